This is an optimization exercise on Yosys and OpenROAD, whose aim is small area, a short achievable clock period and few clock cycles, not a production implementation.
At most, simulation tests tie the RTL to the original design; equivalence was not proved.
Runs are listed by start time; runs that overlapped did not see each other's results, and the first one shown may already differ from the original design.
Some runs may be left out. An edit can pass the tests and still lose a function that they never use.
Function not checked in runs 2, 5, 6, 8, 12 and 15: the RTL went through the layout flow alone.
Power figures rest on the tool's default switching activity, not on a simulated workload.

$ cat run.sh
#!/bin/bash
# synth_recipe.tcl (not shown) runs the flow's synth.tcl, then flattens the netlist and writes it again
# the make line also repeats each setting of config.mk as NAME=value (left out here)
make -C /OpenROAD-flow-scripts/flow DESIGN_CONFIG=/design/flow/config.mk WORK_HOME=/design/flow/orfs CLKGATE_MAP_FILE= SYNTH_SCRIPT=/design/flow/synth_recipe.tcl finish
$ cat config.mk
export PLATFORM = sky130hd
export DESIGN_NAME = systolic_4x4
export DESIGN_NICKNAME = systolic_4x4
export VERILOG_FILES = /design/flow/design.v
export SDC_FILE = /design/flow/constraint.sdc
export NUM_CORES = 4
export LEC_CHECK = 0
export CAP_MARGIN = 20
export CORE_MARGIN = 2
export CORE_UTILIZATION = 22
export PLACE_DENSITY = 0.35
export SLEW_MARGIN = 20
$ cat constraint.sdc
create_clock -name core_clock -period 10.0 [get_ports {clk}]
set_input_delay 2.0000 -clock core_clock [delete_from_list [all_inputs] [get_ports {clk}]]
set_output_delay 2.0000 -clock core_clock [all_outputs]
set_load 0.01 [all_outputs]
$ cat design.v
/*verilator lint_off WIDTH*/
module std_reg #(
    parameter width = 32
) (
   input wire [ width-1:0]    in,
   input wire                 write_en,
   input wire                 clk,
   input wire                 reset,
   output logic [width - 1:0] out,
   output logic               done
);
  always_ff @(posedge clk) begin
    if (reset) begin
      out <= 0;
      done <= 1'd0;
    end else if (write_en) begin
      out <= in;
      done <= 1'd1;
    end else done <= 1'd0;
  end
endmodule
module std_add #(
    parameter width = 32
) (
   input wire               logic [width-1:0] left,
   input wire               logic [width-1:0] right,
   output logic [width-1:0] out
);
  assign out = left + right;
endmodule
module std_mult_pipe #(
    parameter width = 32
) (
    input  logic [width-1:0] left,
    input  logic [width-1:0] right,
    input  logic             go,
    input  logic             clk,
    input  logic             reset,
    output logic [width-1:0] out,
    output logic             done
);
  logic [width-1:0] rtmp;
  logic [width-1:0] ltmp;
  logic [width-1:0] out_tmp;
  reg done_buf[1:0];
  always_ff @(posedge clk) begin
    if (reset) begin
      rtmp <= 0;
      ltmp <= 0;
      out_tmp <= 0;
      out <= 0;
      done <= 0;
      done_buf[0] <= 0;
      done_buf[1] <= 0;
    end else if (go) begin
      rtmp <= right;
      ltmp <= left;
      out_tmp <= rtmp * ltmp;
      out <= out_tmp;
      done <= done_buf[1];
      done_buf[0] <= 1'b1;
      done_buf[1] <= done_buf[0];
    end else begin
      rtmp <= 0;
      ltmp <= 0;
      out_tmp <= 0;
      out <= 0;
      done <= 0;
      done_buf[0] <= 0;
      done_buf[1] <= 0;
    end
  end
endmodule
/*verilator lint_off WIDTH*/
module systolic_4x4 (
    input logic go,
    input logic clk,
    input logic reset,
    output logic done,
    output logic [4:0] t0_addr0,
    input logic [31:0] t0_read_data,
    output logic [4:0] t1_addr0,
    input logic [31:0] t1_read_data,
    output logic [4:0] t2_addr0,
    input logic [31:0] t2_read_data,
    output logic [4:0] t3_addr0,
    input logic [31:0] t3_read_data,
    output logic [4:0] l0_addr0,
    input logic [31:0] l0_read_data,
    output logic [4:0] l1_addr0,
    input logic [31:0] l1_read_data,
    output logic [4:0] l2_addr0,
    input logic [31:0] l2_read_data,
    output logic [4:0] l3_addr0,
    input logic [31:0] l3_read_data,
    output logic [4:0] out_mem_addr0,
    output logic [4:0] out_mem_addr1,
    output logic [31:0] out_mem_write_data,
    output logic out_mem_write_en
);
    logic [4:0] t0_idx_in;
    logic t0_idx_write_en;
    logic t0_idx_clk;
    logic [4:0] t0_idx_out;
    logic t0_idx_done;
    logic [4:0] t0_add_left;
    logic [4:0] t0_add_right;
    logic [4:0] t0_add_out;
    logic [4:0] t1_idx_in;
    logic t1_idx_write_en;
    logic t1_idx_clk;
    logic [4:0] t1_idx_out;
    logic t1_idx_done;
    logic [4:0] t1_add_left;
    logic [4:0] t1_add_right;
    logic [4:0] t1_add_out;
    logic [4:0] t2_idx_in;
    logic t2_idx_write_en;
    logic t2_idx_clk;
    logic [4:0] t2_idx_out;
    logic t2_idx_done;
    logic [4:0] t2_add_left;
    logic [4:0] t2_add_right;
    logic [4:0] t2_add_out;
    logic [4:0] t3_idx_in;
    logic t3_idx_write_en;
    logic t3_idx_clk;
    logic [4:0] t3_idx_out;
    logic t3_idx_done;
    logic [4:0] t3_add_left;
    logic [4:0] t3_add_right;
    logic [4:0] t3_add_out;
    logic [4:0] l0_idx_in;
    logic l0_idx_write_en;
    logic l0_idx_clk;
    logic [4:0] l0_idx_out;
    logic l0_idx_done;
    logic [4:0] l0_add_left;
    logic [4:0] l0_add_right;
    logic [4:0] l0_add_out;
    logic [4:0] l1_idx_in;
    logic l1_idx_write_en;
    logic l1_idx_clk;
    logic [4:0] l1_idx_out;
    logic l1_idx_done;
    logic [4:0] l1_add_left;
    logic [4:0] l1_add_right;
    logic [4:0] l1_add_out;
    logic [4:0] l2_idx_in;
    logic l2_idx_write_en;
    logic l2_idx_clk;
    logic [4:0] l2_idx_out;
    logic l2_idx_done;
    logic [4:0] l2_add_left;
    logic [4:0] l2_add_right;
    logic [4:0] l2_add_out;
    logic [4:0] l3_idx_in;
    logic l3_idx_write_en;
    logic l3_idx_clk;
    logic [4:0] l3_idx_out;
    logic l3_idx_done;
    logic [4:0] l3_add_left;
    logic [4:0] l3_add_right;
    logic [4:0] l3_add_out;
    logic [31:0] pe_0_0_top;
    logic [31:0] pe_0_0_left;
    logic [31:0] pe_0_0_out;
    logic pe_0_0_go;
    logic pe_0_0_clk;
    logic pe_0_0_done;
    logic [31:0] top_0_0_in;
    logic top_0_0_write_en;
    logic top_0_0_clk;
    logic [31:0] top_0_0_out;
    logic top_0_0_done;
    logic [31:0] left_0_0_in;
    logic left_0_0_write_en;
    logic left_0_0_clk;
    logic [31:0] left_0_0_out;
    logic left_0_0_done;
    logic [31:0] pe_0_1_top;
    logic [31:0] pe_0_1_left;
    logic [31:0] pe_0_1_out;
    logic pe_0_1_go;
    logic pe_0_1_clk;
    logic pe_0_1_done;
    logic [31:0] top_0_1_in;
    logic top_0_1_write_en;
    logic top_0_1_clk;
    logic [31:0] top_0_1_out;
    logic top_0_1_done;
    logic [31:0] left_0_1_in;
    logic left_0_1_write_en;
    logic left_0_1_clk;
    logic [31:0] left_0_1_out;
    logic left_0_1_done;
    logic [31:0] pe_0_2_top;
    logic [31:0] pe_0_2_left;
    logic [31:0] pe_0_2_out;
    logic pe_0_2_go;
    logic pe_0_2_clk;
    logic pe_0_2_done;
    logic [31:0] top_0_2_in;
    logic top_0_2_write_en;
    logic top_0_2_clk;
    logic [31:0] top_0_2_out;
    logic top_0_2_done;
    logic [31:0] left_0_2_in;
    logic left_0_2_write_en;
    logic left_0_2_clk;
    logic [31:0] left_0_2_out;
    logic left_0_2_done;
    logic [31:0] pe_0_3_top;
    logic [31:0] pe_0_3_left;
    logic [31:0] pe_0_3_out;
    logic pe_0_3_go;
    logic pe_0_3_clk;
    logic pe_0_3_done;
    logic [31:0] top_0_3_in;
    logic top_0_3_write_en;
    logic top_0_3_clk;
    logic [31:0] top_0_3_out;
    logic top_0_3_done;
    logic [31:0] left_0_3_in;
    logic left_0_3_write_en;
    logic left_0_3_clk;
    logic [31:0] left_0_3_out;
    logic left_0_3_done;
    logic [31:0] pe_1_0_top;
    logic [31:0] pe_1_0_left;
    logic [31:0] pe_1_0_out;
    logic pe_1_0_go;
    logic pe_1_0_clk;
    logic pe_1_0_done;
    logic [31:0] top_1_0_in;
    logic top_1_0_write_en;
    logic top_1_0_clk;
    logic [31:0] top_1_0_out;
    logic top_1_0_done;
    logic [31:0] left_1_0_in;
    logic left_1_0_write_en;
    logic left_1_0_clk;
    logic [31:0] left_1_0_out;
    logic left_1_0_done;
    logic [31:0] pe_1_1_top;
    logic [31:0] pe_1_1_left;
    logic [31:0] pe_1_1_out;
    logic pe_1_1_go;
    logic pe_1_1_clk;
    logic pe_1_1_done;
    logic [31:0] top_1_1_in;
    logic top_1_1_write_en;
    logic top_1_1_clk;
    logic [31:0] top_1_1_out;
    logic top_1_1_done;
    logic [31:0] left_1_1_in;
    logic left_1_1_write_en;
    logic left_1_1_clk;
    logic [31:0] left_1_1_out;
    logic left_1_1_done;
    logic [31:0] pe_1_2_top;
    logic [31:0] pe_1_2_left;
    logic [31:0] pe_1_2_out;
    logic pe_1_2_go;
    logic pe_1_2_clk;
    logic pe_1_2_done;
    logic [31:0] top_1_2_in;
    logic top_1_2_write_en;
    logic top_1_2_clk;
    logic [31:0] top_1_2_out;
    logic top_1_2_done;
    logic [31:0] left_1_2_in;
    logic left_1_2_write_en;
    logic left_1_2_clk;
    logic [31:0] left_1_2_out;
    logic left_1_2_done;
    logic [31:0] pe_1_3_top;
    logic [31:0] pe_1_3_left;
    logic [31:0] pe_1_3_out;
    logic pe_1_3_go;
    logic pe_1_3_clk;
    logic pe_1_3_done;
    logic [31:0] top_1_3_in;
    logic top_1_3_write_en;
    logic top_1_3_clk;
    logic [31:0] top_1_3_out;
    logic top_1_3_done;
    logic [31:0] left_1_3_in;
    logic left_1_3_write_en;
    logic left_1_3_clk;
    logic [31:0] left_1_3_out;
    logic left_1_3_done;
    logic [31:0] pe_2_0_top;
    logic [31:0] pe_2_0_left;
    logic [31:0] pe_2_0_out;
    logic pe_2_0_go;
    logic pe_2_0_clk;
    logic pe_2_0_done;
    logic [31:0] top_2_0_in;
    logic top_2_0_write_en;
    logic top_2_0_clk;
    logic [31:0] top_2_0_out;
    logic top_2_0_done;
    logic [31:0] left_2_0_in;
    logic left_2_0_write_en;
    logic left_2_0_clk;
    logic [31:0] left_2_0_out;
    logic left_2_0_done;
    logic [31:0] pe_2_1_top;
    logic [31:0] pe_2_1_left;
    logic [31:0] pe_2_1_out;
    logic pe_2_1_go;
    logic pe_2_1_clk;
    logic pe_2_1_done;
    logic [31:0] top_2_1_in;
    logic top_2_1_write_en;
    logic top_2_1_clk;
    logic [31:0] top_2_1_out;
    logic top_2_1_done;
    logic [31:0] left_2_1_in;
    logic left_2_1_write_en;
    logic left_2_1_clk;
    logic [31:0] left_2_1_out;
    logic left_2_1_done;
    logic [31:0] pe_2_2_top;
    logic [31:0] pe_2_2_left;
    logic [31:0] pe_2_2_out;
    logic pe_2_2_go;
    logic pe_2_2_clk;
    logic pe_2_2_done;
    logic [31:0] top_2_2_in;
    logic top_2_2_write_en;
    logic top_2_2_clk;
    logic [31:0] top_2_2_out;
    logic top_2_2_done;
    logic [31:0] left_2_2_in;
    logic left_2_2_write_en;
    logic left_2_2_clk;
    logic [31:0] left_2_2_out;
    logic left_2_2_done;
    logic [31:0] pe_2_3_top;
    logic [31:0] pe_2_3_left;
    logic [31:0] pe_2_3_out;
    logic pe_2_3_go;
    logic pe_2_3_clk;
    logic pe_2_3_done;
    logic [31:0] top_2_3_in;
    logic top_2_3_write_en;
    logic top_2_3_clk;
    logic [31:0] top_2_3_out;
    logic top_2_3_done;
    logic [31:0] left_2_3_in;
    logic left_2_3_write_en;
    logic left_2_3_clk;
    logic [31:0] left_2_3_out;
    logic left_2_3_done;
    logic [31:0] pe_3_0_top;
    logic [31:0] pe_3_0_left;
    logic [31:0] pe_3_0_out;
    logic pe_3_0_go;
    logic pe_3_0_clk;
    logic pe_3_0_done;
    logic [31:0] top_3_0_in;
    logic top_3_0_write_en;
    logic top_3_0_clk;
    logic [31:0] top_3_0_out;
    logic top_3_0_done;
    logic [31:0] left_3_0_in;
    logic left_3_0_write_en;
    logic left_3_0_clk;
    logic [31:0] left_3_0_out;
    logic left_3_0_done;
    logic [31:0] pe_3_1_top;
    logic [31:0] pe_3_1_left;
    logic [31:0] pe_3_1_out;
    logic pe_3_1_go;
    logic pe_3_1_clk;
    logic pe_3_1_done;
    logic [31:0] top_3_1_in;
    logic top_3_1_write_en;
    logic top_3_1_clk;
    logic [31:0] top_3_1_out;
    logic top_3_1_done;
    logic [31:0] left_3_1_in;
    logic left_3_1_write_en;
    logic left_3_1_clk;
    logic [31:0] left_3_1_out;
    logic left_3_1_done;
    logic [31:0] pe_3_2_top;
    logic [31:0] pe_3_2_left;
    logic [31:0] pe_3_2_out;
    logic pe_3_2_go;
    logic pe_3_2_clk;
    logic pe_3_2_done;
    logic [31:0] top_3_2_in;
    logic top_3_2_write_en;
    logic top_3_2_clk;
    logic [31:0] top_3_2_out;
    logic top_3_2_done;
    logic [31:0] left_3_2_in;
    logic left_3_2_write_en;
    logic left_3_2_clk;
    logic [31:0] left_3_2_out;
    logic left_3_2_done;
    logic [31:0] pe_3_3_top;
    logic [31:0] pe_3_3_left;
    logic [31:0] pe_3_3_out;
    logic pe_3_3_go;
    logic pe_3_3_clk;
    logic pe_3_3_done;
    logic [31:0] top_3_3_in;
    logic top_3_3_write_en;
    logic top_3_3_clk;
    logic [31:0] top_3_3_out;
    logic top_3_3_done;
    logic [31:0] left_3_3_in;
    logic left_3_3_write_en;
    logic left_3_3_clk;
    logic [31:0] left_3_3_out;
    logic left_3_3_done;
    logic fsm_in;
    logic fsm_write_en;
    logic fsm_clk;
    logic fsm_out;
    logic fsm_done;
    logic incr_left;
    logic incr_right;
    logic incr_out;
    logic fsm0_in;
    logic fsm0_write_en;
    logic fsm0_clk;
    logic fsm0_out;
    logic fsm0_done;
    logic incr0_left;
    logic incr0_right;
    logic incr0_out;
    logic fsm1_in;
    logic fsm1_write_en;
    logic fsm1_clk;
    logic fsm1_out;
    logic fsm1_done;
    logic incr1_left;
    logic incr1_right;
    logic incr1_out;
    logic [2:0] fsm2_in;
    logic fsm2_write_en;
    logic fsm2_clk;
    logic [2:0] fsm2_out;
    logic fsm2_done;
    logic [2:0] incr2_left;
    logic [2:0] incr2_right;
    logic [2:0] incr2_out;
    logic fsm3_in;
    logic fsm3_write_en;
    logic fsm3_clk;
    logic fsm3_out;
    logic fsm3_done;
    logic incr3_left;
    logic incr3_right;
    logic incr3_out;
    logic [2:0] fsm4_in;
    logic fsm4_write_en;
    logic fsm4_clk;
    logic [2:0] fsm4_out;
    logic fsm4_done;
    logic [2:0] incr4_left;
    logic [2:0] incr4_right;
    logic [2:0] incr4_out;
    logic fsm5_in;
    logic fsm5_write_en;
    logic fsm5_clk;
    logic fsm5_out;
    logic fsm5_done;
    logic incr5_left;
    logic incr5_right;
    logic incr5_out;
    logic [2:0] fsm6_in;
    logic fsm6_write_en;
    logic fsm6_clk;
    logic [2:0] fsm6_out;
    logic fsm6_done;
    logic [2:0] incr6_left;
    logic [2:0] incr6_right;
    logic [2:0] incr6_out;
    logic fsm7_in;
    logic fsm7_write_en;
    logic fsm7_clk;
    logic fsm7_out;
    logic fsm7_done;
    logic incr7_left;
    logic incr7_right;
    logic incr7_out;
    logic [2:0] fsm8_in;
    logic fsm8_write_en;
    logic fsm8_clk;
    logic [2:0] fsm8_out;
    logic fsm8_done;
    logic [2:0] incr8_left;
    logic [2:0] incr8_right;
    logic [2:0] incr8_out;
    logic fsm9_in;
    logic fsm9_write_en;
    logic fsm9_clk;
    logic fsm9_out;
    logic fsm9_done;
    logic incr9_left;
    logic incr9_right;
    logic incr9_out;
    logic [2:0] fsm10_in;
    logic fsm10_write_en;
    logic fsm10_clk;
    logic [2:0] fsm10_out;
    logic fsm10_done;
    logic [2:0] incr10_left;
    logic [2:0] incr10_right;
    logic [2:0] incr10_out;
    logic fsm11_in;
    logic fsm11_write_en;
    logic fsm11_clk;
    logic fsm11_out;
    logic fsm11_done;
    logic incr11_left;
    logic incr11_right;
    logic incr11_out;
    logic [2:0] fsm12_in;
    logic fsm12_write_en;
    logic fsm12_clk;
    logic [2:0] fsm12_out;
    logic fsm12_done;
    logic [2:0] incr12_left;
    logic [2:0] incr12_right;
    logic [2:0] incr12_out;
    logic fsm13_in;
    logic fsm13_write_en;
    logic fsm13_clk;
    logic fsm13_out;
    logic fsm13_done;
    logic incr13_left;
    logic incr13_right;
    logic incr13_out;
    logic [2:0] fsm14_in;
    logic fsm14_write_en;
    logic fsm14_clk;
    logic [2:0] fsm14_out;
    logic fsm14_done;
    logic [2:0] incr14_left;
    logic [2:0] incr14_right;
    logic [2:0] incr14_out;
    logic fsm15_in;
    logic fsm15_write_en;
    logic fsm15_clk;
    logic fsm15_out;
    logic fsm15_done;
    logic incr15_left;
    logic incr15_right;
    logic incr15_out;
    logic [2:0] fsm16_in;
    logic fsm16_write_en;
    logic fsm16_clk;
    logic [2:0] fsm16_out;
    logic fsm16_done;
    logic [2:0] incr16_left;
    logic [2:0] incr16_right;
    logic [2:0] incr16_out;
    logic fsm17_in;
    logic fsm17_write_en;
    logic fsm17_clk;
    logic fsm17_out;
    logic fsm17_done;
    logic incr17_left;
    logic incr17_right;
    logic incr17_out;
    logic [2:0] fsm18_in;
    logic fsm18_write_en;
    logic fsm18_clk;
    logic [2:0] fsm18_out;
    logic fsm18_done;
    logic [2:0] incr18_left;
    logic [2:0] incr18_right;
    logic [2:0] incr18_out;
    logic fsm19_in;
    logic fsm19_write_en;
    logic fsm19_clk;
    logic fsm19_out;
    logic fsm19_done;
    logic incr19_left;
    logic incr19_right;
    logic incr19_out;
    logic [2:0] fsm20_in;
    logic fsm20_write_en;
    logic fsm20_clk;
    logic [2:0] fsm20_out;
    logic fsm20_done;
    logic [2:0] incr20_left;
    logic [2:0] incr20_right;
    logic [2:0] incr20_out;
    logic fsm21_in;
    logic fsm21_write_en;
    logic fsm21_clk;
    logic fsm21_out;
    logic fsm21_done;
    logic incr21_left;
    logic incr21_right;
    logic incr21_out;
    logic [2:0] fsm22_in;
    logic fsm22_write_en;
    logic fsm22_clk;
    logic [2:0] fsm22_out;
    logic fsm22_done;
    logic [2:0] incr22_left;
    logic [2:0] incr22_right;
    logic [2:0] incr22_out;
    logic fsm23_in;
    logic fsm23_write_en;
    logic fsm23_clk;
    logic fsm23_out;
    logic fsm23_done;
    logic incr23_left;
    logic incr23_right;
    logic incr23_out;
    logic [2:0] fsm24_in;
    logic fsm24_write_en;
    logic fsm24_clk;
    logic [2:0] fsm24_out;
    logic fsm24_done;
    logic [2:0] incr24_left;
    logic [2:0] incr24_right;
    logic [2:0] incr24_out;
    logic fsm25_in;
    logic fsm25_write_en;
    logic fsm25_clk;
    logic fsm25_out;
    logic fsm25_done;
    logic incr25_left;
    logic incr25_right;
    logic incr25_out;
    logic [2:0] fsm26_in;
    logic fsm26_write_en;
    logic fsm26_clk;
    logic [2:0] fsm26_out;
    logic fsm26_done;
    logic [2:0] incr26_left;
    logic [2:0] incr26_right;
    logic [2:0] incr26_out;
    logic fsm27_in;
    logic fsm27_write_en;
    logic fsm27_clk;
    logic fsm27_out;
    logic fsm27_done;
    logic incr27_left;
    logic incr27_right;
    logic incr27_out;
    logic [2:0] fsm28_in;
    logic fsm28_write_en;
    logic fsm28_clk;
    logic [2:0] fsm28_out;
    logic fsm28_done;
    logic [2:0] incr28_left;
    logic [2:0] incr28_right;
    logic [2:0] incr28_out;
    logic fsm29_in;
    logic fsm29_write_en;
    logic fsm29_clk;
    logic fsm29_out;
    logic fsm29_done;
    logic incr29_left;
    logic incr29_right;
    logic incr29_out;
    logic [2:0] fsm30_in;
    logic fsm30_write_en;
    logic fsm30_clk;
    logic [2:0] fsm30_out;
    logic fsm30_done;
    logic [2:0] incr30_left;
    logic [2:0] incr30_right;
    logic [2:0] incr30_out;
    logic fsm31_in;
    logic fsm31_write_en;
    logic fsm31_clk;
    logic fsm31_out;
    logic fsm31_done;
    logic incr31_left;
    logic incr31_right;
    logic incr31_out;
    logic [2:0] fsm32_in;
    logic fsm32_write_en;
    logic fsm32_clk;
    logic [2:0] fsm32_out;
    logic fsm32_done;
    logic [2:0] incr32_left;
    logic [2:0] incr32_right;
    logic [2:0] incr32_out;
    logic fsm33_in;
    logic fsm33_write_en;
    logic fsm33_clk;
    logic fsm33_out;
    logic fsm33_done;
    logic incr33_left;
    logic incr33_right;
    logic incr33_out;
    logic [2:0] fsm34_in;
    logic fsm34_write_en;
    logic fsm34_clk;
    logic [2:0] fsm34_out;
    logic fsm34_done;
    logic [2:0] incr34_left;
    logic [2:0] incr34_right;
    logic [2:0] incr34_out;
    logic fsm35_in;
    logic fsm35_write_en;
    logic fsm35_clk;
    logic fsm35_out;
    logic fsm35_done;
    logic incr35_left;
    logic incr35_right;
    logic incr35_out;
    logic [2:0] fsm36_in;
    logic fsm36_write_en;
    logic fsm36_clk;
    logic [2:0] fsm36_out;
    logic fsm36_done;
    logic [2:0] incr36_left;
    logic [2:0] incr36_right;
    logic [2:0] incr36_out;
    logic fsm37_in;
    logic fsm37_write_en;
    logic fsm37_clk;
    logic fsm37_out;
    logic fsm37_done;
    logic incr37_left;
    logic incr37_right;
    logic incr37_out;
    logic [2:0] fsm38_in;
    logic fsm38_write_en;
    logic fsm38_clk;
    logic [2:0] fsm38_out;
    logic fsm38_done;
    logic [2:0] incr38_left;
    logic [2:0] incr38_right;
    logic [2:0] incr38_out;
    logic fsm39_in;
    logic fsm39_write_en;
    logic fsm39_clk;
    logic fsm39_out;
    logic fsm39_done;
    logic incr39_left;
    logic incr39_right;
    logic incr39_out;
    logic [2:0] fsm40_in;
    logic fsm40_write_en;
    logic fsm40_clk;
    logic [2:0] fsm40_out;
    logic fsm40_done;
    logic [2:0] incr40_left;
    logic [2:0] incr40_right;
    logic [2:0] incr40_out;
    logic fsm41_in;
    logic fsm41_write_en;
    logic fsm41_clk;
    logic fsm41_out;
    logic fsm41_done;
    logic incr41_left;
    logic incr41_right;
    logic incr41_out;
    logic [2:0] fsm42_in;
    logic fsm42_write_en;
    logic fsm42_clk;
    logic [2:0] fsm42_out;
    logic fsm42_done;
    logic [2:0] incr42_left;
    logic [2:0] incr42_right;
    logic [2:0] incr42_out;
    logic fsm43_in;
    logic fsm43_write_en;
    logic fsm43_clk;
    logic fsm43_out;
    logic fsm43_done;
    logic incr43_left;
    logic incr43_right;
    logic incr43_out;
    logic [2:0] fsm44_in;
    logic fsm44_write_en;
    logic fsm44_clk;
    logic [2:0] fsm44_out;
    logic fsm44_done;
    logic [2:0] incr44_left;
    logic [2:0] incr44_right;
    logic [2:0] incr44_out;
    logic fsm45_in;
    logic fsm45_write_en;
    logic fsm45_clk;
    logic fsm45_out;
    logic fsm45_done;
    logic incr45_left;
    logic incr45_right;
    logic incr45_out;
    logic [2:0] fsm46_in;
    logic fsm46_write_en;
    logic fsm46_clk;
    logic [2:0] fsm46_out;
    logic fsm46_done;
    logic [2:0] incr46_left;
    logic [2:0] incr46_right;
    logic [2:0] incr46_out;
    logic fsm47_in;
    logic fsm47_write_en;
    logic fsm47_clk;
    logic fsm47_out;
    logic fsm47_done;
    logic incr47_left;
    logic incr47_right;
    logic incr47_out;
    logic [2:0] fsm48_in;
    logic fsm48_write_en;
    logic fsm48_clk;
    logic [2:0] fsm48_out;
    logic fsm48_done;
    logic [2:0] incr48_left;
    logic [2:0] incr48_right;
    logic [2:0] incr48_out;
    logic fsm49_in;
    logic fsm49_write_en;
    logic fsm49_clk;
    logic fsm49_out;
    logic fsm49_done;
    logic incr49_left;
    logic incr49_right;
    logic incr49_out;
    logic [2:0] fsm50_in;
    logic fsm50_write_en;
    logic fsm50_clk;
    logic [2:0] fsm50_out;
    logic fsm50_done;
    logic [2:0] incr50_left;
    logic [2:0] incr50_right;
    logic [2:0] incr50_out;
    logic fsm51_in;
    logic fsm51_write_en;
    logic fsm51_clk;
    logic fsm51_out;
    logic fsm51_done;
    logic incr51_left;
    logic incr51_right;
    logic incr51_out;
    logic [2:0] fsm52_in;
    logic fsm52_write_en;
    logic fsm52_clk;
    logic [2:0] fsm52_out;
    logic fsm52_done;
    logic [2:0] incr52_left;
    logic [2:0] incr52_right;
    logic [2:0] incr52_out;
    logic fsm53_in;
    logic fsm53_write_en;
    logic fsm53_clk;
    logic fsm53_out;
    logic fsm53_done;
    logic incr53_left;
    logic incr53_right;
    logic incr53_out;
    logic [2:0] fsm54_in;
    logic fsm54_write_en;
    logic fsm54_clk;
    logic [2:0] fsm54_out;
    logic fsm54_done;
    logic [2:0] incr54_left;
    logic [2:0] incr54_right;
    logic [2:0] incr54_out;
    logic fsm55_in;
    logic fsm55_write_en;
    logic fsm55_clk;
    logic fsm55_out;
    logic fsm55_done;
    logic incr55_left;
    logic incr55_right;
    logic incr55_out;
    logic [2:0] fsm56_in;
    logic fsm56_write_en;
    logic fsm56_clk;
    logic [2:0] fsm56_out;
    logic fsm56_done;
    logic [2:0] incr56_left;
    logic [2:0] incr56_right;
    logic [2:0] incr56_out;
    logic fsm57_in;
    logic fsm57_write_en;
    logic fsm57_clk;
    logic fsm57_out;
    logic fsm57_done;
    logic incr57_left;
    logic incr57_right;
    logic incr57_out;
    logic [2:0] fsm58_in;
    logic fsm58_write_en;
    logic fsm58_clk;
    logic [2:0] fsm58_out;
    logic fsm58_done;
    logic [2:0] incr58_left;
    logic [2:0] incr58_right;
    logic [2:0] incr58_out;
    logic fsm59_in;
    logic fsm59_write_en;
    logic fsm59_clk;
    logic fsm59_out;
    logic fsm59_done;
    logic incr59_left;
    logic incr59_right;
    logic incr59_out;
    logic [2:0] fsm60_in;
    logic fsm60_write_en;
    logic fsm60_clk;
    logic [2:0] fsm60_out;
    logic fsm60_done;
    logic [2:0] incr60_left;
    logic [2:0] incr60_right;
    logic [2:0] incr60_out;
    logic fsm61_in;
    logic fsm61_write_en;
    logic fsm61_clk;
    logic fsm61_out;
    logic fsm61_done;
    logic incr61_left;
    logic incr61_right;
    logic incr61_out;
    logic [2:0] fsm62_in;
    logic fsm62_write_en;
    logic fsm62_clk;
    logic [2:0] fsm62_out;
    logic fsm62_done;
    logic [2:0] incr62_left;
    logic [2:0] incr62_right;
    logic [2:0] incr62_out;
    logic fsm63_in;
    logic fsm63_write_en;
    logic fsm63_clk;
    logic fsm63_out;
    logic fsm63_done;
    logic incr63_left;
    logic incr63_right;
    logic incr63_out;
    logic [2:0] fsm64_in;
    logic fsm64_write_en;
    logic fsm64_clk;
    logic [2:0] fsm64_out;
    logic fsm64_done;
    logic [2:0] incr64_left;
    logic [2:0] incr64_right;
    logic [2:0] incr64_out;
    logic fsm65_in;
    logic fsm65_write_en;
    logic fsm65_clk;
    logic fsm65_out;
    logic fsm65_done;
    logic incr65_left;
    logic incr65_right;
    logic incr65_out;
    logic [2:0] fsm66_in;
    logic fsm66_write_en;
    logic fsm66_clk;
    logic [2:0] fsm66_out;
    logic fsm66_done;
    logic [2:0] incr66_left;
    logic [2:0] incr66_right;
    logic [2:0] incr66_out;
    logic fsm67_in;
    logic fsm67_write_en;
    logic fsm67_clk;
    logic fsm67_out;
    logic fsm67_done;
    logic incr67_left;
    logic incr67_right;
    logic incr67_out;
    logic [2:0] fsm68_in;
    logic fsm68_write_en;
    logic fsm68_clk;
    logic [2:0] fsm68_out;
    logic fsm68_done;
    logic [2:0] incr68_left;
    logic [2:0] incr68_right;
    logic [2:0] incr68_out;
    logic fsm69_in;
    logic fsm69_write_en;
    logic fsm69_clk;
    logic fsm69_out;
    logic fsm69_done;
    logic incr69_left;
    logic incr69_right;
    logic incr69_out;
    logic [2:0] fsm70_in;
    logic fsm70_write_en;
    logic fsm70_clk;
    logic [2:0] fsm70_out;
    logic fsm70_done;
    logic [2:0] incr70_left;
    logic [2:0] incr70_right;
    logic [2:0] incr70_out;
    logic fsm71_in;
    logic fsm71_write_en;
    logic fsm71_clk;
    logic fsm71_out;
    logic fsm71_done;
    logic incr71_left;
    logic incr71_right;
    logic incr71_out;
    logic [2:0] fsm72_in;
    logic fsm72_write_en;
    logic fsm72_clk;
    logic [2:0] fsm72_out;
    logic fsm72_done;
    logic [2:0] incr72_left;
    logic [2:0] incr72_right;
    logic [2:0] incr72_out;
    logic fsm73_in;
    logic fsm73_write_en;
    logic fsm73_clk;
    logic fsm73_out;
    logic fsm73_done;
    logic incr73_left;
    logic incr73_right;
    logic incr73_out;
    logic [2:0] fsm74_in;
    logic fsm74_write_en;
    logic fsm74_clk;
    logic [2:0] fsm74_out;
    logic fsm74_done;
    logic [2:0] incr74_left;
    logic [2:0] incr74_right;
    logic [2:0] incr74_out;
    logic fsm75_in;
    logic fsm75_write_en;
    logic fsm75_clk;
    logic fsm75_out;
    logic fsm75_done;
    logic incr75_left;
    logic incr75_right;
    logic incr75_out;
    logic [2:0] fsm76_in;
    logic fsm76_write_en;
    logic fsm76_clk;
    logic [2:0] fsm76_out;
    logic fsm76_done;
    logic [2:0] incr76_left;
    logic [2:0] incr76_right;
    logic [2:0] incr76_out;
    logic fsm77_in;
    logic fsm77_write_en;
    logic fsm77_clk;
    logic fsm77_out;
    logic fsm77_done;
    logic incr77_left;
    logic incr77_right;
    logic incr77_out;
    logic [2:0] fsm78_in;
    logic fsm78_write_en;
    logic fsm78_clk;
    logic [2:0] fsm78_out;
    logic fsm78_done;
    logic [2:0] incr78_left;
    logic [2:0] incr78_right;
    logic [2:0] incr78_out;
    logic fsm79_in;
    logic fsm79_write_en;
    logic fsm79_clk;
    logic fsm79_out;
    logic fsm79_done;
    logic incr79_left;
    logic incr79_right;
    logic incr79_out;
    logic [2:0] fsm80_in;
    logic fsm80_write_en;
    logic fsm80_clk;
    logic [2:0] fsm80_out;
    logic fsm80_done;
    logic [2:0] incr80_left;
    logic [2:0] incr80_right;
    logic [2:0] incr80_out;
    logic fsm81_in;
    logic fsm81_write_en;
    logic fsm81_clk;
    logic fsm81_out;
    logic fsm81_done;
    logic incr81_left;
    logic incr81_right;
    logic incr81_out;
    logic [2:0] fsm82_in;
    logic fsm82_write_en;
    logic fsm82_clk;
    logic [2:0] fsm82_out;
    logic fsm82_done;
    logic [2:0] incr82_left;
    logic [2:0] incr82_right;
    logic [2:0] incr82_out;
    logic fsm83_in;
    logic fsm83_write_en;
    logic fsm83_clk;
    logic fsm83_out;
    logic fsm83_done;
    logic incr83_left;
    logic incr83_right;
    logic incr83_out;
    logic [2:0] fsm84_in;
    logic fsm84_write_en;
    logic fsm84_clk;
    logic [2:0] fsm84_out;
    logic fsm84_done;
    logic [2:0] incr84_left;
    logic [2:0] incr84_right;
    logic [2:0] incr84_out;
    logic fsm85_in;
    logic fsm85_write_en;
    logic fsm85_clk;
    logic fsm85_out;
    logic fsm85_done;
    logic incr85_left;
    logic incr85_right;
    logic incr85_out;
    logic [2:0] fsm86_in;
    logic fsm86_write_en;
    logic fsm86_clk;
    logic [2:0] fsm86_out;
    logic fsm86_done;
    logic [2:0] incr86_left;
    logic [2:0] incr86_right;
    logic [2:0] incr86_out;
    logic fsm87_in;
    logic fsm87_write_en;
    logic fsm87_clk;
    logic fsm87_out;
    logic fsm87_done;
    logic incr87_left;
    logic incr87_right;
    logic incr87_out;
    logic [2:0] fsm88_in;
    logic fsm88_write_en;
    logic fsm88_clk;
    logic [2:0] fsm88_out;
    logic fsm88_done;
    logic [2:0] incr88_left;
    logic [2:0] incr88_right;
    logic [2:0] incr88_out;
    logic fsm89_in;
    logic fsm89_write_en;
    logic fsm89_clk;
    logic fsm89_out;
    logic fsm89_done;
    logic incr89_left;
    logic incr89_right;
    logic incr89_out;
    logic [2:0] fsm90_in;
    logic fsm90_write_en;
    logic fsm90_clk;
    logic [2:0] fsm90_out;
    logic fsm90_done;
    logic [2:0] incr90_left;
    logic [2:0] incr90_right;
    logic [2:0] incr90_out;
    logic fsm91_in;
    logic fsm91_write_en;
    logic fsm91_clk;
    logic fsm91_out;
    logic fsm91_done;
    logic incr91_left;
    logic incr91_right;
    logic incr91_out;
    logic [9:0] fsm92_in;
    logic fsm92_write_en;
    logic fsm92_clk;
    logic [9:0] fsm92_out;
    logic fsm92_done;
    logic [9:0] incr92_left;
    logic [9:0] incr92_right;
    logic [9:0] incr92_out;
    std_reg # (
        .width(5)
    ) t0_idx (
        .clk(t0_idx_clk),
        .reset(reset),
        .done(t0_idx_done),
        .in(t0_idx_in),
        .out(t0_idx_out),
        .write_en(t0_idx_write_en)
    );
    std_add # (
        .width(5)
    ) t0_add (
        .left(t0_add_left),
        .out(t0_add_out),
        .right(t0_add_right)
    );
    std_reg # (
        .width(5)
    ) t1_idx (
        .clk(t1_idx_clk),
        .reset(reset),
        .done(t1_idx_done),
        .in(t1_idx_in),
        .out(t1_idx_out),
        .write_en(t1_idx_write_en)
    );
    std_add # (
        .width(5)
    ) t1_add (
        .left(t1_add_left),
        .out(t1_add_out),
        .right(t1_add_right)
    );
    std_reg # (
        .width(5)
    ) t2_idx (
        .clk(t2_idx_clk),
        .reset(reset),
        .done(t2_idx_done),
        .in(t2_idx_in),
        .out(t2_idx_out),
        .write_en(t2_idx_write_en)
    );
    std_add # (
        .width(5)
    ) t2_add (
        .left(t2_add_left),
        .out(t2_add_out),
        .right(t2_add_right)
    );
    std_reg # (
        .width(5)
    ) t3_idx (
        .clk(t3_idx_clk),
        .reset(reset),
        .done(t3_idx_done),
        .in(t3_idx_in),
        .out(t3_idx_out),
        .write_en(t3_idx_write_en)
    );
    std_add # (
        .width(5)
    ) t3_add (
        .left(t3_add_left),
        .out(t3_add_out),
        .right(t3_add_right)
    );
    std_reg # (
        .width(5)
    ) l0_idx (
        .clk(l0_idx_clk),
        .reset(reset),
        .done(l0_idx_done),
        .in(l0_idx_in),
        .out(l0_idx_out),
        .write_en(l0_idx_write_en)
    );
    std_add # (
        .width(5)
    ) l0_add (
        .left(l0_add_left),
        .out(l0_add_out),
        .right(l0_add_right)
    );
    std_reg # (
        .width(5)
    ) l1_idx (
        .clk(l1_idx_clk),
        .reset(reset),
        .done(l1_idx_done),
        .in(l1_idx_in),
        .out(l1_idx_out),
        .write_en(l1_idx_write_en)
    );
    std_add # (
        .width(5)
    ) l1_add (
        .left(l1_add_left),
        .out(l1_add_out),
        .right(l1_add_right)
    );
    std_reg # (
        .width(5)
    ) l2_idx (
        .clk(l2_idx_clk),
        .reset(reset),
        .done(l2_idx_done),
        .in(l2_idx_in),
        .out(l2_idx_out),
        .write_en(l2_idx_write_en)
    );
    std_add # (
        .width(5)
    ) l2_add (
        .left(l2_add_left),
        .out(l2_add_out),
        .right(l2_add_right)
    );
    std_reg # (
        .width(5)
    ) l3_idx (
        .clk(l3_idx_clk),
        .reset(reset),
        .done(l3_idx_done),
        .in(l3_idx_in),
        .out(l3_idx_out),
        .write_en(l3_idx_write_en)
    );
    std_add # (
        .width(5)
    ) l3_add (
        .left(l3_add_left),
        .out(l3_add_out),
        .right(l3_add_right)
    );
    mac_pe pe_0_0 (
        .clk(pe_0_0_clk),
        .reset(reset),
        .done(pe_0_0_done),
        .go(pe_0_0_go),
        .left(pe_0_0_left),
        .out(pe_0_0_out),
        .top(pe_0_0_top)
    );
    std_reg # (
        .width(32)
    ) top_0_0 (
        .clk(top_0_0_clk),
        .reset(reset),
        .done(top_0_0_done),
        .in(top_0_0_in),
        .out(top_0_0_out),
        .write_en(top_0_0_write_en)
    );
    std_reg # (
        .width(32)
    ) left_0_0 (
        .clk(left_0_0_clk),
        .reset(reset),
        .done(left_0_0_done),
        .in(left_0_0_in),
        .out(left_0_0_out),
        .write_en(left_0_0_write_en)
    );
    mac_pe pe_0_1 (
        .clk(pe_0_1_clk),
        .reset(reset),
        .done(pe_0_1_done),
        .go(pe_0_1_go),
        .left(pe_0_1_left),
        .out(pe_0_1_out),
        .top(pe_0_1_top)
    );
    std_reg # (
        .width(32)
    ) top_0_1 (
        .clk(top_0_1_clk),
        .reset(reset),
        .done(top_0_1_done),
        .in(top_0_1_in),
        .out(top_0_1_out),
        .write_en(top_0_1_write_en)
    );
    std_reg # (
        .width(32)
    ) left_0_1 (
        .clk(left_0_1_clk),
        .reset(reset),
        .done(left_0_1_done),
        .in(left_0_1_in),
        .out(left_0_1_out),
        .write_en(left_0_1_write_en)
    );
    mac_pe pe_0_2 (
        .clk(pe_0_2_clk),
        .reset(reset),
        .done(pe_0_2_done),
        .go(pe_0_2_go),
        .left(pe_0_2_left),
        .out(pe_0_2_out),
        .top(pe_0_2_top)
    );
    std_reg # (
        .width(32)
    ) top_0_2 (
        .clk(top_0_2_clk),
        .reset(reset),
        .done(top_0_2_done),
        .in(top_0_2_in),
        .out(top_0_2_out),
        .write_en(top_0_2_write_en)
    );
    std_reg # (
        .width(32)
    ) left_0_2 (
        .clk(left_0_2_clk),
        .reset(reset),
        .done(left_0_2_done),
        .in(left_0_2_in),
        .out(left_0_2_out),
        .write_en(left_0_2_write_en)
    );
    mac_pe pe_0_3 (
        .clk(pe_0_3_clk),
        .reset(reset),
        .done(pe_0_3_done),
        .go(pe_0_3_go),
        .left(pe_0_3_left),
        .out(pe_0_3_out),
        .top(pe_0_3_top)
    );
    std_reg # (
        .width(32)
    ) top_0_3 (
        .clk(top_0_3_clk),
        .reset(reset),
        .done(top_0_3_done),
        .in(top_0_3_in),
        .out(top_0_3_out),
        .write_en(top_0_3_write_en)
    );
    std_reg # (
        .width(32)
    ) left_0_3 (
        .clk(left_0_3_clk),
        .reset(reset),
        .done(left_0_3_done),
        .in(left_0_3_in),
        .out(left_0_3_out),
        .write_en(left_0_3_write_en)
    );
    mac_pe pe_1_0 (
        .clk(pe_1_0_clk),
        .reset(reset),
        .done(pe_1_0_done),
        .go(pe_1_0_go),
        .left(pe_1_0_left),
        .out(pe_1_0_out),
        .top(pe_1_0_top)
    );
    std_reg # (
        .width(32)
    ) top_1_0 (
        .clk(top_1_0_clk),
        .reset(reset),
        .done(top_1_0_done),
        .in(top_1_0_in),
        .out(top_1_0_out),
        .write_en(top_1_0_write_en)
    );
    std_reg # (
        .width(32)
    ) left_1_0 (
        .clk(left_1_0_clk),
        .reset(reset),
        .done(left_1_0_done),
        .in(left_1_0_in),
        .out(left_1_0_out),
        .write_en(left_1_0_write_en)
    );
    mac_pe pe_1_1 (
        .clk(pe_1_1_clk),
        .reset(reset),
        .done(pe_1_1_done),
        .go(pe_1_1_go),
        .left(pe_1_1_left),
        .out(pe_1_1_out),
        .top(pe_1_1_top)
    );
    std_reg # (
        .width(32)
    ) top_1_1 (
        .clk(top_1_1_clk),
        .reset(reset),
        .done(top_1_1_done),
        .in(top_1_1_in),
        .out(top_1_1_out),
        .write_en(top_1_1_write_en)
    );
    std_reg # (
        .width(32)
    ) left_1_1 (
        .clk(left_1_1_clk),
        .reset(reset),
        .done(left_1_1_done),
        .in(left_1_1_in),
        .out(left_1_1_out),
        .write_en(left_1_1_write_en)
    );
    mac_pe pe_1_2 (
        .clk(pe_1_2_clk),
        .reset(reset),
        .done(pe_1_2_done),
        .go(pe_1_2_go),
        .left(pe_1_2_left),
        .out(pe_1_2_out),
        .top(pe_1_2_top)
    );
    std_reg # (
        .width(32)
    ) top_1_2 (
        .clk(top_1_2_clk),
        .reset(reset),
        .done(top_1_2_done),
        .in(top_1_2_in),
        .out(top_1_2_out),
        .write_en(top_1_2_write_en)
    );
    std_reg # (
        .width(32)
    ) left_1_2 (
        .clk(left_1_2_clk),
        .reset(reset),
        .done(left_1_2_done),
        .in(left_1_2_in),
        .out(left_1_2_out),
        .write_en(left_1_2_write_en)
    );
    mac_pe pe_1_3 (
        .clk(pe_1_3_clk),
        .reset(reset),
        .done(pe_1_3_done),
        .go(pe_1_3_go),
        .left(pe_1_3_left),
        .out(pe_1_3_out),
        .top(pe_1_3_top)
    );
    std_reg # (
        .width(32)
    ) top_1_3 (
        .clk(top_1_3_clk),
        .reset(reset),
        .done(top_1_3_done),
        .in(top_1_3_in),
        .out(top_1_3_out),
        .write_en(top_1_3_write_en)
    );
    std_reg # (
        .width(32)
    ) left_1_3 (
        .clk(left_1_3_clk),
        .reset(reset),
        .done(left_1_3_done),
        .in(left_1_3_in),
        .out(left_1_3_out),
        .write_en(left_1_3_write_en)
    );
    mac_pe pe_2_0 (
        .clk(pe_2_0_clk),
        .reset(reset),
        .done(pe_2_0_done),
        .go(pe_2_0_go),
        .left(pe_2_0_left),
        .out(pe_2_0_out),
        .top(pe_2_0_top)
    );
    std_reg # (
        .width(32)
    ) top_2_0 (
        .clk(top_2_0_clk),
        .reset(reset),
        .done(top_2_0_done),
        .in(top_2_0_in),
        .out(top_2_0_out),
        .write_en(top_2_0_write_en)
    );
    std_reg # (
        .width(32)
    ) left_2_0 (
        .clk(left_2_0_clk),
        .reset(reset),
        .done(left_2_0_done),
        .in(left_2_0_in),
        .out(left_2_0_out),
        .write_en(left_2_0_write_en)
    );
    mac_pe pe_2_1 (
        .clk(pe_2_1_clk),
        .reset(reset),
        .done(pe_2_1_done),
        .go(pe_2_1_go),
        .left(pe_2_1_left),
        .out(pe_2_1_out),
        .top(pe_2_1_top)
    );
    std_reg # (
        .width(32)
    ) top_2_1 (
        .clk(top_2_1_clk),
        .reset(reset),
        .done(top_2_1_done),
        .in(top_2_1_in),
        .out(top_2_1_out),
        .write_en(top_2_1_write_en)
    );
    std_reg # (
        .width(32)
    ) left_2_1 (
        .clk(left_2_1_clk),
        .reset(reset),
        .done(left_2_1_done),
        .in(left_2_1_in),
        .out(left_2_1_out),
        .write_en(left_2_1_write_en)
    );
    mac_pe pe_2_2 (
        .clk(pe_2_2_clk),
        .reset(reset),
        .done(pe_2_2_done),
        .go(pe_2_2_go),
        .left(pe_2_2_left),
        .out(pe_2_2_out),
        .top(pe_2_2_top)
    );
    std_reg # (
        .width(32)
    ) top_2_2 (
        .clk(top_2_2_clk),
        .reset(reset),
        .done(top_2_2_done),
        .in(top_2_2_in),
        .out(top_2_2_out),
        .write_en(top_2_2_write_en)
    );
    std_reg # (
        .width(32)
    ) left_2_2 (
        .clk(left_2_2_clk),
        .reset(reset),
        .done(left_2_2_done),
        .in(left_2_2_in),
        .out(left_2_2_out),
        .write_en(left_2_2_write_en)
    );
    mac_pe pe_2_3 (
        .clk(pe_2_3_clk),
        .reset(reset),
        .done(pe_2_3_done),
        .go(pe_2_3_go),
        .left(pe_2_3_left),
        .out(pe_2_3_out),
        .top(pe_2_3_top)
    );
    std_reg # (
        .width(32)
    ) top_2_3 (
        .clk(top_2_3_clk),
        .reset(reset),
        .done(top_2_3_done),
        .in(top_2_3_in),
        .out(top_2_3_out),
        .write_en(top_2_3_write_en)
    );
    std_reg # (
        .width(32)
    ) left_2_3 (
        .clk(left_2_3_clk),
        .reset(reset),
        .done(left_2_3_done),
        .in(left_2_3_in),
        .out(left_2_3_out),
        .write_en(left_2_3_write_en)
    );
    mac_pe pe_3_0 (
        .clk(pe_3_0_clk),
        .reset(reset),
        .done(pe_3_0_done),
        .go(pe_3_0_go),
        .left(pe_3_0_left),
        .out(pe_3_0_out),
        .top(pe_3_0_top)
    );
    std_reg # (
        .width(32)
    ) top_3_0 (
        .clk(top_3_0_clk),
        .reset(reset),
        .done(top_3_0_done),
        .in(top_3_0_in),
        .out(top_3_0_out),
        .write_en(top_3_0_write_en)
    );
    std_reg # (
        .width(32)
    ) left_3_0 (
        .clk(left_3_0_clk),
        .reset(reset),
        .done(left_3_0_done),
        .in(left_3_0_in),
        .out(left_3_0_out),
        .write_en(left_3_0_write_en)
    );
    mac_pe pe_3_1 (
        .clk(pe_3_1_clk),
        .reset(reset),
        .done(pe_3_1_done),
        .go(pe_3_1_go),
        .left(pe_3_1_left),
        .out(pe_3_1_out),
        .top(pe_3_1_top)
    );
    std_reg # (
        .width(32)
    ) top_3_1 (
        .clk(top_3_1_clk),
        .reset(reset),
        .done(top_3_1_done),
        .in(top_3_1_in),
        .out(top_3_1_out),
        .write_en(top_3_1_write_en)
    );
    std_reg # (
        .width(32)
    ) left_3_1 (
        .clk(left_3_1_clk),
        .reset(reset),
        .done(left_3_1_done),
        .in(left_3_1_in),
        .out(left_3_1_out),
        .write_en(left_3_1_write_en)
    );
    mac_pe pe_3_2 (
        .clk(pe_3_2_clk),
        .reset(reset),
        .done(pe_3_2_done),
        .go(pe_3_2_go),
        .left(pe_3_2_left),
        .out(pe_3_2_out),
        .top(pe_3_2_top)
    );
    std_reg # (
        .width(32)
    ) top_3_2 (
        .clk(top_3_2_clk),
        .reset(reset),
        .done(top_3_2_done),
        .in(top_3_2_in),
        .out(top_3_2_out),
        .write_en(top_3_2_write_en)
    );
    std_reg # (
        .width(32)
    ) left_3_2 (
        .clk(left_3_2_clk),
        .reset(reset),
        .done(left_3_2_done),
        .in(left_3_2_in),
        .out(left_3_2_out),
        .write_en(left_3_2_write_en)
    );
    mac_pe pe_3_3 (
        .clk(pe_3_3_clk),
        .reset(reset),
        .done(pe_3_3_done),
        .go(pe_3_3_go),
        .left(pe_3_3_left),
        .out(pe_3_3_out),
        .top(pe_3_3_top)
    );
    std_reg # (
        .width(32)
    ) top_3_3 (
        .clk(top_3_3_clk),
        .reset(reset),
        .done(top_3_3_done),
        .in(top_3_3_in),
        .out(top_3_3_out),
        .write_en(top_3_3_write_en)
    );
    std_reg # (
        .width(32)
    ) left_3_3 (
        .clk(left_3_3_clk),
        .reset(reset),
        .done(left_3_3_done),
        .in(left_3_3_in),
        .out(left_3_3_out),
        .write_en(left_3_3_write_en)
    );
    std_reg # (
        .width(1)
    ) fsm (
        .clk(fsm_clk),
        .reset(reset),
        .done(fsm_done),
        .in(fsm_in),
        .out(fsm_out),
        .write_en(fsm_write_en)
    );
    std_add # (
        .width(1)
    ) incr (
        .left(incr_left),
        .out(incr_out),
        .right(incr_right)
    );
    std_reg # (
        .width(1)
    ) fsm0 (
        .clk(fsm0_clk),
        .reset(reset),
        .done(fsm0_done),
        .in(fsm0_in),
        .out(fsm0_out),
        .write_en(fsm0_write_en)
    );
    std_add # (
        .width(1)
    ) incr0 (
        .left(incr0_left),
        .out(incr0_out),
        .right(incr0_right)
    );
    std_reg # (
        .width(1)
    ) fsm1 (
        .clk(fsm1_clk),
        .reset(reset),
        .done(fsm1_done),
        .in(fsm1_in),
        .out(fsm1_out),
        .write_en(fsm1_write_en)
    );
    std_add # (
        .width(1)
    ) incr1 (
        .left(incr1_left),
        .out(incr1_out),
        .right(incr1_right)
    );
    std_reg # (
        .width(3)
    ) fsm2 (
        .clk(fsm2_clk),
        .reset(reset),
        .done(fsm2_done),
        .in(fsm2_in),
        .out(fsm2_out),
        .write_en(fsm2_write_en)
    );
    std_add # (
        .width(3)
    ) incr2 (
        .left(incr2_left),
        .out(incr2_out),
        .right(incr2_right)
    );
    std_reg # (
        .width(1)
    ) fsm3 (
        .clk(fsm3_clk),
        .reset(reset),
        .done(fsm3_done),
        .in(fsm3_in),
        .out(fsm3_out),
        .write_en(fsm3_write_en)
    );
    std_add # (
        .width(1)
    ) incr3 (
        .left(incr3_left),
        .out(incr3_out),
        .right(incr3_right)
    );
    std_reg # (
        .width(3)
    ) fsm4 (
        .clk(fsm4_clk),
        .reset(reset),
        .done(fsm4_done),
        .in(fsm4_in),
        .out(fsm4_out),
        .write_en(fsm4_write_en)
    );
    std_add # (
        .width(3)
    ) incr4 (
        .left(incr4_left),
        .out(incr4_out),
        .right(incr4_right)
    );
    std_reg # (
        .width(1)
    ) fsm5 (
        .clk(fsm5_clk),
        .reset(reset),
        .done(fsm5_done),
        .in(fsm5_in),
        .out(fsm5_out),
        .write_en(fsm5_write_en)
    );
    std_add # (
        .width(1)
    ) incr5 (
        .left(incr5_left),
        .out(incr5_out),
        .right(incr5_right)
    );
    std_reg # (
        .width(3)
    ) fsm6 (
        .clk(fsm6_clk),
        .reset(reset),
        .done(fsm6_done),
        .in(fsm6_in),
        .out(fsm6_out),
        .write_en(fsm6_write_en)
    );
    std_add # (
        .width(3)
    ) incr6 (
        .left(incr6_left),
        .out(incr6_out),
        .right(incr6_right)
    );
    std_reg # (
        .width(1)
    ) fsm7 (
        .clk(fsm7_clk),
        .reset(reset),
        .done(fsm7_done),
        .in(fsm7_in),
        .out(fsm7_out),
        .write_en(fsm7_write_en)
    );
    std_add # (
        .width(1)
    ) incr7 (
        .left(incr7_left),
        .out(incr7_out),
        .right(incr7_right)
    );
    std_reg # (
        .width(3)
    ) fsm8 (
        .clk(fsm8_clk),
        .reset(reset),
        .done(fsm8_done),
        .in(fsm8_in),
        .out(fsm8_out),
        .write_en(fsm8_write_en)
    );
    std_add # (
        .width(3)
    ) incr8 (
        .left(incr8_left),
        .out(incr8_out),
        .right(incr8_right)
    );
    std_reg # (
        .width(1)
    ) fsm9 (
        .clk(fsm9_clk),
        .reset(reset),
        .done(fsm9_done),
        .in(fsm9_in),
        .out(fsm9_out),
        .write_en(fsm9_write_en)
    );
    std_add # (
        .width(1)
    ) incr9 (
        .left(incr9_left),
        .out(incr9_out),
        .right(incr9_right)
    );
    std_reg # (
        .width(3)
    ) fsm10 (
        .clk(fsm10_clk),
        .reset(reset),
        .done(fsm10_done),
        .in(fsm10_in),
        .out(fsm10_out),
        .write_en(fsm10_write_en)
    );
    std_add # (
        .width(3)
    ) incr10 (
        .left(incr10_left),
        .out(incr10_out),
        .right(incr10_right)
    );
    std_reg # (
        .width(1)
    ) fsm11 (
        .clk(fsm11_clk),
        .reset(reset),
        .done(fsm11_done),
        .in(fsm11_in),
        .out(fsm11_out),
        .write_en(fsm11_write_en)
    );
    std_add # (
        .width(1)
    ) incr11 (
        .left(incr11_left),
        .out(incr11_out),
        .right(incr11_right)
    );
    std_reg # (
        .width(3)
    ) fsm12 (
        .clk(fsm12_clk),
        .reset(reset),
        .done(fsm12_done),
        .in(fsm12_in),
        .out(fsm12_out),
        .write_en(fsm12_write_en)
    );
    std_add # (
        .width(3)
    ) incr12 (
        .left(incr12_left),
        .out(incr12_out),
        .right(incr12_right)
    );
    std_reg # (
        .width(1)
    ) fsm13 (
        .clk(fsm13_clk),
        .reset(reset),
        .done(fsm13_done),
        .in(fsm13_in),
        .out(fsm13_out),
        .write_en(fsm13_write_en)
    );
    std_add # (
        .width(1)
    ) incr13 (
        .left(incr13_left),
        .out(incr13_out),
        .right(incr13_right)
    );
    std_reg # (
        .width(3)
    ) fsm14 (
        .clk(fsm14_clk),
        .reset(reset),
        .done(fsm14_done),
        .in(fsm14_in),
        .out(fsm14_out),
        .write_en(fsm14_write_en)
    );
    std_add # (
        .width(3)
    ) incr14 (
        .left(incr14_left),
        .out(incr14_out),
        .right(incr14_right)
    );
    std_reg # (
        .width(1)
    ) fsm15 (
        .clk(fsm15_clk),
        .reset(reset),
        .done(fsm15_done),
        .in(fsm15_in),
        .out(fsm15_out),
        .write_en(fsm15_write_en)
    );
    std_add # (
        .width(1)
    ) incr15 (
        .left(incr15_left),
        .out(incr15_out),
        .right(incr15_right)
    );
    std_reg # (
        .width(3)
    ) fsm16 (
        .clk(fsm16_clk),
        .reset(reset),
        .done(fsm16_done),
        .in(fsm16_in),
        .out(fsm16_out),
        .write_en(fsm16_write_en)
    );
    std_add # (
        .width(3)
    ) incr16 (
        .left(incr16_left),
        .out(incr16_out),
        .right(incr16_right)
    );
    std_reg # (
        .width(1)
    ) fsm17 (
        .clk(fsm17_clk),
        .reset(reset),
        .done(fsm17_done),
        .in(fsm17_in),
        .out(fsm17_out),
        .write_en(fsm17_write_en)
    );
    std_add # (
        .width(1)
    ) incr17 (
        .left(incr17_left),
        .out(incr17_out),
        .right(incr17_right)
    );
    std_reg # (
        .width(3)
    ) fsm18 (
        .clk(fsm18_clk),
        .reset(reset),
        .done(fsm18_done),
        .in(fsm18_in),
        .out(fsm18_out),
        .write_en(fsm18_write_en)
    );
    std_add # (
        .width(3)
    ) incr18 (
        .left(incr18_left),
        .out(incr18_out),
        .right(incr18_right)
    );
    std_reg # (
        .width(1)
    ) fsm19 (
        .clk(fsm19_clk),
        .reset(reset),
        .done(fsm19_done),
        .in(fsm19_in),
        .out(fsm19_out),
        .write_en(fsm19_write_en)
    );
    std_add # (
        .width(1)
    ) incr19 (
        .left(incr19_left),
        .out(incr19_out),
        .right(incr19_right)
    );
    std_reg # (
        .width(3)
    ) fsm20 (
        .clk(fsm20_clk),
        .reset(reset),
        .done(fsm20_done),
        .in(fsm20_in),
        .out(fsm20_out),
        .write_en(fsm20_write_en)
    );
    std_add # (
        .width(3)
    ) incr20 (
        .left(incr20_left),
        .out(incr20_out),
        .right(incr20_right)
    );
    std_reg # (
        .width(1)
    ) fsm21 (
        .clk(fsm21_clk),
        .reset(reset),
        .done(fsm21_done),
        .in(fsm21_in),
        .out(fsm21_out),
        .write_en(fsm21_write_en)
    );
    std_add # (
        .width(1)
    ) incr21 (
        .left(incr21_left),
        .out(incr21_out),
        .right(incr21_right)
    );
    std_reg # (
        .width(3)
    ) fsm22 (
        .clk(fsm22_clk),
        .reset(reset),
        .done(fsm22_done),
        .in(fsm22_in),
        .out(fsm22_out),
        .write_en(fsm22_write_en)
    );
    std_add # (
        .width(3)
    ) incr22 (
        .left(incr22_left),
        .out(incr22_out),
        .right(incr22_right)
    );
    std_reg # (
        .width(1)
    ) fsm23 (
        .clk(fsm23_clk),
        .reset(reset),
        .done(fsm23_done),
        .in(fsm23_in),
        .out(fsm23_out),
        .write_en(fsm23_write_en)
    );
    std_add # (
        .width(1)
    ) incr23 (
        .left(incr23_left),
        .out(incr23_out),
        .right(incr23_right)
    );
    std_reg # (
        .width(3)
    ) fsm24 (
        .clk(fsm24_clk),
        .reset(reset),
        .done(fsm24_done),
        .in(fsm24_in),
        .out(fsm24_out),
        .write_en(fsm24_write_en)
    );
    std_add # (
        .width(3)
    ) incr24 (
        .left(incr24_left),
        .out(incr24_out),
        .right(incr24_right)
    );
    std_reg # (
        .width(1)
    ) fsm25 (
        .clk(fsm25_clk),
        .reset(reset),
        .done(fsm25_done),
        .in(fsm25_in),
        .out(fsm25_out),
        .write_en(fsm25_write_en)
    );
    std_add # (
        .width(1)
    ) incr25 (
        .left(incr25_left),
        .out(incr25_out),
        .right(incr25_right)
    );
    std_reg # (
        .width(3)
    ) fsm26 (
        .clk(fsm26_clk),
        .reset(reset),
        .done(fsm26_done),
        .in(fsm26_in),
        .out(fsm26_out),
        .write_en(fsm26_write_en)
    );
    std_add # (
        .width(3)
    ) incr26 (
        .left(incr26_left),
        .out(incr26_out),
        .right(incr26_right)
    );
    std_reg # (
        .width(1)
    ) fsm27 (
        .clk(fsm27_clk),
        .reset(reset),
        .done(fsm27_done),
        .in(fsm27_in),
        .out(fsm27_out),
        .write_en(fsm27_write_en)
    );
    std_add # (
        .width(1)
    ) incr27 (
        .left(incr27_left),
        .out(incr27_out),
        .right(incr27_right)
    );
    std_reg # (
        .width(3)
    ) fsm28 (
        .clk(fsm28_clk),
        .reset(reset),
        .done(fsm28_done),
        .in(fsm28_in),
        .out(fsm28_out),
        .write_en(fsm28_write_en)
    );
    std_add # (
        .width(3)
    ) incr28 (
        .left(incr28_left),
        .out(incr28_out),
        .right(incr28_right)
    );
    std_reg # (
        .width(1)
    ) fsm29 (
        .clk(fsm29_clk),
        .reset(reset),
        .done(fsm29_done),
        .in(fsm29_in),
        .out(fsm29_out),
        .write_en(fsm29_write_en)
    );
    std_add # (
        .width(1)
    ) incr29 (
        .left(incr29_left),
        .out(incr29_out),
        .right(incr29_right)
    );
    std_reg # (
        .width(3)
    ) fsm30 (
        .clk(fsm30_clk),
        .reset(reset),
        .done(fsm30_done),
        .in(fsm30_in),
        .out(fsm30_out),
        .write_en(fsm30_write_en)
    );
    std_add # (
        .width(3)
    ) incr30 (
        .left(incr30_left),
        .out(incr30_out),
        .right(incr30_right)
    );
    std_reg # (
        .width(1)
    ) fsm31 (
        .clk(fsm31_clk),
        .reset(reset),
        .done(fsm31_done),
        .in(fsm31_in),
        .out(fsm31_out),
        .write_en(fsm31_write_en)
    );
    std_add # (
        .width(1)
    ) incr31 (
        .left(incr31_left),
        .out(incr31_out),
        .right(incr31_right)
    );
    std_reg # (
        .width(3)
    ) fsm32 (
        .clk(fsm32_clk),
        .reset(reset),
        .done(fsm32_done),
        .in(fsm32_in),
        .out(fsm32_out),
        .write_en(fsm32_write_en)
    );
    std_add # (
        .width(3)
    ) incr32 (
        .left(incr32_left),
        .out(incr32_out),
        .right(incr32_right)
    );
    std_reg # (
        .width(1)
    ) fsm33 (
        .clk(fsm33_clk),
        .reset(reset),
        .done(fsm33_done),
        .in(fsm33_in),
        .out(fsm33_out),
        .write_en(fsm33_write_en)
    );
    std_add # (
        .width(1)
    ) incr33 (
        .left(incr33_left),
        .out(incr33_out),
        .right(incr33_right)
    );
    std_reg # (
        .width(3)
    ) fsm34 (
        .clk(fsm34_clk),
        .reset(reset),
        .done(fsm34_done),
        .in(fsm34_in),
        .out(fsm34_out),
        .write_en(fsm34_write_en)
    );
    std_add # (
        .width(3)
    ) incr34 (
        .left(incr34_left),
        .out(incr34_out),
        .right(incr34_right)
    );
    std_reg # (
        .width(1)
    ) fsm35 (
        .clk(fsm35_clk),
        .reset(reset),
        .done(fsm35_done),
        .in(fsm35_in),
        .out(fsm35_out),
        .write_en(fsm35_write_en)
    );
    std_add # (
        .width(1)
    ) incr35 (
        .left(incr35_left),
        .out(incr35_out),
        .right(incr35_right)
    );
    std_reg # (
        .width(3)
    ) fsm36 (
        .clk(fsm36_clk),
        .reset(reset),
        .done(fsm36_done),
        .in(fsm36_in),
        .out(fsm36_out),
        .write_en(fsm36_write_en)
    );
    std_add # (
        .width(3)
    ) incr36 (
        .left(incr36_left),
        .out(incr36_out),
        .right(incr36_right)
    );
    std_reg # (
        .width(1)
    ) fsm37 (
        .clk(fsm37_clk),
        .reset(reset),
        .done(fsm37_done),
        .in(fsm37_in),
        .out(fsm37_out),
        .write_en(fsm37_write_en)
    );
    std_add # (
        .width(1)
    ) incr37 (
        .left(incr37_left),
        .out(incr37_out),
        .right(incr37_right)
    );
    std_reg # (
        .width(3)
    ) fsm38 (
        .clk(fsm38_clk),
        .reset(reset),
        .done(fsm38_done),
        .in(fsm38_in),
        .out(fsm38_out),
        .write_en(fsm38_write_en)
    );
    std_add # (
        .width(3)
    ) incr38 (
        .left(incr38_left),
        .out(incr38_out),
        .right(incr38_right)
    );
    std_reg # (
        .width(1)
    ) fsm39 (
        .clk(fsm39_clk),
        .reset(reset),
        .done(fsm39_done),
        .in(fsm39_in),
        .out(fsm39_out),
        .write_en(fsm39_write_en)
    );
    std_add # (
        .width(1)
    ) incr39 (
        .left(incr39_left),
        .out(incr39_out),
        .right(incr39_right)
    );
    std_reg # (
        .width(3)
    ) fsm40 (
        .clk(fsm40_clk),
        .reset(reset),
        .done(fsm40_done),
        .in(fsm40_in),
        .out(fsm40_out),
        .write_en(fsm40_write_en)
    );
    std_add # (
        .width(3)
    ) incr40 (
        .left(incr40_left),
        .out(incr40_out),
        .right(incr40_right)
    );
    std_reg # (
        .width(1)
    ) fsm41 (
        .clk(fsm41_clk),
        .reset(reset),
        .done(fsm41_done),
        .in(fsm41_in),
        .out(fsm41_out),
        .write_en(fsm41_write_en)
    );
    std_add # (
        .width(1)
    ) incr41 (
        .left(incr41_left),
        .out(incr41_out),
        .right(incr41_right)
    );
    std_reg # (
        .width(3)
    ) fsm42 (
        .clk(fsm42_clk),
        .reset(reset),
        .done(fsm42_done),
        .in(fsm42_in),
        .out(fsm42_out),
        .write_en(fsm42_write_en)
    );
    std_add # (
        .width(3)
    ) incr42 (
        .left(incr42_left),
        .out(incr42_out),
        .right(incr42_right)
    );
    std_reg # (
        .width(1)
    ) fsm43 (
        .clk(fsm43_clk),
        .reset(reset),
        .done(fsm43_done),
        .in(fsm43_in),
        .out(fsm43_out),
        .write_en(fsm43_write_en)
    );
    std_add # (
        .width(1)
    ) incr43 (
        .left(incr43_left),
        .out(incr43_out),
        .right(incr43_right)
    );
    std_reg # (
        .width(3)
    ) fsm44 (
        .clk(fsm44_clk),
        .reset(reset),
        .done(fsm44_done),
        .in(fsm44_in),
        .out(fsm44_out),
        .write_en(fsm44_write_en)
    );
    std_add # (
        .width(3)
    ) incr44 (
        .left(incr44_left),
        .out(incr44_out),
        .right(incr44_right)
    );
    std_reg # (
        .width(1)
    ) fsm45 (
        .clk(fsm45_clk),
        .reset(reset),
        .done(fsm45_done),
        .in(fsm45_in),
        .out(fsm45_out),
        .write_en(fsm45_write_en)
    );
    std_add # (
        .width(1)
    ) incr45 (
        .left(incr45_left),
        .out(incr45_out),
        .right(incr45_right)
    );
    std_reg # (
        .width(3)
    ) fsm46 (
        .clk(fsm46_clk),
        .reset(reset),
        .done(fsm46_done),
        .in(fsm46_in),
        .out(fsm46_out),
        .write_en(fsm46_write_en)
    );
    std_add # (
        .width(3)
    ) incr46 (
        .left(incr46_left),
        .out(incr46_out),
        .right(incr46_right)
    );
    std_reg # (
        .width(1)
    ) fsm47 (
        .clk(fsm47_clk),
        .reset(reset),
        .done(fsm47_done),
        .in(fsm47_in),
        .out(fsm47_out),
        .write_en(fsm47_write_en)
    );
    std_add # (
        .width(1)
    ) incr47 (
        .left(incr47_left),
        .out(incr47_out),
        .right(incr47_right)
    );
    std_reg # (
        .width(3)
    ) fsm48 (
        .clk(fsm48_clk),
        .reset(reset),
        .done(fsm48_done),
        .in(fsm48_in),
        .out(fsm48_out),
        .write_en(fsm48_write_en)
    );
    std_add # (
        .width(3)
    ) incr48 (
        .left(incr48_left),
        .out(incr48_out),
        .right(incr48_right)
    );
    std_reg # (
        .width(1)
    ) fsm49 (
        .clk(fsm49_clk),
        .reset(reset),
        .done(fsm49_done),
        .in(fsm49_in),
        .out(fsm49_out),
        .write_en(fsm49_write_en)
    );
    std_add # (
        .width(1)
    ) incr49 (
        .left(incr49_left),
        .out(incr49_out),
        .right(incr49_right)
    );
    std_reg # (
        .width(3)
    ) fsm50 (
        .clk(fsm50_clk),
        .reset(reset),
        .done(fsm50_done),
        .in(fsm50_in),
        .out(fsm50_out),
        .write_en(fsm50_write_en)
    );
    std_add # (
        .width(3)
    ) incr50 (
        .left(incr50_left),
        .out(incr50_out),
        .right(incr50_right)
    );
    std_reg # (
        .width(1)
    ) fsm51 (
        .clk(fsm51_clk),
        .reset(reset),
        .done(fsm51_done),
        .in(fsm51_in),
        .out(fsm51_out),
        .write_en(fsm51_write_en)
    );
    std_add # (
        .width(1)
    ) incr51 (
        .left(incr51_left),
        .out(incr51_out),
        .right(incr51_right)
    );
    std_reg # (
        .width(3)
    ) fsm52 (
        .clk(fsm52_clk),
        .reset(reset),
        .done(fsm52_done),
        .in(fsm52_in),
        .out(fsm52_out),
        .write_en(fsm52_write_en)
    );
    std_add # (
        .width(3)
    ) incr52 (
        .left(incr52_left),
        .out(incr52_out),
        .right(incr52_right)
    );
    std_reg # (
        .width(1)
    ) fsm53 (
        .clk(fsm53_clk),
        .reset(reset),
        .done(fsm53_done),
        .in(fsm53_in),
        .out(fsm53_out),
        .write_en(fsm53_write_en)
    );
    std_add # (
        .width(1)
    ) incr53 (
        .left(incr53_left),
        .out(incr53_out),
        .right(incr53_right)
    );
    std_reg # (
        .width(3)
    ) fsm54 (
        .clk(fsm54_clk),
        .reset(reset),
        .done(fsm54_done),
        .in(fsm54_in),
        .out(fsm54_out),
        .write_en(fsm54_write_en)
    );
    std_add # (
        .width(3)
    ) incr54 (
        .left(incr54_left),
        .out(incr54_out),
        .right(incr54_right)
    );
    std_reg # (
        .width(1)
    ) fsm55 (
        .clk(fsm55_clk),
        .reset(reset),
        .done(fsm55_done),
        .in(fsm55_in),
        .out(fsm55_out),
        .write_en(fsm55_write_en)
    );
    std_add # (
        .width(1)
    ) incr55 (
        .left(incr55_left),
        .out(incr55_out),
        .right(incr55_right)
    );
    std_reg # (
        .width(3)
    ) fsm56 (
        .clk(fsm56_clk),
        .reset(reset),
        .done(fsm56_done),
        .in(fsm56_in),
        .out(fsm56_out),
        .write_en(fsm56_write_en)
    );
    std_add # (
        .width(3)
    ) incr56 (
        .left(incr56_left),
        .out(incr56_out),
        .right(incr56_right)
    );
    std_reg # (
        .width(1)
    ) fsm57 (
        .clk(fsm57_clk),
        .reset(reset),
        .done(fsm57_done),
        .in(fsm57_in),
        .out(fsm57_out),
        .write_en(fsm57_write_en)
    );
    std_add # (
        .width(1)
    ) incr57 (
        .left(incr57_left),
        .out(incr57_out),
        .right(incr57_right)
    );
    std_reg # (
        .width(3)
    ) fsm58 (
        .clk(fsm58_clk),
        .reset(reset),
        .done(fsm58_done),
        .in(fsm58_in),
        .out(fsm58_out),
        .write_en(fsm58_write_en)
    );
    std_add # (
        .width(3)
    ) incr58 (
        .left(incr58_left),
        .out(incr58_out),
        .right(incr58_right)
    );
    std_reg # (
        .width(1)
    ) fsm59 (
        .clk(fsm59_clk),
        .reset(reset),
        .done(fsm59_done),
        .in(fsm59_in),
        .out(fsm59_out),
        .write_en(fsm59_write_en)
    );
    std_add # (
        .width(1)
    ) incr59 (
        .left(incr59_left),
        .out(incr59_out),
        .right(incr59_right)
    );
    std_reg # (
        .width(3)
    ) fsm60 (
        .clk(fsm60_clk),
        .reset(reset),
        .done(fsm60_done),
        .in(fsm60_in),
        .out(fsm60_out),
        .write_en(fsm60_write_en)
    );
    std_add # (
        .width(3)
    ) incr60 (
        .left(incr60_left),
        .out(incr60_out),
        .right(incr60_right)
    );
    std_reg # (
        .width(1)
    ) fsm61 (
        .clk(fsm61_clk),
        .reset(reset),
        .done(fsm61_done),
        .in(fsm61_in),
        .out(fsm61_out),
        .write_en(fsm61_write_en)
    );
    std_add # (
        .width(1)
    ) incr61 (
        .left(incr61_left),
        .out(incr61_out),
        .right(incr61_right)
    );
    std_reg # (
        .width(3)
    ) fsm62 (
        .clk(fsm62_clk),
        .reset(reset),
        .done(fsm62_done),
        .in(fsm62_in),
        .out(fsm62_out),
        .write_en(fsm62_write_en)
    );
    std_add # (
        .width(3)
    ) incr62 (
        .left(incr62_left),
        .out(incr62_out),
        .right(incr62_right)
    );
    std_reg # (
        .width(1)
    ) fsm63 (
        .clk(fsm63_clk),
        .reset(reset),
        .done(fsm63_done),
        .in(fsm63_in),
        .out(fsm63_out),
        .write_en(fsm63_write_en)
    );
    std_add # (
        .width(1)
    ) incr63 (
        .left(incr63_left),
        .out(incr63_out),
        .right(incr63_right)
    );
    std_reg # (
        .width(3)
    ) fsm64 (
        .clk(fsm64_clk),
        .reset(reset),
        .done(fsm64_done),
        .in(fsm64_in),
        .out(fsm64_out),
        .write_en(fsm64_write_en)
    );
    std_add # (
        .width(3)
    ) incr64 (
        .left(incr64_left),
        .out(incr64_out),
        .right(incr64_right)
    );
    std_reg # (
        .width(1)
    ) fsm65 (
        .clk(fsm65_clk),
        .reset(reset),
        .done(fsm65_done),
        .in(fsm65_in),
        .out(fsm65_out),
        .write_en(fsm65_write_en)
    );
    std_add # (
        .width(1)
    ) incr65 (
        .left(incr65_left),
        .out(incr65_out),
        .right(incr65_right)
    );
    std_reg # (
        .width(3)
    ) fsm66 (
        .clk(fsm66_clk),
        .reset(reset),
        .done(fsm66_done),
        .in(fsm66_in),
        .out(fsm66_out),
        .write_en(fsm66_write_en)
    );
    std_add # (
        .width(3)
    ) incr66 (
        .left(incr66_left),
        .out(incr66_out),
        .right(incr66_right)
    );
    std_reg # (
        .width(1)
    ) fsm67 (
        .clk(fsm67_clk),
        .reset(reset),
        .done(fsm67_done),
        .in(fsm67_in),
        .out(fsm67_out),
        .write_en(fsm67_write_en)
    );
    std_add # (
        .width(1)
    ) incr67 (
        .left(incr67_left),
        .out(incr67_out),
        .right(incr67_right)
    );
    std_reg # (
        .width(3)
    ) fsm68 (
        .clk(fsm68_clk),
        .reset(reset),
        .done(fsm68_done),
        .in(fsm68_in),
        .out(fsm68_out),
        .write_en(fsm68_write_en)
    );
    std_add # (
        .width(3)
    ) incr68 (
        .left(incr68_left),
        .out(incr68_out),
        .right(incr68_right)
    );
    std_reg # (
        .width(1)
    ) fsm69 (
        .clk(fsm69_clk),
        .reset(reset),
        .done(fsm69_done),
        .in(fsm69_in),
        .out(fsm69_out),
        .write_en(fsm69_write_en)
    );
    std_add # (
        .width(1)
    ) incr69 (
        .left(incr69_left),
        .out(incr69_out),
        .right(incr69_right)
    );
    std_reg # (
        .width(3)
    ) fsm70 (
        .clk(fsm70_clk),
        .reset(reset),
        .done(fsm70_done),
        .in(fsm70_in),
        .out(fsm70_out),
        .write_en(fsm70_write_en)
    );
    std_add # (
        .width(3)
    ) incr70 (
        .left(incr70_left),
        .out(incr70_out),
        .right(incr70_right)
    );
    std_reg # (
        .width(1)
    ) fsm71 (
        .clk(fsm71_clk),
        .reset(reset),
        .done(fsm71_done),
        .in(fsm71_in),
        .out(fsm71_out),
        .write_en(fsm71_write_en)
    );
    std_add # (
        .width(1)
    ) incr71 (
        .left(incr71_left),
        .out(incr71_out),
        .right(incr71_right)
    );
    std_reg # (
        .width(3)
    ) fsm72 (
        .clk(fsm72_clk),
        .reset(reset),
        .done(fsm72_done),
        .in(fsm72_in),
        .out(fsm72_out),
        .write_en(fsm72_write_en)
    );
    std_add # (
        .width(3)
    ) incr72 (
        .left(incr72_left),
        .out(incr72_out),
        .right(incr72_right)
    );
    std_reg # (
        .width(1)
    ) fsm73 (
        .clk(fsm73_clk),
        .reset(reset),
        .done(fsm73_done),
        .in(fsm73_in),
        .out(fsm73_out),
        .write_en(fsm73_write_en)
    );
    std_add # (
        .width(1)
    ) incr73 (
        .left(incr73_left),
        .out(incr73_out),
        .right(incr73_right)
    );
    std_reg # (
        .width(3)
    ) fsm74 (
        .clk(fsm74_clk),
        .reset(reset),
        .done(fsm74_done),
        .in(fsm74_in),
        .out(fsm74_out),
        .write_en(fsm74_write_en)
    );
    std_add # (
        .width(3)
    ) incr74 (
        .left(incr74_left),
        .out(incr74_out),
        .right(incr74_right)
    );
    std_reg # (
        .width(1)
    ) fsm75 (
        .clk(fsm75_clk),
        .reset(reset),
        .done(fsm75_done),
        .in(fsm75_in),
        .out(fsm75_out),
        .write_en(fsm75_write_en)
    );
    std_add # (
        .width(1)
    ) incr75 (
        .left(incr75_left),
        .out(incr75_out),
        .right(incr75_right)
    );
    std_reg # (
        .width(3)
    ) fsm76 (
        .clk(fsm76_clk),
        .reset(reset),
        .done(fsm76_done),
        .in(fsm76_in),
        .out(fsm76_out),
        .write_en(fsm76_write_en)
    );
    std_add # (
        .width(3)
    ) incr76 (
        .left(incr76_left),
        .out(incr76_out),
        .right(incr76_right)
    );
    std_reg # (
        .width(1)
    ) fsm77 (
        .clk(fsm77_clk),
        .reset(reset),
        .done(fsm77_done),
        .in(fsm77_in),
        .out(fsm77_out),
        .write_en(fsm77_write_en)
    );
    std_add # (
        .width(1)
    ) incr77 (
        .left(incr77_left),
        .out(incr77_out),
        .right(incr77_right)
    );
    std_reg # (
        .width(3)
    ) fsm78 (
        .clk(fsm78_clk),
        .reset(reset),
        .done(fsm78_done),
        .in(fsm78_in),
        .out(fsm78_out),
        .write_en(fsm78_write_en)
    );
    std_add # (
        .width(3)
    ) incr78 (
        .left(incr78_left),
        .out(incr78_out),
        .right(incr78_right)
    );
    std_reg # (
        .width(1)
    ) fsm79 (
        .clk(fsm79_clk),
        .reset(reset),
        .done(fsm79_done),
        .in(fsm79_in),
        .out(fsm79_out),
        .write_en(fsm79_write_en)
    );
    std_add # (
        .width(1)
    ) incr79 (
        .left(incr79_left),
        .out(incr79_out),
        .right(incr79_right)
    );
    std_reg # (
        .width(3)
    ) fsm80 (
        .clk(fsm80_clk),
        .reset(reset),
        .done(fsm80_done),
        .in(fsm80_in),
        .out(fsm80_out),
        .write_en(fsm80_write_en)
    );
    std_add # (
        .width(3)
    ) incr80 (
        .left(incr80_left),
        .out(incr80_out),
        .right(incr80_right)
    );
    std_reg # (
        .width(1)
    ) fsm81 (
        .clk(fsm81_clk),
        .reset(reset),
        .done(fsm81_done),
        .in(fsm81_in),
        .out(fsm81_out),
        .write_en(fsm81_write_en)
    );
    std_add # (
        .width(1)
    ) incr81 (
        .left(incr81_left),
        .out(incr81_out),
        .right(incr81_right)
    );
    std_reg # (
        .width(3)
    ) fsm82 (
        .clk(fsm82_clk),
        .reset(reset),
        .done(fsm82_done),
        .in(fsm82_in),
        .out(fsm82_out),
        .write_en(fsm82_write_en)
    );
    std_add # (
        .width(3)
    ) incr82 (
        .left(incr82_left),
        .out(incr82_out),
        .right(incr82_right)
    );
    std_reg # (
        .width(1)
    ) fsm83 (
        .clk(fsm83_clk),
        .reset(reset),
        .done(fsm83_done),
        .in(fsm83_in),
        .out(fsm83_out),
        .write_en(fsm83_write_en)
    );
    std_add # (
        .width(1)
    ) incr83 (
        .left(incr83_left),
        .out(incr83_out),
        .right(incr83_right)
    );
    std_reg # (
        .width(3)
    ) fsm84 (
        .clk(fsm84_clk),
        .reset(reset),
        .done(fsm84_done),
        .in(fsm84_in),
        .out(fsm84_out),
        .write_en(fsm84_write_en)
    );
    std_add # (
        .width(3)
    ) incr84 (
        .left(incr84_left),
        .out(incr84_out),
        .right(incr84_right)
    );
    std_reg # (
        .width(1)
    ) fsm85 (
        .clk(fsm85_clk),
        .reset(reset),
        .done(fsm85_done),
        .in(fsm85_in),
        .out(fsm85_out),
        .write_en(fsm85_write_en)
    );
    std_add # (
        .width(1)
    ) incr85 (
        .left(incr85_left),
        .out(incr85_out),
        .right(incr85_right)
    );
    std_reg # (
        .width(3)
    ) fsm86 (
        .clk(fsm86_clk),
        .reset(reset),
        .done(fsm86_done),
        .in(fsm86_in),
        .out(fsm86_out),
        .write_en(fsm86_write_en)
    );
    std_add # (
        .width(3)
    ) incr86 (
        .left(incr86_left),
        .out(incr86_out),
        .right(incr86_right)
    );
    std_reg # (
        .width(1)
    ) fsm87 (
        .clk(fsm87_clk),
        .reset(reset),
        .done(fsm87_done),
        .in(fsm87_in),
        .out(fsm87_out),
        .write_en(fsm87_write_en)
    );
    std_add # (
        .width(1)
    ) incr87 (
        .left(incr87_left),
        .out(incr87_out),
        .right(incr87_right)
    );
    std_reg # (
        .width(3)
    ) fsm88 (
        .clk(fsm88_clk),
        .reset(reset),
        .done(fsm88_done),
        .in(fsm88_in),
        .out(fsm88_out),
        .write_en(fsm88_write_en)
    );
    std_add # (
        .width(3)
    ) incr88 (
        .left(incr88_left),
        .out(incr88_out),
        .right(incr88_right)
    );
    std_reg # (
        .width(1)
    ) fsm89 (
        .clk(fsm89_clk),
        .reset(reset),
        .done(fsm89_done),
        .in(fsm89_in),
        .out(fsm89_out),
        .write_en(fsm89_write_en)
    );
    std_add # (
        .width(1)
    ) incr89 (
        .left(incr89_left),
        .out(incr89_out),
        .right(incr89_right)
    );
    std_reg # (
        .width(3)
    ) fsm90 (
        .clk(fsm90_clk),
        .reset(reset),
        .done(fsm90_done),
        .in(fsm90_in),
        .out(fsm90_out),
        .write_en(fsm90_write_en)
    );
    std_add # (
        .width(3)
    ) incr90 (
        .left(incr90_left),
        .out(incr90_out),
        .right(incr90_right)
    );
    std_reg # (
        .width(1)
    ) fsm91 (
        .clk(fsm91_clk),
        .reset(reset),
        .done(fsm91_done),
        .in(fsm91_in),
        .out(fsm91_out),
        .write_en(fsm91_write_en)
    );
    std_add # (
        .width(1)
    ) incr91 (
        .left(incr91_left),
        .out(incr91_out),
        .right(incr91_right)
    );
    std_reg # (
        .width(10)
    ) fsm92 (
        .clk(fsm92_clk),
        .reset(reset),
        .done(fsm92_done),
        .in(fsm92_in),
        .out(fsm92_out),
        .write_en(fsm92_write_en)
    );
    std_add # (
        .width(10)
    ) incr92 (
        .left(incr92_left),
        .out(incr92_out),
        .right(incr92_right)
    );
    assign done =
     fsm92_out == 10'd534 ? 1'd1 : 1'd0;
    assign l0_addr0 =
     fsm1_out < 1'd1 & fsm92_out == 10'd2 & go | fsm3_out < 1'd1 & fsm92_out == 10'd8 & go | fsm5_out < 1'd1 & fsm92_out == 10'd14 & go | fsm7_out < 1'd1 & fsm92_out == 10'd20 & go | fsm9_out < 1'd1 & fsm92_out == 10'd26 & go | fsm11_out < 1'd1 & fsm92_out == 10'd32 & go | fsm13_out < 1'd1 & fsm92_out == 10'd38 & go | fsm15_out < 1'd1 & fsm92_out == 10'd44 & go | fsm17_out < 1'd1 & fsm92_out == 10'd50 & go | fsm19_out < 1'd1 & fsm92_out == 10'd56 & go | fsm21_out < 1'd1 & fsm92_out == 10'd62 & go | fsm23_out < 1'd1 & fsm92_out == 10'd68 & go | fsm25_out < 1'd1 & fsm92_out == 10'd74 & go | fsm27_out < 1'd1 & fsm92_out == 10'd80 & go | fsm29_out < 1'd1 & fsm92_out == 10'd86 & go | fsm31_out < 1'd1 & fsm92_out == 10'd92 & go ? l0_idx_out : 5'd0;
    assign l1_addr0 =
     fsm3_out < 1'd1 & fsm92_out == 10'd8 & go | fsm5_out < 1'd1 & fsm92_out == 10'd14 & go | fsm7_out < 1'd1 & fsm92_out == 10'd20 & go | fsm9_out < 1'd1 & fsm92_out == 10'd26 & go | fsm11_out < 1'd1 & fsm92_out == 10'd32 & go | fsm13_out < 1'd1 & fsm92_out == 10'd38 & go | fsm15_out < 1'd1 & fsm92_out == 10'd44 & go | fsm17_out < 1'd1 & fsm92_out == 10'd50 & go | fsm19_out < 1'd1 & fsm92_out == 10'd56 & go | fsm21_out < 1'd1 & fsm92_out == 10'd62 & go | fsm23_out < 1'd1 & fsm92_out == 10'd68 & go | fsm25_out < 1'd1 & fsm92_out == 10'd74 & go | fsm27_out < 1'd1 & fsm92_out == 10'd80 & go | fsm29_out < 1'd1 & fsm92_out == 10'd86 & go | fsm31_out < 1'd1 & fsm92_out == 10'd92 & go | fsm33_out < 1'd1 & fsm92_out == 10'd98 & go ? l1_idx_out : 5'd0;
    assign l2_addr0 =
     fsm5_out < 1'd1 & fsm92_out == 10'd14 & go | fsm7_out < 1'd1 & fsm92_out == 10'd20 & go | fsm9_out < 1'd1 & fsm92_out == 10'd26 & go | fsm11_out < 1'd1 & fsm92_out == 10'd32 & go | fsm13_out < 1'd1 & fsm92_out == 10'd38 & go | fsm15_out < 1'd1 & fsm92_out == 10'd44 & go | fsm17_out < 1'd1 & fsm92_out == 10'd50 & go | fsm19_out < 1'd1 & fsm92_out == 10'd56 & go | fsm21_out < 1'd1 & fsm92_out == 10'd62 & go | fsm23_out < 1'd1 & fsm92_out == 10'd68 & go | fsm25_out < 1'd1 & fsm92_out == 10'd74 & go | fsm27_out < 1'd1 & fsm92_out == 10'd80 & go | fsm29_out < 1'd1 & fsm92_out == 10'd86 & go | fsm31_out < 1'd1 & fsm92_out == 10'd92 & go | fsm33_out < 1'd1 & fsm92_out == 10'd98 & go | fsm35_out < 1'd1 & fsm92_out == 10'd104 & go ? l2_idx_out : 5'd0;
    assign l3_addr0 =
     fsm7_out < 1'd1 & fsm92_out == 10'd20 & go | fsm9_out < 1'd1 & fsm92_out == 10'd26 & go | fsm11_out < 1'd1 & fsm92_out == 10'd32 & go | fsm13_out < 1'd1 & fsm92_out == 10'd38 & go | fsm15_out < 1'd1 & fsm92_out == 10'd44 & go | fsm17_out < 1'd1 & fsm92_out == 10'd50 & go | fsm19_out < 1'd1 & fsm92_out == 10'd56 & go | fsm21_out < 1'd1 & fsm92_out == 10'd62 & go | fsm23_out < 1'd1 & fsm92_out == 10'd68 & go | fsm25_out < 1'd1 & fsm92_out == 10'd74 & go | fsm27_out < 1'd1 & fsm92_out == 10'd80 & go | fsm29_out < 1'd1 & fsm92_out == 10'd86 & go | fsm31_out < 1'd1 & fsm92_out == 10'd92 & go | fsm33_out < 1'd1 & fsm92_out == 10'd98 & go | fsm35_out < 1'd1 & fsm92_out == 10'd104 & go | fsm37_out < 1'd1 & fsm92_out == 10'd110 & go ? l3_idx_out : 5'd0;
    assign out_mem_addr0 =
     fsm92_out == 10'd278 & go | fsm92_out == 10'd279 & go | fsm92_out == 10'd280 & go | fsm92_out == 10'd281 & go | fsm92_out == 10'd282 & go | fsm92_out == 10'd283 & go | fsm92_out == 10'd284 & go | fsm92_out == 10'd285 & go | fsm92_out == 10'd286 & go | fsm92_out == 10'd287 & go | fsm92_out == 10'd288 & go | fsm92_out == 10'd289 & go | fsm92_out == 10'd290 & go | fsm92_out == 10'd291 & go | fsm92_out == 10'd292 & go | fsm92_out == 10'd293 & go ? 5'd0 :
     fsm92_out == 10'd438 & go | fsm92_out == 10'd439 & go | fsm92_out == 10'd440 & go | fsm92_out == 10'd441 & go | fsm92_out == 10'd442 & go | fsm92_out == 10'd443 & go | fsm92_out == 10'd444 & go | fsm92_out == 10'd445 & go | fsm92_out == 10'd446 & go | fsm92_out == 10'd447 & go | fsm92_out == 10'd448 & go | fsm92_out == 10'd449 & go | fsm92_out == 10'd450 & go | fsm92_out == 10'd451 & go | fsm92_out == 10'd452 & go | fsm92_out == 10'd453 & go ? 5'd10 :
     fsm92_out == 10'd454 & go | fsm92_out == 10'd455 & go | fsm92_out == 10'd456 & go | fsm92_out == 10'd457 & go | fsm92_out == 10'd458 & go | fsm92_out == 10'd459 & go | fsm92_out == 10'd460 & go | fsm92_out == 10'd461 & go | fsm92_out == 10'd462 & go | fsm92_out == 10'd463 & go | fsm92_out == 10'd464 & go | fsm92_out == 10'd465 & go | fsm92_out == 10'd466 & go | fsm92_out == 10'd467 & go | fsm92_out == 10'd468 & go | fsm92_out == 10'd469 & go ? 5'd11 :
     fsm92_out == 10'd470 & go | fsm92_out == 10'd471 & go | fsm92_out == 10'd472 & go | fsm92_out == 10'd473 & go | fsm92_out == 10'd474 & go | fsm92_out == 10'd475 & go | fsm92_out == 10'd476 & go | fsm92_out == 10'd477 & go | fsm92_out == 10'd478 & go | fsm92_out == 10'd479 & go | fsm92_out == 10'd480 & go | fsm92_out == 10'd481 & go | fsm92_out == 10'd482 & go | fsm92_out == 10'd483 & go | fsm92_out == 10'd484 & go | fsm92_out == 10'd485 & go ? 5'd12 :
     fsm92_out == 10'd486 & go | fsm92_out == 10'd487 & go | fsm92_out == 10'd488 & go | fsm92_out == 10'd489 & go | fsm92_out == 10'd490 & go | fsm92_out == 10'd491 & go | fsm92_out == 10'd492 & go | fsm92_out == 10'd493 & go | fsm92_out == 10'd494 & go | fsm92_out == 10'd495 & go | fsm92_out == 10'd496 & go | fsm92_out == 10'd497 & go | fsm92_out == 10'd498 & go | fsm92_out == 10'd499 & go | fsm92_out == 10'd500 & go | fsm92_out == 10'd501 & go ? 5'd13 :
     fsm92_out == 10'd502 & go | fsm92_out == 10'd503 & go | fsm92_out == 10'd504 & go | fsm92_out == 10'd505 & go | fsm92_out == 10'd506 & go | fsm92_out == 10'd507 & go | fsm92_out == 10'd508 & go | fsm92_out == 10'd509 & go | fsm92_out == 10'd510 & go | fsm92_out == 10'd511 & go | fsm92_out == 10'd512 & go | fsm92_out == 10'd513 & go | fsm92_out == 10'd514 & go | fsm92_out == 10'd515 & go | fsm92_out == 10'd516 & go | fsm92_out == 10'd517 & go ? 5'd14 :
     fsm92_out == 10'd518 & go | fsm92_out == 10'd519 & go | fsm92_out == 10'd520 & go | fsm92_out == 10'd521 & go | fsm92_out == 10'd522 & go | fsm92_out == 10'd523 & go | fsm92_out == 10'd524 & go | fsm92_out == 10'd525 & go | fsm92_out == 10'd526 & go | fsm92_out == 10'd527 & go | fsm92_out == 10'd528 & go | fsm92_out == 10'd529 & go | fsm92_out == 10'd530 & go | fsm92_out == 10'd531 & go | fsm92_out == 10'd532 & go | fsm92_out == 10'd533 & go ? 5'd15 :
     fsm92_out == 10'd294 & go | fsm92_out == 10'd295 & go | fsm92_out == 10'd296 & go | fsm92_out == 10'd297 & go | fsm92_out == 10'd298 & go | fsm92_out == 10'd299 & go | fsm92_out == 10'd300 & go | fsm92_out == 10'd301 & go | fsm92_out == 10'd302 & go | fsm92_out == 10'd303 & go | fsm92_out == 10'd304 & go | fsm92_out == 10'd305 & go | fsm92_out == 10'd306 & go | fsm92_out == 10'd307 & go | fsm92_out == 10'd308 & go | fsm92_out == 10'd309 & go ? 5'd1 :
     fsm92_out == 10'd310 & go | fsm92_out == 10'd311 & go | fsm92_out == 10'd312 & go | fsm92_out == 10'd313 & go | fsm92_out == 10'd314 & go | fsm92_out == 10'd315 & go | fsm92_out == 10'd316 & go | fsm92_out == 10'd317 & go | fsm92_out == 10'd318 & go | fsm92_out == 10'd319 & go | fsm92_out == 10'd320 & go | fsm92_out == 10'd321 & go | fsm92_out == 10'd322 & go | fsm92_out == 10'd323 & go | fsm92_out == 10'd324 & go | fsm92_out == 10'd325 & go ? 5'd2 :
     fsm92_out == 10'd326 & go | fsm92_out == 10'd327 & go | fsm92_out == 10'd328 & go | fsm92_out == 10'd329 & go | fsm92_out == 10'd330 & go | fsm92_out == 10'd331 & go | fsm92_out == 10'd332 & go | fsm92_out == 10'd333 & go | fsm92_out == 10'd334 & go | fsm92_out == 10'd335 & go | fsm92_out == 10'd336 & go | fsm92_out == 10'd337 & go | fsm92_out == 10'd338 & go | fsm92_out == 10'd339 & go | fsm92_out == 10'd340 & go | fsm92_out == 10'd341 & go ? 5'd3 :
     fsm92_out == 10'd342 & go | fsm92_out == 10'd343 & go | fsm92_out == 10'd344 & go | fsm92_out == 10'd345 & go | fsm92_out == 10'd346 & go | fsm92_out == 10'd347 & go | fsm92_out == 10'd348 & go | fsm92_out == 10'd349 & go | fsm92_out == 10'd350 & go | fsm92_out == 10'd351 & go | fsm92_out == 10'd352 & go | fsm92_out == 10'd353 & go | fsm92_out == 10'd354 & go | fsm92_out == 10'd355 & go | fsm92_out == 10'd356 & go | fsm92_out == 10'd357 & go ? 5'd4 :
     fsm92_out == 10'd358 & go | fsm92_out == 10'd359 & go | fsm92_out == 10'd360 & go | fsm92_out == 10'd361 & go | fsm92_out == 10'd362 & go | fsm92_out == 10'd363 & go | fsm92_out == 10'd364 & go | fsm92_out == 10'd365 & go | fsm92_out == 10'd366 & go | fsm92_out == 10'd367 & go | fsm92_out == 10'd368 & go | fsm92_out == 10'd369 & go | fsm92_out == 10'd370 & go | fsm92_out == 10'd371 & go | fsm92_out == 10'd372 & go | fsm92_out == 10'd373 & go ? 5'd5 :
     fsm92_out == 10'd374 & go | fsm92_out == 10'd375 & go | fsm92_out == 10'd376 & go | fsm92_out == 10'd377 & go | fsm92_out == 10'd378 & go | fsm92_out == 10'd379 & go | fsm92_out == 10'd380 & go | fsm92_out == 10'd381 & go | fsm92_out == 10'd382 & go | fsm92_out == 10'd383 & go | fsm92_out == 10'd384 & go | fsm92_out == 10'd385 & go | fsm92_out == 10'd386 & go | fsm92_out == 10'd387 & go | fsm92_out == 10'd388 & go | fsm92_out == 10'd389 & go ? 5'd6 :
     fsm92_out == 10'd390 & go | fsm92_out == 10'd391 & go | fsm92_out == 10'd392 & go | fsm92_out == 10'd393 & go | fsm92_out == 10'd394 & go | fsm92_out == 10'd395 & go | fsm92_out == 10'd396 & go | fsm92_out == 10'd397 & go | fsm92_out == 10'd398 & go | fsm92_out == 10'd399 & go | fsm92_out == 10'd400 & go | fsm92_out == 10'd401 & go | fsm92_out == 10'd402 & go | fsm92_out == 10'd403 & go | fsm92_out == 10'd404 & go | fsm92_out == 10'd405 & go ? 5'd7 :
     fsm92_out == 10'd406 & go | fsm92_out == 10'd407 & go | fsm92_out == 10'd408 & go | fsm92_out == 10'd409 & go | fsm92_out == 10'd410 & go | fsm92_out == 10'd411 & go | fsm92_out == 10'd412 & go | fsm92_out == 10'd413 & go | fsm92_out == 10'd414 & go | fsm92_out == 10'd415 & go | fsm92_out == 10'd416 & go | fsm92_out == 10'd417 & go | fsm92_out == 10'd418 & go | fsm92_out == 10'd419 & go | fsm92_out == 10'd420 & go | fsm92_out == 10'd421 & go ? 5'd8 :
     fsm92_out == 10'd422 & go | fsm92_out == 10'd423 & go | fsm92_out == 10'd424 & go | fsm92_out == 10'd425 & go | fsm92_out == 10'd426 & go | fsm92_out == 10'd427 & go | fsm92_out == 10'd428 & go | fsm92_out == 10'd429 & go | fsm92_out == 10'd430 & go | fsm92_out == 10'd431 & go | fsm92_out == 10'd432 & go | fsm92_out == 10'd433 & go | fsm92_out == 10'd434 & go | fsm92_out == 10'd435 & go | fsm92_out == 10'd436 & go | fsm92_out == 10'd437 & go ? 5'd9 : 5'd0;
    assign out_mem_addr1 =
     fsm92_out == 10'd278 & go | fsm92_out == 10'd294 & go | fsm92_out == 10'd310 & go | fsm92_out == 10'd326 & go | fsm92_out == 10'd342 & go | fsm92_out == 10'd358 & go | fsm92_out == 10'd374 & go | fsm92_out == 10'd390 & go | fsm92_out == 10'd406 & go | fsm92_out == 10'd422 & go | fsm92_out == 10'd438 & go | fsm92_out == 10'd454 & go | fsm92_out == 10'd470 & go | fsm92_out == 10'd486 & go | fsm92_out == 10'd502 & go | fsm92_out == 10'd518 & go ? 5'd0 :
     fsm92_out == 10'd288 & go | fsm92_out == 10'd304 & go | fsm92_out == 10'd320 & go | fsm92_out == 10'd336 & go | fsm92_out == 10'd352 & go | fsm92_out == 10'd368 & go | fsm92_out == 10'd384 & go | fsm92_out == 10'd400 & go | fsm92_out == 10'd416 & go | fsm92_out == 10'd432 & go | fsm92_out == 10'd448 & go | fsm92_out == 10'd464 & go | fsm92_out == 10'd480 & go | fsm92_out == 10'd496 & go | fsm92_out == 10'd512 & go | fsm92_out == 10'd528 & go ? 5'd10 :
     fsm92_out == 10'd289 & go | fsm92_out == 10'd305 & go | fsm92_out == 10'd321 & go | fsm92_out == 10'd337 & go | fsm92_out == 10'd353 & go | fsm92_out == 10'd369 & go | fsm92_out == 10'd385 & go | fsm92_out == 10'd401 & go | fsm92_out == 10'd417 & go | fsm92_out == 10'd433 & go | fsm92_out == 10'd449 & go | fsm92_out == 10'd465 & go | fsm92_out == 10'd481 & go | fsm92_out == 10'd497 & go | fsm92_out == 10'd513 & go | fsm92_out == 10'd529 & go ? 5'd11 :
     fsm92_out == 10'd290 & go | fsm92_out == 10'd306 & go | fsm92_out == 10'd322 & go | fsm92_out == 10'd338 & go | fsm92_out == 10'd354 & go | fsm92_out == 10'd370 & go | fsm92_out == 10'd386 & go | fsm92_out == 10'd402 & go | fsm92_out == 10'd418 & go | fsm92_out == 10'd434 & go | fsm92_out == 10'd450 & go | fsm92_out == 10'd466 & go | fsm92_out == 10'd482 & go | fsm92_out == 10'd498 & go | fsm92_out == 10'd514 & go | fsm92_out == 10'd530 & go ? 5'd12 :
     fsm92_out == 10'd291 & go | fsm92_out == 10'd307 & go | fsm92_out == 10'd323 & go | fsm92_out == 10'd339 & go | fsm92_out == 10'd355 & go | fsm92_out == 10'd371 & go | fsm92_out == 10'd387 & go | fsm92_out == 10'd403 & go | fsm92_out == 10'd419 & go | fsm92_out == 10'd435 & go | fsm92_out == 10'd451 & go | fsm92_out == 10'd467 & go | fsm92_out == 10'd483 & go | fsm92_out == 10'd499 & go | fsm92_out == 10'd515 & go | fsm92_out == 10'd531 & go ? 5'd13 :
     fsm92_out == 10'd292 & go | fsm92_out == 10'd308 & go | fsm92_out == 10'd324 & go | fsm92_out == 10'd340 & go | fsm92_out == 10'd356 & go | fsm92_out == 10'd372 & go | fsm92_out == 10'd388 & go | fsm92_out == 10'd404 & go | fsm92_out == 10'd420 & go | fsm92_out == 10'd436 & go | fsm92_out == 10'd452 & go | fsm92_out == 10'd468 & go | fsm92_out == 10'd484 & go | fsm92_out == 10'd500 & go | fsm92_out == 10'd516 & go | fsm92_out == 10'd532 & go ? 5'd14 :
     fsm92_out == 10'd293 & go | fsm92_out == 10'd309 & go | fsm92_out == 10'd325 & go | fsm92_out == 10'd341 & go | fsm92_out == 10'd357 & go | fsm92_out == 10'd373 & go | fsm92_out == 10'd389 & go | fsm92_out == 10'd405 & go | fsm92_out == 10'd421 & go | fsm92_out == 10'd437 & go | fsm92_out == 10'd453 & go | fsm92_out == 10'd469 & go | fsm92_out == 10'd485 & go | fsm92_out == 10'd501 & go | fsm92_out == 10'd517 & go | fsm92_out == 10'd533 & go ? 5'd15 :
     fsm92_out == 10'd279 & go | fsm92_out == 10'd295 & go | fsm92_out == 10'd311 & go | fsm92_out == 10'd327 & go | fsm92_out == 10'd343 & go | fsm92_out == 10'd359 & go | fsm92_out == 10'd375 & go | fsm92_out == 10'd391 & go | fsm92_out == 10'd407 & go | fsm92_out == 10'd423 & go | fsm92_out == 10'd439 & go | fsm92_out == 10'd455 & go | fsm92_out == 10'd471 & go | fsm92_out == 10'd487 & go | fsm92_out == 10'd503 & go | fsm92_out == 10'd519 & go ? 5'd1 :
     fsm92_out == 10'd280 & go | fsm92_out == 10'd296 & go | fsm92_out == 10'd312 & go | fsm92_out == 10'd328 & go | fsm92_out == 10'd344 & go | fsm92_out == 10'd360 & go | fsm92_out == 10'd376 & go | fsm92_out == 10'd392 & go | fsm92_out == 10'd408 & go | fsm92_out == 10'd424 & go | fsm92_out == 10'd440 & go | fsm92_out == 10'd456 & go | fsm92_out == 10'd472 & go | fsm92_out == 10'd488 & go | fsm92_out == 10'd504 & go | fsm92_out == 10'd520 & go ? 5'd2 :
     fsm92_out == 10'd281 & go | fsm92_out == 10'd297 & go | fsm92_out == 10'd313 & go | fsm92_out == 10'd329 & go | fsm92_out == 10'd345 & go | fsm92_out == 10'd361 & go | fsm92_out == 10'd377 & go | fsm92_out == 10'd393 & go | fsm92_out == 10'd409 & go | fsm92_out == 10'd425 & go | fsm92_out == 10'd441 & go | fsm92_out == 10'd457 & go | fsm92_out == 10'd473 & go | fsm92_out == 10'd489 & go | fsm92_out == 10'd505 & go | fsm92_out == 10'd521 & go ? 5'd3 :
     fsm92_out == 10'd282 & go | fsm92_out == 10'd298 & go | fsm92_out == 10'd314 & go | fsm92_out == 10'd330 & go | fsm92_out == 10'd346 & go | fsm92_out == 10'd362 & go | fsm92_out == 10'd378 & go | fsm92_out == 10'd394 & go | fsm92_out == 10'd410 & go | fsm92_out == 10'd426 & go | fsm92_out == 10'd442 & go | fsm92_out == 10'd458 & go | fsm92_out == 10'd474 & go | fsm92_out == 10'd490 & go | fsm92_out == 10'd506 & go | fsm92_out == 10'd522 & go ? 5'd4 :
     fsm92_out == 10'd283 & go | fsm92_out == 10'd299 & go | fsm92_out == 10'd315 & go | fsm92_out == 10'd331 & go | fsm92_out == 10'd347 & go | fsm92_out == 10'd363 & go | fsm92_out == 10'd379 & go | fsm92_out == 10'd395 & go | fsm92_out == 10'd411 & go | fsm92_out == 10'd427 & go | fsm92_out == 10'd443 & go | fsm92_out == 10'd459 & go | fsm92_out == 10'd475 & go | fsm92_out == 10'd491 & go | fsm92_out == 10'd507 & go | fsm92_out == 10'd523 & go ? 5'd5 :
     fsm92_out == 10'd284 & go | fsm92_out == 10'd300 & go | fsm92_out == 10'd316 & go | fsm92_out == 10'd332 & go | fsm92_out == 10'd348 & go | fsm92_out == 10'd364 & go | fsm92_out == 10'd380 & go | fsm92_out == 10'd396 & go | fsm92_out == 10'd412 & go | fsm92_out == 10'd428 & go | fsm92_out == 10'd444 & go | fsm92_out == 10'd460 & go | fsm92_out == 10'd476 & go | fsm92_out == 10'd492 & go | fsm92_out == 10'd508 & go | fsm92_out == 10'd524 & go ? 5'd6 :
     fsm92_out == 10'd285 & go | fsm92_out == 10'd301 & go | fsm92_out == 10'd317 & go | fsm92_out == 10'd333 & go | fsm92_out == 10'd349 & go | fsm92_out == 10'd365 & go | fsm92_out == 10'd381 & go | fsm92_out == 10'd397 & go | fsm92_out == 10'd413 & go | fsm92_out == 10'd429 & go | fsm92_out == 10'd445 & go | fsm92_out == 10'd461 & go | fsm92_out == 10'd477 & go | fsm92_out == 10'd493 & go | fsm92_out == 10'd509 & go | fsm92_out == 10'd525 & go ? 5'd7 :
     fsm92_out == 10'd286 & go | fsm92_out == 10'd302 & go | fsm92_out == 10'd318 & go | fsm92_out == 10'd334 & go | fsm92_out == 10'd350 & go | fsm92_out == 10'd366 & go | fsm92_out == 10'd382 & go | fsm92_out == 10'd398 & go | fsm92_out == 10'd414 & go | fsm92_out == 10'd430 & go | fsm92_out == 10'd446 & go | fsm92_out == 10'd462 & go | fsm92_out == 10'd478 & go | fsm92_out == 10'd494 & go | fsm92_out == 10'd510 & go | fsm92_out == 10'd526 & go ? 5'd8 :
     fsm92_out == 10'd287 & go | fsm92_out == 10'd303 & go | fsm92_out == 10'd319 & go | fsm92_out == 10'd335 & go | fsm92_out == 10'd351 & go | fsm92_out == 10'd367 & go | fsm92_out == 10'd383 & go | fsm92_out == 10'd399 & go | fsm92_out == 10'd415 & go | fsm92_out == 10'd431 & go | fsm92_out == 10'd447 & go | fsm92_out == 10'd463 & go | fsm92_out == 10'd479 & go | fsm92_out == 10'd495 & go | fsm92_out == 10'd511 & go | fsm92_out == 10'd527 & go ? 5'd9 : 5'd0;
    assign out_mem_write_data =
     fsm92_out == 10'd278 & go ? pe_0_0_out :
     fsm92_out == 10'd279 & go ? pe_0_1_out :
     fsm92_out == 10'd280 & go ? pe_0_2_out :
     fsm92_out == 10'd281 & go ? pe_0_3_out :
     fsm92_out == 10'd294 & go ? pe_1_0_out :
     fsm92_out == 10'd295 & go ? pe_1_1_out :
     fsm92_out == 10'd296 & go ? pe_1_2_out :
     fsm92_out == 10'd297 & go ? pe_1_3_out :
     fsm92_out == 10'd310 & go ? pe_2_0_out :
     fsm92_out == 10'd311 & go ? pe_2_1_out :
     fsm92_out == 10'd312 & go ? pe_2_2_out :
     fsm92_out == 10'd313 & go ? pe_2_3_out :
     fsm92_out == 10'd326 & go ? pe_3_0_out :
     fsm92_out == 10'd327 & go ? pe_3_1_out :
     fsm92_out == 10'd328 & go ? pe_3_2_out :
     fsm92_out == 10'd329 & go ? pe_3_3_out :
     32'd0;
    assign out_mem_write_en =
     fsm92_out == 10'd278 & go | fsm92_out == 10'd279 & go | fsm92_out == 10'd280 & go | fsm92_out == 10'd281 & go | fsm92_out == 10'd294 & go | fsm92_out == 10'd295 & go | fsm92_out == 10'd296 & go | fsm92_out == 10'd297 & go | fsm92_out == 10'd310 & go | fsm92_out == 10'd311 & go | fsm92_out == 10'd312 & go | fsm92_out == 10'd313 & go | fsm92_out == 10'd326 & go | fsm92_out == 10'd327 & go | fsm92_out == 10'd328 & go | fsm92_out == 10'd329 & go ? 1'd1 : 1'd0;
    assign t0_addr0 =
     fsm1_out < 1'd1 & fsm92_out == 10'd2 & go | fsm3_out < 1'd1 & fsm92_out == 10'd8 & go | fsm5_out < 1'd1 & fsm92_out == 10'd14 & go | fsm7_out < 1'd1 & fsm92_out == 10'd20 & go | fsm9_out < 1'd1 & fsm92_out == 10'd26 & go | fsm11_out < 1'd1 & fsm92_out == 10'd32 & go | fsm13_out < 1'd1 & fsm92_out == 10'd38 & go | fsm15_out < 1'd1 & fsm92_out == 10'd44 & go | fsm17_out < 1'd1 & fsm92_out == 10'd50 & go | fsm19_out < 1'd1 & fsm92_out == 10'd56 & go | fsm21_out < 1'd1 & fsm92_out == 10'd62 & go | fsm23_out < 1'd1 & fsm92_out == 10'd68 & go | fsm25_out < 1'd1 & fsm92_out == 10'd74 & go | fsm27_out < 1'd1 & fsm92_out == 10'd80 & go | fsm29_out < 1'd1 & fsm92_out == 10'd86 & go | fsm31_out < 1'd1 & fsm92_out == 10'd92 & go ? t0_idx_out : 5'd0;
    assign t1_addr0 =
     fsm3_out < 1'd1 & fsm92_out == 10'd8 & go | fsm5_out < 1'd1 & fsm92_out == 10'd14 & go | fsm7_out < 1'd1 & fsm92_out == 10'd20 & go | fsm9_out < 1'd1 & fsm92_out == 10'd26 & go | fsm11_out < 1'd1 & fsm92_out == 10'd32 & go | fsm13_out < 1'd1 & fsm92_out == 10'd38 & go | fsm15_out < 1'd1 & fsm92_out == 10'd44 & go | fsm17_out < 1'd1 & fsm92_out == 10'd50 & go | fsm19_out < 1'd1 & fsm92_out == 10'd56 & go | fsm21_out < 1'd1 & fsm92_out == 10'd62 & go | fsm23_out < 1'd1 & fsm92_out == 10'd68 & go | fsm25_out < 1'd1 & fsm92_out == 10'd74 & go | fsm27_out < 1'd1 & fsm92_out == 10'd80 & go | fsm29_out < 1'd1 & fsm92_out == 10'd86 & go | fsm31_out < 1'd1 & fsm92_out == 10'd92 & go | fsm33_out < 1'd1 & fsm92_out == 10'd98 & go ? t1_idx_out : 5'd0;
    assign t2_addr0 =
     fsm5_out < 1'd1 & fsm92_out == 10'd14 & go | fsm7_out < 1'd1 & fsm92_out == 10'd20 & go | fsm9_out < 1'd1 & fsm92_out == 10'd26 & go | fsm11_out < 1'd1 & fsm92_out == 10'd32 & go | fsm13_out < 1'd1 & fsm92_out == 10'd38 & go | fsm15_out < 1'd1 & fsm92_out == 10'd44 & go | fsm17_out < 1'd1 & fsm92_out == 10'd50 & go | fsm19_out < 1'd1 & fsm92_out == 10'd56 & go | fsm21_out < 1'd1 & fsm92_out == 10'd62 & go | fsm23_out < 1'd1 & fsm92_out == 10'd68 & go | fsm25_out < 1'd1 & fsm92_out == 10'd74 & go | fsm27_out < 1'd1 & fsm92_out == 10'd80 & go | fsm29_out < 1'd1 & fsm92_out == 10'd86 & go | fsm31_out < 1'd1 & fsm92_out == 10'd92 & go | fsm33_out < 1'd1 & fsm92_out == 10'd98 & go | fsm35_out < 1'd1 & fsm92_out == 10'd104 & go ? t2_idx_out : 5'd0;
    assign t3_addr0 =
     fsm7_out < 1'd1 & fsm92_out == 10'd20 & go | fsm9_out < 1'd1 & fsm92_out == 10'd26 & go | fsm11_out < 1'd1 & fsm92_out == 10'd32 & go | fsm13_out < 1'd1 & fsm92_out == 10'd38 & go | fsm15_out < 1'd1 & fsm92_out == 10'd44 & go | fsm17_out < 1'd1 & fsm92_out == 10'd50 & go | fsm19_out < 1'd1 & fsm92_out == 10'd56 & go | fsm21_out < 1'd1 & fsm92_out == 10'd62 & go | fsm23_out < 1'd1 & fsm92_out == 10'd68 & go | fsm25_out < 1'd1 & fsm92_out == 10'd74 & go | fsm27_out < 1'd1 & fsm92_out == 10'd80 & go | fsm29_out < 1'd1 & fsm92_out == 10'd86 & go | fsm31_out < 1'd1 & fsm92_out == 10'd92 & go | fsm33_out < 1'd1 & fsm92_out == 10'd98 & go | fsm35_out < 1'd1 & fsm92_out == 10'd104 & go | fsm37_out < 1'd1 & fsm92_out == 10'd110 & go ? t3_idx_out : 5'd0;
    assign fsm_clk =
     1'b1 ? clk : 1'd0;
    assign fsm_in =
     fsm_out == 1'd1 ? 1'd0 :
     fsm_out != 1'd1 & fsm92_out == 10'd0 & go ? incr_out : 1'd0;
    assign fsm_write_en =
     fsm_out != 1'd1 & fsm92_out == 10'd0 & go | fsm_out == 1'd1 ? 1'd1 : 1'd0;
    assign fsm0_clk =
     1'b1 ? clk : 1'd0;
    assign fsm0_in =
     fsm0_out == 1'd1 ? 1'd0 :
     fsm0_out != 1'd1 & fsm92_out == 10'd1 & go ? incr0_out : 1'd0;
    assign fsm0_write_en =
     fsm0_out != 1'd1 & fsm92_out == 10'd1 & go | fsm0_out == 1'd1 ? 1'd1 : 1'd0;
    assign fsm1_clk =
     1'b1 ? clk : 1'd0;
    assign fsm1_in =
     fsm1_out == 1'd1 ? 1'd0 :
     fsm1_out != 1'd1 & fsm92_out == 10'd2 & go ? incr1_out : 1'd0;
    assign fsm1_write_en =
     fsm1_out != 1'd1 & fsm92_out == 10'd2 & go | fsm1_out == 1'd1 ? 1'd1 : 1'd0;
    assign fsm10_clk =
     1'b1 ? clk : 1'd0;
    assign fsm10_in =
     fsm10_out == 3'd5 ? 3'd0 :
     fsm10_out != 3'd5 & fsm92_out >= 10'd27 & fsm92_out < 10'd32 & go ? incr10_out : 3'd0;
    assign fsm10_write_en =
     fsm10_out != 3'd5 & fsm92_out >= 10'd27 & fsm92_out < 10'd32 & go | fsm10_out == 3'd5 ? 1'd1 : 1'd0;
    assign fsm11_clk =
     1'b1 ? clk : 1'd0;
    assign fsm11_in =
     fsm11_out == 1'd1 ? 1'd0 :
     fsm11_out != 1'd1 & fsm92_out == 10'd32 & go ? incr11_out : 1'd0;
    assign fsm11_write_en =
     fsm11_out != 1'd1 & fsm92_out == 10'd32 & go | fsm11_out == 1'd1 ? 1'd1 : 1'd0;
    assign fsm12_clk =
     1'b1 ? clk : 1'd0;
    assign fsm12_in =
     fsm12_out == 3'd5 ? 3'd0 :
     fsm12_out != 3'd5 & fsm92_out >= 10'd33 & fsm92_out < 10'd38 & go ? incr12_out : 3'd0;
    assign fsm12_write_en =
     fsm12_out != 3'd5 & fsm92_out >= 10'd33 & fsm92_out < 10'd38 & go | fsm12_out == 3'd5 ? 1'd1 : 1'd0;
    assign fsm13_clk =
     1'b1 ? clk : 1'd0;
    assign fsm13_in =
     fsm13_out == 1'd1 ? 1'd0 :
     fsm13_out != 1'd1 & fsm92_out == 10'd38 & go ? incr13_out : 1'd0;
    assign fsm13_write_en =
     fsm13_out != 1'd1 & fsm92_out == 10'd38 & go | fsm13_out == 1'd1 ? 1'd1 : 1'd0;
    assign fsm14_clk =
     1'b1 ? clk : 1'd0;
    assign fsm14_in =
     fsm14_out == 3'd5 ? 3'd0 :
     fsm14_out != 3'd5 & fsm92_out >= 10'd39 & fsm92_out < 10'd44 & go ? incr14_out : 3'd0;
    assign fsm14_write_en =
     fsm14_out != 3'd5 & fsm92_out >= 10'd39 & fsm92_out < 10'd44 & go | fsm14_out == 3'd5 ? 1'd1 : 1'd0;
    assign fsm15_clk =
     1'b1 ? clk : 1'd0;
    assign fsm15_in =
     fsm15_out == 1'd1 ? 1'd0 :
     fsm15_out != 1'd1 & fsm92_out == 10'd44 & go ? incr15_out : 1'd0;
    assign fsm15_write_en =
     fsm15_out != 1'd1 & fsm92_out == 10'd44 & go | fsm15_out == 1'd1 ? 1'd1 : 1'd0;
    assign fsm16_clk =
     1'b1 ? clk : 1'd0;
    assign fsm16_in =
     fsm16_out == 3'd5 ? 3'd0 :
     fsm16_out != 3'd5 & fsm92_out >= 10'd45 & fsm92_out < 10'd50 & go ? incr16_out : 3'd0;
    assign fsm16_write_en =
     fsm16_out != 3'd5 & fsm92_out >= 10'd45 & fsm92_out < 10'd50 & go | fsm16_out == 3'd5 ? 1'd1 : 1'd0;
    assign fsm17_clk =
     1'b1 ? clk : 1'd0;
    assign fsm17_in =
     fsm17_out == 1'd1 ? 1'd0 :
     fsm17_out != 1'd1 & fsm92_out == 10'd50 & go ? incr17_out : 1'd0;
    assign fsm17_write_en =
     fsm17_out != 1'd1 & fsm92_out == 10'd50 & go | fsm17_out == 1'd1 ? 1'd1 : 1'd0;
    assign fsm18_clk =
     1'b1 ? clk : 1'd0;
    assign fsm18_in =
     fsm18_out == 3'd5 ? 3'd0 :
     fsm18_out != 3'd5 & fsm92_out >= 10'd51 & fsm92_out < 10'd56 & go ? incr18_out : 3'd0;
    assign fsm18_write_en =
     fsm18_out != 3'd5 & fsm92_out >= 10'd51 & fsm92_out < 10'd56 & go | fsm18_out == 3'd5 ? 1'd1 : 1'd0;
    assign fsm19_clk =
     1'b1 ? clk : 1'd0;
    assign fsm19_in =
     fsm19_out == 1'd1 ? 1'd0 :
     fsm19_out != 1'd1 & fsm92_out == 10'd56 & go ? incr19_out : 1'd0;
    assign fsm19_write_en =
     fsm19_out != 1'd1 & fsm92_out == 10'd56 & go | fsm19_out == 1'd1 ? 1'd1 : 1'd0;
    assign fsm2_clk =
     1'b1 ? clk : 1'd0;
    assign fsm2_in =
     fsm2_out == 3'd5 ? 3'd0 :
     fsm2_out != 3'd5 & fsm92_out >= 10'd3 & fsm92_out < 10'd8 & go ? incr2_out : 3'd0;
    assign fsm2_write_en =
     fsm2_out != 3'd5 & fsm92_out >= 10'd3 & fsm92_out < 10'd8 & go | fsm2_out == 3'd5 ? 1'd1 : 1'd0;
    assign fsm20_clk =
     1'b1 ? clk : 1'd0;
    assign fsm20_in =
     fsm20_out == 3'd5 ? 3'd0 :
     fsm20_out != 3'd5 & fsm92_out >= 10'd57 & fsm92_out < 10'd62 & go ? incr20_out : 3'd0;
    assign fsm20_write_en =
     fsm20_out != 3'd5 & fsm92_out >= 10'd57 & fsm92_out < 10'd62 & go | fsm20_out == 3'd5 ? 1'd1 : 1'd0;
    assign fsm21_clk =
     1'b1 ? clk : 1'd0;
    assign fsm21_in =
     fsm21_out == 1'd1 ? 1'd0 :
     fsm21_out != 1'd1 & fsm92_out == 10'd62 & go ? incr21_out : 1'd0;
    assign fsm21_write_en =
     fsm21_out != 1'd1 & fsm92_out == 10'd62 & go | fsm21_out == 1'd1 ? 1'd1 : 1'd0;
    assign fsm22_clk =
     1'b1 ? clk : 1'd0;
    assign fsm22_in =
     fsm22_out == 3'd5 ? 3'd0 :
     fsm22_out != 3'd5 & fsm92_out >= 10'd63 & fsm92_out < 10'd68 & go ? incr22_out : 3'd0;
    assign fsm22_write_en =
     fsm22_out != 3'd5 & fsm92_out >= 10'd63 & fsm92_out < 10'd68 & go | fsm22_out == 3'd5 ? 1'd1 : 1'd0;
    assign fsm23_clk =
     1'b1 ? clk : 1'd0;
    assign fsm23_in =
     fsm23_out == 1'd1 ? 1'd0 :
     fsm23_out != 1'd1 & fsm92_out == 10'd68 & go ? incr23_out : 1'd0;
    assign fsm23_write_en =
     fsm23_out != 1'd1 & fsm92_out == 10'd68 & go | fsm23_out == 1'd1 ? 1'd1 : 1'd0;
    assign fsm24_clk =
     1'b1 ? clk : 1'd0;
    assign fsm24_in =
     fsm24_out == 3'd5 ? 3'd0 :
     fsm24_out != 3'd5 & fsm92_out >= 10'd69 & fsm92_out < 10'd74 & go ? incr24_out : 3'd0;
    assign fsm24_write_en =
     fsm24_out != 3'd5 & fsm92_out >= 10'd69 & fsm92_out < 10'd74 & go | fsm24_out == 3'd5 ? 1'd1 : 1'd0;
    assign fsm25_clk =
     1'b1 ? clk : 1'd0;
    assign fsm25_in =
     fsm25_out == 1'd1 ? 1'd0 :
     fsm25_out != 1'd1 & fsm92_out == 10'd74 & go ? incr25_out : 1'd0;
    assign fsm25_write_en =
     fsm25_out != 1'd1 & fsm92_out == 10'd74 & go | fsm25_out == 1'd1 ? 1'd1 : 1'd0;
    assign fsm26_clk =
     1'b1 ? clk : 1'd0;
    assign fsm26_in =
     fsm26_out == 3'd5 ? 3'd0 :
     fsm26_out != 3'd5 & fsm92_out >= 10'd75 & fsm92_out < 10'd80 & go ? incr26_out : 3'd0;
    assign fsm26_write_en =
     fsm26_out != 3'd5 & fsm92_out >= 10'd75 & fsm92_out < 10'd80 & go | fsm26_out == 3'd5 ? 1'd1 : 1'd0;
    assign fsm27_clk =
     1'b1 ? clk : 1'd0;
    assign fsm27_in =
     fsm27_out == 1'd1 ? 1'd0 :
     fsm27_out != 1'd1 & fsm92_out == 10'd80 & go ? incr27_out : 1'd0;
    assign fsm27_write_en =
     fsm27_out != 1'd1 & fsm92_out == 10'd80 & go | fsm27_out == 1'd1 ? 1'd1 : 1'd0;
    assign fsm28_clk =
     1'b1 ? clk : 1'd0;
    assign fsm28_in =
     fsm28_out == 3'd5 ? 3'd0 :
     fsm28_out != 3'd5 & fsm92_out >= 10'd81 & fsm92_out < 10'd86 & go ? incr28_out : 3'd0;
    assign fsm28_write_en =
     fsm28_out != 3'd5 & fsm92_out >= 10'd81 & fsm92_out < 10'd86 & go | fsm28_out == 3'd5 ? 1'd1 : 1'd0;
    assign fsm29_clk =
     1'b1 ? clk : 1'd0;
    assign fsm29_in =
     fsm29_out == 1'd1 ? 1'd0 :
     fsm29_out != 1'd1 & fsm92_out == 10'd86 & go ? incr29_out : 1'd0;
    assign fsm29_write_en =
     fsm29_out != 1'd1 & fsm92_out == 10'd86 & go | fsm29_out == 1'd1 ? 1'd1 : 1'd0;
    assign fsm3_clk =
     1'b1 ? clk : 1'd0;
    assign fsm3_in =
     fsm3_out == 1'd1 ? 1'd0 :
     fsm3_out != 1'd1 & fsm92_out == 10'd8 & go ? incr3_out : 1'd0;
    assign fsm3_write_en =
     fsm3_out != 1'd1 & fsm92_out == 10'd8 & go | fsm3_out == 1'd1 ? 1'd1 : 1'd0;
    assign fsm30_clk =
     1'b1 ? clk : 1'd0;
    assign fsm30_in =
     fsm30_out == 3'd5 ? 3'd0 :
     fsm30_out != 3'd5 & fsm92_out >= 10'd87 & fsm92_out < 10'd92 & go ? incr30_out : 3'd0;
    assign fsm30_write_en =
     fsm30_out != 3'd5 & fsm92_out >= 10'd87 & fsm92_out < 10'd92 & go | fsm30_out == 3'd5 ? 1'd1 : 1'd0;
    assign fsm31_clk =
     1'b1 ? clk : 1'd0;
    assign fsm31_in =
     fsm31_out == 1'd1 ? 1'd0 :
     fsm31_out != 1'd1 & fsm92_out == 10'd92 & go ? incr31_out : 1'd0;
    assign fsm31_write_en =
     fsm31_out != 1'd1 & fsm92_out == 10'd92 & go | fsm31_out == 1'd1 ? 1'd1 : 1'd0;
    assign fsm32_clk =
     1'b1 ? clk : 1'd0;
    assign fsm32_in =
     fsm32_out == 3'd5 ? 3'd0 :
     fsm32_out != 3'd5 & fsm92_out >= 10'd93 & fsm92_out < 10'd98 & go ? incr32_out : 3'd0;
    assign fsm32_write_en =
     fsm32_out != 3'd5 & fsm92_out >= 10'd93 & fsm92_out < 10'd98 & go | fsm32_out == 3'd5 ? 1'd1 : 1'd0;
    assign fsm33_clk =
     1'b1 ? clk : 1'd0;
    assign fsm33_in =
     fsm33_out == 1'd1 ? 1'd0 :
     fsm33_out != 1'd1 & fsm92_out == 10'd98 & go ? incr33_out : 1'd0;
    assign fsm33_write_en =
     fsm33_out != 1'd1 & fsm92_out == 10'd98 & go | fsm33_out == 1'd1 ? 1'd1 : 1'd0;
    assign fsm34_clk =
     1'b1 ? clk : 1'd0;
    assign fsm34_in =
     fsm34_out == 3'd5 ? 3'd0 :
     fsm34_out != 3'd5 & fsm92_out >= 10'd99 & fsm92_out < 10'd104 & go ? incr34_out : 3'd0;
    assign fsm34_write_en =
     fsm34_out != 3'd5 & fsm92_out >= 10'd99 & fsm92_out < 10'd104 & go | fsm34_out == 3'd5 ? 1'd1 : 1'd0;
    assign fsm35_clk =
     1'b1 ? clk : 1'd0;
    assign fsm35_in =
     fsm35_out == 1'd1 ? 1'd0 :
     fsm35_out != 1'd1 & fsm92_out == 10'd104 & go ? incr35_out : 1'd0;
    assign fsm35_write_en =
     fsm35_out != 1'd1 & fsm92_out == 10'd104 & go | fsm35_out == 1'd1 ? 1'd1 : 1'd0;
    assign fsm36_clk =
     1'b1 ? clk : 1'd0;
    assign fsm36_in =
     fsm36_out == 3'd5 ? 3'd0 :
     fsm36_out != 3'd5 & fsm92_out >= 10'd105 & fsm92_out < 10'd110 & go ? incr36_out : 3'd0;
    assign fsm36_write_en =
     fsm36_out != 3'd5 & fsm92_out >= 10'd105 & fsm92_out < 10'd110 & go | fsm36_out == 3'd5 ? 1'd1 : 1'd0;
    assign fsm37_clk =
     1'b1 ? clk : 1'd0;
    assign fsm37_in =
     fsm37_out == 1'd1 ? 1'd0 :
     fsm37_out != 1'd1 & fsm92_out == 10'd110 & go ? incr37_out : 1'd0;
    assign fsm37_write_en =
     fsm37_out != 1'd1 & fsm92_out == 10'd110 & go | fsm37_out == 1'd1 ? 1'd1 : 1'd0;
    assign fsm38_clk =
     1'b1 ? clk : 1'd0;
    assign fsm38_in =
     fsm38_out == 3'd5 ? 3'd0 :
     fsm38_out != 3'd5 & fsm92_out >= 10'd111 & fsm92_out < 10'd116 & go ? incr38_out : 3'd0;
    assign fsm38_write_en =
     fsm38_out != 3'd5 & fsm92_out >= 10'd111 & fsm92_out < 10'd116 & go | fsm38_out == 3'd5 ? 1'd1 : 1'd0;
    assign fsm39_clk =
     1'b1 ? clk : 1'd0;
    assign fsm39_in =
     fsm39_out == 1'd1 ? 1'd0 :
     fsm39_out != 1'd1 & fsm92_out == 10'd116 & go ? incr39_out : 1'd0;
    assign fsm39_write_en =
     fsm39_out != 1'd1 & fsm92_out == 10'd116 & go | fsm39_out == 1'd1 ? 1'd1 : 1'd0;
    assign fsm4_clk =
     1'b1 ? clk : 1'd0;
    assign fsm4_in =
     fsm4_out == 3'd5 ? 3'd0 :
     fsm4_out != 3'd5 & fsm92_out >= 10'd9 & fsm92_out < 10'd14 & go ? incr4_out : 3'd0;
    assign fsm4_write_en =
     fsm4_out != 3'd5 & fsm92_out >= 10'd9 & fsm92_out < 10'd14 & go | fsm4_out == 3'd5 ? 1'd1 : 1'd0;
    assign fsm40_clk =
     1'b1 ? clk : 1'd0;
    assign fsm40_in =
     fsm40_out == 3'd5 ? 3'd0 :
     fsm40_out != 3'd5 & fsm92_out >= 10'd117 & fsm92_out < 10'd122 & go ? incr40_out : 3'd0;
    assign fsm40_write_en =
     fsm40_out != 3'd5 & fsm92_out >= 10'd117 & fsm92_out < 10'd122 & go | fsm40_out == 3'd5 ? 1'd1 : 1'd0;
    assign fsm41_clk =
     1'b1 ? clk : 1'd0;
    assign fsm41_in =
     fsm41_out == 1'd1 ? 1'd0 :
     fsm41_out != 1'd1 & fsm92_out == 10'd122 & go ? incr41_out : 1'd0;
    assign fsm41_write_en =
     fsm41_out != 1'd1 & fsm92_out == 10'd122 & go | fsm41_out == 1'd1 ? 1'd1 : 1'd0;
    assign fsm42_clk =
     1'b1 ? clk : 1'd0;
    assign fsm42_in =
     fsm42_out == 3'd5 ? 3'd0 :
     fsm42_out != 3'd5 & fsm92_out >= 10'd123 & fsm92_out < 10'd128 & go ? incr42_out : 3'd0;
    assign fsm42_write_en =
     fsm42_out != 3'd5 & fsm92_out >= 10'd123 & fsm92_out < 10'd128 & go | fsm42_out == 3'd5 ? 1'd1 : 1'd0;
    assign fsm43_clk =
     1'b1 ? clk : 1'd0;
    assign fsm43_in =
     fsm43_out == 1'd1 ? 1'd0 :
     fsm43_out != 1'd1 & fsm92_out == 10'd128 & go ? incr43_out : 1'd0;
    assign fsm43_write_en =
     fsm43_out != 1'd1 & fsm92_out == 10'd128 & go | fsm43_out == 1'd1 ? 1'd1 : 1'd0;
    assign fsm44_clk =
     1'b1 ? clk : 1'd0;
    assign fsm44_in =
     fsm44_out == 3'd5 ? 3'd0 :
     fsm44_out != 3'd5 & fsm92_out >= 10'd129 & fsm92_out < 10'd134 & go ? incr44_out : 3'd0;
    assign fsm44_write_en =
     fsm44_out != 3'd5 & fsm92_out >= 10'd129 & fsm92_out < 10'd134 & go | fsm44_out == 3'd5 ? 1'd1 : 1'd0;
    assign fsm45_clk =
     1'b1 ? clk : 1'd0;
    assign fsm45_in =
     fsm45_out == 1'd1 ? 1'd0 :
     fsm45_out != 1'd1 & fsm92_out == 10'd134 & go ? incr45_out : 1'd0;
    assign fsm45_write_en =
     fsm45_out != 1'd1 & fsm92_out == 10'd134 & go | fsm45_out == 1'd1 ? 1'd1 : 1'd0;
    assign fsm46_clk =
     1'b1 ? clk : 1'd0;
    assign fsm46_in =
     fsm46_out == 3'd5 ? 3'd0 :
     fsm46_out != 3'd5 & fsm92_out >= 10'd135 & fsm92_out < 10'd140 & go ? incr46_out : 3'd0;
    assign fsm46_write_en =
     fsm46_out != 3'd5 & fsm92_out >= 10'd135 & fsm92_out < 10'd140 & go | fsm46_out == 3'd5 ? 1'd1 : 1'd0;
    assign fsm47_clk =
     1'b1 ? clk : 1'd0;
    assign fsm47_in =
     fsm47_out == 1'd1 ? 1'd0 :
     fsm47_out != 1'd1 & fsm92_out == 10'd140 & go ? incr47_out : 1'd0;
    assign fsm47_write_en =
     fsm47_out != 1'd1 & fsm92_out == 10'd140 & go | fsm47_out == 1'd1 ? 1'd1 : 1'd0;
    assign fsm48_clk =
     1'b1 ? clk : 1'd0;
    assign fsm48_in =
     fsm48_out == 3'd5 ? 3'd0 :
     fsm48_out != 3'd5 & fsm92_out >= 10'd141 & fsm92_out < 10'd146 & go ? incr48_out : 3'd0;
    assign fsm48_write_en =
     fsm48_out != 3'd5 & fsm92_out >= 10'd141 & fsm92_out < 10'd146 & go | fsm48_out == 3'd5 ? 1'd1 : 1'd0;
    assign fsm49_clk =
     1'b1 ? clk : 1'd0;
    assign fsm49_in =
     fsm49_out == 1'd1 ? 1'd0 :
     fsm49_out != 1'd1 & fsm92_out == 10'd146 & go ? incr49_out : 1'd0;
    assign fsm49_write_en =
     fsm49_out != 1'd1 & fsm92_out == 10'd146 & go | fsm49_out == 1'd1 ? 1'd1 : 1'd0;
    assign fsm5_clk =
     1'b1 ? clk : 1'd0;
    assign fsm5_in =
     fsm5_out == 1'd1 ? 1'd0 :
     fsm5_out != 1'd1 & fsm92_out == 10'd14 & go ? incr5_out : 1'd0;
    assign fsm5_write_en =
     fsm5_out != 1'd1 & fsm92_out == 10'd14 & go | fsm5_out == 1'd1 ? 1'd1 : 1'd0;
    assign fsm50_clk =
     1'b1 ? clk : 1'd0;
    assign fsm50_in =
     fsm50_out == 3'd5 ? 3'd0 :
     fsm50_out != 3'd5 & fsm92_out >= 10'd147 & fsm92_out < 10'd152 & go ? incr50_out : 3'd0;
    assign fsm50_write_en =
     fsm50_out != 3'd5 & fsm92_out >= 10'd147 & fsm92_out < 10'd152 & go | fsm50_out == 3'd5 ? 1'd1 : 1'd0;
    assign fsm51_clk =
     1'b1 ? clk : 1'd0;
    assign fsm51_in =
     fsm51_out == 1'd1 ? 1'd0 :
     fsm51_out != 1'd1 & fsm92_out == 10'd152 & go ? incr51_out : 1'd0;
    assign fsm51_write_en =
     fsm51_out != 1'd1 & fsm92_out == 10'd152 & go | fsm51_out == 1'd1 ? 1'd1 : 1'd0;
    assign fsm52_clk =
     1'b1 ? clk : 1'd0;
    assign fsm52_in =
     fsm52_out == 3'd5 ? 3'd0 :
     fsm52_out != 3'd5 & fsm92_out >= 10'd153 & fsm92_out < 10'd158 & go ? incr52_out : 3'd0;
    assign fsm52_write_en =
     fsm52_out != 3'd5 & fsm92_out >= 10'd153 & fsm92_out < 10'd158 & go | fsm52_out == 3'd5 ? 1'd1 : 1'd0;
    assign fsm53_clk =
     1'b1 ? clk : 1'd0;
    assign fsm53_in =
     fsm53_out == 1'd1 ? 1'd0 :
     fsm53_out != 1'd1 & fsm92_out == 10'd158 & go ? incr53_out : 1'd0;
    assign fsm53_write_en =
     fsm53_out != 1'd1 & fsm92_out == 10'd158 & go | fsm53_out == 1'd1 ? 1'd1 : 1'd0;
    assign fsm54_clk =
     1'b1 ? clk : 1'd0;
    assign fsm54_in =
     fsm54_out == 3'd5 ? 3'd0 :
     fsm54_out != 3'd5 & fsm92_out >= 10'd159 & fsm92_out < 10'd164 & go ? incr54_out : 3'd0;
    assign fsm54_write_en =
     fsm54_out != 3'd5 & fsm92_out >= 10'd159 & fsm92_out < 10'd164 & go | fsm54_out == 3'd5 ? 1'd1 : 1'd0;
    assign fsm55_clk =
     1'b1 ? clk : 1'd0;
    assign fsm55_in =
     fsm55_out == 1'd1 ? 1'd0 :
     fsm55_out != 1'd1 & fsm92_out == 10'd164 & go ? incr55_out : 1'd0;
    assign fsm55_write_en =
     fsm55_out != 1'd1 & fsm92_out == 10'd164 & go | fsm55_out == 1'd1 ? 1'd1 : 1'd0;
    assign fsm56_clk =
     1'b1 ? clk : 1'd0;
    assign fsm56_in =
     fsm56_out == 3'd5 ? 3'd0 :
     fsm56_out != 3'd5 & fsm92_out >= 10'd165 & fsm92_out < 10'd170 & go ? incr56_out : 3'd0;
    assign fsm56_write_en =
     fsm56_out != 3'd5 & fsm92_out >= 10'd165 & fsm92_out < 10'd170 & go | fsm56_out == 3'd5 ? 1'd1 : 1'd0;
    assign fsm57_clk =
     1'b1 ? clk : 1'd0;
    assign fsm57_in =
     fsm57_out == 1'd1 ? 1'd0 :
     fsm57_out != 1'd1 & fsm92_out == 10'd170 & go ? incr57_out : 1'd0;
    assign fsm57_write_en =
     fsm57_out != 1'd1 & fsm92_out == 10'd170 & go | fsm57_out == 1'd1 ? 1'd1 : 1'd0;
    assign fsm58_clk =
     1'b1 ? clk : 1'd0;
    assign fsm58_in =
     fsm58_out == 3'd5 ? 3'd0 :
     fsm58_out != 3'd5 & fsm92_out >= 10'd171 & fsm92_out < 10'd176 & go ? incr58_out : 3'd0;
    assign fsm58_write_en =
     fsm58_out != 3'd5 & fsm92_out >= 10'd171 & fsm92_out < 10'd176 & go | fsm58_out == 3'd5 ? 1'd1 : 1'd0;
    assign fsm59_clk =
     1'b1 ? clk : 1'd0;
    assign fsm59_in =
     fsm59_out == 1'd1 ? 1'd0 :
     fsm59_out != 1'd1 & fsm92_out == 10'd176 & go ? incr59_out : 1'd0;
    assign fsm59_write_en =
     fsm59_out != 1'd1 & fsm92_out == 10'd176 & go | fsm59_out == 1'd1 ? 1'd1 : 1'd0;
    assign fsm6_clk =
     1'b1 ? clk : 1'd0;
    assign fsm6_in =
     fsm6_out == 3'd5 ? 3'd0 :
     fsm6_out != 3'd5 & fsm92_out >= 10'd15 & fsm92_out < 10'd20 & go ? incr6_out : 3'd0;
    assign fsm6_write_en =
     fsm6_out != 3'd5 & fsm92_out >= 10'd15 & fsm92_out < 10'd20 & go | fsm6_out == 3'd5 ? 1'd1 : 1'd0;
    assign fsm60_clk =
     1'b1 ? clk : 1'd0;
    assign fsm60_in =
     fsm60_out == 3'd5 ? 3'd0 :
     fsm60_out != 3'd5 & fsm92_out >= 10'd177 & fsm92_out < 10'd182 & go ? incr60_out : 3'd0;
    assign fsm60_write_en =
     fsm60_out != 3'd5 & fsm92_out >= 10'd177 & fsm92_out < 10'd182 & go | fsm60_out == 3'd5 ? 1'd1 : 1'd0;
    assign fsm61_clk =
     1'b1 ? clk : 1'd0;
    assign fsm61_in =
     fsm61_out == 1'd1 ? 1'd0 :
     fsm61_out != 1'd1 & fsm92_out == 10'd182 & go ? incr61_out : 1'd0;
    assign fsm61_write_en =
     fsm61_out != 1'd1 & fsm92_out == 10'd182 & go | fsm61_out == 1'd1 ? 1'd1 : 1'd0;
    assign fsm62_clk =
     1'b1 ? clk : 1'd0;
    assign fsm62_in =
     fsm62_out == 3'd5 ? 3'd0 :
     fsm62_out != 3'd5 & fsm92_out >= 10'd183 & fsm92_out < 10'd188 & go ? incr62_out : 3'd0;
    assign fsm62_write_en =
     fsm62_out != 3'd5 & fsm92_out >= 10'd183 & fsm92_out < 10'd188 & go | fsm62_out == 3'd5 ? 1'd1 : 1'd0;
    assign fsm63_clk =
     1'b1 ? clk : 1'd0;
    assign fsm63_in =
     fsm63_out == 1'd1 ? 1'd0 :
     fsm63_out != 1'd1 & fsm92_out == 10'd188 & go ? incr63_out : 1'd0;
    assign fsm63_write_en =
     fsm63_out != 1'd1 & fsm92_out == 10'd188 & go | fsm63_out == 1'd1 ? 1'd1 : 1'd0;
    assign fsm64_clk =
     1'b1 ? clk : 1'd0;
    assign fsm64_in =
     fsm64_out == 3'd5 ? 3'd0 :
     fsm64_out != 3'd5 & fsm92_out >= 10'd189 & fsm92_out < 10'd194 & go ? incr64_out : 3'd0;
    assign fsm64_write_en =
     fsm64_out != 3'd5 & fsm92_out >= 10'd189 & fsm92_out < 10'd194 & go | fsm64_out == 3'd5 ? 1'd1 : 1'd0;
    assign fsm65_clk =
     1'b1 ? clk : 1'd0;
    assign fsm65_in =
     fsm65_out == 1'd1 ? 1'd0 :
     fsm65_out != 1'd1 & fsm92_out == 10'd194 & go ? incr65_out : 1'd0;
    assign fsm65_write_en =
     fsm65_out != 1'd1 & fsm92_out == 10'd194 & go | fsm65_out == 1'd1 ? 1'd1 : 1'd0;
    assign fsm66_clk =
     1'b1 ? clk : 1'd0;
    assign fsm66_in =
     fsm66_out == 3'd5 ? 3'd0 :
     fsm66_out != 3'd5 & fsm92_out >= 10'd195 & fsm92_out < 10'd200 & go ? incr66_out : 3'd0;
    assign fsm66_write_en =
     fsm66_out != 3'd5 & fsm92_out >= 10'd195 & fsm92_out < 10'd200 & go | fsm66_out == 3'd5 ? 1'd1 : 1'd0;
    assign fsm67_clk =
     1'b1 ? clk : 1'd0;
    assign fsm67_in =
     fsm67_out == 1'd1 ? 1'd0 :
     fsm67_out != 1'd1 & fsm92_out == 10'd200 & go ? incr67_out : 1'd0;
    assign fsm67_write_en =
     fsm67_out != 1'd1 & fsm92_out == 10'd200 & go | fsm67_out == 1'd1 ? 1'd1 : 1'd0;
    assign fsm68_clk =
     1'b1 ? clk : 1'd0;
    assign fsm68_in =
     fsm68_out == 3'd5 ? 3'd0 :
     fsm68_out != 3'd5 & fsm92_out >= 10'd201 & fsm92_out < 10'd206 & go ? incr68_out : 3'd0;
    assign fsm68_write_en =
     fsm68_out != 3'd5 & fsm92_out >= 10'd201 & fsm92_out < 10'd206 & go | fsm68_out == 3'd5 ? 1'd1 : 1'd0;
    assign fsm69_clk =
     1'b1 ? clk : 1'd0;
    assign fsm69_in =
     fsm69_out == 1'd1 ? 1'd0 :
     fsm69_out != 1'd1 & fsm92_out == 10'd206 & go ? incr69_out : 1'd0;
    assign fsm69_write_en =
     fsm69_out != 1'd1 & fsm92_out == 10'd206 & go | fsm69_out == 1'd1 ? 1'd1 : 1'd0;
    assign fsm7_clk =
     1'b1 ? clk : 1'd0;
    assign fsm7_in =
     fsm7_out == 1'd1 ? 1'd0 :
     fsm7_out != 1'd1 & fsm92_out == 10'd20 & go ? incr7_out : 1'd0;
    assign fsm7_write_en =
     fsm7_out != 1'd1 & fsm92_out == 10'd20 & go | fsm7_out == 1'd1 ? 1'd1 : 1'd0;
    assign fsm70_clk =
     1'b1 ? clk : 1'd0;
    assign fsm70_in =
     fsm70_out == 3'd5 ? 3'd0 :
     fsm70_out != 3'd5 & fsm92_out >= 10'd207 & fsm92_out < 10'd212 & go ? incr70_out : 3'd0;
    assign fsm70_write_en =
     fsm70_out != 3'd5 & fsm92_out >= 10'd207 & fsm92_out < 10'd212 & go | fsm70_out == 3'd5 ? 1'd1 : 1'd0;
    assign fsm71_clk =
     1'b1 ? clk : 1'd0;
    assign fsm71_in =
     fsm71_out == 1'd1 ? 1'd0 :
     fsm71_out != 1'd1 & fsm92_out == 10'd212 & go ? incr71_out : 1'd0;
    assign fsm71_write_en =
     fsm71_out != 1'd1 & fsm92_out == 10'd212 & go | fsm71_out == 1'd1 ? 1'd1 : 1'd0;
    assign fsm72_clk =
     1'b1 ? clk : 1'd0;
    assign fsm72_in =
     fsm72_out == 3'd5 ? 3'd0 :
     fsm72_out != 3'd5 & fsm92_out >= 10'd213 & fsm92_out < 10'd218 & go ? incr72_out : 3'd0;
    assign fsm72_write_en =
     fsm72_out != 3'd5 & fsm92_out >= 10'd213 & fsm92_out < 10'd218 & go | fsm72_out == 3'd5 ? 1'd1 : 1'd0;
    assign fsm73_clk =
     1'b1 ? clk : 1'd0;
    assign fsm73_in =
     fsm73_out == 1'd1 ? 1'd0 :
     fsm73_out != 1'd1 & fsm92_out == 10'd218 & go ? incr73_out : 1'd0;
    assign fsm73_write_en =
     fsm73_out != 1'd1 & fsm92_out == 10'd218 & go | fsm73_out == 1'd1 ? 1'd1 : 1'd0;
    assign fsm74_clk =
     1'b1 ? clk : 1'd0;
    assign fsm74_in =
     fsm74_out == 3'd5 ? 3'd0 :
     fsm74_out != 3'd5 & fsm92_out >= 10'd219 & fsm92_out < 10'd224 & go ? incr74_out : 3'd0;
    assign fsm74_write_en =
     fsm74_out != 3'd5 & fsm92_out >= 10'd219 & fsm92_out < 10'd224 & go | fsm74_out == 3'd5 ? 1'd1 : 1'd0;
    assign fsm75_clk =
     1'b1 ? clk : 1'd0;
    assign fsm75_in =
     fsm75_out == 1'd1 ? 1'd0 :
     fsm75_out != 1'd1 & fsm92_out == 10'd224 & go ? incr75_out : 1'd0;
    assign fsm75_write_en =
     fsm75_out != 1'd1 & fsm92_out == 10'd224 & go | fsm75_out == 1'd1 ? 1'd1 : 1'd0;
    assign fsm76_clk =
     1'b1 ? clk : 1'd0;
    assign fsm76_in =
     fsm76_out == 3'd5 ? 3'd0 :
     fsm76_out != 3'd5 & fsm92_out >= 10'd225 & fsm92_out < 10'd230 & go ? incr76_out : 3'd0;
    assign fsm76_write_en =
     fsm76_out != 3'd5 & fsm92_out >= 10'd225 & fsm92_out < 10'd230 & go | fsm76_out == 3'd5 ? 1'd1 : 1'd0;
    assign fsm77_clk =
     1'b1 ? clk : 1'd0;
    assign fsm77_in =
     fsm77_out == 1'd1 ? 1'd0 :
     fsm77_out != 1'd1 & fsm92_out == 10'd230 & go ? incr77_out : 1'd0;
    assign fsm77_write_en =
     fsm77_out != 1'd1 & fsm92_out == 10'd230 & go | fsm77_out == 1'd1 ? 1'd1 : 1'd0;
    assign fsm78_clk =
     1'b1 ? clk : 1'd0;
    assign fsm78_in =
     fsm78_out == 3'd5 ? 3'd0 :
     fsm78_out != 3'd5 & fsm92_out >= 10'd231 & fsm92_out < 10'd236 & go ? incr78_out : 3'd0;
    assign fsm78_write_en =
     fsm78_out != 3'd5 & fsm92_out >= 10'd231 & fsm92_out < 10'd236 & go | fsm78_out == 3'd5 ? 1'd1 : 1'd0;
    assign fsm79_clk =
     1'b1 ? clk : 1'd0;
    assign fsm79_in =
     fsm79_out == 1'd1 ? 1'd0 :
     fsm79_out != 1'd1 & fsm92_out == 10'd236 & go ? incr79_out : 1'd0;
    assign fsm79_write_en =
     fsm79_out != 1'd1 & fsm92_out == 10'd236 & go | fsm79_out == 1'd1 ? 1'd1 : 1'd0;
    assign fsm8_clk =
     1'b1 ? clk : 1'd0;
    assign fsm8_in =
     fsm8_out == 3'd5 ? 3'd0 :
     fsm8_out != 3'd5 & fsm92_out >= 10'd21 & fsm92_out < 10'd26 & go ? incr8_out : 3'd0;
    assign fsm8_write_en =
     fsm8_out != 3'd5 & fsm92_out >= 10'd21 & fsm92_out < 10'd26 & go | fsm8_out == 3'd5 ? 1'd1 : 1'd0;
    assign fsm80_clk =
     1'b1 ? clk : 1'd0;
    assign fsm80_in =
     fsm80_out == 3'd5 ? 3'd0 :
     fsm80_out != 3'd5 & fsm92_out >= 10'd237 & fsm92_out < 10'd242 & go ? incr80_out : 3'd0;
    assign fsm80_write_en =
     fsm80_out != 3'd5 & fsm92_out >= 10'd237 & fsm92_out < 10'd242 & go | fsm80_out == 3'd5 ? 1'd1 : 1'd0;
    assign fsm81_clk =
     1'b1 ? clk : 1'd0;
    assign fsm81_in =
     fsm81_out == 1'd1 ? 1'd0 :
     fsm81_out != 1'd1 & fsm92_out == 10'd242 & go ? incr81_out : 1'd0;
    assign fsm81_write_en =
     fsm81_out != 1'd1 & fsm92_out == 10'd242 & go | fsm81_out == 1'd1 ? 1'd1 : 1'd0;
    assign fsm82_clk =
     1'b1 ? clk : 1'd0;
    assign fsm82_in =
     fsm82_out == 3'd5 ? 3'd0 :
     fsm82_out != 3'd5 & fsm92_out >= 10'd243 & fsm92_out < 10'd248 & go ? incr82_out : 3'd0;
    assign fsm82_write_en =
     fsm82_out != 3'd5 & fsm92_out >= 10'd243 & fsm92_out < 10'd248 & go | fsm82_out == 3'd5 ? 1'd1 : 1'd0;
    assign fsm83_clk =
     1'b1 ? clk : 1'd0;
    assign fsm83_in =
     fsm83_out == 1'd1 ? 1'd0 :
     fsm83_out != 1'd1 & fsm92_out == 10'd248 & go ? incr83_out : 1'd0;
    assign fsm83_write_en =
     fsm83_out != 1'd1 & fsm92_out == 10'd248 & go | fsm83_out == 1'd1 ? 1'd1 : 1'd0;
    assign fsm84_clk =
     1'b1 ? clk : 1'd0;
    assign fsm84_in =
     fsm84_out == 3'd5 ? 3'd0 :
     fsm84_out != 3'd5 & fsm92_out >= 10'd249 & fsm92_out < 10'd254 & go ? incr84_out : 3'd0;
    assign fsm84_write_en =
     fsm84_out != 3'd5 & fsm92_out >= 10'd249 & fsm92_out < 10'd254 & go | fsm84_out == 3'd5 ? 1'd1 : 1'd0;
    assign fsm85_clk =
     1'b1 ? clk : 1'd0;
    assign fsm85_in =
     fsm85_out == 1'd1 ? 1'd0 :
     fsm85_out != 1'd1 & fsm92_out == 10'd254 & go ? incr85_out : 1'd0;
    assign fsm85_write_en =
     fsm85_out != 1'd1 & fsm92_out == 10'd254 & go | fsm85_out == 1'd1 ? 1'd1 : 1'd0;
    assign fsm86_clk =
     1'b1 ? clk : 1'd0;
    assign fsm86_in =
     fsm86_out == 3'd5 ? 3'd0 :
     fsm86_out != 3'd5 & fsm92_out >= 10'd255 & fsm92_out < 10'd260 & go ? incr86_out : 3'd0;
    assign fsm86_write_en =
     fsm86_out != 3'd5 & fsm92_out >= 10'd255 & fsm92_out < 10'd260 & go | fsm86_out == 3'd5 ? 1'd1 : 1'd0;
    assign fsm87_clk =
     1'b1 ? clk : 1'd0;
    assign fsm87_in =
     fsm87_out == 1'd1 ? 1'd0 :
     fsm87_out != 1'd1 & fsm92_out == 10'd260 & go ? incr87_out : 1'd0;
    assign fsm87_write_en =
     fsm87_out != 1'd1 & fsm92_out == 10'd260 & go | fsm87_out == 1'd1 ? 1'd1 : 1'd0;
    assign fsm88_clk =
     1'b1 ? clk : 1'd0;
    assign fsm88_in =
     fsm88_out == 3'd5 ? 3'd0 :
     fsm88_out != 3'd5 & fsm92_out >= 10'd261 & fsm92_out < 10'd266 & go ? incr88_out : 3'd0;
    assign fsm88_write_en =
     fsm88_out != 3'd5 & fsm92_out >= 10'd261 & fsm92_out < 10'd266 & go | fsm88_out == 3'd5 ? 1'd1 : 1'd0;
    assign fsm89_clk =
     1'b1 ? clk : 1'd0;
    assign fsm89_in =
     fsm89_out == 1'd1 ? 1'd0 :
     fsm89_out != 1'd1 & fsm92_out == 10'd266 & go ? incr89_out : 1'd0;
    assign fsm89_write_en =
     fsm89_out != 1'd1 & fsm92_out == 10'd266 & go | fsm89_out == 1'd1 ? 1'd1 : 1'd0;
    assign fsm9_clk =
     1'b1 ? clk : 1'd0;
    assign fsm9_in =
     fsm9_out == 1'd1 ? 1'd0 :
     fsm9_out != 1'd1 & fsm92_out == 10'd26 & go ? incr9_out : 1'd0;
    assign fsm9_write_en =
     fsm9_out != 1'd1 & fsm92_out == 10'd26 & go | fsm9_out == 1'd1 ? 1'd1 : 1'd0;
    assign fsm90_clk =
     1'b1 ? clk : 1'd0;
    assign fsm90_in =
     fsm90_out == 3'd5 ? 3'd0 :
     fsm90_out != 3'd5 & fsm92_out >= 10'd267 & fsm92_out < 10'd272 & go ? incr90_out : 3'd0;
    assign fsm90_write_en =
     fsm90_out != 3'd5 & fsm92_out >= 10'd267 & fsm92_out < 10'd272 & go | fsm90_out == 3'd5 ? 1'd1 : 1'd0;
    assign fsm91_clk =
     1'b1 ? clk : 1'd0;
    assign fsm91_in =
     fsm91_out == 1'd1 ? 1'd0 :
     fsm91_out != 1'd1 & fsm92_out == 10'd272 & go ? incr91_out : 1'd0;
    assign fsm91_write_en =
     fsm91_out != 1'd1 & fsm92_out == 10'd272 & go | fsm91_out == 1'd1 ? 1'd1 : 1'd0;
    assign fsm92_clk =
     1'b1 ? clk : 1'd0;
    assign fsm92_in =
     fsm92_out == 10'd534 ? 10'd0 :
     fsm92_out != 10'd534 & go ? incr92_out : 10'd0;
    assign fsm92_write_en =
     fsm92_out != 10'd534 & go | fsm92_out == 10'd534 ? 1'd1 : 1'd0;
    assign incr_left =
     fsm92_out == 10'd0 & go ? 1'd1 : 1'd0;
    assign incr_right =
     fsm92_out == 10'd0 & go ? fsm_out : 1'd0;
    assign incr0_left =
     fsm92_out == 10'd1 & go ? 1'd1 : 1'd0;
    assign incr0_right =
     fsm92_out == 10'd1 & go ? fsm0_out : 1'd0;
    assign incr1_left =
     fsm92_out == 10'd2 & go ? 1'd1 : 1'd0;
    assign incr1_right =
     fsm92_out == 10'd2 & go ? fsm1_out : 1'd0;
    assign incr10_left =
     fsm92_out >= 10'd27 & fsm92_out < 10'd32 & go ? 3'd1 : 3'd0;
    assign incr10_right =
     fsm92_out >= 10'd27 & fsm92_out < 10'd32 & go ? fsm10_out : 3'd0;
    assign incr11_left =
     fsm92_out == 10'd32 & go ? 1'd1 : 1'd0;
    assign incr11_right =
     fsm92_out == 10'd32 & go ? fsm11_out : 1'd0;
    assign incr12_left =
     fsm92_out >= 10'd33 & fsm92_out < 10'd38 & go ? 3'd1 : 3'd0;
    assign incr12_right =
     fsm92_out >= 10'd33 & fsm92_out < 10'd38 & go ? fsm12_out : 3'd0;
    assign incr13_left =
     fsm92_out == 10'd38 & go ? 1'd1 : 1'd0;
    assign incr13_right =
     fsm92_out == 10'd38 & go ? fsm13_out : 1'd0;
    assign incr14_left =
     fsm92_out >= 10'd39 & fsm92_out < 10'd44 & go ? 3'd1 : 3'd0;
    assign incr14_right =
     fsm92_out >= 10'd39 & fsm92_out < 10'd44 & go ? fsm14_out : 3'd0;
    assign incr15_left =
     fsm92_out == 10'd44 & go ? 1'd1 : 1'd0;
    assign incr15_right =
     fsm92_out == 10'd44 & go ? fsm15_out : 1'd0;
    assign incr16_left =
     fsm92_out >= 10'd45 & fsm92_out < 10'd50 & go ? 3'd1 : 3'd0;
    assign incr16_right =
     fsm92_out >= 10'd45 & fsm92_out < 10'd50 & go ? fsm16_out : 3'd0;
    assign incr17_left =
     fsm92_out == 10'd50 & go ? 1'd1 : 1'd0;
    assign incr17_right =
     fsm92_out == 10'd50 & go ? fsm17_out : 1'd0;
    assign incr18_left =
     fsm92_out >= 10'd51 & fsm92_out < 10'd56 & go ? 3'd1 : 3'd0;
    assign incr18_right =
     fsm92_out >= 10'd51 & fsm92_out < 10'd56 & go ? fsm18_out : 3'd0;
    assign incr19_left =
     fsm92_out == 10'd56 & go ? 1'd1 : 1'd0;
    assign incr19_right =
     fsm92_out == 10'd56 & go ? fsm19_out : 1'd0;
    assign incr2_left =
     fsm92_out >= 10'd3 & fsm92_out < 10'd8 & go ? 3'd1 : 3'd0;
    assign incr2_right =
     fsm92_out >= 10'd3 & fsm92_out < 10'd8 & go ? fsm2_out : 3'd0;
    assign incr20_left =
     fsm92_out >= 10'd57 & fsm92_out < 10'd62 & go ? 3'd1 : 3'd0;
    assign incr20_right =
     fsm92_out >= 10'd57 & fsm92_out < 10'd62 & go ? fsm20_out : 3'd0;
    assign incr21_left =
     fsm92_out == 10'd62 & go ? 1'd1 : 1'd0;
    assign incr21_right =
     fsm92_out == 10'd62 & go ? fsm21_out : 1'd0;
    assign incr22_left =
     fsm92_out >= 10'd63 & fsm92_out < 10'd68 & go ? 3'd1 : 3'd0;
    assign incr22_right =
     fsm92_out >= 10'd63 & fsm92_out < 10'd68 & go ? fsm22_out : 3'd0;
    assign incr23_left =
     fsm92_out == 10'd68 & go ? 1'd1 : 1'd0;
    assign incr23_right =
     fsm92_out == 10'd68 & go ? fsm23_out : 1'd0;
    assign incr24_left =
     fsm92_out >= 10'd69 & fsm92_out < 10'd74 & go ? 3'd1 : 3'd0;
    assign incr24_right =
     fsm92_out >= 10'd69 & fsm92_out < 10'd74 & go ? fsm24_out : 3'd0;
    assign incr25_left =
     fsm92_out == 10'd74 & go ? 1'd1 : 1'd0;
    assign incr25_right =
     fsm92_out == 10'd74 & go ? fsm25_out : 1'd0;
    assign incr26_left =
     fsm92_out >= 10'd75 & fsm92_out < 10'd80 & go ? 3'd1 : 3'd0;
    assign incr26_right =
     fsm92_out >= 10'd75 & fsm92_out < 10'd80 & go ? fsm26_out : 3'd0;
    assign incr27_left =
     fsm92_out == 10'd80 & go ? 1'd1 : 1'd0;
    assign incr27_right =
     fsm92_out == 10'd80 & go ? fsm27_out : 1'd0;
    assign incr28_left =
     fsm92_out >= 10'd81 & fsm92_out < 10'd86 & go ? 3'd1 : 3'd0;
    assign incr28_right =
     fsm92_out >= 10'd81 & fsm92_out < 10'd86 & go ? fsm28_out : 3'd0;
    assign incr29_left =
     fsm92_out == 10'd86 & go ? 1'd1 : 1'd0;
    assign incr29_right =
     fsm92_out == 10'd86 & go ? fsm29_out : 1'd0;
    assign incr3_left =
     fsm92_out == 10'd8 & go ? 1'd1 : 1'd0;
    assign incr3_right =
     fsm92_out == 10'd8 & go ? fsm3_out : 1'd0;
    assign incr30_left =
     fsm92_out >= 10'd87 & fsm92_out < 10'd92 & go ? 3'd1 : 3'd0;
    assign incr30_right =
     fsm92_out >= 10'd87 & fsm92_out < 10'd92 & go ? fsm30_out : 3'd0;
    assign incr31_left =
     fsm92_out == 10'd92 & go ? 1'd1 : 1'd0;
    assign incr31_right =
     fsm92_out == 10'd92 & go ? fsm31_out : 1'd0;
    assign incr32_left =
     fsm92_out >= 10'd93 & fsm92_out < 10'd98 & go ? 3'd1 : 3'd0;
    assign incr32_right =
     fsm92_out >= 10'd93 & fsm92_out < 10'd98 & go ? fsm32_out : 3'd0;
    assign incr33_left =
     fsm92_out == 10'd98 & go ? 1'd1 : 1'd0;
    assign incr33_right =
     fsm92_out == 10'd98 & go ? fsm33_out : 1'd0;
    assign incr34_left =
     fsm92_out >= 10'd99 & fsm92_out < 10'd104 & go ? 3'd1 : 3'd0;
    assign incr34_right =
     fsm92_out >= 10'd99 & fsm92_out < 10'd104 & go ? fsm34_out : 3'd0;
    assign incr35_left =
     fsm92_out == 10'd104 & go ? 1'd1 : 1'd0;
    assign incr35_right =
     fsm92_out == 10'd104 & go ? fsm35_out : 1'd0;
    assign incr36_left =
     fsm92_out >= 10'd105 & fsm92_out < 10'd110 & go ? 3'd1 : 3'd0;
    assign incr36_right =
     fsm92_out >= 10'd105 & fsm92_out < 10'd110 & go ? fsm36_out : 3'd0;
    assign incr37_left =
     fsm92_out == 10'd110 & go ? 1'd1 : 1'd0;
    assign incr37_right =
     fsm92_out == 10'd110 & go ? fsm37_out : 1'd0;
    assign incr38_left =
     fsm92_out >= 10'd111 & fsm92_out < 10'd116 & go ? 3'd1 : 3'd0;
    assign incr38_right =
     fsm92_out >= 10'd111 & fsm92_out < 10'd116 & go ? fsm38_out : 3'd0;
    assign incr39_left =
     fsm92_out == 10'd116 & go ? 1'd1 : 1'd0;
    assign incr39_right =
     fsm92_out == 10'd116 & go ? fsm39_out : 1'd0;
    assign incr4_left =
     fsm92_out >= 10'd9 & fsm92_out < 10'd14 & go ? 3'd1 : 3'd0;
    assign incr4_right =
     fsm92_out >= 10'd9 & fsm92_out < 10'd14 & go ? fsm4_out : 3'd0;
    assign incr40_left =
     fsm92_out >= 10'd117 & fsm92_out < 10'd122 & go ? 3'd1 : 3'd0;
    assign incr40_right =
     fsm92_out >= 10'd117 & fsm92_out < 10'd122 & go ? fsm40_out : 3'd0;
    assign incr41_left =
     fsm92_out == 10'd122 & go ? 1'd1 : 1'd0;
    assign incr41_right =
     fsm92_out == 10'd122 & go ? fsm41_out : 1'd0;
    assign incr42_left =
     fsm92_out >= 10'd123 & fsm92_out < 10'd128 & go ? 3'd1 : 3'd0;
    assign incr42_right =
     fsm92_out >= 10'd123 & fsm92_out < 10'd128 & go ? fsm42_out : 3'd0;
    assign incr43_left =
     fsm92_out == 10'd128 & go ? 1'd1 : 1'd0;
    assign incr43_right =
     fsm92_out == 10'd128 & go ? fsm43_out : 1'd0;
    assign incr44_left =
     fsm92_out >= 10'd129 & fsm92_out < 10'd134 & go ? 3'd1 : 3'd0;
    assign incr44_right =
     fsm92_out >= 10'd129 & fsm92_out < 10'd134 & go ? fsm44_out : 3'd0;
    assign incr45_left =
     fsm92_out == 10'd134 & go ? 1'd1 : 1'd0;
    assign incr45_right =
     fsm92_out == 10'd134 & go ? fsm45_out : 1'd0;
    assign incr46_left =
     fsm92_out >= 10'd135 & fsm92_out < 10'd140 & go ? 3'd1 : 3'd0;
    assign incr46_right =
     fsm92_out >= 10'd135 & fsm92_out < 10'd140 & go ? fsm46_out : 3'd0;
    assign incr47_left =
     fsm92_out == 10'd140 & go ? 1'd1 : 1'd0;
    assign incr47_right =
     fsm92_out == 10'd140 & go ? fsm47_out : 1'd0;
    assign incr48_left =
     fsm92_out >= 10'd141 & fsm92_out < 10'd146 & go ? 3'd1 : 3'd0;
    assign incr48_right =
     fsm92_out >= 10'd141 & fsm92_out < 10'd146 & go ? fsm48_out : 3'd0;
    assign incr49_left =
     fsm92_out == 10'd146 & go ? 1'd1 : 1'd0;
    assign incr49_right =
     fsm92_out == 10'd146 & go ? fsm49_out : 1'd0;
    assign incr5_left =
     fsm92_out == 10'd14 & go ? 1'd1 : 1'd0;
    assign incr5_right =
     fsm92_out == 10'd14 & go ? fsm5_out : 1'd0;
    assign incr50_left =
     fsm92_out >= 10'd147 & fsm92_out < 10'd152 & go ? 3'd1 : 3'd0;
    assign incr50_right =
     fsm92_out >= 10'd147 & fsm92_out < 10'd152 & go ? fsm50_out : 3'd0;
    assign incr51_left =
     fsm92_out == 10'd152 & go ? 1'd1 : 1'd0;
    assign incr51_right =
     fsm92_out == 10'd152 & go ? fsm51_out : 1'd0;
    assign incr52_left =
     fsm92_out >= 10'd153 & fsm92_out < 10'd158 & go ? 3'd1 : 3'd0;
    assign incr52_right =
     fsm92_out >= 10'd153 & fsm92_out < 10'd158 & go ? fsm52_out : 3'd0;
    assign incr53_left =
     fsm92_out == 10'd158 & go ? 1'd1 : 1'd0;
    assign incr53_right =
     fsm92_out == 10'd158 & go ? fsm53_out : 1'd0;
    assign incr54_left =
     fsm92_out >= 10'd159 & fsm92_out < 10'd164 & go ? 3'd1 : 3'd0;
    assign incr54_right =
     fsm92_out >= 10'd159 & fsm92_out < 10'd164 & go ? fsm54_out : 3'd0;
    assign incr55_left =
     fsm92_out == 10'd164 & go ? 1'd1 : 1'd0;
    assign incr55_right =
     fsm92_out == 10'd164 & go ? fsm55_out : 1'd0;
    assign incr56_left =
     fsm92_out >= 10'd165 & fsm92_out < 10'd170 & go ? 3'd1 : 3'd0;
    assign incr56_right =
     fsm92_out >= 10'd165 & fsm92_out < 10'd170 & go ? fsm56_out : 3'd0;
    assign incr57_left =
     fsm92_out == 10'd170 & go ? 1'd1 : 1'd0;
    assign incr57_right =
     fsm92_out == 10'd170 & go ? fsm57_out : 1'd0;
    assign incr58_left =
     fsm92_out >= 10'd171 & fsm92_out < 10'd176 & go ? 3'd1 : 3'd0;
    assign incr58_right =
     fsm92_out >= 10'd171 & fsm92_out < 10'd176 & go ? fsm58_out : 3'd0;
    assign incr59_left =
     fsm92_out == 10'd176 & go ? 1'd1 : 1'd0;
    assign incr59_right =
     fsm92_out == 10'd176 & go ? fsm59_out : 1'd0;
    assign incr6_left =
     fsm92_out >= 10'd15 & fsm92_out < 10'd20 & go ? 3'd1 : 3'd0;
    assign incr6_right =
     fsm92_out >= 10'd15 & fsm92_out < 10'd20 & go ? fsm6_out : 3'd0;
    assign incr60_left =
     fsm92_out >= 10'd177 & fsm92_out < 10'd182 & go ? 3'd1 : 3'd0;
    assign incr60_right =
     fsm92_out >= 10'd177 & fsm92_out < 10'd182 & go ? fsm60_out : 3'd0;
    assign incr61_left =
     fsm92_out == 10'd182 & go ? 1'd1 : 1'd0;
    assign incr61_right =
     fsm92_out == 10'd182 & go ? fsm61_out : 1'd0;
    assign incr62_left =
     fsm92_out >= 10'd183 & fsm92_out < 10'd188 & go ? 3'd1 : 3'd0;
    assign incr62_right =
     fsm92_out >= 10'd183 & fsm92_out < 10'd188 & go ? fsm62_out : 3'd0;
    assign incr63_left =
     fsm92_out == 10'd188 & go ? 1'd1 : 1'd0;
    assign incr63_right =
     fsm92_out == 10'd188 & go ? fsm63_out : 1'd0;
    assign incr64_left =
     fsm92_out >= 10'd189 & fsm92_out < 10'd194 & go ? 3'd1 : 3'd0;
    assign incr64_right =
     fsm92_out >= 10'd189 & fsm92_out < 10'd194 & go ? fsm64_out : 3'd0;
    assign incr65_left =
     fsm92_out == 10'd194 & go ? 1'd1 : 1'd0;
    assign incr65_right =
     fsm92_out == 10'd194 & go ? fsm65_out : 1'd0;
    assign incr66_left =
     fsm92_out >= 10'd195 & fsm92_out < 10'd200 & go ? 3'd1 : 3'd0;
    assign incr66_right =
     fsm92_out >= 10'd195 & fsm92_out < 10'd200 & go ? fsm66_out : 3'd0;
    assign incr67_left =
     fsm92_out == 10'd200 & go ? 1'd1 : 1'd0;
    assign incr67_right =
     fsm92_out == 10'd200 & go ? fsm67_out : 1'd0;
    assign incr68_left =
     fsm92_out >= 10'd201 & fsm92_out < 10'd206 & go ? 3'd1 : 3'd0;
    assign incr68_right =
     fsm92_out >= 10'd201 & fsm92_out < 10'd206 & go ? fsm68_out : 3'd0;
    assign incr69_left =
     fsm92_out == 10'd206 & go ? 1'd1 : 1'd0;
    assign incr69_right =
     fsm92_out == 10'd206 & go ? fsm69_out : 1'd0;
    assign incr7_left =
     fsm92_out == 10'd20 & go ? 1'd1 : 1'd0;
    assign incr7_right =
     fsm92_out == 10'd20 & go ? fsm7_out : 1'd0;
    assign incr70_left =
     fsm92_out >= 10'd207 & fsm92_out < 10'd212 & go ? 3'd1 : 3'd0;
    assign incr70_right =
     fsm92_out >= 10'd207 & fsm92_out < 10'd212 & go ? fsm70_out : 3'd0;
    assign incr71_left =
     fsm92_out == 10'd212 & go ? 1'd1 : 1'd0;
    assign incr71_right =
     fsm92_out == 10'd212 & go ? fsm71_out : 1'd0;
    assign incr72_left =
     fsm92_out >= 10'd213 & fsm92_out < 10'd218 & go ? 3'd1 : 3'd0;
    assign incr72_right =
     fsm92_out >= 10'd213 & fsm92_out < 10'd218 & go ? fsm72_out : 3'd0;
    assign incr73_left =
     fsm92_out == 10'd218 & go ? 1'd1 : 1'd0;
    assign incr73_right =
     fsm92_out == 10'd218 & go ? fsm73_out : 1'd0;
    assign incr74_left =
     fsm92_out >= 10'd219 & fsm92_out < 10'd224 & go ? 3'd1 : 3'd0;
    assign incr74_right =
     fsm92_out >= 10'd219 & fsm92_out < 10'd224 & go ? fsm74_out : 3'd0;
    assign incr75_left =
     fsm92_out == 10'd224 & go ? 1'd1 : 1'd0;
    assign incr75_right =
     fsm92_out == 10'd224 & go ? fsm75_out : 1'd0;
    assign incr76_left =
     fsm92_out >= 10'd225 & fsm92_out < 10'd230 & go ? 3'd1 : 3'd0;
    assign incr76_right =
     fsm92_out >= 10'd225 & fsm92_out < 10'd230 & go ? fsm76_out : 3'd0;
    assign incr77_left =
     fsm92_out == 10'd230 & go ? 1'd1 : 1'd0;
    assign incr77_right =
     fsm92_out == 10'd230 & go ? fsm77_out : 1'd0;
    assign incr78_left =
     fsm92_out >= 10'd231 & fsm92_out < 10'd236 & go ? 3'd1 : 3'd0;
    assign incr78_right =
     fsm92_out >= 10'd231 & fsm92_out < 10'd236 & go ? fsm78_out : 3'd0;
    assign incr79_left =
     fsm92_out == 10'd236 & go ? 1'd1 : 1'd0;
    assign incr79_right =
     fsm92_out == 10'd236 & go ? fsm79_out : 1'd0;
    assign incr8_left =
     fsm92_out >= 10'd21 & fsm92_out < 10'd26 & go ? 3'd1 : 3'd0;
    assign incr8_right =
     fsm92_out >= 10'd21 & fsm92_out < 10'd26 & go ? fsm8_out : 3'd0;
    assign incr80_left =
     fsm92_out >= 10'd237 & fsm92_out < 10'd242 & go ? 3'd1 : 3'd0;
    assign incr80_right =
     fsm92_out >= 10'd237 & fsm92_out < 10'd242 & go ? fsm80_out : 3'd0;
    assign incr81_left =
     fsm92_out == 10'd242 & go ? 1'd1 : 1'd0;
    assign incr81_right =
     fsm92_out == 10'd242 & go ? fsm81_out : 1'd0;
    assign incr82_left =
     fsm92_out >= 10'd243 & fsm92_out < 10'd248 & go ? 3'd1 : 3'd0;
    assign incr82_right =
     fsm92_out >= 10'd243 & fsm92_out < 10'd248 & go ? fsm82_out : 3'd0;
    assign incr83_left =
     fsm92_out == 10'd248 & go ? 1'd1 : 1'd0;
    assign incr83_right =
     fsm92_out == 10'd248 & go ? fsm83_out : 1'd0;
    assign incr84_left =
     fsm92_out >= 10'd249 & fsm92_out < 10'd254 & go ? 3'd1 : 3'd0;
    assign incr84_right =
     fsm92_out >= 10'd249 & fsm92_out < 10'd254 & go ? fsm84_out : 3'd0;
    assign incr85_left =
     fsm92_out == 10'd254 & go ? 1'd1 : 1'd0;
    assign incr85_right =
     fsm92_out == 10'd254 & go ? fsm85_out : 1'd0;
    assign incr86_left =
     fsm92_out >= 10'd255 & fsm92_out < 10'd260 & go ? 3'd1 : 3'd0;
    assign incr86_right =
     fsm92_out >= 10'd255 & fsm92_out < 10'd260 & go ? fsm86_out : 3'd0;
    assign incr87_left =
     fsm92_out == 10'd260 & go ? 1'd1 : 1'd0;
    assign incr87_right =
     fsm92_out == 10'd260 & go ? fsm87_out : 1'd0;
    assign incr88_left =
     fsm92_out >= 10'd261 & fsm92_out < 10'd266 & go ? 3'd1 : 3'd0;
    assign incr88_right =
     fsm92_out >= 10'd261 & fsm92_out < 10'd266 & go ? fsm88_out : 3'd0;
    assign incr89_left =
     fsm92_out == 10'd266 & go ? 1'd1 : 1'd0;
    assign incr89_right =
     fsm92_out == 10'd266 & go ? fsm89_out : 1'd0;
    assign incr9_left =
     fsm92_out == 10'd26 & go ? 1'd1 : 1'd0;
    assign incr9_right =
     fsm92_out == 10'd26 & go ? fsm9_out : 1'd0;
    assign incr90_left =
     fsm92_out >= 10'd267 & fsm92_out < 10'd272 & go ? 3'd1 : 3'd0;
    assign incr90_right =
     fsm92_out >= 10'd267 & fsm92_out < 10'd272 & go ? fsm90_out : 3'd0;
    assign incr91_left =
     fsm92_out == 10'd272 & go ? 1'd1 : 1'd0;
    assign incr91_right =
     fsm92_out == 10'd272 & go ? fsm91_out : 1'd0;
    assign incr92_left =
     go ? 10'd1 : 10'd0;
    assign incr92_right =
     go ? fsm92_out : 10'd0;
    assign l0_add_left =
     fsm0_out < 1'd1 & fsm92_out == 10'd1 & go | fsm2_out < 3'd1 & fsm92_out >= 10'd3 & fsm92_out < 10'd8 & go | fsm4_out < 3'd1 & fsm92_out >= 10'd9 & fsm92_out < 10'd14 & go | fsm6_out < 3'd1 & fsm92_out >= 10'd15 & fsm92_out < 10'd20 & go | fsm8_out < 3'd1 & fsm92_out >= 10'd21 & fsm92_out < 10'd26 & go | fsm10_out < 3'd1 & fsm92_out >= 10'd27 & fsm92_out < 10'd32 & go | fsm12_out < 3'd1 & fsm92_out >= 10'd33 & fsm92_out < 10'd38 & go | fsm14_out < 3'd1 & fsm92_out >= 10'd39 & fsm92_out < 10'd44 & go | fsm16_out < 3'd1 & fsm92_out >= 10'd45 & fsm92_out < 10'd50 & go | fsm18_out < 3'd1 & fsm92_out >= 10'd51 & fsm92_out < 10'd56 & go | fsm20_out < 3'd1 & fsm92_out >= 10'd57 & fsm92_out < 10'd62 & go | fsm22_out < 3'd1 & fsm92_out >= 10'd63 & fsm92_out < 10'd68 & go | fsm24_out < 3'd1 & fsm92_out >= 10'd69 & fsm92_out < 10'd74 & go | fsm26_out < 3'd1 & fsm92_out >= 10'd75 & fsm92_out < 10'd80 & go | fsm28_out < 3'd1 & fsm92_out >= 10'd81 & fsm92_out < 10'd86 & go | fsm30_out < 3'd1 & fsm92_out >= 10'd87 & fsm92_out < 10'd92 & go ? 5'd1 : 5'd0;
    assign l0_add_right =
     fsm0_out < 1'd1 & fsm92_out == 10'd1 & go | fsm2_out < 3'd1 & fsm92_out >= 10'd3 & fsm92_out < 10'd8 & go | fsm4_out < 3'd1 & fsm92_out >= 10'd9 & fsm92_out < 10'd14 & go | fsm6_out < 3'd1 & fsm92_out >= 10'd15 & fsm92_out < 10'd20 & go | fsm8_out < 3'd1 & fsm92_out >= 10'd21 & fsm92_out < 10'd26 & go | fsm10_out < 3'd1 & fsm92_out >= 10'd27 & fsm92_out < 10'd32 & go | fsm12_out < 3'd1 & fsm92_out >= 10'd33 & fsm92_out < 10'd38 & go | fsm14_out < 3'd1 & fsm92_out >= 10'd39 & fsm92_out < 10'd44 & go | fsm16_out < 3'd1 & fsm92_out >= 10'd45 & fsm92_out < 10'd50 & go | fsm18_out < 3'd1 & fsm92_out >= 10'd51 & fsm92_out < 10'd56 & go | fsm20_out < 3'd1 & fsm92_out >= 10'd57 & fsm92_out < 10'd62 & go | fsm22_out < 3'd1 & fsm92_out >= 10'd63 & fsm92_out < 10'd68 & go | fsm24_out < 3'd1 & fsm92_out >= 10'd69 & fsm92_out < 10'd74 & go | fsm26_out < 3'd1 & fsm92_out >= 10'd75 & fsm92_out < 10'd80 & go | fsm28_out < 3'd1 & fsm92_out >= 10'd81 & fsm92_out < 10'd86 & go | fsm30_out < 3'd1 & fsm92_out >= 10'd87 & fsm92_out < 10'd92 & go ? l0_idx_out : 5'd0;
    assign l0_idx_clk =
     1'b1 ? clk : 1'd0;
    assign l0_idx_in =
     fsm_out < 1'd1 & fsm92_out == 10'd0 & go ? 5'd31 :
     fsm0_out < 1'd1 & fsm92_out == 10'd1 & go | fsm2_out < 3'd1 & fsm92_out >= 10'd3 & fsm92_out < 10'd8 & go | fsm4_out < 3'd1 & fsm92_out >= 10'd9 & fsm92_out < 10'd14 & go | fsm6_out < 3'd1 & fsm92_out >= 10'd15 & fsm92_out < 10'd20 & go | fsm8_out < 3'd1 & fsm92_out >= 10'd21 & fsm92_out < 10'd26 & go | fsm10_out < 3'd1 & fsm92_out >= 10'd27 & fsm92_out < 10'd32 & go | fsm12_out < 3'd1 & fsm92_out >= 10'd33 & fsm92_out < 10'd38 & go | fsm14_out < 3'd1 & fsm92_out >= 10'd39 & fsm92_out < 10'd44 & go | fsm16_out < 3'd1 & fsm92_out >= 10'd45 & fsm92_out < 10'd50 & go | fsm18_out < 3'd1 & fsm92_out >= 10'd51 & fsm92_out < 10'd56 & go | fsm20_out < 3'd1 & fsm92_out >= 10'd57 & fsm92_out < 10'd62 & go | fsm22_out < 3'd1 & fsm92_out >= 10'd63 & fsm92_out < 10'd68 & go | fsm24_out < 3'd1 & fsm92_out >= 10'd69 & fsm92_out < 10'd74 & go | fsm26_out < 3'd1 & fsm92_out >= 10'd75 & fsm92_out < 10'd80 & go | fsm28_out < 3'd1 & fsm92_out >= 10'd81 & fsm92_out < 10'd86 & go | fsm30_out < 3'd1 & fsm92_out >= 10'd87 & fsm92_out < 10'd92 & go ? l0_add_out : 5'd0;
    assign l0_idx_write_en =
     fsm_out < 1'd1 & fsm92_out == 10'd0 & go | fsm0_out < 1'd1 & fsm92_out == 10'd1 & go | fsm2_out < 3'd1 & fsm92_out >= 10'd3 & fsm92_out < 10'd8 & go | fsm4_out < 3'd1 & fsm92_out >= 10'd9 & fsm92_out < 10'd14 & go | fsm6_out < 3'd1 & fsm92_out >= 10'd15 & fsm92_out < 10'd20 & go | fsm8_out < 3'd1 & fsm92_out >= 10'd21 & fsm92_out < 10'd26 & go | fsm10_out < 3'd1 & fsm92_out >= 10'd27 & fsm92_out < 10'd32 & go | fsm12_out < 3'd1 & fsm92_out >= 10'd33 & fsm92_out < 10'd38 & go | fsm14_out < 3'd1 & fsm92_out >= 10'd39 & fsm92_out < 10'd44 & go | fsm16_out < 3'd1 & fsm92_out >= 10'd45 & fsm92_out < 10'd50 & go | fsm18_out < 3'd1 & fsm92_out >= 10'd51 & fsm92_out < 10'd56 & go | fsm20_out < 3'd1 & fsm92_out >= 10'd57 & fsm92_out < 10'd62 & go | fsm22_out < 3'd1 & fsm92_out >= 10'd63 & fsm92_out < 10'd68 & go | fsm24_out < 3'd1 & fsm92_out >= 10'd69 & fsm92_out < 10'd74 & go | fsm26_out < 3'd1 & fsm92_out >= 10'd75 & fsm92_out < 10'd80 & go | fsm28_out < 3'd1 & fsm92_out >= 10'd81 & fsm92_out < 10'd86 & go | fsm30_out < 3'd1 & fsm92_out >= 10'd87 & fsm92_out < 10'd92 & go ? 1'd1 : 1'd0;
    assign l1_add_left =
     fsm2_out < 3'd1 & fsm92_out >= 10'd3 & fsm92_out < 10'd8 & go | fsm4_out < 3'd1 & fsm92_out >= 10'd9 & fsm92_out < 10'd14 & go | fsm6_out < 3'd1 & fsm92_out >= 10'd15 & fsm92_out < 10'd20 & go | fsm8_out < 3'd1 & fsm92_out >= 10'd21 & fsm92_out < 10'd26 & go | fsm10_out < 3'd1 & fsm92_out >= 10'd27 & fsm92_out < 10'd32 & go | fsm12_out < 3'd1 & fsm92_out >= 10'd33 & fsm92_out < 10'd38 & go | fsm14_out < 3'd1 & fsm92_out >= 10'd39 & fsm92_out < 10'd44 & go | fsm16_out < 3'd1 & fsm92_out >= 10'd45 & fsm92_out < 10'd50 & go | fsm18_out < 3'd1 & fsm92_out >= 10'd51 & fsm92_out < 10'd56 & go | fsm20_out < 3'd1 & fsm92_out >= 10'd57 & fsm92_out < 10'd62 & go | fsm22_out < 3'd1 & fsm92_out >= 10'd63 & fsm92_out < 10'd68 & go | fsm24_out < 3'd1 & fsm92_out >= 10'd69 & fsm92_out < 10'd74 & go | fsm26_out < 3'd1 & fsm92_out >= 10'd75 & fsm92_out < 10'd80 & go | fsm28_out < 3'd1 & fsm92_out >= 10'd81 & fsm92_out < 10'd86 & go | fsm30_out < 3'd1 & fsm92_out >= 10'd87 & fsm92_out < 10'd92 & go | fsm32_out < 3'd1 & fsm92_out >= 10'd93 & fsm92_out < 10'd98 & go ? 5'd1 : 5'd0;
    assign l1_add_right =
     fsm2_out < 3'd1 & fsm92_out >= 10'd3 & fsm92_out < 10'd8 & go | fsm4_out < 3'd1 & fsm92_out >= 10'd9 & fsm92_out < 10'd14 & go | fsm6_out < 3'd1 & fsm92_out >= 10'd15 & fsm92_out < 10'd20 & go | fsm8_out < 3'd1 & fsm92_out >= 10'd21 & fsm92_out < 10'd26 & go | fsm10_out < 3'd1 & fsm92_out >= 10'd27 & fsm92_out < 10'd32 & go | fsm12_out < 3'd1 & fsm92_out >= 10'd33 & fsm92_out < 10'd38 & go | fsm14_out < 3'd1 & fsm92_out >= 10'd39 & fsm92_out < 10'd44 & go | fsm16_out < 3'd1 & fsm92_out >= 10'd45 & fsm92_out < 10'd50 & go | fsm18_out < 3'd1 & fsm92_out >= 10'd51 & fsm92_out < 10'd56 & go | fsm20_out < 3'd1 & fsm92_out >= 10'd57 & fsm92_out < 10'd62 & go | fsm22_out < 3'd1 & fsm92_out >= 10'd63 & fsm92_out < 10'd68 & go | fsm24_out < 3'd1 & fsm92_out >= 10'd69 & fsm92_out < 10'd74 & go | fsm26_out < 3'd1 & fsm92_out >= 10'd75 & fsm92_out < 10'd80 & go | fsm28_out < 3'd1 & fsm92_out >= 10'd81 & fsm92_out < 10'd86 & go | fsm30_out < 3'd1 & fsm92_out >= 10'd87 & fsm92_out < 10'd92 & go | fsm32_out < 3'd1 & fsm92_out >= 10'd93 & fsm92_out < 10'd98 & go ? l1_idx_out : 5'd0;
    assign l1_idx_clk =
     1'b1 ? clk : 1'd0;
    assign l1_idx_in =
     fsm_out < 1'd1 & fsm92_out == 10'd0 & go ? 5'd31 :
     fsm2_out < 3'd1 & fsm92_out >= 10'd3 & fsm92_out < 10'd8 & go | fsm4_out < 3'd1 & fsm92_out >= 10'd9 & fsm92_out < 10'd14 & go | fsm6_out < 3'd1 & fsm92_out >= 10'd15 & fsm92_out < 10'd20 & go | fsm8_out < 3'd1 & fsm92_out >= 10'd21 & fsm92_out < 10'd26 & go | fsm10_out < 3'd1 & fsm92_out >= 10'd27 & fsm92_out < 10'd32 & go | fsm12_out < 3'd1 & fsm92_out >= 10'd33 & fsm92_out < 10'd38 & go | fsm14_out < 3'd1 & fsm92_out >= 10'd39 & fsm92_out < 10'd44 & go | fsm16_out < 3'd1 & fsm92_out >= 10'd45 & fsm92_out < 10'd50 & go | fsm18_out < 3'd1 & fsm92_out >= 10'd51 & fsm92_out < 10'd56 & go | fsm20_out < 3'd1 & fsm92_out >= 10'd57 & fsm92_out < 10'd62 & go | fsm22_out < 3'd1 & fsm92_out >= 10'd63 & fsm92_out < 10'd68 & go | fsm24_out < 3'd1 & fsm92_out >= 10'd69 & fsm92_out < 10'd74 & go | fsm26_out < 3'd1 & fsm92_out >= 10'd75 & fsm92_out < 10'd80 & go | fsm28_out < 3'd1 & fsm92_out >= 10'd81 & fsm92_out < 10'd86 & go | fsm30_out < 3'd1 & fsm92_out >= 10'd87 & fsm92_out < 10'd92 & go | fsm32_out < 3'd1 & fsm92_out >= 10'd93 & fsm92_out < 10'd98 & go ? l1_add_out : 5'd0;
    assign l1_idx_write_en =
     fsm_out < 1'd1 & fsm92_out == 10'd0 & go | fsm2_out < 3'd1 & fsm92_out >= 10'd3 & fsm92_out < 10'd8 & go | fsm4_out < 3'd1 & fsm92_out >= 10'd9 & fsm92_out < 10'd14 & go | fsm6_out < 3'd1 & fsm92_out >= 10'd15 & fsm92_out < 10'd20 & go | fsm8_out < 3'd1 & fsm92_out >= 10'd21 & fsm92_out < 10'd26 & go | fsm10_out < 3'd1 & fsm92_out >= 10'd27 & fsm92_out < 10'd32 & go | fsm12_out < 3'd1 & fsm92_out >= 10'd33 & fsm92_out < 10'd38 & go | fsm14_out < 3'd1 & fsm92_out >= 10'd39 & fsm92_out < 10'd44 & go | fsm16_out < 3'd1 & fsm92_out >= 10'd45 & fsm92_out < 10'd50 & go | fsm18_out < 3'd1 & fsm92_out >= 10'd51 & fsm92_out < 10'd56 & go | fsm20_out < 3'd1 & fsm92_out >= 10'd57 & fsm92_out < 10'd62 & go | fsm22_out < 3'd1 & fsm92_out >= 10'd63 & fsm92_out < 10'd68 & go | fsm24_out < 3'd1 & fsm92_out >= 10'd69 & fsm92_out < 10'd74 & go | fsm26_out < 3'd1 & fsm92_out >= 10'd75 & fsm92_out < 10'd80 & go | fsm28_out < 3'd1 & fsm92_out >= 10'd81 & fsm92_out < 10'd86 & go | fsm30_out < 3'd1 & fsm92_out >= 10'd87 & fsm92_out < 10'd92 & go | fsm32_out < 3'd1 & fsm92_out >= 10'd93 & fsm92_out < 10'd98 & go ? 1'd1 : 1'd0;
    assign l2_add_left =
     fsm4_out < 3'd1 & fsm92_out >= 10'd9 & fsm92_out < 10'd14 & go | fsm6_out < 3'd1 & fsm92_out >= 10'd15 & fsm92_out < 10'd20 & go | fsm8_out < 3'd1 & fsm92_out >= 10'd21 & fsm92_out < 10'd26 & go | fsm10_out < 3'd1 & fsm92_out >= 10'd27 & fsm92_out < 10'd32 & go | fsm12_out < 3'd1 & fsm92_out >= 10'd33 & fsm92_out < 10'd38 & go | fsm14_out < 3'd1 & fsm92_out >= 10'd39 & fsm92_out < 10'd44 & go | fsm16_out < 3'd1 & fsm92_out >= 10'd45 & fsm92_out < 10'd50 & go | fsm18_out < 3'd1 & fsm92_out >= 10'd51 & fsm92_out < 10'd56 & go | fsm20_out < 3'd1 & fsm92_out >= 10'd57 & fsm92_out < 10'd62 & go | fsm22_out < 3'd1 & fsm92_out >= 10'd63 & fsm92_out < 10'd68 & go | fsm24_out < 3'd1 & fsm92_out >= 10'd69 & fsm92_out < 10'd74 & go | fsm26_out < 3'd1 & fsm92_out >= 10'd75 & fsm92_out < 10'd80 & go | fsm28_out < 3'd1 & fsm92_out >= 10'd81 & fsm92_out < 10'd86 & go | fsm30_out < 3'd1 & fsm92_out >= 10'd87 & fsm92_out < 10'd92 & go | fsm32_out < 3'd1 & fsm92_out >= 10'd93 & fsm92_out < 10'd98 & go | fsm34_out < 3'd1 & fsm92_out >= 10'd99 & fsm92_out < 10'd104 & go ? 5'd1 : 5'd0;
    assign l2_add_right =
     fsm4_out < 3'd1 & fsm92_out >= 10'd9 & fsm92_out < 10'd14 & go | fsm6_out < 3'd1 & fsm92_out >= 10'd15 & fsm92_out < 10'd20 & go | fsm8_out < 3'd1 & fsm92_out >= 10'd21 & fsm92_out < 10'd26 & go | fsm10_out < 3'd1 & fsm92_out >= 10'd27 & fsm92_out < 10'd32 & go | fsm12_out < 3'd1 & fsm92_out >= 10'd33 & fsm92_out < 10'd38 & go | fsm14_out < 3'd1 & fsm92_out >= 10'd39 & fsm92_out < 10'd44 & go | fsm16_out < 3'd1 & fsm92_out >= 10'd45 & fsm92_out < 10'd50 & go | fsm18_out < 3'd1 & fsm92_out >= 10'd51 & fsm92_out < 10'd56 & go | fsm20_out < 3'd1 & fsm92_out >= 10'd57 & fsm92_out < 10'd62 & go | fsm22_out < 3'd1 & fsm92_out >= 10'd63 & fsm92_out < 10'd68 & go | fsm24_out < 3'd1 & fsm92_out >= 10'd69 & fsm92_out < 10'd74 & go | fsm26_out < 3'd1 & fsm92_out >= 10'd75 & fsm92_out < 10'd80 & go | fsm28_out < 3'd1 & fsm92_out >= 10'd81 & fsm92_out < 10'd86 & go | fsm30_out < 3'd1 & fsm92_out >= 10'd87 & fsm92_out < 10'd92 & go | fsm32_out < 3'd1 & fsm92_out >= 10'd93 & fsm92_out < 10'd98 & go | fsm34_out < 3'd1 & fsm92_out >= 10'd99 & fsm92_out < 10'd104 & go ? l2_idx_out : 5'd0;
    assign l2_idx_clk =
     1'b1 ? clk : 1'd0;
    assign l2_idx_in =
     fsm_out < 1'd1 & fsm92_out == 10'd0 & go ? 5'd31 :
     fsm4_out < 3'd1 & fsm92_out >= 10'd9 & fsm92_out < 10'd14 & go | fsm6_out < 3'd1 & fsm92_out >= 10'd15 & fsm92_out < 10'd20 & go | fsm8_out < 3'd1 & fsm92_out >= 10'd21 & fsm92_out < 10'd26 & go | fsm10_out < 3'd1 & fsm92_out >= 10'd27 & fsm92_out < 10'd32 & go | fsm12_out < 3'd1 & fsm92_out >= 10'd33 & fsm92_out < 10'd38 & go | fsm14_out < 3'd1 & fsm92_out >= 10'd39 & fsm92_out < 10'd44 & go | fsm16_out < 3'd1 & fsm92_out >= 10'd45 & fsm92_out < 10'd50 & go | fsm18_out < 3'd1 & fsm92_out >= 10'd51 & fsm92_out < 10'd56 & go | fsm20_out < 3'd1 & fsm92_out >= 10'd57 & fsm92_out < 10'd62 & go | fsm22_out < 3'd1 & fsm92_out >= 10'd63 & fsm92_out < 10'd68 & go | fsm24_out < 3'd1 & fsm92_out >= 10'd69 & fsm92_out < 10'd74 & go | fsm26_out < 3'd1 & fsm92_out >= 10'd75 & fsm92_out < 10'd80 & go | fsm28_out < 3'd1 & fsm92_out >= 10'd81 & fsm92_out < 10'd86 & go | fsm30_out < 3'd1 & fsm92_out >= 10'd87 & fsm92_out < 10'd92 & go | fsm32_out < 3'd1 & fsm92_out >= 10'd93 & fsm92_out < 10'd98 & go | fsm34_out < 3'd1 & fsm92_out >= 10'd99 & fsm92_out < 10'd104 & go ? l2_add_out : 5'd0;
    assign l2_idx_write_en =
     fsm_out < 1'd1 & fsm92_out == 10'd0 & go | fsm4_out < 3'd1 & fsm92_out >= 10'd9 & fsm92_out < 10'd14 & go | fsm6_out < 3'd1 & fsm92_out >= 10'd15 & fsm92_out < 10'd20 & go | fsm8_out < 3'd1 & fsm92_out >= 10'd21 & fsm92_out < 10'd26 & go | fsm10_out < 3'd1 & fsm92_out >= 10'd27 & fsm92_out < 10'd32 & go | fsm12_out < 3'd1 & fsm92_out >= 10'd33 & fsm92_out < 10'd38 & go | fsm14_out < 3'd1 & fsm92_out >= 10'd39 & fsm92_out < 10'd44 & go | fsm16_out < 3'd1 & fsm92_out >= 10'd45 & fsm92_out < 10'd50 & go | fsm18_out < 3'd1 & fsm92_out >= 10'd51 & fsm92_out < 10'd56 & go | fsm20_out < 3'd1 & fsm92_out >= 10'd57 & fsm92_out < 10'd62 & go | fsm22_out < 3'd1 & fsm92_out >= 10'd63 & fsm92_out < 10'd68 & go | fsm24_out < 3'd1 & fsm92_out >= 10'd69 & fsm92_out < 10'd74 & go | fsm26_out < 3'd1 & fsm92_out >= 10'd75 & fsm92_out < 10'd80 & go | fsm28_out < 3'd1 & fsm92_out >= 10'd81 & fsm92_out < 10'd86 & go | fsm30_out < 3'd1 & fsm92_out >= 10'd87 & fsm92_out < 10'd92 & go | fsm32_out < 3'd1 & fsm92_out >= 10'd93 & fsm92_out < 10'd98 & go | fsm34_out < 3'd1 & fsm92_out >= 10'd99 & fsm92_out < 10'd104 & go ? 1'd1 : 1'd0;
    assign l3_add_left =
     fsm6_out < 3'd1 & fsm92_out >= 10'd15 & fsm92_out < 10'd20 & go | fsm8_out < 3'd1 & fsm92_out >= 10'd21 & fsm92_out < 10'd26 & go | fsm10_out < 3'd1 & fsm92_out >= 10'd27 & fsm92_out < 10'd32 & go | fsm12_out < 3'd1 & fsm92_out >= 10'd33 & fsm92_out < 10'd38 & go | fsm14_out < 3'd1 & fsm92_out >= 10'd39 & fsm92_out < 10'd44 & go | fsm16_out < 3'd1 & fsm92_out >= 10'd45 & fsm92_out < 10'd50 & go | fsm18_out < 3'd1 & fsm92_out >= 10'd51 & fsm92_out < 10'd56 & go | fsm20_out < 3'd1 & fsm92_out >= 10'd57 & fsm92_out < 10'd62 & go | fsm22_out < 3'd1 & fsm92_out >= 10'd63 & fsm92_out < 10'd68 & go | fsm24_out < 3'd1 & fsm92_out >= 10'd69 & fsm92_out < 10'd74 & go | fsm26_out < 3'd1 & fsm92_out >= 10'd75 & fsm92_out < 10'd80 & go | fsm28_out < 3'd1 & fsm92_out >= 10'd81 & fsm92_out < 10'd86 & go | fsm30_out < 3'd1 & fsm92_out >= 10'd87 & fsm92_out < 10'd92 & go | fsm32_out < 3'd1 & fsm92_out >= 10'd93 & fsm92_out < 10'd98 & go | fsm34_out < 3'd1 & fsm92_out >= 10'd99 & fsm92_out < 10'd104 & go | fsm36_out < 3'd1 & fsm92_out >= 10'd105 & fsm92_out < 10'd110 & go ? 5'd1 : 5'd0;
    assign l3_add_right =
     fsm6_out < 3'd1 & fsm92_out >= 10'd15 & fsm92_out < 10'd20 & go | fsm8_out < 3'd1 & fsm92_out >= 10'd21 & fsm92_out < 10'd26 & go | fsm10_out < 3'd1 & fsm92_out >= 10'd27 & fsm92_out < 10'd32 & go | fsm12_out < 3'd1 & fsm92_out >= 10'd33 & fsm92_out < 10'd38 & go | fsm14_out < 3'd1 & fsm92_out >= 10'd39 & fsm92_out < 10'd44 & go | fsm16_out < 3'd1 & fsm92_out >= 10'd45 & fsm92_out < 10'd50 & go | fsm18_out < 3'd1 & fsm92_out >= 10'd51 & fsm92_out < 10'd56 & go | fsm20_out < 3'd1 & fsm92_out >= 10'd57 & fsm92_out < 10'd62 & go | fsm22_out < 3'd1 & fsm92_out >= 10'd63 & fsm92_out < 10'd68 & go | fsm24_out < 3'd1 & fsm92_out >= 10'd69 & fsm92_out < 10'd74 & go | fsm26_out < 3'd1 & fsm92_out >= 10'd75 & fsm92_out < 10'd80 & go | fsm28_out < 3'd1 & fsm92_out >= 10'd81 & fsm92_out < 10'd86 & go | fsm30_out < 3'd1 & fsm92_out >= 10'd87 & fsm92_out < 10'd92 & go | fsm32_out < 3'd1 & fsm92_out >= 10'd93 & fsm92_out < 10'd98 & go | fsm34_out < 3'd1 & fsm92_out >= 10'd99 & fsm92_out < 10'd104 & go | fsm36_out < 3'd1 & fsm92_out >= 10'd105 & fsm92_out < 10'd110 & go ? l3_idx_out : 5'd0;
    assign l3_idx_clk =
     1'b1 ? clk : 1'd0;
    assign l3_idx_in =
     fsm_out < 1'd1 & fsm92_out == 10'd0 & go ? 5'd31 :
     fsm6_out < 3'd1 & fsm92_out >= 10'd15 & fsm92_out < 10'd20 & go | fsm8_out < 3'd1 & fsm92_out >= 10'd21 & fsm92_out < 10'd26 & go | fsm10_out < 3'd1 & fsm92_out >= 10'd27 & fsm92_out < 10'd32 & go | fsm12_out < 3'd1 & fsm92_out >= 10'd33 & fsm92_out < 10'd38 & go | fsm14_out < 3'd1 & fsm92_out >= 10'd39 & fsm92_out < 10'd44 & go | fsm16_out < 3'd1 & fsm92_out >= 10'd45 & fsm92_out < 10'd50 & go | fsm18_out < 3'd1 & fsm92_out >= 10'd51 & fsm92_out < 10'd56 & go | fsm20_out < 3'd1 & fsm92_out >= 10'd57 & fsm92_out < 10'd62 & go | fsm22_out < 3'd1 & fsm92_out >= 10'd63 & fsm92_out < 10'd68 & go | fsm24_out < 3'd1 & fsm92_out >= 10'd69 & fsm92_out < 10'd74 & go | fsm26_out < 3'd1 & fsm92_out >= 10'd75 & fsm92_out < 10'd80 & go | fsm28_out < 3'd1 & fsm92_out >= 10'd81 & fsm92_out < 10'd86 & go | fsm30_out < 3'd1 & fsm92_out >= 10'd87 & fsm92_out < 10'd92 & go | fsm32_out < 3'd1 & fsm92_out >= 10'd93 & fsm92_out < 10'd98 & go | fsm34_out < 3'd1 & fsm92_out >= 10'd99 & fsm92_out < 10'd104 & go | fsm36_out < 3'd1 & fsm92_out >= 10'd105 & fsm92_out < 10'd110 & go ? l3_add_out : 5'd0;
    assign l3_idx_write_en =
     fsm_out < 1'd1 & fsm92_out == 10'd0 & go | fsm6_out < 3'd1 & fsm92_out >= 10'd15 & fsm92_out < 10'd20 & go | fsm8_out < 3'd1 & fsm92_out >= 10'd21 & fsm92_out < 10'd26 & go | fsm10_out < 3'd1 & fsm92_out >= 10'd27 & fsm92_out < 10'd32 & go | fsm12_out < 3'd1 & fsm92_out >= 10'd33 & fsm92_out < 10'd38 & go | fsm14_out < 3'd1 & fsm92_out >= 10'd39 & fsm92_out < 10'd44 & go | fsm16_out < 3'd1 & fsm92_out >= 10'd45 & fsm92_out < 10'd50 & go | fsm18_out < 3'd1 & fsm92_out >= 10'd51 & fsm92_out < 10'd56 & go | fsm20_out < 3'd1 & fsm92_out >= 10'd57 & fsm92_out < 10'd62 & go | fsm22_out < 3'd1 & fsm92_out >= 10'd63 & fsm92_out < 10'd68 & go | fsm24_out < 3'd1 & fsm92_out >= 10'd69 & fsm92_out < 10'd74 & go | fsm26_out < 3'd1 & fsm92_out >= 10'd75 & fsm92_out < 10'd80 & go | fsm28_out < 3'd1 & fsm92_out >= 10'd81 & fsm92_out < 10'd86 & go | fsm30_out < 3'd1 & fsm92_out >= 10'd87 & fsm92_out < 10'd92 & go | fsm32_out < 3'd1 & fsm92_out >= 10'd93 & fsm92_out < 10'd98 & go | fsm34_out < 3'd1 & fsm92_out >= 10'd99 & fsm92_out < 10'd104 & go | fsm36_out < 3'd1 & fsm92_out >= 10'd105 & fsm92_out < 10'd110 & go ? 1'd1 : 1'd0;
    assign left_0_0_clk =
     1'b1 ? clk : 1'd0;
    assign left_0_0_in =
     fsm1_out < 1'd1 & fsm92_out == 10'd2 & go | fsm3_out < 1'd1 & fsm92_out == 10'd8 & go | fsm5_out < 1'd1 & fsm92_out == 10'd14 & go | fsm7_out < 1'd1 & fsm92_out == 10'd20 & go | fsm9_out < 1'd1 & fsm92_out == 10'd26 & go | fsm11_out < 1'd1 & fsm92_out == 10'd32 & go | fsm13_out < 1'd1 & fsm92_out == 10'd38 & go | fsm15_out < 1'd1 & fsm92_out == 10'd44 & go | fsm17_out < 1'd1 & fsm92_out == 10'd50 & go | fsm19_out < 1'd1 & fsm92_out == 10'd56 & go | fsm21_out < 1'd1 & fsm92_out == 10'd62 & go | fsm23_out < 1'd1 & fsm92_out == 10'd68 & go | fsm25_out < 1'd1 & fsm92_out == 10'd74 & go | fsm27_out < 1'd1 & fsm92_out == 10'd80 & go | fsm29_out < 1'd1 & fsm92_out == 10'd86 & go | fsm31_out < 1'd1 & fsm92_out == 10'd92 & go ? l0_read_data : 32'd0;
    assign left_0_0_write_en =
     fsm1_out < 1'd1 & fsm92_out == 10'd2 & go | fsm3_out < 1'd1 & fsm92_out == 10'd8 & go | fsm5_out < 1'd1 & fsm92_out == 10'd14 & go | fsm7_out < 1'd1 & fsm92_out == 10'd20 & go | fsm9_out < 1'd1 & fsm92_out == 10'd26 & go | fsm11_out < 1'd1 & fsm92_out == 10'd32 & go | fsm13_out < 1'd1 & fsm92_out == 10'd38 & go | fsm15_out < 1'd1 & fsm92_out == 10'd44 & go | fsm17_out < 1'd1 & fsm92_out == 10'd50 & go | fsm19_out < 1'd1 & fsm92_out == 10'd56 & go | fsm21_out < 1'd1 & fsm92_out == 10'd62 & go | fsm23_out < 1'd1 & fsm92_out == 10'd68 & go | fsm25_out < 1'd1 & fsm92_out == 10'd74 & go | fsm27_out < 1'd1 & fsm92_out == 10'd80 & go | fsm29_out < 1'd1 & fsm92_out == 10'd86 & go | fsm31_out < 1'd1 & fsm92_out == 10'd92 & go ? 1'd1 : 1'd0;
    assign left_0_1_clk =
     1'b1 ? clk : 1'd0;
    assign left_0_1_in =
     fsm3_out < 1'd1 & fsm92_out == 10'd8 & go | fsm5_out < 1'd1 & fsm92_out == 10'd14 & go | fsm7_out < 1'd1 & fsm92_out == 10'd20 & go | fsm9_out < 1'd1 & fsm92_out == 10'd26 & go | fsm11_out < 1'd1 & fsm92_out == 10'd32 & go | fsm13_out < 1'd1 & fsm92_out == 10'd38 & go | fsm15_out < 1'd1 & fsm92_out == 10'd44 & go | fsm17_out < 1'd1 & fsm92_out == 10'd50 & go | fsm19_out < 1'd1 & fsm92_out == 10'd56 & go | fsm21_out < 1'd1 & fsm92_out == 10'd62 & go | fsm23_out < 1'd1 & fsm92_out == 10'd68 & go | fsm25_out < 1'd1 & fsm92_out == 10'd74 & go | fsm27_out < 1'd1 & fsm92_out == 10'd80 & go | fsm29_out < 1'd1 & fsm92_out == 10'd86 & go | fsm31_out < 1'd1 & fsm92_out == 10'd92 & go | fsm33_out < 1'd1 & fsm92_out == 10'd98 & go ? left_0_0_out : 32'd0;
    assign left_0_1_write_en =
     fsm3_out < 1'd1 & fsm92_out == 10'd8 & go | fsm5_out < 1'd1 & fsm92_out == 10'd14 & go | fsm7_out < 1'd1 & fsm92_out == 10'd20 & go | fsm9_out < 1'd1 & fsm92_out == 10'd26 & go | fsm11_out < 1'd1 & fsm92_out == 10'd32 & go | fsm13_out < 1'd1 & fsm92_out == 10'd38 & go | fsm15_out < 1'd1 & fsm92_out == 10'd44 & go | fsm17_out < 1'd1 & fsm92_out == 10'd50 & go | fsm19_out < 1'd1 & fsm92_out == 10'd56 & go | fsm21_out < 1'd1 & fsm92_out == 10'd62 & go | fsm23_out < 1'd1 & fsm92_out == 10'd68 & go | fsm25_out < 1'd1 & fsm92_out == 10'd74 & go | fsm27_out < 1'd1 & fsm92_out == 10'd80 & go | fsm29_out < 1'd1 & fsm92_out == 10'd86 & go | fsm31_out < 1'd1 & fsm92_out == 10'd92 & go | fsm33_out < 1'd1 & fsm92_out == 10'd98 & go ? 1'd1 : 1'd0;
    assign left_0_2_clk =
     1'b1 ? clk : 1'd0;
    assign left_0_2_in =
     fsm5_out < 1'd1 & fsm92_out == 10'd14 & go | fsm7_out < 1'd1 & fsm92_out == 10'd20 & go | fsm9_out < 1'd1 & fsm92_out == 10'd26 & go | fsm11_out < 1'd1 & fsm92_out == 10'd32 & go | fsm13_out < 1'd1 & fsm92_out == 10'd38 & go | fsm15_out < 1'd1 & fsm92_out == 10'd44 & go | fsm17_out < 1'd1 & fsm92_out == 10'd50 & go | fsm19_out < 1'd1 & fsm92_out == 10'd56 & go | fsm21_out < 1'd1 & fsm92_out == 10'd62 & go | fsm23_out < 1'd1 & fsm92_out == 10'd68 & go | fsm25_out < 1'd1 & fsm92_out == 10'd74 & go | fsm27_out < 1'd1 & fsm92_out == 10'd80 & go | fsm29_out < 1'd1 & fsm92_out == 10'd86 & go | fsm31_out < 1'd1 & fsm92_out == 10'd92 & go | fsm33_out < 1'd1 & fsm92_out == 10'd98 & go | fsm35_out < 1'd1 & fsm92_out == 10'd104 & go ? left_0_1_out : 32'd0;
    assign left_0_2_write_en =
     fsm5_out < 1'd1 & fsm92_out == 10'd14 & go | fsm7_out < 1'd1 & fsm92_out == 10'd20 & go | fsm9_out < 1'd1 & fsm92_out == 10'd26 & go | fsm11_out < 1'd1 & fsm92_out == 10'd32 & go | fsm13_out < 1'd1 & fsm92_out == 10'd38 & go | fsm15_out < 1'd1 & fsm92_out == 10'd44 & go | fsm17_out < 1'd1 & fsm92_out == 10'd50 & go | fsm19_out < 1'd1 & fsm92_out == 10'd56 & go | fsm21_out < 1'd1 & fsm92_out == 10'd62 & go | fsm23_out < 1'd1 & fsm92_out == 10'd68 & go | fsm25_out < 1'd1 & fsm92_out == 10'd74 & go | fsm27_out < 1'd1 & fsm92_out == 10'd80 & go | fsm29_out < 1'd1 & fsm92_out == 10'd86 & go | fsm31_out < 1'd1 & fsm92_out == 10'd92 & go | fsm33_out < 1'd1 & fsm92_out == 10'd98 & go | fsm35_out < 1'd1 & fsm92_out == 10'd104 & go ? 1'd1 : 1'd0;
    assign left_0_3_clk =
     1'b1 ? clk : 1'd0;
    assign left_0_3_in =
     fsm7_out < 1'd1 & fsm92_out == 10'd20 & go | fsm9_out < 1'd1 & fsm92_out == 10'd26 & go | fsm11_out < 1'd1 & fsm92_out == 10'd32 & go | fsm13_out < 1'd1 & fsm92_out == 10'd38 & go | fsm15_out < 1'd1 & fsm92_out == 10'd44 & go | fsm17_out < 1'd1 & fsm92_out == 10'd50 & go | fsm19_out < 1'd1 & fsm92_out == 10'd56 & go | fsm21_out < 1'd1 & fsm92_out == 10'd62 & go | fsm23_out < 1'd1 & fsm92_out == 10'd68 & go | fsm25_out < 1'd1 & fsm92_out == 10'd74 & go | fsm27_out < 1'd1 & fsm92_out == 10'd80 & go | fsm29_out < 1'd1 & fsm92_out == 10'd86 & go | fsm31_out < 1'd1 & fsm92_out == 10'd92 & go | fsm33_out < 1'd1 & fsm92_out == 10'd98 & go | fsm35_out < 1'd1 & fsm92_out == 10'd104 & go | fsm37_out < 1'd1 & fsm92_out == 10'd110 & go ? left_0_2_out : 32'd0;
    assign left_0_3_write_en =
     fsm7_out < 1'd1 & fsm92_out == 10'd20 & go | fsm9_out < 1'd1 & fsm92_out == 10'd26 & go | fsm11_out < 1'd1 & fsm92_out == 10'd32 & go | fsm13_out < 1'd1 & fsm92_out == 10'd38 & go | fsm15_out < 1'd1 & fsm92_out == 10'd44 & go | fsm17_out < 1'd1 & fsm92_out == 10'd50 & go | fsm19_out < 1'd1 & fsm92_out == 10'd56 & go | fsm21_out < 1'd1 & fsm92_out == 10'd62 & go | fsm23_out < 1'd1 & fsm92_out == 10'd68 & go | fsm25_out < 1'd1 & fsm92_out == 10'd74 & go | fsm27_out < 1'd1 & fsm92_out == 10'd80 & go | fsm29_out < 1'd1 & fsm92_out == 10'd86 & go | fsm31_out < 1'd1 & fsm92_out == 10'd92 & go | fsm33_out < 1'd1 & fsm92_out == 10'd98 & go | fsm35_out < 1'd1 & fsm92_out == 10'd104 & go | fsm37_out < 1'd1 & fsm92_out == 10'd110 & go ? 1'd1 : 1'd0;
    assign left_1_0_clk =
     1'b1 ? clk : 1'd0;
    assign left_1_0_in =
     fsm3_out < 1'd1 & fsm92_out == 10'd8 & go | fsm5_out < 1'd1 & fsm92_out == 10'd14 & go | fsm7_out < 1'd1 & fsm92_out == 10'd20 & go | fsm9_out < 1'd1 & fsm92_out == 10'd26 & go | fsm11_out < 1'd1 & fsm92_out == 10'd32 & go | fsm13_out < 1'd1 & fsm92_out == 10'd38 & go | fsm15_out < 1'd1 & fsm92_out == 10'd44 & go | fsm17_out < 1'd1 & fsm92_out == 10'd50 & go | fsm19_out < 1'd1 & fsm92_out == 10'd56 & go | fsm21_out < 1'd1 & fsm92_out == 10'd62 & go | fsm23_out < 1'd1 & fsm92_out == 10'd68 & go | fsm25_out < 1'd1 & fsm92_out == 10'd74 & go | fsm27_out < 1'd1 & fsm92_out == 10'd80 & go | fsm29_out < 1'd1 & fsm92_out == 10'd86 & go | fsm31_out < 1'd1 & fsm92_out == 10'd92 & go | fsm33_out < 1'd1 & fsm92_out == 10'd98 & go ? l1_read_data : 32'd0;
    assign left_1_0_write_en =
     fsm3_out < 1'd1 & fsm92_out == 10'd8 & go | fsm5_out < 1'd1 & fsm92_out == 10'd14 & go | fsm7_out < 1'd1 & fsm92_out == 10'd20 & go | fsm9_out < 1'd1 & fsm92_out == 10'd26 & go | fsm11_out < 1'd1 & fsm92_out == 10'd32 & go | fsm13_out < 1'd1 & fsm92_out == 10'd38 & go | fsm15_out < 1'd1 & fsm92_out == 10'd44 & go | fsm17_out < 1'd1 & fsm92_out == 10'd50 & go | fsm19_out < 1'd1 & fsm92_out == 10'd56 & go | fsm21_out < 1'd1 & fsm92_out == 10'd62 & go | fsm23_out < 1'd1 & fsm92_out == 10'd68 & go | fsm25_out < 1'd1 & fsm92_out == 10'd74 & go | fsm27_out < 1'd1 & fsm92_out == 10'd80 & go | fsm29_out < 1'd1 & fsm92_out == 10'd86 & go | fsm31_out < 1'd1 & fsm92_out == 10'd92 & go | fsm33_out < 1'd1 & fsm92_out == 10'd98 & go ? 1'd1 : 1'd0;
    assign left_1_1_clk =
     1'b1 ? clk : 1'd0;
    assign left_1_1_in =
     fsm5_out < 1'd1 & fsm92_out == 10'd14 & go | fsm7_out < 1'd1 & fsm92_out == 10'd20 & go | fsm9_out < 1'd1 & fsm92_out == 10'd26 & go | fsm11_out < 1'd1 & fsm92_out == 10'd32 & go | fsm13_out < 1'd1 & fsm92_out == 10'd38 & go | fsm15_out < 1'd1 & fsm92_out == 10'd44 & go | fsm17_out < 1'd1 & fsm92_out == 10'd50 & go | fsm19_out < 1'd1 & fsm92_out == 10'd56 & go | fsm21_out < 1'd1 & fsm92_out == 10'd62 & go | fsm23_out < 1'd1 & fsm92_out == 10'd68 & go | fsm25_out < 1'd1 & fsm92_out == 10'd74 & go | fsm27_out < 1'd1 & fsm92_out == 10'd80 & go | fsm29_out < 1'd1 & fsm92_out == 10'd86 & go | fsm31_out < 1'd1 & fsm92_out == 10'd92 & go | fsm33_out < 1'd1 & fsm92_out == 10'd98 & go | fsm35_out < 1'd1 & fsm92_out == 10'd104 & go ? left_1_0_out : 32'd0;
    assign left_1_1_write_en =
     fsm5_out < 1'd1 & fsm92_out == 10'd14 & go | fsm7_out < 1'd1 & fsm92_out == 10'd20 & go | fsm9_out < 1'd1 & fsm92_out == 10'd26 & go | fsm11_out < 1'd1 & fsm92_out == 10'd32 & go | fsm13_out < 1'd1 & fsm92_out == 10'd38 & go | fsm15_out < 1'd1 & fsm92_out == 10'd44 & go | fsm17_out < 1'd1 & fsm92_out == 10'd50 & go | fsm19_out < 1'd1 & fsm92_out == 10'd56 & go | fsm21_out < 1'd1 & fsm92_out == 10'd62 & go | fsm23_out < 1'd1 & fsm92_out == 10'd68 & go | fsm25_out < 1'd1 & fsm92_out == 10'd74 & go | fsm27_out < 1'd1 & fsm92_out == 10'd80 & go | fsm29_out < 1'd1 & fsm92_out == 10'd86 & go | fsm31_out < 1'd1 & fsm92_out == 10'd92 & go | fsm33_out < 1'd1 & fsm92_out == 10'd98 & go | fsm35_out < 1'd1 & fsm92_out == 10'd104 & go ? 1'd1 : 1'd0;
    assign left_1_2_clk =
     1'b1 ? clk : 1'd0;
    assign left_1_2_in =
     fsm7_out < 1'd1 & fsm92_out == 10'd20 & go | fsm9_out < 1'd1 & fsm92_out == 10'd26 & go | fsm11_out < 1'd1 & fsm92_out == 10'd32 & go | fsm13_out < 1'd1 & fsm92_out == 10'd38 & go | fsm15_out < 1'd1 & fsm92_out == 10'd44 & go | fsm17_out < 1'd1 & fsm92_out == 10'd50 & go | fsm19_out < 1'd1 & fsm92_out == 10'd56 & go | fsm21_out < 1'd1 & fsm92_out == 10'd62 & go | fsm23_out < 1'd1 & fsm92_out == 10'd68 & go | fsm25_out < 1'd1 & fsm92_out == 10'd74 & go | fsm27_out < 1'd1 & fsm92_out == 10'd80 & go | fsm29_out < 1'd1 & fsm92_out == 10'd86 & go | fsm31_out < 1'd1 & fsm92_out == 10'd92 & go | fsm33_out < 1'd1 & fsm92_out == 10'd98 & go | fsm35_out < 1'd1 & fsm92_out == 10'd104 & go | fsm37_out < 1'd1 & fsm92_out == 10'd110 & go ? left_1_1_out : 32'd0;
    assign left_1_2_write_en =
     fsm7_out < 1'd1 & fsm92_out == 10'd20 & go | fsm9_out < 1'd1 & fsm92_out == 10'd26 & go | fsm11_out < 1'd1 & fsm92_out == 10'd32 & go | fsm13_out < 1'd1 & fsm92_out == 10'd38 & go | fsm15_out < 1'd1 & fsm92_out == 10'd44 & go | fsm17_out < 1'd1 & fsm92_out == 10'd50 & go | fsm19_out < 1'd1 & fsm92_out == 10'd56 & go | fsm21_out < 1'd1 & fsm92_out == 10'd62 & go | fsm23_out < 1'd1 & fsm92_out == 10'd68 & go | fsm25_out < 1'd1 & fsm92_out == 10'd74 & go | fsm27_out < 1'd1 & fsm92_out == 10'd80 & go | fsm29_out < 1'd1 & fsm92_out == 10'd86 & go | fsm31_out < 1'd1 & fsm92_out == 10'd92 & go | fsm33_out < 1'd1 & fsm92_out == 10'd98 & go | fsm35_out < 1'd1 & fsm92_out == 10'd104 & go | fsm37_out < 1'd1 & fsm92_out == 10'd110 & go ? 1'd1 : 1'd0;
    assign left_1_3_clk =
     1'b1 ? clk : 1'd0;
    assign left_1_3_in =
     fsm9_out < 1'd1 & fsm92_out == 10'd26 & go | fsm11_out < 1'd1 & fsm92_out == 10'd32 & go | fsm13_out < 1'd1 & fsm92_out == 10'd38 & go | fsm15_out < 1'd1 & fsm92_out == 10'd44 & go | fsm17_out < 1'd1 & fsm92_out == 10'd50 & go | fsm19_out < 1'd1 & fsm92_out == 10'd56 & go | fsm21_out < 1'd1 & fsm92_out == 10'd62 & go | fsm23_out < 1'd1 & fsm92_out == 10'd68 & go | fsm25_out < 1'd1 & fsm92_out == 10'd74 & go | fsm27_out < 1'd1 & fsm92_out == 10'd80 & go | fsm29_out < 1'd1 & fsm92_out == 10'd86 & go | fsm31_out < 1'd1 & fsm92_out == 10'd92 & go | fsm33_out < 1'd1 & fsm92_out == 10'd98 & go | fsm35_out < 1'd1 & fsm92_out == 10'd104 & go | fsm37_out < 1'd1 & fsm92_out == 10'd110 & go | fsm39_out < 1'd1 & fsm92_out == 10'd116 & go ? left_1_2_out : 32'd0;
    assign left_1_3_write_en =
     fsm9_out < 1'd1 & fsm92_out == 10'd26 & go | fsm11_out < 1'd1 & fsm92_out == 10'd32 & go | fsm13_out < 1'd1 & fsm92_out == 10'd38 & go | fsm15_out < 1'd1 & fsm92_out == 10'd44 & go | fsm17_out < 1'd1 & fsm92_out == 10'd50 & go | fsm19_out < 1'd1 & fsm92_out == 10'd56 & go | fsm21_out < 1'd1 & fsm92_out == 10'd62 & go | fsm23_out < 1'd1 & fsm92_out == 10'd68 & go | fsm25_out < 1'd1 & fsm92_out == 10'd74 & go | fsm27_out < 1'd1 & fsm92_out == 10'd80 & go | fsm29_out < 1'd1 & fsm92_out == 10'd86 & go | fsm31_out < 1'd1 & fsm92_out == 10'd92 & go | fsm33_out < 1'd1 & fsm92_out == 10'd98 & go | fsm35_out < 1'd1 & fsm92_out == 10'd104 & go | fsm37_out < 1'd1 & fsm92_out == 10'd110 & go | fsm39_out < 1'd1 & fsm92_out == 10'd116 & go ? 1'd1 : 1'd0;
    assign left_2_0_clk =
     1'b1 ? clk : 1'd0;
    assign left_2_0_in =
     fsm5_out < 1'd1 & fsm92_out == 10'd14 & go | fsm7_out < 1'd1 & fsm92_out == 10'd20 & go | fsm9_out < 1'd1 & fsm92_out == 10'd26 & go | fsm11_out < 1'd1 & fsm92_out == 10'd32 & go | fsm13_out < 1'd1 & fsm92_out == 10'd38 & go | fsm15_out < 1'd1 & fsm92_out == 10'd44 & go | fsm17_out < 1'd1 & fsm92_out == 10'd50 & go | fsm19_out < 1'd1 & fsm92_out == 10'd56 & go | fsm21_out < 1'd1 & fsm92_out == 10'd62 & go | fsm23_out < 1'd1 & fsm92_out == 10'd68 & go | fsm25_out < 1'd1 & fsm92_out == 10'd74 & go | fsm27_out < 1'd1 & fsm92_out == 10'd80 & go | fsm29_out < 1'd1 & fsm92_out == 10'd86 & go | fsm31_out < 1'd1 & fsm92_out == 10'd92 & go | fsm33_out < 1'd1 & fsm92_out == 10'd98 & go | fsm35_out < 1'd1 & fsm92_out == 10'd104 & go ? l2_read_data : 32'd0;
    assign left_2_0_write_en =
     fsm5_out < 1'd1 & fsm92_out == 10'd14 & go | fsm7_out < 1'd1 & fsm92_out == 10'd20 & go | fsm9_out < 1'd1 & fsm92_out == 10'd26 & go | fsm11_out < 1'd1 & fsm92_out == 10'd32 & go | fsm13_out < 1'd1 & fsm92_out == 10'd38 & go | fsm15_out < 1'd1 & fsm92_out == 10'd44 & go | fsm17_out < 1'd1 & fsm92_out == 10'd50 & go | fsm19_out < 1'd1 & fsm92_out == 10'd56 & go | fsm21_out < 1'd1 & fsm92_out == 10'd62 & go | fsm23_out < 1'd1 & fsm92_out == 10'd68 & go | fsm25_out < 1'd1 & fsm92_out == 10'd74 & go | fsm27_out < 1'd1 & fsm92_out == 10'd80 & go | fsm29_out < 1'd1 & fsm92_out == 10'd86 & go | fsm31_out < 1'd1 & fsm92_out == 10'd92 & go | fsm33_out < 1'd1 & fsm92_out == 10'd98 & go | fsm35_out < 1'd1 & fsm92_out == 10'd104 & go ? 1'd1 : 1'd0;
    assign left_2_1_clk =
     1'b1 ? clk : 1'd0;
    assign left_2_1_in =
     fsm7_out < 1'd1 & fsm92_out == 10'd20 & go | fsm9_out < 1'd1 & fsm92_out == 10'd26 & go | fsm11_out < 1'd1 & fsm92_out == 10'd32 & go | fsm13_out < 1'd1 & fsm92_out == 10'd38 & go | fsm15_out < 1'd1 & fsm92_out == 10'd44 & go | fsm17_out < 1'd1 & fsm92_out == 10'd50 & go | fsm19_out < 1'd1 & fsm92_out == 10'd56 & go | fsm21_out < 1'd1 & fsm92_out == 10'd62 & go | fsm23_out < 1'd1 & fsm92_out == 10'd68 & go | fsm25_out < 1'd1 & fsm92_out == 10'd74 & go | fsm27_out < 1'd1 & fsm92_out == 10'd80 & go | fsm29_out < 1'd1 & fsm92_out == 10'd86 & go | fsm31_out < 1'd1 & fsm92_out == 10'd92 & go | fsm33_out < 1'd1 & fsm92_out == 10'd98 & go | fsm35_out < 1'd1 & fsm92_out == 10'd104 & go | fsm37_out < 1'd1 & fsm92_out == 10'd110 & go ? left_2_0_out : 32'd0;
    assign left_2_1_write_en =
     fsm7_out < 1'd1 & fsm92_out == 10'd20 & go | fsm9_out < 1'd1 & fsm92_out == 10'd26 & go | fsm11_out < 1'd1 & fsm92_out == 10'd32 & go | fsm13_out < 1'd1 & fsm92_out == 10'd38 & go | fsm15_out < 1'd1 & fsm92_out == 10'd44 & go | fsm17_out < 1'd1 & fsm92_out == 10'd50 & go | fsm19_out < 1'd1 & fsm92_out == 10'd56 & go | fsm21_out < 1'd1 & fsm92_out == 10'd62 & go | fsm23_out < 1'd1 & fsm92_out == 10'd68 & go | fsm25_out < 1'd1 & fsm92_out == 10'd74 & go | fsm27_out < 1'd1 & fsm92_out == 10'd80 & go | fsm29_out < 1'd1 & fsm92_out == 10'd86 & go | fsm31_out < 1'd1 & fsm92_out == 10'd92 & go | fsm33_out < 1'd1 & fsm92_out == 10'd98 & go | fsm35_out < 1'd1 & fsm92_out == 10'd104 & go | fsm37_out < 1'd1 & fsm92_out == 10'd110 & go ? 1'd1 : 1'd0;
    assign left_2_2_clk =
     1'b1 ? clk : 1'd0;
    assign left_2_2_in =
     fsm9_out < 1'd1 & fsm92_out == 10'd26 & go | fsm11_out < 1'd1 & fsm92_out == 10'd32 & go | fsm13_out < 1'd1 & fsm92_out == 10'd38 & go | fsm15_out < 1'd1 & fsm92_out == 10'd44 & go | fsm17_out < 1'd1 & fsm92_out == 10'd50 & go | fsm19_out < 1'd1 & fsm92_out == 10'd56 & go | fsm21_out < 1'd1 & fsm92_out == 10'd62 & go | fsm23_out < 1'd1 & fsm92_out == 10'd68 & go | fsm25_out < 1'd1 & fsm92_out == 10'd74 & go | fsm27_out < 1'd1 & fsm92_out == 10'd80 & go | fsm29_out < 1'd1 & fsm92_out == 10'd86 & go | fsm31_out < 1'd1 & fsm92_out == 10'd92 & go | fsm33_out < 1'd1 & fsm92_out == 10'd98 & go | fsm35_out < 1'd1 & fsm92_out == 10'd104 & go | fsm37_out < 1'd1 & fsm92_out == 10'd110 & go | fsm39_out < 1'd1 & fsm92_out == 10'd116 & go ? left_2_1_out : 32'd0;
    assign left_2_2_write_en =
     fsm9_out < 1'd1 & fsm92_out == 10'd26 & go | fsm11_out < 1'd1 & fsm92_out == 10'd32 & go | fsm13_out < 1'd1 & fsm92_out == 10'd38 & go | fsm15_out < 1'd1 & fsm92_out == 10'd44 & go | fsm17_out < 1'd1 & fsm92_out == 10'd50 & go | fsm19_out < 1'd1 & fsm92_out == 10'd56 & go | fsm21_out < 1'd1 & fsm92_out == 10'd62 & go | fsm23_out < 1'd1 & fsm92_out == 10'd68 & go | fsm25_out < 1'd1 & fsm92_out == 10'd74 & go | fsm27_out < 1'd1 & fsm92_out == 10'd80 & go | fsm29_out < 1'd1 & fsm92_out == 10'd86 & go | fsm31_out < 1'd1 & fsm92_out == 10'd92 & go | fsm33_out < 1'd1 & fsm92_out == 10'd98 & go | fsm35_out < 1'd1 & fsm92_out == 10'd104 & go | fsm37_out < 1'd1 & fsm92_out == 10'd110 & go | fsm39_out < 1'd1 & fsm92_out == 10'd116 & go ? 1'd1 : 1'd0;
    assign left_2_3_clk =
     1'b1 ? clk : 1'd0;
    assign left_2_3_in =
     fsm11_out < 1'd1 & fsm92_out == 10'd32 & go | fsm13_out < 1'd1 & fsm92_out == 10'd38 & go | fsm15_out < 1'd1 & fsm92_out == 10'd44 & go | fsm17_out < 1'd1 & fsm92_out == 10'd50 & go | fsm19_out < 1'd1 & fsm92_out == 10'd56 & go | fsm21_out < 1'd1 & fsm92_out == 10'd62 & go | fsm23_out < 1'd1 & fsm92_out == 10'd68 & go | fsm25_out < 1'd1 & fsm92_out == 10'd74 & go | fsm27_out < 1'd1 & fsm92_out == 10'd80 & go | fsm29_out < 1'd1 & fsm92_out == 10'd86 & go | fsm31_out < 1'd1 & fsm92_out == 10'd92 & go | fsm33_out < 1'd1 & fsm92_out == 10'd98 & go | fsm35_out < 1'd1 & fsm92_out == 10'd104 & go | fsm37_out < 1'd1 & fsm92_out == 10'd110 & go | fsm39_out < 1'd1 & fsm92_out == 10'd116 & go | fsm41_out < 1'd1 & fsm92_out == 10'd122 & go ? left_2_2_out : 32'd0;
    assign left_2_3_write_en =
     fsm11_out < 1'd1 & fsm92_out == 10'd32 & go | fsm13_out < 1'd1 & fsm92_out == 10'd38 & go | fsm15_out < 1'd1 & fsm92_out == 10'd44 & go | fsm17_out < 1'd1 & fsm92_out == 10'd50 & go | fsm19_out < 1'd1 & fsm92_out == 10'd56 & go | fsm21_out < 1'd1 & fsm92_out == 10'd62 & go | fsm23_out < 1'd1 & fsm92_out == 10'd68 & go | fsm25_out < 1'd1 & fsm92_out == 10'd74 & go | fsm27_out < 1'd1 & fsm92_out == 10'd80 & go | fsm29_out < 1'd1 & fsm92_out == 10'd86 & go | fsm31_out < 1'd1 & fsm92_out == 10'd92 & go | fsm33_out < 1'd1 & fsm92_out == 10'd98 & go | fsm35_out < 1'd1 & fsm92_out == 10'd104 & go | fsm37_out < 1'd1 & fsm92_out == 10'd110 & go | fsm39_out < 1'd1 & fsm92_out == 10'd116 & go | fsm41_out < 1'd1 & fsm92_out == 10'd122 & go ? 1'd1 : 1'd0;
    assign left_3_0_clk =
     1'b1 ? clk : 1'd0;
    assign left_3_0_in =
     fsm7_out < 1'd1 & fsm92_out == 10'd20 & go | fsm9_out < 1'd1 & fsm92_out == 10'd26 & go | fsm11_out < 1'd1 & fsm92_out == 10'd32 & go | fsm13_out < 1'd1 & fsm92_out == 10'd38 & go | fsm15_out < 1'd1 & fsm92_out == 10'd44 & go | fsm17_out < 1'd1 & fsm92_out == 10'd50 & go | fsm19_out < 1'd1 & fsm92_out == 10'd56 & go | fsm21_out < 1'd1 & fsm92_out == 10'd62 & go | fsm23_out < 1'd1 & fsm92_out == 10'd68 & go | fsm25_out < 1'd1 & fsm92_out == 10'd74 & go | fsm27_out < 1'd1 & fsm92_out == 10'd80 & go | fsm29_out < 1'd1 & fsm92_out == 10'd86 & go | fsm31_out < 1'd1 & fsm92_out == 10'd92 & go | fsm33_out < 1'd1 & fsm92_out == 10'd98 & go | fsm35_out < 1'd1 & fsm92_out == 10'd104 & go | fsm37_out < 1'd1 & fsm92_out == 10'd110 & go ? l3_read_data : 32'd0;
    assign left_3_0_write_en =
     fsm7_out < 1'd1 & fsm92_out == 10'd20 & go | fsm9_out < 1'd1 & fsm92_out == 10'd26 & go | fsm11_out < 1'd1 & fsm92_out == 10'd32 & go | fsm13_out < 1'd1 & fsm92_out == 10'd38 & go | fsm15_out < 1'd1 & fsm92_out == 10'd44 & go | fsm17_out < 1'd1 & fsm92_out == 10'd50 & go | fsm19_out < 1'd1 & fsm92_out == 10'd56 & go | fsm21_out < 1'd1 & fsm92_out == 10'd62 & go | fsm23_out < 1'd1 & fsm92_out == 10'd68 & go | fsm25_out < 1'd1 & fsm92_out == 10'd74 & go | fsm27_out < 1'd1 & fsm92_out == 10'd80 & go | fsm29_out < 1'd1 & fsm92_out == 10'd86 & go | fsm31_out < 1'd1 & fsm92_out == 10'd92 & go | fsm33_out < 1'd1 & fsm92_out == 10'd98 & go | fsm35_out < 1'd1 & fsm92_out == 10'd104 & go | fsm37_out < 1'd1 & fsm92_out == 10'd110 & go ? 1'd1 : 1'd0;
    assign left_3_1_clk =
     1'b1 ? clk : 1'd0;
    assign left_3_1_in =
     fsm9_out < 1'd1 & fsm92_out == 10'd26 & go | fsm11_out < 1'd1 & fsm92_out == 10'd32 & go | fsm13_out < 1'd1 & fsm92_out == 10'd38 & go | fsm15_out < 1'd1 & fsm92_out == 10'd44 & go | fsm17_out < 1'd1 & fsm92_out == 10'd50 & go | fsm19_out < 1'd1 & fsm92_out == 10'd56 & go | fsm21_out < 1'd1 & fsm92_out == 10'd62 & go | fsm23_out < 1'd1 & fsm92_out == 10'd68 & go | fsm25_out < 1'd1 & fsm92_out == 10'd74 & go | fsm27_out < 1'd1 & fsm92_out == 10'd80 & go | fsm29_out < 1'd1 & fsm92_out == 10'd86 & go | fsm31_out < 1'd1 & fsm92_out == 10'd92 & go | fsm33_out < 1'd1 & fsm92_out == 10'd98 & go | fsm35_out < 1'd1 & fsm92_out == 10'd104 & go | fsm37_out < 1'd1 & fsm92_out == 10'd110 & go | fsm39_out < 1'd1 & fsm92_out == 10'd116 & go ? left_3_0_out : 32'd0;
    assign left_3_1_write_en =
     fsm9_out < 1'd1 & fsm92_out == 10'd26 & go | fsm11_out < 1'd1 & fsm92_out == 10'd32 & go | fsm13_out < 1'd1 & fsm92_out == 10'd38 & go | fsm15_out < 1'd1 & fsm92_out == 10'd44 & go | fsm17_out < 1'd1 & fsm92_out == 10'd50 & go | fsm19_out < 1'd1 & fsm92_out == 10'd56 & go | fsm21_out < 1'd1 & fsm92_out == 10'd62 & go | fsm23_out < 1'd1 & fsm92_out == 10'd68 & go | fsm25_out < 1'd1 & fsm92_out == 10'd74 & go | fsm27_out < 1'd1 & fsm92_out == 10'd80 & go | fsm29_out < 1'd1 & fsm92_out == 10'd86 & go | fsm31_out < 1'd1 & fsm92_out == 10'd92 & go | fsm33_out < 1'd1 & fsm92_out == 10'd98 & go | fsm35_out < 1'd1 & fsm92_out == 10'd104 & go | fsm37_out < 1'd1 & fsm92_out == 10'd110 & go | fsm39_out < 1'd1 & fsm92_out == 10'd116 & go ? 1'd1 : 1'd0;
    assign left_3_2_clk =
     1'b1 ? clk : 1'd0;
    assign left_3_2_in =
     fsm11_out < 1'd1 & fsm92_out == 10'd32 & go | fsm13_out < 1'd1 & fsm92_out == 10'd38 & go | fsm15_out < 1'd1 & fsm92_out == 10'd44 & go | fsm17_out < 1'd1 & fsm92_out == 10'd50 & go | fsm19_out < 1'd1 & fsm92_out == 10'd56 & go | fsm21_out < 1'd1 & fsm92_out == 10'd62 & go | fsm23_out < 1'd1 & fsm92_out == 10'd68 & go | fsm25_out < 1'd1 & fsm92_out == 10'd74 & go | fsm27_out < 1'd1 & fsm92_out == 10'd80 & go | fsm29_out < 1'd1 & fsm92_out == 10'd86 & go | fsm31_out < 1'd1 & fsm92_out == 10'd92 & go | fsm33_out < 1'd1 & fsm92_out == 10'd98 & go | fsm35_out < 1'd1 & fsm92_out == 10'd104 & go | fsm37_out < 1'd1 & fsm92_out == 10'd110 & go | fsm39_out < 1'd1 & fsm92_out == 10'd116 & go | fsm41_out < 1'd1 & fsm92_out == 10'd122 & go ? left_3_1_out : 32'd0;
    assign left_3_2_write_en =
     fsm11_out < 1'd1 & fsm92_out == 10'd32 & go | fsm13_out < 1'd1 & fsm92_out == 10'd38 & go | fsm15_out < 1'd1 & fsm92_out == 10'd44 & go | fsm17_out < 1'd1 & fsm92_out == 10'd50 & go | fsm19_out < 1'd1 & fsm92_out == 10'd56 & go | fsm21_out < 1'd1 & fsm92_out == 10'd62 & go | fsm23_out < 1'd1 & fsm92_out == 10'd68 & go | fsm25_out < 1'd1 & fsm92_out == 10'd74 & go | fsm27_out < 1'd1 & fsm92_out == 10'd80 & go | fsm29_out < 1'd1 & fsm92_out == 10'd86 & go | fsm31_out < 1'd1 & fsm92_out == 10'd92 & go | fsm33_out < 1'd1 & fsm92_out == 10'd98 & go | fsm35_out < 1'd1 & fsm92_out == 10'd104 & go | fsm37_out < 1'd1 & fsm92_out == 10'd110 & go | fsm39_out < 1'd1 & fsm92_out == 10'd116 & go | fsm41_out < 1'd1 & fsm92_out == 10'd122 & go ? 1'd1 : 1'd0;
    assign left_3_3_clk =
     1'b1 ? clk : 1'd0;
    assign left_3_3_in =
     fsm13_out < 1'd1 & fsm92_out == 10'd38 & go | fsm15_out < 1'd1 & fsm92_out == 10'd44 & go | fsm17_out < 1'd1 & fsm92_out == 10'd50 & go | fsm19_out < 1'd1 & fsm92_out == 10'd56 & go | fsm21_out < 1'd1 & fsm92_out == 10'd62 & go | fsm23_out < 1'd1 & fsm92_out == 10'd68 & go | fsm25_out < 1'd1 & fsm92_out == 10'd74 & go | fsm27_out < 1'd1 & fsm92_out == 10'd80 & go | fsm29_out < 1'd1 & fsm92_out == 10'd86 & go | fsm31_out < 1'd1 & fsm92_out == 10'd92 & go | fsm33_out < 1'd1 & fsm92_out == 10'd98 & go | fsm35_out < 1'd1 & fsm92_out == 10'd104 & go | fsm37_out < 1'd1 & fsm92_out == 10'd110 & go | fsm39_out < 1'd1 & fsm92_out == 10'd116 & go | fsm41_out < 1'd1 & fsm92_out == 10'd122 & go | fsm43_out < 1'd1 & fsm92_out == 10'd128 & go ? left_3_2_out : 32'd0;
    assign left_3_3_write_en =
     fsm13_out < 1'd1 & fsm92_out == 10'd38 & go | fsm15_out < 1'd1 & fsm92_out == 10'd44 & go | fsm17_out < 1'd1 & fsm92_out == 10'd50 & go | fsm19_out < 1'd1 & fsm92_out == 10'd56 & go | fsm21_out < 1'd1 & fsm92_out == 10'd62 & go | fsm23_out < 1'd1 & fsm92_out == 10'd68 & go | fsm25_out < 1'd1 & fsm92_out == 10'd74 & go | fsm27_out < 1'd1 & fsm92_out == 10'd80 & go | fsm29_out < 1'd1 & fsm92_out == 10'd86 & go | fsm31_out < 1'd1 & fsm92_out == 10'd92 & go | fsm33_out < 1'd1 & fsm92_out == 10'd98 & go | fsm35_out < 1'd1 & fsm92_out == 10'd104 & go | fsm37_out < 1'd1 & fsm92_out == 10'd110 & go | fsm39_out < 1'd1 & fsm92_out == 10'd116 & go | fsm41_out < 1'd1 & fsm92_out == 10'd122 & go | fsm43_out < 1'd1 & fsm92_out == 10'd128 & go ? 1'd1 : 1'd0;
    assign pe_0_0_clk =
     1'b1 ? clk : 1'd0;
    assign pe_0_0_go =
     fsm2_out < 3'd5 & fsm92_out >= 10'd3 & fsm92_out < 10'd8 & go | fsm4_out < 3'd5 & fsm92_out >= 10'd9 & fsm92_out < 10'd14 & go | fsm6_out < 3'd5 & fsm92_out >= 10'd15 & fsm92_out < 10'd20 & go | fsm8_out < 3'd5 & fsm92_out >= 10'd21 & fsm92_out < 10'd26 & go | fsm10_out < 3'd5 & fsm92_out >= 10'd27 & fsm92_out < 10'd32 & go | fsm12_out < 3'd5 & fsm92_out >= 10'd33 & fsm92_out < 10'd38 & go | fsm14_out < 3'd5 & fsm92_out >= 10'd39 & fsm92_out < 10'd44 & go | fsm16_out < 3'd5 & fsm92_out >= 10'd45 & fsm92_out < 10'd50 & go | fsm18_out < 3'd5 & fsm92_out >= 10'd51 & fsm92_out < 10'd56 & go | fsm20_out < 3'd5 & fsm92_out >= 10'd57 & fsm92_out < 10'd62 & go | fsm22_out < 3'd5 & fsm92_out >= 10'd63 & fsm92_out < 10'd68 & go | fsm24_out < 3'd5 & fsm92_out >= 10'd69 & fsm92_out < 10'd74 & go | fsm26_out < 3'd5 & fsm92_out >= 10'd75 & fsm92_out < 10'd80 & go | fsm28_out < 3'd5 & fsm92_out >= 10'd81 & fsm92_out < 10'd86 & go | fsm30_out < 3'd5 & fsm92_out >= 10'd87 & fsm92_out < 10'd92 & go | fsm32_out < 3'd5 & fsm92_out >= 10'd93 & fsm92_out < 10'd98 & go ? 1'd1 : 1'd0;
    assign pe_0_0_left =
     fsm2_out < 3'd5 & fsm92_out >= 10'd3 & fsm92_out < 10'd8 & go | fsm4_out < 3'd5 & fsm92_out >= 10'd9 & fsm92_out < 10'd14 & go | fsm6_out < 3'd5 & fsm92_out >= 10'd15 & fsm92_out < 10'd20 & go | fsm8_out < 3'd5 & fsm92_out >= 10'd21 & fsm92_out < 10'd26 & go | fsm10_out < 3'd5 & fsm92_out >= 10'd27 & fsm92_out < 10'd32 & go | fsm12_out < 3'd5 & fsm92_out >= 10'd33 & fsm92_out < 10'd38 & go | fsm14_out < 3'd5 & fsm92_out >= 10'd39 & fsm92_out < 10'd44 & go | fsm16_out < 3'd5 & fsm92_out >= 10'd45 & fsm92_out < 10'd50 & go | fsm18_out < 3'd5 & fsm92_out >= 10'd51 & fsm92_out < 10'd56 & go | fsm20_out < 3'd5 & fsm92_out >= 10'd57 & fsm92_out < 10'd62 & go | fsm22_out < 3'd5 & fsm92_out >= 10'd63 & fsm92_out < 10'd68 & go | fsm24_out < 3'd5 & fsm92_out >= 10'd69 & fsm92_out < 10'd74 & go | fsm26_out < 3'd5 & fsm92_out >= 10'd75 & fsm92_out < 10'd80 & go | fsm28_out < 3'd5 & fsm92_out >= 10'd81 & fsm92_out < 10'd86 & go | fsm30_out < 3'd5 & fsm92_out >= 10'd87 & fsm92_out < 10'd92 & go | fsm32_out < 3'd5 & fsm92_out >= 10'd93 & fsm92_out < 10'd98 & go ? left_0_0_out : 32'd0;
    assign pe_0_0_top =
     fsm2_out < 3'd5 & fsm92_out >= 10'd3 & fsm92_out < 10'd8 & go | fsm4_out < 3'd5 & fsm92_out >= 10'd9 & fsm92_out < 10'd14 & go | fsm6_out < 3'd5 & fsm92_out >= 10'd15 & fsm92_out < 10'd20 & go | fsm8_out < 3'd5 & fsm92_out >= 10'd21 & fsm92_out < 10'd26 & go | fsm10_out < 3'd5 & fsm92_out >= 10'd27 & fsm92_out < 10'd32 & go | fsm12_out < 3'd5 & fsm92_out >= 10'd33 & fsm92_out < 10'd38 & go | fsm14_out < 3'd5 & fsm92_out >= 10'd39 & fsm92_out < 10'd44 & go | fsm16_out < 3'd5 & fsm92_out >= 10'd45 & fsm92_out < 10'd50 & go | fsm18_out < 3'd5 & fsm92_out >= 10'd51 & fsm92_out < 10'd56 & go | fsm20_out < 3'd5 & fsm92_out >= 10'd57 & fsm92_out < 10'd62 & go | fsm22_out < 3'd5 & fsm92_out >= 10'd63 & fsm92_out < 10'd68 & go | fsm24_out < 3'd5 & fsm92_out >= 10'd69 & fsm92_out < 10'd74 & go | fsm26_out < 3'd5 & fsm92_out >= 10'd75 & fsm92_out < 10'd80 & go | fsm28_out < 3'd5 & fsm92_out >= 10'd81 & fsm92_out < 10'd86 & go | fsm30_out < 3'd5 & fsm92_out >= 10'd87 & fsm92_out < 10'd92 & go | fsm32_out < 3'd5 & fsm92_out >= 10'd93 & fsm92_out < 10'd98 & go ? top_0_0_out : 32'd0;
    assign pe_0_1_clk =
     1'b1 ? clk : 1'd0;
    assign pe_0_1_go =
     fsm4_out < 3'd5 & fsm92_out >= 10'd9 & fsm92_out < 10'd14 & go | fsm6_out < 3'd5 & fsm92_out >= 10'd15 & fsm92_out < 10'd20 & go | fsm8_out < 3'd5 & fsm92_out >= 10'd21 & fsm92_out < 10'd26 & go | fsm10_out < 3'd5 & fsm92_out >= 10'd27 & fsm92_out < 10'd32 & go | fsm12_out < 3'd5 & fsm92_out >= 10'd33 & fsm92_out < 10'd38 & go | fsm14_out < 3'd5 & fsm92_out >= 10'd39 & fsm92_out < 10'd44 & go | fsm16_out < 3'd5 & fsm92_out >= 10'd45 & fsm92_out < 10'd50 & go | fsm18_out < 3'd5 & fsm92_out >= 10'd51 & fsm92_out < 10'd56 & go | fsm20_out < 3'd5 & fsm92_out >= 10'd57 & fsm92_out < 10'd62 & go | fsm22_out < 3'd5 & fsm92_out >= 10'd63 & fsm92_out < 10'd68 & go | fsm24_out < 3'd5 & fsm92_out >= 10'd69 & fsm92_out < 10'd74 & go | fsm26_out < 3'd5 & fsm92_out >= 10'd75 & fsm92_out < 10'd80 & go | fsm28_out < 3'd5 & fsm92_out >= 10'd81 & fsm92_out < 10'd86 & go | fsm30_out < 3'd5 & fsm92_out >= 10'd87 & fsm92_out < 10'd92 & go | fsm32_out < 3'd5 & fsm92_out >= 10'd93 & fsm92_out < 10'd98 & go | fsm34_out < 3'd5 & fsm92_out >= 10'd99 & fsm92_out < 10'd104 & go ? 1'd1 : 1'd0;
    assign pe_0_1_left =
     fsm4_out < 3'd5 & fsm92_out >= 10'd9 & fsm92_out < 10'd14 & go | fsm6_out < 3'd5 & fsm92_out >= 10'd15 & fsm92_out < 10'd20 & go | fsm8_out < 3'd5 & fsm92_out >= 10'd21 & fsm92_out < 10'd26 & go | fsm10_out < 3'd5 & fsm92_out >= 10'd27 & fsm92_out < 10'd32 & go | fsm12_out < 3'd5 & fsm92_out >= 10'd33 & fsm92_out < 10'd38 & go | fsm14_out < 3'd5 & fsm92_out >= 10'd39 & fsm92_out < 10'd44 & go | fsm16_out < 3'd5 & fsm92_out >= 10'd45 & fsm92_out < 10'd50 & go | fsm18_out < 3'd5 & fsm92_out >= 10'd51 & fsm92_out < 10'd56 & go | fsm20_out < 3'd5 & fsm92_out >= 10'd57 & fsm92_out < 10'd62 & go | fsm22_out < 3'd5 & fsm92_out >= 10'd63 & fsm92_out < 10'd68 & go | fsm24_out < 3'd5 & fsm92_out >= 10'd69 & fsm92_out < 10'd74 & go | fsm26_out < 3'd5 & fsm92_out >= 10'd75 & fsm92_out < 10'd80 & go | fsm28_out < 3'd5 & fsm92_out >= 10'd81 & fsm92_out < 10'd86 & go | fsm30_out < 3'd5 & fsm92_out >= 10'd87 & fsm92_out < 10'd92 & go | fsm32_out < 3'd5 & fsm92_out >= 10'd93 & fsm92_out < 10'd98 & go | fsm34_out < 3'd5 & fsm92_out >= 10'd99 & fsm92_out < 10'd104 & go ? left_0_1_out : 32'd0;
    assign pe_0_1_top =
     fsm4_out < 3'd5 & fsm92_out >= 10'd9 & fsm92_out < 10'd14 & go | fsm6_out < 3'd5 & fsm92_out >= 10'd15 & fsm92_out < 10'd20 & go | fsm8_out < 3'd5 & fsm92_out >= 10'd21 & fsm92_out < 10'd26 & go | fsm10_out < 3'd5 & fsm92_out >= 10'd27 & fsm92_out < 10'd32 & go | fsm12_out < 3'd5 & fsm92_out >= 10'd33 & fsm92_out < 10'd38 & go | fsm14_out < 3'd5 & fsm92_out >= 10'd39 & fsm92_out < 10'd44 & go | fsm16_out < 3'd5 & fsm92_out >= 10'd45 & fsm92_out < 10'd50 & go | fsm18_out < 3'd5 & fsm92_out >= 10'd51 & fsm92_out < 10'd56 & go | fsm20_out < 3'd5 & fsm92_out >= 10'd57 & fsm92_out < 10'd62 & go | fsm22_out < 3'd5 & fsm92_out >= 10'd63 & fsm92_out < 10'd68 & go | fsm24_out < 3'd5 & fsm92_out >= 10'd69 & fsm92_out < 10'd74 & go | fsm26_out < 3'd5 & fsm92_out >= 10'd75 & fsm92_out < 10'd80 & go | fsm28_out < 3'd5 & fsm92_out >= 10'd81 & fsm92_out < 10'd86 & go | fsm30_out < 3'd5 & fsm92_out >= 10'd87 & fsm92_out < 10'd92 & go | fsm32_out < 3'd5 & fsm92_out >= 10'd93 & fsm92_out < 10'd98 & go | fsm34_out < 3'd5 & fsm92_out >= 10'd99 & fsm92_out < 10'd104 & go ? top_0_1_out : 32'd0;
    assign pe_0_2_clk =
     1'b1 ? clk : 1'd0;
    assign pe_0_2_go =
     fsm6_out < 3'd5 & fsm92_out >= 10'd15 & fsm92_out < 10'd20 & go | fsm8_out < 3'd5 & fsm92_out >= 10'd21 & fsm92_out < 10'd26 & go | fsm10_out < 3'd5 & fsm92_out >= 10'd27 & fsm92_out < 10'd32 & go | fsm12_out < 3'd5 & fsm92_out >= 10'd33 & fsm92_out < 10'd38 & go | fsm14_out < 3'd5 & fsm92_out >= 10'd39 & fsm92_out < 10'd44 & go | fsm16_out < 3'd5 & fsm92_out >= 10'd45 & fsm92_out < 10'd50 & go | fsm18_out < 3'd5 & fsm92_out >= 10'd51 & fsm92_out < 10'd56 & go | fsm20_out < 3'd5 & fsm92_out >= 10'd57 & fsm92_out < 10'd62 & go | fsm22_out < 3'd5 & fsm92_out >= 10'd63 & fsm92_out < 10'd68 & go | fsm24_out < 3'd5 & fsm92_out >= 10'd69 & fsm92_out < 10'd74 & go | fsm26_out < 3'd5 & fsm92_out >= 10'd75 & fsm92_out < 10'd80 & go | fsm28_out < 3'd5 & fsm92_out >= 10'd81 & fsm92_out < 10'd86 & go | fsm30_out < 3'd5 & fsm92_out >= 10'd87 & fsm92_out < 10'd92 & go | fsm32_out < 3'd5 & fsm92_out >= 10'd93 & fsm92_out < 10'd98 & go | fsm34_out < 3'd5 & fsm92_out >= 10'd99 & fsm92_out < 10'd104 & go | fsm36_out < 3'd5 & fsm92_out >= 10'd105 & fsm92_out < 10'd110 & go ? 1'd1 : 1'd0;
    assign pe_0_2_left =
     fsm6_out < 3'd5 & fsm92_out >= 10'd15 & fsm92_out < 10'd20 & go | fsm8_out < 3'd5 & fsm92_out >= 10'd21 & fsm92_out < 10'd26 & go | fsm10_out < 3'd5 & fsm92_out >= 10'd27 & fsm92_out < 10'd32 & go | fsm12_out < 3'd5 & fsm92_out >= 10'd33 & fsm92_out < 10'd38 & go | fsm14_out < 3'd5 & fsm92_out >= 10'd39 & fsm92_out < 10'd44 & go | fsm16_out < 3'd5 & fsm92_out >= 10'd45 & fsm92_out < 10'd50 & go | fsm18_out < 3'd5 & fsm92_out >= 10'd51 & fsm92_out < 10'd56 & go | fsm20_out < 3'd5 & fsm92_out >= 10'd57 & fsm92_out < 10'd62 & go | fsm22_out < 3'd5 & fsm92_out >= 10'd63 & fsm92_out < 10'd68 & go | fsm24_out < 3'd5 & fsm92_out >= 10'd69 & fsm92_out < 10'd74 & go | fsm26_out < 3'd5 & fsm92_out >= 10'd75 & fsm92_out < 10'd80 & go | fsm28_out < 3'd5 & fsm92_out >= 10'd81 & fsm92_out < 10'd86 & go | fsm30_out < 3'd5 & fsm92_out >= 10'd87 & fsm92_out < 10'd92 & go | fsm32_out < 3'd5 & fsm92_out >= 10'd93 & fsm92_out < 10'd98 & go | fsm34_out < 3'd5 & fsm92_out >= 10'd99 & fsm92_out < 10'd104 & go | fsm36_out < 3'd5 & fsm92_out >= 10'd105 & fsm92_out < 10'd110 & go ? left_0_2_out : 32'd0;
    assign pe_0_2_top =
     fsm6_out < 3'd5 & fsm92_out >= 10'd15 & fsm92_out < 10'd20 & go | fsm8_out < 3'd5 & fsm92_out >= 10'd21 & fsm92_out < 10'd26 & go | fsm10_out < 3'd5 & fsm92_out >= 10'd27 & fsm92_out < 10'd32 & go | fsm12_out < 3'd5 & fsm92_out >= 10'd33 & fsm92_out < 10'd38 & go | fsm14_out < 3'd5 & fsm92_out >= 10'd39 & fsm92_out < 10'd44 & go | fsm16_out < 3'd5 & fsm92_out >= 10'd45 & fsm92_out < 10'd50 & go | fsm18_out < 3'd5 & fsm92_out >= 10'd51 & fsm92_out < 10'd56 & go | fsm20_out < 3'd5 & fsm92_out >= 10'd57 & fsm92_out < 10'd62 & go | fsm22_out < 3'd5 & fsm92_out >= 10'd63 & fsm92_out < 10'd68 & go | fsm24_out < 3'd5 & fsm92_out >= 10'd69 & fsm92_out < 10'd74 & go | fsm26_out < 3'd5 & fsm92_out >= 10'd75 & fsm92_out < 10'd80 & go | fsm28_out < 3'd5 & fsm92_out >= 10'd81 & fsm92_out < 10'd86 & go | fsm30_out < 3'd5 & fsm92_out >= 10'd87 & fsm92_out < 10'd92 & go | fsm32_out < 3'd5 & fsm92_out >= 10'd93 & fsm92_out < 10'd98 & go | fsm34_out < 3'd5 & fsm92_out >= 10'd99 & fsm92_out < 10'd104 & go | fsm36_out < 3'd5 & fsm92_out >= 10'd105 & fsm92_out < 10'd110 & go ? top_0_2_out : 32'd0;
    assign pe_0_3_clk =
     1'b1 ? clk : 1'd0;
    assign pe_0_3_go =
     fsm8_out < 3'd5 & fsm92_out >= 10'd21 & fsm92_out < 10'd26 & go | fsm10_out < 3'd5 & fsm92_out >= 10'd27 & fsm92_out < 10'd32 & go | fsm12_out < 3'd5 & fsm92_out >= 10'd33 & fsm92_out < 10'd38 & go | fsm14_out < 3'd5 & fsm92_out >= 10'd39 & fsm92_out < 10'd44 & go | fsm16_out < 3'd5 & fsm92_out >= 10'd45 & fsm92_out < 10'd50 & go | fsm18_out < 3'd5 & fsm92_out >= 10'd51 & fsm92_out < 10'd56 & go | fsm20_out < 3'd5 & fsm92_out >= 10'd57 & fsm92_out < 10'd62 & go | fsm22_out < 3'd5 & fsm92_out >= 10'd63 & fsm92_out < 10'd68 & go | fsm24_out < 3'd5 & fsm92_out >= 10'd69 & fsm92_out < 10'd74 & go | fsm26_out < 3'd5 & fsm92_out >= 10'd75 & fsm92_out < 10'd80 & go | fsm28_out < 3'd5 & fsm92_out >= 10'd81 & fsm92_out < 10'd86 & go | fsm30_out < 3'd5 & fsm92_out >= 10'd87 & fsm92_out < 10'd92 & go | fsm32_out < 3'd5 & fsm92_out >= 10'd93 & fsm92_out < 10'd98 & go | fsm34_out < 3'd5 & fsm92_out >= 10'd99 & fsm92_out < 10'd104 & go | fsm36_out < 3'd5 & fsm92_out >= 10'd105 & fsm92_out < 10'd110 & go | fsm38_out < 3'd5 & fsm92_out >= 10'd111 & fsm92_out < 10'd116 & go ? 1'd1 : 1'd0;
    assign pe_0_3_left =
     fsm8_out < 3'd5 & fsm92_out >= 10'd21 & fsm92_out < 10'd26 & go | fsm10_out < 3'd5 & fsm92_out >= 10'd27 & fsm92_out < 10'd32 & go | fsm12_out < 3'd5 & fsm92_out >= 10'd33 & fsm92_out < 10'd38 & go | fsm14_out < 3'd5 & fsm92_out >= 10'd39 & fsm92_out < 10'd44 & go | fsm16_out < 3'd5 & fsm92_out >= 10'd45 & fsm92_out < 10'd50 & go | fsm18_out < 3'd5 & fsm92_out >= 10'd51 & fsm92_out < 10'd56 & go | fsm20_out < 3'd5 & fsm92_out >= 10'd57 & fsm92_out < 10'd62 & go | fsm22_out < 3'd5 & fsm92_out >= 10'd63 & fsm92_out < 10'd68 & go | fsm24_out < 3'd5 & fsm92_out >= 10'd69 & fsm92_out < 10'd74 & go | fsm26_out < 3'd5 & fsm92_out >= 10'd75 & fsm92_out < 10'd80 & go | fsm28_out < 3'd5 & fsm92_out >= 10'd81 & fsm92_out < 10'd86 & go | fsm30_out < 3'd5 & fsm92_out >= 10'd87 & fsm92_out < 10'd92 & go | fsm32_out < 3'd5 & fsm92_out >= 10'd93 & fsm92_out < 10'd98 & go | fsm34_out < 3'd5 & fsm92_out >= 10'd99 & fsm92_out < 10'd104 & go | fsm36_out < 3'd5 & fsm92_out >= 10'd105 & fsm92_out < 10'd110 & go | fsm38_out < 3'd5 & fsm92_out >= 10'd111 & fsm92_out < 10'd116 & go ? left_0_3_out : 32'd0;
    assign pe_0_3_top =
     fsm8_out < 3'd5 & fsm92_out >= 10'd21 & fsm92_out < 10'd26 & go | fsm10_out < 3'd5 & fsm92_out >= 10'd27 & fsm92_out < 10'd32 & go | fsm12_out < 3'd5 & fsm92_out >= 10'd33 & fsm92_out < 10'd38 & go | fsm14_out < 3'd5 & fsm92_out >= 10'd39 & fsm92_out < 10'd44 & go | fsm16_out < 3'd5 & fsm92_out >= 10'd45 & fsm92_out < 10'd50 & go | fsm18_out < 3'd5 & fsm92_out >= 10'd51 & fsm92_out < 10'd56 & go | fsm20_out < 3'd5 & fsm92_out >= 10'd57 & fsm92_out < 10'd62 & go | fsm22_out < 3'd5 & fsm92_out >= 10'd63 & fsm92_out < 10'd68 & go | fsm24_out < 3'd5 & fsm92_out >= 10'd69 & fsm92_out < 10'd74 & go | fsm26_out < 3'd5 & fsm92_out >= 10'd75 & fsm92_out < 10'd80 & go | fsm28_out < 3'd5 & fsm92_out >= 10'd81 & fsm92_out < 10'd86 & go | fsm30_out < 3'd5 & fsm92_out >= 10'd87 & fsm92_out < 10'd92 & go | fsm32_out < 3'd5 & fsm92_out >= 10'd93 & fsm92_out < 10'd98 & go | fsm34_out < 3'd5 & fsm92_out >= 10'd99 & fsm92_out < 10'd104 & go | fsm36_out < 3'd5 & fsm92_out >= 10'd105 & fsm92_out < 10'd110 & go | fsm38_out < 3'd5 & fsm92_out >= 10'd111 & fsm92_out < 10'd116 & go ? top_0_3_out : 32'd0;
    assign pe_1_0_clk =
     1'b1 ? clk : 1'd0;
    assign pe_1_0_go =
     fsm4_out < 3'd5 & fsm92_out >= 10'd9 & fsm92_out < 10'd14 & go | fsm6_out < 3'd5 & fsm92_out >= 10'd15 & fsm92_out < 10'd20 & go | fsm8_out < 3'd5 & fsm92_out >= 10'd21 & fsm92_out < 10'd26 & go | fsm10_out < 3'd5 & fsm92_out >= 10'd27 & fsm92_out < 10'd32 & go | fsm12_out < 3'd5 & fsm92_out >= 10'd33 & fsm92_out < 10'd38 & go | fsm14_out < 3'd5 & fsm92_out >= 10'd39 & fsm92_out < 10'd44 & go | fsm16_out < 3'd5 & fsm92_out >= 10'd45 & fsm92_out < 10'd50 & go | fsm18_out < 3'd5 & fsm92_out >= 10'd51 & fsm92_out < 10'd56 & go | fsm20_out < 3'd5 & fsm92_out >= 10'd57 & fsm92_out < 10'd62 & go | fsm22_out < 3'd5 & fsm92_out >= 10'd63 & fsm92_out < 10'd68 & go | fsm24_out < 3'd5 & fsm92_out >= 10'd69 & fsm92_out < 10'd74 & go | fsm26_out < 3'd5 & fsm92_out >= 10'd75 & fsm92_out < 10'd80 & go | fsm28_out < 3'd5 & fsm92_out >= 10'd81 & fsm92_out < 10'd86 & go | fsm30_out < 3'd5 & fsm92_out >= 10'd87 & fsm92_out < 10'd92 & go | fsm32_out < 3'd5 & fsm92_out >= 10'd93 & fsm92_out < 10'd98 & go | fsm34_out < 3'd5 & fsm92_out >= 10'd99 & fsm92_out < 10'd104 & go ? 1'd1 : 1'd0;
    assign pe_1_0_left =
     fsm4_out < 3'd5 & fsm92_out >= 10'd9 & fsm92_out < 10'd14 & go | fsm6_out < 3'd5 & fsm92_out >= 10'd15 & fsm92_out < 10'd20 & go | fsm8_out < 3'd5 & fsm92_out >= 10'd21 & fsm92_out < 10'd26 & go | fsm10_out < 3'd5 & fsm92_out >= 10'd27 & fsm92_out < 10'd32 & go | fsm12_out < 3'd5 & fsm92_out >= 10'd33 & fsm92_out < 10'd38 & go | fsm14_out < 3'd5 & fsm92_out >= 10'd39 & fsm92_out < 10'd44 & go | fsm16_out < 3'd5 & fsm92_out >= 10'd45 & fsm92_out < 10'd50 & go | fsm18_out < 3'd5 & fsm92_out >= 10'd51 & fsm92_out < 10'd56 & go | fsm20_out < 3'd5 & fsm92_out >= 10'd57 & fsm92_out < 10'd62 & go | fsm22_out < 3'd5 & fsm92_out >= 10'd63 & fsm92_out < 10'd68 & go | fsm24_out < 3'd5 & fsm92_out >= 10'd69 & fsm92_out < 10'd74 & go | fsm26_out < 3'd5 & fsm92_out >= 10'd75 & fsm92_out < 10'd80 & go | fsm28_out < 3'd5 & fsm92_out >= 10'd81 & fsm92_out < 10'd86 & go | fsm30_out < 3'd5 & fsm92_out >= 10'd87 & fsm92_out < 10'd92 & go | fsm32_out < 3'd5 & fsm92_out >= 10'd93 & fsm92_out < 10'd98 & go | fsm34_out < 3'd5 & fsm92_out >= 10'd99 & fsm92_out < 10'd104 & go ? left_1_0_out : 32'd0;
    assign pe_1_0_top =
     fsm4_out < 3'd5 & fsm92_out >= 10'd9 & fsm92_out < 10'd14 & go | fsm6_out < 3'd5 & fsm92_out >= 10'd15 & fsm92_out < 10'd20 & go | fsm8_out < 3'd5 & fsm92_out >= 10'd21 & fsm92_out < 10'd26 & go | fsm10_out < 3'd5 & fsm92_out >= 10'd27 & fsm92_out < 10'd32 & go | fsm12_out < 3'd5 & fsm92_out >= 10'd33 & fsm92_out < 10'd38 & go | fsm14_out < 3'd5 & fsm92_out >= 10'd39 & fsm92_out < 10'd44 & go | fsm16_out < 3'd5 & fsm92_out >= 10'd45 & fsm92_out < 10'd50 & go | fsm18_out < 3'd5 & fsm92_out >= 10'd51 & fsm92_out < 10'd56 & go | fsm20_out < 3'd5 & fsm92_out >= 10'd57 & fsm92_out < 10'd62 & go | fsm22_out < 3'd5 & fsm92_out >= 10'd63 & fsm92_out < 10'd68 & go | fsm24_out < 3'd5 & fsm92_out >= 10'd69 & fsm92_out < 10'd74 & go | fsm26_out < 3'd5 & fsm92_out >= 10'd75 & fsm92_out < 10'd80 & go | fsm28_out < 3'd5 & fsm92_out >= 10'd81 & fsm92_out < 10'd86 & go | fsm30_out < 3'd5 & fsm92_out >= 10'd87 & fsm92_out < 10'd92 & go | fsm32_out < 3'd5 & fsm92_out >= 10'd93 & fsm92_out < 10'd98 & go | fsm34_out < 3'd5 & fsm92_out >= 10'd99 & fsm92_out < 10'd104 & go ? top_1_0_out : 32'd0;
    assign pe_1_1_clk =
     1'b1 ? clk : 1'd0;
    assign pe_1_1_go =
     fsm6_out < 3'd5 & fsm92_out >= 10'd15 & fsm92_out < 10'd20 & go | fsm8_out < 3'd5 & fsm92_out >= 10'd21 & fsm92_out < 10'd26 & go | fsm10_out < 3'd5 & fsm92_out >= 10'd27 & fsm92_out < 10'd32 & go | fsm12_out < 3'd5 & fsm92_out >= 10'd33 & fsm92_out < 10'd38 & go | fsm14_out < 3'd5 & fsm92_out >= 10'd39 & fsm92_out < 10'd44 & go | fsm16_out < 3'd5 & fsm92_out >= 10'd45 & fsm92_out < 10'd50 & go | fsm18_out < 3'd5 & fsm92_out >= 10'd51 & fsm92_out < 10'd56 & go | fsm20_out < 3'd5 & fsm92_out >= 10'd57 & fsm92_out < 10'd62 & go | fsm22_out < 3'd5 & fsm92_out >= 10'd63 & fsm92_out < 10'd68 & go | fsm24_out < 3'd5 & fsm92_out >= 10'd69 & fsm92_out < 10'd74 & go | fsm26_out < 3'd5 & fsm92_out >= 10'd75 & fsm92_out < 10'd80 & go | fsm28_out < 3'd5 & fsm92_out >= 10'd81 & fsm92_out < 10'd86 & go | fsm30_out < 3'd5 & fsm92_out >= 10'd87 & fsm92_out < 10'd92 & go | fsm32_out < 3'd5 & fsm92_out >= 10'd93 & fsm92_out < 10'd98 & go | fsm34_out < 3'd5 & fsm92_out >= 10'd99 & fsm92_out < 10'd104 & go | fsm36_out < 3'd5 & fsm92_out >= 10'd105 & fsm92_out < 10'd110 & go ? 1'd1 : 1'd0;
    assign pe_1_1_left =
     fsm6_out < 3'd5 & fsm92_out >= 10'd15 & fsm92_out < 10'd20 & go | fsm8_out < 3'd5 & fsm92_out >= 10'd21 & fsm92_out < 10'd26 & go | fsm10_out < 3'd5 & fsm92_out >= 10'd27 & fsm92_out < 10'd32 & go | fsm12_out < 3'd5 & fsm92_out >= 10'd33 & fsm92_out < 10'd38 & go | fsm14_out < 3'd5 & fsm92_out >= 10'd39 & fsm92_out < 10'd44 & go | fsm16_out < 3'd5 & fsm92_out >= 10'd45 & fsm92_out < 10'd50 & go | fsm18_out < 3'd5 & fsm92_out >= 10'd51 & fsm92_out < 10'd56 & go | fsm20_out < 3'd5 & fsm92_out >= 10'd57 & fsm92_out < 10'd62 & go | fsm22_out < 3'd5 & fsm92_out >= 10'd63 & fsm92_out < 10'd68 & go | fsm24_out < 3'd5 & fsm92_out >= 10'd69 & fsm92_out < 10'd74 & go | fsm26_out < 3'd5 & fsm92_out >= 10'd75 & fsm92_out < 10'd80 & go | fsm28_out < 3'd5 & fsm92_out >= 10'd81 & fsm92_out < 10'd86 & go | fsm30_out < 3'd5 & fsm92_out >= 10'd87 & fsm92_out < 10'd92 & go | fsm32_out < 3'd5 & fsm92_out >= 10'd93 & fsm92_out < 10'd98 & go | fsm34_out < 3'd5 & fsm92_out >= 10'd99 & fsm92_out < 10'd104 & go | fsm36_out < 3'd5 & fsm92_out >= 10'd105 & fsm92_out < 10'd110 & go ? left_1_1_out : 32'd0;
    assign pe_1_1_top =
     fsm6_out < 3'd5 & fsm92_out >= 10'd15 & fsm92_out < 10'd20 & go | fsm8_out < 3'd5 & fsm92_out >= 10'd21 & fsm92_out < 10'd26 & go | fsm10_out < 3'd5 & fsm92_out >= 10'd27 & fsm92_out < 10'd32 & go | fsm12_out < 3'd5 & fsm92_out >= 10'd33 & fsm92_out < 10'd38 & go | fsm14_out < 3'd5 & fsm92_out >= 10'd39 & fsm92_out < 10'd44 & go | fsm16_out < 3'd5 & fsm92_out >= 10'd45 & fsm92_out < 10'd50 & go | fsm18_out < 3'd5 & fsm92_out >= 10'd51 & fsm92_out < 10'd56 & go | fsm20_out < 3'd5 & fsm92_out >= 10'd57 & fsm92_out < 10'd62 & go | fsm22_out < 3'd5 & fsm92_out >= 10'd63 & fsm92_out < 10'd68 & go | fsm24_out < 3'd5 & fsm92_out >= 10'd69 & fsm92_out < 10'd74 & go | fsm26_out < 3'd5 & fsm92_out >= 10'd75 & fsm92_out < 10'd80 & go | fsm28_out < 3'd5 & fsm92_out >= 10'd81 & fsm92_out < 10'd86 & go | fsm30_out < 3'd5 & fsm92_out >= 10'd87 & fsm92_out < 10'd92 & go | fsm32_out < 3'd5 & fsm92_out >= 10'd93 & fsm92_out < 10'd98 & go | fsm34_out < 3'd5 & fsm92_out >= 10'd99 & fsm92_out < 10'd104 & go | fsm36_out < 3'd5 & fsm92_out >= 10'd105 & fsm92_out < 10'd110 & go ? top_1_1_out : 32'd0;
    assign pe_1_2_clk =
     1'b1 ? clk : 1'd0;
    assign pe_1_2_go =
     fsm8_out < 3'd5 & fsm92_out >= 10'd21 & fsm92_out < 10'd26 & go | fsm10_out < 3'd5 & fsm92_out >= 10'd27 & fsm92_out < 10'd32 & go | fsm12_out < 3'd5 & fsm92_out >= 10'd33 & fsm92_out < 10'd38 & go | fsm14_out < 3'd5 & fsm92_out >= 10'd39 & fsm92_out < 10'd44 & go | fsm16_out < 3'd5 & fsm92_out >= 10'd45 & fsm92_out < 10'd50 & go | fsm18_out < 3'd5 & fsm92_out >= 10'd51 & fsm92_out < 10'd56 & go | fsm20_out < 3'd5 & fsm92_out >= 10'd57 & fsm92_out < 10'd62 & go | fsm22_out < 3'd5 & fsm92_out >= 10'd63 & fsm92_out < 10'd68 & go | fsm24_out < 3'd5 & fsm92_out >= 10'd69 & fsm92_out < 10'd74 & go | fsm26_out < 3'd5 & fsm92_out >= 10'd75 & fsm92_out < 10'd80 & go | fsm28_out < 3'd5 & fsm92_out >= 10'd81 & fsm92_out < 10'd86 & go | fsm30_out < 3'd5 & fsm92_out >= 10'd87 & fsm92_out < 10'd92 & go | fsm32_out < 3'd5 & fsm92_out >= 10'd93 & fsm92_out < 10'd98 & go | fsm34_out < 3'd5 & fsm92_out >= 10'd99 & fsm92_out < 10'd104 & go | fsm36_out < 3'd5 & fsm92_out >= 10'd105 & fsm92_out < 10'd110 & go | fsm38_out < 3'd5 & fsm92_out >= 10'd111 & fsm92_out < 10'd116 & go ? 1'd1 : 1'd0;
    assign pe_1_2_left =
     fsm8_out < 3'd5 & fsm92_out >= 10'd21 & fsm92_out < 10'd26 & go | fsm10_out < 3'd5 & fsm92_out >= 10'd27 & fsm92_out < 10'd32 & go | fsm12_out < 3'd5 & fsm92_out >= 10'd33 & fsm92_out < 10'd38 & go | fsm14_out < 3'd5 & fsm92_out >= 10'd39 & fsm92_out < 10'd44 & go | fsm16_out < 3'd5 & fsm92_out >= 10'd45 & fsm92_out < 10'd50 & go | fsm18_out < 3'd5 & fsm92_out >= 10'd51 & fsm92_out < 10'd56 & go | fsm20_out < 3'd5 & fsm92_out >= 10'd57 & fsm92_out < 10'd62 & go | fsm22_out < 3'd5 & fsm92_out >= 10'd63 & fsm92_out < 10'd68 & go | fsm24_out < 3'd5 & fsm92_out >= 10'd69 & fsm92_out < 10'd74 & go | fsm26_out < 3'd5 & fsm92_out >= 10'd75 & fsm92_out < 10'd80 & go | fsm28_out < 3'd5 & fsm92_out >= 10'd81 & fsm92_out < 10'd86 & go | fsm30_out < 3'd5 & fsm92_out >= 10'd87 & fsm92_out < 10'd92 & go | fsm32_out < 3'd5 & fsm92_out >= 10'd93 & fsm92_out < 10'd98 & go | fsm34_out < 3'd5 & fsm92_out >= 10'd99 & fsm92_out < 10'd104 & go | fsm36_out < 3'd5 & fsm92_out >= 10'd105 & fsm92_out < 10'd110 & go | fsm38_out < 3'd5 & fsm92_out >= 10'd111 & fsm92_out < 10'd116 & go ? left_1_2_out : 32'd0;
    assign pe_1_2_top =
     fsm8_out < 3'd5 & fsm92_out >= 10'd21 & fsm92_out < 10'd26 & go | fsm10_out < 3'd5 & fsm92_out >= 10'd27 & fsm92_out < 10'd32 & go | fsm12_out < 3'd5 & fsm92_out >= 10'd33 & fsm92_out < 10'd38 & go | fsm14_out < 3'd5 & fsm92_out >= 10'd39 & fsm92_out < 10'd44 & go | fsm16_out < 3'd5 & fsm92_out >= 10'd45 & fsm92_out < 10'd50 & go | fsm18_out < 3'd5 & fsm92_out >= 10'd51 & fsm92_out < 10'd56 & go | fsm20_out < 3'd5 & fsm92_out >= 10'd57 & fsm92_out < 10'd62 & go | fsm22_out < 3'd5 & fsm92_out >= 10'd63 & fsm92_out < 10'd68 & go | fsm24_out < 3'd5 & fsm92_out >= 10'd69 & fsm92_out < 10'd74 & go | fsm26_out < 3'd5 & fsm92_out >= 10'd75 & fsm92_out < 10'd80 & go | fsm28_out < 3'd5 & fsm92_out >= 10'd81 & fsm92_out < 10'd86 & go | fsm30_out < 3'd5 & fsm92_out >= 10'd87 & fsm92_out < 10'd92 & go | fsm32_out < 3'd5 & fsm92_out >= 10'd93 & fsm92_out < 10'd98 & go | fsm34_out < 3'd5 & fsm92_out >= 10'd99 & fsm92_out < 10'd104 & go | fsm36_out < 3'd5 & fsm92_out >= 10'd105 & fsm92_out < 10'd110 & go | fsm38_out < 3'd5 & fsm92_out >= 10'd111 & fsm92_out < 10'd116 & go ? top_1_2_out : 32'd0;
    assign pe_1_3_clk =
     1'b1 ? clk : 1'd0;
    assign pe_1_3_go =
     fsm10_out < 3'd5 & fsm92_out >= 10'd27 & fsm92_out < 10'd32 & go | fsm12_out < 3'd5 & fsm92_out >= 10'd33 & fsm92_out < 10'd38 & go | fsm14_out < 3'd5 & fsm92_out >= 10'd39 & fsm92_out < 10'd44 & go | fsm16_out < 3'd5 & fsm92_out >= 10'd45 & fsm92_out < 10'd50 & go | fsm18_out < 3'd5 & fsm92_out >= 10'd51 & fsm92_out < 10'd56 & go | fsm20_out < 3'd5 & fsm92_out >= 10'd57 & fsm92_out < 10'd62 & go | fsm22_out < 3'd5 & fsm92_out >= 10'd63 & fsm92_out < 10'd68 & go | fsm24_out < 3'd5 & fsm92_out >= 10'd69 & fsm92_out < 10'd74 & go | fsm26_out < 3'd5 & fsm92_out >= 10'd75 & fsm92_out < 10'd80 & go | fsm28_out < 3'd5 & fsm92_out >= 10'd81 & fsm92_out < 10'd86 & go | fsm30_out < 3'd5 & fsm92_out >= 10'd87 & fsm92_out < 10'd92 & go | fsm32_out < 3'd5 & fsm92_out >= 10'd93 & fsm92_out < 10'd98 & go | fsm34_out < 3'd5 & fsm92_out >= 10'd99 & fsm92_out < 10'd104 & go | fsm36_out < 3'd5 & fsm92_out >= 10'd105 & fsm92_out < 10'd110 & go | fsm38_out < 3'd5 & fsm92_out >= 10'd111 & fsm92_out < 10'd116 & go | fsm40_out < 3'd5 & fsm92_out >= 10'd117 & fsm92_out < 10'd122 & go ? 1'd1 : 1'd0;
    assign pe_1_3_left =
     fsm10_out < 3'd5 & fsm92_out >= 10'd27 & fsm92_out < 10'd32 & go | fsm12_out < 3'd5 & fsm92_out >= 10'd33 & fsm92_out < 10'd38 & go | fsm14_out < 3'd5 & fsm92_out >= 10'd39 & fsm92_out < 10'd44 & go | fsm16_out < 3'd5 & fsm92_out >= 10'd45 & fsm92_out < 10'd50 & go | fsm18_out < 3'd5 & fsm92_out >= 10'd51 & fsm92_out < 10'd56 & go | fsm20_out < 3'd5 & fsm92_out >= 10'd57 & fsm92_out < 10'd62 & go | fsm22_out < 3'd5 & fsm92_out >= 10'd63 & fsm92_out < 10'd68 & go | fsm24_out < 3'd5 & fsm92_out >= 10'd69 & fsm92_out < 10'd74 & go | fsm26_out < 3'd5 & fsm92_out >= 10'd75 & fsm92_out < 10'd80 & go | fsm28_out < 3'd5 & fsm92_out >= 10'd81 & fsm92_out < 10'd86 & go | fsm30_out < 3'd5 & fsm92_out >= 10'd87 & fsm92_out < 10'd92 & go | fsm32_out < 3'd5 & fsm92_out >= 10'd93 & fsm92_out < 10'd98 & go | fsm34_out < 3'd5 & fsm92_out >= 10'd99 & fsm92_out < 10'd104 & go | fsm36_out < 3'd5 & fsm92_out >= 10'd105 & fsm92_out < 10'd110 & go | fsm38_out < 3'd5 & fsm92_out >= 10'd111 & fsm92_out < 10'd116 & go | fsm40_out < 3'd5 & fsm92_out >= 10'd117 & fsm92_out < 10'd122 & go ? left_1_3_out : 32'd0;
    assign pe_1_3_top =
     fsm10_out < 3'd5 & fsm92_out >= 10'd27 & fsm92_out < 10'd32 & go | fsm12_out < 3'd5 & fsm92_out >= 10'd33 & fsm92_out < 10'd38 & go | fsm14_out < 3'd5 & fsm92_out >= 10'd39 & fsm92_out < 10'd44 & go | fsm16_out < 3'd5 & fsm92_out >= 10'd45 & fsm92_out < 10'd50 & go | fsm18_out < 3'd5 & fsm92_out >= 10'd51 & fsm92_out < 10'd56 & go | fsm20_out < 3'd5 & fsm92_out >= 10'd57 & fsm92_out < 10'd62 & go | fsm22_out < 3'd5 & fsm92_out >= 10'd63 & fsm92_out < 10'd68 & go | fsm24_out < 3'd5 & fsm92_out >= 10'd69 & fsm92_out < 10'd74 & go | fsm26_out < 3'd5 & fsm92_out >= 10'd75 & fsm92_out < 10'd80 & go | fsm28_out < 3'd5 & fsm92_out >= 10'd81 & fsm92_out < 10'd86 & go | fsm30_out < 3'd5 & fsm92_out >= 10'd87 & fsm92_out < 10'd92 & go | fsm32_out < 3'd5 & fsm92_out >= 10'd93 & fsm92_out < 10'd98 & go | fsm34_out < 3'd5 & fsm92_out >= 10'd99 & fsm92_out < 10'd104 & go | fsm36_out < 3'd5 & fsm92_out >= 10'd105 & fsm92_out < 10'd110 & go | fsm38_out < 3'd5 & fsm92_out >= 10'd111 & fsm92_out < 10'd116 & go | fsm40_out < 3'd5 & fsm92_out >= 10'd117 & fsm92_out < 10'd122 & go ? top_1_3_out : 32'd0;
    assign pe_2_0_clk =
     1'b1 ? clk : 1'd0;
    assign pe_2_0_go =
     fsm6_out < 3'd5 & fsm92_out >= 10'd15 & fsm92_out < 10'd20 & go | fsm8_out < 3'd5 & fsm92_out >= 10'd21 & fsm92_out < 10'd26 & go | fsm10_out < 3'd5 & fsm92_out >= 10'd27 & fsm92_out < 10'd32 & go | fsm12_out < 3'd5 & fsm92_out >= 10'd33 & fsm92_out < 10'd38 & go | fsm14_out < 3'd5 & fsm92_out >= 10'd39 & fsm92_out < 10'd44 & go | fsm16_out < 3'd5 & fsm92_out >= 10'd45 & fsm92_out < 10'd50 & go | fsm18_out < 3'd5 & fsm92_out >= 10'd51 & fsm92_out < 10'd56 & go | fsm20_out < 3'd5 & fsm92_out >= 10'd57 & fsm92_out < 10'd62 & go | fsm22_out < 3'd5 & fsm92_out >= 10'd63 & fsm92_out < 10'd68 & go | fsm24_out < 3'd5 & fsm92_out >= 10'd69 & fsm92_out < 10'd74 & go | fsm26_out < 3'd5 & fsm92_out >= 10'd75 & fsm92_out < 10'd80 & go | fsm28_out < 3'd5 & fsm92_out >= 10'd81 & fsm92_out < 10'd86 & go | fsm30_out < 3'd5 & fsm92_out >= 10'd87 & fsm92_out < 10'd92 & go | fsm32_out < 3'd5 & fsm92_out >= 10'd93 & fsm92_out < 10'd98 & go | fsm34_out < 3'd5 & fsm92_out >= 10'd99 & fsm92_out < 10'd104 & go | fsm36_out < 3'd5 & fsm92_out >= 10'd105 & fsm92_out < 10'd110 & go ? 1'd1 : 1'd0;
    assign pe_2_0_left =
     fsm6_out < 3'd5 & fsm92_out >= 10'd15 & fsm92_out < 10'd20 & go | fsm8_out < 3'd5 & fsm92_out >= 10'd21 & fsm92_out < 10'd26 & go | fsm10_out < 3'd5 & fsm92_out >= 10'd27 & fsm92_out < 10'd32 & go | fsm12_out < 3'd5 & fsm92_out >= 10'd33 & fsm92_out < 10'd38 & go | fsm14_out < 3'd5 & fsm92_out >= 10'd39 & fsm92_out < 10'd44 & go | fsm16_out < 3'd5 & fsm92_out >= 10'd45 & fsm92_out < 10'd50 & go | fsm18_out < 3'd5 & fsm92_out >= 10'd51 & fsm92_out < 10'd56 & go | fsm20_out < 3'd5 & fsm92_out >= 10'd57 & fsm92_out < 10'd62 & go | fsm22_out < 3'd5 & fsm92_out >= 10'd63 & fsm92_out < 10'd68 & go | fsm24_out < 3'd5 & fsm92_out >= 10'd69 & fsm92_out < 10'd74 & go | fsm26_out < 3'd5 & fsm92_out >= 10'd75 & fsm92_out < 10'd80 & go | fsm28_out < 3'd5 & fsm92_out >= 10'd81 & fsm92_out < 10'd86 & go | fsm30_out < 3'd5 & fsm92_out >= 10'd87 & fsm92_out < 10'd92 & go | fsm32_out < 3'd5 & fsm92_out >= 10'd93 & fsm92_out < 10'd98 & go | fsm34_out < 3'd5 & fsm92_out >= 10'd99 & fsm92_out < 10'd104 & go | fsm36_out < 3'd5 & fsm92_out >= 10'd105 & fsm92_out < 10'd110 & go ? left_2_0_out : 32'd0;
    assign pe_2_0_top =
     fsm6_out < 3'd5 & fsm92_out >= 10'd15 & fsm92_out < 10'd20 & go | fsm8_out < 3'd5 & fsm92_out >= 10'd21 & fsm92_out < 10'd26 & go | fsm10_out < 3'd5 & fsm92_out >= 10'd27 & fsm92_out < 10'd32 & go | fsm12_out < 3'd5 & fsm92_out >= 10'd33 & fsm92_out < 10'd38 & go | fsm14_out < 3'd5 & fsm92_out >= 10'd39 & fsm92_out < 10'd44 & go | fsm16_out < 3'd5 & fsm92_out >= 10'd45 & fsm92_out < 10'd50 & go | fsm18_out < 3'd5 & fsm92_out >= 10'd51 & fsm92_out < 10'd56 & go | fsm20_out < 3'd5 & fsm92_out >= 10'd57 & fsm92_out < 10'd62 & go | fsm22_out < 3'd5 & fsm92_out >= 10'd63 & fsm92_out < 10'd68 & go | fsm24_out < 3'd5 & fsm92_out >= 10'd69 & fsm92_out < 10'd74 & go | fsm26_out < 3'd5 & fsm92_out >= 10'd75 & fsm92_out < 10'd80 & go | fsm28_out < 3'd5 & fsm92_out >= 10'd81 & fsm92_out < 10'd86 & go | fsm30_out < 3'd5 & fsm92_out >= 10'd87 & fsm92_out < 10'd92 & go | fsm32_out < 3'd5 & fsm92_out >= 10'd93 & fsm92_out < 10'd98 & go | fsm34_out < 3'd5 & fsm92_out >= 10'd99 & fsm92_out < 10'd104 & go | fsm36_out < 3'd5 & fsm92_out >= 10'd105 & fsm92_out < 10'd110 & go ? top_2_0_out : 32'd0;
    assign pe_2_1_clk =
     1'b1 ? clk : 1'd0;
    assign pe_2_1_go =
     fsm8_out < 3'd5 & fsm92_out >= 10'd21 & fsm92_out < 10'd26 & go | fsm10_out < 3'd5 & fsm92_out >= 10'd27 & fsm92_out < 10'd32 & go | fsm12_out < 3'd5 & fsm92_out >= 10'd33 & fsm92_out < 10'd38 & go | fsm14_out < 3'd5 & fsm92_out >= 10'd39 & fsm92_out < 10'd44 & go | fsm16_out < 3'd5 & fsm92_out >= 10'd45 & fsm92_out < 10'd50 & go | fsm18_out < 3'd5 & fsm92_out >= 10'd51 & fsm92_out < 10'd56 & go | fsm20_out < 3'd5 & fsm92_out >= 10'd57 & fsm92_out < 10'd62 & go | fsm22_out < 3'd5 & fsm92_out >= 10'd63 & fsm92_out < 10'd68 & go | fsm24_out < 3'd5 & fsm92_out >= 10'd69 & fsm92_out < 10'd74 & go | fsm26_out < 3'd5 & fsm92_out >= 10'd75 & fsm92_out < 10'd80 & go | fsm28_out < 3'd5 & fsm92_out >= 10'd81 & fsm92_out < 10'd86 & go | fsm30_out < 3'd5 & fsm92_out >= 10'd87 & fsm92_out < 10'd92 & go | fsm32_out < 3'd5 & fsm92_out >= 10'd93 & fsm92_out < 10'd98 & go | fsm34_out < 3'd5 & fsm92_out >= 10'd99 & fsm92_out < 10'd104 & go | fsm36_out < 3'd5 & fsm92_out >= 10'd105 & fsm92_out < 10'd110 & go | fsm38_out < 3'd5 & fsm92_out >= 10'd111 & fsm92_out < 10'd116 & go ? 1'd1 : 1'd0;
    assign pe_2_1_left =
     fsm8_out < 3'd5 & fsm92_out >= 10'd21 & fsm92_out < 10'd26 & go | fsm10_out < 3'd5 & fsm92_out >= 10'd27 & fsm92_out < 10'd32 & go | fsm12_out < 3'd5 & fsm92_out >= 10'd33 & fsm92_out < 10'd38 & go | fsm14_out < 3'd5 & fsm92_out >= 10'd39 & fsm92_out < 10'd44 & go | fsm16_out < 3'd5 & fsm92_out >= 10'd45 & fsm92_out < 10'd50 & go | fsm18_out < 3'd5 & fsm92_out >= 10'd51 & fsm92_out < 10'd56 & go | fsm20_out < 3'd5 & fsm92_out >= 10'd57 & fsm92_out < 10'd62 & go | fsm22_out < 3'd5 & fsm92_out >= 10'd63 & fsm92_out < 10'd68 & go | fsm24_out < 3'd5 & fsm92_out >= 10'd69 & fsm92_out < 10'd74 & go | fsm26_out < 3'd5 & fsm92_out >= 10'd75 & fsm92_out < 10'd80 & go | fsm28_out < 3'd5 & fsm92_out >= 10'd81 & fsm92_out < 10'd86 & go | fsm30_out < 3'd5 & fsm92_out >= 10'd87 & fsm92_out < 10'd92 & go | fsm32_out < 3'd5 & fsm92_out >= 10'd93 & fsm92_out < 10'd98 & go | fsm34_out < 3'd5 & fsm92_out >= 10'd99 & fsm92_out < 10'd104 & go | fsm36_out < 3'd5 & fsm92_out >= 10'd105 & fsm92_out < 10'd110 & go | fsm38_out < 3'd5 & fsm92_out >= 10'd111 & fsm92_out < 10'd116 & go ? left_2_1_out : 32'd0;
    assign pe_2_1_top =
     fsm8_out < 3'd5 & fsm92_out >= 10'd21 & fsm92_out < 10'd26 & go | fsm10_out < 3'd5 & fsm92_out >= 10'd27 & fsm92_out < 10'd32 & go | fsm12_out < 3'd5 & fsm92_out >= 10'd33 & fsm92_out < 10'd38 & go | fsm14_out < 3'd5 & fsm92_out >= 10'd39 & fsm92_out < 10'd44 & go | fsm16_out < 3'd5 & fsm92_out >= 10'd45 & fsm92_out < 10'd50 & go | fsm18_out < 3'd5 & fsm92_out >= 10'd51 & fsm92_out < 10'd56 & go | fsm20_out < 3'd5 & fsm92_out >= 10'd57 & fsm92_out < 10'd62 & go | fsm22_out < 3'd5 & fsm92_out >= 10'd63 & fsm92_out < 10'd68 & go | fsm24_out < 3'd5 & fsm92_out >= 10'd69 & fsm92_out < 10'd74 & go | fsm26_out < 3'd5 & fsm92_out >= 10'd75 & fsm92_out < 10'd80 & go | fsm28_out < 3'd5 & fsm92_out >= 10'd81 & fsm92_out < 10'd86 & go | fsm30_out < 3'd5 & fsm92_out >= 10'd87 & fsm92_out < 10'd92 & go | fsm32_out < 3'd5 & fsm92_out >= 10'd93 & fsm92_out < 10'd98 & go | fsm34_out < 3'd5 & fsm92_out >= 10'd99 & fsm92_out < 10'd104 & go | fsm36_out < 3'd5 & fsm92_out >= 10'd105 & fsm92_out < 10'd110 & go | fsm38_out < 3'd5 & fsm92_out >= 10'd111 & fsm92_out < 10'd116 & go ? top_2_1_out : 32'd0;
    assign pe_2_2_clk =
     1'b1 ? clk : 1'd0;
    assign pe_2_2_go =
     fsm10_out < 3'd5 & fsm92_out >= 10'd27 & fsm92_out < 10'd32 & go | fsm12_out < 3'd5 & fsm92_out >= 10'd33 & fsm92_out < 10'd38 & go | fsm14_out < 3'd5 & fsm92_out >= 10'd39 & fsm92_out < 10'd44 & go | fsm16_out < 3'd5 & fsm92_out >= 10'd45 & fsm92_out < 10'd50 & go | fsm18_out < 3'd5 & fsm92_out >= 10'd51 & fsm92_out < 10'd56 & go | fsm20_out < 3'd5 & fsm92_out >= 10'd57 & fsm92_out < 10'd62 & go | fsm22_out < 3'd5 & fsm92_out >= 10'd63 & fsm92_out < 10'd68 & go | fsm24_out < 3'd5 & fsm92_out >= 10'd69 & fsm92_out < 10'd74 & go | fsm26_out < 3'd5 & fsm92_out >= 10'd75 & fsm92_out < 10'd80 & go | fsm28_out < 3'd5 & fsm92_out >= 10'd81 & fsm92_out < 10'd86 & go | fsm30_out < 3'd5 & fsm92_out >= 10'd87 & fsm92_out < 10'd92 & go | fsm32_out < 3'd5 & fsm92_out >= 10'd93 & fsm92_out < 10'd98 & go | fsm34_out < 3'd5 & fsm92_out >= 10'd99 & fsm92_out < 10'd104 & go | fsm36_out < 3'd5 & fsm92_out >= 10'd105 & fsm92_out < 10'd110 & go | fsm38_out < 3'd5 & fsm92_out >= 10'd111 & fsm92_out < 10'd116 & go | fsm40_out < 3'd5 & fsm92_out >= 10'd117 & fsm92_out < 10'd122 & go ? 1'd1 : 1'd0;
    assign pe_2_2_left =
     fsm10_out < 3'd5 & fsm92_out >= 10'd27 & fsm92_out < 10'd32 & go | fsm12_out < 3'd5 & fsm92_out >= 10'd33 & fsm92_out < 10'd38 & go | fsm14_out < 3'd5 & fsm92_out >= 10'd39 & fsm92_out < 10'd44 & go | fsm16_out < 3'd5 & fsm92_out >= 10'd45 & fsm92_out < 10'd50 & go | fsm18_out < 3'd5 & fsm92_out >= 10'd51 & fsm92_out < 10'd56 & go | fsm20_out < 3'd5 & fsm92_out >= 10'd57 & fsm92_out < 10'd62 & go | fsm22_out < 3'd5 & fsm92_out >= 10'd63 & fsm92_out < 10'd68 & go | fsm24_out < 3'd5 & fsm92_out >= 10'd69 & fsm92_out < 10'd74 & go | fsm26_out < 3'd5 & fsm92_out >= 10'd75 & fsm92_out < 10'd80 & go | fsm28_out < 3'd5 & fsm92_out >= 10'd81 & fsm92_out < 10'd86 & go | fsm30_out < 3'd5 & fsm92_out >= 10'd87 & fsm92_out < 10'd92 & go | fsm32_out < 3'd5 & fsm92_out >= 10'd93 & fsm92_out < 10'd98 & go | fsm34_out < 3'd5 & fsm92_out >= 10'd99 & fsm92_out < 10'd104 & go | fsm36_out < 3'd5 & fsm92_out >= 10'd105 & fsm92_out < 10'd110 & go | fsm38_out < 3'd5 & fsm92_out >= 10'd111 & fsm92_out < 10'd116 & go | fsm40_out < 3'd5 & fsm92_out >= 10'd117 & fsm92_out < 10'd122 & go ? left_2_2_out : 32'd0;
    assign pe_2_2_top =
     fsm10_out < 3'd5 & fsm92_out >= 10'd27 & fsm92_out < 10'd32 & go | fsm12_out < 3'd5 & fsm92_out >= 10'd33 & fsm92_out < 10'd38 & go | fsm14_out < 3'd5 & fsm92_out >= 10'd39 & fsm92_out < 10'd44 & go | fsm16_out < 3'd5 & fsm92_out >= 10'd45 & fsm92_out < 10'd50 & go | fsm18_out < 3'd5 & fsm92_out >= 10'd51 & fsm92_out < 10'd56 & go | fsm20_out < 3'd5 & fsm92_out >= 10'd57 & fsm92_out < 10'd62 & go | fsm22_out < 3'd5 & fsm92_out >= 10'd63 & fsm92_out < 10'd68 & go | fsm24_out < 3'd5 & fsm92_out >= 10'd69 & fsm92_out < 10'd74 & go | fsm26_out < 3'd5 & fsm92_out >= 10'd75 & fsm92_out < 10'd80 & go | fsm28_out < 3'd5 & fsm92_out >= 10'd81 & fsm92_out < 10'd86 & go | fsm30_out < 3'd5 & fsm92_out >= 10'd87 & fsm92_out < 10'd92 & go | fsm32_out < 3'd5 & fsm92_out >= 10'd93 & fsm92_out < 10'd98 & go | fsm34_out < 3'd5 & fsm92_out >= 10'd99 & fsm92_out < 10'd104 & go | fsm36_out < 3'd5 & fsm92_out >= 10'd105 & fsm92_out < 10'd110 & go | fsm38_out < 3'd5 & fsm92_out >= 10'd111 & fsm92_out < 10'd116 & go | fsm40_out < 3'd5 & fsm92_out >= 10'd117 & fsm92_out < 10'd122 & go ? top_2_2_out : 32'd0;
    assign pe_2_3_clk =
     1'b1 ? clk : 1'd0;
    assign pe_2_3_go =
     fsm12_out < 3'd5 & fsm92_out >= 10'd33 & fsm92_out < 10'd38 & go | fsm14_out < 3'd5 & fsm92_out >= 10'd39 & fsm92_out < 10'd44 & go | fsm16_out < 3'd5 & fsm92_out >= 10'd45 & fsm92_out < 10'd50 & go | fsm18_out < 3'd5 & fsm92_out >= 10'd51 & fsm92_out < 10'd56 & go | fsm20_out < 3'd5 & fsm92_out >= 10'd57 & fsm92_out < 10'd62 & go | fsm22_out < 3'd5 & fsm92_out >= 10'd63 & fsm92_out < 10'd68 & go | fsm24_out < 3'd5 & fsm92_out >= 10'd69 & fsm92_out < 10'd74 & go | fsm26_out < 3'd5 & fsm92_out >= 10'd75 & fsm92_out < 10'd80 & go | fsm28_out < 3'd5 & fsm92_out >= 10'd81 & fsm92_out < 10'd86 & go | fsm30_out < 3'd5 & fsm92_out >= 10'd87 & fsm92_out < 10'd92 & go | fsm32_out < 3'd5 & fsm92_out >= 10'd93 & fsm92_out < 10'd98 & go | fsm34_out < 3'd5 & fsm92_out >= 10'd99 & fsm92_out < 10'd104 & go | fsm36_out < 3'd5 & fsm92_out >= 10'd105 & fsm92_out < 10'd110 & go | fsm38_out < 3'd5 & fsm92_out >= 10'd111 & fsm92_out < 10'd116 & go | fsm40_out < 3'd5 & fsm92_out >= 10'd117 & fsm92_out < 10'd122 & go | fsm42_out < 3'd5 & fsm92_out >= 10'd123 & fsm92_out < 10'd128 & go ? 1'd1 : 1'd0;
    assign pe_2_3_left =
     fsm12_out < 3'd5 & fsm92_out >= 10'd33 & fsm92_out < 10'd38 & go | fsm14_out < 3'd5 & fsm92_out >= 10'd39 & fsm92_out < 10'd44 & go | fsm16_out < 3'd5 & fsm92_out >= 10'd45 & fsm92_out < 10'd50 & go | fsm18_out < 3'd5 & fsm92_out >= 10'd51 & fsm92_out < 10'd56 & go | fsm20_out < 3'd5 & fsm92_out >= 10'd57 & fsm92_out < 10'd62 & go | fsm22_out < 3'd5 & fsm92_out >= 10'd63 & fsm92_out < 10'd68 & go | fsm24_out < 3'd5 & fsm92_out >= 10'd69 & fsm92_out < 10'd74 & go | fsm26_out < 3'd5 & fsm92_out >= 10'd75 & fsm92_out < 10'd80 & go | fsm28_out < 3'd5 & fsm92_out >= 10'd81 & fsm92_out < 10'd86 & go | fsm30_out < 3'd5 & fsm92_out >= 10'd87 & fsm92_out < 10'd92 & go | fsm32_out < 3'd5 & fsm92_out >= 10'd93 & fsm92_out < 10'd98 & go | fsm34_out < 3'd5 & fsm92_out >= 10'd99 & fsm92_out < 10'd104 & go | fsm36_out < 3'd5 & fsm92_out >= 10'd105 & fsm92_out < 10'd110 & go | fsm38_out < 3'd5 & fsm92_out >= 10'd111 & fsm92_out < 10'd116 & go | fsm40_out < 3'd5 & fsm92_out >= 10'd117 & fsm92_out < 10'd122 & go | fsm42_out < 3'd5 & fsm92_out >= 10'd123 & fsm92_out < 10'd128 & go ? left_2_3_out : 32'd0;
    assign pe_2_3_top =
     fsm12_out < 3'd5 & fsm92_out >= 10'd33 & fsm92_out < 10'd38 & go | fsm14_out < 3'd5 & fsm92_out >= 10'd39 & fsm92_out < 10'd44 & go | fsm16_out < 3'd5 & fsm92_out >= 10'd45 & fsm92_out < 10'd50 & go | fsm18_out < 3'd5 & fsm92_out >= 10'd51 & fsm92_out < 10'd56 & go | fsm20_out < 3'd5 & fsm92_out >= 10'd57 & fsm92_out < 10'd62 & go | fsm22_out < 3'd5 & fsm92_out >= 10'd63 & fsm92_out < 10'd68 & go | fsm24_out < 3'd5 & fsm92_out >= 10'd69 & fsm92_out < 10'd74 & go | fsm26_out < 3'd5 & fsm92_out >= 10'd75 & fsm92_out < 10'd80 & go | fsm28_out < 3'd5 & fsm92_out >= 10'd81 & fsm92_out < 10'd86 & go | fsm30_out < 3'd5 & fsm92_out >= 10'd87 & fsm92_out < 10'd92 & go | fsm32_out < 3'd5 & fsm92_out >= 10'd93 & fsm92_out < 10'd98 & go | fsm34_out < 3'd5 & fsm92_out >= 10'd99 & fsm92_out < 10'd104 & go | fsm36_out < 3'd5 & fsm92_out >= 10'd105 & fsm92_out < 10'd110 & go | fsm38_out < 3'd5 & fsm92_out >= 10'd111 & fsm92_out < 10'd116 & go | fsm40_out < 3'd5 & fsm92_out >= 10'd117 & fsm92_out < 10'd122 & go | fsm42_out < 3'd5 & fsm92_out >= 10'd123 & fsm92_out < 10'd128 & go ? top_2_3_out : 32'd0;
    assign pe_3_0_clk =
     1'b1 ? clk : 1'd0;
    assign pe_3_0_go =
     fsm8_out < 3'd5 & fsm92_out >= 10'd21 & fsm92_out < 10'd26 & go | fsm10_out < 3'd5 & fsm92_out >= 10'd27 & fsm92_out < 10'd32 & go | fsm12_out < 3'd5 & fsm92_out >= 10'd33 & fsm92_out < 10'd38 & go | fsm14_out < 3'd5 & fsm92_out >= 10'd39 & fsm92_out < 10'd44 & go | fsm16_out < 3'd5 & fsm92_out >= 10'd45 & fsm92_out < 10'd50 & go | fsm18_out < 3'd5 & fsm92_out >= 10'd51 & fsm92_out < 10'd56 & go | fsm20_out < 3'd5 & fsm92_out >= 10'd57 & fsm92_out < 10'd62 & go | fsm22_out < 3'd5 & fsm92_out >= 10'd63 & fsm92_out < 10'd68 & go | fsm24_out < 3'd5 & fsm92_out >= 10'd69 & fsm92_out < 10'd74 & go | fsm26_out < 3'd5 & fsm92_out >= 10'd75 & fsm92_out < 10'd80 & go | fsm28_out < 3'd5 & fsm92_out >= 10'd81 & fsm92_out < 10'd86 & go | fsm30_out < 3'd5 & fsm92_out >= 10'd87 & fsm92_out < 10'd92 & go | fsm32_out < 3'd5 & fsm92_out >= 10'd93 & fsm92_out < 10'd98 & go | fsm34_out < 3'd5 & fsm92_out >= 10'd99 & fsm92_out < 10'd104 & go | fsm36_out < 3'd5 & fsm92_out >= 10'd105 & fsm92_out < 10'd110 & go | fsm38_out < 3'd5 & fsm92_out >= 10'd111 & fsm92_out < 10'd116 & go ? 1'd1 : 1'd0;
    assign pe_3_0_left =
     fsm8_out < 3'd5 & fsm92_out >= 10'd21 & fsm92_out < 10'd26 & go | fsm10_out < 3'd5 & fsm92_out >= 10'd27 & fsm92_out < 10'd32 & go | fsm12_out < 3'd5 & fsm92_out >= 10'd33 & fsm92_out < 10'd38 & go | fsm14_out < 3'd5 & fsm92_out >= 10'd39 & fsm92_out < 10'd44 & go | fsm16_out < 3'd5 & fsm92_out >= 10'd45 & fsm92_out < 10'd50 & go | fsm18_out < 3'd5 & fsm92_out >= 10'd51 & fsm92_out < 10'd56 & go | fsm20_out < 3'd5 & fsm92_out >= 10'd57 & fsm92_out < 10'd62 & go | fsm22_out < 3'd5 & fsm92_out >= 10'd63 & fsm92_out < 10'd68 & go | fsm24_out < 3'd5 & fsm92_out >= 10'd69 & fsm92_out < 10'd74 & go | fsm26_out < 3'd5 & fsm92_out >= 10'd75 & fsm92_out < 10'd80 & go | fsm28_out < 3'd5 & fsm92_out >= 10'd81 & fsm92_out < 10'd86 & go | fsm30_out < 3'd5 & fsm92_out >= 10'd87 & fsm92_out < 10'd92 & go | fsm32_out < 3'd5 & fsm92_out >= 10'd93 & fsm92_out < 10'd98 & go | fsm34_out < 3'd5 & fsm92_out >= 10'd99 & fsm92_out < 10'd104 & go | fsm36_out < 3'd5 & fsm92_out >= 10'd105 & fsm92_out < 10'd110 & go | fsm38_out < 3'd5 & fsm92_out >= 10'd111 & fsm92_out < 10'd116 & go ? left_3_0_out : 32'd0;
    assign pe_3_0_top =
     fsm8_out < 3'd5 & fsm92_out >= 10'd21 & fsm92_out < 10'd26 & go | fsm10_out < 3'd5 & fsm92_out >= 10'd27 & fsm92_out < 10'd32 & go | fsm12_out < 3'd5 & fsm92_out >= 10'd33 & fsm92_out < 10'd38 & go | fsm14_out < 3'd5 & fsm92_out >= 10'd39 & fsm92_out < 10'd44 & go | fsm16_out < 3'd5 & fsm92_out >= 10'd45 & fsm92_out < 10'd50 & go | fsm18_out < 3'd5 & fsm92_out >= 10'd51 & fsm92_out < 10'd56 & go | fsm20_out < 3'd5 & fsm92_out >= 10'd57 & fsm92_out < 10'd62 & go | fsm22_out < 3'd5 & fsm92_out >= 10'd63 & fsm92_out < 10'd68 & go | fsm24_out < 3'd5 & fsm92_out >= 10'd69 & fsm92_out < 10'd74 & go | fsm26_out < 3'd5 & fsm92_out >= 10'd75 & fsm92_out < 10'd80 & go | fsm28_out < 3'd5 & fsm92_out >= 10'd81 & fsm92_out < 10'd86 & go | fsm30_out < 3'd5 & fsm92_out >= 10'd87 & fsm92_out < 10'd92 & go | fsm32_out < 3'd5 & fsm92_out >= 10'd93 & fsm92_out < 10'd98 & go | fsm34_out < 3'd5 & fsm92_out >= 10'd99 & fsm92_out < 10'd104 & go | fsm36_out < 3'd5 & fsm92_out >= 10'd105 & fsm92_out < 10'd110 & go | fsm38_out < 3'd5 & fsm92_out >= 10'd111 & fsm92_out < 10'd116 & go ? top_3_0_out : 32'd0;
    assign pe_3_1_clk =
     1'b1 ? clk : 1'd0;
    assign pe_3_1_go =
     fsm10_out < 3'd5 & fsm92_out >= 10'd27 & fsm92_out < 10'd32 & go | fsm12_out < 3'd5 & fsm92_out >= 10'd33 & fsm92_out < 10'd38 & go | fsm14_out < 3'd5 & fsm92_out >= 10'd39 & fsm92_out < 10'd44 & go | fsm16_out < 3'd5 & fsm92_out >= 10'd45 & fsm92_out < 10'd50 & go | fsm18_out < 3'd5 & fsm92_out >= 10'd51 & fsm92_out < 10'd56 & go | fsm20_out < 3'd5 & fsm92_out >= 10'd57 & fsm92_out < 10'd62 & go | fsm22_out < 3'd5 & fsm92_out >= 10'd63 & fsm92_out < 10'd68 & go | fsm24_out < 3'd5 & fsm92_out >= 10'd69 & fsm92_out < 10'd74 & go | fsm26_out < 3'd5 & fsm92_out >= 10'd75 & fsm92_out < 10'd80 & go | fsm28_out < 3'd5 & fsm92_out >= 10'd81 & fsm92_out < 10'd86 & go | fsm30_out < 3'd5 & fsm92_out >= 10'd87 & fsm92_out < 10'd92 & go | fsm32_out < 3'd5 & fsm92_out >= 10'd93 & fsm92_out < 10'd98 & go | fsm34_out < 3'd5 & fsm92_out >= 10'd99 & fsm92_out < 10'd104 & go | fsm36_out < 3'd5 & fsm92_out >= 10'd105 & fsm92_out < 10'd110 & go | fsm38_out < 3'd5 & fsm92_out >= 10'd111 & fsm92_out < 10'd116 & go | fsm40_out < 3'd5 & fsm92_out >= 10'd117 & fsm92_out < 10'd122 & go ? 1'd1 : 1'd0;
    assign pe_3_1_left =
     fsm10_out < 3'd5 & fsm92_out >= 10'd27 & fsm92_out < 10'd32 & go | fsm12_out < 3'd5 & fsm92_out >= 10'd33 & fsm92_out < 10'd38 & go | fsm14_out < 3'd5 & fsm92_out >= 10'd39 & fsm92_out < 10'd44 & go | fsm16_out < 3'd5 & fsm92_out >= 10'd45 & fsm92_out < 10'd50 & go | fsm18_out < 3'd5 & fsm92_out >= 10'd51 & fsm92_out < 10'd56 & go | fsm20_out < 3'd5 & fsm92_out >= 10'd57 & fsm92_out < 10'd62 & go | fsm22_out < 3'd5 & fsm92_out >= 10'd63 & fsm92_out < 10'd68 & go | fsm24_out < 3'd5 & fsm92_out >= 10'd69 & fsm92_out < 10'd74 & go | fsm26_out < 3'd5 & fsm92_out >= 10'd75 & fsm92_out < 10'd80 & go | fsm28_out < 3'd5 & fsm92_out >= 10'd81 & fsm92_out < 10'd86 & go | fsm30_out < 3'd5 & fsm92_out >= 10'd87 & fsm92_out < 10'd92 & go | fsm32_out < 3'd5 & fsm92_out >= 10'd93 & fsm92_out < 10'd98 & go | fsm34_out < 3'd5 & fsm92_out >= 10'd99 & fsm92_out < 10'd104 & go | fsm36_out < 3'd5 & fsm92_out >= 10'd105 & fsm92_out < 10'd110 & go | fsm38_out < 3'd5 & fsm92_out >= 10'd111 & fsm92_out < 10'd116 & go | fsm40_out < 3'd5 & fsm92_out >= 10'd117 & fsm92_out < 10'd122 & go ? left_3_1_out : 32'd0;
    assign pe_3_1_top =
     fsm10_out < 3'd5 & fsm92_out >= 10'd27 & fsm92_out < 10'd32 & go | fsm12_out < 3'd5 & fsm92_out >= 10'd33 & fsm92_out < 10'd38 & go | fsm14_out < 3'd5 & fsm92_out >= 10'd39 & fsm92_out < 10'd44 & go | fsm16_out < 3'd5 & fsm92_out >= 10'd45 & fsm92_out < 10'd50 & go | fsm18_out < 3'd5 & fsm92_out >= 10'd51 & fsm92_out < 10'd56 & go | fsm20_out < 3'd5 & fsm92_out >= 10'd57 & fsm92_out < 10'd62 & go | fsm22_out < 3'd5 & fsm92_out >= 10'd63 & fsm92_out < 10'd68 & go | fsm24_out < 3'd5 & fsm92_out >= 10'd69 & fsm92_out < 10'd74 & go | fsm26_out < 3'd5 & fsm92_out >= 10'd75 & fsm92_out < 10'd80 & go | fsm28_out < 3'd5 & fsm92_out >= 10'd81 & fsm92_out < 10'd86 & go | fsm30_out < 3'd5 & fsm92_out >= 10'd87 & fsm92_out < 10'd92 & go | fsm32_out < 3'd5 & fsm92_out >= 10'd93 & fsm92_out < 10'd98 & go | fsm34_out < 3'd5 & fsm92_out >= 10'd99 & fsm92_out < 10'd104 & go | fsm36_out < 3'd5 & fsm92_out >= 10'd105 & fsm92_out < 10'd110 & go | fsm38_out < 3'd5 & fsm92_out >= 10'd111 & fsm92_out < 10'd116 & go | fsm40_out < 3'd5 & fsm92_out >= 10'd117 & fsm92_out < 10'd122 & go ? top_3_1_out : 32'd0;
    assign pe_3_2_clk =
     1'b1 ? clk : 1'd0;
    assign pe_3_2_go =
     fsm12_out < 3'd5 & fsm92_out >= 10'd33 & fsm92_out < 10'd38 & go | fsm14_out < 3'd5 & fsm92_out >= 10'd39 & fsm92_out < 10'd44 & go | fsm16_out < 3'd5 & fsm92_out >= 10'd45 & fsm92_out < 10'd50 & go | fsm18_out < 3'd5 & fsm92_out >= 10'd51 & fsm92_out < 10'd56 & go | fsm20_out < 3'd5 & fsm92_out >= 10'd57 & fsm92_out < 10'd62 & go | fsm22_out < 3'd5 & fsm92_out >= 10'd63 & fsm92_out < 10'd68 & go | fsm24_out < 3'd5 & fsm92_out >= 10'd69 & fsm92_out < 10'd74 & go | fsm26_out < 3'd5 & fsm92_out >= 10'd75 & fsm92_out < 10'd80 & go | fsm28_out < 3'd5 & fsm92_out >= 10'd81 & fsm92_out < 10'd86 & go | fsm30_out < 3'd5 & fsm92_out >= 10'd87 & fsm92_out < 10'd92 & go | fsm32_out < 3'd5 & fsm92_out >= 10'd93 & fsm92_out < 10'd98 & go | fsm34_out < 3'd5 & fsm92_out >= 10'd99 & fsm92_out < 10'd104 & go | fsm36_out < 3'd5 & fsm92_out >= 10'd105 & fsm92_out < 10'd110 & go | fsm38_out < 3'd5 & fsm92_out >= 10'd111 & fsm92_out < 10'd116 & go | fsm40_out < 3'd5 & fsm92_out >= 10'd117 & fsm92_out < 10'd122 & go | fsm42_out < 3'd5 & fsm92_out >= 10'd123 & fsm92_out < 10'd128 & go ? 1'd1 : 1'd0;
    assign pe_3_2_left =
     fsm12_out < 3'd5 & fsm92_out >= 10'd33 & fsm92_out < 10'd38 & go | fsm14_out < 3'd5 & fsm92_out >= 10'd39 & fsm92_out < 10'd44 & go | fsm16_out < 3'd5 & fsm92_out >= 10'd45 & fsm92_out < 10'd50 & go | fsm18_out < 3'd5 & fsm92_out >= 10'd51 & fsm92_out < 10'd56 & go | fsm20_out < 3'd5 & fsm92_out >= 10'd57 & fsm92_out < 10'd62 & go | fsm22_out < 3'd5 & fsm92_out >= 10'd63 & fsm92_out < 10'd68 & go | fsm24_out < 3'd5 & fsm92_out >= 10'd69 & fsm92_out < 10'd74 & go | fsm26_out < 3'd5 & fsm92_out >= 10'd75 & fsm92_out < 10'd80 & go | fsm28_out < 3'd5 & fsm92_out >= 10'd81 & fsm92_out < 10'd86 & go | fsm30_out < 3'd5 & fsm92_out >= 10'd87 & fsm92_out < 10'd92 & go | fsm32_out < 3'd5 & fsm92_out >= 10'd93 & fsm92_out < 10'd98 & go | fsm34_out < 3'd5 & fsm92_out >= 10'd99 & fsm92_out < 10'd104 & go | fsm36_out < 3'd5 & fsm92_out >= 10'd105 & fsm92_out < 10'd110 & go | fsm38_out < 3'd5 & fsm92_out >= 10'd111 & fsm92_out < 10'd116 & go | fsm40_out < 3'd5 & fsm92_out >= 10'd117 & fsm92_out < 10'd122 & go | fsm42_out < 3'd5 & fsm92_out >= 10'd123 & fsm92_out < 10'd128 & go ? left_3_2_out : 32'd0;
    assign pe_3_2_top =
     fsm12_out < 3'd5 & fsm92_out >= 10'd33 & fsm92_out < 10'd38 & go | fsm14_out < 3'd5 & fsm92_out >= 10'd39 & fsm92_out < 10'd44 & go | fsm16_out < 3'd5 & fsm92_out >= 10'd45 & fsm92_out < 10'd50 & go | fsm18_out < 3'd5 & fsm92_out >= 10'd51 & fsm92_out < 10'd56 & go | fsm20_out < 3'd5 & fsm92_out >= 10'd57 & fsm92_out < 10'd62 & go | fsm22_out < 3'd5 & fsm92_out >= 10'd63 & fsm92_out < 10'd68 & go | fsm24_out < 3'd5 & fsm92_out >= 10'd69 & fsm92_out < 10'd74 & go | fsm26_out < 3'd5 & fsm92_out >= 10'd75 & fsm92_out < 10'd80 & go | fsm28_out < 3'd5 & fsm92_out >= 10'd81 & fsm92_out < 10'd86 & go | fsm30_out < 3'd5 & fsm92_out >= 10'd87 & fsm92_out < 10'd92 & go | fsm32_out < 3'd5 & fsm92_out >= 10'd93 & fsm92_out < 10'd98 & go | fsm34_out < 3'd5 & fsm92_out >= 10'd99 & fsm92_out < 10'd104 & go | fsm36_out < 3'd5 & fsm92_out >= 10'd105 & fsm92_out < 10'd110 & go | fsm38_out < 3'd5 & fsm92_out >= 10'd111 & fsm92_out < 10'd116 & go | fsm40_out < 3'd5 & fsm92_out >= 10'd117 & fsm92_out < 10'd122 & go | fsm42_out < 3'd5 & fsm92_out >= 10'd123 & fsm92_out < 10'd128 & go ? top_3_2_out : 32'd0;
    assign pe_3_3_clk =
     1'b1 ? clk : 1'd0;
    assign pe_3_3_go =
     fsm14_out < 3'd5 & fsm92_out >= 10'd39 & fsm92_out < 10'd44 & go | fsm16_out < 3'd5 & fsm92_out >= 10'd45 & fsm92_out < 10'd50 & go | fsm18_out < 3'd5 & fsm92_out >= 10'd51 & fsm92_out < 10'd56 & go | fsm20_out < 3'd5 & fsm92_out >= 10'd57 & fsm92_out < 10'd62 & go | fsm22_out < 3'd5 & fsm92_out >= 10'd63 & fsm92_out < 10'd68 & go | fsm24_out < 3'd5 & fsm92_out >= 10'd69 & fsm92_out < 10'd74 & go | fsm26_out < 3'd5 & fsm92_out >= 10'd75 & fsm92_out < 10'd80 & go | fsm28_out < 3'd5 & fsm92_out >= 10'd81 & fsm92_out < 10'd86 & go | fsm30_out < 3'd5 & fsm92_out >= 10'd87 & fsm92_out < 10'd92 & go | fsm32_out < 3'd5 & fsm92_out >= 10'd93 & fsm92_out < 10'd98 & go | fsm34_out < 3'd5 & fsm92_out >= 10'd99 & fsm92_out < 10'd104 & go | fsm36_out < 3'd5 & fsm92_out >= 10'd105 & fsm92_out < 10'd110 & go | fsm38_out < 3'd5 & fsm92_out >= 10'd111 & fsm92_out < 10'd116 & go | fsm40_out < 3'd5 & fsm92_out >= 10'd117 & fsm92_out < 10'd122 & go | fsm42_out < 3'd5 & fsm92_out >= 10'd123 & fsm92_out < 10'd128 & go | fsm44_out < 3'd5 & fsm92_out >= 10'd129 & fsm92_out < 10'd134 & go ? 1'd1 : 1'd0;
    assign pe_3_3_left =
     fsm14_out < 3'd5 & fsm92_out >= 10'd39 & fsm92_out < 10'd44 & go | fsm16_out < 3'd5 & fsm92_out >= 10'd45 & fsm92_out < 10'd50 & go | fsm18_out < 3'd5 & fsm92_out >= 10'd51 & fsm92_out < 10'd56 & go | fsm20_out < 3'd5 & fsm92_out >= 10'd57 & fsm92_out < 10'd62 & go | fsm22_out < 3'd5 & fsm92_out >= 10'd63 & fsm92_out < 10'd68 & go | fsm24_out < 3'd5 & fsm92_out >= 10'd69 & fsm92_out < 10'd74 & go | fsm26_out < 3'd5 & fsm92_out >= 10'd75 & fsm92_out < 10'd80 & go | fsm28_out < 3'd5 & fsm92_out >= 10'd81 & fsm92_out < 10'd86 & go | fsm30_out < 3'd5 & fsm92_out >= 10'd87 & fsm92_out < 10'd92 & go | fsm32_out < 3'd5 & fsm92_out >= 10'd93 & fsm92_out < 10'd98 & go | fsm34_out < 3'd5 & fsm92_out >= 10'd99 & fsm92_out < 10'd104 & go | fsm36_out < 3'd5 & fsm92_out >= 10'd105 & fsm92_out < 10'd110 & go | fsm38_out < 3'd5 & fsm92_out >= 10'd111 & fsm92_out < 10'd116 & go | fsm40_out < 3'd5 & fsm92_out >= 10'd117 & fsm92_out < 10'd122 & go | fsm42_out < 3'd5 & fsm92_out >= 10'd123 & fsm92_out < 10'd128 & go | fsm44_out < 3'd5 & fsm92_out >= 10'd129 & fsm92_out < 10'd134 & go ? left_3_3_out : 32'd0;
    assign pe_3_3_top =
     fsm14_out < 3'd5 & fsm92_out >= 10'd39 & fsm92_out < 10'd44 & go | fsm16_out < 3'd5 & fsm92_out >= 10'd45 & fsm92_out < 10'd50 & go | fsm18_out < 3'd5 & fsm92_out >= 10'd51 & fsm92_out < 10'd56 & go | fsm20_out < 3'd5 & fsm92_out >= 10'd57 & fsm92_out < 10'd62 & go | fsm22_out < 3'd5 & fsm92_out >= 10'd63 & fsm92_out < 10'd68 & go | fsm24_out < 3'd5 & fsm92_out >= 10'd69 & fsm92_out < 10'd74 & go | fsm26_out < 3'd5 & fsm92_out >= 10'd75 & fsm92_out < 10'd80 & go | fsm28_out < 3'd5 & fsm92_out >= 10'd81 & fsm92_out < 10'd86 & go | fsm30_out < 3'd5 & fsm92_out >= 10'd87 & fsm92_out < 10'd92 & go | fsm32_out < 3'd5 & fsm92_out >= 10'd93 & fsm92_out < 10'd98 & go | fsm34_out < 3'd5 & fsm92_out >= 10'd99 & fsm92_out < 10'd104 & go | fsm36_out < 3'd5 & fsm92_out >= 10'd105 & fsm92_out < 10'd110 & go | fsm38_out < 3'd5 & fsm92_out >= 10'd111 & fsm92_out < 10'd116 & go | fsm40_out < 3'd5 & fsm92_out >= 10'd117 & fsm92_out < 10'd122 & go | fsm42_out < 3'd5 & fsm92_out >= 10'd123 & fsm92_out < 10'd128 & go | fsm44_out < 3'd5 & fsm92_out >= 10'd129 & fsm92_out < 10'd134 & go ? top_3_3_out : 32'd0;
    assign t0_add_left =
     fsm0_out < 1'd1 & fsm92_out == 10'd1 & go | fsm2_out < 3'd1 & fsm92_out >= 10'd3 & fsm92_out < 10'd8 & go | fsm4_out < 3'd1 & fsm92_out >= 10'd9 & fsm92_out < 10'd14 & go | fsm6_out < 3'd1 & fsm92_out >= 10'd15 & fsm92_out < 10'd20 & go | fsm8_out < 3'd1 & fsm92_out >= 10'd21 & fsm92_out < 10'd26 & go | fsm10_out < 3'd1 & fsm92_out >= 10'd27 & fsm92_out < 10'd32 & go | fsm12_out < 3'd1 & fsm92_out >= 10'd33 & fsm92_out < 10'd38 & go | fsm14_out < 3'd1 & fsm92_out >= 10'd39 & fsm92_out < 10'd44 & go | fsm16_out < 3'd1 & fsm92_out >= 10'd45 & fsm92_out < 10'd50 & go | fsm18_out < 3'd1 & fsm92_out >= 10'd51 & fsm92_out < 10'd56 & go | fsm20_out < 3'd1 & fsm92_out >= 10'd57 & fsm92_out < 10'd62 & go | fsm22_out < 3'd1 & fsm92_out >= 10'd63 & fsm92_out < 10'd68 & go | fsm24_out < 3'd1 & fsm92_out >= 10'd69 & fsm92_out < 10'd74 & go | fsm26_out < 3'd1 & fsm92_out >= 10'd75 & fsm92_out < 10'd80 & go | fsm28_out < 3'd1 & fsm92_out >= 10'd81 & fsm92_out < 10'd86 & go | fsm30_out < 3'd1 & fsm92_out >= 10'd87 & fsm92_out < 10'd92 & go ? 5'd1 : 5'd0;
    assign t0_add_right =
     fsm0_out < 1'd1 & fsm92_out == 10'd1 & go | fsm2_out < 3'd1 & fsm92_out >= 10'd3 & fsm92_out < 10'd8 & go | fsm4_out < 3'd1 & fsm92_out >= 10'd9 & fsm92_out < 10'd14 & go | fsm6_out < 3'd1 & fsm92_out >= 10'd15 & fsm92_out < 10'd20 & go | fsm8_out < 3'd1 & fsm92_out >= 10'd21 & fsm92_out < 10'd26 & go | fsm10_out < 3'd1 & fsm92_out >= 10'd27 & fsm92_out < 10'd32 & go | fsm12_out < 3'd1 & fsm92_out >= 10'd33 & fsm92_out < 10'd38 & go | fsm14_out < 3'd1 & fsm92_out >= 10'd39 & fsm92_out < 10'd44 & go | fsm16_out < 3'd1 & fsm92_out >= 10'd45 & fsm92_out < 10'd50 & go | fsm18_out < 3'd1 & fsm92_out >= 10'd51 & fsm92_out < 10'd56 & go | fsm20_out < 3'd1 & fsm92_out >= 10'd57 & fsm92_out < 10'd62 & go | fsm22_out < 3'd1 & fsm92_out >= 10'd63 & fsm92_out < 10'd68 & go | fsm24_out < 3'd1 & fsm92_out >= 10'd69 & fsm92_out < 10'd74 & go | fsm26_out < 3'd1 & fsm92_out >= 10'd75 & fsm92_out < 10'd80 & go | fsm28_out < 3'd1 & fsm92_out >= 10'd81 & fsm92_out < 10'd86 & go | fsm30_out < 3'd1 & fsm92_out >= 10'd87 & fsm92_out < 10'd92 & go ? t0_idx_out : 5'd0;
    assign t0_idx_clk =
     1'b1 ? clk : 1'd0;
    assign t0_idx_in =
     fsm_out < 1'd1 & fsm92_out == 10'd0 & go ? 5'd31 :
     fsm0_out < 1'd1 & fsm92_out == 10'd1 & go | fsm2_out < 3'd1 & fsm92_out >= 10'd3 & fsm92_out < 10'd8 & go | fsm4_out < 3'd1 & fsm92_out >= 10'd9 & fsm92_out < 10'd14 & go | fsm6_out < 3'd1 & fsm92_out >= 10'd15 & fsm92_out < 10'd20 & go | fsm8_out < 3'd1 & fsm92_out >= 10'd21 & fsm92_out < 10'd26 & go | fsm10_out < 3'd1 & fsm92_out >= 10'd27 & fsm92_out < 10'd32 & go | fsm12_out < 3'd1 & fsm92_out >= 10'd33 & fsm92_out < 10'd38 & go | fsm14_out < 3'd1 & fsm92_out >= 10'd39 & fsm92_out < 10'd44 & go | fsm16_out < 3'd1 & fsm92_out >= 10'd45 & fsm92_out < 10'd50 & go | fsm18_out < 3'd1 & fsm92_out >= 10'd51 & fsm92_out < 10'd56 & go | fsm20_out < 3'd1 & fsm92_out >= 10'd57 & fsm92_out < 10'd62 & go | fsm22_out < 3'd1 & fsm92_out >= 10'd63 & fsm92_out < 10'd68 & go | fsm24_out < 3'd1 & fsm92_out >= 10'd69 & fsm92_out < 10'd74 & go | fsm26_out < 3'd1 & fsm92_out >= 10'd75 & fsm92_out < 10'd80 & go | fsm28_out < 3'd1 & fsm92_out >= 10'd81 & fsm92_out < 10'd86 & go | fsm30_out < 3'd1 & fsm92_out >= 10'd87 & fsm92_out < 10'd92 & go ? t0_add_out : 5'd0;
    assign t0_idx_write_en =
     fsm_out < 1'd1 & fsm92_out == 10'd0 & go | fsm0_out < 1'd1 & fsm92_out == 10'd1 & go | fsm2_out < 3'd1 & fsm92_out >= 10'd3 & fsm92_out < 10'd8 & go | fsm4_out < 3'd1 & fsm92_out >= 10'd9 & fsm92_out < 10'd14 & go | fsm6_out < 3'd1 & fsm92_out >= 10'd15 & fsm92_out < 10'd20 & go | fsm8_out < 3'd1 & fsm92_out >= 10'd21 & fsm92_out < 10'd26 & go | fsm10_out < 3'd1 & fsm92_out >= 10'd27 & fsm92_out < 10'd32 & go | fsm12_out < 3'd1 & fsm92_out >= 10'd33 & fsm92_out < 10'd38 & go | fsm14_out < 3'd1 & fsm92_out >= 10'd39 & fsm92_out < 10'd44 & go | fsm16_out < 3'd1 & fsm92_out >= 10'd45 & fsm92_out < 10'd50 & go | fsm18_out < 3'd1 & fsm92_out >= 10'd51 & fsm92_out < 10'd56 & go | fsm20_out < 3'd1 & fsm92_out >= 10'd57 & fsm92_out < 10'd62 & go | fsm22_out < 3'd1 & fsm92_out >= 10'd63 & fsm92_out < 10'd68 & go | fsm24_out < 3'd1 & fsm92_out >= 10'd69 & fsm92_out < 10'd74 & go | fsm26_out < 3'd1 & fsm92_out >= 10'd75 & fsm92_out < 10'd80 & go | fsm28_out < 3'd1 & fsm92_out >= 10'd81 & fsm92_out < 10'd86 & go | fsm30_out < 3'd1 & fsm92_out >= 10'd87 & fsm92_out < 10'd92 & go ? 1'd1 : 1'd0;
    assign t1_add_left =
     fsm2_out < 3'd1 & fsm92_out >= 10'd3 & fsm92_out < 10'd8 & go | fsm4_out < 3'd1 & fsm92_out >= 10'd9 & fsm92_out < 10'd14 & go | fsm6_out < 3'd1 & fsm92_out >= 10'd15 & fsm92_out < 10'd20 & go | fsm8_out < 3'd1 & fsm92_out >= 10'd21 & fsm92_out < 10'd26 & go | fsm10_out < 3'd1 & fsm92_out >= 10'd27 & fsm92_out < 10'd32 & go | fsm12_out < 3'd1 & fsm92_out >= 10'd33 & fsm92_out < 10'd38 & go | fsm14_out < 3'd1 & fsm92_out >= 10'd39 & fsm92_out < 10'd44 & go | fsm16_out < 3'd1 & fsm92_out >= 10'd45 & fsm92_out < 10'd50 & go | fsm18_out < 3'd1 & fsm92_out >= 10'd51 & fsm92_out < 10'd56 & go | fsm20_out < 3'd1 & fsm92_out >= 10'd57 & fsm92_out < 10'd62 & go | fsm22_out < 3'd1 & fsm92_out >= 10'd63 & fsm92_out < 10'd68 & go | fsm24_out < 3'd1 & fsm92_out >= 10'd69 & fsm92_out < 10'd74 & go | fsm26_out < 3'd1 & fsm92_out >= 10'd75 & fsm92_out < 10'd80 & go | fsm28_out < 3'd1 & fsm92_out >= 10'd81 & fsm92_out < 10'd86 & go | fsm30_out < 3'd1 & fsm92_out >= 10'd87 & fsm92_out < 10'd92 & go | fsm32_out < 3'd1 & fsm92_out >= 10'd93 & fsm92_out < 10'd98 & go ? 5'd1 : 5'd0;
    assign t1_add_right =
     fsm2_out < 3'd1 & fsm92_out >= 10'd3 & fsm92_out < 10'd8 & go | fsm4_out < 3'd1 & fsm92_out >= 10'd9 & fsm92_out < 10'd14 & go | fsm6_out < 3'd1 & fsm92_out >= 10'd15 & fsm92_out < 10'd20 & go | fsm8_out < 3'd1 & fsm92_out >= 10'd21 & fsm92_out < 10'd26 & go | fsm10_out < 3'd1 & fsm92_out >= 10'd27 & fsm92_out < 10'd32 & go | fsm12_out < 3'd1 & fsm92_out >= 10'd33 & fsm92_out < 10'd38 & go | fsm14_out < 3'd1 & fsm92_out >= 10'd39 & fsm92_out < 10'd44 & go | fsm16_out < 3'd1 & fsm92_out >= 10'd45 & fsm92_out < 10'd50 & go | fsm18_out < 3'd1 & fsm92_out >= 10'd51 & fsm92_out < 10'd56 & go | fsm20_out < 3'd1 & fsm92_out >= 10'd57 & fsm92_out < 10'd62 & go | fsm22_out < 3'd1 & fsm92_out >= 10'd63 & fsm92_out < 10'd68 & go | fsm24_out < 3'd1 & fsm92_out >= 10'd69 & fsm92_out < 10'd74 & go | fsm26_out < 3'd1 & fsm92_out >= 10'd75 & fsm92_out < 10'd80 & go | fsm28_out < 3'd1 & fsm92_out >= 10'd81 & fsm92_out < 10'd86 & go | fsm30_out < 3'd1 & fsm92_out >= 10'd87 & fsm92_out < 10'd92 & go | fsm32_out < 3'd1 & fsm92_out >= 10'd93 & fsm92_out < 10'd98 & go ? t1_idx_out : 5'd0;
    assign t1_idx_clk =
     1'b1 ? clk : 1'd0;
    assign t1_idx_in =
     fsm_out < 1'd1 & fsm92_out == 10'd0 & go ? 5'd31 :
     fsm2_out < 3'd1 & fsm92_out >= 10'd3 & fsm92_out < 10'd8 & go | fsm4_out < 3'd1 & fsm92_out >= 10'd9 & fsm92_out < 10'd14 & go | fsm6_out < 3'd1 & fsm92_out >= 10'd15 & fsm92_out < 10'd20 & go | fsm8_out < 3'd1 & fsm92_out >= 10'd21 & fsm92_out < 10'd26 & go | fsm10_out < 3'd1 & fsm92_out >= 10'd27 & fsm92_out < 10'd32 & go | fsm12_out < 3'd1 & fsm92_out >= 10'd33 & fsm92_out < 10'd38 & go | fsm14_out < 3'd1 & fsm92_out >= 10'd39 & fsm92_out < 10'd44 & go | fsm16_out < 3'd1 & fsm92_out >= 10'd45 & fsm92_out < 10'd50 & go | fsm18_out < 3'd1 & fsm92_out >= 10'd51 & fsm92_out < 10'd56 & go | fsm20_out < 3'd1 & fsm92_out >= 10'd57 & fsm92_out < 10'd62 & go | fsm22_out < 3'd1 & fsm92_out >= 10'd63 & fsm92_out < 10'd68 & go | fsm24_out < 3'd1 & fsm92_out >= 10'd69 & fsm92_out < 10'd74 & go | fsm26_out < 3'd1 & fsm92_out >= 10'd75 & fsm92_out < 10'd80 & go | fsm28_out < 3'd1 & fsm92_out >= 10'd81 & fsm92_out < 10'd86 & go | fsm30_out < 3'd1 & fsm92_out >= 10'd87 & fsm92_out < 10'd92 & go | fsm32_out < 3'd1 & fsm92_out >= 10'd93 & fsm92_out < 10'd98 & go ? t1_add_out : 5'd0;
    assign t1_idx_write_en =
     fsm_out < 1'd1 & fsm92_out == 10'd0 & go | fsm2_out < 3'd1 & fsm92_out >= 10'd3 & fsm92_out < 10'd8 & go | fsm4_out < 3'd1 & fsm92_out >= 10'd9 & fsm92_out < 10'd14 & go | fsm6_out < 3'd1 & fsm92_out >= 10'd15 & fsm92_out < 10'd20 & go | fsm8_out < 3'd1 & fsm92_out >= 10'd21 & fsm92_out < 10'd26 & go | fsm10_out < 3'd1 & fsm92_out >= 10'd27 & fsm92_out < 10'd32 & go | fsm12_out < 3'd1 & fsm92_out >= 10'd33 & fsm92_out < 10'd38 & go | fsm14_out < 3'd1 & fsm92_out >= 10'd39 & fsm92_out < 10'd44 & go | fsm16_out < 3'd1 & fsm92_out >= 10'd45 & fsm92_out < 10'd50 & go | fsm18_out < 3'd1 & fsm92_out >= 10'd51 & fsm92_out < 10'd56 & go | fsm20_out < 3'd1 & fsm92_out >= 10'd57 & fsm92_out < 10'd62 & go | fsm22_out < 3'd1 & fsm92_out >= 10'd63 & fsm92_out < 10'd68 & go | fsm24_out < 3'd1 & fsm92_out >= 10'd69 & fsm92_out < 10'd74 & go | fsm26_out < 3'd1 & fsm92_out >= 10'd75 & fsm92_out < 10'd80 & go | fsm28_out < 3'd1 & fsm92_out >= 10'd81 & fsm92_out < 10'd86 & go | fsm30_out < 3'd1 & fsm92_out >= 10'd87 & fsm92_out < 10'd92 & go | fsm32_out < 3'd1 & fsm92_out >= 10'd93 & fsm92_out < 10'd98 & go ? 1'd1 : 1'd0;
    assign t2_add_left =
     fsm4_out < 3'd1 & fsm92_out >= 10'd9 & fsm92_out < 10'd14 & go | fsm6_out < 3'd1 & fsm92_out >= 10'd15 & fsm92_out < 10'd20 & go | fsm8_out < 3'd1 & fsm92_out >= 10'd21 & fsm92_out < 10'd26 & go | fsm10_out < 3'd1 & fsm92_out >= 10'd27 & fsm92_out < 10'd32 & go | fsm12_out < 3'd1 & fsm92_out >= 10'd33 & fsm92_out < 10'd38 & go | fsm14_out < 3'd1 & fsm92_out >= 10'd39 & fsm92_out < 10'd44 & go | fsm16_out < 3'd1 & fsm92_out >= 10'd45 & fsm92_out < 10'd50 & go | fsm18_out < 3'd1 & fsm92_out >= 10'd51 & fsm92_out < 10'd56 & go | fsm20_out < 3'd1 & fsm92_out >= 10'd57 & fsm92_out < 10'd62 & go | fsm22_out < 3'd1 & fsm92_out >= 10'd63 & fsm92_out < 10'd68 & go | fsm24_out < 3'd1 & fsm92_out >= 10'd69 & fsm92_out < 10'd74 & go | fsm26_out < 3'd1 & fsm92_out >= 10'd75 & fsm92_out < 10'd80 & go | fsm28_out < 3'd1 & fsm92_out >= 10'd81 & fsm92_out < 10'd86 & go | fsm30_out < 3'd1 & fsm92_out >= 10'd87 & fsm92_out < 10'd92 & go | fsm32_out < 3'd1 & fsm92_out >= 10'd93 & fsm92_out < 10'd98 & go | fsm34_out < 3'd1 & fsm92_out >= 10'd99 & fsm92_out < 10'd104 & go ? 5'd1 : 5'd0;
    assign t2_add_right =
     fsm4_out < 3'd1 & fsm92_out >= 10'd9 & fsm92_out < 10'd14 & go | fsm6_out < 3'd1 & fsm92_out >= 10'd15 & fsm92_out < 10'd20 & go | fsm8_out < 3'd1 & fsm92_out >= 10'd21 & fsm92_out < 10'd26 & go | fsm10_out < 3'd1 & fsm92_out >= 10'd27 & fsm92_out < 10'd32 & go | fsm12_out < 3'd1 & fsm92_out >= 10'd33 & fsm92_out < 10'd38 & go | fsm14_out < 3'd1 & fsm92_out >= 10'd39 & fsm92_out < 10'd44 & go | fsm16_out < 3'd1 & fsm92_out >= 10'd45 & fsm92_out < 10'd50 & go | fsm18_out < 3'd1 & fsm92_out >= 10'd51 & fsm92_out < 10'd56 & go | fsm20_out < 3'd1 & fsm92_out >= 10'd57 & fsm92_out < 10'd62 & go | fsm22_out < 3'd1 & fsm92_out >= 10'd63 & fsm92_out < 10'd68 & go | fsm24_out < 3'd1 & fsm92_out >= 10'd69 & fsm92_out < 10'd74 & go | fsm26_out < 3'd1 & fsm92_out >= 10'd75 & fsm92_out < 10'd80 & go | fsm28_out < 3'd1 & fsm92_out >= 10'd81 & fsm92_out < 10'd86 & go | fsm30_out < 3'd1 & fsm92_out >= 10'd87 & fsm92_out < 10'd92 & go | fsm32_out < 3'd1 & fsm92_out >= 10'd93 & fsm92_out < 10'd98 & go | fsm34_out < 3'd1 & fsm92_out >= 10'd99 & fsm92_out < 10'd104 & go ? t2_idx_out : 5'd0;
    assign t2_idx_clk =
     1'b1 ? clk : 1'd0;
    assign t2_idx_in =
     fsm_out < 1'd1 & fsm92_out == 10'd0 & go ? 5'd31 :
     fsm4_out < 3'd1 & fsm92_out >= 10'd9 & fsm92_out < 10'd14 & go | fsm6_out < 3'd1 & fsm92_out >= 10'd15 & fsm92_out < 10'd20 & go | fsm8_out < 3'd1 & fsm92_out >= 10'd21 & fsm92_out < 10'd26 & go | fsm10_out < 3'd1 & fsm92_out >= 10'd27 & fsm92_out < 10'd32 & go | fsm12_out < 3'd1 & fsm92_out >= 10'd33 & fsm92_out < 10'd38 & go | fsm14_out < 3'd1 & fsm92_out >= 10'd39 & fsm92_out < 10'd44 & go | fsm16_out < 3'd1 & fsm92_out >= 10'd45 & fsm92_out < 10'd50 & go | fsm18_out < 3'd1 & fsm92_out >= 10'd51 & fsm92_out < 10'd56 & go | fsm20_out < 3'd1 & fsm92_out >= 10'd57 & fsm92_out < 10'd62 & go | fsm22_out < 3'd1 & fsm92_out >= 10'd63 & fsm92_out < 10'd68 & go | fsm24_out < 3'd1 & fsm92_out >= 10'd69 & fsm92_out < 10'd74 & go | fsm26_out < 3'd1 & fsm92_out >= 10'd75 & fsm92_out < 10'd80 & go | fsm28_out < 3'd1 & fsm92_out >= 10'd81 & fsm92_out < 10'd86 & go | fsm30_out < 3'd1 & fsm92_out >= 10'd87 & fsm92_out < 10'd92 & go | fsm32_out < 3'd1 & fsm92_out >= 10'd93 & fsm92_out < 10'd98 & go | fsm34_out < 3'd1 & fsm92_out >= 10'd99 & fsm92_out < 10'd104 & go ? t2_add_out : 5'd0;
    assign t2_idx_write_en =
     fsm_out < 1'd1 & fsm92_out == 10'd0 & go | fsm4_out < 3'd1 & fsm92_out >= 10'd9 & fsm92_out < 10'd14 & go | fsm6_out < 3'd1 & fsm92_out >= 10'd15 & fsm92_out < 10'd20 & go | fsm8_out < 3'd1 & fsm92_out >= 10'd21 & fsm92_out < 10'd26 & go | fsm10_out < 3'd1 & fsm92_out >= 10'd27 & fsm92_out < 10'd32 & go | fsm12_out < 3'd1 & fsm92_out >= 10'd33 & fsm92_out < 10'd38 & go | fsm14_out < 3'd1 & fsm92_out >= 10'd39 & fsm92_out < 10'd44 & go | fsm16_out < 3'd1 & fsm92_out >= 10'd45 & fsm92_out < 10'd50 & go | fsm18_out < 3'd1 & fsm92_out >= 10'd51 & fsm92_out < 10'd56 & go | fsm20_out < 3'd1 & fsm92_out >= 10'd57 & fsm92_out < 10'd62 & go | fsm22_out < 3'd1 & fsm92_out >= 10'd63 & fsm92_out < 10'd68 & go | fsm24_out < 3'd1 & fsm92_out >= 10'd69 & fsm92_out < 10'd74 & go | fsm26_out < 3'd1 & fsm92_out >= 10'd75 & fsm92_out < 10'd80 & go | fsm28_out < 3'd1 & fsm92_out >= 10'd81 & fsm92_out < 10'd86 & go | fsm30_out < 3'd1 & fsm92_out >= 10'd87 & fsm92_out < 10'd92 & go | fsm32_out < 3'd1 & fsm92_out >= 10'd93 & fsm92_out < 10'd98 & go | fsm34_out < 3'd1 & fsm92_out >= 10'd99 & fsm92_out < 10'd104 & go ? 1'd1 : 1'd0;
    assign t3_add_left =
     fsm6_out < 3'd1 & fsm92_out >= 10'd15 & fsm92_out < 10'd20 & go | fsm8_out < 3'd1 & fsm92_out >= 10'd21 & fsm92_out < 10'd26 & go | fsm10_out < 3'd1 & fsm92_out >= 10'd27 & fsm92_out < 10'd32 & go | fsm12_out < 3'd1 & fsm92_out >= 10'd33 & fsm92_out < 10'd38 & go | fsm14_out < 3'd1 & fsm92_out >= 10'd39 & fsm92_out < 10'd44 & go | fsm16_out < 3'd1 & fsm92_out >= 10'd45 & fsm92_out < 10'd50 & go | fsm18_out < 3'd1 & fsm92_out >= 10'd51 & fsm92_out < 10'd56 & go | fsm20_out < 3'd1 & fsm92_out >= 10'd57 & fsm92_out < 10'd62 & go | fsm22_out < 3'd1 & fsm92_out >= 10'd63 & fsm92_out < 10'd68 & go | fsm24_out < 3'd1 & fsm92_out >= 10'd69 & fsm92_out < 10'd74 & go | fsm26_out < 3'd1 & fsm92_out >= 10'd75 & fsm92_out < 10'd80 & go | fsm28_out < 3'd1 & fsm92_out >= 10'd81 & fsm92_out < 10'd86 & go | fsm30_out < 3'd1 & fsm92_out >= 10'd87 & fsm92_out < 10'd92 & go | fsm32_out < 3'd1 & fsm92_out >= 10'd93 & fsm92_out < 10'd98 & go | fsm34_out < 3'd1 & fsm92_out >= 10'd99 & fsm92_out < 10'd104 & go | fsm36_out < 3'd1 & fsm92_out >= 10'd105 & fsm92_out < 10'd110 & go ? 5'd1 : 5'd0;
    assign t3_add_right =
     fsm6_out < 3'd1 & fsm92_out >= 10'd15 & fsm92_out < 10'd20 & go | fsm8_out < 3'd1 & fsm92_out >= 10'd21 & fsm92_out < 10'd26 & go | fsm10_out < 3'd1 & fsm92_out >= 10'd27 & fsm92_out < 10'd32 & go | fsm12_out < 3'd1 & fsm92_out >= 10'd33 & fsm92_out < 10'd38 & go | fsm14_out < 3'd1 & fsm92_out >= 10'd39 & fsm92_out < 10'd44 & go | fsm16_out < 3'd1 & fsm92_out >= 10'd45 & fsm92_out < 10'd50 & go | fsm18_out < 3'd1 & fsm92_out >= 10'd51 & fsm92_out < 10'd56 & go | fsm20_out < 3'd1 & fsm92_out >= 10'd57 & fsm92_out < 10'd62 & go | fsm22_out < 3'd1 & fsm92_out >= 10'd63 & fsm92_out < 10'd68 & go | fsm24_out < 3'd1 & fsm92_out >= 10'd69 & fsm92_out < 10'd74 & go | fsm26_out < 3'd1 & fsm92_out >= 10'd75 & fsm92_out < 10'd80 & go | fsm28_out < 3'd1 & fsm92_out >= 10'd81 & fsm92_out < 10'd86 & go | fsm30_out < 3'd1 & fsm92_out >= 10'd87 & fsm92_out < 10'd92 & go | fsm32_out < 3'd1 & fsm92_out >= 10'd93 & fsm92_out < 10'd98 & go | fsm34_out < 3'd1 & fsm92_out >= 10'd99 & fsm92_out < 10'd104 & go | fsm36_out < 3'd1 & fsm92_out >= 10'd105 & fsm92_out < 10'd110 & go ? t3_idx_out : 5'd0;
    assign t3_idx_clk =
     1'b1 ? clk : 1'd0;
    assign t3_idx_in =
     fsm_out < 1'd1 & fsm92_out == 10'd0 & go ? 5'd31 :
     fsm6_out < 3'd1 & fsm92_out >= 10'd15 & fsm92_out < 10'd20 & go | fsm8_out < 3'd1 & fsm92_out >= 10'd21 & fsm92_out < 10'd26 & go | fsm10_out < 3'd1 & fsm92_out >= 10'd27 & fsm92_out < 10'd32 & go | fsm12_out < 3'd1 & fsm92_out >= 10'd33 & fsm92_out < 10'd38 & go | fsm14_out < 3'd1 & fsm92_out >= 10'd39 & fsm92_out < 10'd44 & go | fsm16_out < 3'd1 & fsm92_out >= 10'd45 & fsm92_out < 10'd50 & go | fsm18_out < 3'd1 & fsm92_out >= 10'd51 & fsm92_out < 10'd56 & go | fsm20_out < 3'd1 & fsm92_out >= 10'd57 & fsm92_out < 10'd62 & go | fsm22_out < 3'd1 & fsm92_out >= 10'd63 & fsm92_out < 10'd68 & go | fsm24_out < 3'd1 & fsm92_out >= 10'd69 & fsm92_out < 10'd74 & go | fsm26_out < 3'd1 & fsm92_out >= 10'd75 & fsm92_out < 10'd80 & go | fsm28_out < 3'd1 & fsm92_out >= 10'd81 & fsm92_out < 10'd86 & go | fsm30_out < 3'd1 & fsm92_out >= 10'd87 & fsm92_out < 10'd92 & go | fsm32_out < 3'd1 & fsm92_out >= 10'd93 & fsm92_out < 10'd98 & go | fsm34_out < 3'd1 & fsm92_out >= 10'd99 & fsm92_out < 10'd104 & go | fsm36_out < 3'd1 & fsm92_out >= 10'd105 & fsm92_out < 10'd110 & go ? t3_add_out : 5'd0;
    assign t3_idx_write_en =
     fsm_out < 1'd1 & fsm92_out == 10'd0 & go | fsm6_out < 3'd1 & fsm92_out >= 10'd15 & fsm92_out < 10'd20 & go | fsm8_out < 3'd1 & fsm92_out >= 10'd21 & fsm92_out < 10'd26 & go | fsm10_out < 3'd1 & fsm92_out >= 10'd27 & fsm92_out < 10'd32 & go | fsm12_out < 3'd1 & fsm92_out >= 10'd33 & fsm92_out < 10'd38 & go | fsm14_out < 3'd1 & fsm92_out >= 10'd39 & fsm92_out < 10'd44 & go | fsm16_out < 3'd1 & fsm92_out >= 10'd45 & fsm92_out < 10'd50 & go | fsm18_out < 3'd1 & fsm92_out >= 10'd51 & fsm92_out < 10'd56 & go | fsm20_out < 3'd1 & fsm92_out >= 10'd57 & fsm92_out < 10'd62 & go | fsm22_out < 3'd1 & fsm92_out >= 10'd63 & fsm92_out < 10'd68 & go | fsm24_out < 3'd1 & fsm92_out >= 10'd69 & fsm92_out < 10'd74 & go | fsm26_out < 3'd1 & fsm92_out >= 10'd75 & fsm92_out < 10'd80 & go | fsm28_out < 3'd1 & fsm92_out >= 10'd81 & fsm92_out < 10'd86 & go | fsm30_out < 3'd1 & fsm92_out >= 10'd87 & fsm92_out < 10'd92 & go | fsm32_out < 3'd1 & fsm92_out >= 10'd93 & fsm92_out < 10'd98 & go | fsm34_out < 3'd1 & fsm92_out >= 10'd99 & fsm92_out < 10'd104 & go | fsm36_out < 3'd1 & fsm92_out >= 10'd105 & fsm92_out < 10'd110 & go ? 1'd1 : 1'd0;
    assign top_0_0_clk =
     1'b1 ? clk : 1'd0;
    assign top_0_0_in =
     fsm1_out < 1'd1 & fsm92_out == 10'd2 & go | fsm3_out < 1'd1 & fsm92_out == 10'd8 & go | fsm5_out < 1'd1 & fsm92_out == 10'd14 & go | fsm7_out < 1'd1 & fsm92_out == 10'd20 & go | fsm9_out < 1'd1 & fsm92_out == 10'd26 & go | fsm11_out < 1'd1 & fsm92_out == 10'd32 & go | fsm13_out < 1'd1 & fsm92_out == 10'd38 & go | fsm15_out < 1'd1 & fsm92_out == 10'd44 & go | fsm17_out < 1'd1 & fsm92_out == 10'd50 & go | fsm19_out < 1'd1 & fsm92_out == 10'd56 & go | fsm21_out < 1'd1 & fsm92_out == 10'd62 & go | fsm23_out < 1'd1 & fsm92_out == 10'd68 & go | fsm25_out < 1'd1 & fsm92_out == 10'd74 & go | fsm27_out < 1'd1 & fsm92_out == 10'd80 & go | fsm29_out < 1'd1 & fsm92_out == 10'd86 & go | fsm31_out < 1'd1 & fsm92_out == 10'd92 & go ? t0_read_data : 32'd0;
    assign top_0_0_write_en =
     fsm1_out < 1'd1 & fsm92_out == 10'd2 & go | fsm3_out < 1'd1 & fsm92_out == 10'd8 & go | fsm5_out < 1'd1 & fsm92_out == 10'd14 & go | fsm7_out < 1'd1 & fsm92_out == 10'd20 & go | fsm9_out < 1'd1 & fsm92_out == 10'd26 & go | fsm11_out < 1'd1 & fsm92_out == 10'd32 & go | fsm13_out < 1'd1 & fsm92_out == 10'd38 & go | fsm15_out < 1'd1 & fsm92_out == 10'd44 & go | fsm17_out < 1'd1 & fsm92_out == 10'd50 & go | fsm19_out < 1'd1 & fsm92_out == 10'd56 & go | fsm21_out < 1'd1 & fsm92_out == 10'd62 & go | fsm23_out < 1'd1 & fsm92_out == 10'd68 & go | fsm25_out < 1'd1 & fsm92_out == 10'd74 & go | fsm27_out < 1'd1 & fsm92_out == 10'd80 & go | fsm29_out < 1'd1 & fsm92_out == 10'd86 & go | fsm31_out < 1'd1 & fsm92_out == 10'd92 & go ? 1'd1 : 1'd0;
    assign top_0_1_clk =
     1'b1 ? clk : 1'd0;
    assign top_0_1_in =
     fsm3_out < 1'd1 & fsm92_out == 10'd8 & go | fsm5_out < 1'd1 & fsm92_out == 10'd14 & go | fsm7_out < 1'd1 & fsm92_out == 10'd20 & go | fsm9_out < 1'd1 & fsm92_out == 10'd26 & go | fsm11_out < 1'd1 & fsm92_out == 10'd32 & go | fsm13_out < 1'd1 & fsm92_out == 10'd38 & go | fsm15_out < 1'd1 & fsm92_out == 10'd44 & go | fsm17_out < 1'd1 & fsm92_out == 10'd50 & go | fsm19_out < 1'd1 & fsm92_out == 10'd56 & go | fsm21_out < 1'd1 & fsm92_out == 10'd62 & go | fsm23_out < 1'd1 & fsm92_out == 10'd68 & go | fsm25_out < 1'd1 & fsm92_out == 10'd74 & go | fsm27_out < 1'd1 & fsm92_out == 10'd80 & go | fsm29_out < 1'd1 & fsm92_out == 10'd86 & go | fsm31_out < 1'd1 & fsm92_out == 10'd92 & go | fsm33_out < 1'd1 & fsm92_out == 10'd98 & go ? t1_read_data : 32'd0;
    assign top_0_1_write_en =
     fsm3_out < 1'd1 & fsm92_out == 10'd8 & go | fsm5_out < 1'd1 & fsm92_out == 10'd14 & go | fsm7_out < 1'd1 & fsm92_out == 10'd20 & go | fsm9_out < 1'd1 & fsm92_out == 10'd26 & go | fsm11_out < 1'd1 & fsm92_out == 10'd32 & go | fsm13_out < 1'd1 & fsm92_out == 10'd38 & go | fsm15_out < 1'd1 & fsm92_out == 10'd44 & go | fsm17_out < 1'd1 & fsm92_out == 10'd50 & go | fsm19_out < 1'd1 & fsm92_out == 10'd56 & go | fsm21_out < 1'd1 & fsm92_out == 10'd62 & go | fsm23_out < 1'd1 & fsm92_out == 10'd68 & go | fsm25_out < 1'd1 & fsm92_out == 10'd74 & go | fsm27_out < 1'd1 & fsm92_out == 10'd80 & go | fsm29_out < 1'd1 & fsm92_out == 10'd86 & go | fsm31_out < 1'd1 & fsm92_out == 10'd92 & go | fsm33_out < 1'd1 & fsm92_out == 10'd98 & go ? 1'd1 : 1'd0;
    assign top_0_2_clk =
     1'b1 ? clk : 1'd0;
    assign top_0_2_in =
     fsm5_out < 1'd1 & fsm92_out == 10'd14 & go | fsm7_out < 1'd1 & fsm92_out == 10'd20 & go | fsm9_out < 1'd1 & fsm92_out == 10'd26 & go | fsm11_out < 1'd1 & fsm92_out == 10'd32 & go | fsm13_out < 1'd1 & fsm92_out == 10'd38 & go | fsm15_out < 1'd1 & fsm92_out == 10'd44 & go | fsm17_out < 1'd1 & fsm92_out == 10'd50 & go | fsm19_out < 1'd1 & fsm92_out == 10'd56 & go | fsm21_out < 1'd1 & fsm92_out == 10'd62 & go | fsm23_out < 1'd1 & fsm92_out == 10'd68 & go | fsm25_out < 1'd1 & fsm92_out == 10'd74 & go | fsm27_out < 1'd1 & fsm92_out == 10'd80 & go | fsm29_out < 1'd1 & fsm92_out == 10'd86 & go | fsm31_out < 1'd1 & fsm92_out == 10'd92 & go | fsm33_out < 1'd1 & fsm92_out == 10'd98 & go | fsm35_out < 1'd1 & fsm92_out == 10'd104 & go ? t2_read_data : 32'd0;
    assign top_0_2_write_en =
     fsm5_out < 1'd1 & fsm92_out == 10'd14 & go | fsm7_out < 1'd1 & fsm92_out == 10'd20 & go | fsm9_out < 1'd1 & fsm92_out == 10'd26 & go | fsm11_out < 1'd1 & fsm92_out == 10'd32 & go | fsm13_out < 1'd1 & fsm92_out == 10'd38 & go | fsm15_out < 1'd1 & fsm92_out == 10'd44 & go | fsm17_out < 1'd1 & fsm92_out == 10'd50 & go | fsm19_out < 1'd1 & fsm92_out == 10'd56 & go | fsm21_out < 1'd1 & fsm92_out == 10'd62 & go | fsm23_out < 1'd1 & fsm92_out == 10'd68 & go | fsm25_out < 1'd1 & fsm92_out == 10'd74 & go | fsm27_out < 1'd1 & fsm92_out == 10'd80 & go | fsm29_out < 1'd1 & fsm92_out == 10'd86 & go | fsm31_out < 1'd1 & fsm92_out == 10'd92 & go | fsm33_out < 1'd1 & fsm92_out == 10'd98 & go | fsm35_out < 1'd1 & fsm92_out == 10'd104 & go ? 1'd1 : 1'd0;
    assign top_0_3_clk =
     1'b1 ? clk : 1'd0;
    assign top_0_3_in =
     fsm7_out < 1'd1 & fsm92_out == 10'd20 & go | fsm9_out < 1'd1 & fsm92_out == 10'd26 & go | fsm11_out < 1'd1 & fsm92_out == 10'd32 & go | fsm13_out < 1'd1 & fsm92_out == 10'd38 & go | fsm15_out < 1'd1 & fsm92_out == 10'd44 & go | fsm17_out < 1'd1 & fsm92_out == 10'd50 & go | fsm19_out < 1'd1 & fsm92_out == 10'd56 & go | fsm21_out < 1'd1 & fsm92_out == 10'd62 & go | fsm23_out < 1'd1 & fsm92_out == 10'd68 & go | fsm25_out < 1'd1 & fsm92_out == 10'd74 & go | fsm27_out < 1'd1 & fsm92_out == 10'd80 & go | fsm29_out < 1'd1 & fsm92_out == 10'd86 & go | fsm31_out < 1'd1 & fsm92_out == 10'd92 & go | fsm33_out < 1'd1 & fsm92_out == 10'd98 & go | fsm35_out < 1'd1 & fsm92_out == 10'd104 & go | fsm37_out < 1'd1 & fsm92_out == 10'd110 & go ? t3_read_data : 32'd0;
    assign top_0_3_write_en =
     fsm7_out < 1'd1 & fsm92_out == 10'd20 & go | fsm9_out < 1'd1 & fsm92_out == 10'd26 & go | fsm11_out < 1'd1 & fsm92_out == 10'd32 & go | fsm13_out < 1'd1 & fsm92_out == 10'd38 & go | fsm15_out < 1'd1 & fsm92_out == 10'd44 & go | fsm17_out < 1'd1 & fsm92_out == 10'd50 & go | fsm19_out < 1'd1 & fsm92_out == 10'd56 & go | fsm21_out < 1'd1 & fsm92_out == 10'd62 & go | fsm23_out < 1'd1 & fsm92_out == 10'd68 & go | fsm25_out < 1'd1 & fsm92_out == 10'd74 & go | fsm27_out < 1'd1 & fsm92_out == 10'd80 & go | fsm29_out < 1'd1 & fsm92_out == 10'd86 & go | fsm31_out < 1'd1 & fsm92_out == 10'd92 & go | fsm33_out < 1'd1 & fsm92_out == 10'd98 & go | fsm35_out < 1'd1 & fsm92_out == 10'd104 & go | fsm37_out < 1'd1 & fsm92_out == 10'd110 & go ? 1'd1 : 1'd0;
    assign top_1_0_clk =
     1'b1 ? clk : 1'd0;
    assign top_1_0_in =
     fsm3_out < 1'd1 & fsm92_out == 10'd8 & go | fsm5_out < 1'd1 & fsm92_out == 10'd14 & go | fsm7_out < 1'd1 & fsm92_out == 10'd20 & go | fsm9_out < 1'd1 & fsm92_out == 10'd26 & go | fsm11_out < 1'd1 & fsm92_out == 10'd32 & go | fsm13_out < 1'd1 & fsm92_out == 10'd38 & go | fsm15_out < 1'd1 & fsm92_out == 10'd44 & go | fsm17_out < 1'd1 & fsm92_out == 10'd50 & go | fsm19_out < 1'd1 & fsm92_out == 10'd56 & go | fsm21_out < 1'd1 & fsm92_out == 10'd62 & go | fsm23_out < 1'd1 & fsm92_out == 10'd68 & go | fsm25_out < 1'd1 & fsm92_out == 10'd74 & go | fsm27_out < 1'd1 & fsm92_out == 10'd80 & go | fsm29_out < 1'd1 & fsm92_out == 10'd86 & go | fsm31_out < 1'd1 & fsm92_out == 10'd92 & go | fsm33_out < 1'd1 & fsm92_out == 10'd98 & go ? top_0_0_out : 32'd0;
    assign top_1_0_write_en =
     fsm3_out < 1'd1 & fsm92_out == 10'd8 & go | fsm5_out < 1'd1 & fsm92_out == 10'd14 & go | fsm7_out < 1'd1 & fsm92_out == 10'd20 & go | fsm9_out < 1'd1 & fsm92_out == 10'd26 & go | fsm11_out < 1'd1 & fsm92_out == 10'd32 & go | fsm13_out < 1'd1 & fsm92_out == 10'd38 & go | fsm15_out < 1'd1 & fsm92_out == 10'd44 & go | fsm17_out < 1'd1 & fsm92_out == 10'd50 & go | fsm19_out < 1'd1 & fsm92_out == 10'd56 & go | fsm21_out < 1'd1 & fsm92_out == 10'd62 & go | fsm23_out < 1'd1 & fsm92_out == 10'd68 & go | fsm25_out < 1'd1 & fsm92_out == 10'd74 & go | fsm27_out < 1'd1 & fsm92_out == 10'd80 & go | fsm29_out < 1'd1 & fsm92_out == 10'd86 & go | fsm31_out < 1'd1 & fsm92_out == 10'd92 & go | fsm33_out < 1'd1 & fsm92_out == 10'd98 & go ? 1'd1 : 1'd0;
    assign top_1_1_clk =
     1'b1 ? clk : 1'd0;
    assign top_1_1_in =
     fsm5_out < 1'd1 & fsm92_out == 10'd14 & go | fsm7_out < 1'd1 & fsm92_out == 10'd20 & go | fsm9_out < 1'd1 & fsm92_out == 10'd26 & go | fsm11_out < 1'd1 & fsm92_out == 10'd32 & go | fsm13_out < 1'd1 & fsm92_out == 10'd38 & go | fsm15_out < 1'd1 & fsm92_out == 10'd44 & go | fsm17_out < 1'd1 & fsm92_out == 10'd50 & go | fsm19_out < 1'd1 & fsm92_out == 10'd56 & go | fsm21_out < 1'd1 & fsm92_out == 10'd62 & go | fsm23_out < 1'd1 & fsm92_out == 10'd68 & go | fsm25_out < 1'd1 & fsm92_out == 10'd74 & go | fsm27_out < 1'd1 & fsm92_out == 10'd80 & go | fsm29_out < 1'd1 & fsm92_out == 10'd86 & go | fsm31_out < 1'd1 & fsm92_out == 10'd92 & go | fsm33_out < 1'd1 & fsm92_out == 10'd98 & go | fsm35_out < 1'd1 & fsm92_out == 10'd104 & go ? top_0_1_out : 32'd0;
    assign top_1_1_write_en =
     fsm5_out < 1'd1 & fsm92_out == 10'd14 & go | fsm7_out < 1'd1 & fsm92_out == 10'd20 & go | fsm9_out < 1'd1 & fsm92_out == 10'd26 & go | fsm11_out < 1'd1 & fsm92_out == 10'd32 & go | fsm13_out < 1'd1 & fsm92_out == 10'd38 & go | fsm15_out < 1'd1 & fsm92_out == 10'd44 & go | fsm17_out < 1'd1 & fsm92_out == 10'd50 & go | fsm19_out < 1'd1 & fsm92_out == 10'd56 & go | fsm21_out < 1'd1 & fsm92_out == 10'd62 & go | fsm23_out < 1'd1 & fsm92_out == 10'd68 & go | fsm25_out < 1'd1 & fsm92_out == 10'd74 & go | fsm27_out < 1'd1 & fsm92_out == 10'd80 & go | fsm29_out < 1'd1 & fsm92_out == 10'd86 & go | fsm31_out < 1'd1 & fsm92_out == 10'd92 & go | fsm33_out < 1'd1 & fsm92_out == 10'd98 & go | fsm35_out < 1'd1 & fsm92_out == 10'd104 & go ? 1'd1 : 1'd0;
    assign top_1_2_clk =
     1'b1 ? clk : 1'd0;
    assign top_1_2_in =
     fsm7_out < 1'd1 & fsm92_out == 10'd20 & go | fsm9_out < 1'd1 & fsm92_out == 10'd26 & go | fsm11_out < 1'd1 & fsm92_out == 10'd32 & go | fsm13_out < 1'd1 & fsm92_out == 10'd38 & go | fsm15_out < 1'd1 & fsm92_out == 10'd44 & go | fsm17_out < 1'd1 & fsm92_out == 10'd50 & go | fsm19_out < 1'd1 & fsm92_out == 10'd56 & go | fsm21_out < 1'd1 & fsm92_out == 10'd62 & go | fsm23_out < 1'd1 & fsm92_out == 10'd68 & go | fsm25_out < 1'd1 & fsm92_out == 10'd74 & go | fsm27_out < 1'd1 & fsm92_out == 10'd80 & go | fsm29_out < 1'd1 & fsm92_out == 10'd86 & go | fsm31_out < 1'd1 & fsm92_out == 10'd92 & go | fsm33_out < 1'd1 & fsm92_out == 10'd98 & go | fsm35_out < 1'd1 & fsm92_out == 10'd104 & go | fsm37_out < 1'd1 & fsm92_out == 10'd110 & go ? top_0_2_out : 32'd0;
    assign top_1_2_write_en =
     fsm7_out < 1'd1 & fsm92_out == 10'd20 & go | fsm9_out < 1'd1 & fsm92_out == 10'd26 & go | fsm11_out < 1'd1 & fsm92_out == 10'd32 & go | fsm13_out < 1'd1 & fsm92_out == 10'd38 & go | fsm15_out < 1'd1 & fsm92_out == 10'd44 & go | fsm17_out < 1'd1 & fsm92_out == 10'd50 & go | fsm19_out < 1'd1 & fsm92_out == 10'd56 & go | fsm21_out < 1'd1 & fsm92_out == 10'd62 & go | fsm23_out < 1'd1 & fsm92_out == 10'd68 & go | fsm25_out < 1'd1 & fsm92_out == 10'd74 & go | fsm27_out < 1'd1 & fsm92_out == 10'd80 & go | fsm29_out < 1'd1 & fsm92_out == 10'd86 & go | fsm31_out < 1'd1 & fsm92_out == 10'd92 & go | fsm33_out < 1'd1 & fsm92_out == 10'd98 & go | fsm35_out < 1'd1 & fsm92_out == 10'd104 & go | fsm37_out < 1'd1 & fsm92_out == 10'd110 & go ? 1'd1 : 1'd0;
    assign top_1_3_clk =
     1'b1 ? clk : 1'd0;
    assign top_1_3_in =
     fsm9_out < 1'd1 & fsm92_out == 10'd26 & go | fsm11_out < 1'd1 & fsm92_out == 10'd32 & go | fsm13_out < 1'd1 & fsm92_out == 10'd38 & go | fsm15_out < 1'd1 & fsm92_out == 10'd44 & go | fsm17_out < 1'd1 & fsm92_out == 10'd50 & go | fsm19_out < 1'd1 & fsm92_out == 10'd56 & go | fsm21_out < 1'd1 & fsm92_out == 10'd62 & go | fsm23_out < 1'd1 & fsm92_out == 10'd68 & go | fsm25_out < 1'd1 & fsm92_out == 10'd74 & go | fsm27_out < 1'd1 & fsm92_out == 10'd80 & go | fsm29_out < 1'd1 & fsm92_out == 10'd86 & go | fsm31_out < 1'd1 & fsm92_out == 10'd92 & go | fsm33_out < 1'd1 & fsm92_out == 10'd98 & go | fsm35_out < 1'd1 & fsm92_out == 10'd104 & go | fsm37_out < 1'd1 & fsm92_out == 10'd110 & go | fsm39_out < 1'd1 & fsm92_out == 10'd116 & go ? top_0_3_out : 32'd0;
    assign top_1_3_write_en =
     fsm9_out < 1'd1 & fsm92_out == 10'd26 & go | fsm11_out < 1'd1 & fsm92_out == 10'd32 & go | fsm13_out < 1'd1 & fsm92_out == 10'd38 & go | fsm15_out < 1'd1 & fsm92_out == 10'd44 & go | fsm17_out < 1'd1 & fsm92_out == 10'd50 & go | fsm19_out < 1'd1 & fsm92_out == 10'd56 & go | fsm21_out < 1'd1 & fsm92_out == 10'd62 & go | fsm23_out < 1'd1 & fsm92_out == 10'd68 & go | fsm25_out < 1'd1 & fsm92_out == 10'd74 & go | fsm27_out < 1'd1 & fsm92_out == 10'd80 & go | fsm29_out < 1'd1 & fsm92_out == 10'd86 & go | fsm31_out < 1'd1 & fsm92_out == 10'd92 & go | fsm33_out < 1'd1 & fsm92_out == 10'd98 & go | fsm35_out < 1'd1 & fsm92_out == 10'd104 & go | fsm37_out < 1'd1 & fsm92_out == 10'd110 & go | fsm39_out < 1'd1 & fsm92_out == 10'd116 & go ? 1'd1 : 1'd0;
    assign top_2_0_clk =
     1'b1 ? clk : 1'd0;
    assign top_2_0_in =
     fsm5_out < 1'd1 & fsm92_out == 10'd14 & go | fsm7_out < 1'd1 & fsm92_out == 10'd20 & go | fsm9_out < 1'd1 & fsm92_out == 10'd26 & go | fsm11_out < 1'd1 & fsm92_out == 10'd32 & go | fsm13_out < 1'd1 & fsm92_out == 10'd38 & go | fsm15_out < 1'd1 & fsm92_out == 10'd44 & go | fsm17_out < 1'd1 & fsm92_out == 10'd50 & go | fsm19_out < 1'd1 & fsm92_out == 10'd56 & go | fsm21_out < 1'd1 & fsm92_out == 10'd62 & go | fsm23_out < 1'd1 & fsm92_out == 10'd68 & go | fsm25_out < 1'd1 & fsm92_out == 10'd74 & go | fsm27_out < 1'd1 & fsm92_out == 10'd80 & go | fsm29_out < 1'd1 & fsm92_out == 10'd86 & go | fsm31_out < 1'd1 & fsm92_out == 10'd92 & go | fsm33_out < 1'd1 & fsm92_out == 10'd98 & go | fsm35_out < 1'd1 & fsm92_out == 10'd104 & go ? top_1_0_out : 32'd0;
    assign top_2_0_write_en =
     fsm5_out < 1'd1 & fsm92_out == 10'd14 & go | fsm7_out < 1'd1 & fsm92_out == 10'd20 & go | fsm9_out < 1'd1 & fsm92_out == 10'd26 & go | fsm11_out < 1'd1 & fsm92_out == 10'd32 & go | fsm13_out < 1'd1 & fsm92_out == 10'd38 & go | fsm15_out < 1'd1 & fsm92_out == 10'd44 & go | fsm17_out < 1'd1 & fsm92_out == 10'd50 & go | fsm19_out < 1'd1 & fsm92_out == 10'd56 & go | fsm21_out < 1'd1 & fsm92_out == 10'd62 & go | fsm23_out < 1'd1 & fsm92_out == 10'd68 & go | fsm25_out < 1'd1 & fsm92_out == 10'd74 & go | fsm27_out < 1'd1 & fsm92_out == 10'd80 & go | fsm29_out < 1'd1 & fsm92_out == 10'd86 & go | fsm31_out < 1'd1 & fsm92_out == 10'd92 & go | fsm33_out < 1'd1 & fsm92_out == 10'd98 & go | fsm35_out < 1'd1 & fsm92_out == 10'd104 & go ? 1'd1 : 1'd0;
    assign top_2_1_clk =
     1'b1 ? clk : 1'd0;
    assign top_2_1_in =
     fsm7_out < 1'd1 & fsm92_out == 10'd20 & go | fsm9_out < 1'd1 & fsm92_out == 10'd26 & go | fsm11_out < 1'd1 & fsm92_out == 10'd32 & go | fsm13_out < 1'd1 & fsm92_out == 10'd38 & go | fsm15_out < 1'd1 & fsm92_out == 10'd44 & go | fsm17_out < 1'd1 & fsm92_out == 10'd50 & go | fsm19_out < 1'd1 & fsm92_out == 10'd56 & go | fsm21_out < 1'd1 & fsm92_out == 10'd62 & go | fsm23_out < 1'd1 & fsm92_out == 10'd68 & go | fsm25_out < 1'd1 & fsm92_out == 10'd74 & go | fsm27_out < 1'd1 & fsm92_out == 10'd80 & go | fsm29_out < 1'd1 & fsm92_out == 10'd86 & go | fsm31_out < 1'd1 & fsm92_out == 10'd92 & go | fsm33_out < 1'd1 & fsm92_out == 10'd98 & go | fsm35_out < 1'd1 & fsm92_out == 10'd104 & go | fsm37_out < 1'd1 & fsm92_out == 10'd110 & go ? top_1_1_out : 32'd0;
    assign top_2_1_write_en =
     fsm7_out < 1'd1 & fsm92_out == 10'd20 & go | fsm9_out < 1'd1 & fsm92_out == 10'd26 & go | fsm11_out < 1'd1 & fsm92_out == 10'd32 & go | fsm13_out < 1'd1 & fsm92_out == 10'd38 & go | fsm15_out < 1'd1 & fsm92_out == 10'd44 & go | fsm17_out < 1'd1 & fsm92_out == 10'd50 & go | fsm19_out < 1'd1 & fsm92_out == 10'd56 & go | fsm21_out < 1'd1 & fsm92_out == 10'd62 & go | fsm23_out < 1'd1 & fsm92_out == 10'd68 & go | fsm25_out < 1'd1 & fsm92_out == 10'd74 & go | fsm27_out < 1'd1 & fsm92_out == 10'd80 & go | fsm29_out < 1'd1 & fsm92_out == 10'd86 & go | fsm31_out < 1'd1 & fsm92_out == 10'd92 & go | fsm33_out < 1'd1 & fsm92_out == 10'd98 & go | fsm35_out < 1'd1 & fsm92_out == 10'd104 & go | fsm37_out < 1'd1 & fsm92_out == 10'd110 & go ? 1'd1 : 1'd0;
    assign top_2_2_clk =
     1'b1 ? clk : 1'd0;
    assign top_2_2_in =
     fsm9_out < 1'd1 & fsm92_out == 10'd26 & go | fsm11_out < 1'd1 & fsm92_out == 10'd32 & go | fsm13_out < 1'd1 & fsm92_out == 10'd38 & go | fsm15_out < 1'd1 & fsm92_out == 10'd44 & go | fsm17_out < 1'd1 & fsm92_out == 10'd50 & go | fsm19_out < 1'd1 & fsm92_out == 10'd56 & go | fsm21_out < 1'd1 & fsm92_out == 10'd62 & go | fsm23_out < 1'd1 & fsm92_out == 10'd68 & go | fsm25_out < 1'd1 & fsm92_out == 10'd74 & go | fsm27_out < 1'd1 & fsm92_out == 10'd80 & go | fsm29_out < 1'd1 & fsm92_out == 10'd86 & go | fsm31_out < 1'd1 & fsm92_out == 10'd92 & go | fsm33_out < 1'd1 & fsm92_out == 10'd98 & go | fsm35_out < 1'd1 & fsm92_out == 10'd104 & go | fsm37_out < 1'd1 & fsm92_out == 10'd110 & go | fsm39_out < 1'd1 & fsm92_out == 10'd116 & go ? top_1_2_out : 32'd0;
    assign top_2_2_write_en =
     fsm9_out < 1'd1 & fsm92_out == 10'd26 & go | fsm11_out < 1'd1 & fsm92_out == 10'd32 & go | fsm13_out < 1'd1 & fsm92_out == 10'd38 & go | fsm15_out < 1'd1 & fsm92_out == 10'd44 & go | fsm17_out < 1'd1 & fsm92_out == 10'd50 & go | fsm19_out < 1'd1 & fsm92_out == 10'd56 & go | fsm21_out < 1'd1 & fsm92_out == 10'd62 & go | fsm23_out < 1'd1 & fsm92_out == 10'd68 & go | fsm25_out < 1'd1 & fsm92_out == 10'd74 & go | fsm27_out < 1'd1 & fsm92_out == 10'd80 & go | fsm29_out < 1'd1 & fsm92_out == 10'd86 & go | fsm31_out < 1'd1 & fsm92_out == 10'd92 & go | fsm33_out < 1'd1 & fsm92_out == 10'd98 & go | fsm35_out < 1'd1 & fsm92_out == 10'd104 & go | fsm37_out < 1'd1 & fsm92_out == 10'd110 & go | fsm39_out < 1'd1 & fsm92_out == 10'd116 & go ? 1'd1 : 1'd0;
    assign top_2_3_clk =
     1'b1 ? clk : 1'd0;
    assign top_2_3_in =
     fsm11_out < 1'd1 & fsm92_out == 10'd32 & go | fsm13_out < 1'd1 & fsm92_out == 10'd38 & go | fsm15_out < 1'd1 & fsm92_out == 10'd44 & go | fsm17_out < 1'd1 & fsm92_out == 10'd50 & go | fsm19_out < 1'd1 & fsm92_out == 10'd56 & go | fsm21_out < 1'd1 & fsm92_out == 10'd62 & go | fsm23_out < 1'd1 & fsm92_out == 10'd68 & go | fsm25_out < 1'd1 & fsm92_out == 10'd74 & go | fsm27_out < 1'd1 & fsm92_out == 10'd80 & go | fsm29_out < 1'd1 & fsm92_out == 10'd86 & go | fsm31_out < 1'd1 & fsm92_out == 10'd92 & go | fsm33_out < 1'd1 & fsm92_out == 10'd98 & go | fsm35_out < 1'd1 & fsm92_out == 10'd104 & go | fsm37_out < 1'd1 & fsm92_out == 10'd110 & go | fsm39_out < 1'd1 & fsm92_out == 10'd116 & go | fsm41_out < 1'd1 & fsm92_out == 10'd122 & go ? top_1_3_out : 32'd0;
    assign top_2_3_write_en =
     fsm11_out < 1'd1 & fsm92_out == 10'd32 & go | fsm13_out < 1'd1 & fsm92_out == 10'd38 & go | fsm15_out < 1'd1 & fsm92_out == 10'd44 & go | fsm17_out < 1'd1 & fsm92_out == 10'd50 & go | fsm19_out < 1'd1 & fsm92_out == 10'd56 & go | fsm21_out < 1'd1 & fsm92_out == 10'd62 & go | fsm23_out < 1'd1 & fsm92_out == 10'd68 & go | fsm25_out < 1'd1 & fsm92_out == 10'd74 & go | fsm27_out < 1'd1 & fsm92_out == 10'd80 & go | fsm29_out < 1'd1 & fsm92_out == 10'd86 & go | fsm31_out < 1'd1 & fsm92_out == 10'd92 & go | fsm33_out < 1'd1 & fsm92_out == 10'd98 & go | fsm35_out < 1'd1 & fsm92_out == 10'd104 & go | fsm37_out < 1'd1 & fsm92_out == 10'd110 & go | fsm39_out < 1'd1 & fsm92_out == 10'd116 & go | fsm41_out < 1'd1 & fsm92_out == 10'd122 & go ? 1'd1 : 1'd0;
    assign top_3_0_clk =
     1'b1 ? clk : 1'd0;
    assign top_3_0_in =
     fsm7_out < 1'd1 & fsm92_out == 10'd20 & go | fsm9_out < 1'd1 & fsm92_out == 10'd26 & go | fsm11_out < 1'd1 & fsm92_out == 10'd32 & go | fsm13_out < 1'd1 & fsm92_out == 10'd38 & go | fsm15_out < 1'd1 & fsm92_out == 10'd44 & go | fsm17_out < 1'd1 & fsm92_out == 10'd50 & go | fsm19_out < 1'd1 & fsm92_out == 10'd56 & go | fsm21_out < 1'd1 & fsm92_out == 10'd62 & go | fsm23_out < 1'd1 & fsm92_out == 10'd68 & go | fsm25_out < 1'd1 & fsm92_out == 10'd74 & go | fsm27_out < 1'd1 & fsm92_out == 10'd80 & go | fsm29_out < 1'd1 & fsm92_out == 10'd86 & go | fsm31_out < 1'd1 & fsm92_out == 10'd92 & go | fsm33_out < 1'd1 & fsm92_out == 10'd98 & go | fsm35_out < 1'd1 & fsm92_out == 10'd104 & go | fsm37_out < 1'd1 & fsm92_out == 10'd110 & go ? top_2_0_out : 32'd0;
    assign top_3_0_write_en =
     fsm7_out < 1'd1 & fsm92_out == 10'd20 & go | fsm9_out < 1'd1 & fsm92_out == 10'd26 & go | fsm11_out < 1'd1 & fsm92_out == 10'd32 & go | fsm13_out < 1'd1 & fsm92_out == 10'd38 & go | fsm15_out < 1'd1 & fsm92_out == 10'd44 & go | fsm17_out < 1'd1 & fsm92_out == 10'd50 & go | fsm19_out < 1'd1 & fsm92_out == 10'd56 & go | fsm21_out < 1'd1 & fsm92_out == 10'd62 & go | fsm23_out < 1'd1 & fsm92_out == 10'd68 & go | fsm25_out < 1'd1 & fsm92_out == 10'd74 & go | fsm27_out < 1'd1 & fsm92_out == 10'd80 & go | fsm29_out < 1'd1 & fsm92_out == 10'd86 & go | fsm31_out < 1'd1 & fsm92_out == 10'd92 & go | fsm33_out < 1'd1 & fsm92_out == 10'd98 & go | fsm35_out < 1'd1 & fsm92_out == 10'd104 & go | fsm37_out < 1'd1 & fsm92_out == 10'd110 & go ? 1'd1 : 1'd0;
    assign top_3_1_clk =
     1'b1 ? clk : 1'd0;
    assign top_3_1_in =
     fsm9_out < 1'd1 & fsm92_out == 10'd26 & go | fsm11_out < 1'd1 & fsm92_out == 10'd32 & go | fsm13_out < 1'd1 & fsm92_out == 10'd38 & go | fsm15_out < 1'd1 & fsm92_out == 10'd44 & go | fsm17_out < 1'd1 & fsm92_out == 10'd50 & go | fsm19_out < 1'd1 & fsm92_out == 10'd56 & go | fsm21_out < 1'd1 & fsm92_out == 10'd62 & go | fsm23_out < 1'd1 & fsm92_out == 10'd68 & go | fsm25_out < 1'd1 & fsm92_out == 10'd74 & go | fsm27_out < 1'd1 & fsm92_out == 10'd80 & go | fsm29_out < 1'd1 & fsm92_out == 10'd86 & go | fsm31_out < 1'd1 & fsm92_out == 10'd92 & go | fsm33_out < 1'd1 & fsm92_out == 10'd98 & go | fsm35_out < 1'd1 & fsm92_out == 10'd104 & go | fsm37_out < 1'd1 & fsm92_out == 10'd110 & go | fsm39_out < 1'd1 & fsm92_out == 10'd116 & go ? top_2_1_out : 32'd0;
    assign top_3_1_write_en =
     fsm9_out < 1'd1 & fsm92_out == 10'd26 & go | fsm11_out < 1'd1 & fsm92_out == 10'd32 & go | fsm13_out < 1'd1 & fsm92_out == 10'd38 & go | fsm15_out < 1'd1 & fsm92_out == 10'd44 & go | fsm17_out < 1'd1 & fsm92_out == 10'd50 & go | fsm19_out < 1'd1 & fsm92_out == 10'd56 & go | fsm21_out < 1'd1 & fsm92_out == 10'd62 & go | fsm23_out < 1'd1 & fsm92_out == 10'd68 & go | fsm25_out < 1'd1 & fsm92_out == 10'd74 & go | fsm27_out < 1'd1 & fsm92_out == 10'd80 & go | fsm29_out < 1'd1 & fsm92_out == 10'd86 & go | fsm31_out < 1'd1 & fsm92_out == 10'd92 & go | fsm33_out < 1'd1 & fsm92_out == 10'd98 & go | fsm35_out < 1'd1 & fsm92_out == 10'd104 & go | fsm37_out < 1'd1 & fsm92_out == 10'd110 & go | fsm39_out < 1'd1 & fsm92_out == 10'd116 & go ? 1'd1 : 1'd0;
    assign top_3_2_clk =
     1'b1 ? clk : 1'd0;
    assign top_3_2_in =
     fsm11_out < 1'd1 & fsm92_out == 10'd32 & go | fsm13_out < 1'd1 & fsm92_out == 10'd38 & go | fsm15_out < 1'd1 & fsm92_out == 10'd44 & go | fsm17_out < 1'd1 & fsm92_out == 10'd50 & go | fsm19_out < 1'd1 & fsm92_out == 10'd56 & go | fsm21_out < 1'd1 & fsm92_out == 10'd62 & go | fsm23_out < 1'd1 & fsm92_out == 10'd68 & go | fsm25_out < 1'd1 & fsm92_out == 10'd74 & go | fsm27_out < 1'd1 & fsm92_out == 10'd80 & go | fsm29_out < 1'd1 & fsm92_out == 10'd86 & go | fsm31_out < 1'd1 & fsm92_out == 10'd92 & go | fsm33_out < 1'd1 & fsm92_out == 10'd98 & go | fsm35_out < 1'd1 & fsm92_out == 10'd104 & go | fsm37_out < 1'd1 & fsm92_out == 10'd110 & go | fsm39_out < 1'd1 & fsm92_out == 10'd116 & go | fsm41_out < 1'd1 & fsm92_out == 10'd122 & go ? top_2_2_out : 32'd0;
    assign top_3_2_write_en =
     fsm11_out < 1'd1 & fsm92_out == 10'd32 & go | fsm13_out < 1'd1 & fsm92_out == 10'd38 & go | fsm15_out < 1'd1 & fsm92_out == 10'd44 & go | fsm17_out < 1'd1 & fsm92_out == 10'd50 & go | fsm19_out < 1'd1 & fsm92_out == 10'd56 & go | fsm21_out < 1'd1 & fsm92_out == 10'd62 & go | fsm23_out < 1'd1 & fsm92_out == 10'd68 & go | fsm25_out < 1'd1 & fsm92_out == 10'd74 & go | fsm27_out < 1'd1 & fsm92_out == 10'd80 & go | fsm29_out < 1'd1 & fsm92_out == 10'd86 & go | fsm31_out < 1'd1 & fsm92_out == 10'd92 & go | fsm33_out < 1'd1 & fsm92_out == 10'd98 & go | fsm35_out < 1'd1 & fsm92_out == 10'd104 & go | fsm37_out < 1'd1 & fsm92_out == 10'd110 & go | fsm39_out < 1'd1 & fsm92_out == 10'd116 & go | fsm41_out < 1'd1 & fsm92_out == 10'd122 & go ? 1'd1 : 1'd0;
    assign top_3_3_clk =
     1'b1 ? clk : 1'd0;
    assign top_3_3_in =
     fsm13_out < 1'd1 & fsm92_out == 10'd38 & go | fsm15_out < 1'd1 & fsm92_out == 10'd44 & go | fsm17_out < 1'd1 & fsm92_out == 10'd50 & go | fsm19_out < 1'd1 & fsm92_out == 10'd56 & go | fsm21_out < 1'd1 & fsm92_out == 10'd62 & go | fsm23_out < 1'd1 & fsm92_out == 10'd68 & go | fsm25_out < 1'd1 & fsm92_out == 10'd74 & go | fsm27_out < 1'd1 & fsm92_out == 10'd80 & go | fsm29_out < 1'd1 & fsm92_out == 10'd86 & go | fsm31_out < 1'd1 & fsm92_out == 10'd92 & go | fsm33_out < 1'd1 & fsm92_out == 10'd98 & go | fsm35_out < 1'd1 & fsm92_out == 10'd104 & go | fsm37_out < 1'd1 & fsm92_out == 10'd110 & go | fsm39_out < 1'd1 & fsm92_out == 10'd116 & go | fsm41_out < 1'd1 & fsm92_out == 10'd122 & go | fsm43_out < 1'd1 & fsm92_out == 10'd128 & go ? top_2_3_out : 32'd0;
    assign top_3_3_write_en =
     fsm13_out < 1'd1 & fsm92_out == 10'd38 & go | fsm15_out < 1'd1 & fsm92_out == 10'd44 & go | fsm17_out < 1'd1 & fsm92_out == 10'd50 & go | fsm19_out < 1'd1 & fsm92_out == 10'd56 & go | fsm21_out < 1'd1 & fsm92_out == 10'd62 & go | fsm23_out < 1'd1 & fsm92_out == 10'd68 & go | fsm25_out < 1'd1 & fsm92_out == 10'd74 & go | fsm27_out < 1'd1 & fsm92_out == 10'd80 & go | fsm29_out < 1'd1 & fsm92_out == 10'd86 & go | fsm31_out < 1'd1 & fsm92_out == 10'd92 & go | fsm33_out < 1'd1 & fsm92_out == 10'd98 & go | fsm35_out < 1'd1 & fsm92_out == 10'd104 & go | fsm37_out < 1'd1 & fsm92_out == 10'd110 & go | fsm39_out < 1'd1 & fsm92_out == 10'd116 & go | fsm41_out < 1'd1 & fsm92_out == 10'd122 & go | fsm43_out < 1'd1 & fsm92_out == 10'd128 & go ? 1'd1 : 1'd0;
endmodule
module mac_pe (
    input logic [31:0] top,
    input logic [31:0] left,
    output logic [31:0] out,
    input logic go,
    input logic clk,
    input logic reset,
    output logic done
);
    logic [31:0] acc_in;
    logic acc_write_en;
    logic acc_clk;
    logic [31:0] acc_out;
    logic acc_done;
    logic [31:0] mul_reg_in;
    logic mul_reg_write_en;
    logic mul_reg_clk;
    logic [31:0] mul_reg_out;
    logic mul_reg_done;
    logic [31:0] add_left;
    logic [31:0] add_right;
    logic [31:0] add_out;
    logic mul_clk;
    logic mul_go;
    logic [31:0] mul_left;
    logic [31:0] mul_right;
    logic [31:0] mul_out;
    logic mul_done;
    logic [2:0] fsm_in;
    logic fsm_write_en;
    logic fsm_clk;
    logic [2:0] fsm_out;
    logic fsm_done;
    logic [2:0] incr_left;
    logic [2:0] incr_right;
    logic [2:0] incr_out;
    std_reg # (
        .width(32)
    ) acc (
        .clk(acc_clk),
        .reset(reset),
        .done(acc_done),
        .in(acc_in),
        .out(acc_out),
        .write_en(acc_write_en)
    );
    std_reg # (
        .width(32)
    ) mul_reg (
        .clk(mul_reg_clk),
        .reset(reset),
        .done(mul_reg_done),
        .in(mul_reg_in),
        .out(mul_reg_out),
        .write_en(mul_reg_write_en)
    );
    std_add # (
        .width(32)
    ) add (
        .left(add_left),
        .out(add_out),
        .right(add_right)
    );
    std_mult_pipe # (
        .width(32)
    ) mul (
        .clk(mul_clk),
        .reset(reset),
        .done(mul_done),
        .go(mul_go),
        .left(mul_left),
        .out(mul_out),
        .right(mul_right)
    );
    std_reg # (
        .width(3)
    ) fsm (
        .clk(fsm_clk),
        .reset(reset),
        .done(fsm_done),
        .in(fsm_in),
        .out(fsm_out),
        .write_en(fsm_write_en)
    );
    std_add # (
        .width(3)
    ) incr (
        .left(incr_left),
        .out(incr_out),
        .right(incr_right)
    );
    assign done =
     fsm_out == 3'd5 ? 1'd1 : 1'd0;
    assign out =
     1'b1 ? acc_out : 32'd0;
    assign acc_clk =
     1'b1 ? clk : 1'd0;
    assign acc_in =
     fsm_out == 3'd4 & go ? add_out : 32'd0;
    assign acc_write_en =
     fsm_out == 3'd4 & go ? 1'd1 : 1'd0;
    assign add_left =
     fsm_out == 3'd4 & go ? acc_out : 32'd0;
    assign add_right =
     fsm_out == 3'd4 & go ? mul_reg_out : 32'd0;
    assign fsm_clk =
     1'b1 ? clk : 1'd0;
    assign fsm_in =
     fsm_out == 3'd5 ? 3'd0 :
     fsm_out != 3'd5 & go ? incr_out : 3'd0;
    assign fsm_write_en =
     fsm_out != 3'd5 & go | fsm_out == 3'd5 ? 1'd1 : 1'd0;
    assign incr_left =
     go ? 3'd1 : 3'd0;
    assign incr_right =
     go ? fsm_out : 3'd0;
    assign mul_clk =
     1'b1 ? clk : 1'd0;
    assign mul_go =
     ~mul_done & fsm_out < 3'd4 & go ? 1'd1 : 1'd0;
    assign mul_left =
     fsm_out < 3'd4 & go ? top : 32'd0;
    assign mul_right =
     fsm_out < 3'd4 & go ? left : 32'd0;
    assign mul_reg_clk =
     1'b1 ? clk : 1'd0;
    assign mul_reg_in =
     mul_done & fsm_out < 3'd4 & go ? mul_out : 32'd0;
    assign mul_reg_write_en =
     mul_done & fsm_out < 3'd4 & go ? 1'd1 : 1'd0;
endmodule
==> results of run 1 <==
==> synth_stat cells (176+ instances only) <==
master,n
nand2_1,10580
a21o_1,339
nand3_1,184
dfxtp_1,4332
o21ai_0,487
nor3_1,231
inv_1,8467
ha_1,2511
clkbuf_1,2407
a21oi_1,2866
and3_1,260
and2_1,4749
xnor2_1,1305
nor2_1,1034
fa_1,6544
xor2_1,486
nand2b_1,176
==> metrics by stage <==
stage / area (um^2) / setup slack (ns)
2_1_floorplan: 418000 / 2.25
3_3_place_gp: 451000 / 0.291
3_5_place_dp: 451000 / 0.237
4_1_cts: 470000 / 0.204
5_1_grt: 471000 / 0.327
6_report: 471000 / 0.509
==> area by class of cell <==
type                    instances  area (um^2)  share of cell area
multi-input cells           33525       290000               0.616
clock buffers                 763        15900              0.0337
repair buffers               1299        11000              0.0234
well taps                   25146        31500              0.0668
clock inverters               248         3500             0.00744
flip-flops and latches       4332        86900               0.184
inverters                    8482        31800              0.0676
diodes                        165          413            0.000877
==> critical path: cells and delay by family <==
kind | cells | cell delay (ns)
AND/OR/NAND/NOR | 3 | 1.52
AO/OA/AOI/OAI | 6 | 2.21
buffers and inverters | 3 | 1.68
==> worst max path at each step <==
stage	startpoint	to	slack, ns	cells past startpoint
finish	go	out_mem_write_data[12]	0.51	12
global route	go	out_mem_write_data[12]	0.33	12
CTS	go	out_mem_write_data[12]	0.20	12
detailed placement	go	out_mem_write_data[12]	0.24	12
global placement	go	out_mem_write_data[12]	0.29	12
floorplan	go	pe_0_0.acc.out[31]$_SDFFE_PP0N_	2.25	26
==> layer usage <==
layer | GRT usage | vias up
met5 | 0 | -
met4 | 0.0403 | 16
met3 | 0.0151 | 1211
met2 | 0.306 | 4932
met1 | 0.249 | 160901
li1 | - | 145632
==> logic make-up (layout without fill, tap and decap cells) <==
kind of cell,Yosys count,in the layout,synth area share
xor gates and xnor gates,1791,1791,0.0375
other,1,167,0.00000897
AOI/OAI and AO/OA,4818,4818,0.0679
and+or+nand+nor,17805,17805,0.197
adders and majority gates,9055,9055,0.388
muxes,54,54,0.00138
buffers and inverters,11170,10792,0.101
DFF,4332,4332,0.207
==> notes.md, run 1 <==
- Status: complete, no violations
- TritonCTS Sinks: 4332
- Initial antenna violation count: 186
- Antenna viol nets, final: 0
- Post-CTS Setup Bufs: 0
- Drt first-iter violations: 19151
- Number of global-route vias before repair: 330758
- Routability Congestion: 0.853
- Critical path arrival: 7.49 ns
- Crit path capture type: output pin
- Fraction of registers with async set/reset: 0
- Fin util: 0.248
- Most frequent cells in the layout: nand2_1, inv_1, fa_1
- Area grow syn2layout: 12.6%
- Slowest CP cell: nor2_2
- Routed met1 length: 815000 um
- Worst path max stage delay: 0.79 ns
- Seq cells post-synth: 4332
- Total global routing overflow: 0
- Core ar.: 1.90 mm^2
- Die width: 1380 um
- Number of port buffers: 340
- IO Pins: 343
- WL met3: 54800 um
- Share of layout cells above drive strength 1: 0.0458
- Mapped Cells: 49026
- Setup violations, final: 0
- Die Height: 1380 um
- Root Buffer: clkbuf_16
- FMAX: 0.105 GHz
- Placed cells: 72784
- Fin crit share: 0.949
- Reg clk slew, reported paths: 0.06 ns
- Routed wire length: 1740000 um
- # DRC: 0
- Depth of the most critical reg-to-reg path: 24
- Max_cap viols: 0
- YS warnings: 7
- Starting density of the core: 0.221
- CTS tree: done
- Final std cells w/o fill: 73960
- # rows: 506
- Worst skew pair latency: 1.18 ns
- TritonCTS Buffers: 566
- GR Util All Layers: 0.180
- Leading area contributor after synthesis: fa_1
- Final Max Tran Viols: 0
- RR Startpoint: pe_0_0.mul.rtmp[6]$_SDFF_PP0_
- Drt via density: 4.23
- Metal2 WL: 828000 um
- CTS H-tree depth: 6
- Hold Path Stages: 1
- Nets: 57520
- Pre-Repair DR Iteration Count: 6
- Avg WL per Cell: 23.6 um
- Min-Delay Endpoint: pe_0_0.mul.out[10]$_SDFF_PP0_
- Min Tclk post-route: 9.49 ns
- Fin. Hold Viols: 0
- Post-synth EDFFs: 0
- DR vias: 312692
- Startpoint types: input pin
- Yosys top cell area share: 0.313
- Die ar.: 1.91 mm^2
- Max clock buf depth: 5
- Top sig layer: met5
- Crit-path cells: clkdlybuf4s50_1 > buf_4 > and2_1 > nand2_1 > nor2_2 > a22o_1 > a221oi_1 > a31oi_1 > a21oi_1 > a31oi_1 > a221o_1 > clkdlybuf4s50_1
- Synth cell types: 110
- RR Endpoint: pe_0_0.mul.out_tmp[31]$_SDFF_PP0_
- First-pass GRT wire length: 2520000 um
- Leading cell type in the layout, fill and taps excluded: nand2_1
- Crit path max fanout: 18
- Setup TNS Final: 0 ns
- Slew HR: 0.156
- Worst path required time: 8.00 ns
- Pin count of the biggest net entering global routing: 151
- Crit Path Class: in -> out
- Sequential area share after synthesis: 0.207
- Fill cells: 208703
- Hold Buf Count CTS: 0
- Hold_sp: pe_0_0.mul.out_tmp[10]$_SDFF_PP0_
- Hpwl dp: 1410000 um
- HP Class: reg -> reg
- Syn avg cell area: 8.53 um^2
- Reg2Reg Setup Slack: 1.30 ns
- RSZ-0062 raised after global routing: false
- Cell area after synthesis: 0.418 mm^2
- Post-synth top flop: dfxtp_1
- Worst-margin pin slew: 1.27 ns
- Synth area leaders: fa_1, dfxtp_1, nand2_1, inv_1, ha_1
- Fin Hold WS: 0.341 ns
- CTS resizes: 0
- Clk_skew: 0.105 ns
Testbench counts, summed over its fixed seeds: cycles 25,680.
Power of run 1 is not shown: the default activity estimate is doubtful for this run.
==> run 2: changes to the inputs <==
==> design.v (replaced) <==
module systolic_4x4 (
    input logic go,
    input logic clk,
    input logic reset,
    output logic done,
    output logic [4:0] t0_addr0,
    input logic [31:0] t0_read_data,
    output logic [4:0] t1_addr0,
    input logic [31:0] t1_read_data,
    output logic [4:0] t2_addr0,
    input logic [31:0] t2_read_data,
    output logic [4:0] t3_addr0,
    input logic [31:0] t3_read_data,
    output logic [4:0] l0_addr0,
    input logic [31:0] l0_read_data,
    output logic [4:0] l1_addr0,
    input logic [31:0] l1_read_data,
    output logic [4:0] l2_addr0,
    input logic [31:0] l2_read_data,
    output logic [4:0] l3_addr0,
    input logic [31:0] l3_read_data,
    output logic [4:0] out_mem_addr0,
    output logic [4:0] out_mem_addr1,
    output logic [31:0] out_mem_write_data,
    output logic out_mem_write_en
);
  localparam int LAST = 69;
  logic [6:0] cnt;
  logic [3:0] l_addr;
  logic [3:0] t_addr [4];
  logic [1:0] row;           
  logic [31:0] lr [4];
  logic [31:0] tr [4];
  logic [3:0] first;
  logic [31:0] acc [4];
  logic [3:0] fin;           
  logic [1:0] wr_row;
  logic [1:0] wr_col;
  logic [31:0] wr_data;
  logic wr_en;
  logic done_r;
  always_ff @(posedge clk) begin
    if (reset) begin
      cnt <= '0;
      l_addr <= '0;
      row <= '0;
      for (int j = 0; j < 4; j++) t_addr[j] <= 4'(-j);
      first <= '0;
      fin <= '0;
      wr_en <= 1'b0;
      done_r <= 1'b0;
    end else if (go) begin
      if (cnt != LAST) cnt <= cnt + 7'd1;
      l_addr <= l_addr + 4'd1;
      if (l_addr == 4'd15) row <= row + 2'd1;
      for (int j = 0; j < 4; j++) t_addr[j] <= t_addr[j] + 4'd1;
      for (int j = 0; j < 4; j++)
        first[j] <= (t_addr[j] == 4'd0) && (cnt >= 7'(j)) && (cnt < 7'(64 + j));
      for (int j = 0; j < 4; j++)
        fin[j] <= (t_addr[j] == 4'd0) && (cnt >= 7'(j + 16)) && (cnt <= 7'(j + 64));
      wr_en <= |fin;
      done_r <= (cnt == 7'(LAST - 1));
    end
  end
  always_ff @(posedge clk) begin
    logic [1:0] sel;
    lr[0] <= (row == 2'd0) ? l0_read_data :
             (row == 2'd1) ? l1_read_data :
             (row == 2'd2) ? l2_read_data : l3_read_data;
    for (int j = 1; j < 4; j++) lr[j] <= lr[j-1];
    tr[0] <= t0_read_data;
    tr[1] <= t1_read_data;
    tr[2] <= t2_read_data;
    tr[3] <= t3_read_data;
    for (int j = 0; j < 4; j++)
      acc[j] <= (first[j] ? 32'd0 : acc[j]) + lr[j] * tr[j];
    sel = fin[1] ? 2'd1 : fin[2] ? 2'd2 : fin[3] ? 2'd3 : 2'd0;
    wr_data <= acc[sel];
    wr_col <= sel;
    wr_row <= 2'((cnt - 7'(sel) - 7'd2) >> 4);
  end
  assign done = done_r;
  assign out_mem_write_en = wr_en;
  assign out_mem_write_data = wr_data;
  assign out_mem_addr0 = {3'd0, wr_row};
  assign out_mem_addr1 = {3'd0, wr_col};
  assign l0_addr0 = {1'b0, l_addr};
  assign l1_addr0 = {1'b0, l_addr};
  assign l2_addr0 = {1'b0, l_addr};
  assign l3_addr0 = {1'b0, l_addr};
  assign t0_addr0 = {1'b0, t_addr[0]};
  assign t1_addr0 = {1'b0, t_addr[1]};
  assign t2_addr0 = {1'b0, t_addr[2]};
  assign t3_addr0 = {1'b0, t_addr[3]};
endmodule
--- a/config.mk
+++ b/config.mk
@@ -9,4 +9,4 @@
 export CORE_MARGIN = 2
-export CORE_UTILIZATION = 22
-export PLACE_DENSITY = 0.35
+export CORE_UTILIZATION = 50
+export PLACE_DENSITY = 0.6
 export SLEW_MARGIN = 20
==> run 2 against run 1 <==
Still clean on timing, DRC and antenna. Critical path depth is 10 higher. Die area decreased by 91%. Sequential share of layout area decreased by 7.9 points. Worst setup slack improved by 1.8 ns. Worst hold slack improved by 0.049 ns. Clock skew fell by 0.067 ns. Fmax increased by 23%. Cell area decreased by 81%.
==> notes.md, run 2 <==
- CTS tree: done
- Reg clk slew, reported paths: 0.06 ns (about the same)
- Cell area after synthesis: 0.0799 mm^2 (-81%)
- Synth area leaders: fa_1, dfxtp_1, and2_1, inv_1, ha_1
- Post-Synth Adder-Cell Area: 0.519 (+0.131)
- Worst-margin pin slew: 1.22 ns (-0.0427 ns)
- Final Max Tran Viols: 0 (unchanged)
- Top sig layer: met5
- Depth of the most critical reg-to-reg path: 22 (-8.3%)
- Fin. Hold Viols: 0 (unchanged)
- Worst setup margin: 2.27 ns (+1.76 ns)
- Leading cell type in the layout, fill and taps excluded: inv_1
- Worst path required time: 10.56 ns (+2.56 ns)
- Mapped Cells: 8643 (-82%)
- Sequential cell area: 0.00921 mm^2 (-89%)
- Drt first-iter violations: 3414 (-82%)
- Routed wire length: 234000 um (-87%)
- Slew HR: 0.183 (+0.0274)
- Crit path capture type: register
- Synth cell types: 72 (-35%)
- Post-Synth XOR/XNOR Area: 0.0398 (+0.00227)
- Setup TNS Final: 0 ns (unchanged)
- IO Pins: 343 (unchanged)
- Post-CTS Setup Bufs: 0 (unchanged)
- Final Cell Area: 0.0873 mm^2 (-81%)
- Post-synth top flop: dfxtp_1
- M3 GR Usage: 0.0530 (+0.0379)
- YS warnings: 5 (-2)
- HP Class: reg -> reg
- Critical path arrival: 8.30 ns (+0.81 ns)
- Reg2Reg Setup Slack: 2.27 ns (+0.97 ns)
- Drt via density: 5.23 (+24%)
- Synth Area in Simple Gates: 0.169 (-0.0272)
- Pin count of the biggest net entering global routing: 67 (-56%)
- Startpoint types: register
- Metal2 WL: 111000 um (-87%)
- GR Util All Layers: 0.298 (+0.118)
- Routability Congestion: 1.01 (+18%)
- RR Startpoint: tr[2][4]$_DFF_P_
- Number of port buffers: 328 (-3.5%)
- Status: complete, no violations
- Worst skew pair latency: 0.70 ns (-0.48 ns)
- Routed met1 length: 95300 um (-88%)
- Seq cells post-synth: 459 (-89%)
- # DRC: 0 (unchanged)
- Most frequent cell after synthesis: inv_1
- Syn avg cell area: 9.25 um^2 (+8.4%)
- Die Height: 404 um (-71%)
- Final std cells w/o fill: 10862 (-85%)
- Root Buffer: clkbuf_16
- Placed inst area: 0.0850 mm^2 (-81%)
- Largest family of logic cells by synthesized area: adder cells
- Synth Area in Compound Gates: 0.0357 (-0.0322)
- Most frequent cells in the layout: inv_1, fa_1, and2_1
- Min Tclk post-route: 7.73 ns (-1.76 ns)
- FMAX: 0.129 GHz (+23%)
- Starting density of the core: 0.504 (+0.284)
- Synth top cells by count: inv_1, fa_1, and2_1
- Hold Path Stages: 0 (-1)
- Mux cell area share after synthesis: 0.00476 (+0.00338)
- Nets: 11257 (-80%)
- Die ar.: 0.163 mm^2 (-91%)
- Number of global-route vias before repair: 62825 (-81%)
- Total global routing overflow: 0 (unchanged)
- Crit Path Class: reg -> reg
- RSZ-0062 raised after global routing: false
- Die width: 404 um (-71%)
- Met1 usage: 0.387 (+0.138)
- Avg WL per Cell: 21.5 um (-8.7%)
- RR Endpoint: acc[2][30]$_DFF_P_
- Hold Buf Count CTS: 0 (unchanged)
## run 2: cell types whose count changed after synthesis, sizes merged, moves of 1021 or more
cell | previous run | this run
clkbuf | 2430 | 382
and2 | 4753 | 1239
fa | 6544 | 1752
ha | 2511 | 514
nand2 | 10580 | 972
a21oi | 2866 | 177
inv | 8481 | 2020
xnor2 | 1305 | 284
dfxtp | 4332 | 459
## run 2: critical path, cell delays in order, from the launching register on
cell and delay (ns):
dfxtp_1 1.08, and2_1 0.27, fa_1 0.44, fa_1 0.46
fa_1 0.51, inv_1 0.07, fa_1 0.54, inv_1 0.05
fa_1 0.48, fa_1 0.51, fa_1 0.50, inv_1 0.05
fa_1 0.48, inv_1 0.05, ha_1 0.35, a21oi_1 0.16
o21ai_0 0.08, a21oi_1 0.17, o21a_1 0.13, o31ai_1 0.07
nor4b_1 0.61, nor2_1 0.14, o311ai_0 0.40
## run 2: worst max-delay path by stage
stage | from | to | slack (ns) | depth (start not counted)
floorplan | lr[0][12]$_DFF_P_ | acc[0][31]$_DFF_P_ | 3.06 | 25
global placement | tr[2][0]$_DFF_P_ | acc[2][30]$_DFF_P_ | 2.29 | 23
detailed placement | tr[2][7]$_DFF_P_ | acc[2][30]$_DFF_P_ | 2.31 | 22
CTS | tr[2][7]$_DFF_P_ | acc[2][30]$_DFF_P_ | 2.25 | 22
global route | first[2]$_SDFFE_PP0P_ | acc[2][30]$_DFF_P_ | 1.95 | 25
finish | tr[2][4]$_DFF_P_ | acc[2][30]$_DFF_P_ | 2.27 | 22
## run 2: final cells by class
type | count | share of cell area
sequential | 459 | 0.105
clock inverter | 35 | 0.00516
tap | 2072 | 0.0297
inverter | 2021 | 0.0869
clock buffer | 84 | 0.0212
timing repair buffer | 433 | 0.0468
multi-input combinational | 5751 | 0.705
antenna | 7 | 0.000201
Power of run 2 is left out: the tool's default activity adds up to more than one toggle a clock period on the data nets, which glitch-free logic cannot reach.
## Run 3: large edit since run 2, in outline
design.v: 95 -> 1723 lines; modules unchanged: 0
  systolic_4x4: edited, 95 -> 128 lines, not shown
  mac32: new, 1595 lines, shown in part
==> module mac32 as of run 3, first 106 of 1595 lines <==
module mac32 (
    input  wire [31:0] a,
    input  wire [15:0] bone,
    input  wire [15:0] btwo,
    input  wire [15:0] bneg,
    input  wire [31:0] si,
    input  wire [31:0] ci,
    output wire [31:0] so,
    output wire [31:0] co
);
  wire one0, two0, neg0;
  wire pp0_0;
  wire pp0_1;
  wire pp0_2;
  wire pp0_3;
  wire pp0_4;
  wire pp0_5;
  wire pp0_6;
  wire pp0_7;
  wire pp0_8;
  wire pp0_9;
  wire pp0_10;
  wire pp0_11;
  wire pp0_12;
  wire pp0_13;
  wire pp0_14;
  wire pp0_15;
  wire pp0_16;
  wire pp0_17;
  wire pp0_18;
  wire pp0_19;
  wire pp0_20;
  wire pp0_21;
  wire pp0_22;
  wire pp0_23;
  wire pp0_24;
  wire pp0_25;
  wire pp0_26;
  wire pp0_27;
  wire pp0_28;
  wire pp0_29;
  wire pp0_30;
  wire pp0_31;
  wire one1, two1, neg1;
  wire pp1_0;
  wire pp1_1;
  wire pp1_2;
  wire pp1_3;
  wire pp1_4;
  wire pp1_5;
  wire pp1_6;
  wire pp1_7;
  wire pp1_8;
  wire pp1_9;
  wire pp1_10;
  wire pp1_11;
  wire pp1_12;
  wire pp1_13;
  wire pp1_14;
  wire pp1_15;
  wire pp1_16;
  wire pp1_17;
  wire pp1_18;
  wire pp1_19;
  wire pp1_20;
  wire pp1_21;
  wire pp1_22;
  wire pp1_23;
  wire pp1_24;
  wire pp1_25;
  wire pp1_26;
  wire pp1_27;
  wire pp1_28;
  wire pp1_29;
  wire one2, two2, neg2;
  wire pp2_0;
  wire pp2_1;
  wire pp2_2;
  wire pp2_3;
  wire pp2_4;
  wire pp2_5;
  wire pp2_6;
  wire pp2_7;
  wire pp2_8;
  wire pp2_9;
  wire pp2_10;
  wire pp2_11;
  wire pp2_12;
  wire pp2_13;
  wire pp2_14;
  wire pp2_15;
  wire pp2_16;
  wire pp2_17;
  wire pp2_18;
  wire pp2_19;
  wire pp2_20;
  wire pp2_21;
  wire pp2_22;
  wire pp2_23;
  wire pp2_24;
  wire pp2_25;
  wire pp2_26;
  wire pp2_27;
  wire one3, two3, neg3;
  wire pp3_0;
  wire pp3_1;
--- a/config.mk
+++ b/config.mk
@@ -7,2 +7,3 @@
 export LEC_CHECK = 0
+export ABC_AREA = 1
 export CAP_MARGIN = 20
==> run 3 against run 2 <==
Still clean on timing, DRC and antenna. Register-to-register slack better by 2.7 ns. Worst hold slack got worse by 0.026 ns. Flip-flop and latch count increased by 192. Worst setup slack improved by 2.7 ns. Fmax increased by 54%. Largest cell class unchanged. Highest routed layer unchanged.
==> notes.md, run 3 <==
- Crit path max fanout: 19
- First-pass GRT wire length: 389000 um
- Crit-path cells: clkinv_1 > o22ai_1 > xor2_1 > fa_1 > fa_1 > fa_1 > fa_1 > nand3b_1 > nand2_1 > nand2_1 > nand2_1 > nand2_1 > nand2_1 > inv_1 > nand2_1 > nand2_1 > nand2_1 > nand2_1 > nand2_1 > nand2_1
- TritonCTS Buffers: 80
- TritonCTS Sinks: 651
- # DRC: 0 (unchanged)
- Fin. Hold Viols: 0 (unchanged)
- Core ar.: 0.137 mm^2
- Most frequent cell after synthesis: inv_1
- YS warnings: 19 (+14)
- Regs by FF count: acc_c (128), acc_s (128), lr (128)
- Hpwl dp: 205000 um
- Post-synth top flop: dfxtp_1
- Reg clk slew, reported paths: 0.07 ns (about the same)
- Seq cells post-synth: 651 (+42%)
- Synth area leaders: fa_1, dfxtp_1, xor2_1, o22ai_1, inv_1
- Worst skew pair latency: 0.71 ns (about the same)
- Min Tclk post-route: 5.03 ns (-2.70 ns)
- Cell area after synthesis: 0.0687 mm^2 (-14%)
- Fraction of registers with async set/reset: 0
- Synth top cells by count: inv_1, xor2_1, fa_1
- Drt via density: 5.89 (+13%)
- Post-synth EDFFs: 0
- Setup TNS Final: 0 ns (unchanged)
- Total global routing overflow: 0 (unchanged)
- Slew HR: 0.120 (-0.0628)
- Status: complete, no violations
- Hold Buf Count CTS: 0 (unchanged)
- CTS tree: done
- Worst path max stage delay: 0.75 ns (-0.33 ns)
- Most frequent cells in the layout: inv_1, xor2_1, fa_1
- IO Pins: 343 (unchanged)
- Worst path required time: 10.60 ns (+0.04 ns)
- Final Max Tran Viols: 0 (unchanged)
- Number of port buffers: 328 (unchanged)
- Mapped Cells: 7936 (-8.2%)
- DR vias: 58008
- Die ar.: 0.140 mm^2 (-14%)
- Avg WL per Cell: 27.1 um (+26%)
- Clk_skew: 0.0311 ns
- Post-CTS Setup Bufs: 0 (unchanged)
- Starting density of the core: 0.502 (-0.00234)
- Critical path arrival: 5.63 ns (-2.67 ns)
- Routed wire length: 266000 um (+14%)
- Worst path most repeated cell: nand2_1
- # rows: 136
- Yosys top cell area share: 0.297
- GR Util All Layers: 0.377 (+0.0792)
- Max clock buf depth: 3
- FMAX: 0.199 GHz (+54%)
- Synth cell types: 51 (-29%)
- Crit path capture type: register
- Worst-margin pin slew: 1.32 ns (+0.0959 ns)
- Root Buffer: clkbuf_16
- Fin crit share: 0.503
- Pin count of the biggest net entering global routing: 75 (+12%)
- Number of global-route vias before repair: 58254 (-7.3%)
- Die Height: 375 um (-7.2%)
- Leading area contributor after synthesis: fa_1
- CTS resizes: 0
- Crit Path Class: reg -> reg
- Leading cell type in the layout, fill and taps excluded: inv_1
- Drt first-iter violations: 6451 (+89%)
- Sequential area share after synthesis: 0.190
- Syn avg cell area: 8.66 um^2 (-6.4%)
- Setup violations, final: 0
- Area grow syn2layout: 10.2%
- Placed inst area: 0.0730 mm^2 (-14%)
- RSZ-0062 raised after global routing: false
- Antenna viol nets, final: 0
- Max_cap viols: 0
- Startpoint types: register
- HP Class: reg -> reg
- CTS H-tree depth: 3
- Slowest CP cell: clkinv_1
- Final Cell Area: 0.0757 mm^2 (-13%)
- Routability Congestion: 1.08 (+7.5%)
- Nets: 9436 (-16%)
- Die width: 375 um (-7.2%)
- Initial antenna violation count: 15
- Share of layout cells above drive strength 1: 0.0513
- Pre-Repair DR Iteration Count: 8
==> run 3: area by class of cell <==
cell class	instances	area, um^2
flip-flops and latches	651	13000
diodes	5	12.5
clock buffers	115	2260
multi-input cells	5327	48100
well taps	1794	2240
repair buffers	435	4080
clock inverters	31	455
fillers	12625	61200
inverters	1484	5600
==> run 3: cells by family after synthesis <==
family | Yosys count | synth area share
other | 1 | 0.0000546
XOR/XNOR | 1122 | 0.143
adder cells (fa/ha/maj) | 1198 | 0.330
AO/OA/AOI/OAI | 1314 | 0.118
AND/OR/NAND/NOR | 1587 | 0.0935
flip-flops | 651 | 0.190
multiplexers | 92 | 0.0145
buffers and inverters | 1971 | 0.112
==> run 3: routing by layer <==
layer  vias up  global-route usage  routed length (um)
met4         8               0.216               18700
met2      3793               0.569              114000
li1      25115                   -                   -
met1     28295               0.488              103000
met3       797               0.103               31200
met5         -                   0                  63
==> run 3: worst max-delay path, delay by kind of cell (launching register included) <==
family          cells  cell delay, ns
compound gates      1            0.35
xor+xnor            1            0.26
fa+ha+maj           4            1.90
buf+inv             2            0.79
flops               1            0.72
simple gates       12            0.87
==> run 3: path summary, 6_finish.rpt <==
kind	start	to	slack (ns)	cells after the start
hold reg to reg	lr[1][13]$_DFF_P_	lr[2][13]$_DFF_P_	0.36	0
hold / removal	lr[1][13]$_DFF_P_	lr[2][13]$_DFF_P_	0.36	0
setup / recovery	lr[2][12]$_DFF_P_	acc_s[2][31]$_DFF_P_	4.97	20
setup reg to reg	lr[2][12]$_DFF_P_	acc_s[2][31]$_DFF_P_	4.97	20
==> run 3: metrics by stage <==
stage,hold slack (ns),util,cells,worst slack [ns]
after global routing,0.355,0.553,9837,4.72
after CTS,0.343,0.553,9837,5.01
after detailed placement,0.368,0.533,9691,5.05
final,0.363,0.553,9842,4.97
after global placement,0.358,0.533,9691,4.98
after floorplan,0.326,-,7949,5.47
Testbench counts for the RTL of run 3, summed over its fixed seeds: cycles 3,360.
Power of run 3 is not shown: the default activity estimate is doubtful for this run.
==> run 4: changes to the inputs <==
==> flow/run.sh (new file) <==
#!/bin/bash
# The standard layout, with timing repair aiming for a setup slack of
# MARGIN ns at the design's clock period (so the repair works on paths the
# 10 ns constraint alone would leave untouched).
set -euo pipefail
MARGIN=6.0
bash standard.sh SETUP_SLACK_MARGIN=$MARGIN finish > standard_finish.log 2>&1
==> standard.sh (new file) <==
#!/bin/bash
# synth_recipe.tcl (not shown) runs the flow's synth.tcl, then flattens the netlist and writes it again
# the make line also repeats each setting of config.mk as NAME=value (left out here)
make -C /OpenROAD-flow-scripts/flow DESIGN_CONFIG=/design/flow/config.mk WORK_HOME=/design/flow/orfs CLKGATE_MAP_FILE= SYNTH_SCRIPT=/design/flow/synth_recipe.tcl "${@:-finish}"
removed: run.sh
==> run 4 against run 3 <==
Routed wire length increased by 8.2%. Largest cell class unchanged. Synthesized cell count did not move. Global-route usage up 2.5 points. Critical endpoint unchanged. Sequential share of layout area shrank 1.1 points. Non-clock buffer count is 371 higher. Via count up 5.7%. Flip-flop and latch count unchanged. Area after synthesis unchanged. Still clean. Cell area increased by 11%.
==> notes.md, run 4 <==
- Sequential area share after synthesis: 0.190 (unchanged)
- Slew HR: 0.224 (+0.104)
- IO Pins: 343 (unchanged)
- Setup TNS Final: 0 ns (unchanged)
- CTS H-tree depth: 3 (unchanged)
- Metal2 WL: 123000 um (+7.7%)
- # rows: 136 (unchanged)
- WL met3: 39400 um (+26%)
- Worst-margin pin slew: 1.16 ns (-0.156 ns)
- HP Class: reg -> reg
- Routed met1 length: 105000 um (+1.8%)
- Max_cap viols: 0 (unchanged)
- Core ar.: 0.137 mm^2 (unchanged)
- Number of global-route vias before repair: 61086 (+4.9%)
- Routed wire length: 288000 um (+8.2%)
- Fin. Hold Viols: 0 (unchanged)
- CTS resizes: 783 (+783)
- Top sig layer: met5
- Pin count of the biggest net entering global routing: 65 (-13%)
- Met2 GRT Util: 0.604 (+0.0347)
- Pre-Repair DR Iteration Count: 12 (+4)
- Die width: 375 um (unchanged)
- Area grow syn2layout: 22.0%
- Yosys top cell area share: 0.297 (unchanged)
- Synth top cells by count: inv_1, xor2_1, fa_1
- YS warnings: 19 (unchanged)
- Status: complete, no violations
- Worst skew pair latency: 0.75 ns (+0.04 ns)
- Min-Delay Endpoint: lr[2][28]$_DFF_P_
- Setup violations, final: 0 (unchanged)
- Min Tclk post-route: 4.29 ns (-0.740 ns)
- Drt via density: 5.98 (+1.4%)
- FMAX: 0.233 GHz (+17%)
- Fin Hold WS: 0.347 ns (-0.0163 ns)
- Post-synth EDFFs: 0 (unchanged)
- Initial antenna violation count: 24 (+9)
- Synth area leaders: fa_1, dfxtp_1, xor2_1, o22ai_1, inv_1
- Most frequent cell after synthesis: inv_1
- Syn avg cell area: 8.66 um^2 (unchanged)
- Crit Path Class: reg -> reg
- Regs by FF count: acc_c (128), acc_s (128), lr (128)
- Most frequent cells in the layout: inv_1, xor2_1, nand2_1
- Hold Buf Count CTS: 0 (unchanged)
- Post-CTS Setup Bufs: 229 (+229)
- Cell area after synthesis: 0.0687 mm^2 (unchanged)
- Critical path arrival: 4.91 ns (-0.72 ns)
- # DRC: 0 (unchanged)
- Max clock buf depth: 3 (unchanged)
- Leading area contributor after synthesis: fa_1
- Synth cell types: 51 (unchanged)
- Final Cell Area: 0.0839 mm^2 (+11%)
- Fin util: 0.612 (+0.0593)
- Seq cells post-synth: 651 (unchanged)
- Worst setup margin: 5.71 ns (+0.740 ns)
- First-pass GRT wire length: 412000 um (+6.1%)
- RR Startpoint: lr[2][14]$_DFF_P_
- M3 GR Usage: 0.147 (+0.0439)
- Crit path max fanout: 17 (-2)
- Die Height: 375 um (unchanged)
- Final std cells w/o fill: 10257 (+4.2%)
- Total global routing overflow: 0 (unchanged)
- Leading cell type in the layout, fill and taps excluded: inv_1
- CTS tree: done
- Mapped Cells: 7936 (unchanged)
- Antenna viol nets, final: 0 (unchanged)
- Root Buffer: clkbuf_16
- Hold Path Stages: 0 (unchanged)
- Met1 usage: 0.500 (+0.0117)
- TritonCTS Buffers: 81 (+1.3%)
- TritonCTS Sinks: 651 (unchanged)
- Nets: 9849 (+4.4%)
==> run 4: cell counts after synthesis <==
Identical to the previous run, type by type.
==> run 4: final cells by class <==
class / instances / area (um^2)
Multi-Input combinational cell: 5329 / 50100
Sequential cell: 651 / 13500
Clock buffer: 92 / 2120
Clock inverter: 57 / 767
Inverter: 1484 / 6490
Timing Repair inverter: 39 / 297
Timing Repair Buffer: 806 / 8360
Tap cell: 1794 / 2240
Fill cell: 11631 / 53100
Antenna cell: 5 / 12.5
==> run 4: critical path, stage by stage, from the launching register on <==
cell      delay (ns)
dfxtp_2         0.60
clkinv_4        0.27
o22ai_1         0.22
xor2_1          0.29
fa_1            0.50
fa_2            0.48
fa_1            0.44
fa_2            0.44
nand3b_1        0.20
nand2_1         0.08
nand2_1         0.06
nand2_1         0.05
nand2_1         0.05
nand2_1         0.08
inv_1           0.04
nand2_1         0.07
nand2_1         0.05
nand2_1         0.07
nand2_1         0.05
nand2_1         0.05
nand2_1         0.05
==> run 4: logic make-up after synthesis <==
group | count (synthesis) | synth area share
compound gates | 1314 | 0.118
xor+xnor | 1122 | 0.143
fa+ha+maj | 1198 | 0.330
mux | 92 | 0.0145
other cells | 1 | 0.0000546
buf+inv | 1971 | 0.112
simple gates | 1587 | 0.0935
flops | 651 | 0.190
==> run 4: how the worst max path moves through the flow <==
stage	end	slack (ns)	cells after the start
after detailed placement	acc_s[2][31]$_DFF_P_	4.81	23
final	acc_s[2][31]$_DFF_P_	5.71	20
after global routing	acc_s[2][31]$_DFF_P_	5.52	23
after global placement	acc_s[2][31]$_DFF_P_	4.87	23
after CTS	acc_s[2][31]$_DFF_P_	5.77	22
after floorplan	acc_s[0][26]$_DFF_P_	5.92	14
==> run 4: power breakdown <==
group          switching, W  internal, W
combinational        0.0135      0.00991
clock               0.00139      0.00185
sequential          0.00103      0.00401
total                0.0160       0.0158
## Run 5: large edit since run 4, in outline
design.v: 1723 -> 1679 lines; modules unchanged: 0
  systolic_4x4: edited, 128 -> 130 lines, not shown
  mac32: edited, 1595 -> 1549 lines, shown in part
==> module mac32 as of run 5, first 104 of 1549 lines <==
module mac32 (
    input  wire        clk,
    input  wire [31:0] a,
    input  wire [15:0] bone,
    input  wire [15:0] btwo,
    input  wire [15:0] bneg,
    input  wire [31:0] si,
    input  wire [31:0] ci,
    output wire [31:0] so,
    output wire [31:0] co
);
  wire pp0_0;
  wire pp0_1;
  wire pp0_2;
  wire pp0_3;
  wire pp0_4;
  wire pp0_5;
  wire pp0_6;
  wire pp0_7;
  wire pp0_8;
  wire pp0_9;
  wire pp0_10;
  wire pp0_11;
  wire pp0_12;
  wire pp0_13;
  wire pp0_14;
  wire pp0_15;
  wire pp0_16;
  wire pp0_17;
  wire pp0_18;
  wire pp0_19;
  wire pp0_20;
  wire pp0_21;
  wire pp0_22;
  wire pp0_23;
  wire pp0_24;
  wire pp0_25;
  wire pp0_26;
  wire pp0_27;
  wire pp0_28;
  wire pp0_29;
  wire pp0_30;
  wire pp0_31;
  wire pp1_0;
  wire pp1_1;
  wire pp1_2;
  wire pp1_3;
  wire pp1_4;
  wire pp1_5;
  wire pp1_6;
  wire pp1_7;
  wire pp1_8;
  wire pp1_9;
  wire pp1_10;
  wire pp1_11;
  wire pp1_12;
  wire pp1_13;
  wire pp1_14;
  wire pp1_15;
  wire pp1_16;
  wire pp1_17;
  wire pp1_18;
  wire pp1_19;
  wire pp1_20;
  wire pp1_21;
  wire pp1_22;
  wire pp1_23;
  wire pp1_24;
  wire pp1_25;
  wire pp1_26;
  wire pp1_27;
  wire pp1_28;
  wire pp1_29;
  wire pp2_0;
  wire pp2_1;
  wire pp2_2;
  wire pp2_3;
  wire pp2_4;
  wire pp2_5;
  wire pp2_6;
  wire pp2_7;
  wire pp2_8;
  wire pp2_9;
  wire pp2_10;
  wire pp2_11;
  wire pp2_12;
  wire pp2_13;
  wire pp2_14;
  wire pp2_15;
  wire pp2_16;
  wire pp2_17;
  wire pp2_18;
  wire pp2_19;
  wire pp2_20;
  wire pp2_21;
  wire pp2_22;
  wire pp2_23;
  wire pp2_24;
  wire pp2_25;
  wire pp2_26;
  wire pp2_27;
  wire pp3_0;
  wire pp3_1;
  wire pp3_2;
--- a/flow/run.sh
+++ b/flow/run.sh
@@ -5,3 +5,3 @@
 set -euo pipefail
-MARGIN=6.0
+MARGIN=6.3
 bash standard.sh SETUP_SLACK_MARGIN=$MARGIN finish > standard_finish.log 2>&1
==> run 5 against run 4 <==
Register-to-register slack better by 0.40 ns. Worst hold slack worse by 0.00081 ns. Final cell count increased by 7.8%. First-iteration DRC count is 15% lower. Highest routed layer unchanged. Still clean. Combinational power shrank 38%.
==> notes.md, run 5 <==
- Status: complete, no violations
- Die width: 397 um (+6.0%)
- Core ar.: 0.154 mm^2 (+12%)
- Drt via density: 5.62 (-6.0%)
- FMAX: 0.257 GHz (+10%)
- Largest cell class: multi-input gates
- Mapped Cells: 8658 (+9.1%)
- Leading cell type in the layout, fill and taps excluded: inv_1
- WP buf/inv: 6 (+4)
- Plain + repair buffers: 561 (-30%)
- Switching share of total power: 0.454 (-0.0490)
- IO Pins: 343 (unchanged)
- Die Height: 397 um (+6.0%)
- Synth cell types: 49 (-3.9%)
- Max clock buf depth: 3 (unchanged)
- Crit-path cells: clkinvlp_4 > o22ai_2 > xor2_2 > fa_1 > inv_2 > fa_1 > fa_1 > inv_2 > fa_2 > xnor2_2 > nand2_1 > nand2_1 > nand3_1 > nand2_2 > inv_2 > nand2_2 > nand2_2 > inv_2 > nand3_2 > nand2_1 > inv_1
- TritonCTS Buffers: 113 (+40%)
- Signal inverters: 1923 (+26%)
- # DRC: 0 (unchanged)
- Post-synth EDFFs: 0 (unchanged)
- Final Cell Area: 0.0891 mm^2 (+6.2%)
- Multi-input combinational cell area: 0.0484 mm^2 (-3.4%)
- Largest family of logic cells by synthesized area: adder cells
- Layout non-clock buf frac: 0.0612 (-0.0385)
- TritonCTS Sinks: 1019 (+57%)
- Post-Synth XOR/XNOR Area: 0.129 (-0.0140)
- Diode count: 24 (+19)
- Nets: 10352 (+5.1%)
- FFs & Latches: 1019 (+57%)
- HP Class: reg -> reg
- Clkbuf count: 145 (+58%)
- Worst path most repeated cell: inv_2
- YS warnings: 20 (+1)
- Switching power: 0.0119 W (-26%)
- Leading area contributor after synthesis: dfxtp_1
- Int Pwr: 0.0143 W (-9.4%)
- Critical path arrival: 4.52 ns (-0.39 ns)
- Fin util: 0.579 (-0.0334)
- Clk cell area share: 0.0452 (+0.0108)
- # rows: 144 (+5.9%)
- CTS tree: done
- Sequential share of power: 0.278 (+0.119)
- Seq area share: 0.233 (+0.0718)
- Synth area leaders: dfxtp_1, fa_1, xor2_1, inv_1, o22ai_1
- Slew HR: 0.298 (+0.0736)
- Root Buffer: clkbuf_16
- Fin Hold WS: 0.346 ns (-0.000812 ns)
- Area grow syn2layout: 15.2%
- Power share of the clock group: 0.172 (+0.070)
- Crit path max fanout: 3 (-14)
- Seq cells post-synth: 1019 (+57%)
- #MultiIn Comb: 5281 (-0.90%)
- Mux cell area share after synthesis: 0.0135 (-0.00103)
- Total global routing overflow: 0 (unchanged)
- Post-Synth Adder-Cell Area: 0.292 (-0.0377)
- Worst path max stage delay: 0.51 ns (-0.09 ns)
- Hold Buf Count CTS: 0 (unchanged)
- Antenna viol nets, final: 0 (unchanged)
- Multi-input combinational area share: 0.543 (-0.0540)
- Yosys top cell area share: 0.264 (-0.0336)
- RR Startpoint: lr[3][9]$_DFF_P_
- Syn avg cell area: 8.93 um^2 (+3.1%)
- Min Tclk post-route: 3.89 ns (-0.405 ns)
- Max_cap viols: 0 (unchanged)
- Fin. Hold Viols: 0 (unchanged)
- Worst-margin pin slew: 1.05 ns (-0.111 ns)
- Initial antenna violation count: 21 (-13%)
- Slowest CP cell: fa_1
- Synth top cells by count: inv_1, xor2_1, nand2_1
- Most frequent cells in the layout: inv_1, xor2_1, nand2_1
- Fill cells: 14058 (+21%)
==> run 5: changes by cell type in the layout (fill, tap and decap cells not counted), sizes merged, moves of 31 or more <==
| cell | change |
|---|---|
| inv | +381 |
| dfxtp | +368 |
| buf | -230 |
| nor2 | -67 |
| nand2 | +62 |
| clkdlybuf4s50 | -60 |
| dlygate4sd2 | +58 |
| clkbuf | +51 |
| nor3 | -32 |
| nand3 | -31 |
==> run 5: per-stage QoR <==
step                      cells  total power, W
after CTS                 10961          0.0261
after global placement    10615          0.0209
final                     11059          0.0262
after detailed placement  10615          0.0213
after global routing      11038          0.0287
after floorplan            8671          0.0161
==> run 5: what timing repair did <==
action	4_1_cts	5_1_grt
cloned	39	15
setup endpoints to repair	230	74
gates resized for setup	452	214
pin swaps	22	37
setup buffers	100	59
==> run 5: per-layer routing <==
layer,up-vias,track usage,wire [um]
met1,30675,0.507,120000
li1,27258,-,-
met2,3506,0.536,123000
met5,-,0.0142,155
met4,10,0.195,19200
met3,717,0.0810,31000
==> run 5: worst paths after layout <==
path / endpoint / depth (start not counted)
setup / recovery: g_mac[3].u_mac.p1[90]$_DFF_P_ / 21
hold / removal: lr[1][24]$_DFF_P_ / 0
setup reg to reg: g_mac[3].u_mac.p1[90]$_DFF_P_ / 21
hold reg to reg: lr[1][24]$_DFF_P_ / 0
==> run 5: power groups by stage <==
stage | clock network (W) | logic [W] | registers (W)
finish | 0.00451 | 0.0144 | 0.00727
global placement | 0 | 0.0137 | 0.00729
floorplan | 0 | 0.00976 | 0.00638
CTS | 0.00458 | 0.0143 | 0.00722
detailed placement | 0 | 0.0141 | 0.00726
global route | 0.00473 | 0.0167 | 0.00731
--- run 6: outline of the changes from run 5 ---
design.v: 1679 -> 1262 lines; modules unchanged: 0
  systolic_4x4: edited, 130 -> 142 lines, not shown
  mac32: edited, 1549 -> 1120 lines, not shown
--- a/flow/run.sh
+++ b/flow/run.sh
@@ -5,3 +5,3 @@
 set -euo pipefail
-MARGIN=6.3
+MARGIN=6.6
 bash standard.sh SETUP_SLACK_MARGIN=$MARGIN finish > standard_finish.log 2>&1
==> run 6 against run 5 <==
Combinational power increased by 3%. Flip-flop and latch count increased by 128. Global-route usage up 3.4 points. First-iteration DRC count up 43%. Core utilization rose by 2.1 points. Final cell count rose by 1.9%. Routed wire length is 10% higher. Via count rose by 10%. Critical path depth fell by 4. Worst hold slack gained 0.015 ns. Sequential share of layout area is 2.2 points higher. Power is 7.8% higher. Critical path type is now in -> reg.
==> notes.md, run 6 <==
- Synth area leaders: dfxtp_1, fa_1, xor2_1, inv_1, a221oi_1
- Post-synth EDFFs: 0 (unchanged)
- Hold Path Stages: 0 (unchanged)
- Most frequent cells in the layout: inv_1, dfxtp_1, nand2_1
- Int Pwr: 0.0153 W (+7.4%)
- Die width: 396 um (-0.36%)
- Post-Synth XOR/XNOR Area: 0.100 (-0.0288)
- Yosys top cell area share: 0.299 (+0.0353)
- YS warnings: 28 (+40%)
- Slowest CP cell: fa_2
- Fin Hold WS: 0.361 ns (+0.0154 ns)
- Mux cell area share after synthesis: 0 (-0.0135)
- Slew HR: 0.281 (-0.0166)
- Number of port buffers: 328
- # rows: 143 (-0.69%)
- Depth of the most critical reg-to-reg path: 10 (-52%)
- Sequential share of power: 0.290 (+0.012)
- Mapped Cells: 8785 (+1.5%)
- Post-CTS Setup Bufs: 153 (+53%)
- Post-Synth Adder-Cell Area: 0.228 (-0.0636)
- WP buf/inv: 5 (-1)
- Nets: 10366 (+0.14%)
- Area grow syn2layout: 19.0%
- # DRC: 0 (unchanged)
- Met2 GRT Util: 0.583 (+0.0465)
- Leading area contributor after synthesis: dfxtp_1
- Min Tclk post-route: 3.54 ns (-0.352 ns)
- Hold Buf Count CTS: 0 (unchanged)
- M3 GR Usage: 0.134 (+0.0530)
- Drt via density: 6.08 (+8.2%)
- Worst-margin pin slew: 1.08 ns (+0.0245 ns)
- HP Class: reg -> reg
- Placed cells: 10723 (+1.0%)
- Post-synth top flop: dfxtp_1
- Power share of the clock group: 0.181 (+0.009)
- Fill cells: 13360 (-5.0%)
- Seq cells post-synth: 1147 (+13%)
- Largest register FFs: 356
- Status: complete, no violations
- Pin count of the biggest net entering global routing: 65
- Syn avg cell area: 8.74 um^2 (-2.2%)
- Core ar.: 0.152 mm^2 (-1.0%)
- Switching power: 0.0129 W (+8.2%)
- Worst path most repeated cell: buf_6
- Worst path max stage delay: 0.34 ns (-0.17 ns)
- Final std cells w/o fill: 11273 (+1.9%)
- Final Cell Area: 0.0914 mm^2 (+2.6%)
- Crit-path cells: clkdlybuf4s15_1 > a21oi_2 > o31ai_2 > o21a_2 > buf_6 > ha_4 > inv_4 > fa_2 > inv_2 > nand2_4 > o21ai_4 > a21boi_2 > o21ai_2 > buf_6 > nand4_1 > nand3b_1 > nand2_1
- Reg with most FFs: g_mac.u_mac.p1
- Root Buffer: clkbuf_16
- IO Pins: 343 (unchanged)
- Largest family of logic cells by synthesized area: adder cells
- RR Startpoint: lr3[2][26]$_DFF_P_
- Clk_skew: 0.0317 ns
- TritonCTS Buffers: 133 (+18%)
- Switching share of total power: 0.456 (+0.00200)
- Antenna viol nets, final: 0 (unchanged)
- CTS tree: done
- Gr busiest metal: met2
- Max_cap viols: 0 (unchanged)
- Min-Delay Endpoint: lr3[2][27]$_DFF_P_
- TritonCTS Sinks: 1147 (+13%)
- Synth cell types: 57 (+16%)
- CTS resizes: 799 (+77%)
- Synth top cells by count: inv_1, dfxtp_1, nand2_1
- Crit path capture type: register
- Final Power: 0.0282 W (+7.8%)
- Fin. Hold Viols: 0 (unchanged)
- Crit path max fanout: 4 (+1)
- Total global routing overflow: 0 (unchanged)
- Fin util: 0.600 (+0.0213)
run 6: cell types whose count changed in the layout (fill, tap and decap cells not counted), sizes merged, moves of 160 or more:
cell | before | now
o22ai | 958 | 618
xor2 | 1089 | 781
a221oi | 40 | 659
buf | 224 | 396
inv | 1752 | 1592
o21ai | 82 | 262
fa | 1017 | 702
nor3 | 9 | 181
run 6: worst max-delay path by stage:
| stage | startpoint | end | slack, ns | cells after the start |
|---|---|---|---|---|
| after detailed placement | l3_read_data[1] | lr3[0][31]$_DFF_P_ | 5.02 | 15 |
| after global routing | l3_read_data[1] | lr3[0][27]$_DFF_P_ | 6.42 | 19 |
| after floorplan | l3_read_data[1] | lr3[0][27]$_DFF_P_ | 5.98 | 16 |
| after CTS | fin[3]$_SDFFE_PP0P_ | wr_data[31]$_DFF_P_ | 6.55 | 16 |
| after global placement | l3_read_data[1] | lr3[0][31]$_DFF_P_ | 4.96 | 15 |
| final | l1_read_data[1] | lr3[0][31]$_DFF_P_ | 6.46 | 17 |
run 6: power by group through the flow:
stage	Clock [W]	Combinational [W]	Sequential [W]
2_1_floorplan	0	0.00957	0.00706
3_3_place_gp	0	0.0138	0.00812
3_5_place_dp	0	0.0142	0.00812
4_1_cts	0.00514	0.0145	0.00807
5_1_grt	0.00534	0.0169	0.00822
6_report	0.00509	0.0149	0.00818
run 6: area by class of cell:
type	instances	area share
antenna	13	0.000356
clock inverter	57	0.00858
timing repair inverter	36	0.00222
timing repair buffer	698	0.0715
sequential	1147	0.255
inverter	1697	0.0749
multi-input combinational	5414	0.519
clock buffer	181	0.0413
tap	2030	0.0278
run 6: layer usage:
metal	share of wire	up-vias
met4	0.073	34
met3	0.12	1104
met5	0.00080	-
li1	-	29703
met1	0.39	33093
met2	0.42	4644
--- run 7: outline of the changes from run 6 ---
design.v: 1262 -> 1679 lines; modules unchanged: 0
  systolic_4x4: edited, 142 -> 130 lines, not shown
  mac32: edited, 1120 -> 1549 lines, not shown
--- a/flow/run.sh
+++ b/flow/run.sh
@@ -5,3 +5,3 @@
 set -euo pipefail
-MARGIN=6.6
+MARGIN=6.5
 bash standard.sh SETUP_SLACK_MARGIN=$MARGIN finish > standard_finish.log 2>&1
==> run 7 against run 6 <==
Still clean. Worst setup slack improved by 0.070 ns. Sequential power decreased by 2%. Final cell count fell by 0.43%. Critical path depth decreased by 8. Clock skew fell by 0.0045 ns. Via count is 7.9% lower. Register-to-register slack about the same. Critical endpoint is now g_mac[3].u_mac.p1[112]$_DFF_P_.
==> notes.md, run 7 <==
- CTS resizes: 257 (-68%)
- Hold Buf Count CTS: 0 (unchanged)
- Post-synth top flop: dfxtp_1
- Hold Path Stages: 0 (unchanged)
- Fin. Hold Viols: 0 (unchanged)
- # rows: 146 (+2.1%)
- Slowest CP cell: dfxtp_1
- Status: complete, no violations
- Final std cells w/o fill: 11225 (-0.43%)
- Startpoint types: register
- Max_cap viols: 0 (unchanged)
- Pin count of the biggest net entering global routing: 67 (+3.1%)
- Post-CTS Setup Bufs: 41 (-73%)
- Fin util: 0.571 (-0.0290)
- Reg with most FFs: g_mac.u_mac.p1
- Setup violations, final: 0
- Clk_skew: 0.0272 ns (-0.00452 ns)
- Core ar.: 0.159 mm^2 (+4.1%)
- IO Pins: 343 (unchanged)
- Root Buffer: clkbuf_16
- Worst-margin pin slew: 1.08 ns (+0.00484 ns)
- Worst skew pair latency: 0.79 ns
- Min-Delay Endpoint: lr[1][8]$_DFF_P_
- Die width: 404 um (+2.0%)
- CP startpoint: t_one[3][10]$_DFF_P_
- # DRC: 0 (unchanged)
- Fraction of registers with async set/reset: 0
- Nets: 10491 (+1.2%)
- Synth top cells by count: inv_1, dfxtp_1, xor2_1
- Fill cells: 14408 (+7.8%)
- Crit path capture type: register
- Final Power: 0.0280 W (-0.68%)
- Seq cells post-synth: 1127 (-1.7%)
- Slew HR: 0.278 (-0.00304)
- HP Class: reg -> reg
- Hpwl dp: 237000 um
- Critical path depth: 9 (-8)
- Yosys top cell area share: 0.283 (-0.0165)
- Depth of the most critical reg-to-reg path: 9 (-1)
- Largest register FFs: 476 (+34%)
- Setup TNS Final: 0 ns
- Mapped Cells: 8833 (+0.55%)
- TritonCTS Sinks: 1127 (-1.7%)
- Synth area leaders: dfxtp_1, fa_1, xor2_1, inv_1, o22ai_1
- Critical path endpoint: g_mac[3].u_mac.p1[112]$_DFF_P_
- Share of layout cells above drive strength 1: 0.0882
- Total global routing overflow: 0 (unchanged)
- Worst path most repeated cell: fa_1
- Crit path max fanout: 10 (+6)
- Area grow syn2layout: 13.4%
- Final Cell Area: 0.0906 mm^2 (-0.90%)
- DR vias: 63132
- Number of port buffers: 328 (unchanged)
- Fin crit share: 0.347
- CTS H-tree depth: 4
- RR Startpoint: t_one[3][10]$_DFF_P_
- Drt via density: 5.62 (-7.5%)
- Crit-path cells: clkinv_2 > o22ai_1 > xor2_1 > fa_1 > fa_1 > inv_1 > fa_1 > inv_1 > fa_1
- TritonCTS Buffers: 135 (+1.5%)
- Pre-Repair DR Iteration Count: 6
- CTS tree: done
- Antenna viol nets, final: 0 (unchanged)
- Post-synth EDFFs: 0 (unchanged)
- Synth cell types: 49 (-14%)
- WP buf/inv: 3 (-2)
- Crit Path Class: reg -> reg
- Placed cells: 10855 (+1.2%)
- Min Tclk post-route: 3.47 ns (-0.0698 ns)
- Syn avg cell area: 9.04 um^2 (+3.4%)
- Worst path max stage delay: 0.55 ns (+0.21 ns)
- Leading area contributor after synthesis: dfxtp_1
run 7: cell count changes after synthesis, sizes merged, moves of 77 or more:
cell,delta
xor2,+301
a21oi,-77
o21ai,-188
nor3,-169
o22ai,+339
ha,-101
a221oi,-617
inv,+198
fa,+315
run 7: where the power goes:
part / internal [W] / switching [W]
logic: 0.00586 / 0.00890
registers: 0.00650 / 0.00153
clock network: 0.00308 / 0.00213
run 7: per-stage QoR:
step / hold WS [ns] / setup slack, ns
4_1_cts: 0.364 / 6.48
6_report: 0.354 / 6.53
5_1_grt: 0.366 / 6.42
3_3_place_gp: 0.343 / 5.41
3_5_place_dp: 0.355 / 5.41
2_1_floorplan: 0.326 / 6.68
run 7: kinds of logic after synthesis:
family	count (synthesis)	synth area share
AOI/OAI and AO/OA	1314	0.102
xor gates and xnor gates	1128	0.124
adders and majority gates	1194	0.283
buffers and inverters	2353	0.115
DFF	1127	0.283
muxes	96	0.0130
other	1	0.0000470
and+or+nand+nor	1620	0.0812
run 7: routing by layer:
| metal | routed length [um] | vias to the layer above | global-route usage | part of all wire |
|---|---|---|---|---|
| li1 | - | 27813 | - | - |
| met1 | 122000 | 31136 | 0.490 | 0.39 |
| met2 | 135000 | 3362 | 0.575 | 0.44 |
| met3 | 29100 | 805 | 0.0849 | 0.094 |
| met4 | 23600 | 16 | 0.241 | 0.076 |
| met5 | 103 | - | 0.000595 | 0.00033 |
run 7: final cells by class:
class                   count  area, um^2  area share
flip-flops and latches   1127       22700       0.251
repair inverters           22         113     0.00124
inverters                1862        7310      0.0807
clock buffers             185        3730      0.0412
clock inverters            61         930      0.0103
diodes                      6        15.0    0.000166
repair buffers            523        4910      0.0542
multi-input cells        5367       48200       0.532
well taps                2072        2590      0.0286
Testbench counts for the RTL of run 7, summed over its fixed seeds: cycles 3,408.
--- run 8: outline of the changes from run 7 ---
design.v: 1679 -> 1260 lines; modules unchanged: 0
  systolic_4x4: edited, 130 -> 142 lines, not shown
  mac32: edited, 1549 -> 1118 lines, not shown
--- a/flow/run.sh
+++ b/flow/run.sh
@@ -5,3 +5,3 @@
 set -euo pipefail
-MARGIN=6.5
+MARGIN=6.2
 bash standard.sh SETUP_SLACK_MARGIN=$MARGIN finish > standard_finish.log 2>&1
==> run 8 against run 7 <==
First-iteration DRC count increased by 57%. Core utilization grew 5.7 points. Worst hold slack improved by 0.0023 ns. Clock-buffer cell count down 67. Fmax fell by 11%. Clock power is 28% lower. Cell area is 6.0% lower. Final cell count shrank 5.5%. Combinational power increased by about 40%. Sequential share of layout area shrank 5.9 points. Flip-flop and latch count decreased by 336. Sequential power is 28% lower. Critical endpoint is now acc_s[1][26]$_DFF_P_. Largest power group unchanged.
==> notes.md, run 8 <==
- Yosys top cell area share: 0.231 (-0.0512)
- Worst-margin pin slew: 1.17 ns (+0.0864 ns)
- Max_cap viols: 0 (unchanged)
- Syn avg cell area: 8.32 um^2 (-8.0%)
- Hold Buf Count CTS: 0 (unchanged)
- Worst path max stage delay: 0.55 ns (about the same)
- Final Cell Area: 0.0852 mm^2 (-6.0%)
- Post-Synth XOR/XNOR Area: 0.107 (-0.0166)
- Drt via density: 6.40 (+14%)
- Slowest CP cell: fa_2
- Routed met1 length: 109000 um (-10%)
- TritonCTS Buffers: 95 (-30%)
- Fin util: 0.628 (+0.0567)
- IO Pins: 343 (unchanged)
- Clk_skew: 0.0346 ns (+0.00745 ns)
- Post-synth EDFFs: 0 (unchanged)
- Min-Delay Endpoint: lr3[3][8]$_DFF_P_
- Hpwl dp: 222000 um (-6.1%)
- Mapped Cells: 8230 (-6.8%)
- Routability Congestion: 1.21
- Pin count of the biggest net entering global routing: 66 (-1.5%)
- TritonCTS Sinks: 791 (-30%)
- Fill cells: 11618 (-19%)
- DR vias: 67829 (+7.4%)
- RR Startpoint: t_s3[1][3]$_DFF_P_
- Crit-path cells: clkinvlp_4 > buf_6 > buf_4 > o22ai_4 > a221oi_4 > xor2_2 > fa_1 > fa_1 > inv_1 > fa_2 > fa_1 > inv_1 > fa_2 > inv_1
- Final std cells w/o fill: 10604 (-5.5%)
- Nets: 9973 (-4.9%)
- Fin crit share: 0.392 (+0.0448)
- Crit path capture type: register
- # rows: 135 (-7.5%)
- Status: complete, no violations
- CP startpoint: t_s3[1][3]$_DFF_P_
- Fin. Hold Viols: 0 (unchanged)
- Placed cells: 9930 (-8.5%)
- Pre-Repair DR Iteration Count: 14 (+8)
- Startpoint types: register
- Setup violations, final: 0 (unchanged)
- Worst skew pair latency: 0.75 ns (-0.04 ns)
- Top sig layer: met5
- Setup TNS Final: 0 ns (unchanged)
- Die width: 374 um (-7.3%)
- Fraction of registers with async set/reset: 0 (unchanged)
- WL met3: 42400 um (+46%)
- Synth top cells by count: inv_1, nand2_1, dfxtp_1
- Leading area contributor after synthesis: dfxtp_1
- Core ar.: 0.136 mm^2 (-14%)
- Largest family of logic cells by synthesized area: adder cells
- Min Tclk post-route: 3.92 ns (+0.448 ns)
- Critical path depth: 14 (+5)
- CTS tree: done
- Root Buffer: clkbuf_16
- Post-Synth Adder-Cell Area: 0.256 (-0.0265)
- Seq cells post-synth: 791 (-30%)
- Pre-CTS WS: 4.93 ns (-0.480 ns)
- M3 GR Usage: 0.169 (+0.0843)
- Area grow syn2layout: 24.5%
- Initial antenna violation count: 22
- Depth of the most critical reg-to-reg path: 14 (+5)
- Mux cell area share after synthesis: 0 (-0.0130)
- Gr busiest metal: met2
- Synth area leaders: dfxtp_1, fa_1, xor2_1, a221oi_1, inv_1
- Worst setup margin: 6.08 ns (-0.448 ns)
- Crit path max fanout: 5 (-5)
- Synth Area in Simple Gates: 0.102 (+0.0206)
- Total global routing overflow: 0 (unchanged)
- Routed wire length: 315000 um
- Crit Path Class: reg -> reg
- Met1 usage: 0.505 (+0.0154)
- Hold Path Stages: 0 (unchanged)
- Synth Area in Compound Gates: 0.188 (+0.0864)
==> run 8: cell count changes in the layout (fill, tap and decap cells not counted), sizes merged, moves of 212 or more <==
cell / before / now
dfxtp: 1127 / 791
xor2: 1082 / 759
fa: 1017 / 702
a221oi: 42 / 620
buf: 193 / 554
inv: 1772 / 1358
o22ai: 957 / 617
o21ai: 74 / 286
==> run 8: stage by stage <==
step	power (W)	hold slack [ns]
global placement	0.0243	0.346
detailed placement	0.0249	0.358
finish	0.0303	0.357
floorplan	0.0185	0.326
global route	0.0334	0.363
CTS	0.0293	0.359
==> run 8: timing repair <==
| item | in CTS | in global routing |
|---|---|---|
| setup endpoints to repair | 187 | 140 |
| gates cloned | 39 | 10 |
| pin swaps | 74 | 207 |
| resized for setup | 743 | 779 |
| setup buffers | 232 | 207 |
| endpoints found under the hold margin | 0 | 0 |
==> run 8: cell type report <==
type	instances	area, um^2	area share
multi-input cells	5434	47900	0.563
clock buffers	118	2630	0.0308
clock inverters	59	691	0.00811
flip-flops and latches	791	16300	0.192
well taps	1781	2230	0.0262
inverters	1479	6410	0.0753
diodes	9	22.5	0.000264
repair inverters	36	228	0.00267
repair buffers	897	8690	0.102
==> run 8: cells by family (layout without fill, tap and decap cells) <==
family	Yosys count	after routing
AO/OA/AOI/OAI	1878	1878
XOR/XNOR	838	838
adder cells (fa/ha/maj)	980	980
buffers and inverters	2018	2589
flip-flops	791	791
other	1	23
AND/OR/NAND/NOR	1724	1724
==> run 8: power breakdown <==
part | total [W] | internal, W | switching, W | leakage, nW
clock | 0.00373 | 0.00213 | 0.00160 | 1.61
sequential | 0.00582 | 0.00457 | 0.00124 | 6.70
combinational | 0.0207 | 0.00847 | 0.0123 | 29.3
--- run 9: outline of the changes from run 8 ---
design.v: 1260 -> 1261 lines; modules unchanged: 0
  systolic_4x4: edited, 142 -> 141 lines, not shown
  mac32: edited, 1118 -> 1120 lines, shown in part
==> module mac32 as of run 9, first 100 of 1120 lines <==
module mac32 (
    input  wire        clk,
    input  wire [31:0] a,
    input  wire [31:0] a3,
    input  wire [9:0]  bs1,
    input  wire [9:0]  bs2,
    input  wire [9:0]  bs3,
    input  wire [9:0]  bs4,
    input  wire [9:0]  bneg,
    input  wire [1:0]  be,
    input  wire [31:0] si,
    input  wire [31:0] ci,
    output wire [31:0] so,
    output wire [31:0] co
);
  wire pp0_0;
  wire pp0_1;
  wire pp0_2;
  wire pp0_3;
  wire pp0_4;
  wire pp0_5;
  wire pp0_6;
  wire pp0_7;
  wire pp0_8;
  wire pp0_9;
  wire pp0_10;
  wire pp0_11;
  wire pp0_12;
  wire pp0_13;
  wire pp0_14;
  wire pp0_15;
  wire pp0_16;
  wire pp0_17;
  wire pp0_18;
  wire pp0_19;
  wire pp0_20;
  wire pp0_21;
  wire pp0_22;
  wire pp0_23;
  wire pp0_24;
  wire pp0_25;
  wire pp0_26;
  wire pp0_27;
  wire pp0_28;
  wire pp0_29;
  wire pp0_30;
  wire pp0_31;
  wire pp1_0;
  wire pp1_1;
  wire pp1_2;
  wire pp1_3;
  wire pp1_4;
  wire pp1_5;
  wire pp1_6;
  wire pp1_7;
  wire pp1_8;
  wire pp1_9;
  wire pp1_10;
  wire pp1_11;
  wire pp1_12;
  wire pp1_13;
  wire pp1_14;
  wire pp1_15;
  wire pp1_16;
  wire pp1_17;
  wire pp1_18;
  wire pp1_19;
  wire pp1_20;
  wire pp1_21;
  wire pp1_22;
  wire pp1_23;
  wire pp1_24;
  wire pp1_25;
  wire pp1_26;
  wire pp1_27;
  wire pp1_28;
  wire pp2_0;
  wire pp2_1;
  wire pp2_2;
  wire pp2_3;
  wire pp2_4;
  wire pp2_5;
  wire pp2_6;
  wire pp2_7;
  wire pp2_8;
  wire pp2_9;
  wire pp2_10;
  wire pp2_11;
  wire pp2_12;
  wire pp2_13;
  wire pp2_14;
  wire pp2_15;
  wire pp2_16;
  wire pp2_17;
  wire pp2_18;
  wire pp2_19;
  wire pp2_20;
  wire pp2_21;
  wire pp2_22;
  wire pp2_23;
--- a/flow/run.sh
+++ b/flow/run.sh
@@ -5,3 +5,3 @@
 set -euo pipefail
-MARGIN=6.2
+MARGIN=6.8
 bash standard.sh SETUP_SLACK_MARGIN=$MARGIN finish > standard_finish.log 2>&1
==> run 9 against run 8 <==
Critical path depth is 13 lower. Clock skew increased by 0.00078 ns. Worst setup slack improved by 0.51 ns. Core utilization fell by 4.7 points. Fmax up 15%. Clock-buffer cell count grew 66. Combinational power is 26% lower. Register-to-register slack better by 0.66 ns. Flip-flop and latch count up 484. Sequential share of layout area grew 9.1 points. Clock power increased by 53%. Critical path type is now reg -> out. Largest cell class unchanged.
==> notes.md, run 9 <==
- Status: complete, no violations
- CTS tree: done
- Root Buffer: clkbuf_16
- Min Tclk post-route: 3.41 ns (-0.510 ns)
- Worst path max stage delay: 0.46 ns (-0.09 ns)
- TritonCTS Sinks: 1275 (+61%)
- Crit path capture type: output pin
- Most frequent cell after synthesis: inv_1
- Core ar.: 0.156 mm^2 (+15%)
- Syn avg cell area: 9.00 um^2 (+8.3%)
- Multi-input combinational area share: 0.500 (-0.0631)
- Seq area share: 0.283 (+0.0914)
- CTS resizes: 522 (-30%)
- Plain + repair buffers: 588 (-34%)
- Top sig layer: met5
- Setup TNS Final: 0 ns (unchanged)
- #MultiIn Comb: 5378 (-1.0%)
- Largest cell class: multi-input gates
- Pre-Repair DR Iteration Count: 14 (unchanged)
- Fin. Hold Viols: 0 (unchanged)
- Seq cells post-synth: 1275 (+61%)
- Hpwl dp: 246000 um (+11%)
- Die ar.: 0.161 mm^2
- Clkbuf count: 184 (+56%)
- Synth area leaders: dfxtp_1, fa_1, xor2_1, a221oi_1, inv_1
- Fraction of registers with async set/reset: 0 (unchanged)
- Routed wire length: 327000 um (+3.8%)
- Setup violations, final: 0 (unchanged)
- Worst setup margin: 6.59 ns (+0.510 ns)
- Diode count: 18 (+9)
- Clk cell area share: 0.0566 (+0.0176)
- Layout non-clock buf frac: 0.0623 (-0.0397)
- Tap Count: 2058 (+16%)
- Crit-path cells: buf_6
- Synth cell types: 52
- Fill cells: 14032 (+21%)
- Post-synth EDFFs: 0 (unchanged)
- IO Pins: 343 (unchanged)
- Nets: 10223 (+2.5%)
- Signal inverters: 1597 (+5.4%)
- Synth top cells by count: inv_1, dfxtp_1, nand2_1
- Fin crit share: 0.341 (-0.0510)
- Total global routing overflow: 0 (unchanged)
- Max_cap viols: 0 (unchanged)
- Multi-input combinational cell area: 0.0454 mm^2 (-5.3%)
- M3 GR Usage: 0.151 (-0.0181)
- Clk_skew: 0.0354 ns (+0.000781 ns)
- Met1 usage: 0.512 (+0.00681)
- Crit Path Class: reg -> out
- Worst-margin pin slew: 1.11 ns (-0.0550 ns)
- Sequential cell area: 0.0257 mm^2 (+57%)
- Routability Congestion: 1.06 (-13%)
- Drt via density: 6.13 (-4.2%)
- # rows: 145 (+7.4%)
- Area grow syn2layout: 15.2%
- Initial antenna violation count: 34 (+55%)
- Slowest CP cell: dfxtp_4
- Pre-CTS WS: 5.69 ns (+0.762 ns)
- Reg clk slew, reported paths: 0.06 ns
- Hold Buf Count CTS: 0 (unchanged)
- Gr busiest metal: met2
- Post-CTS Setup Bufs: 49 (-79%)
- Yosys top cell area share: 0.324 (+0.0922)
- FMAX: 0.294 GHz
- TritonCTS Buffers: 144 (+52%)
- Mapped Cells: 8761 (+6.5%)
- Die width: 401 um (+7.3%)
- Routed met1 length: 127000 um (+16%)
- FFs & Latches: 1275 (+61%)
- Worst skew pair latency: 0.81 ns (+0.06 ns)
- Pin count of the biggest net entering global routing: 65 (-1.5%)
-- run 9: cell types whose count changed after synthesis, moves of 41 or more --
cell,delta
nand2_1,-112
o21ai_0,-64
a221oi_1,+41
dfxtp_1,+484
clkbuf_1,-104
buf_2,+94
a21oi_1,+56
inv_1,+100
-- run 9: final timing paths --
path                                     startpoint                       endpoint  depth (start not counted)
worst max register to register    lr3[2][6]$_DFF_P_  g_mac[1].u_mac.p1[94]$_DFF_P_                          6
worst max-delay path            wr_data[18]$_DFF_P_         out_mem_write_data[18]                          1
worst min-delay path             lr3[1][31]$_DFF_P_             lr3[2][31]$_DFF_P_                          0
worst min register to register   lr3[1][31]$_DFF_P_             lr3[2][31]$_DFF_P_                          0
-- run 9: cells by family (layout without fill, tap and decap cells) --
group	Yosys count	in the layout	synth area share
buffers and inverters	2123	2446	0.107
adder cells (fa/ha/maj)	980	980	0.222
AND/OR/NAND/NOR	1625	1627	0.0841
other	1	32	0.0000475
flip-flops	1275	1275	0.324
XOR/XNOR	873	873	0.0970
AO/OA/AOI/OAI	1852	1852	0.162
multiplexers	32	32	0.00406
-- run 9: metrics by stage --
step	util	cell area (um^2)	instances	total power (W)	hold slack (ns)
finish	0.581	90900	11175	0.0304	0.353
floorplan	-	78900	8774	0.0178	0.326
global placement	0.533	83300	10748	0.0236	0.340
detailed placement	0.533	83300	10750	0.0241	0.340
global route	0.581	90800	11158	0.0328	0.354
CTS	0.572	89500	11075	0.0299	0.352
-- run 9: report_power, final --
part           leakage [nW]  switching (W)  internal (W)
Combinational          27.5        0.00940       0.00604
Sequential             10.7        0.00206       0.00720
Clock                  2.49        0.00236       0.00333
Total                  40.7         0.0138        0.0166
Testbench counts for the RTL of run 9, summed over its fixed seeds: cycles 3,456.
==> run 10: changes to the inputs <==
==> design.v: back to that of run 7 <==
--- a/flow/run.sh
+++ b/flow/run.sh
@@ -5,3 +5,3 @@
 set -euo pipefail
-MARGIN=6.8
+MARGIN=6.5
 bash standard.sh SETUP_SLACK_MARGIN=$MARGIN finish > standard_finish.log 2>&1
--- a/config.mk
+++ b/config.mk
@@ -10,4 +10,4 @@
 export CORE_MARGIN = 2
-export CORE_UTILIZATION = 50
-export PLACE_DENSITY = 0.6
+export CORE_UTILIZATION = 65
+export PLACE_DENSITY = 0.72
 export SLEW_MARGIN = 20
==> run 10 against run 9 <==
Combinational power decreased by 3%. Register-to-register slack got worse by 0.32 ns. Power decreased by 9.1%. Sequential power decreased by 14%. Worst hold slack improved by 0.031 ns. Via count decreased by 4.1%. Final cell count decreased by 3.8%. Cell area decreased by 1.4%. Flip-flop and latch count decreased by 148. Highest routed layer unchanged.
==> notes.md, run 10 <==
- Largest family of logic cells by synthesized area: adder cells
- Fin. Hold Viols: 0 (unchanged)
- M3 GR Usage: 0.166 (+0.0152)
- Met1 usage: 0.569 (+0.0574)
- Post-Synth XOR/XNOR Area: 0.124 (+0.0268)
- Mapped Cells: 8833 (+0.82%)
- Min Tclk post-route: 3.58 ns (+0.173 ns)
- Nets: 10459 (+2.3%)
- Multi-input combinational cell area: 0.0483 mm^2 (+6.3%)
- Fill cells: 8826 (-37%)
- Fraction of registers with async set/reset: 0 (unchanged)
- CTS H-tree depth: 3
- CTS tree: done
- Initial antenna violation count: 26 (-24%)
- Die width: 354 um (-12%)
- Cell area after synthesis: 0.0798 mm^2
- Seq cells post-synth: 1127 (-12%)
- Die ar.: 0.126 mm^2 (-22%)
- Gr busiest metal: met2
- Post-Synth Adder-Cell Area: 0.283 (+0.0605)
- Drt via density: 6.10 (-0.37%)
- Post-synth EDFFs: 0 (unchanged)
- Power share of the clock group: 0.171 (-0.016)
- Pre-Repair DR Iteration Count: 9 (-5)
- Setup TNS Final: 0 ns (unchanged)
- Worst-margin pin slew: 1.05 ns (-0.0636 ns)
- Hold Buf Count CTS: 0 (unchanged)
- TritonCTS Buffers: 116 (-19%)
- Total global routing overflow: 0 (unchanged)
- Setup violations, final: 0 (unchanged)
- FMAX: 0.279 GHz (-4.8%)
- Worst skew pair latency: 0.79 ns (-0.02 ns)
- Most frequent cell after synthesis: inv_1
- Fin crit share: 0.358 (+0.0173)
- Combinational Power Share: 0.540 (+0.032)
- Fin util: 0.735 (+0.154)
- Worst setup margin: 6.42 ns (-0.173 ns)
- Crit path capture type: register
- Hpwl dp: 207000 um (-16%)
- Final Max Tran Viols: 0
- Placed cells: 10384 (-3.4%)
- Final std cells w/o fill: 10754 (-3.8%)
- Routed met1 length: 102000 um (-20%)
- Synth Area in Compound Gates: 0.102 (-0.0601)
- Max_cap viols: 0 (unchanged)
- Placed inst area: 0.0837 mm^2 (+0.39%)
- Sequential cell area: 0.0227 mm^2 (-12%)
- Switching share of total power: 0.451 (-0.00342)
- Area grow syn2layout: 12.2%
- # rows: 128 (-12%)
- TritonCTS Sinks: 1127 (-12%)
- Top sig layer: met5
- Routability Congestion: 1.04 (-2.0%)
- Mux cell area share after synthesis: 0.0130 (+0.00898)
- Synth Area in Simple Gates: 0.0812 (-0.00296)
- Synth cell types: 49 (-5.8%)
- Syn avg cell area: 9.04 um^2 (+0.40%)
- Root Buffer: clkbuf_16
- Yosys top cell area share: 0.283 (-0.0410)
- IO Pins: 343 (unchanged)
- Sequential share of power: 0.289 (-0.015)
- Switching power: 0.0125 W (-9.8%)
- Share of layout cells above drive strength 1: 0.0864
- Final Power: 0.0276 W (-9.1%)
- Leakage: 43.3 nW
- Int Pwr: 0.0151 W (-8.6%)
- Final Cell Area: 0.0896 mm^2 (-1.4%)
- Fin Hold WS: 0.384 ns (+0.0306 ns)
- Pre-CTS WS: 5.58 ns (-0.104 ns)
- Status: complete, no violations
- Synth top cells by count: inv_1, dfxtp_1, xor2_1
## run 10: changes by cell type in the layout (fill, tap and decap cells not counted), moves of 121 or more
cell	change
dfxtp_1	-130
a221oi_1	-606
o21ai_0	-131
o22ai_1	+337
inv_1	+256
nand2_1	+121
xor2_1	+304
nor3_1	-143
fa_1	+314
## run 10: cell type report
class | count | area share
antenna | 21 | 0.000586
sequential | 1127 | 0.254
inverter | 1862 | 0.0818
timing repair buffer | 507 | 0.0544
timing repair inverter | 26 | 0.00151
multi-input combinational | 5366 | 0.539
clock buffer | 150 | 0.0359
clock inverter | 70 | 0.0107
tap | 1625 | 0.0227
## run 10: repair_timing
action	CTS	global route
resized for setup	236	150
cloned	24	8
setup buffers	47	50
pin swaps	1	10
endpoints found under the setup margin	199	80
## run 10: final timing paths
check | start | end | cells after the start
worst min register to register | lr[1][1]$_DFF_P_ | lr[2][1]$_DFF_P_ | 0
worst max register to register | lr[1][17]$_DFF_P_ | g_mac[1].u_mac.p1[108]$_DFF_P_ | 8
worst max-delay path | lr[1][17]$_DFF_P_ | g_mac[1].u_mac.p1[108]$_DFF_P_ | 8
worst min-delay path | lr[1][1]$_DFF_P_ | lr[2][1]$_DFF_P_ | 0
## run 10: worst max-delay path, cell delays in order, from the launching register on
cell and delay (ns):
dfxtp_1 0.90, clkinvlp_4 0.20, buf_4 0.25, o22ai_1 0.20, xor2_1 0.13, fa_1 0.57, inv_1 0.11, fa_1 0.54
fa_1 0.48
## run 10: power by group through the flow
stage	combinational (W)	sequential, W	clock (W)
after global placement	0.0135	0.00792	0
after detailed placement	0.0143	0.00792	0
after CTS	0.0147	0.00788	0.00474
after floorplan	0.0101	0.00709	0
final	0.0149	0.00797	0.00473
after global routing	0.0172	0.00801	0.00492
Testbench counts for the RTL of run 10, summed over its fixed seeds: cycles 3,408.
==> run 11: changes to the inputs <==
==> flow/run.sh (replaced) <==
#!/bin/bash
# The standard layout, with timing repair aiming for a setup slack of
# MARGIN ns at the design's clock period (so the repair works on paths the
# 10 ns constraint alone would leave untouched), and the port buffers made
# with buf_2 cells.
set -euo pipefail
MARGIN=6.7
bash standard.sh SETUP_SLACK_MARGIN=$MARGIN \
  "BUFFER_PORTS_ARGS=-buffer_cell sky130_fd_sc_hd__buf_2" finish > standard_finish.log 2>&1
--- a/config.mk
+++ b/config.mk
@@ -10,4 +10,6 @@
 export CORE_MARGIN = 2
-export CORE_UTILIZATION = 65
-export PLACE_DENSITY = 0.72
+export CORE_UTILIZATION = 50
+export CTS_CLUSTER_DIAMETER = 100
+export CTS_CLUSTER_SIZE = 20
+export PLACE_DENSITY = 0.6
 export SLEW_MARGIN = 20
==> run 11 against run 10 <==
Still clean on timing, DRC and antenna. Power decreased by 5.8%. Clock power decreased by 32%. Synthesized cell count unchanged. Area after synthesis unchanged. Register-to-register slack improved by 0.27 ns. Highest routed layer unchanged.
==> notes.md, run 11 <==
- Met2 GRT Util: 0.562
- Yosys top cell area share: 0.283 (unchanged)
- Min Tclk post-route: 3.31 ns (-0.270 ns)
- TritonCTS Sinks: 1127 (unchanged)
- Worst skew pair latency: 0.72 ns (-0.07 ns)
- Syn avg cell area: 9.04 um^2 (unchanged)
- HP Class: reg -> reg
- TritonCTS Buffers: 74 (-36%)
- Die ar.: 0.163 mm^2 (+30%)
- Die width: 404 um (+14%)
- RR Startpoint: t_one[2][4]$_DFF_P_
- Pre-Repair DR Iteration Count: 6 (-3)
- RR Endpoint: g_mac[2].u_mac.p1[72]$_DFF_P_
- WL met3: 30800 um
- Max_cap viols: 0 (unchanged)
- Initial antenna violation count: 20 (-23%)
- Mapped Cells: 8833 (unchanged)
- Pin count of the biggest net entering global routing: 65
- Worst path max stage delay: 0.65 ns (-0.25 ns)
- Top sig layer: met5
- Met1 usage: 0.475 (-0.0945)
- Crit path capture type: register
- Hpwl dp: 228000 um (+10%)
- Seq cells post-synth: 1127 (unchanged)
- FMAX: 0.302 GHz (+8.1%)
- Worst setup margin: 6.69 ns (+0.270 ns)
- Starting density of the core: 0.504
- Critical path endpoint: g_mac[2].u_mac.p1[72]$_DFF_P_
- Hold_sp: lr[0][6]$_DFF_P_
- Routed met1 length: 118000 um (+15%)
- # rows: 146 (+14%)
- Pre-CTS WS: 5.08 ns (-0.504 ns)
- Setup violations, final: 0 (unchanged)
- Placed cells: 10849 (+4.5%)
- Area grow syn2layout: 10.5%
- Total global routing overflow: 0 (unchanged)
- Final Max Tran Viols: 0 (unchanged)
- IO Pins: 343 (unchanged)
- Most frequent cell after synthesis: inv_1
- Final Cell Area: 0.0882 mm^2 (-1.5%)
- Power density over cell area: 295 mW/mm^2
- Fin. Hold Viols: 0 (unchanged)
- Root Buffer: clkbuf_16
- Depth of the most critical reg-to-reg path: 8 (unchanged)
- Nets: 10485 (+0.25%)
- Worst-margin pin slew: 1.10 ns (+0.0505 ns)
- Leakage: 42.8 nW (-1.0%)
- Final std cells w/o fill: 11139 (+3.6%)
- Fin Hold WS: 0.357 ns (-0.0263 ns)
- Status: complete, no violations
- Slowest CP cell: clkinvlp_2
- Worst path required time: 10.57 ns
- Synth cell types: 49 (unchanged)
- CTS tree: done
- Share of layout cells above drive strength 1: 0.132 (+0.0456)
- Fraction of registers with async set/reset: 0 (unchanged)
- RSZ-0062 raised after global routing: true
- Post-synth EDFFs: 0 (unchanged)
- Gr busiest metal: met2
- Final Power: 0.0260 W (-5.8%)
- Setup TNS Final: 0 ns (unchanged)
- Routability Congestion: 0.998 (-3.7%)
- Drt first-iter violations: 6600
- Drt via density: 5.67 (-7.1%)
- Crit-path cells: clkinvlp_2 > o22ai_1 > xor2_1 > ha_1 > inv_1 > fa_1 > inv_1 > fa_1
- Placed inst area: 0.0827 mm^2 (-1.1%)
- Fin crit share: 0.331 (-0.0270)
- CP startpoint: t_one[2][4]$_DFF_P_
- Fill cells: 14553 (+65%)
- CTS H-tree depth: 3 (unchanged)
- M3 GR Usage: 0.0919 (-0.0744)
-- run 11: critical path: cells and delay by family, from the launching register on --
family	cells	cell delay [ns]
buffers and inverters	3	0.75
XOR/XNOR	1	0.12
flip-flops	1	0.63
AO/OA/AOI/OAI	1	0.38
adder cells (fa/ha/maj)	3	1.28
-- run 11: logic make-up after synthesis --
group	Yosys count	share of synthesized area
buf+inv	2353	0.115
simple gates	1620	0.0812
compound gates	1314	0.102
fa+ha+maj	1194	0.283
xor+xnor	1128	0.124
flops	1127	0.283
mux	96	0.0130
other cells	1	0.0000470
-- run 11: worst min path at each step --
stage                              endpoint  slack (ns)  depth (start not counted)
6_report                   lr[1][6]$_DFF_P_        0.36                          0
3_3_place_gp               lr[1][6]$_DFF_P_        0.35                          0
5_1_grt                    lr[1][6]$_DFF_P_        0.37                          0
2_1_floorplan  g_mac[1].u_mac.p1[3]$_DFF_P_        0.33                          0
3_5_place_dp               lr[1][6]$_DFF_P_        0.35                          0
4_1_cts                    lr[1][6]$_DFF_P_        0.36                          0
-- run 11: layout make-up --
type	instances	area, um^2	area share
clock buffers	79	1930	0.0219
diodes	8	20.0	0.000227
well taps	2072	2590	0.0294
flip-flops and latches	1127	22900	0.259
repair buffers	571	4130	0.0467
clock inverters	24	335	0.00380
repair inverters	30	153	0.00173
multi-input cells	5366	48700	0.552
inverters	1862	7550	0.0856
-- run 11: report_power, final --
part | switching, W | internal (W) | total, W | leakage, nW
combinational | 0.00888 | 0.00588 | 0.0148 | 32.2
sequential | 0.00150 | 0.00650 | 0.00800 | 9.51
clock | 0.00176 | 0.00148 | 0.00324 | 1.09
-- run 11: repair_timing --
action                     in CTS  in global routing
buffers inserted               63                 74
resized for setup             311                236
cloned                         29                 13
hold buffers                    0                  0
pin swaps                       5                 23
setup endpoints to repair     266                127
--- run 12: outline of the changes from run 11 ---
design.v: 1679 -> 1580 lines; modules unchanged: 0
  systolic_4x4: edited, 130 -> 129 lines, not shown
  mac32: edited, 1549 -> 1451 lines, shown in part
==> module mac32, changes in run 12, first 71 of 608 lines <==
@@ -7,3 +7,2 @@
     input  wire [31:0] si,
-    input  wire [31:0] ci,
     output wire [31:0] so,
@@ -565,41 +564,8 @@
   wire s536, c537;
-  wire s538, c539;
-  wire s540, c541;
-  wire s542, c543;
-  wire s544, c545;
-  wire s546, c547;
-  wire s548, c549;
-  wire s550, c551;
-  wire s552, c553;
-  wire s554, c555;
-  wire s556, c557;
-  wire s558, c559;
-  wire s560, c561;
-  wire s562, c563;
-  wire s564, c565;
-  wire s566, c567;
-  wire s568, c569;
-  wire s570, c571;
-  wire s572, c573;
-  wire s574, c575;
-  wire s576, c577;
-  wire s578, c579;
-  wire s580, c581;
-  wire s582, c583;
-  wire s584, c585;
-  wire s586, c587;
-  wire s588, c589;
-  wire s590, c591;
-  wire s592, c593;
-  wire s594, c595;
-  wire s596, c597;
-  wire s598, c599;
-  wire x600;
-  wire x601;
-  wire x602;
-  wire x603;
-  wire x604;
-  wire x605;
-  wire x606;
-  wire x607;
+  wire x538;
+  wire x539;
+  wire x540;
+  wire x541;
+  wire x542;
+  wire x543;
   assign pp0_0 = (bone[0] & a[0]) ^ bneg[0];
@@ -1239,311 +1205,247 @@
   assign x363 = x360 ^ x361;
-  assign s364 = ci[2] ^ p1[3];
-  assign c365 = ci[2] & p1[3];
-  assign s366 = ci[3] ^ p1[6];
-  assign c367 = ci[3] & p1[6];
-  assign s368 = ci[4] ^ p1[10] ^ p1[11];
-  assign c369 = (ci[4] & p1[10]) | (p1[11] & (ci[4] ^ p1[10]));
-  assign s370 = p1[8] ^ p1[9];
-  assign c371 = p1[8] & p1[9];
-  assign s372 = ci[5] ^ p1[12] ^ p1[13];
-  assign c373 = (ci[5] & p1[12]) | (p1[13] & (ci[5] ^ p1[12]));
-  assign s374 = p1[14] ^ si[5];
-  assign c375 = p1[14] & si[5];
-  assign s376 = ci[6] ^ p1[15] ^ p1[16];
-  assign c377 = (ci[6] & p1[15]) | (p1[16] & (ci[6] ^ p1[15]));
-  assign s378 = p1[17] ^ p1[18] ^ si[6];
-  assign c379 = (p1[17] & p1[18]) | (si[6] & (p1[17] ^ p1[18]));
-  assign s380 = ci[7] ^ p1[19] ^ p1[20];
==> run 12 against run 11 <==
Final cell count grew 1.2%. Sequential share of layout area decreased by 3.2 points. Non-clock buffer count is 68 higher. Critical path depth did not move. Fmax shrank 0.31%. Routed wire length decreased by 3.3%. Global-route usage decreased by 0.31 points. Cell area grew 0.93%. Clock-buffer cell count decreased by 2. Flip-flop and latch count shrank 128. Synthesized cell count rose by 0.80%.
==> notes.md, run 12 <==
- Status: complete, no violations
- Root Buffer: clkbuf_16
- Yosys top cell area share: 0.258 (-0.0249)
- HP Class: reg -> reg
- Worst path required time: 10.59 ns (+0.02 ns)
- Post-Synth Adder-Cell Area: 0.275 (-0.00790)
- Final Cell Area: 0.0891 mm^2 (+0.93%)
- WP buf/inv: 3 (unchanged)
- Final std cells w/o fill: 11271 (+1.2%)
- CTS H-tree depth: 3 (unchanged)
- Hpwl dp: 221000 um (-3.2%)
- Worst setup margin: 6.68 ns (-0.0102 ns)
- GR Util All Layers: 0.365
- Mux cell area share after synthesis: 0.0134 (+0.000373)
- Hold Buf Count CTS: 0 (unchanged)
- Fraction of registers with async set/reset: 0 (unchanged)
- Routability Congestion: 0.999 (+0.19%)
- Pre-Repair DR Iteration Count: 6 (unchanged)
- Antenna viol nets, final: 0
- Synth Area in Simple Gates: 0.0968 (+0.0157)
- Syn avg cell area: 8.72 um^2 (-3.6%)
- CP startpoint: lr[2][11]$_DFF_P_
- Max_cap viols: 0 (unchanged)
- Crit-path cells: clkinvlp_4 > o22ai_1 > xor2_1 > fa_1 > inv_1 > fa_1 > inv_1 > fa_1
- RR Startpoint: lr[2][11]$_DFF_P_
- FMAX: 0.301 GHz (-0.31%)
- Synth cell types: 58 (+18%)
- Setup TNS Final: 0 ns (unchanged)
- Area grow syn2layout: 14.7%
- Setup violations, final: 0 (unchanged)
- Nets: 10615 (+1.2%)
- Most frequent cell after synthesis: inv_1
- Placed inst area: 0.0805 mm^2 (-2.6%)
- Initial antenna violation count: 22 (+10%)
- Largest family of logic cells by synthesized area: adder cells
- CTS tree: done
- Seq cells post-synth: 999 (-11%)
- Worst path max stage delay: 0.69 ns (+0.04 ns)
- Crit path max fanout: 7
- Pre-CTS WS: 5.84 ns (+0.764 ns)
- Starting density of the core: 0.504 (about the same)
- Share of layout cells above drive strength 1: 0.193 (+0.0605)
- Fin crit share: 0.332 (+0.00102)
- Top delay family on crit path: adder cells
- Number of global-route vias before repair: 64433
- Worst skew pair latency: 0.71 ns (about the same)
- Drt via density: 5.70 (+0.60%)
- IO Pins: 343 (unchanged)
- Post-Synth XOR/XNOR Area: 0.136 (+0.0120)
- Die ar.: 0.158 mm^2 (-2.8%)
- Mapped Cells: 8904 (+0.80%)
- Final Max Tran Viols: 0 (unchanged)
- Pin count of the biggest net entering global routing: 65 (unchanged)
- Post-synth EDFFs: 0 (unchanged)
- TritonCTS Sinks: 999 (-11%)
- RSZ-0062 raised after global routing: true
- Hold_sp: lr[0][6]$_DFF_P_
- Die width: 398 um (-1.4%)
- Crit path capture type: register
- Min Tclk post-route: 3.32 ns (+0.0102 ns)
- Placed cells: 10919 (+0.65%)
- Total global routing overflow: 0 (unchanged)
- Slowest CP cell: dfxtp_1
- Drt first-iter violations: 6642 (+0.64%)
- Synth Area in Compound Gates: 0.113 (+0.0110)
- Die Height: 398 um
- Fin Hold WS: 0.369 ns (+0.0116 ns)
- Fin. Hold Viols: 0 (unchanged)
- # rows: 144 (-1.4%)
- TritonCTS Buffers: 66 (-11%)
- Worst-margin pin slew: 1.01 ns (-0.0918 ns)
==> run 12: changes by cell type after synthesis, moves of 35 or more <==
cell      change
inv_1       -168
dfxtp_1     -128
fa_1        -117
a21oi_1      +94
ha_1         +88
nand2_1      +87
nand3_1      +70
o21ai_0      +51
xor2_1       +46
a221oi_1     -42
nand4_1      +35
==> run 12: logic make-up (layout without fill, tap and decap cells) <==
logic type      Yosys count  after routing
buf+inv                2156           2457
mux                      96             96
flops                   999            999
xor+xnor               1203           1203
compound gates         1454           1454
fa+ha+maj              1165           1165
simple gates           1830           1830
other cells               1             23
==> run 12: final timing paths <==
| check | end | depth (start not counted) |
|---|---|---|
| hold reg to reg | lr[1][6]$_DFF_P_ | 0 |
| setup / recovery | g_mac[2].u_mac.p1[104]$_DFF_P_ | 8 |
| setup reg to reg | g_mac[2].u_mac.p1[104]$_DFF_P_ | 8 |
| hold / removal | lr[1][6]$_DFF_P_ | 0 |
==> run 12: final cells by class <==
| class | instances | area, um^2 |
|---|---|---|
| clock buffer | 77 | 1810 |
| multi-input combinational | 5762 | 52900 |
| tap | 2044 | 2560 |
| timing repair buffer | 639 | 4360 |
| antenna | 9 | 22.5 |
| clock inverter | 18 | 204 |
| timing repair inverter | 29 | 178 |
| fill | 13948 | 65000 |
| inverter | 1694 | 6790 |
| sequential | 999 | 20300 |
==> run 12: per-layer routing <==
layer  wire [um]  global-route usage  share of wire  vias up
met5          71                   0        0.00024        -
li1            -                   -              -    28610
met2      129000               0.569           0.44     3580
met3       29200              0.0890           0.10      791
met1      116000               0.473           0.40    31297
met4       18400               0.180          0.063       10
==> run 12: timing repair <==
action,in CTS,in global routing
resized for setup,563,716
gates cloned,22,8
pin swaps,62,216
buffers inserted,60,158
setup endpoints to repair,264,159
Power of run 12 is not shown: default switching activity piles up to over one toggle a cycle in this logic, so the estimate is an artifact.
==> run 13: changes to the inputs <==
==> design.v: back to that of run 9 <==
--- a/flow/run.sh
+++ b/flow/run.sh
@@ -6,3 +6,3 @@
 set -euo pipefail
-MARGIN=6.7
+MARGIN=6.9
 bash standard.sh SETUP_SLACK_MARGIN=$MARGIN \
==> run 13 against run 12 <==
Still clean. Cell area decreased by 2.7%. Die area increased by 1.6%. Final cell count decreased by 2.4%. Area after synthesis increased by 1.6%. Clock-buffer cell count increased by 5. Via count increased by 5.1%. Global-route usage increased by 2.8 points. Synthesized cell count decreased by 1.6%. Flip-flop and latch count increased by 276.
==> notes.md, run 13 <==
- M3 GR Usage: 0.132 (+0.0427)
- Worst path required time: 8.00 ns (-2.59 ns)
- # rows: 145 (+0.69%)
- Crit Path Class: reg -> out
- Pin count of the biggest net entering global routing: 65 (unchanged)
- Number of global-route vias before repair: 65269 (+1.3%)
- Worst-margin pin slew: 0.945 ns (-0.0629 ns)
- Post-synth EDFFs: 0 (unchanged)
- Die ar.: 0.161 mm^2 (+1.6%)
- HP Class: reg -> reg
- Multi-input combinational cell area: 0.0454 mm^2 (-14%)
- Crit path capture type: output pin
- #MultiIn Comb: 5378 (-6.7%)
- Initial antenna violation count: 25 (+14%)
- Sequential cell area: 0.0257 mm^2 (+27%)
- Placed inst area: 0.0816 mm^2 (+1.3%)
- Setup violations, final: 0 (unchanged)
- Multi-input combinational area share: 0.524 (-0.0693)
- Largest cell class: multi-input gates
- TritonCTS Sinks: 1275 (+28%)
- CTS tree: done
- CTS resizes: 252 (-55%)
- Final std cells w/o fill: 10995 (-2.4%)
- Plain + repair buffers: 573 (-10%)
- Seq cells post-synth: 1275 (+28%)
- # DRC: 0
- FMAX: 0.299 GHz (-0.84%)
- Fill cells: 14499 (+4.0%)
- Gr busiest metal: met2
- Worst path max stage delay: 0.47 ns (-0.22 ns)
- Worst skew pair latency: 0.74 ns (+0.03 ns)
- GR Util All Layers: 0.392 (+0.0276)
- IO Pins: 343 (unchanged)
- Placed cells: 10742 (-1.6%)
- Yosys top cell area share: 0.324 (+0.0660)
- Clk cell area share: 0.0267 (+0.00411)
- Status: complete, no violations
- Nets: 10145 (-4.4%)
- Synth cell types: 52 (-10%)
- RSZ-0062 raised after global routing: true
- Clkbuf count: 82 (+6.5%)
- Drt via density: 6.15 (+7.8%)
- Diode count: 10 (+1)
- Fin crit share: 0.335 (+0.00282)
- Met1 usage: 0.532 (+0.0595)
- Die width: 401 um (+0.80%)
- Reg clk slew, reported paths: 0.09 ns
- TritonCTS Buffers: 79 (+20%)
- Tap Count: 2058 (+0.68%)
- Syn avg cell area: 9.00 um^2 (+3.3%)
- Routability Congestion: 1.09 (+9.2%)
- Met2 GRT Util: 0.554 (-0.0150)
- Max_cap viols: 0 (unchanged)
- Starting density of the core: 0.504 (about the same)
- Signal inverters: 1599 (-7.2%)
- Crit-path cells: buf_6
- Crit path max fanout: 1 (-6)
- FFs & Latches: 1275 (+28%)
- Share of layout cells above drive strength 1: 0.117 (-0.0754)
- Final Cell Area: 0.0867 mm^2 (-2.7%)
- Hold Buf Count CTS: 0 (unchanged)
- Layout non-clock buf frac: 0.0492 (+0.000274)
- CTS H-tree depth: 3 (unchanged)
- Die Height: 401 um (+0.80%)
- Most frequent cell after synthesis: inv_1
- Post-CTS Setup Bufs: 46 (-23%)
- Routed wire length: 324000 um
- Pre-Repair DR Iteration Count: 10 (+4)
- Mapped Cells: 8761 (-1.6%)
- Seq area share: 0.297 (+0.0694)
- Drt first-iter violations: 10105 (+52%)
## run 13: changes by cell type in the layout (fill, tap and decap cells not counted), moves of 134 or more
cell,before,now
a221oi_1,0,648
xor2_1,1117,777
o22ai_1,951,620
dfxtp_1,864,1165
fa_1,852,698
nor3_1,17,154
o21ai_0,56,190
## run 13: worst paths after layout
path,startpoint,to,slack [ns],cells past startpoint
setup / recovery,wr_data[17]$_DFF_P_,out_mem_write_data[17],6.65,1
hold / removal,lr3[1][24]$_DFF_P_,lr3[2][24]$_DFF_P_,0.36,0
setup reg to reg,lr3[1][5]$_DFF_P_,g_mac[0].u_mac.p1[102]$_DFF_P_,6.80,7
hold reg to reg,lr3[1][24]$_DFF_P_,lr3[2][24]$_DFF_P_,0.36,0
## run 13: through the flow
stage	setup slack [ns]	hold slack (ns)
after global placement	5.91	0.345
final	6.65	0.361
after CTS	6.62	0.363
after detailed placement	5.93	0.350
after floorplan	7.06	0.326
after global routing	6.62	0.367
## run 13: per-layer routing
layer  routed length (um)  up-vias  part of all wire
li1                     -    29196                 -
met1               130000    32772              0.40
met2               131000     4575              0.40
met3                41600     1031              0.13
met4                20800       19             0.064
met5                  261        -           0.00081
## run 13: power by group through the flow
stage / sequential (W) / combinational [W] / clock, W
after floorplan: 0.00786 / 0.00995 / 0
after global placement: 0.00928 / 0.0139 / 0
after detailed placement: 0.00925 / 0.0144 / 0
after CTS: 0.00919 / 0.0146 / 0.00348
after global routing: 0.00932 / 0.0173 / 0.00364
final: 0.00930 / 0.0150 / 0.00343
## run 13: logic make-up after synthesis
kind of cell / after synthesis / synth area share
AOI/OAI and AO/OA: 1852 / 0.162
other: 1 / 0.0000475
adders and majority gates: 980 / 0.222
muxes: 32 / 0.00406
DFF: 1275 / 0.324
xor gates and xnor gates: 873 / 0.0970
and+or+nand+nor: 1625 / 0.0841
buffers and inverters: 2123 / 0.107
Testbench counts for the RTL of run 13, summed over its fixed seeds: cycles 3,456.
==> run 14: changes to the inputs <==
--- a/flow/run.sh
+++ b/flow/run.sh
@@ -6,3 +6,3 @@
 set -euo pipefail
-MARGIN=6.9
+MARGIN=7.0
 bash standard.sh SETUP_SLACK_MARGIN=$MARGIN \
==> run 14 against run 13 <==
Still clean on timing, DRC and antenna. Core utilization grew 0.65 points. Clock skew grew 0.0014 ns. First-iteration DRC count is essentially flat. Sequential share of layout area shrank 0.28 points. Critical endpoint unchanged.
==> notes.md, run 14 <==
- Synth area leaders: dfxtp_1, fa_1, xor2_1, a221oi_1, inv_1
- CTS H-tree depth: 3 (unchanged)
- Fin Hold WS: 0.361 ns (-0.000168 ns)
- Top sig layer: met5
- # rows: 145 (unchanged)
- Avg WL per Cell: 29.5 um
- GR Util All Layers: 0.394 (+0.00138)
- Cell area after synthesis: 0.0789 mm^2
- Top delay family on crit path: flip-flops
- Die ar.: 0.161 mm^2 (unchanged)
- Hold Buf Count CTS: 0 (unchanged)
- Mapped Cells: 8761 (unchanged)
- Core ar.: 0.156 mm^2
- TritonCTS Sinks: 1275 (unchanged)
- Crit path capture type: output pin
- Reg clk slew, reported paths: 0.10 ns (about the same)
- Met1 usage: 0.531 (-0.00136)
- Setup violations, final: 0 (unchanged)
- Yosys top cell area share: 0.324 (unchanged)
- TritonCTS Buffers: 79 (unchanged)
- Fill cells: 14424 (-0.52%)
- Worst path required time: 8.00 ns (about the same)
- DR vias: 67832
- Crit Path Class: reg -> out
- Initial antenna violation count: 22 (-12%)
- Syn avg cell area: 9.00 um^2 (unchanged)
- Max_cap viols: 0 (unchanged)
- Status: complete, no violations
- Synth cell types: 52 (unchanged)
- Gr busiest metal: met2
- Hpwl dp: 249000 um
- Worst skew pair latency: 0.74 ns (about the same)
- Routed wire length: 326000 um (+0.68%)
- First-pass GRT wire length: 463000 um
- Share of layout cells above drive strength 1: 0.137 (+0.0194)
- Number of global-route vias before repair: 65633 (+0.56%)
- FMAX: 0.298 GHz (-0.17%)
- Setup TNS Final: 0 ns
- Seq cells post-synth: 1275 (unchanged)
- Routed met1 length: 131000 um (+0.54%)
- Crit-path cells: buf_6
- Root Buffer: clkbuf_16
- Routability Congestion: 1.09 (unchanged)
- M3 GR Usage: 0.138 (+0.00673)
- RSZ-0062 raised after global routing: true
- Max clock buf depth: 3
- Fin crit share: 0.335 (+0.000563)
- Post-CTS Setup Bufs: 71 (+54%)
- Final Max Tran Viols: 0
- Nets: 10188 (+0.42%)
- Drt via density: 6.14 (about the same)
- Die width: 401 um (unchanged)
- CTS tree: done
- IO Pins: 343 (unchanged)
- Die Height: 401 um (unchanged)
- HP Class: reg -> reg
- Worst path max stage delay: 0.47 ns (about the same)
- Drt first-iter violations: 10104 (-0.0099%)
- Crit path max fanout: 1 (unchanged)
- CTS resizes: 345 (+37%)
- Post-synth EDFFs: 0 (unchanged)
- # DRC: 0 (unchanged)
- Met2 GRT Util: 0.553 (-0.000880)
- Metal2 WL: 132000 um (+0.70%)
- Starting density of the core: 0.504 (unchanged)
- Most frequent cell after synthesis: inv_1
- WL met3: 42200 um (+1.3%)
- Slowest CP cell: dfxtp_4
- Pin count of the biggest net entering global routing: 65 (unchanged)
- Worst-margin pin slew: 0.901 ns (-0.0442 ns)
- Pre-Repair DR Iteration Count: 10 (unchanged)
[run 14: cell counts after synthesis]
Identical to the previous run, type by type.
[run 14: report_power, final]
part	total, W	internal (W)	switching (W)
sequential	0.00932	0.00719	0.00214
combinational	0.0153	0.00605	0.00924
clock	0.00343	0.00152	0.00191
[run 14: cell families (layout without fill, tap and decap cells)]
logic type | Yosys count | count (layout) | synth area share
flip-flops | 1275 | 1275 | 0.324
AND/OR/NAND/NOR | 1625 | 1627 | 0.0841
multiplexers | 32 | 32 | 0.00406
adder cells (fa/ha/maj) | 980 | 980 | 0.222
buffers and inverters | 2123 | 2317 | 0.107
AO/OA/AOI/OAI | 1852 | 1852 | 0.162
XOR/XNOR | 873 | 873 | 0.0970
other | 1 | 26 | 0.0000475
[run 14: final timing paths]
kind                        from                       endpoint  slack, ns  cells after the start
max          wr_data[17]$_DFF_P_         out_mem_write_data[17]       6.65                      1
min           lr3[3][11]$_DFF_P_             lr3[4][11]$_DFF_P_       0.36                      0
max reg2reg    lr3[1][4]$_DFF_P_  g_mac[0].u_mac.p1[98]$_DFF_P_       6.93                      7
min reg2reg   lr3[3][11]$_DFF_P_             lr3[4][11]$_DFF_P_       0.36                      0
[run 14: cell type report]
class	instances	area, um^2	area share
clock buffers	82	2010	0.0229
well taps	2058	2570	0.0294
repair inverters	21	108	0.00123
clock inverters	20	307	0.00350
multi-input cells	5378	45900	0.523
inverters	1581	6270	0.0715
diodes	12	30.0	0.000342
repair buffers	613	4730	0.0539
flip-flops and latches	1275	25800	0.294
[run 14: through the flow]
stage | std cells | worst slack (ns) | instance area [um^2]
finish | 11040 | 6.65 | 87700
global route | 11028 | 6.62 | 87700
CTS | 10939 | 6.62 | 85800
detailed placement | 10742 | 5.93 | 81600
global placement | 10742 | 5.91 | 81600
floorplan | 8774 | 7.06 | 78900
==> run 15: changes to the inputs <==
--- a/design.v
+++ b/design.v
@@ -27,3 +27,3 @@
   localparam int LAT = 2;
-  localparam int D = 2;
+  localparam int D = 1;
   localparam int LAST = 67 + D + LAT;
@@ -34,3 +34,3 @@
   logic [31:0] lr [4+D-1];
-  logic [31:0] lr3 [1:4];    
+  logic [31:0] lr3 [4];      
   logic [9:0] t_s1 [4];
@@ -99,5 +99,7 @@
     lr[0] <= ld;
-    for (int j = 1; j < 5; j++) lr[j] <= lr[j-1];
-    lr3[1] <= lr[0] + {lr[0][30:0], 1'b0};
-    for (int j = 2; j < 5; j++) lr3[j] <= lr3[j-1];
+    lr3[0] <= ld + {ld[30:0], 1'b0};
+    for (int j = 1; j < 4; j++) begin
+      lr[j] <= lr[j-1];
+      lr3[j] <= lr3[j-1];
+    end
     for (int j = 0; j < 4; j++) begin
@@ -122,3 +124,3 @@
         .clk(clk),
-        .a(lr[j+1]), .a3(lr3[j+1]), .bs1(t_s1[j]), .bs2(t_s2[j]), .bs3(t_s3[j]), .bs4(t_s4[j]),
+        .a(lr[j]), .a3(lr3[j]), .bs1(t_s1[j]), .bs2(t_s2[j]), .bs3(t_s3[j]), .bs4(t_s4[j]),
         .bneg(t_neg[j]), .be(t_e[j]),
--- a/flow/run.sh
+++ b/flow/run.sh
@@ -6,3 +6,3 @@
 set -euo pipefail
-MARGIN=7.0
+MARGIN=6.9
 bash standard.sh SETUP_SLACK_MARGIN=$MARGIN \
==> run 15 against run 14 <==
Flip-flop and latch count is 32 lower. Cell area is 1.1% higher. Worst setup slack worse by 0.025 ns. Register-to-register slack worse by 0.14 ns. Critical path depth stayed put. Clock-buffer cell count is 1 higher. Highest routed layer unchanged.
==> notes.md, run 15 <==
- Status: complete, no violations
- Die ar.: 0.159 mm^2 (-1.0%)
- Cell area after synthesis: 0.0780 mm^2 (-1.0%)
- TritonCTS Sinks: 1243 (-2.5%)
- IO Pins: 343 (unchanged)
- CTS H-tree depth: 3 (unchanged)
- Hpwl dp: 252000 um (+1.2%)
- Min-Delay Endpoint: lr3[2][3]$_DFF_P_
- Post-CTS Setup Bufs: 101 (+42%)
- Reg clk slew, reported paths: 0.09 ns (about the same)
- GR Util All Layers: 0.415 (+0.0209)
- Routability Congestion: 1.01 (-7.2%)
- Metal2 WL: 135000 um (+2.6%)
- Root Buffer: clkbuf_16
- DR vias: 69005 (+1.7%)
- Routed met1 length: 135000 um (+3.0%)
- Switching share of total power: 0.481 (+0.00685)
- Seq cells post-synth: 1243 (-2.5%)
- Combinational Power Share: 0.565 (+0.020)
- Syn avg cell area: 8.94 um^2 (-0.69%)
- Pre-CTS WS: 5.53 ns (-0.400 ns)
- Avg WL per Cell: 30.6 um (+3.6%)
- Routed wire length: 339000 um (+3.8%)
- Int Pwr: 0.0148 W (+0.53%)
- Power share of the clock group: 0.115 (-0.007)
- Max_cap viols: 0 (unchanged)
- RSZ-0062 raised after global routing: true
- Most frequent cell after synthesis: inv_1
- Pin count of the biggest net entering global routing: 59 (-9.2%)
- Crit path max fanout: 1 (unchanged)
- Drt first-iter violations: 10651 (+5.4%)
- Synth area leaders: dfxtp_1, fa_1, xor2_1, a221oi_1, inv_1
- First-pass GRT wire length: 474000 um (+2.6%)
- HP Class: reg -> reg
- FMAX: 0.296 GHz (-0.75%)
- Worst path required time: 8.00 ns (about the same)
- Share of layout cells above drive strength 1: 0.160 (+0.0237)
- Number of global-route vias before repair: 66139 (+0.77%)
- Met2 GRT Util: 0.576 (+0.0229)
- Worst setup margin: 6.62 ns (-0.0253 ns)
- Setup violations, final: 0 (unchanged)
- Fin crit share: 0.338 (+0.00253)
- Top sig layer: met5
- CTS resizes: 449 (+30%)
- WL met3: 45400 um (+7.7%)
- Initial antenna violation count: 42 (+91%)
- Slowest CP cell: dfxtp_4
- Die width: 399 um (-0.52%)
- Post-synth EDFFs: 0 (unchanged)
- Hold_sp: lr3[1][3]$_DFF_P_
- CTS tree: done
- Hold Path Stages: 0 (unchanged)
- Switching power: 0.0137 W (+3.3%)
- Nets: 10216 (+0.27%)
- Worst path max stage delay: 0.52 ns (+0.05 ns)
- Max clock buf depth: 3 (unchanged)
- Gr busiest metal: met2
- Drt via density: 6.24 (+1.5%)
- Pre-Repair DR Iteration Count: 10 (unchanged)
- Starting density of the core: 0.505 (+0.000536)
- Placed cells: 10691 (-0.47%)
- Sequential share of power: 0.320 (-0.013)
- Final Cell Area: 0.0886 mm^2 (+1.1%)
- Hold Buf Count CTS: 0 (unchanged)
- Worst-margin pin slew: 1.06 ns (+0.160 ns)
- Final std cells w/o fill: 11061 (+0.19%)
- TritonCTS Buffers: 77 (-2.5%)
- Die Height: 399 um (-0.52%)
- RR Startpoint: row[0]$_SDFFE_PP0P_
- Placed inst area: 0.0808 mm^2 (-0.98%)
- Synth cell types: 56 (+7.7%)
[run 15: cell count changes after synthesis, moves of 31 or more]
cell     delta
dfxtp_1    -32
inv_1      -39
mux2i_1    -32
or2_2      -31
nand2_1    +40
a21oi_1    -40
inv_2      +42
o21ai_1    +41
[run 15: worst max-delay path by stage]
stage / startpoint / end / cells after the start
3_3_place_gp: fin[1]$_SDFFE_PP0P_ / wr_data[15]$_DFF_P_ / 13
4_1_cts: wr_data[22]$_DFF_P_ / out_mem_write_data[22] / 1
2_1_floorplan: l3_read_data[1] / lr3[0][29]$_DFF_P_ / 12
5_1_grt: l2_read_data[1] / lr3[0][31]$_DFF_P_ / 13
3_5_place_dp: row[0]$_SDFFE_PP0P_ / lr3[0][31]$_DFF_P_ / 15
6_report: wr_data[26]$_DFF_P_ / out_mem_write_data[26] / 1
[run 15: layout make-up]
| cell class | count | area [um^2] |
|---|---|---|
| inverters | 1572 | 6320 |
| repair buffers | 670 | 5180 |
| diodes | 19 | 47.5 |
| fillers | 13966 | 66000 |
| clock buffers | 83 | 2000 |
| clock inverters | 17 | 198 |
| well taps | 2044 | 2560 |
| repair inverters | 25 | 149 |
| flip-flops and latches | 1243 | 25100 |
| multi-input cells | 5388 | 47100 |
[run 15: cell families after synthesis]
family	synth area share
buffers and inverters	0.107
AO/OA/AOI/OAI	0.165
AND/OR/NAND/NOR	0.0856
flip-flops	0.319
adder cells (fa/ha/maj)	0.225
XOR/XNOR	0.0989
other	0.0000480
[run 15: power groups by stage]
stage	combinational [W]	clock, W	sequential (W)
CTS	0.0153	0.00331	0.00900
detailed placement	0.0149	0	0.00904
floorplan	0.00996	0	0.00772
global placement	0.0143	0	0.00905
global route	0.0182	0.00349	0.00916
finish	0.0161	0.00328	0.00915
==> run 16: changes to the inputs <==
--- a/design.v
+++ b/design.v
@@ -27,3 +27,3 @@
   localparam int LAT = 2;
-  localparam int D = 1;
+  localparam int D = 2;
   localparam int LAST = 67 + D + LAT;
@@ -34,3 +34,3 @@
   logic [31:0] lr [4+D-1];
-  logic [31:0] lr3 [4];      
+  logic [31:0] lr3 [1:4];    
   logic [9:0] t_s1 [4];
@@ -99,7 +99,5 @@
     lr[0] <= ld;
-    lr3[0] <= ld + {ld[30:0], 1'b0};
-    for (int j = 1; j < 4; j++) begin
-      lr[j] <= lr[j-1];
-      lr3[j] <= lr3[j-1];
-    end
+    for (int j = 1; j < 5; j++) lr[j] <= lr[j-1];
+    lr3[1] <= lr[0] + {lr[0][30:0], 1'b0};
+    for (int j = 2; j < 5; j++) lr3[j] <= lr3[j-1];
     for (int j = 0; j < 4; j++) begin
@@ -124,3 +122,3 @@
         .clk(clk),
-        .a(lr[j]), .a3(lr3[j]), .bs1(t_s1[j]), .bs2(t_s2[j]), .bs3(t_s3[j]), .bs4(t_s4[j]),
+        .a(lr[j+1]), .a3(lr3[j+1]), .bs1(t_s1[j]), .bs2(t_s2[j]), .bs3(t_s3[j]), .bs4(t_s4[j]),
         .bneg(t_neg[j]), .be(t_e[j]),
--- a/config.mk
+++ b/config.mk
@@ -10,6 +10,6 @@
 export CORE_MARGIN = 2
-export CORE_UTILIZATION = 50
+export CORE_UTILIZATION = 45
 export CTS_CLUSTER_DIAMETER = 100
 export CTS_CLUSTER_SIZE = 20
-export PLACE_DENSITY = 0.6
+export PLACE_DENSITY = 0.5
 export SLEW_MARGIN = 20
==> run 16 against run 15 <==
Via count fell by 2.7%. Flip-flop and latch count rose by 32. Register-to-register slack improved by 0.08 ns. Global-route usage fell by 4.2 points. Fmax rose by 1.5%. Sequential power rose by 3.3%. Area after synthesis rose by 1.1%. Core utilization fell by 6.6 points. Synthesized cell count rose by 0.36%. Sequential share of layout area rose by 0.85 points. Critical path type unchanged. Largest cell class unchanged.
==> notes.md, run 16 <==
- Status: complete, no violations
- Starting density of the core: 0.453 (-0.0516)
- Seq cells post-synth: 1275 (+2.6%)
- Synth cell types: 52 (-7.1%)
- Int Pwr: 0.0148 W (-0.14%)
- Placed cells: 11030 (+3.2%)
- First-pass GRT wire length: 480000 um (+1.1%)
- Leakage: 39.8 nW
- Hold_sp: lr[0][0]$_DFF_P_
- Min-Delay Endpoint: lr3[1][0]$_DFF_P_
- Fin. Hold Viols: 0
- Routed wire length: 344000 um (+1.5%)
- Avg WL per Cell: 30.3 um (-1.1%)
- Antenna viol nets, final: 0
- Fill cells: 16531 (+18%)
- RSZ-0062 raised after global routing: true
- Fin util: 0.508
- Initial antenna violation count: 34 (-19%)
- FMAX: 0.300 GHz (+1.5%)
- Leading cell type in the layout, fill and taps excluded: inv_1
- GR Util All Layers: 0.373 (-0.0420)
- Sequential share of power: 0.333 (+0.013)
- Reg clk slew, reported paths: 0.09 ns (about the same)
- IO Pins: 343 (unchanged)
- TritonCTS Sinks: 1275 (+2.6%)
- Critical path depth: 1 (unchanged)
- Drt first-iter violations: 8492 (-20%)
- Slowest CP cell: dfxtp_4
- Die Height: 423 um (+5.9%)
- Max clock buf depth: 3 (unchanged)
- Final std cells w/o fill: 11346 (+2.6%)
- Critical path endpoint: out_mem_write_data[19]
- Root Buffer: clkbuf_16
- Crit path max fanout: 1 (unchanged)
- Die width: 423 um (+5.9%)
- Post-synth EDFFs: 0 (unchanged)
- CTS H-tree depth: 3 (unchanged)
- RR Startpoint: lr3[2][3]$_DFF_P_
- Worst setup margin: 6.67 ns (+0.0496 ns)
- Hold Buf Count CTS: 0 (unchanged)
- Routability Congestion: 1.00 (-1.0%)
- Share of layout cells above drive strength 1: 0.131 (-0.0297)
- Number of global-route vias before repair: 65349 (-1.2%)
- Pre-CTS WS: 5.61 ns (+0.0853 ns)
- Pre-Repair DR Iteration Count: 8 (-2)
- Worst path max stage delay: 0.42 ns (-0.10 ns)
- Die ar.: 0.179 mm^2 (+12%)
- CP startpoint: wr_data[19]$_DFF_P_
- Power share of the clock group: 0.118 (+0.003)
- Fin Hold WS: 0.359 ns
- Setup violations, final: 0 (unchanged)
- Final Cell Area: 0.0883 mm^2 (-0.34%)
- Synth top cells by count: inv_1, dfxtp_1, nand2_1
- Combinational Power Share: 0.548 (-0.017)
- CTS tree: done
- Max_cap viols: 0 (unchanged)
- Nets: 10194 (-0.22%)
- DR vias: 67117 (-2.7%)
- Synth area leaders: dfxtp_1, fa_1, xor2_1, a221oi_1, inv_1
- Cell area after synthesis: 0.0789 mm^2 (+1.1%)
- Worst-margin pin slew: 1.06 ns (+0.000951 ns)
- Most frequent cell after synthesis: inv_1
- Switching share of total power: 0.477 (-0.00326)
- Reg2Reg Setup Slack: 6.87 ns
- Hold Path Stages: 0 (unchanged)
- Hpwl dp: 260000 um (+3.3%)
- Syn avg cell area: 9.00 um^2 (+0.70%)
- Placed inst area: 0.0821 mm^2 (+1.6%)
- TritonCTS Buffers: 78 (+1.3%)
- HP Class: reg -> reg
- Drt via density: 5.92 (-5.2%)
==> run 16: power by group through the flow <==
stage / clock, W / combinational (W) / sequential, W
after floorplan: 0 / 0.00995 / 0.00786
after global placement: 0 / 0.0141 / 0.00946
after detailed placement: 0 / 0.0146 / 0.00941
after CTS: 0.00342 / 0.0150 / 0.00937
after global routing: 0.00358 / 0.0178 / 0.00949
final: 0.00335 / 0.0155 / 0.00945
==> run 16: layout make-up <==
type | instances | area [um^2] | area share
timing repair inverter | 17 | 87.6 | 0.000992
clock buffer | 81 | 1970 | 0.0223
clock inverter | 16 | 226 | 0.00256
tap | 2325 | 2910 | 0.0329
inverter | 1581 | 6170 | 0.0699
timing repair buffer | 625 | 5000 | 0.0566
multi-input combinational | 5377 | 46100 | 0.521
sequential | 1275 | 25800 | 0.292
antenna | 49 | 123 | 0.00139
==> run 16: per-layer routing <==
metal / share of wire / global-route usage
met2: 0.42 / 0.543
met4: 0.063 / 0.204
met1: 0.41 / 0.489
met3: 0.11 / 0.117
met5: 0.00042 / 0
==> run 16: logic make-up after synthesis <==
kind of cell | after synthesis | synth area share
xor gates and xnor gates | 873 | 0.0970
buffers and inverters | 2123 | 0.107
AOI/OAI and AO/OA | 1852 | 0.162
DFF | 1275 | 0.324
and+or+nand+nor | 1625 | 0.0841
adders and majority gates | 980 | 0.222
muxes | 32 | 0.00406
other | 1 | 0.0000475
==> run 16: repair_timing <==
item | in CTS | in global routing
gates cloned | 16 | 17
endpoints found under the hold margin | 0 | 0
gates resized for setup | 338 | 283
pin swaps | 16 | 52
setup endpoints to repair | 244 | 136
buffers inserted | 51 | 85
Testbench counts for the RTL of run 16, summed over its fixed seeds: cycles 3,456.
==> run 17: changes to the inputs <==
--- a/flow/run.sh
+++ b/flow/run.sh
@@ -6,3 +6,3 @@
 set -euo pipefail
-MARGIN=6.9
+MARGIN=6.75
 bash standard.sh SETUP_SLACK_MARGIN=$MARGIN \
--- a/config.mk
+++ b/config.mk
@@ -10,6 +10,6 @@
 export CORE_MARGIN = 2
-export CORE_UTILIZATION = 45
+export CORE_UTILIZATION = 50
 export CTS_CLUSTER_DIAMETER = 100
 export CTS_CLUSTER_SIZE = 20
-export PLACE_DENSITY = 0.5
+export PLACE_DENSITY = 0.6
 export SLEW_MARGIN = 20
==> run 17 against run 16 <==
Sequential power down 2%. Area after synthesis unchanged. Sequential share of layout area up 0.87 points. Routed wire length down 6.3%. Combinational power down 5%. Die area down 9.9%. Synthesized cell count unchanged. Critical endpoint is now out_mem_write_data[24]. Largest power group unchanged. Power down 3.0%. Non-clock buffer count down 104.
==> notes.md, run 17 <==
- GR Util All Layers: 0.390 (+0.0177)
- M3 GR Usage: 0.130 (+0.0131)
- Synth Area in Simple Gates: 0.0841 (unchanged)
- Seq cells post-synth: 1275 (unchanged)
- Pre-Repair DR Iteration Count: 10 (+2)
- Placed inst area: 0.0816 mm^2 (-0.60%)
- Drt first-iter violations: 9937 (+17%)
- Largest family of logic cells by synthesized area: adder cells
- Post-Synth Adder-Cell Area: 0.222 (unchanged)
- Die ar.: 0.161 mm^2 (-9.9%)
- DR vias: 67216 (+0.15%)
- Root Buffer: clkbuf_16
- Antenna viol nets, final: 0 (unchanged)
- Setup violations, final: 0 (unchanged)
- Starting density of the core: 0.504 (+0.0511)
- Met2 GRT Util: 0.548 (+0.00514)
- Slowest CP cell: dfxtp_4
- Synth top cells by count: inv_1, dfxtp_1, nand2_1
- Reg2Reg Setup Slack: 6.74 ns (-0.13 ns)
- Most frequent cell after synthesis: inv_1
- Worst-margin pin slew: 1.11 ns (+0.0455 ns)
- CTS H-tree depth: 3 (unchanged)
- # DRC: 0
- Nets: 10087 (-1.0%)
- TritonCTS Buffers: 79 (+1.3%)
- CTS tree: done
- Drt via density: 6.15 (+3.9%)
- Hpwl dp: 249000 um (-4.4%)
- Die Height: 401 um (-5.1%)
- Status: complete, no violations
- Cell area after synthesis: 0.0789 mm^2 (unchanged)
- Routed met1 length: 130000 um (-7.1%)
- Max clock buf depth: 3 (unchanged)
- HP Class: reg -> reg
- Synth area leaders: dfxtp_1, fa_1, xor2_1, a221oi_1, inv_1
- Fill cells: 14591 (-12%)
- Avg WL per Cell: 29.4 um (-2.8%)
- Mux cell area share after synthesis: 0.00406 (unchanged)
- Fin. Hold Viols: 0 (unchanged)
- Max_cap viols: 0 (unchanged)
- Routability Congestion: 1.09 (+8.9%)
- Post-CTS Setup Bufs: 20 (-61%)
- Initial antenna violation count: 24 (-29%)
- Worst path max stage delay: 0.47 ns (+0.05 ns)
- Top sig layer: met5
- Synth cell types: 52 (unchanged)
- First-pass GRT wire length: 459000 um (-4.3%)
- Crit path max fanout: 1 (unchanged)
- Metal2 WL: 130000 um (-10%)
- IO Pins: 343 (unchanged)
- WL met3: 41300 um (+12%)
- Hold Buf Count CTS: 0 (unchanged)
- WP buf/inv: 1
- Reg clk slew, reported paths: 0.09 ns (about the same)
- Post-synth EDFFs: 0 (unchanged)
- Share of layout cells above drive strength 1: 0.0983 (-0.0322)
- Leading cell type in the layout, fill and taps excluded: inv_1
- Post-Synth XOR/XNOR Area: 0.0970 (unchanged)
- FMAX: 0.299 GHz (-0.39%)
- Syn avg cell area: 9.00 um^2 (unchanged)
- Die width: 401 um (-5.1%)
- CTS resizes: 166 (-51%)
- Number of global-route vias before repair: 64969 (-0.58%)
- TritonCTS Sinks: 1275 (unchanged)
- Leakage: 38.9 nW (-2.3%)
- Synth Area in Compound Gates: 0.162 (unchanged)
- Final Cell Area: 0.0855 mm^2 (-3.2%)
- Power density over cell area: 322 mW/mm^2
- RSZ-0062 raised after global routing: true
- Gr busiest metal: met2
- Routed wire length: 322000 um (-6.3%)
run 17: per-stage QoR:
step / total power, W / hold WS, ns / setup slack [ns] / utilization / cells
after global routing: 0.0300 / 0.367 / 6.62 / 0.546 / 10929
after global placement: 0.0231 / 0.345 / 5.91 / 0.522 / 10742
after detailed placement: 0.0236 / 0.350 / 5.93 / 0.522 / 10742
final: 0.0275 / 0.361 / 6.66 / 0.546 / 10937
after CTS: 0.0272 / 0.363 / 6.62 / 0.542 / 10870
after floorplan: 0.0178 / 0.326 / 7.06 / - / 8774
run 17: cells by family (layout without fill, tap and decap cells):
logic type      after synthesis  after routing
buf+inv                    2123           2216
other cells                   1             24
fa+ha+maj                   980            980
flops                      1275           1275
mux                          32             32
xor+xnor                    873            873
simple gates               1625           1627
compound gates             1852           1852
run 17: final timing paths:
| kind | from | to | depth (start not counted) |
|---|---|---|---|
| max | wr_data[24]$_DFF_P_ | out_mem_write_data[24] | 1 |
| min | lr3[3][11]$_DFF_P_ | lr3[4][11]$_DFF_P_ | 0 |
| max reg2reg | lr3[1][4]$_DFF_P_ | g_mac[0].u_mac.p1[98]$_DFF_P_ | 7 |
| min reg2reg | lr3[3][11]$_DFF_P_ | lr3[4][11]$_DFF_P_ | 0 |
run 17: area by class of cell:
type	instances	area, um^2	share of cell area
clock inverters	20	307	0.00359
repair inverters	12	62.6	0.000732
inverters	1581	6120	0.0716
flip-flops and latches	1275	25700	0.300
clock buffers	82	2010	0.0235
well taps	2058	2570	0.0301
diodes	10	25.0	0.000293
multi-input cells	5378	45200	0.529
repair buffers	521	3510	0.0411
run 17: where the power goes:
group          total (W)  internal (W)  switching, W
sequential       0.00928       0.00718       0.00210
combinational     0.0148       0.00573       0.00905
clock            0.00343       0.00152       0.00191
total             0.0275        0.0144        0.0131
--- run 18: outline of the changes from run 17 ---
design.v: 1261 -> 1240 lines; modules unchanged: 1
  mac32: edited, 1120 -> 1099 lines, not shown
--- a/flow/run.sh
+++ b/flow/run.sh
@@ -6,3 +6,3 @@
 set -euo pipefail
-MARGIN=6.75
+MARGIN=6.9
 bash standard.sh SETUP_SLACK_MARGIN=$MARGIN \
==> run 18 against run 17 <==
Routed wire length fell by 1.6%. Clock skew rose by 0.0041 ns. Final cell count fell by 1.8%. Synthesized cell count fell by 2.7%. Clock-buffer cell count fell by 3. Sequential power fell by 3.4%. Die area fell by 2.1%.
==> notes.md, run 18 <==
- Setup violations, final: 0 (unchanged)
- Main power group: combinational logic
- Power share of the clock group: 0.122 (-0.003)
- Initial antenna violation count: 35 (+46%)
- Nets: 9861 (-2.2%)
- Max clock buf depth: 3 (unchanged)
- # DRC: 0 (unchanged)
- Area grow syn2layout: 11.0%
- Share of layout cells above drive strength 1: 0.127 (+0.0285)
- Comb power: 0.0151 W (about the same)
- Worst-margin pin slew: 1.21 ns (+0.101 ns)
- Antenna viol nets, final: 0 (unchanged)
- Synth Area in Compound Gates: 0.168 (+0.00636)
- Drt first-iter violations: 9729 (-2.1%)
- Status: complete, no violations
- CTS tree: done
- Number of global-route vias before repair: 64281 (-1.1%)
- Post-Synth Adder-Cell Area: 0.222 (about the same)
- Synth top cells by count: inv_1, dfxtp_1, xor2_1
- Clock Power: 0.00334 W (-3%)
- CTS H-tree depth: 3 (unchanged)
- Fill cells: 14016 (-3.9%)
- Reg clk slew, reported paths: 0.09 ns (about the same)
- Drt via density: 6.15 (+0.10%)
- Hold_sp: lr3[2][20]$_DFF_P_
- Switching share of total power: 0.470 (-0.00529)
- Worst path max stage delay: 0.45 ns (-0.02 ns)
- Largest family of logic cells by synthesized area: adder cells
- Starting density of the core: 0.503 (-0.00178)
- Max_cap viols: 0 (unchanged)
- Routability Congestion: 1.04 (-4.3%)
- Leading cell type in the layout, fill and taps excluded: inv_1
- Seq cells post-synth: 1251 (-1.9%)
- Crit path max fanout: 1 (unchanged)
- Post-synth EDFFs: 0 (unchanged)
- First-pass GRT wire length: 449000 um (-2.2%)
- Mux cell area share after synthesis: 0.00415 (+0.0000860)
- Most frequent cell after synthesis: inv_1
- TritonCTS Sinks: 1251 (-1.9%)
- GR Util All Layers: 0.390 (about the same)
- M3 GR Usage: 0.126 (-0.00370)
- Hpwl dp: 238000 um (-4.0%)
- Die Height: 397 um (-1.0%)
- Avg WL per Cell: 29.5 um (+0.21%)
- HP Class: reg -> reg
- Placed inst area: 0.0801 mm^2 (-1.8%)
- DR vias: 66066 (-1.7%)
- WP buf/inv: 1 (unchanged)
- Final Cell Area: 0.0858 mm^2 (+0.36%)
- Worst setup margin: 6.71 ns (+0.0516 ns)
- Slowest CP cell: dfxtp_4
- Synth cell types: 52 (unchanged)
- RR Startpoint: fin[2]$_SDFFE_PP0P_
- FMAX: 0.304 GHz (+1.6%)
- Gr busiest metal: met2
- Root Buffer: clkbuf_16
- CP startpoint: wr_data[16]$_DFF_P_
- Synth area leaders: dfxtp_1, fa_1, xor2_1, a221oi_1, inv_1
- Synth Area in Simple Gates: 0.0728 (-0.0114)
- Pre-Repair DR Iteration Count: 12 (+2)
- Leakage: 38.6 nW (-0.71%)
- Post-Synth XOR/XNOR Area: 0.101 (+0.00445)
- Pre-CTS WS: 5.55 ns (-0.373 ns)
- Die width: 397 um (-1.0%)
- Combinational Power Share: 0.552 (+0.014)
- Int Pwr: 0.0145 W (+0.82%)
- Routed wire length: 317000 um (-1.6%)
- Syn avg cell area: 9.06 um^2 (+0.60%)
- Sequential cell area: 0.0253 mm^2 (-1.3%)
- Cell area after synthesis: 0.0772 mm^2 (-2.1%)
- Met2 GRT Util: 0.586 (+0.0374)
==> run 18: logic make-up (layout without fill, tap and decap cells) <==
kind of cell,Yosys count,after routing
AOI/OAI and AO/OA,1865,1865
xor gates and xnor gates,895,895
adders and majority gates,950,950
buffers and inverters,2152,2283
DFF,1251,1251
muxes,32,32
other,1,37
and+or+nand+nor,1382,1382
==> run 18: worst paths after layout <==
kind	end	slack (ns)	cells past startpoint
worst max register to register	wr_data[16]$_DFF_P_	6.86	16
worst min register to register	lr3[3][20]$_DFF_P_	0.34	0
worst min-delay path	lr3[3][20]$_DFF_P_	0.34	0
worst max-delay path	out_mem_write_data[16]	6.71	1
==> run 18: metal layers <==
layer	up-vias	wire length [um]
li1	28438	-
met1	31624	120000
met2	4630	134000
met3	1338	38300
met4	36	24700
met5	-	362
==> run 18: repair_timing <==
item                       CTS  global route
setup buffers               40            53
pin swaps                    2            48
gates cloned                14            19
gates resized for setup    316           310
setup endpoints to repair  247           182
hold buffers                 0             0
==> run 18: metrics by stage <==
| step | std cells | total power, W | utilization | hold slack (ns) |
|---|---|---|---|---|
| detailed placement | 10490 | 0.0231 | 0.521 | 0.338 |
| global placement | 10490 | 0.0226 | 0.521 | 0.339 |
| CTS | 10643 | 0.0267 | 0.546 | 0.339 |
| global route | 10718 | 0.0298 | 0.558 | 0.349 |
| floorplan | 8541 | 0.0175 | - | 0.326 |
| finish | 10739 | 0.0274 | 0.558 | 0.343 |
==> run 18: layout make-up <==
| cell class | count | area share |
|---|---|---|
| Clock buffer | 79 | 0.0228 |
| Sequential cell | 1251 | 0.295 |
| Timing Repair inverter | 16 | 0.000934 |
| Clock inverter | 20 | 0.00366 |
| Antenna cell | 23 | 0.000671 |
| Multi-Input combinational cell | 5138 | 0.523 |
| Inverter | 1630 | 0.0753 |
| Timing Repair Buffer | 538 | 0.0484 |
| Tap cell | 2044 | 0.0298 |
Testbench counts for the RTL of run 18, summed over its fixed seeds: cycles 3,456.
==> run 19: changes to the inputs <==
--- a/flow/run.sh
+++ b/flow/run.sh
@@ -6,3 +6,3 @@
 set -euo pipefail
-MARGIN=6.9
+MARGIN=6.75
 bash standard.sh SETUP_SLACK_MARGIN=$MARGIN \
==> run 19 against run 18 <==
Synthesized cell count unchanged. Critical path depth unchanged. Final cell count is 0.59% lower. Register-to-register slack lost 0.10 ns. Clock skew about the same. Combinational power decreased by 3%. Highest routed layer unchanged.
==> notes.md, run 19 <==
- Slowest CP cell: dfxtp_4
- TritonCTS Sinks: 1251 (unchanged)
- Gr busiest metal: met2
- CP startpoint: wr_data[16]$_DFF_P_
- First-pass GRT wire length: 446000 um (-0.62%)
- Sequential area share after synthesis: 0.324
- M3 GR Usage: 0.124 (-0.00205)
- Setup violations, final: 0 (unchanged)
- Share of layout cells above drive strength 1: 0.103 (-0.0235)
- Min-Delay Endpoint: lr3[3][20]$_DFF_P_
- Routed wire length: 311000 um (-1.8%)
- Crit path max fanout: 1 (unchanged)
- Status: complete, no violations
- Post-CTS Setup Bufs: 24 (-40%)
- CTS resizes: 186 (-41%)
- Met2 GRT Util: 0.582 (-0.00348)
- Hold_sp: lr3[2][20]$_DFF_P_
- RR Endpoint: g_mac[0].u_mac.p1[78]$_DFF_P_
- Initial antenna violation count: 30 (-14%)
- Crit Path Class: reg -> out
- Leading cell type in the layout, fill and taps excluded: inv_1
- Power share of the clock group: 0.124 (+0.002)
- Hold Buf Count CTS: 0 (unchanged)
- # DRC: 0 (unchanged)
- Nets: 9803 (-0.59%)
- CTS tree: done
- Drt via density: 6.12 (-0.53%)
- Critical path endpoint: out_mem_write_data[16]
- Power density over cell area: 320 mW/mm^2
- RR Startpoint: t_s3[0][0]$_DFF_P_
- Number of global-route vias before repair: 64158 (-0.19%)
- Reg2Reg Setup Slack: 6.76 ns (-0.10 ns)
- Most frequent cell after synthesis: inv_1
- Critical path depth: 1 (unchanged)
- Starting density of the core: 0.503 (unchanged)
- Synth top cells by count: inv_1, dfxtp_1, xor2_1
- Switching share of total power: 0.470 (about the same)
- Worst path max stage delay: 0.45 ns (about the same)
- Combinational Power Share: 0.545 (-0.007)
- Root Buffer: clkbuf_16
- Reg clk slew, reported paths: 0.09 ns (about the same)
- Post-synth EDFFs: 0 (unchanged)
- Synth cell types: 52 (unchanged)
- Yosys top cell area share: 0.324
- Area grow syn2layout: 8.88%
- Fill cells: 14217 (+1.4%)
- Int Pwr: 0.0143 W (-1.8%)
- Hold Path Stages: 0 (unchanged)
- Antenna viol nets, final: 0 (unchanged)
- Placed cells: 10490 (unchanged)
- Hpwl dp: 238000 um (unchanged)
- WP buf/inv: 1 (unchanged)
- Drt first-iter violations: 9409 (-3.3%)
- Syn avg cell area: 9.06 um^2 (unchanged)
- Final std cells w/o fill: 10676 (-0.59%)
- Worst-margin pin slew: 1.16 ns (-0.0456 ns)
- Synth area leaders: dfxtp_1, fa_1, xor2_1, a221oi_1, inv_1
- Max clock buf depth: 3 (unchanged)
- Pre-Repair DR Iteration Count: 12 (unchanged)
- Routability Congestion: 1.04 (unchanged)
- Die Height: 397 um (unchanged)
- Depth of the most critical reg-to-reg path: 7 (-9)
- Avg WL per Cell: 29.1 um (-1.2%)
- Die width: 397 um (unchanged)
- Seq cells post-synth: 1251 (unchanged)
- Setup TNS Final: 0 ns
- FMAX: 0.304 GHz (-0.14%)
- CTS H-tree depth: 3 (unchanged)
- Max_cap viols: 0 (unchanged)
- Leakage: 38.1 nW (-1.3%)
- DR vias: 65331 (-1.1%)
-- run 19: area by class of cell --
class	count	area [um^2]	share of cell area
clock inverters	20	314	0.00373
multi-input cells	5138	44400	0.528
clock buffers	79	1950	0.0232
flip-flops and latches	1251	25200	0.300
repair inverters	8	40.0	0.000476
inverters	1630	6300	0.0749
well taps	2044	2560	0.0304
repair buffers	488	3270	0.0389
diodes	18	45.0	0.000536
-- run 19: metal layers --
metal	routed length (um)	share of wire	vias up
met3	37200	0.12	1241
met2	131000	0.42	4519
li1	-	-	28282
met5	242	0.00078	-
met4	24400	0.078	22
met1	118000	0.38	31267
-- run 19: cells by family after synthesis --
kind of cell / synth area share
AND/OR/NAND/NOR: 0.0728
adder cells (fa/ha/maj): 0.222
XOR/XNOR: 0.101
other: 0.0000486
buffers and inverters: 0.107
AO/OA/AOI/OAI: 0.168
multiplexers: 0.00415
flip-flops: 0.324
-- run 19: per-stage QoR --
step | worst slack [ns] | util | hold WS (ns) | area [um^2] | total power, W
2_1_floorplan | 7.00 | - | 0.326 | 77300 | 0.0175
3_3_place_gp | 5.65 | 0.521 | 0.339 | 80100 | 0.0226
3_5_place_dp | 5.55 | 0.521 | 0.338 | 80100 | 0.0231
4_1_cts | 6.67 | 0.541 | 0.347 | 83200 | 0.0266
5_1_grt | 6.62 | 0.547 | 0.349 | 84100 | 0.0294
6_report | 6.71 | 0.547 | 0.343 | 84100 | 0.0269
-- run 19: power groups by stage --
stage,registers (W),clock network [W],logic [W]
floorplan,0.00771,0,0.00983
global placement,0.00892,0,0.0137
detailed placement,0.00889,0,0.0142
CTS,0.00883,0.00339,0.0144
global route,0.00897,0.00355,0.0168
finish,0.00893,0.00334,0.0147
==> run 20: changes to the inputs <==
--- a/flow/run.sh
+++ b/flow/run.sh
@@ -6,3 +6,3 @@
 set -euo pipefail
-MARGIN=6.75
+MARGIN=6.6
 bash standard.sh SETUP_SLACK_MARGIN=$MARGIN \
==> run 20 against run 19 <==
Still clean. Final cell count down 0.42%. Fmax down 3.9%. Synthesized cell count unchanged. Sequential power down 0.6%. Cell area down 1.2%. Critical endpoint is now g_mac[0].u_mac.p1[82]$_DFF_P_. Largest power group unchanged. Highest routed layer unchanged.
==> notes.md, run 20 <==
- Status: complete, no violations
- Largest family of logic cells by synthesized area: adder cells
- Hpwl dp: 238000 um (unchanged)
- RR Endpoint: g_mac[0].u_mac.p1[82]$_DFF_P_
- Hold_sp: lr[2][28]$_DFF_P_
- Worst path max stage delay: 0.84 ns (+0.39 ns)
- Slowest CP cell: a221oi_1
- First-pass GRT wire length: 445000 um (-0.25%)
- Die width: 397 um (unchanged)
- Share of layout cells above drive strength 1: 0.0852 (-0.0182)
- Pre-CTS WS: 5.55 ns (unchanged)
- P_seq: 0.00888 W (-0.6%)
- Synth Area in Compound Gates: 0.168 (unchanged)
- DR vias: 65453 (+0.19%)
- Max_cap viols: 0 (unchanged)
- CTS tree: done
- Depth of the most critical reg-to-reg path: 7 (unchanged)
- CTS H-tree depth: 3 (unchanged)
- Switching share of total power: 0.471 (+0.00112)
- Syn avg cell area: 9.06 um^2 (unchanged)
- Final Cell Area: 0.0831 mm^2 (-1.2%)
- Seq cells post-synth: 1251 (unchanged)
- Sequential area share after synthesis: 0.324 (unchanged)
- Root Buffer: clkbuf_16
- Routed wire length: 311000 um (about the same)
- FMAX: 0.292 GHz (-3.9%)
- Worst-margin pin slew: 1.26 ns (+0.0928 ns)
- Starting density of the core: 0.503 (unchanged)
- Regs by FF count: g_mac.u_mac.p1 (436), lr (156), lr3 (128)
- Setup TNS Final: 0 ns (unchanged)
- Pre-Repair DR Iteration Count: 11 (-1)
- Placed cells: 10490 (unchanged)
- Post-Synth Adder-Cell Area: 0.222 (unchanged)
- # DRC: 0 (unchanged)
- Post-Synth XOR/XNOR Area: 0.101 (unchanged)
- Avg WL per Cell: 29.2 um (+0.36%)
- Clock Power: 0.00334 W (about the same)
- Placed inst area: 0.0801 mm^2 (unchanged)
- Drt via density: 6.16 (+0.61%)
- Min-Delay Endpoint: lr[3][28]$_DFF_P_
- Drt first-iter violations: 9857 (+4.8%)
- Leading cell type in the layout, fill and taps excluded: inv_1
- Hold Path Stages: 0 (unchanged)
- Crit path max fanout: 28 (+27)
- Synth cell types: 52 (unchanged)
- Number of global-route vias before repair: 63837 (-0.50%)
- Worst skew pair latency: 0.74 ns
- Synth area leaders: dfxtp_1, fa_1, xor2_1, a221oi_1, inv_1
- Routability Congestion: 1.04 (unchanged)
- Initial antenna violation count: 34 (+13%)
- Max clock buf depth: 3 (unchanged)
- Reg2Reg Setup Slack: 6.57 ns (-0.19 ns)
- Power density over cell area: 322 mW/mm^2 (+0.39%)
- Combinational Power Share: 0.542 (-0.003)
- Setup violations, final: 0 (unchanged)
- Mux cell area share after synthesis: 0.00415 (unchanged)
- Crit Path Class: reg -> reg
- Final Power: 0.0267 W (-0.83%)
- Die Height: 397 um (unchanged)
- Hold Buf Count CTS: 0 (unchanged)
- Comb power: 0.0145 W (about the same)
- Int Pwr: 0.0141 W (-1.0%)
- Most frequent cell after synthesis: inv_1
- Main power group: combinational logic
- Yosys top cell area share: 0.324 (unchanged)
- # rows: 144
- TritonCTS Sinks: 1251 (unchanged)
- TritonCTS Buffers: 77
- Reg clk slew, reported paths: 0.09 ns (about the same)
- Leakage: 37.8 nW (-0.89%)
- Fin Hold WS: 0.349 ns (+0.00617 ns)
==> run 20: changes by cell type in the layout (fill, tap and decap cells not counted), moves of 8 or more <==
cell	before	now
dfxtp_1	1145	1206
clkinv_1	65	73
buf_2	294	328
a221oi_1	634	652
a221oi_2	28	10
buf_6	39	2
dfxtp_2	77	42
dfxtp_4	29	3
buf_4	143	108
==> run 20: layer usage <==
| layer | wire length (um) | GRT usage |
|---|---|---|
| met5 | 268 | 0 |
| met2 | 132000 | 0.584 |
| met1 | 118000 | 0.492 |
| met3 | 37100 | 0.120 |
| met4 | 23400 | 0.214 |
==> run 20: area by class of cell <==
class	instances	area (um^2)
Antenna cell	15	37.5
Timing Repair Buffer	448	2720
Fill cell	14264	70600
Clock inverter	20	314
Clock buffer	79	1950
Sequential cell	1251	25100
Multi-Input combinational cell	5138	44100
Timing Repair inverter	6	30.0
Inverter	1630	6220
Tap cell	2044	2560
==> run 20: worst max-delay path by stage <==
stage | start | to | slack (ns) | cells after the start
after CTS | fin[1]$_SDFFE_PP0P_ | wr_data[29]$_DFF_P_ | 6.60 | 20
final | t_s1[0][0]$_DFF_P_ | g_mac[0].u_mac.p1[82]$_DFF_P_ | 6.57 | 7
after global placement | fin[1]$_SDFFE_PP0P_ | wr_data[29]$_DFF_P_ | 5.65 | 20
after detailed placement | fin[1]$_SDFFE_PP0P_ | wr_data[29]$_DFF_P_ | 5.55 | 20
after floorplan | go | cnt[6]$_SDFFE_PP0P_ | 7.00 | 6
after global routing | t_s4[1][0]$_SDFF_PN0_ | g_mac[1].u_mac.p1[106]$_DFF_P_ | 6.56 | 15
==> run 20: repair_timing <==
action,4_1_cts,5_1_grt
gates resized for setup,50,89
setup endpoints to repair,104,58
hold endpoints to repair,0,0
pin swaps,0,4
setup buffers,1,15
cloned,4,7

==> static timing again, ports no longer ideal <==
Ports are ideal in the flow. The routed layouts listed here were re-timed in OpenROAD. Step 1: set_driving_cell puts a clkbuf_16 on clk and a buf_2 on each other input, an assumption about the parent block. Step 2 adds t to the input delays and takes it off the output delays; t is the mean of the earliest and latest rising clock arrival at the registers after step 1. Input paths then give back, and output paths get back, about the clock's delay inside the block. a / b / c = no drivers / after step 1 / after step 2; a / b = the first two.
run | t (ns) | setup WS [ns] | worst hold slack (ns)
run 1 | 1.322 | 0.509 / 0.230 / 0.042 | 0.341 / 0.341 / 0.341
run 2 | 0.774 | 2.265 / 2.265 / 2.265 | 0.389 / 0.389 / 0.389
run 3 | 0.784 | 4.967 / 4.967 / 4.967 | 0.363 / 0.363 / 0.363
run 4 | 0.821 | 5.706 / 5.706 / 5.504 | 0.347 / 0.347 / 0.347
run 5 | 0.837 | 6.111 / 6.111 / 5.792 | 0.346 / 0.346 / 0.346
run 6 | 0.873 | 6.463 / 6.518 / 5.645 | 0.361 / 0.361 / 0.361
run 7 | 0.858 | 6.533 / 6.458 / 6.021 | 0.354 / 0.354 / 0.354
run 8 | 0.802 | 6.084 / 6.084 / 5.495 | 0.357 / 0.357 / 0.357
run 9 | 0.883 | 6.594 / 6.504 / 6.063 | 0.353 / 0.353 / 0.353
run 10 | 0.840 | 6.422 / 6.421 / 5.946 | 0.384 / 0.384 / 0.384
run 11 | 0.790 | 6.691 / 6.638 / 6.195 | 0.357 / 0.357 / 0.357
run 12 | 0.793 | 6.681 / 6.634 / 6.265 | 0.369 / 0.369 / 0.369
run 13 | 0.813 | 6.653 / 6.566 / 6.317 | 0.361 / 0.361 / 0.361
run 14 | 0.813 | 6.647 / 6.559 / 6.308 | 0.361 / 0.361 / 0.361
run 15 | 0.793 | 6.622 / 6.540 / 5.886 | 0.341 / 0.341 / 0.341
run 16 | 0.846 | 6.672 / 6.585 / 6.371 | 0.359 / 0.359 / 0.359
run 17 | 0.810 | 6.659 / 6.571 / 6.106 | 0.361 / 0.361 / 0.361
run 18 | 0.811 | 6.710 / 6.617 / 6.365 | 0.343 / 0.343 / 0.343
run 19 | 0.809 | 6.706 / 6.612 / 6.197 | 0.343 / 0.343 / 0.343
run 20 | 0.811 | 6.571 / 6.534 / 6.154 | 0.349 / 0.349 / 0.349
After both steps every run listed still meets setup and hold. The setup slack of run 6, which loses most, moves by +0.055 ns with the drivers and by -0.818 ns with both steps.
